From an optimization exercise on the open Yosys and OpenROAD flow, aimed at small area, a short achievable clock period and few clock cycles per item; shortcuts taken in it are not production practice.
RTL that was checked went through simulation tests only; none was proved equivalent to the original.
The runs stand in the order in which they began. Some may have run side by side, so a run need not build on the results above it, and the first need not be the original design.
Not every run is shown, and edits may drop behaviour that the tests do not exercise.
For runs 4, 10, 23 and 28, only the layout was checked, not whether the RTL still works.

--- flow/design.v ---
module skid_buffer #(parameter WIDTH = 8)(
    input  logic clk, rstn, s_valid, m_ready,
    input  logic [WIDTH-1:0] s_data,
    output logic [WIDTH-1:0] m_data,
    output logic m_valid, s_ready
);
    assign s_ready = !m_valid || m_ready;
    wire load = s_valid && s_ready;
    always_ff @(posedge clk or negedge rstn)
        if (!rstn) m_valid <= 1'b0;
        else if (s_ready) m_valid <= s_valid;
    always_ff @(posedge clk)
        if (load) m_data <= s_data;
endmodule
module averaging_filter (
    input  logic [199:0] img,
    output logic [199:0] final_img
);
    function automatic logic [7:0] pix(input logic [199:0] im, input integer r, input integer c);
        if (r < 0 || r > 4 || c < 0 || c > 4) pix = 8'd0;
        else pix = im[(r*5 + c)*8 +: 8];
    endfunction
    genvar r, c;
    for (r = 0; r < 5; r++) begin : g_r
        for (c = 0; c < 5; c++) begin : g_c
            wire [11:0] s = pix(img, r-1, c-1) + pix(img, r-1, c) + pix(img, r-1, c+1)
                          + pix(img, r,   c-1) + pix(img, r,   c) + pix(img, r,   c+1)
                          + pix(img, r+1, c-1) + pix(img, r+1, c) + pix(img, r+1, c+1);
            assign final_img[(r*5 + c)*8 +: 8] = s / 4'd9;
        end
    end
endmodule
module axis_averaging_filter #(
    parameter R_I=5, C_I=5, W_I=8, R_K=3, C_K=3,
              DEPTH = $clog2(R_K*C_K),
              LATENCY = DEPTH + 1)(
    input                       clk, rstn,
    output                      s_axis_averaging_ready,
    input                       s_axis_averaging_valid,
    input  [R_I*C_I*W_I-1:0]    s_axis_averaging_data,
    input                       m_axis_averaging_ready,
    output                      m_axis_averaging_valid,
    output [R_I*C_I*W_I-1:0]    m_axis_averaging_data
);
    wire [R_I*C_I*W_I-1:0] f_data;
    averaging_filter AVERAGING_FILTER (
        .img(s_axis_averaging_data),
        .final_img(f_data)
    );
    skid_buffer #(.WIDTH(R_I*C_I*W_I)) SKID (
        .clk(clk), .rstn(rstn),
        .s_ready(s_axis_averaging_ready),
        .s_valid(s_axis_averaging_valid),
        .s_data (f_data),
        .m_ready(m_axis_averaging_ready),
        .m_valid(m_axis_averaging_valid),
        .m_data (m_axis_averaging_data)
    );
endmodule
--- flow/config.mk ---
export PLATFORM = sky130hd
export DESIGN_NAME = axis_averaging_filter
export DESIGN_NICKNAME = axis_averaging_filter
export VERILOG_FILES = /design/flow/design.v
export SDC_FILE = /design/flow/constraint.sdc
export NUM_CORES = 8
export LEC_CHECK = 0
export CAP_MARGIN = 20
export CORE_MARGIN = 2
export CORE_UTILIZATION = 40
export SLEW_MARGIN = 20
--- flow/run.sh ---
#!/bin/bash
# synth_recipe.tcl (not shown) runs the flow's synth.tcl, then flattens the netlist and writes it again
# the make line also repeats each setting of config.mk as NAME=value (left out here)
make -C /OpenROAD-flow-scripts/flow DESIGN_CONFIG=/design/flow/config.mk WORK_HOME=/design/flow/orfs CLKGATE_MAP_FILE= SYNTH_SCRIPT=/design/flow/synth_recipe.tcl finish
--- flow/constraint.sdc ---
create_clock -name core_clock -period 8.5 [get_ports {clk}]
set_input_delay 1.7000 -clock core_clock [delete_from_list [all_inputs] [get_ports {clk}]]
set_output_delay 1.7000 -clock core_clock [all_outputs]
set_load 0.01 [all_outputs]
==> qor.txt, run 1 <==
status = finished with violations
layout check faults = setup timing
slowest CP cell = fa_1
WL final = 268000 um
Startpoint Class = input port
gr usage total = 0.332
CTS tree = built
vias in the first global route = 72295
number of DRC markers in iteration 0 = 4826
Min Clock Period, post-route = 9.78 ns
Final Hold Viols = 0
Worst R2R End = SKID.m_data[45]
Reg2Reg Depth = 3
Reg clk slew, reported paths = 0.07 ns
fmax = 102 MHz
met1 Resource Use GR = 0.410
Final setup viols = 51
Bufs on Longest Clock Path = 2
FF-to-FF Start = SKID.m_valid
mapped cell area = 61800 sq um
wire per inst = 20.9 um
worst hold path depth = 2
Initial DRT Pass Iterations = 8
Yosys reg bits = 197
CP delay by family, top = adder cells
RSZ-0062 raised after global routing = true
gpl congestion = 1.02
layout cells sized above 1 = 0.439
first-pass GRT wire length = 407000 um
most common cell after layout, fill and taps aside = buf_4
Buffers & Inverters on Critical Path = 7
number of synthesized flops with an enable pin = 196
final setup TNS = -26.75 ns
area grow syn2layout = 64.6%
number of antenna violations at the first check in global routing = 32
CTS Buf Count = 17
crit end category = register
hold crit path type = register to register
hold_sp = SKID.m_valid
library cells used by synthesis = 140
core footprint = 154000 sq um
setup ws final = -1.28 ns
CP Max Fanout = 6
hold endpoint = SKID.m_valid
via count of the routed design = 70748
Worst-Skew Late Latency = 0.59 ns
max_cap viols = 0
clock sink total = 197
CTS H-Tree Depth = 4
Synth Area per Inst = 8.31 sq um
worst relative slew slack = 0.447
total grt overflow = 0
Placement Rows = 144
final count of pins violating max slew = 0
Top FF cell, synth = edfxtp_1
met2 Use GR = 0.562
post-DP HPWL = 223000 um
# DRC = 0
global routing's busiest layer = met2
M3 GR Usage = 0.0643
Critical Path AT = 10.10 ns
worst reg2reg setup slack = 6.26 ns
pin count of the biggest net entering global routing = 107
sequential-to-total area share from yosys stat = 0.0957
Critical Path RT = 8.82 ns
chip width = 397 um
I/O Buffers = 401
Avg Vias per Cell = 5.52
commonest non-fill, non-tap cells in the layout = buf_4, inv_1, fa_1, nor2_1, nand2_1
CP peak stage delay = 0.55 ns
Max Clock Skew = 0.0253 ns
Initial Utilization = 0.402
Final period util = 1.15
Fillers = 12590
antenna-violating nets left = 0
DIE AREA = 158000 sq um
Die Span Y = 397 um
Synthesis Warnings = 2
worst slew pin tran = 0.823 ns
Multi-input gate area = 60000 sq um
Post-Synthesis Cells = 7433
clk root buf = clkbuf_16
IO Pins = 406
Crit Path Class = input port to register
Layout Nets = 12117
Synth async-reset ratio = 0.00508
Seq. cell area = 5910 sq um
layout make-up:
| cell class | count | area share |
|---|---|---|
| diodes | 24 | 0.000591 |
| clock buffers | 18 | 0.00422 |
| clock inverters | 14 | 0.00128 |
| inverters | 1214 | 0.0452 |
| multi-input cells | 5861 | 0.590 |
| flip-flops and latches | 197 | 0.0581 |
| well taps | 2044 | 0.0251 |
| repair buffers | 3438 | 0.275 |
tightest hold or removal path, cell delays in order, from the launching register on:
cell and delay, ns:
dfrtp_1 0.35, nand2b_1 0.09, nand2b_1 0.09
per-layer routing:
| metal | vias to the layer above | share of wire |
|---|---|---|
| met4 | 10 | 0.049 |
| li1 | 33158 | - |
| met2 | 2299 | 0.48 |
| met1 | 34751 | 0.40 |
| met3 | 530 | 0.073 |
| met5 | - | 0.00020 |
Yosys cell counts, drive strengths merged (82+ instances only):
master | count | area [sq um]
inv | 1210 | 4540
fa | 722 | 14500
a21oi | 479 | 2430
nor2 | 464 | 1750
ha | 462 | 5780
o21ai | 431 | 2170
nand2 | 395 | 1480
xnor2 | 293 | 2580
nor3 | 199 | 1030
edfxtp | 196 | 5890
a21o | 179 | 1350
nand3 | 158 | 796
a211oi | 130 | 1020
clkbuf | 129 | 485
o21a | 106 | 797
xor2 | 101 | 892
o211ai | 91 | 698
o21bai | 83 | 623
a31oi | 82 | 519
how the worst max path moves through the flow:
| stage | start | to | slack (ns) | depth (start not counted) |
|---|---|---|---|---|
| 2_1_floorplan | s_axis_averaging_data[0] | SKID.m_data[48] | -1.65 | 39 |
| 4_1_cts | s_axis_averaging_data[56] | SKID.m_data[104] | -1.17 | 39 |
| 6_report | s_axis_averaging_data[57] | SKID.m_data[104] | -1.28 | 40 |
| 3_5_place_dp | s_axis_averaging_data[9] | SKID.m_data[48] | -2.52 | 40 |
| 5_1_grt | s_axis_averaging_data[59] | SKID.m_data[104] | -1.57 | 39 |
| 3_3_place_gp | s_axis_averaging_data[17] | SKID.m_data[56] | -2.47 | 38 |
stage by stage:
step,area (sq um),hold WS (ns),setup slack (ns),util,cells
global route,102000,0.604,-1.57,0.661,12798
floorplan,65300,0.622,-1.65,-,7436
global placement,91100,0.515,-2.47,0.593,12343
CTS,99200,0.562,-1.17,0.645,12700
detailed placement,91100,0.542,-2.52,0.593,12343
finish,102000,0.559,-1.28,0.662,12810
flip-flops by register name (all words and copies together), names as in the netlist:
name,count
SKID.m_valid,1
SKID.m_data,196
cell families (layout without fill, tap and decap cells):
group	after synthesis	in the layout	synth area share
other cells	1	28	0.0000607
flops	197	197	0.0957
mux	89	89	0.0149
compound gates	2344	2344	0.266
xor+xnor	398	398	0.0577
fa+ha+maj	1232	1232	0.335
buf+inv	1378	4684	0.0851
simple gates	1794	1794	0.145
what timing repair did:
action                      CTS  global route
hold buffers                  0             0
resized for setup          1227           437
gates cloned                  0             0
pin swaps                   924           422
setup endpoints to repair    73            68
setup buffers               343            96
Testbench counts, summed over its fixed seeds: cycles 2,056, items 2,048.
Power of run 1 is not shown: default switching activity piles up to over one toggle a cycle in this logic, so the estimate is an artifact.
==> run 2: changes to the inputs <==
==> flow/design.v (replaced) <==
module skid_buffer #(parameter WIDTH = 8)(
    input  logic clk, rstn, s_valid, m_ready,
    input  logic [WIDTH-1:0] s_data,
    output logic [WIDTH-1:0] m_data,
    output logic m_valid, s_ready
);
    assign s_ready = !m_valid || m_ready;
    wire load = s_valid && s_ready;
    always_ff @(posedge clk or negedge rstn)
        if (!rstn) m_valid <= 1'b0;
        else if (s_ready) m_valid <= s_valid;
    always_ff @(posedge clk)
        if (load) m_data <= s_data;
endmodule
module averaging_filter (
    input  logic [199:0] img,
    output logic [299:0] sums
);
    wire s1;
    wire c2;
    wire s3;
    wire c4;
    wire s5;
    wire c6;
    wire s7;
    wire c8;
    wire s9;
    wire c10;
    wire s11;
    wire c12;
    wire s13;
    wire c14;
    wire s15;
    wire c16;
    wire s17;
    wire c18;
    wire s19;
    wire c20;
    wire s21;
    wire c22;
    wire s23;
    wire c24;
    wire s25;
    wire c26;
    wire s27;
    wire c28;
    wire s29;
    wire c30;
    wire s31;
    wire c32;
    wire s33;
    wire c34;
    wire s35;
    wire c36;
    wire s37;
    wire c38;
    wire s39;
    wire c40;
    wire s41;
    wire c42;
    wire s43;
    wire c44;
    wire s45;
    wire c46;
    wire s47;
    wire c48;
    wire s49;
    wire c50;
    wire s51;
    wire c52;
    wire s53;
    wire c54;
    wire s55;
    wire c56;
    wire s57;
    wire c58;
    wire s59;
    wire c60;
    wire s61;
    wire c62;
    wire s63;
    wire c64;
    wire s65;
    wire c66;
    wire s67;
    wire c68;
    wire s69;
    wire c70;
    wire s71;
    wire c72;
    wire s73;
    wire c74;
    wire s75;
    wire c76;
    wire s77;
    wire c78;
    wire s79;
    wire c80;
    wire s81;
    wire c82;
    wire s83;
    wire c84;
    wire s85;
    wire c86;
    wire s87;
    wire c88;
    wire s89;
    wire c90;
    wire s91;
    wire c92;
    wire s93;
    wire c94;
    wire s95;
    wire c96;
    wire s97;
    wire c98;
    wire s99;
    wire c100;
    wire s101;
    wire c102;
    wire s103;
    wire c104;
    wire s105;
    wire c106;
    wire s107;
    wire c108;
    wire s109;
    wire c110;
    wire s111;
    wire c112;
    wire s113;
    wire c114;
    wire s115;
    wire c116;
    wire s117;
    wire c118;
    wire s119;
    wire c120;
    wire s121;
    wire c122;
    wire s123;
    wire c124;
    wire s125;
    wire c126;
    wire s127;
    wire c128;
    wire s129;
    wire c130;
    wire s131;
    wire c132;
    wire s133;
    wire c134;
    wire s135;
    wire c136;
    wire s137;
    wire c138;
    wire s139;
    wire c140;
    wire s141;
    wire c142;
    wire s143;
    wire c144;
    wire s145;
    wire c146;
    wire s147;
    wire c148;
    wire s149;
    wire c150;
    wire s151;
    wire c152;
    wire s153;
    wire c154;
    wire s155;
    wire c156;
    wire s157;
    wire c158;
    wire s159;
    wire c160;
    wire s161;
    wire c162;
    wire s163;
    wire c164;
    wire s165;
    wire c166;
    wire s167;
    wire c168;
    wire s169;
    wire c170;
    wire s171;
    wire c172;
    wire s173;
    wire c174;
    wire s175;
    wire c176;
    wire s177;
    wire c178;
    wire s179;
    wire c180;
    wire s181;
    wire c182;
    wire s183;
    wire c184;
    wire s185;
    wire c186;
    wire s187;
    wire c188;
    wire s189;
    wire c190;
    wire s191;
    wire c192;
    wire s193;
    wire c194;
    wire s195;
    wire c196;
    wire s197;
    wire c198;
    wire s199;
    wire c200;
    wire s201;
    wire c202;
    wire s203;
    wire c204;
    wire s205;
    wire c206;
    wire s207;
    wire c208;
    wire s209;
    wire c210;
    wire s211;
    wire c212;
    wire s213;
    wire c214;
    wire s215;
    wire c216;
    wire s217;
    wire c218;
    wire s219;
    wire c220;
    wire s221;
    wire c222;
    wire s223;
    wire c224;
    wire s225;
    wire c226;
    wire s227;
    wire c228;
    wire s229;
    wire c230;
    wire s231;
    wire c232;
    wire s233;
    wire c234;
    wire s235;
    wire c236;
    wire s237;
    wire c238;
    wire s239;
    wire c240;
    wire s241;
    wire c242;
    wire s243;
    wire c244;
    wire s245;
    wire c246;
    wire s247;
    wire c248;
    wire s249;
    wire c250;
    wire s251;
    wire c252;
    wire s253;
    wire c254;
    wire s255;
    wire c256;
    wire s257;
    wire c258;
    wire s259;
    wire c260;
    wire s261;
    wire c262;
    wire s263;
    wire c264;
    wire s265;
    wire c266;
    wire s267;
    wire c268;
    wire s269;
    wire c270;
    wire s271;
    wire c272;
    wire s273;
    wire c274;
    wire s275;
    wire c276;
    wire s277;
    wire c278;
    wire s279;
    wire c280;
    wire s281;
    wire c282;
    wire s283;
    wire c284;
    wire s285;
    wire c286;
    wire s287;
    wire c288;
    wire s289;
    wire c290;
    wire s291;
    wire c292;
    wire s293;
    wire c294;
    wire s295;
    wire c296;
    wire s297;
    wire c298;
    wire s299;
    wire c300;
    wire s301;
    wire c302;
    wire s303;
    wire c304;
    wire s305;
    wire c306;
    wire s307;
    wire c308;
    wire s309;
    wire c310;
    wire s311;
    wire c312;
    wire s313;
    wire c314;
    wire s315;
    wire c316;
    wire s317;
    wire c318;
    wire s319;
    wire c320;
    wire s321;
    wire c322;
    wire s323;
    wire c324;
    wire s325;
    wire c326;
    wire s327;
    wire c328;
    wire s329;
    wire c330;
    wire s331;
    wire c332;
    wire s333;
    wire c334;
    wire s335;
    wire c336;
    wire s337;
    wire c338;
    wire s339;
    wire c340;
    wire s341;
    wire c342;
    wire s343;
    wire c344;
    wire s345;
    wire c346;
    wire s347;
    wire c348;
    wire s349;
    wire c350;
    wire s351;
    wire c352;
    wire s353;
    wire c354;
    wire s355;
    wire c356;
    wire s357;
    wire c358;
    wire s359;
    wire c360;
    wire s361;
    wire c362;
    wire s363;
    wire c364;
    wire s365;
    wire c366;
    wire s367;
    wire c368;
    wire s369;
    wire c370;
    wire s371;
    wire c372;
    wire s373;
    wire c374;
    wire s375;
    wire c376;
    wire s377;
    wire c378;
    wire s379;
    wire c380;
    wire s381;
    wire c382;
    wire s383;
    wire c384;
    wire s385;
    wire c386;
    wire s387;
    wire c388;
    wire s389;
    wire c390;
    wire s391;
    wire c392;
    wire s393;
    wire c394;
    wire s395;
    wire c396;
    wire s397;
    wire c398;
    wire s399;
    wire c400;
    wire s401;
    wire c402;
    wire s403;
    wire c404;
    wire s405;
    wire c406;
    wire s407;
    wire c408;
    wire s409;
    wire c410;
    wire s411;
    wire c412;
    wire s413;
    wire c414;
    wire s415;
    wire c416;
    wire s417;
    wire c418;
    wire s419;
    wire c420;
    wire s421;
    wire c422;
    wire s423;
    wire c424;
    wire s425;
    wire c426;
    wire s427;
    wire c428;
    wire s429;
    wire c430;
    wire s431;
    wire c432;
    wire s433;
    wire c434;
    wire s435;
    wire c436;
    wire s437;
    wire c438;
    wire s439;
    wire c440;
    wire s441;
    wire c442;
    wire s443;
    wire c444;
    wire s445;
    wire c446;
    wire s447;
    wire c448;
    wire s449;
    wire c450;
    wire s451;
    wire c452;
    wire s453;
    wire c454;
    wire s455;
    wire c456;
    wire s457;
    wire c458;
    wire s459;
    wire c460;
    wire s461;
    wire c462;
    wire s463;
    wire c464;
    wire s465;
    wire c466;
    wire s467;
    wire c468;
    wire s469;
    wire c470;
    wire s471;
    wire c472;
    wire s473;
    wire c474;
    wire s475;
    wire c476;
    wire s477;
    wire c478;
    wire s479;
    wire c480;
    wire s481;
    wire c482;
    wire s483;
    wire c484;
    wire s485;
    wire c486;
    wire s487;
    wire c488;
    wire s489;
    wire c490;
    wire s491;
    wire c492;
    wire s493;
    wire c494;
    wire s495;
    wire c496;
    wire s497;
    wire c498;
    wire s499;
    wire c500;
    wire s501;
    wire c502;
    wire s503;
    wire c504;
    wire s505;
    wire c506;
    wire s507;
    wire c508;
    wire s509;
    wire c510;
    wire s511;
    wire c512;
    wire s513;
    wire c514;
    wire s515;
    wire c516;
    wire s517;
    wire c518;
    wire s519;
    wire c520;
    wire s521;
    wire c522;
    wire s523;
    wire c524;
    wire s525;
    wire c526;
    wire s527;
    wire c528;
    wire s529;
    wire c530;
    wire s531;
    wire c532;
    wire s533;
    wire c534;
    wire s535;
    wire c536;
    wire s537;
    wire c538;
    wire s539;
    wire c540;
    wire s541;
    wire c542;
    wire s543;
    wire c544;
    wire s545;
    wire c546;
    wire s547;
    wire c548;
    wire s549;
    wire c550;
    wire s551;
    wire c552;
    wire s553;
    wire c554;
    wire s555;
    wire c556;
    wire s557;
    wire c558;
    wire s559;
    wire c560;
    wire s561;
    wire c562;
    wire s563;
    wire c564;
    wire s565;
    wire c566;
    wire s567;
    wire c568;
    wire s569;
    wire c570;
    wire s571;
    wire c572;
    wire s573;
    wire c574;
    wire s575;
    wire c576;
    wire s577;
    wire c578;
    wire s579;
    wire c580;
    wire s581;
    wire c582;
    wire s583;
    wire c584;
    wire s585;
    wire c586;
    wire s587;
    wire c588;
    wire s589;
    wire c590;
    wire s591;
    wire c592;
    wire s593;
    wire c594;
    wire s595;
    wire c596;
    wire s597;
    wire c598;
    wire s599;
    wire c600;
    wire s601;
    wire c602;
    wire s603;
    wire c604;
    wire s605;
    wire c606;
    wire s607;
    wire c608;
    wire s609;
    wire c610;
    wire s611;
    wire c612;
    wire s613;
    wire c614;
    wire s615;
    wire c616;
    wire s617;
    wire c618;
    wire s619;
    wire c620;
    wire s621;
    wire c622;
    wire s623;
    wire c624;
    wire s625;
    wire c626;
    wire s627;
    wire c628;
    wire s629;
    wire c630;
    wire s631;
    wire c632;
    wire s633;
    wire c634;
    wire s635;
    wire c636;
    wire s637;
    wire c638;
    wire s639;
    wire c640;
    wire s641;
    wire c642;
    wire s643;
    wire c644;
    wire s645;
    wire c646;
    wire s647;
    wire c648;
    wire s649;
    wire c650;
    wire s651;
    wire c652;
    wire s653;
    wire c654;
    wire s655;
    wire c656;
    wire s657;
    wire c658;
    wire s659;
    wire c660;
    wire s661;
    wire c662;
    wire s663;
    wire c664;
    wire s665;
    wire c666;
    wire s667;
    wire c668;
    wire s669;
    wire c670;
    wire s671;
    wire c672;
    wire s673;
    wire c674;
    wire s675;
    wire c676;
    wire s677;
    wire c678;
    wire s679;
    wire c680;
    wire s681;
    wire c682;
    wire s683;
    wire c684;
    wire s685;
    wire c686;
    wire s687;
    wire c688;
    wire s689;
    wire c690;
    wire s691;
    wire c692;
    wire s693;
    wire c694;
    wire s695;
    wire c696;
    wire s697;
    wire c698;
    wire s699;
    wire c700;
    wire s701;
    wire c702;
    wire s703;
    wire c704;
    wire s705;
    wire c706;
    wire s707;
    wire c708;
    wire s709;
    wire c710;
    wire s711;
    wire c712;
    wire s713;
    wire c714;
    wire s715;
    wire c716;
    wire s717;
    wire c718;
    wire s719;
    wire c720;
    wire s721;
    wire c722;
    wire s723;
    wire c724;
    wire s725;
    wire c726;
    wire s727;
    wire c728;
    wire s729;
    wire c730;
    wire s731;
    wire c732;
    wire s733;
    wire c734;
    wire s735;
    wire c736;
    wire s737;
    wire c738;
    wire s739;
    wire c740;
    wire s741;
    wire c742;
    wire s743;
    wire c744;
    wire s745;
    wire c746;
    wire s747;
    wire c748;
    wire s749;
    wire c750;
    wire s751;
    wire c752;
    wire s753;
    wire c754;
    wire s755;
    wire c756;
    wire s757;
    wire c758;
    wire s759;
    wire c760;
    wire s761;
    wire c762;
    wire s763;
    wire c764;
    wire s765;
    wire c766;
    wire s767;
    wire c768;
    wire s769;
    wire c770;
    wire s771;
    wire c772;
    wire s773;
    wire c774;
    wire s775;
    wire c776;
    wire s777;
    wire c778;
    wire s779;
    wire c780;
    wire s781;
    wire c782;
    wire s783;
    wire c784;
    wire s785;
    wire c786;
    wire s787;
    wire c788;
    wire s789;
    wire c790;
    wire s791;
    wire c792;
    wire s793;
    wire c794;
    wire s795;
    wire c796;
    wire s797;
    wire c798;
    wire s799;
    wire c800;
    wire s801;
    wire c802;
    wire s803;
    wire c804;
    wire s805;
    wire c806;
    wire s807;
    wire c808;
    wire s809;
    wire c810;
    wire s811;
    wire c812;
    wire s813;
    wire c814;
    wire s815;
    wire c816;
    wire s817;
    wire c818;
    wire s819;
    wire c820;
    wire s821;
    wire c822;
    wire s823;
    wire c824;
    wire s825;
    wire c826;
    wire s827;
    wire c828;
    wire s829;
    wire c830;
    wire s831;
    wire c832;
    wire s833;
    wire c834;
    wire s835;
    wire c836;
    wire s837;
    wire c838;
    wire s839;
    wire c840;
    wire s841;
    wire c842;
    wire s843;
    wire c844;
    wire s845;
    wire c846;
    wire s847;
    wire c848;
    wire s849;
    wire c850;
    wire s851;
    wire c852;
    wire s853;
    wire c854;
    wire s855;
    wire c856;
    wire s857;
    wire c858;
    wire s859;
    wire c860;
    wire s861;
    wire c862;
    wire s863;
    wire c864;
    wire s865;
    wire c866;
    wire s867;
    wire c868;
    wire s869;
    wire c870;
    wire s871;
    wire c872;
    wire s873;
    wire c874;
    wire s875;
    wire c876;
    wire s877;
    wire c878;
    wire s879;
    wire c880;
    wire s881;
    wire c882;
    wire s883;
    wire c884;
    wire s885;
    wire c886;
    wire s887;
    wire c888;
    wire s889;
    wire c890;
    wire s891;
    wire c892;
    wire s893;
    wire c894;
    wire s895;
    wire c896;
    wire s897;
    wire c898;
    wire s899;
    wire c900;
    wire s901;
    wire c902;
    wire s903;
    wire c904;
    wire s905;
    wire c906;
    wire s907;
    wire c908;
    wire s909;
    wire c910;
    wire s911;
    wire c912;
    wire s913;
    wire c914;
    wire s915;
    wire c916;
    wire s917;
    wire c918;
    wire s919;
    wire c920;
    wire s921;
    wire c922;
    wire s923;
    wire c924;
    wire s925;
    wire c926;
    wire s927;
    wire c928;
    wire s929;
    wire c930;
    wire s931;
    wire c932;
    wire s933;
    wire c934;
    wire s935;
    wire c936;
    wire s937;
    wire c938;
    wire s939;
    wire c940;
    wire s941;
    wire c942;
    wire s943;
    wire c944;
    wire s945;
    wire c946;
    wire s947;
    wire c948;
    wire s949;
    wire c950;
    wire s951;
    wire c952;
    wire s953;
    wire c954;
    wire s955;
    wire c956;
    wire s957;
    wire c958;
    wire s959;
    wire c960;
    wire s961;
    wire c962;
    wire s963;
    wire c964;
    wire s965;
    wire c966;
    wire s967;
    wire c968;
    wire s969;
    wire c970;
    wire s971;
    wire c972;
    wire s973;
    wire c974;
    wire s975;
    wire c976;
    wire s977;
    wire c978;
    wire s979;
    wire c980;
    wire s981;
    wire c982;
    wire s983;
    wire c984;
    wire s985;
    wire c986;
    wire s987;
    wire c988;
    wire s989;
    wire c990;
    wire s991;
    wire c992;
    wire s993;
    wire c994;
    wire s995;
    wire c996;
    wire s997;
    wire c998;
    wire s999;
    wire c1000;
    wire s1001;
    wire c1002;
    wire s1003;
    wire c1004;
    wire s1005;
    wire c1006;
    wire s1007;
    wire c1008;
    wire s1009;
    wire c1010;
    wire s1011;
    wire c1012;
    wire s1013;
    wire c1014;
    wire s1015;
    wire c1016;
    wire s1017;
    wire c1018;
    wire s1019;
    wire c1020;
    wire s1021;
    wire c1022;
    wire s1023;
    wire c1024;
    wire s1025;
    wire c1026;
    wire s1027;
    wire c1028;
    wire s1029;
    wire c1030;
    wire s1031;
    wire c1032;
    wire s1033;
    wire c1034;
    wire s1035;
    wire c1036;
    wire s1037;
    wire c1038;
    wire s1039;
    wire c1040;
    wire s1041;
    wire c1042;
    wire s1043;
    wire c1044;
    wire s1045;
    wire c1046;
    wire s1047;
    wire c1048;
    wire s1049;
    wire c1050;
    wire s1051;
    wire c1052;
    wire s1053;
    wire c1054;
    wire s1055;
    wire c1056;
    wire s1057;
    wire c1058;
    wire s1059;
    wire c1060;
    wire s1061;
    wire c1062;
    wire s1063;
    wire c1064;
    wire s1065;
    wire c1066;
    wire s1067;
    wire c1068;
    wire s1069;
    wire c1070;
    wire s1071;
    wire c1072;
    wire s1073;
    wire c1074;
    wire s1075;
    wire c1076;
    wire s1077;
    wire c1078;
    wire s1079;
    wire c1080;
    wire s1081;
    wire c1082;
    wire s1083;
    wire c1084;
    wire s1085;
    wire c1086;
    wire s1087;
    wire c1088;
    wire s1089;
    wire c1090;
    wire s1091;
    wire c1092;
    wire s1093;
    wire c1094;
    wire s1095;
    wire c1096;
    wire s1097;
    wire c1098;
    wire s1099;
    wire c1100;
    wire s1101;
    wire c1102;
    wire s1103;
    wire c1104;
    wire s1105;
    wire c1106;
    wire s1107;
    wire c1108;
    wire s1109;
    wire c1110;
    wire s1111;
    wire c1112;
    wire s1113;
    wire c1114;
    wire s1115;
    wire c1116;
    assign s1 = img[0] ^ img[8];
    assign c2 = img[0] & img[8];
    assign s3 = img[1] ^ img[9] ^ c2;
    assign c4 = (img[1] & img[9]) | (img[1] & c2) | (img[9] & c2);
    assign s5 = img[2] ^ img[10] ^ c4;
    assign c6 = (img[2] & img[10]) | (img[2] & c4) | (img[10] & c4);
    assign s7 = img[3] ^ img[11] ^ c6;
    assign c8 = (img[3] & img[11]) | (img[3] & c6) | (img[11] & c6);
    assign s9 = img[4] ^ img[12] ^ c8;
    assign c10 = (img[4] & img[12]) | (img[4] & c8) | (img[12] & c8);
    assign s11 = img[5] ^ img[13] ^ c10;
    assign c12 = (img[5] & img[13]) | (img[5] & c10) | (img[13] & c10);
    assign s13 = img[6] ^ img[14] ^ c12;
    assign c14 = (img[6] & img[14]) | (img[6] & c12) | (img[14] & c12);
    assign s15 = img[7] ^ img[15] ^ c14;
    assign c16 = (img[7] & img[15]) | (img[7] & c14) | (img[15] & c14);
    assign s17 = img[8] ^ img[16];
    assign c18 = img[8] & img[16];
    assign s19 = img[9] ^ img[17] ^ c18;
    assign c20 = (img[9] & img[17]) | (img[9] & c18) | (img[17] & c18);
    assign s21 = img[10] ^ img[18] ^ c20;
    assign c22 = (img[10] & img[18]) | (img[10] & c20) | (img[18] & c20);
    assign s23 = img[11] ^ img[19] ^ c22;
    assign c24 = (img[11] & img[19]) | (img[11] & c22) | (img[19] & c22);
    assign s25 = img[12] ^ img[20] ^ c24;
    assign c26 = (img[12] & img[20]) | (img[12] & c24) | (img[20] & c24);
    assign s27 = img[13] ^ img[21] ^ c26;
    assign c28 = (img[13] & img[21]) | (img[13] & c26) | (img[21] & c26);
    assign s29 = img[14] ^ img[22] ^ c28;
    assign c30 = (img[14] & img[22]) | (img[14] & c28) | (img[22] & c28);
    assign s31 = img[15] ^ img[23] ^ c30;
    assign c32 = (img[15] & img[23]) | (img[15] & c30) | (img[23] & c30);
    assign s33 = img[24] ^ img[32];
    assign c34 = img[24] & img[32];
    assign s35 = img[25] ^ img[33] ^ c34;
    assign c36 = (img[25] & img[33]) | (img[25] & c34) | (img[33] & c34);
    assign s37 = img[26] ^ img[34] ^ c36;
    assign c38 = (img[26] & img[34]) | (img[26] & c36) | (img[34] & c36);
    assign s39 = img[27] ^ img[35] ^ c38;
    assign c40 = (img[27] & img[35]) | (img[27] & c38) | (img[35] & c38);
    assign s41 = img[28] ^ img[36] ^ c40;
    assign c42 = (img[28] & img[36]) | (img[28] & c40) | (img[36] & c40);
    assign s43 = img[29] ^ img[37] ^ c42;
    assign c44 = (img[29] & img[37]) | (img[29] & c42) | (img[37] & c42);
    assign s45 = img[30] ^ img[38] ^ c44;
    assign c46 = (img[30] & img[38]) | (img[30] & c44) | (img[38] & c44);
    assign s47 = img[31] ^ img[39] ^ c46;
    assign c48 = (img[31] & img[39]) | (img[31] & c46) | (img[39] & c46);
    assign s49 = s1 ^ img[16];
    assign c50 = s1 & img[16];
    assign s51 = s3 ^ img[17] ^ c50;
    assign c52 = (s3 & img[17]) | (s3 & c50) | (img[17] & c50);
    assign s53 = s5 ^ img[18] ^ c52;
    assign c54 = (s5 & img[18]) | (s5 & c52) | (img[18] & c52);
    assign s55 = s7 ^ img[19] ^ c54;
    assign c56 = (s7 & img[19]) | (s7 & c54) | (img[19] & c54);
    assign s57 = s9 ^ img[20] ^ c56;
    assign c58 = (s9 & img[20]) | (s9 & c56) | (img[20] & c56);
    assign s59 = s11 ^ img[21] ^ c58;
    assign c60 = (s11 & img[21]) | (s11 & c58) | (img[21] & c58);
    assign s61 = s13 ^ img[22] ^ c60;
    assign c62 = (s13 & img[22]) | (s13 & c60) | (img[22] & c60);
    assign s63 = s15 ^ img[23] ^ c62;
    assign c64 = (s15 & img[23]) | (s15 & c62) | (img[23] & c62);
    assign s65 = c16 ^ c64;
    assign c66 = c16 & c64;
    assign s67 = s17 ^ img[24];
    assign c68 = s17 & img[24];
    assign s69 = s19 ^ img[25] ^ c68;
    assign c70 = (s19 & img[25]) | (s19 & c68) | (img[25] & c68);
    assign s71 = s21 ^ img[26] ^ c70;
    assign c72 = (s21 & img[26]) | (s21 & c70) | (img[26] & c70);
    assign s73 = s23 ^ img[27] ^ c72;
    assign c74 = (s23 & img[27]) | (s23 & c72) | (img[27] & c72);
    assign s75 = s25 ^ img[28] ^ c74;
    assign c76 = (s25 & img[28]) | (s25 & c74) | (img[28] & c74);
    assign s77 = s27 ^ img[29] ^ c76;
    assign c78 = (s27 & img[29]) | (s27 & c76) | (img[29] & c76);
    assign s79 = s29 ^ img[30] ^ c78;
    assign c80 = (s29 & img[30]) | (s29 & c78) | (img[30] & c78);
    assign s81 = s31 ^ img[31] ^ c80;
    assign c82 = (s31 & img[31]) | (s31 & c80) | (img[31] & c80);
    assign s83 = c32 ^ c82;
    assign c84 = c32 & c82;
    assign s85 = s33 ^ img[16];
    assign c86 = s33 & img[16];
    assign s87 = s35 ^ img[17] ^ c86;
    assign c88 = (s35 & img[17]) | (s35 & c86) | (img[17] & c86);
    assign s89 = s37 ^ img[18] ^ c88;
    assign c90 = (s37 & img[18]) | (s37 & c88) | (img[18] & c88);
    assign s91 = s39 ^ img[19] ^ c90;
    assign c92 = (s39 & img[19]) | (s39 & c90) | (img[19] & c90);
    assign s93 = s41 ^ img[20] ^ c92;
    assign c94 = (s41 & img[20]) | (s41 & c92) | (img[20] & c92);
    assign s95 = s43 ^ img[21] ^ c94;
    assign c96 = (s43 & img[21]) | (s43 & c94) | (img[21] & c94);
    assign s97 = s45 ^ img[22] ^ c96;
    assign c98 = (s45 & img[22]) | (s45 & c96) | (img[22] & c96);
    assign s99 = s47 ^ img[23] ^ c98;
    assign c100 = (s47 & img[23]) | (s47 & c98) | (img[23] & c98);
    assign s101 = c48 ^ c100;
    assign c102 = c48 & c100;
    assign s103 = img[40] ^ img[48];
    assign c104 = img[40] & img[48];
    assign s105 = img[41] ^ img[49] ^ c104;
    assign c106 = (img[41] & img[49]) | (img[41] & c104) | (img[49] & c104);
    assign s107 = img[42] ^ img[50] ^ c106;
    assign c108 = (img[42] & img[50]) | (img[42] & c106) | (img[50] & c106);
    assign s109 = img[43] ^ img[51] ^ c108;
    assign c110 = (img[43] & img[51]) | (img[43] & c108) | (img[51] & c108);
    assign s111 = img[44] ^ img[52] ^ c110;
    assign c112 = (img[44] & img[52]) | (img[44] & c110) | (img[52] & c110);
    assign s113 = img[45] ^ img[53] ^ c112;
    assign c114 = (img[45] & img[53]) | (img[45] & c112) | (img[53] & c112);
    assign s115 = img[46] ^ img[54] ^ c114;
    assign c116 = (img[46] & img[54]) | (img[46] & c114) | (img[54] & c114);
    assign s117 = img[47] ^ img[55] ^ c116;
    assign c118 = (img[47] & img[55]) | (img[47] & c116) | (img[55] & c116);
    assign s119 = img[48] ^ img[56];
    assign c120 = img[48] & img[56];
    assign s121 = img[49] ^ img[57] ^ c120;
    assign c122 = (img[49] & img[57]) | (img[49] & c120) | (img[57] & c120);
    assign s123 = img[50] ^ img[58] ^ c122;
    assign c124 = (img[50] & img[58]) | (img[50] & c122) | (img[58] & c122);
    assign s125 = img[51] ^ img[59] ^ c124;
    assign c126 = (img[51] & img[59]) | (img[51] & c124) | (img[59] & c124);
    assign s127 = img[52] ^ img[60] ^ c126;
    assign c128 = (img[52] & img[60]) | (img[52] & c126) | (img[60] & c126);
    assign s129 = img[53] ^ img[61] ^ c128;
    assign c130 = (img[53] & img[61]) | (img[53] & c128) | (img[61] & c128);
    assign s131 = img[54] ^ img[62] ^ c130;
    assign c132 = (img[54] & img[62]) | (img[54] & c130) | (img[62] & c130);
    assign s133 = img[55] ^ img[63] ^ c132;
    assign c134 = (img[55] & img[63]) | (img[55] & c132) | (img[63] & c132);
    assign s135 = img[64] ^ img[72];
    assign c136 = img[64] & img[72];
    assign s137 = img[65] ^ img[73] ^ c136;
    assign c138 = (img[65] & img[73]) | (img[65] & c136) | (img[73] & c136);
    assign s139 = img[66] ^ img[74] ^ c138;
    assign c140 = (img[66] & img[74]) | (img[66] & c138) | (img[74] & c138);
    assign s141 = img[67] ^ img[75] ^ c140;
    assign c142 = (img[67] & img[75]) | (img[67] & c140) | (img[75] & c140);
    assign s143 = img[68] ^ img[76] ^ c142;
    assign c144 = (img[68] & img[76]) | (img[68] & c142) | (img[76] & c142);
    assign s145 = img[69] ^ img[77] ^ c144;
    assign c146 = (img[69] & img[77]) | (img[69] & c144) | (img[77] & c144);
    assign s147 = img[70] ^ img[78] ^ c146;
    assign c148 = (img[70] & img[78]) | (img[70] & c146) | (img[78] & c146);
    assign s149 = img[71] ^ img[79] ^ c148;
    assign c150 = (img[71] & img[79]) | (img[71] & c148) | (img[79] & c148);
    assign s151 = s103 ^ img[56];
    assign c152 = s103 & img[56];
    assign s153 = s105 ^ img[57] ^ c152;
    assign c154 = (s105 & img[57]) | (s105 & c152) | (img[57] & c152);
    assign s155 = s107 ^ img[58] ^ c154;
    assign c156 = (s107 & img[58]) | (s107 & c154) | (img[58] & c154);
    assign s157 = s109 ^ img[59] ^ c156;
    assign c158 = (s109 & img[59]) | (s109 & c156) | (img[59] & c156);
    assign s159 = s111 ^ img[60] ^ c158;
    assign c160 = (s111 & img[60]) | (s111 & c158) | (img[60] & c158);
    assign s161 = s113 ^ img[61] ^ c160;
    assign c162 = (s113 & img[61]) | (s113 & c160) | (img[61] & c160);
    assign s163 = s115 ^ img[62] ^ c162;
    assign c164 = (s115 & img[62]) | (s115 & c162) | (img[62] & c162);
    assign s165 = s117 ^ img[63] ^ c164;
    assign c166 = (s117 & img[63]) | (s117 & c164) | (img[63] & c164);
    assign s167 = c118 ^ c166;
    assign c168 = c118 & c166;
    assign s169 = s119 ^ img[64];
    assign c170 = s119 & img[64];
    assign s171 = s121 ^ img[65] ^ c170;
    assign c172 = (s121 & img[65]) | (s121 & c170) | (img[65] & c170);
    assign s173 = s123 ^ img[66] ^ c172;
    assign c174 = (s123 & img[66]) | (s123 & c172) | (img[66] & c172);
    assign s175 = s125 ^ img[67] ^ c174;
    assign c176 = (s125 & img[67]) | (s125 & c174) | (img[67] & c174);
    assign s177 = s127 ^ img[68] ^ c176;
    assign c178 = (s127 & img[68]) | (s127 & c176) | (img[68] & c176);
    assign s179 = s129 ^ img[69] ^ c178;
    assign c180 = (s129 & img[69]) | (s129 & c178) | (img[69] & c178);
    assign s181 = s131 ^ img[70] ^ c180;
    assign c182 = (s131 & img[70]) | (s131 & c180) | (img[70] & c180);
    assign s183 = s133 ^ img[71] ^ c182;
    assign c184 = (s133 & img[71]) | (s133 & c182) | (img[71] & c182);
    assign s185 = c134 ^ c184;
    assign c186 = c134 & c184;
    assign s187 = s135 ^ img[56];
    assign c188 = s135 & img[56];
    assign s189 = s137 ^ img[57] ^ c188;
    assign c190 = (s137 & img[57]) | (s137 & c188) | (img[57] & c188);
    assign s191 = s139 ^ img[58] ^ c190;
    assign c192 = (s139 & img[58]) | (s139 & c190) | (img[58] & c190);
    assign s193 = s141 ^ img[59] ^ c192;
    assign c194 = (s141 & img[59]) | (s141 & c192) | (img[59] & c192);
    assign s195 = s143 ^ img[60] ^ c194;
    assign c196 = (s143 & img[60]) | (s143 & c194) | (img[60] & c194);
    assign s197 = s145 ^ img[61] ^ c196;
    assign c198 = (s145 & img[61]) | (s145 & c196) | (img[61] & c196);
    assign s199 = s147 ^ img[62] ^ c198;
    assign c200 = (s147 & img[62]) | (s147 & c198) | (img[62] & c198);
    assign s201 = s149 ^ img[63] ^ c200;
    assign c202 = (s149 & img[63]) | (s149 & c200) | (img[63] & c200);
    assign s203 = c150 ^ c202;
    assign c204 = c150 & c202;
    assign s205 = img[80] ^ img[88];
    assign c206 = img[80] & img[88];
    assign s207 = img[81] ^ img[89] ^ c206;
    assign c208 = (img[81] & img[89]) | (img[81] & c206) | (img[89] & c206);
    assign s209 = img[82] ^ img[90] ^ c208;
    assign c210 = (img[82] & img[90]) | (img[82] & c208) | (img[90] & c208);
    assign s211 = img[83] ^ img[91] ^ c210;
    assign c212 = (img[83] & img[91]) | (img[83] & c210) | (img[91] & c210);
    assign s213 = img[84] ^ img[92] ^ c212;
    assign c214 = (img[84] & img[92]) | (img[84] & c212) | (img[92] & c212);
    assign s215 = img[85] ^ img[93] ^ c214;
    assign c216 = (img[85] & img[93]) | (img[85] & c214) | (img[93] & c214);
    assign s217 = img[86] ^ img[94] ^ c216;
    assign c218 = (img[86] & img[94]) | (img[86] & c216) | (img[94] & c216);
    assign s219 = img[87] ^ img[95] ^ c218;
    assign c220 = (img[87] & img[95]) | (img[87] & c218) | (img[95] & c218);
    assign s221 = img[88] ^ img[96];
    assign c222 = img[88] & img[96];
    assign s223 = img[89] ^ img[97] ^ c222;
    assign c224 = (img[89] & img[97]) | (img[89] & c222) | (img[97] & c222);
    assign s225 = img[90] ^ img[98] ^ c224;
    assign c226 = (img[90] & img[98]) | (img[90] & c224) | (img[98] & c224);
    assign s227 = img[91] ^ img[99] ^ c226;
    assign c228 = (img[91] & img[99]) | (img[91] & c226) | (img[99] & c226);
    assign s229 = img[92] ^ img[100] ^ c228;
    assign c230 = (img[92] & img[100]) | (img[92] & c228) | (img[100] & c228);
    assign s231 = img[93] ^ img[101] ^ c230;
    assign c232 = (img[93] & img[101]) | (img[93] & c230) | (img[101] & c230);
    assign s233 = img[94] ^ img[102] ^ c232;
    assign c234 = (img[94] & img[102]) | (img[94] & c232) | (img[102] & c232);
    assign s235 = img[95] ^ img[103] ^ c234;
    assign c236 = (img[95] & img[103]) | (img[95] & c234) | (img[103] & c234);
    assign s237 = img[104] ^ img[112];
    assign c238 = img[104] & img[112];
    assign s239 = img[105] ^ img[113] ^ c238;
    assign c240 = (img[105] & img[113]) | (img[105] & c238) | (img[113] & c238);
    assign s241 = img[106] ^ img[114] ^ c240;
    assign c242 = (img[106] & img[114]) | (img[106] & c240) | (img[114] & c240);
    assign s243 = img[107] ^ img[115] ^ c242;
    assign c244 = (img[107] & img[115]) | (img[107] & c242) | (img[115] & c242);
    assign s245 = img[108] ^ img[116] ^ c244;
    assign c246 = (img[108] & img[116]) | (img[108] & c244) | (img[116] & c244);
    assign s247 = img[109] ^ img[117] ^ c246;
    assign c248 = (img[109] & img[117]) | (img[109] & c246) | (img[117] & c246);
    assign s249 = img[110] ^ img[118] ^ c248;
    assign c250 = (img[110] & img[118]) | (img[110] & c248) | (img[118] & c248);
    assign s251 = img[111] ^ img[119] ^ c250;
    assign c252 = (img[111] & img[119]) | (img[111] & c250) | (img[119] & c250);
    assign s253 = s205 ^ img[96];
    assign c254 = s205 & img[96];
    assign s255 = s207 ^ img[97] ^ c254;
    assign c256 = (s207 & img[97]) | (s207 & c254) | (img[97] & c254);
    assign s257 = s209 ^ img[98] ^ c256;
    assign c258 = (s209 & img[98]) | (s209 & c256) | (img[98] & c256);
    assign s259 = s211 ^ img[99] ^ c258;
    assign c260 = (s211 & img[99]) | (s211 & c258) | (img[99] & c258);
    assign s261 = s213 ^ img[100] ^ c260;
    assign c262 = (s213 & img[100]) | (s213 & c260) | (img[100] & c260);
    assign s263 = s215 ^ img[101] ^ c262;
    assign c264 = (s215 & img[101]) | (s215 & c262) | (img[101] & c262);
    assign s265 = s217 ^ img[102] ^ c264;
    assign c266 = (s217 & img[102]) | (s217 & c264) | (img[102] & c264);
    assign s267 = s219 ^ img[103] ^ c266;
    assign c268 = (s219 & img[103]) | (s219 & c266) | (img[103] & c266);
    assign s269 = c220 ^ c268;
    assign c270 = c220 & c268;
    assign s271 = s221 ^ img[104];
    assign c272 = s221 & img[104];
    assign s273 = s223 ^ img[105] ^ c272;
    assign c274 = (s223 & img[105]) | (s223 & c272) | (img[105] & c272);
    assign s275 = s225 ^ img[106] ^ c274;
    assign c276 = (s225 & img[106]) | (s225 & c274) | (img[106] & c274);
    assign s277 = s227 ^ img[107] ^ c276;
    assign c278 = (s227 & img[107]) | (s227 & c276) | (img[107] & c276);
    assign s279 = s229 ^ img[108] ^ c278;
    assign c280 = (s229 & img[108]) | (s229 & c278) | (img[108] & c278);
    assign s281 = s231 ^ img[109] ^ c280;
    assign c282 = (s231 & img[109]) | (s231 & c280) | (img[109] & c280);
    assign s283 = s233 ^ img[110] ^ c282;
    assign c284 = (s233 & img[110]) | (s233 & c282) | (img[110] & c282);
    assign s285 = s235 ^ img[111] ^ c284;
    assign c286 = (s235 & img[111]) | (s235 & c284) | (img[111] & c284);
    assign s287 = c236 ^ c286;
    assign c288 = c236 & c286;
    assign s289 = s237 ^ img[96];
    assign c290 = s237 & img[96];
    assign s291 = s239 ^ img[97] ^ c290;
    assign c292 = (s239 & img[97]) | (s239 & c290) | (img[97] & c290);
    assign s293 = s241 ^ img[98] ^ c292;
    assign c294 = (s241 & img[98]) | (s241 & c292) | (img[98] & c292);
    assign s295 = s243 ^ img[99] ^ c294;
    assign c296 = (s243 & img[99]) | (s243 & c294) | (img[99] & c294);
    assign s297 = s245 ^ img[100] ^ c296;
    assign c298 = (s245 & img[100]) | (s245 & c296) | (img[100] & c296);
    assign s299 = s247 ^ img[101] ^ c298;
    assign c300 = (s247 & img[101]) | (s247 & c298) | (img[101] & c298);
    assign s301 = s249 ^ img[102] ^ c300;
    assign c302 = (s249 & img[102]) | (s249 & c300) | (img[102] & c300);
    assign s303 = s251 ^ img[103] ^ c302;
    assign c304 = (s251 & img[103]) | (s251 & c302) | (img[103] & c302);
    assign s305 = c252 ^ c304;
    assign c306 = c252 & c304;
    assign s307 = img[120] ^ img[128];
    assign c308 = img[120] & img[128];
    assign s309 = img[121] ^ img[129] ^ c308;
    assign c310 = (img[121] & img[129]) | (img[121] & c308) | (img[129] & c308);
    assign s311 = img[122] ^ img[130] ^ c310;
    assign c312 = (img[122] & img[130]) | (img[122] & c310) | (img[130] & c310);
    assign s313 = img[123] ^ img[131] ^ c312;
    assign c314 = (img[123] & img[131]) | (img[123] & c312) | (img[131] & c312);
    assign s315 = img[124] ^ img[132] ^ c314;
    assign c316 = (img[124] & img[132]) | (img[124] & c314) | (img[132] & c314);
    assign s317 = img[125] ^ img[133] ^ c316;
    assign c318 = (img[125] & img[133]) | (img[125] & c316) | (img[133] & c316);
    assign s319 = img[126] ^ img[134] ^ c318;
    assign c320 = (img[126] & img[134]) | (img[126] & c318) | (img[134] & c318);
    assign s321 = img[127] ^ img[135] ^ c320;
    assign c322 = (img[127] & img[135]) | (img[127] & c320) | (img[135] & c320);
    assign s323 = img[128] ^ img[136];
    assign c324 = img[128] & img[136];
    assign s325 = img[129] ^ img[137] ^ c324;
    assign c326 = (img[129] & img[137]) | (img[129] & c324) | (img[137] & c324);
    assign s327 = img[130] ^ img[138] ^ c326;
    assign c328 = (img[130] & img[138]) | (img[130] & c326) | (img[138] & c326);
    assign s329 = img[131] ^ img[139] ^ c328;
    assign c330 = (img[131] & img[139]) | (img[131] & c328) | (img[139] & c328);
    assign s331 = img[132] ^ img[140] ^ c330;
    assign c332 = (img[132] & img[140]) | (img[132] & c330) | (img[140] & c330);
    assign s333 = img[133] ^ img[141] ^ c332;
    assign c334 = (img[133] & img[141]) | (img[133] & c332) | (img[141] & c332);
    assign s335 = img[134] ^ img[142] ^ c334;
    assign c336 = (img[134] & img[142]) | (img[134] & c334) | (img[142] & c334);
    assign s337 = img[135] ^ img[143] ^ c336;
    assign c338 = (img[135] & img[143]) | (img[135] & c336) | (img[143] & c336);
    assign s339 = img[144] ^ img[152];
    assign c340 = img[144] & img[152];
    assign s341 = img[145] ^ img[153] ^ c340;
    assign c342 = (img[145] & img[153]) | (img[145] & c340) | (img[153] & c340);
    assign s343 = img[146] ^ img[154] ^ c342;
    assign c344 = (img[146] & img[154]) | (img[146] & c342) | (img[154] & c342);
    assign s345 = img[147] ^ img[155] ^ c344;
    assign c346 = (img[147] & img[155]) | (img[147] & c344) | (img[155] & c344);
    assign s347 = img[148] ^ img[156] ^ c346;
    assign c348 = (img[148] & img[156]) | (img[148] & c346) | (img[156] & c346);
    assign s349 = img[149] ^ img[157] ^ c348;
    assign c350 = (img[149] & img[157]) | (img[149] & c348) | (img[157] & c348);
    assign s351 = img[150] ^ img[158] ^ c350;
    assign c352 = (img[150] & img[158]) | (img[150] & c350) | (img[158] & c350);
    assign s353 = img[151] ^ img[159] ^ c352;
    assign c354 = (img[151] & img[159]) | (img[151] & c352) | (img[159] & c352);
    assign s355 = s307 ^ img[136];
    assign c356 = s307 & img[136];
    assign s357 = s309 ^ img[137] ^ c356;
    assign c358 = (s309 & img[137]) | (s309 & c356) | (img[137] & c356);
    assign s359 = s311 ^ img[138] ^ c358;
    assign c360 = (s311 & img[138]) | (s311 & c358) | (img[138] & c358);
    assign s361 = s313 ^ img[139] ^ c360;
    assign c362 = (s313 & img[139]) | (s313 & c360) | (img[139] & c360);
    assign s363 = s315 ^ img[140] ^ c362;
    assign c364 = (s315 & img[140]) | (s315 & c362) | (img[140] & c362);
    assign s365 = s317 ^ img[141] ^ c364;
    assign c366 = (s317 & img[141]) | (s317 & c364) | (img[141] & c364);
    assign s367 = s319 ^ img[142] ^ c366;
    assign c368 = (s319 & img[142]) | (s319 & c366) | (img[142] & c366);
    assign s369 = s321 ^ img[143] ^ c368;
    assign c370 = (s321 & img[143]) | (s321 & c368) | (img[143] & c368);
    assign s371 = c322 ^ c370;
    assign c372 = c322 & c370;
    assign s373 = s323 ^ img[144];
    assign c374 = s323 & img[144];
    assign s375 = s325 ^ img[145] ^ c374;
    assign c376 = (s325 & img[145]) | (s325 & c374) | (img[145] & c374);
    assign s377 = s327 ^ img[146] ^ c376;
    assign c378 = (s327 & img[146]) | (s327 & c376) | (img[146] & c376);
    assign s379 = s329 ^ img[147] ^ c378;
    assign c380 = (s329 & img[147]) | (s329 & c378) | (img[147] & c378);
    assign s381 = s331 ^ img[148] ^ c380;
    assign c382 = (s331 & img[148]) | (s331 & c380) | (img[148] & c380);
    assign s383 = s333 ^ img[149] ^ c382;
    assign c384 = (s333 & img[149]) | (s333 & c382) | (img[149] & c382);
    assign s385 = s335 ^ img[150] ^ c384;
    assign c386 = (s335 & img[150]) | (s335 & c384) | (img[150] & c384);
    assign s387 = s337 ^ img[151] ^ c386;
    assign c388 = (s337 & img[151]) | (s337 & c386) | (img[151] & c386);
    assign s389 = c338 ^ c388;
    assign c390 = c338 & c388;
    assign s391 = s339 ^ img[136];
    assign c392 = s339 & img[136];
    assign s393 = s341 ^ img[137] ^ c392;
    assign c394 = (s341 & img[137]) | (s341 & c392) | (img[137] & c392);
    assign s395 = s343 ^ img[138] ^ c394;
    assign c396 = (s343 & img[138]) | (s343 & c394) | (img[138] & c394);
    assign s397 = s345 ^ img[139] ^ c396;
    assign c398 = (s345 & img[139]) | (s345 & c396) | (img[139] & c396);
    assign s399 = s347 ^ img[140] ^ c398;
    assign c400 = (s347 & img[140]) | (s347 & c398) | (img[140] & c398);
    assign s401 = s349 ^ img[141] ^ c400;
    assign c402 = (s349 & img[141]) | (s349 & c400) | (img[141] & c400);
    assign s403 = s351 ^ img[142] ^ c402;
    assign c404 = (s351 & img[142]) | (s351 & c402) | (img[142] & c402);
    assign s405 = s353 ^ img[143] ^ c404;
    assign c406 = (s353 & img[143]) | (s353 & c404) | (img[143] & c404);
    assign s407 = c354 ^ c406;
    assign c408 = c354 & c406;
    assign s409 = img[160] ^ img[168];
    assign c410 = img[160] & img[168];
    assign s411 = img[161] ^ img[169] ^ c410;
    assign c412 = (img[161] & img[169]) | (img[161] & c410) | (img[169] & c410);
    assign s413 = img[162] ^ img[170] ^ c412;
    assign c414 = (img[162] & img[170]) | (img[162] & c412) | (img[170] & c412);
    assign s415 = img[163] ^ img[171] ^ c414;
    assign c416 = (img[163] & img[171]) | (img[163] & c414) | (img[171] & c414);
    assign s417 = img[164] ^ img[172] ^ c416;
    assign c418 = (img[164] & img[172]) | (img[164] & c416) | (img[172] & c416);
    assign s419 = img[165] ^ img[173] ^ c418;
    assign c420 = (img[165] & img[173]) | (img[165] & c418) | (img[173] & c418);
    assign s421 = img[166] ^ img[174] ^ c420;
    assign c422 = (img[166] & img[174]) | (img[166] & c420) | (img[174] & c420);
    assign s423 = img[167] ^ img[175] ^ c422;
    assign c424 = (img[167] & img[175]) | (img[167] & c422) | (img[175] & c422);
    assign s425 = img[168] ^ img[176];
    assign c426 = img[168] & img[176];
    assign s427 = img[169] ^ img[177] ^ c426;
    assign c428 = (img[169] & img[177]) | (img[169] & c426) | (img[177] & c426);
    assign s429 = img[170] ^ img[178] ^ c428;
    assign c430 = (img[170] & img[178]) | (img[170] & c428) | (img[178] & c428);
    assign s431 = img[171] ^ img[179] ^ c430;
    assign c432 = (img[171] & img[179]) | (img[171] & c430) | (img[179] & c430);
    assign s433 = img[172] ^ img[180] ^ c432;
    assign c434 = (img[172] & img[180]) | (img[172] & c432) | (img[180] & c432);
    assign s435 = img[173] ^ img[181] ^ c434;
    assign c436 = (img[173] & img[181]) | (img[173] & c434) | (img[181] & c434);
    assign s437 = img[174] ^ img[182] ^ c436;
    assign c438 = (img[174] & img[182]) | (img[174] & c436) | (img[182] & c436);
    assign s439 = img[175] ^ img[183] ^ c438;
    assign c440 = (img[175] & img[183]) | (img[175] & c438) | (img[183] & c438);
    assign s441 = img[184] ^ img[192];
    assign c442 = img[184] & img[192];
    assign s443 = img[185] ^ img[193] ^ c442;
    assign c444 = (img[185] & img[193]) | (img[185] & c442) | (img[193] & c442);
    assign s445 = img[186] ^ img[194] ^ c444;
    assign c446 = (img[186] & img[194]) | (img[186] & c444) | (img[194] & c444);
    assign s447 = img[187] ^ img[195] ^ c446;
    assign c448 = (img[187] & img[195]) | (img[187] & c446) | (img[195] & c446);
    assign s449 = img[188] ^ img[196] ^ c448;
    assign c450 = (img[188] & img[196]) | (img[188] & c448) | (img[196] & c448);
    assign s451 = img[189] ^ img[197] ^ c450;
    assign c452 = (img[189] & img[197]) | (img[189] & c450) | (img[197] & c450);
    assign s453 = img[190] ^ img[198] ^ c452;
    assign c454 = (img[190] & img[198]) | (img[190] & c452) | (img[198] & c452);
    assign s455 = img[191] ^ img[199] ^ c454;
    assign c456 = (img[191] & img[199]) | (img[191] & c454) | (img[199] & c454);
    assign s457 = s409 ^ img[176];
    assign c458 = s409 & img[176];
    assign s459 = s411 ^ img[177] ^ c458;
    assign c460 = (s411 & img[177]) | (s411 & c458) | (img[177] & c458);
    assign s461 = s413 ^ img[178] ^ c460;
    assign c462 = (s413 & img[178]) | (s413 & c460) | (img[178] & c460);
    assign s463 = s415 ^ img[179] ^ c462;
    assign c464 = (s415 & img[179]) | (s415 & c462) | (img[179] & c462);
    assign s465 = s417 ^ img[180] ^ c464;
    assign c466 = (s417 & img[180]) | (s417 & c464) | (img[180] & c464);
    assign s467 = s419 ^ img[181] ^ c466;
    assign c468 = (s419 & img[181]) | (s419 & c466) | (img[181] & c466);
    assign s469 = s421 ^ img[182] ^ c468;
    assign c470 = (s421 & img[182]) | (s421 & c468) | (img[182] & c468);
    assign s471 = s423 ^ img[183] ^ c470;
    assign c472 = (s423 & img[183]) | (s423 & c470) | (img[183] & c470);
    assign s473 = c424 ^ c472;
    assign c474 = c424 & c472;
    assign s475 = s425 ^ img[184];
    assign c476 = s425 & img[184];
    assign s477 = s427 ^ img[185] ^ c476;
    assign c478 = (s427 & img[185]) | (s427 & c476) | (img[185] & c476);
    assign s479 = s429 ^ img[186] ^ c478;
    assign c480 = (s429 & img[186]) | (s429 & c478) | (img[186] & c478);
    assign s481 = s431 ^ img[187] ^ c480;
    assign c482 = (s431 & img[187]) | (s431 & c480) | (img[187] & c480);
    assign s483 = s433 ^ img[188] ^ c482;
    assign c484 = (s433 & img[188]) | (s433 & c482) | (img[188] & c482);
    assign s485 = s435 ^ img[189] ^ c484;
    assign c486 = (s435 & img[189]) | (s435 & c484) | (img[189] & c484);
    assign s487 = s437 ^ img[190] ^ c486;
    assign c488 = (s437 & img[190]) | (s437 & c486) | (img[190] & c486);
    assign s489 = s439 ^ img[191] ^ c488;
    assign c490 = (s439 & img[191]) | (s439 & c488) | (img[191] & c488);
    assign s491 = c440 ^ c490;
    assign c492 = c440 & c490;
    assign s493 = s441 ^ img[176];
    assign c494 = s441 & img[176];
    assign s495 = s443 ^ img[177] ^ c494;
    assign c496 = (s443 & img[177]) | (s443 & c494) | (img[177] & c494);
    assign s497 = s445 ^ img[178] ^ c496;
    assign c498 = (s445 & img[178]) | (s445 & c496) | (img[178] & c496);
    assign s499 = s447 ^ img[179] ^ c498;
    assign c500 = (s447 & img[179]) | (s447 & c498) | (img[179] & c498);
    assign s501 = s449 ^ img[180] ^ c500;
    assign c502 = (s449 & img[180]) | (s449 & c500) | (img[180] & c500);
    assign s503 = s451 ^ img[181] ^ c502;
    assign c504 = (s451 & img[181]) | (s451 & c502) | (img[181] & c502);
    assign s505 = s453 ^ img[182] ^ c504;
    assign c506 = (s453 & img[182]) | (s453 & c504) | (img[182] & c504);
    assign s507 = s455 ^ img[183] ^ c506;
    assign c508 = (s455 & img[183]) | (s455 & c506) | (img[183] & c506);
    assign s509 = c456 ^ c508;
    assign c510 = c456 & c508;
    assign s511 = s1 ^ s103;
    assign c512 = s1 & s103;
    assign s513 = s3 ^ s105 ^ c512;
    assign c514 = (s3 & s105) | (s3 & c512) | (s105 & c512);
    assign s515 = s5 ^ s107 ^ c514;
    assign c516 = (s5 & s107) | (s5 & c514) | (s107 & c514);
    assign s517 = s7 ^ s109 ^ c516;
    assign c518 = (s7 & s109) | (s7 & c516) | (s109 & c516);
    assign s519 = s9 ^ s111 ^ c518;
    assign c520 = (s9 & s111) | (s9 & c518) | (s111 & c518);
    assign s521 = s11 ^ s113 ^ c520;
    assign c522 = (s11 & s113) | (s11 & c520) | (s113 & c520);
    assign s523 = s13 ^ s115 ^ c522;
    assign c524 = (s13 & s115) | (s13 & c522) | (s115 & c522);
    assign s525 = s15 ^ s117 ^ c524;
    assign c526 = (s15 & s117) | (s15 & c524) | (s117 & c524);
    assign s527 = c16 ^ c118 ^ c526;
    assign c528 = (c16 & c118) | (c16 & c526) | (c118 & c526);
    assign s529 = s103 ^ s205;
    assign c530 = s103 & s205;
    assign s531 = s105 ^ s207 ^ c530;
    assign c532 = (s105 & s207) | (s105 & c530) | (s207 & c530);
    assign s533 = s107 ^ s209 ^ c532;
    assign c534 = (s107 & s209) | (s107 & c532) | (s209 & c532);
    assign s535 = s109 ^ s211 ^ c534;
    assign c536 = (s109 & s211) | (s109 & c534) | (s211 & c534);
    assign s537 = s111 ^ s213 ^ c536;
    assign c538 = (s111 & s213) | (s111 & c536) | (s213 & c536);
    assign s539 = s113 ^ s215 ^ c538;
    assign c540 = (s113 & s215) | (s113 & c538) | (s215 & c538);
    assign s541 = s115 ^ s217 ^ c540;
    assign c542 = (s115 & s217) | (s115 & c540) | (s217 & c540);
    assign s543 = s117 ^ s219 ^ c542;
    assign c544 = (s117 & s219) | (s117 & c542) | (s219 & c542);
    assign s545 = c118 ^ c220 ^ c544;
    assign c546 = (c118 & c220) | (c118 & c544) | (c220 & c544);
    assign s547 = s307 ^ s409;
    assign c548 = s307 & s409;
    assign s549 = s309 ^ s411 ^ c548;
    assign c550 = (s309 & s411) | (s309 & c548) | (s411 & c548);
    assign s551 = s311 ^ s413 ^ c550;
    assign c552 = (s311 & s413) | (s311 & c550) | (s413 & c550);
    assign s553 = s313 ^ s415 ^ c552;
    assign c554 = (s313 & s415) | (s313 & c552) | (s415 & c552);
    assign s555 = s315 ^ s417 ^ c554;
    assign c556 = (s315 & s417) | (s315 & c554) | (s417 & c554);
    assign s557 = s317 ^ s419 ^ c556;
    assign c558 = (s317 & s419) | (s317 & c556) | (s419 & c556);
    assign s559 = s319 ^ s421 ^ c558;
    assign c560 = (s319 & s421) | (s319 & c558) | (s421 & c558);
    assign s561 = s321 ^ s423 ^ c560;
    assign c562 = (s321 & s423) | (s321 & c560) | (s423 & c560);
    assign s563 = c322 ^ c424 ^ c562;
    assign c564 = (c322 & c424) | (c322 & c562) | (c424 & c562);
    assign s565 = s511 ^ s205;
    assign c566 = s511 & s205;
    assign s567 = s513 ^ s207 ^ c566;
    assign c568 = (s513 & s207) | (s513 & c566) | (s207 & c566);
    assign s569 = s515 ^ s209 ^ c568;
    assign c570 = (s515 & s209) | (s515 & c568) | (s209 & c568);
    assign s571 = s517 ^ s211 ^ c570;
    assign c572 = (s517 & s211) | (s517 & c570) | (s211 & c570);
    assign s573 = s519 ^ s213 ^ c572;
    assign c574 = (s519 & s213) | (s519 & c572) | (s213 & c572);
    assign s575 = s521 ^ s215 ^ c574;
    assign c576 = (s521 & s215) | (s521 & c574) | (s215 & c574);
    assign s577 = s523 ^ s217 ^ c576;
    assign c578 = (s523 & s217) | (s523 & c576) | (s217 & c576);
    assign s579 = s525 ^ s219 ^ c578;
    assign c580 = (s525 & s219) | (s525 & c578) | (s219 & c578);
    assign s581 = s527 ^ c220 ^ c580;
    assign c582 = (s527 & c220) | (s527 & c580) | (c220 & c580);
    assign s583 = c528 ^ c582;
    assign c584 = c528 & c582;
    assign s585 = s529 ^ s307;
    assign c586 = s529 & s307;
    assign s587 = s531 ^ s309 ^ c586;
    assign c588 = (s531 & s309) | (s531 & c586) | (s309 & c586);
    assign s589 = s533 ^ s311 ^ c588;
    assign c590 = (s533 & s311) | (s533 & c588) | (s311 & c588);
    assign s591 = s535 ^ s313 ^ c590;
    assign c592 = (s535 & s313) | (s535 & c590) | (s313 & c590);
    assign s593 = s537 ^ s315 ^ c592;
    assign c594 = (s537 & s315) | (s537 & c592) | (s315 & c592);
    assign s595 = s539 ^ s317 ^ c594;
    assign c596 = (s539 & s317) | (s539 & c594) | (s317 & c594);
    assign s597 = s541 ^ s319 ^ c596;
    assign c598 = (s541 & s319) | (s541 & c596) | (s319 & c596);
    assign s599 = s543 ^ s321 ^ c598;
    assign c600 = (s543 & s321) | (s543 & c598) | (s321 & c598);
    assign s601 = s545 ^ c322 ^ c600;
    assign c602 = (s545 & c322) | (s545 & c600) | (c322 & c600);
    assign s603 = c546 ^ c602;
    assign c604 = c546 & c602;
    assign s605 = s547 ^ s205;
    assign c606 = s547 & s205;
    assign s607 = s549 ^ s207 ^ c606;
    assign c608 = (s549 & s207) | (s549 & c606) | (s207 & c606);
    assign s609 = s551 ^ s209 ^ c608;
    assign c610 = (s551 & s209) | (s551 & c608) | (s209 & c608);
    assign s611 = s553 ^ s211 ^ c610;
    assign c612 = (s553 & s211) | (s553 & c610) | (s211 & c610);
    assign s613 = s555 ^ s213 ^ c612;
    assign c614 = (s555 & s213) | (s555 & c612) | (s213 & c612);
    assign s615 = s557 ^ s215 ^ c614;
    assign c616 = (s557 & s215) | (s557 & c614) | (s215 & c614);
    assign s617 = s559 ^ s217 ^ c616;
    assign c618 = (s559 & s217) | (s559 & c616) | (s217 & c616);
    assign s619 = s561 ^ s219 ^ c618;
    assign c620 = (s561 & s219) | (s561 & c618) | (s219 & c618);
    assign s621 = s563 ^ c220 ^ c620;
    assign c622 = (s563 & c220) | (s563 & c620) | (c220 & c620);
    assign s623 = c564 ^ c622;
    assign c624 = c564 & c622;
    assign s625 = s49 ^ s151;
    assign c626 = s49 & s151;
    assign s627 = s51 ^ s153 ^ c626;
    assign c628 = (s51 & s153) | (s51 & c626) | (s153 & c626);
    assign s629 = s53 ^ s155 ^ c628;
    assign c630 = (s53 & s155) | (s53 & c628) | (s155 & c628);
    assign s631 = s55 ^ s157 ^ c630;
    assign c632 = (s55 & s157) | (s55 & c630) | (s157 & c630);
    assign s633 = s57 ^ s159 ^ c632;
    assign c634 = (s57 & s159) | (s57 & c632) | (s159 & c632);
    assign s635 = s59 ^ s161 ^ c634;
    assign c636 = (s59 & s161) | (s59 & c634) | (s161 & c634);
    assign s637 = s61 ^ s163 ^ c636;
    assign c638 = (s61 & s163) | (s61 & c636) | (s163 & c636);
    assign s639 = s63 ^ s165 ^ c638;
    assign c640 = (s63 & s165) | (s63 & c638) | (s165 & c638);
    assign s641 = s65 ^ s167 ^ c640;
    assign c642 = (s65 & s167) | (s65 & c640) | (s167 & c640);
    assign s643 = c66 ^ c168 ^ c642;
    assign c644 = (c66 & c168) | (c66 & c642) | (c168 & c642);
    assign s645 = s151 ^ s253;
    assign c646 = s151 & s253;
    assign s647 = s153 ^ s255 ^ c646;
    assign c648 = (s153 & s255) | (s153 & c646) | (s255 & c646);
    assign s649 = s155 ^ s257 ^ c648;
    assign c650 = (s155 & s257) | (s155 & c648) | (s257 & c648);
    assign s651 = s157 ^ s259 ^ c650;
    assign c652 = (s157 & s259) | (s157 & c650) | (s259 & c650);
    assign s653 = s159 ^ s261 ^ c652;
    assign c654 = (s159 & s261) | (s159 & c652) | (s261 & c652);
    assign s655 = s161 ^ s263 ^ c654;
    assign c656 = (s161 & s263) | (s161 & c654) | (s263 & c654);
    assign s657 = s163 ^ s265 ^ c656;
    assign c658 = (s163 & s265) | (s163 & c656) | (s265 & c656);
    assign s659 = s165 ^ s267 ^ c658;
    assign c660 = (s165 & s267) | (s165 & c658) | (s267 & c658);
    assign s661 = s167 ^ s269 ^ c660;
    assign c662 = (s167 & s269) | (s167 & c660) | (s269 & c660);
    assign s663 = c168 ^ c270 ^ c662;
    assign c664 = (c168 & c270) | (c168 & c662) | (c270 & c662);
    assign s665 = s355 ^ s457;
    assign c666 = s355 & s457;
    assign s667 = s357 ^ s459 ^ c666;
    assign c668 = (s357 & s459) | (s357 & c666) | (s459 & c666);
    assign s669 = s359 ^ s461 ^ c668;
    assign c670 = (s359 & s461) | (s359 & c668) | (s461 & c668);
    assign s671 = s361 ^ s463 ^ c670;
    assign c672 = (s361 & s463) | (s361 & c670) | (s463 & c670);
    assign s673 = s363 ^ s465 ^ c672;
    assign c674 = (s363 & s465) | (s363 & c672) | (s465 & c672);
    assign s675 = s365 ^ s467 ^ c674;
    assign c676 = (s365 & s467) | (s365 & c674) | (s467 & c674);
    assign s677 = s367 ^ s469 ^ c676;
    assign c678 = (s367 & s469) | (s367 & c676) | (s469 & c676);
    assign s679 = s369 ^ s471 ^ c678;
    assign c680 = (s369 & s471) | (s369 & c678) | (s471 & c678);
    assign s681 = s371 ^ s473 ^ c680;
    assign c682 = (s371 & s473) | (s371 & c680) | (s473 & c680);
    assign s683 = c372 ^ c474 ^ c682;
    assign c684 = (c372 & c474) | (c372 & c682) | (c474 & c682);
    assign s685 = s625 ^ s253;
    assign c686 = s625 & s253;
    assign s687 = s627 ^ s255 ^ c686;
    assign c688 = (s627 & s255) | (s627 & c686) | (s255 & c686);
    assign s689 = s629 ^ s257 ^ c688;
    assign c690 = (s629 & s257) | (s629 & c688) | (s257 & c688);
    assign s691 = s631 ^ s259 ^ c690;
    assign c692 = (s631 & s259) | (s631 & c690) | (s259 & c690);
    assign s693 = s633 ^ s261 ^ c692;
    assign c694 = (s633 & s261) | (s633 & c692) | (s261 & c692);
    assign s695 = s635 ^ s263 ^ c694;
    assign c696 = (s635 & s263) | (s635 & c694) | (s263 & c694);
    assign s697 = s637 ^ s265 ^ c696;
    assign c698 = (s637 & s265) | (s637 & c696) | (s265 & c696);
    assign s699 = s639 ^ s267 ^ c698;
    assign c700 = (s639 & s267) | (s639 & c698) | (s267 & c698);
    assign s701 = s641 ^ s269 ^ c700;
    assign c702 = (s641 & s269) | (s641 & c700) | (s269 & c700);
    assign s703 = s643 ^ c270 ^ c702;
    assign c704 = (s643 & c270) | (s643 & c702) | (c270 & c702);
    assign s705 = c644 ^ c704;
    assign c706 = c644 & c704;
    assign s707 = s645 ^ s355;
    assign c708 = s645 & s355;
    assign s709 = s647 ^ s357 ^ c708;
    assign c710 = (s647 & s357) | (s647 & c708) | (s357 & c708);
    assign s711 = s649 ^ s359 ^ c710;
    assign c712 = (s649 & s359) | (s649 & c710) | (s359 & c710);
    assign s713 = s651 ^ s361 ^ c712;
    assign c714 = (s651 & s361) | (s651 & c712) | (s361 & c712);
    assign s715 = s653 ^ s363 ^ c714;
    assign c716 = (s653 & s363) | (s653 & c714) | (s363 & c714);
    assign s717 = s655 ^ s365 ^ c716;
    assign c718 = (s655 & s365) | (s655 & c716) | (s365 & c716);
    assign s719 = s657 ^ s367 ^ c718;
    assign c720 = (s657 & s367) | (s657 & c718) | (s367 & c718);
    assign s721 = s659 ^ s369 ^ c720;
    assign c722 = (s659 & s369) | (s659 & c720) | (s369 & c720);
    assign s723 = s661 ^ s371 ^ c722;
    assign c724 = (s661 & s371) | (s661 & c722) | (s371 & c722);
    assign s725 = s663 ^ c372 ^ c724;
    assign c726 = (s663 & c372) | (s663 & c724) | (c372 & c724);
    assign s727 = c664 ^ c726;
    assign c728 = c664 & c726;
    assign s729 = s665 ^ s253;
    assign c730 = s665 & s253;
    assign s731 = s667 ^ s255 ^ c730;
    assign c732 = (s667 & s255) | (s667 & c730) | (s255 & c730);
    assign s733 = s669 ^ s257 ^ c732;
    assign c734 = (s669 & s257) | (s669 & c732) | (s257 & c732);
    assign s735 = s671 ^ s259 ^ c734;
    assign c736 = (s671 & s259) | (s671 & c734) | (s259 & c734);
    assign s737 = s673 ^ s261 ^ c736;
    assign c738 = (s673 & s261) | (s673 & c736) | (s261 & c736);
    assign s739 = s675 ^ s263 ^ c738;
    assign c740 = (s675 & s263) | (s675 & c738) | (s263 & c738);
    assign s741 = s677 ^ s265 ^ c740;
    assign c742 = (s677 & s265) | (s677 & c740) | (s265 & c740);
    assign s743 = s679 ^ s267 ^ c742;
    assign c744 = (s679 & s267) | (s679 & c742) | (s267 & c742);
    assign s745 = s681 ^ s269 ^ c744;
    assign c746 = (s681 & s269) | (s681 & c744) | (s269 & c744);
    assign s747 = s683 ^ c270 ^ c746;
    assign c748 = (s683 & c270) | (s683 & c746) | (c270 & c746);
    assign s749 = c684 ^ c748;
    assign c750 = c684 & c748;
    assign s751 = s67 ^ s169;
    assign c752 = s67 & s169;
    assign s753 = s69 ^ s171 ^ c752;
    assign c754 = (s69 & s171) | (s69 & c752) | (s171 & c752);
    assign s755 = s71 ^ s173 ^ c754;
    assign c756 = (s71 & s173) | (s71 & c754) | (s173 & c754);
    assign s757 = s73 ^ s175 ^ c756;
    assign c758 = (s73 & s175) | (s73 & c756) | (s175 & c756);
    assign s759 = s75 ^ s177 ^ c758;
    assign c760 = (s75 & s177) | (s75 & c758) | (s177 & c758);
    assign s761 = s77 ^ s179 ^ c760;
    assign c762 = (s77 & s179) | (s77 & c760) | (s179 & c760);
    assign s763 = s79 ^ s181 ^ c762;
    assign c764 = (s79 & s181) | (s79 & c762) | (s181 & c762);
    assign s765 = s81 ^ s183 ^ c764;
    assign c766 = (s81 & s183) | (s81 & c764) | (s183 & c764);
    assign s767 = s83 ^ s185 ^ c766;
    assign c768 = (s83 & s185) | (s83 & c766) | (s185 & c766);
    assign s769 = c84 ^ c186 ^ c768;
    assign c770 = (c84 & c186) | (c84 & c768) | (c186 & c768);
    assign s771 = s169 ^ s271;
    assign c772 = s169 & s271;
    assign s773 = s171 ^ s273 ^ c772;
    assign c774 = (s171 & s273) | (s171 & c772) | (s273 & c772);
    assign s775 = s173 ^ s275 ^ c774;
    assign c776 = (s173 & s275) | (s173 & c774) | (s275 & c774);
    assign s777 = s175 ^ s277 ^ c776;
    assign c778 = (s175 & s277) | (s175 & c776) | (s277 & c776);
    assign s779 = s177 ^ s279 ^ c778;
    assign c780 = (s177 & s279) | (s177 & c778) | (s279 & c778);
    assign s781 = s179 ^ s281 ^ c780;
    assign c782 = (s179 & s281) | (s179 & c780) | (s281 & c780);
    assign s783 = s181 ^ s283 ^ c782;
    assign c784 = (s181 & s283) | (s181 & c782) | (s283 & c782);
    assign s785 = s183 ^ s285 ^ c784;
    assign c786 = (s183 & s285) | (s183 & c784) | (s285 & c784);
    assign s787 = s185 ^ s287 ^ c786;
    assign c788 = (s185 & s287) | (s185 & c786) | (s287 & c786);
    assign s789 = c186 ^ c288 ^ c788;
    assign c790 = (c186 & c288) | (c186 & c788) | (c288 & c788);
    assign s791 = s373 ^ s475;
    assign c792 = s373 & s475;
    assign s793 = s375 ^ s477 ^ c792;
    assign c794 = (s375 & s477) | (s375 & c792) | (s477 & c792);
    assign s795 = s377 ^ s479 ^ c794;
    assign c796 = (s377 & s479) | (s377 & c794) | (s479 & c794);
    assign s797 = s379 ^ s481 ^ c796;
    assign c798 = (s379 & s481) | (s379 & c796) | (s481 & c796);
    assign s799 = s381 ^ s483 ^ c798;
    assign c800 = (s381 & s483) | (s381 & c798) | (s483 & c798);
    assign s801 = s383 ^ s485 ^ c800;
    assign c802 = (s383 & s485) | (s383 & c800) | (s485 & c800);
    assign s803 = s385 ^ s487 ^ c802;
    assign c804 = (s385 & s487) | (s385 & c802) | (s487 & c802);
    assign s805 = s387 ^ s489 ^ c804;
    assign c806 = (s387 & s489) | (s387 & c804) | (s489 & c804);
    assign s807 = s389 ^ s491 ^ c806;
    assign c808 = (s389 & s491) | (s389 & c806) | (s491 & c806);
    assign s809 = c390 ^ c492 ^ c808;
    assign c810 = (c390 & c492) | (c390 & c808) | (c492 & c808);
    assign s811 = s751 ^ s271;
    assign c812 = s751 & s271;
    assign s813 = s753 ^ s273 ^ c812;
    assign c814 = (s753 & s273) | (s753 & c812) | (s273 & c812);
    assign s815 = s755 ^ s275 ^ c814;
    assign c816 = (s755 & s275) | (s755 & c814) | (s275 & c814);
    assign s817 = s757 ^ s277 ^ c816;
    assign c818 = (s757 & s277) | (s757 & c816) | (s277 & c816);
    assign s819 = s759 ^ s279 ^ c818;
    assign c820 = (s759 & s279) | (s759 & c818) | (s279 & c818);
    assign s821 = s761 ^ s281 ^ c820;
    assign c822 = (s761 & s281) | (s761 & c820) | (s281 & c820);
    assign s823 = s763 ^ s283 ^ c822;
    assign c824 = (s763 & s283) | (s763 & c822) | (s283 & c822);
    assign s825 = s765 ^ s285 ^ c824;
    assign c826 = (s765 & s285) | (s765 & c824) | (s285 & c824);
    assign s827 = s767 ^ s287 ^ c826;
    assign c828 = (s767 & s287) | (s767 & c826) | (s287 & c826);
    assign s829 = s769 ^ c288 ^ c828;
    assign c830 = (s769 & c288) | (s769 & c828) | (c288 & c828);
    assign s831 = c770 ^ c830;
    assign c832 = c770 & c830;
    assign s833 = s771 ^ s373;
    assign c834 = s771 & s373;
    assign s835 = s773 ^ s375 ^ c834;
    assign c836 = (s773 & s375) | (s773 & c834) | (s375 & c834);
    assign s837 = s775 ^ s377 ^ c836;
    assign c838 = (s775 & s377) | (s775 & c836) | (s377 & c836);
    assign s839 = s777 ^ s379 ^ c838;
    assign c840 = (s777 & s379) | (s777 & c838) | (s379 & c838);
    assign s841 = s779 ^ s381 ^ c840;
    assign c842 = (s779 & s381) | (s779 & c840) | (s381 & c840);
    assign s843 = s781 ^ s383 ^ c842;
    assign c844 = (s781 & s383) | (s781 & c842) | (s383 & c842);
    assign s845 = s783 ^ s385 ^ c844;
    assign c846 = (s783 & s385) | (s783 & c844) | (s385 & c844);
    assign s847 = s785 ^ s387 ^ c846;
    assign c848 = (s785 & s387) | (s785 & c846) | (s387 & c846);
    assign s849 = s787 ^ s389 ^ c848;
    assign c850 = (s787 & s389) | (s787 & c848) | (s389 & c848);
    assign s851 = s789 ^ c390 ^ c850;
    assign c852 = (s789 & c390) | (s789 & c850) | (c390 & c850);
    assign s853 = c790 ^ c852;
    assign c854 = c790 & c852;
    assign s855 = s791 ^ s271;
    assign c856 = s791 & s271;
    assign s857 = s793 ^ s273 ^ c856;
    assign c858 = (s793 & s273) | (s793 & c856) | (s273 & c856);
    assign s859 = s795 ^ s275 ^ c858;
    assign c860 = (s795 & s275) | (s795 & c858) | (s275 & c858);
    assign s861 = s797 ^ s277 ^ c860;
    assign c862 = (s797 & s277) | (s797 & c860) | (s277 & c860);
    assign s863 = s799 ^ s279 ^ c862;
    assign c864 = (s799 & s279) | (s799 & c862) | (s279 & c862);
    assign s865 = s801 ^ s281 ^ c864;
    assign c866 = (s801 & s281) | (s801 & c864) | (s281 & c864);
    assign s867 = s803 ^ s283 ^ c866;
    assign c868 = (s803 & s283) | (s803 & c866) | (s283 & c866);
    assign s869 = s805 ^ s285 ^ c868;
    assign c870 = (s805 & s285) | (s805 & c868) | (s285 & c868);
    assign s871 = s807 ^ s287 ^ c870;
    assign c872 = (s807 & s287) | (s807 & c870) | (s287 & c870);
    assign s873 = s809 ^ c288 ^ c872;
    assign c874 = (s809 & c288) | (s809 & c872) | (c288 & c872);
    assign s875 = c810 ^ c874;
    assign c876 = c810 & c874;
    assign s877 = s85 ^ s187;
    assign c878 = s85 & s187;
    assign s879 = s87 ^ s189 ^ c878;
    assign c880 = (s87 & s189) | (s87 & c878) | (s189 & c878);
    assign s881 = s89 ^ s191 ^ c880;
    assign c882 = (s89 & s191) | (s89 & c880) | (s191 & c880);
    assign s883 = s91 ^ s193 ^ c882;
    assign c884 = (s91 & s193) | (s91 & c882) | (s193 & c882);
    assign s885 = s93 ^ s195 ^ c884;
    assign c886 = (s93 & s195) | (s93 & c884) | (s195 & c884);
    assign s887 = s95 ^ s197 ^ c886;
    assign c888 = (s95 & s197) | (s95 & c886) | (s197 & c886);
    assign s889 = s97 ^ s199 ^ c888;
    assign c890 = (s97 & s199) | (s97 & c888) | (s199 & c888);
    assign s891 = s99 ^ s201 ^ c890;
    assign c892 = (s99 & s201) | (s99 & c890) | (s201 & c890);
    assign s893 = s101 ^ s203 ^ c892;
    assign c894 = (s101 & s203) | (s101 & c892) | (s203 & c892);
    assign s895 = c102 ^ c204 ^ c894;
    assign c896 = (c102 & c204) | (c102 & c894) | (c204 & c894);
    assign s897 = s187 ^ s289;
    assign c898 = s187 & s289;
    assign s899 = s189 ^ s291 ^ c898;
    assign c900 = (s189 & s291) | (s189 & c898) | (s291 & c898);
    assign s901 = s191 ^ s293 ^ c900;
    assign c902 = (s191 & s293) | (s191 & c900) | (s293 & c900);
    assign s903 = s193 ^ s295 ^ c902;
    assign c904 = (s193 & s295) | (s193 & c902) | (s295 & c902);
    assign s905 = s195 ^ s297 ^ c904;
    assign c906 = (s195 & s297) | (s195 & c904) | (s297 & c904);
    assign s907 = s197 ^ s299 ^ c906;
    assign c908 = (s197 & s299) | (s197 & c906) | (s299 & c906);
    assign s909 = s199 ^ s301 ^ c908;
    assign c910 = (s199 & s301) | (s199 & c908) | (s301 & c908);
    assign s911 = s201 ^ s303 ^ c910;
    assign c912 = (s201 & s303) | (s201 & c910) | (s303 & c910);
    assign s913 = s203 ^ s305 ^ c912;
    assign c914 = (s203 & s305) | (s203 & c912) | (s305 & c912);
    assign s915 = c204 ^ c306 ^ c914;
    assign c916 = (c204 & c306) | (c204 & c914) | (c306 & c914);
    assign s917 = s391 ^ s493;
    assign c918 = s391 & s493;
    assign s919 = s393 ^ s495 ^ c918;
    assign c920 = (s393 & s495) | (s393 & c918) | (s495 & c918);
    assign s921 = s395 ^ s497 ^ c920;
    assign c922 = (s395 & s497) | (s395 & c920) | (s497 & c920);
    assign s923 = s397 ^ s499 ^ c922;
    assign c924 = (s397 & s499) | (s397 & c922) | (s499 & c922);
    assign s925 = s399 ^ s501 ^ c924;
    assign c926 = (s399 & s501) | (s399 & c924) | (s501 & c924);
    assign s927 = s401 ^ s503 ^ c926;
    assign c928 = (s401 & s503) | (s401 & c926) | (s503 & c926);
    assign s929 = s403 ^ s505 ^ c928;
    assign c930 = (s403 & s505) | (s403 & c928) | (s505 & c928);
    assign s931 = s405 ^ s507 ^ c930;
    assign c932 = (s405 & s507) | (s405 & c930) | (s507 & c930);
    assign s933 = s407 ^ s509 ^ c932;
    assign c934 = (s407 & s509) | (s407 & c932) | (s509 & c932);
    assign s935 = c408 ^ c510 ^ c934;
    assign c936 = (c408 & c510) | (c408 & c934) | (c510 & c934);
    assign s937 = s877 ^ s289;
    assign c938 = s877 & s289;
    assign s939 = s879 ^ s291 ^ c938;
    assign c940 = (s879 & s291) | (s879 & c938) | (s291 & c938);
    assign s941 = s881 ^ s293 ^ c940;
    assign c942 = (s881 & s293) | (s881 & c940) | (s293 & c940);
    assign s943 = s883 ^ s295 ^ c942;
    assign c944 = (s883 & s295) | (s883 & c942) | (s295 & c942);
    assign s945 = s885 ^ s297 ^ c944;
    assign c946 = (s885 & s297) | (s885 & c944) | (s297 & c944);
    assign s947 = s887 ^ s299 ^ c946;
    assign c948 = (s887 & s299) | (s887 & c946) | (s299 & c946);
    assign s949 = s889 ^ s301 ^ c948;
    assign c950 = (s889 & s301) | (s889 & c948) | (s301 & c948);
    assign s951 = s891 ^ s303 ^ c950;
    assign c952 = (s891 & s303) | (s891 & c950) | (s303 & c950);
    assign s953 = s893 ^ s305 ^ c952;
    assign c954 = (s893 & s305) | (s893 & c952) | (s305 & c952);
    assign s955 = s895 ^ c306 ^ c954;
    assign c956 = (s895 & c306) | (s895 & c954) | (c306 & c954);
    assign s957 = c896 ^ c956;
    assign c958 = c896 & c956;
    assign s959 = s897 ^ s391;
    assign c960 = s897 & s391;
    assign s961 = s899 ^ s393 ^ c960;
    assign c962 = (s899 & s393) | (s899 & c960) | (s393 & c960);
    assign s963 = s901 ^ s395 ^ c962;
    assign c964 = (s901 & s395) | (s901 & c962) | (s395 & c962);
    assign s965 = s903 ^ s397 ^ c964;
    assign c966 = (s903 & s397) | (s903 & c964) | (s397 & c964);
    assign s967 = s905 ^ s399 ^ c966;
    assign c968 = (s905 & s399) | (s905 & c966) | (s399 & c966);
    assign s969 = s907 ^ s401 ^ c968;
    assign c970 = (s907 & s401) | (s907 & c968) | (s401 & c968);
    assign s971 = s909 ^ s403 ^ c970;
    assign c972 = (s909 & s403) | (s909 & c970) | (s403 & c970);
    assign s973 = s911 ^ s405 ^ c972;
    assign c974 = (s911 & s405) | (s911 & c972) | (s405 & c972);
    assign s975 = s913 ^ s407 ^ c974;
    assign c976 = (s913 & s407) | (s913 & c974) | (s407 & c974);
    assign s977 = s915 ^ c408 ^ c976;
    assign c978 = (s915 & c408) | (s915 & c976) | (c408 & c976);
    assign s979 = c916 ^ c978;
    assign c980 = c916 & c978;
    assign s981 = s917 ^ s289;
    assign c982 = s917 & s289;
    assign s983 = s919 ^ s291 ^ c982;
    assign c984 = (s919 & s291) | (s919 & c982) | (s291 & c982);
    assign s985 = s921 ^ s293 ^ c984;
    assign c986 = (s921 & s293) | (s921 & c984) | (s293 & c984);
    assign s987 = s923 ^ s295 ^ c986;
    assign c988 = (s923 & s295) | (s923 & c986) | (s295 & c986);
    assign s989 = s925 ^ s297 ^ c988;
    assign c990 = (s925 & s297) | (s925 & c988) | (s297 & c988);
    assign s991 = s927 ^ s299 ^ c990;
    assign c992 = (s927 & s299) | (s927 & c990) | (s299 & c990);
    assign s993 = s929 ^ s301 ^ c992;
    assign c994 = (s929 & s301) | (s929 & c992) | (s301 & c992);
    assign s995 = s931 ^ s303 ^ c994;
    assign c996 = (s931 & s303) | (s931 & c994) | (s303 & c994);
    assign s997 = s933 ^ s305 ^ c996;
    assign c998 = (s933 & s305) | (s933 & c996) | (s305 & c996);
    assign s999 = s935 ^ c306 ^ c998;
    assign c1000 = (s935 & c306) | (s935 & c998) | (c306 & c998);
    assign s1001 = c936 ^ c1000;
    assign c1002 = c936 & c1000;
    assign s1003 = s33 ^ s135;
    assign c1004 = s33 & s135;
    assign s1005 = s35 ^ s137 ^ c1004;
    assign c1006 = (s35 & s137) | (s35 & c1004) | (s137 & c1004);
    assign s1007 = s37 ^ s139 ^ c1006;
    assign c1008 = (s37 & s139) | (s37 & c1006) | (s139 & c1006);
    assign s1009 = s39 ^ s141 ^ c1008;
    assign c1010 = (s39 & s141) | (s39 & c1008) | (s141 & c1008);
    assign s1011 = s41 ^ s143 ^ c1010;
    assign c1012 = (s41 & s143) | (s41 & c1010) | (s143 & c1010);
    assign s1013 = s43 ^ s145 ^ c1012;
    assign c1014 = (s43 & s145) | (s43 & c1012) | (s145 & c1012);
    assign s1015 = s45 ^ s147 ^ c1014;
    assign c1016 = (s45 & s147) | (s45 & c1014) | (s147 & c1014);
    assign s1017 = s47 ^ s149 ^ c1016;
    assign c1018 = (s47 & s149) | (s47 & c1016) | (s149 & c1016);
    assign s1019 = c48 ^ c150 ^ c1018;
    assign c1020 = (c48 & c150) | (c48 & c1018) | (c150 & c1018);
    assign s1021 = s135 ^ s237;
    assign c1022 = s135 & s237;
    assign s1023 = s137 ^ s239 ^ c1022;
    assign c1024 = (s137 & s239) | (s137 & c1022) | (s239 & c1022);
    assign s1025 = s139 ^ s241 ^ c1024;
    assign c1026 = (s139 & s241) | (s139 & c1024) | (s241 & c1024);
    assign s1027 = s141 ^ s243 ^ c1026;
    assign c1028 = (s141 & s243) | (s141 & c1026) | (s243 & c1026);
    assign s1029 = s143 ^ s245 ^ c1028;
    assign c1030 = (s143 & s245) | (s143 & c1028) | (s245 & c1028);
    assign s1031 = s145 ^ s247 ^ c1030;
    assign c1032 = (s145 & s247) | (s145 & c1030) | (s247 & c1030);
    assign s1033 = s147 ^ s249 ^ c1032;
    assign c1034 = (s147 & s249) | (s147 & c1032) | (s249 & c1032);
    assign s1035 = s149 ^ s251 ^ c1034;
    assign c1036 = (s149 & s251) | (s149 & c1034) | (s251 & c1034);
    assign s1037 = c150 ^ c252 ^ c1036;
    assign c1038 = (c150 & c252) | (c150 & c1036) | (c252 & c1036);
    assign s1039 = s339 ^ s441;
    assign c1040 = s339 & s441;
    assign s1041 = s341 ^ s443 ^ c1040;
    assign c1042 = (s341 & s443) | (s341 & c1040) | (s443 & c1040);
    assign s1043 = s343 ^ s445 ^ c1042;
    assign c1044 = (s343 & s445) | (s343 & c1042) | (s445 & c1042);
    assign s1045 = s345 ^ s447 ^ c1044;
    assign c1046 = (s345 & s447) | (s345 & c1044) | (s447 & c1044);
    assign s1047 = s347 ^ s449 ^ c1046;
    assign c1048 = (s347 & s449) | (s347 & c1046) | (s449 & c1046);
    assign s1049 = s349 ^ s451 ^ c1048;
    assign c1050 = (s349 & s451) | (s349 & c1048) | (s451 & c1048);
    assign s1051 = s351 ^ s453 ^ c1050;
    assign c1052 = (s351 & s453) | (s351 & c1050) | (s453 & c1050);
    assign s1053 = s353 ^ s455 ^ c1052;
    assign c1054 = (s353 & s455) | (s353 & c1052) | (s455 & c1052);
    assign s1055 = c354 ^ c456 ^ c1054;
    assign c1056 = (c354 & c456) | (c354 & c1054) | (c456 & c1054);
    assign s1057 = s1003 ^ s237;
    assign c1058 = s1003 & s237;
    assign s1059 = s1005 ^ s239 ^ c1058;
    assign c1060 = (s1005 & s239) | (s1005 & c1058) | (s239 & c1058);
    assign s1061 = s1007 ^ s241 ^ c1060;
    assign c1062 = (s1007 & s241) | (s1007 & c1060) | (s241 & c1060);
    assign s1063 = s1009 ^ s243 ^ c1062;
    assign c1064 = (s1009 & s243) | (s1009 & c1062) | (s243 & c1062);
    assign s1065 = s1011 ^ s245 ^ c1064;
    assign c1066 = (s1011 & s245) | (s1011 & c1064) | (s245 & c1064);
    assign s1067 = s1013 ^ s247 ^ c1066;
    assign c1068 = (s1013 & s247) | (s1013 & c1066) | (s247 & c1066);
    assign s1069 = s1015 ^ s249 ^ c1068;
    assign c1070 = (s1015 & s249) | (s1015 & c1068) | (s249 & c1068);
    assign s1071 = s1017 ^ s251 ^ c1070;
    assign c1072 = (s1017 & s251) | (s1017 & c1070) | (s251 & c1070);
    assign s1073 = s1019 ^ c252 ^ c1072;
    assign c1074 = (s1019 & c252) | (s1019 & c1072) | (c252 & c1072);
    assign s1075 = c1020 ^ c1074;
    assign c1076 = c1020 & c1074;
    assign s1077 = s1021 ^ s339;
    assign c1078 = s1021 & s339;
    assign s1079 = s1023 ^ s341 ^ c1078;
    assign c1080 = (s1023 & s341) | (s1023 & c1078) | (s341 & c1078);
    assign s1081 = s1025 ^ s343 ^ c1080;
    assign c1082 = (s1025 & s343) | (s1025 & c1080) | (s343 & c1080);
    assign s1083 = s1027 ^ s345 ^ c1082;
    assign c1084 = (s1027 & s345) | (s1027 & c1082) | (s345 & c1082);
    assign s1085 = s1029 ^ s347 ^ c1084;
    assign c1086 = (s1029 & s347) | (s1029 & c1084) | (s347 & c1084);
    assign s1087 = s1031 ^ s349 ^ c1086;
    assign c1088 = (s1031 & s349) | (s1031 & c1086) | (s349 & c1086);
    assign s1089 = s1033 ^ s351 ^ c1088;
    assign c1090 = (s1033 & s351) | (s1033 & c1088) | (s351 & c1088);
    assign s1091 = s1035 ^ s353 ^ c1090;
    assign c1092 = (s1035 & s353) | (s1035 & c1090) | (s353 & c1090);
    assign s1093 = s1037 ^ c354 ^ c1092;
    assign c1094 = (s1037 & c354) | (s1037 & c1092) | (c354 & c1092);
    assign s1095 = c1038 ^ c1094;
    assign c1096 = c1038 & c1094;
    assign s1097 = s1039 ^ s237;
    assign c1098 = s1039 & s237;
    assign s1099 = s1041 ^ s239 ^ c1098;
    assign c1100 = (s1041 & s239) | (s1041 & c1098) | (s239 & c1098);
    assign s1101 = s1043 ^ s241 ^ c1100;
    assign c1102 = (s1043 & s241) | (s1043 & c1100) | (s241 & c1100);
    assign s1103 = s1045 ^ s243 ^ c1102;
    assign c1104 = (s1045 & s243) | (s1045 & c1102) | (s243 & c1102);
    assign s1105 = s1047 ^ s245 ^ c1104;
    assign c1106 = (s1047 & s245) | (s1047 & c1104) | (s245 & c1104);
    assign s1107 = s1049 ^ s247 ^ c1106;
    assign c1108 = (s1049 & s247) | (s1049 & c1106) | (s247 & c1106);
    assign s1109 = s1051 ^ s249 ^ c1108;
    assign c1110 = (s1051 & s249) | (s1051 & c1108) | (s249 & c1108);
    assign s1111 = s1053 ^ s251 ^ c1110;
    assign c1112 = (s1053 & s251) | (s1053 & c1110) | (s251 & c1110);
    assign s1113 = s1055 ^ c252 ^ c1112;
    assign c1114 = (s1055 & c252) | (s1055 & c1112) | (c252 & c1112);
    assign s1115 = c1056 ^ c1114;
    assign c1116 = c1056 & c1114;
    wire [11:0] s_0_0 = {1'b0, 1'b0, c528, s527, s525, s523, s521, s519, s517, s515, s513, s511};
    wire [11:0] s_0_1 = {1'b0, c644, s643, s641, s639, s637, s635, s633, s631, s629, s627, s625};
    wire [11:0] s_0_2 = {1'b0, c770, s769, s767, s765, s763, s761, s759, s757, s755, s753, s751};
    wire [11:0] s_0_3 = {1'b0, c896, s895, s893, s891, s889, s887, s885, s883, s881, s879, s877};
    wire [11:0] s_0_4 = {1'b0, 1'b0, c1020, s1019, s1017, s1015, s1013, s1011, s1009, s1007, s1005, s1003};
    wire [11:0] s_1_0 = {1'b0, c584, s583, s581, s579, s577, s575, s573, s571, s569, s567, s565};
    wire [11:0] s_1_1 = {c706, s705, s703, s701, s699, s697, s695, s693, s691, s689, s687, s685};
    wire [11:0] s_1_2 = {c832, s831, s829, s827, s825, s823, s821, s819, s817, s815, s813, s811};
    wire [11:0] s_1_3 = {c958, s957, s955, s953, s951, s949, s947, s945, s943, s941, s939, s937};
    wire [11:0] s_1_4 = {1'b0, c1076, s1075, s1073, s1071, s1069, s1067, s1065, s1063, s1061, s1059, s1057};
    wire [11:0] s_2_0 = {1'b0, c604, s603, s601, s599, s597, s595, s593, s591, s589, s587, s585};
    wire [11:0] s_2_1 = {c728, s727, s725, s723, s721, s719, s717, s715, s713, s711, s709, s707};
    wire [11:0] s_2_2 = {c854, s853, s851, s849, s847, s845, s843, s841, s839, s837, s835, s833};
    wire [11:0] s_2_3 = {c980, s979, s977, s975, s973, s971, s969, s967, s965, s963, s961, s959};
    wire [11:0] s_2_4 = {1'b0, c1096, s1095, s1093, s1091, s1089, s1087, s1085, s1083, s1081, s1079, s1077};
    wire [11:0] s_3_0 = {1'b0, c624, s623, s621, s619, s617, s615, s613, s611, s609, s607, s605};
    wire [11:0] s_3_1 = {c750, s749, s747, s745, s743, s741, s739, s737, s735, s733, s731, s729};
    wire [11:0] s_3_2 = {c876, s875, s873, s871, s869, s867, s865, s863, s861, s859, s857, s855};
    wire [11:0] s_3_3 = {c1002, s1001, s999, s997, s995, s993, s991, s989, s987, s985, s983, s981};
    wire [11:0] s_3_4 = {1'b0, c1116, s1115, s1113, s1111, s1109, s1107, s1105, s1103, s1101, s1099, s1097};
    wire [11:0] s_4_0 = {1'b0, 1'b0, c564, s563, s561, s559, s557, s555, s553, s551, s549, s547};
    wire [11:0] s_4_1 = {1'b0, c684, s683, s681, s679, s677, s675, s673, s671, s669, s667, s665};
    wire [11:0] s_4_2 = {1'b0, c810, s809, s807, s805, s803, s801, s799, s797, s795, s793, s791};
    wire [11:0] s_4_3 = {1'b0, c936, s935, s933, s931, s929, s927, s925, s923, s921, s919, s917};
    wire [11:0] s_4_4 = {1'b0, 1'b0, c1056, s1055, s1053, s1051, s1049, s1047, s1045, s1043, s1041, s1039};
    assign sums[11:0] = s_0_0;
    assign sums[23:12] = s_0_1;
    assign sums[35:24] = s_0_2;
    assign sums[47:36] = s_0_3;
    assign sums[59:48] = s_0_4;
    assign sums[71:60] = s_1_0;
    assign sums[83:72] = s_1_1;
    assign sums[95:84] = s_1_2;
    assign sums[107:96] = s_1_3;
    assign sums[119:108] = s_1_4;
    assign sums[131:120] = s_2_0;
    assign sums[143:132] = s_2_1;
    assign sums[155:144] = s_2_2;
    assign sums[167:156] = s_2_3;
    assign sums[179:168] = s_2_4;
    assign sums[191:180] = s_3_0;
    assign sums[203:192] = s_3_1;
    assign sums[215:204] = s_3_2;
    assign sums[227:216] = s_3_3;
    assign sums[239:228] = s_3_4;
    assign sums[251:240] = s_4_0;
    assign sums[263:252] = s_4_1;
    assign sums[275:264] = s_4_2;
    assign sums[287:276] = s_4_3;
    assign sums[299:288] = s_4_4;
endmodule
module divide_all (
    input  logic [299:0] sums,
    output logic [199:0] final_img
);
    for (genvar i = 0; i < 25; i++) begin : g_d
        div9 u_d (.s(sums[i*12 +: 12]), .q(final_img[i*8 +: 8]));
    end
endmodule
module div9 (input logic [11:0] s, output logic [7:0] q);
    wire [13:0] t = {s, 3'b000} - s;
    wire [19:0] u = {t, 6'b000000} + t + 20'd256;
    assign q = u[19:12];
endmodule
module axis_averaging_filter #(
    parameter R_I=5, C_I=5, W_I=8, R_K=3, C_K=3,
              DEPTH = $clog2(R_K*C_K),
              LATENCY = DEPTH + 1)(
    input                       clk, rstn,
    output                      s_axis_averaging_ready,
    input                       s_axis_averaging_valid,
    input  [R_I*C_I*W_I-1:0]    s_axis_averaging_data,
    input                       m_axis_averaging_ready,
    output                      m_axis_averaging_valid,
    output [R_I*C_I*W_I-1:0]    m_axis_averaging_data
);
    wire [299:0] sums, sums_q;
    averaging_filter AVERAGING_FILTER (
        .img(s_axis_averaging_data),
        .sums(sums)
    );
    skid_buffer #(.WIDTH(300)) SKID (
        .clk(clk), .rstn(rstn),
        .s_ready(s_axis_averaging_ready),
        .s_valid(s_axis_averaging_valid),
        .s_data (sums),
        .m_ready(m_axis_averaging_ready),
        .m_valid(m_axis_averaging_valid),
        .m_data (sums_q)
    );
    divide_all DIVIDE (
        .sums(sums_q),
        .final_img(m_axis_averaging_data)
    );
endmodule
==> run 2 against run 1 <==
Now clean on timing, DRC and antenna. Critical path depth down 17. Die area decreased by 30%. Final cell count down 48%. Critical endpoint is now SKID.m_data[201]. Largest cell class unchanged.
==> qor.txt, run 2 <==
core footprint = 107000 sq um
gr usage total = 0.238
WL final = 133000 um
Reg clk slew, reported paths = 0.07 ns
max_cap viols = 0
final instance area = 50800 sq um
antenna-violating nets left = 0
share of Yosys cell area claimed by the top area cell type = 0.227
Post-CTS Setup Inserts = 0
clk root buf = clkbuf_16
Final setup viols = 0
CTS Buf Count = 36
via count of the routed design = 34419
DIE AREA = 111000 sq um
library cells used by synthesis = 70
final count of pins violating max slew = 0
Startpoint Class = input port
first-pass GRT wire length = 199000 um
top cells by count, synth = inv_1, ha_1, xnor2_1, nor2_1, edfxtp_1
fmax = 127 MHz
CP Max Fanout = 5
post-synth top area cell = ha_1
count leader, synth = inv_1
Yosys reg bits = 281
number of DRC markers in iteration 0 = 2393
Die Span Y = 333 um
Final Hold Viols = 0
post-DP HPWL = 119000 um
Max Clock Skew = 0.0206 ns
RSZ-0062 raised after global routing = false
hold-fix buffers at CTS = 0
pin count of the biggest net entering global routing = 170
CTS H-Tree Depth = 2
Crit Path Class = input port to register
total grt overflow = 0
biggest regs = SKID.m_data (280), SKID.m_valid (1)
Final period util = 0.929
Bufs on Longest Clock Path = 3
dpl ws = -0.0219 ns
Synth Area per Inst = 9.21 sq um
Synthesis Warnings = 1
IO Pins = 406
Critical Path RT = 8.81 ns
area grow syn2layout = 17.7%
Initial DRT Pass Iterations = 6
Worst-Skew Late Latency = 0.57 ns
Post-Synthesis Cells = 4688
vias in the first global route = 33762
number of antenna violations at the first check in global routing = 14
CTS tree = built
Hold Slack = 0.546 ns
worst relative slew slack = 0.334
clock sink total = 281
I/O Buffers = 405
chip width = 333 um
Synth async-reset ratio = 0.00356
layout cells sized above 1 = 0.0373
setup ws final = 0.602 ns
gpl congestion = 1.01
Placement Rows = 120
number of synthesized flops with an enable pin = 280
Initial Utilization = 0.403
most common cell after layout, fill and taps aside = inv_1
largest register by flop count = SKID.m_data
Area after DPL = 49600 sq um
hold crit path type = register to register
status = timing/DRC/antenna clean
worst slew pin tran = 0.998 ns
sequential-to-total area share from yosys stat = 0.195
max reg flops = 280
commonest non-fill, non-tap cells in the layout = inv_1, ha_1, xnor2_1, clkdlybuf4s50_1, nor2_1
mapped cell area = 43200 sq um
Core Util, Final = 0.475
# DRC = 0
wire per inst = 20.1 um
Critical Path AT = 8.21 ns
crit end category = register
Avg Vias per Cell = 5.19
top post-synthesis cells by area = ha_1, edfxtp_1, fa_1
Top FF cell, synth = edfxtp_1
Layout Nets = 6446
Fillers = 10203
Min Clock Period, post-route = 7.90 ns
run 2: worst paths after layout:
path | startpoint | to | slack, ns | cells after the start
max | s_axis_averaging_data[168] | SKID.m_data[201] | 0.60 | 23
min | SKID.m_valid | SKID.m_valid | 0.55 | 2
max reg2reg | SKID.m_valid | SKID.m_data[278] | 6.12 | 3
min reg2reg | SKID.m_valid | SKID.m_valid | 0.55 | 2
max in group asynchronous | rstn | SKID.m_valid | 7.14 | 1
min in group asynchronous | rstn | SKID.m_valid | 1.26 | 1
run 2: worst max-delay path, cell delays in order:
cell	delay, ns
clkdlybuf4s50_1	0.50
ha_1	0.15
inv_1	0.04
fa_1	0.37
fa_1	0.47
fa_1	0.44
fa_1	0.40
fa_1	0.39
fa_1	0.57
inv_1	0.07
ha_1	0.28
xnor2_1	0.26
ha_1	0.18
nand2b_1	0.17
o21ai_0	0.10
nor2b_1	0.15
fa_1	0.35
inv_1	0.08
fa_1	0.43
ha_1	0.34
or3_1	0.40
o311ai_0	0.28
nor3_1	0.07
run 2: cell families after synthesis:
group,Yosys count,synth area share
xor+xnor,660,0.136
buf+inv,925,0.0804
simple gates,973,0.113
flops,281,0.195
fa+ha+maj,1120,0.365
compound gates,728,0.110
mux,1,0.000232
run 2: final cells by class:
| type | count | area [sq um] | area share |
|---|---|---|---|
| diodes | 3 | 7.51 | 0.000148 |
| clock buffers | 40 | 937 | 0.0184 |
| clock inverters | 26 | 268 | 0.00527 |
| inverters | 909 | 3410 | 0.0672 |
| multi-input cells | 3482 | 31300 | 0.615 |
| flip-flops and latches | 281 | 8430 | 0.166 |
| well taps | 1403 | 1760 | 0.0345 |
| repair buffers | 493 | 4730 | 0.0930 |
run 2: per-stage QoR:
step,std cells,TNS (ns)
2_1_floorplan,4688,0
3_3_place_gp,6568,0
3_5_place_dp,6568,-0.0219
4_1_cts,6634,0
5_1_grt,6634,0
6_report,6637,0
run 2: layer usage:
layer	vias to the layer above	routed length, um	track usage
li1	16890	-	-
met1	16369	59600	0.327
met2	999	59000	0.379
met3	139	11500	0.0536
met4	22	3250	0.0588
met5	-	144	0
run 2: what timing repair did:
item	4_1_cts	5_1_grt
hold endpoints to repair	0	0
resized for setup	0	1
endpoints found under the setup margin	0	1
Testbench counts for the RTL of run 2, summed over its fixed seeds: cycles 2,056, items 2,048.
Power of run 2 is left out for the same reason.
==> run 3: changes to the inputs <==
==> flow/design.v (replaced) <==
module skid_buffer #(parameter WIDTH = 8)(
    input  logic clk, rstn, s_valid, m_ready,
    input  logic [WIDTH-1:0] s_data,
    output logic [WIDTH-1:0] m_data,
    output logic m_valid, s_ready
);
    assign s_ready = !m_valid || m_ready;
    wire load = s_valid && s_ready;
    always_ff @(posedge clk or negedge rstn)
        if (!rstn) m_valid <= 1'b0;
        else if (s_ready) m_valid <= s_valid;
    always_ff @(posedge clk)
        if (load) m_data <= s_data;
endmodule
module averaging_filter (
    input  logic [199:0] img,
    output logic [299:0] sums
);
    logic [7:0]  p [5][5];
    logic [9:0]  h [5][5];    
    logic [11:0] s [5][5];    
    always_comb begin
        for (int r = 0; r < 5; r++)
            for (int c = 0; c < 5; c++)
                p[r][c] = img[(r*5 + c)*8 +: 8];
    end
    genvar r, c;
    for (r = 0; r < 5; r++) begin : g_row
        wire [8:0] ab = p[r][0] + p[r][1];
        wire [8:0] bc = p[r][1] + p[r][2];
        wire [8:0] de = p[r][3] + p[r][4];
        assign h[r][0] = ab;
        assign h[r][1] = ab + p[r][2];
        assign h[r][2] = bc + p[r][3];
        assign h[r][3] = de + p[r][2];
        assign h[r][4] = de;
    end
    for (c = 0; c < 5; c++) begin : g_col
        wire [10:0] ab = h[0][c] + h[1][c];
        wire [10:0] bc = h[1][c] + h[2][c];
        wire [10:0] de = h[3][c] + h[4][c];
        assign s[0][c] = ab;
        assign s[1][c] = ab + h[2][c];
        assign s[2][c] = bc + h[3][c];
        assign s[3][c] = de + h[2][c];
        assign s[4][c] = de;
    end
    for (r = 0; r < 5; r++) begin : g_dr
        for (c = 0; c < 5; c++) begin : g_dc
            assign sums[(r*5 + c)*12 +: 12] = s[r][c];
        end
    end
endmodule
module divide_all (
    input  logic [299:0] sums,
    output logic [199:0] final_img
);
    for (genvar i = 0; i < 25; i++) begin : g_d
        div9 u_d (.s(sums[i*12 +: 12]), .q(final_img[i*8 +: 8]));
    end
endmodule
module div9 (
    input  logic [11:0] s,
    output logic [7:0]  q
);
    wire [13:0] t = {s, 3'b000} - s;
    wire [19:0] u = {t, 6'b000000} + t + 20'd256;
    assign q = u[19:12];
endmodule
module axis_averaging_filter #(
    parameter R_I=5, C_I=5, W_I=8, R_K=3, C_K=3,
              DEPTH = $clog2(R_K*C_K),
              LATENCY = DEPTH + 1)(
    input                       clk, rstn,
    output                      s_axis_averaging_ready,
    input                       s_axis_averaging_valid,
    input  [R_I*C_I*W_I-1:0]    s_axis_averaging_data,
    input                       m_axis_averaging_ready,
    output                      m_axis_averaging_valid,
    output [R_I*C_I*W_I-1:0]    m_axis_averaging_data
);
    wire [299:0] sums, sums_q;
    averaging_filter AVERAGING_FILTER (
        .img(s_axis_averaging_data),
        .sums(sums)
    );
    skid_buffer #(.WIDTH(300)) SKID (
        .clk(clk), .rstn(rstn),
        .s_ready(s_axis_averaging_ready),
        .s_valid(s_axis_averaging_valid),
        .s_data (sums),
        .m_ready(m_axis_averaging_ready),
        .m_valid(m_axis_averaging_valid),
        .m_data (sums_q)
    );
    divide_all DIVIDE (
        .sums(sums_q),
        .final_img(m_axis_averaging_data)
    );
endmodule
==> run 3 against run 2 <==
First-iteration DRC count grew 1.3%. Final cell count up 9.1%. Die area is 8.0% higher. Worst hold slack improved by 0.010 ns.
==> qor.txt, run 3 <==
number of antenna violations at the first check in global routing = 19
clock sink total = 281
adder-cell area share of the yosys netlist = 0.336
core footprint = 116000 sq um
# DRC = 0
CTS H-Tree Depth = 2
clk root buf = clkbuf_16
Critical Path AT = 5.89 ns
Placement Rows = 125
Core Util, Final = 0.466
Yosys reg bits = 281
pin count of the biggest net entering global routing = 119
Critical Path RT = 6.80 ns
Synth Area in XOR/XNOR = 0.138
main combinational cell family by area after synthesis = adder cells
Final Hold Viols = 0
most common cell after layout, fill and taps aside = ha_1
fmax = 132 MHz
Synth Area per Inst = 8.95 sq um
Post-CTS Setup Inserts = 0
CP Max Fanout = 5
top post-synthesis cells by area = ha_1, edfxtp_1, xnor2_1
library cells used by synthesis = 91
antenna-violating nets left = 0
final setup TNS = 0 ns
WL final = 146000 um
worst relative slew slack = 0.235
Max Clock Skew = 0.0145 ns
count leader, synth = ha_1
slowest CP cell = clkdlybuf4s50_1
share of Yosys cell area claimed by the top area cell type = 0.260
Post-Synthesis Cells = 5216
CTS tree = built
Reg clk slew, reported paths = 0.06 ns
total grt overflow = 0
worst path cell trace = ha_1 -> nor4b_1 -> o221ai_1 -> o211ai_1 -> a21oi_1 -> xnor2_1 -> inv_1 -> ha_1 -> ha_1 -> nand4_1 -> nor2_1 -> a41oi_1 -> nand2_1 -> nand3_1 -> a2111oi_2 -> nand2_1 -> xnor2_1 -> clkdlybuf4s50_1
largest register by flop count = SKID.m_data
crit-path most repeated cell = ha_1
crit end category = output pin
status = timing/DRC/antenna clean
RSZ-0062 raised after global routing = false
Initial Utilization = 0.403
Post-Synth Simple-Gate Area = 0.113
max_cap viols = 0
gr usage total = 0.238
Fillers = 11081
CP peak stage delay = 0.63 ns
Synth async-reset ratio = 0.00356
commonest non-fill, non-tap cells in the layout = ha_1, inv_1, xnor2_1, clkdlybuf4s50_1, a21oi_1
gpl congestion = 0.992
layout cells sized above 1 = 0.0235
max reg flops = 280
Startpoint Class = register
Bufs on Longest Clock Path = 3
Initial DRT Pass Iterations = 5
Compound-Gate Fraction of Synth Area = 0.162
Min Clock Period, post-route = 7.59 ns
area grow syn2layout = 15.8%
Final period util = 0.892
worst slew pin tran = 1.14 ns
final count of pins violating max slew = 0
Crit Path Class = register to output pin
hold-fix buffers at CTS = 0
hold crit path type = register to register
Final setup viols = 0
Die Span Y = 346 um
Top FF cell, synth = edfxtp_1
Worst-Skew Late Latency = 0.56 ns
via count of the routed design = 38409
wire per inst = 20.1 um
CTS Buf Count = 36
post-synthesis mux area share = 0.00223
Avg Vias per Cell = 5.31
Synthesis Warnings = 5
Layout Nets = 7031
number of synthesized flops with an enable pin = 280
IO Pins = 406
top cells by count, synth = ha_1, inv_1, xnor2_1, a21oi_1, nor2_1
mapped cell area = 46700 sq um
sequential-to-total area share from yosys stat = 0.181
number of DRC markers in iteration 0 = 2425
biggest regs = SKID.m_data (280), SKID.m_valid (1)
post-synth top area cell = ha_1
I/O Buffers = 405
post-DP HPWL = 127000 um
# resized after CTS = 0
DIE AREA = 119000 sq um
chip width = 346 um
first-pass GRT wire length = 217000 um
vias in the first global route = 37674
==> run 3: cell count changes after synthesis, sizes merged, moves of 42 or more <==
cell,delta
maj3,-81
ha,+183
fa,-76
xnor2,+89
nand2,+42
a21oi,+232
a21o,+106
inv,-67
==> run 3: through the flow <==
stage | cell area, sq um | instances | worst slack [ns] | hold WS [ns]
global placement | 52800 | 7167 | 0.785 | 0.526
detailed placement | 52800 | 7167 | 0.702 | 0.538
global route | 54000 | 7237 | 0.278 | 0.614
finish | 54000 | 7239 | 0.915 | 0.556
CTS | 54000 | 7232 | 0.879 | 0.554
floorplan | 46700 | 5216 | 2.00 | 0.622
==> run 3: logic make-up (layout without fill, tap and decap cells) <==
| group | count (synthesis) | count (layout) |
|---|---|---|
| other cells | 0 | 7 |
| fa+ha+maj | 1146 | 1146 |
| flops | 281 | 281 |
| compound gates | 1160 | 1160 |
| buf+inv | 845 | 1337 |
| simple gates | 1044 | 1044 |
| xor+xnor | 730 | 730 |
| mux | 10 | 10 |
==> run 3: worst paths after layout <==
kind | cells after the start | start | slack [ns] | endpoint
worst max-delay path | 18 | SKID.m_data[168] | 0.91 | m_axis_averaging_data[119]
worst min-delay path | 2 | SKID.m_valid | 0.56 | SKID.m_valid
worst max register to register | 3 | SKID.m_valid | 6.28 | SKID.m_data[161]
worst min register to register | 2 | SKID.m_valid | 0.56 | SKID.m_valid
max in group asynchronous | 1 | rstn | 7.10 | SKID.m_valid
min in group asynchronous | 1 | rstn | 1.29 | SKID.m_valid
==> run 3: per-layer routing <==
layer | vias to the layer above | share of wire | GRT usage
met1 | 17985 | 0.44 | 0.313
li1 | 19187 | - | -
met3 | 150 | 0.099 | 0.0783
met2 | 1073 | 0.43 | 0.376
met5 | - | 0.0012 | 0.00560
met4 | 14 | 0.022 | 0.0578
==> run 3: cell type report <==
| type | instances | area, sq um | area share |
|---|---|---|---|
| antenna | 7 | 17.5 | 0.000324 |
| timing repair buffer | 430 | 4250 | 0.0787 |
| clock buffer | 40 | 937 | 0.0173 |
| sequential | 281 | 8430 | 0.156 |
| tap | 1524 | 1910 | 0.0353 |
| clock inverter | 25 | 250 | 0.00463 |
| inverter | 842 | 3160 | 0.0585 |
| multi-input combinational | 4090 | 35100 | 0.649 |
==> run 3: worst max-delay path, delay by kind of cell (launching register included) <==
kind,cells,cell delay [ns]
AO/OA/AOI/OAI,5,1.20
AND/OR/NAND/NOR,6,1.17
adder cells (fa/ha/maj),3,1.04
buffers and inverters,2,0.79
XOR/XNOR,2,0.64
flip-flops,1,0.49
Testbench counts for the RTL of run 3, summed over its fixed seeds: cycles 2,056, items 2,048.
Power of run 3 is left out for the same reason.
--- run 4: outline of the changes from run 3 ---
flow/design.v: 100 -> 1783 lines; modules unchanged: 3
  averaging_filter: edited, 39 -> 1704 lines, shown in part
  fa: new, 7 lines
  ha: new, 7 lines
  div9: edited, 8 -> 12 lines
==> module averaging_filter, changes in run 4, first 18 of 1740 lines <==
@@ -1,39 +1,1704 @@
 module averaging_filter (
     input  logic [199:0] img,
-    output logic [299:0] sums
+    output logic [299:0] sums           
 );
-    logic [7:0]  p [5][5];
-    logic [9:0]  h [5][5];    
-    logic [11:0] s [5][5];    
-    always_comb begin
-        for (int r = 0; r < 5; r++)
-            for (int c = 0; c < 5; c++)
-                p[r][c] = img[(r*5 + c)*8 +: 8];
-    end
-    genvar r, c;
-    for (r = 0; r < 5; r++) begin : g_row
-        wire [8:0] ab = p[r][0] + p[r][1];
-        wire [8:0] bc = p[r][1] + p[r][2];
==> module fa as of run 4 <==
module fa (
    input  logic a, b, c,
    output logic s, co
);
    assign s  = a ^ b ^ c;
    assign co = (a & b) | (a & c) | (b & c);
endmodule
==> module ha as of run 4 <==
module ha (
    input  logic a, b,
    output logic s, co
);
    assign s  = a ^ b;
    assign co = a & b;
endmodule
==> module div9 as of run 4 <==
module div9 (input logic [11:0] s, output logic [7:0] q);
    logic [3:0] rem [9];
    always_comb begin
        logic [4:0] t;
        rem[0] = s[11:8];
        for (int i = 0; i < 8; i++) begin
            t = {rem[i], s[7-i]};
            q[7-i] = t >= 5'd9;
            rem[i+1] = q[7-i] ? 4'(t - 5'd9) : t[3:0];
        end
    end
endmodule
removed: flow/run.sh
==> flow/flow/run.sh (new file) <==
#!/bin/bash
# Layout flow: the standard ORFS flow, except that some leaf modules of the
# design are technology-mapped here first (premap.py) and handed to the
# standard synthesis as fixed cell netlists. Registers are not touched.
set -uo pipefail
cd "$(dirname "$0")/.."
python3 flow/premap.py > premap.log 2>&1 || { echo "premap failed, standard flow"; cp design.v design_premapped.v; }
bash standard.sh VERILOG_FILES=$PWD/design_premapped.v > standard.log 2>&1
==> flow/flow/premap.json (new file) <==
{
  "fa": {"ports": "input a, input b, input c, output s, output co",
         "cell": "sky130_fd_sc_hd__fa_1", "pins": {"A": "a", "B": "b", "CIN": "c", "SUM": "s", "COUT": "co"}},
  "ha": {"ports": "input a, input b, output s, output co",
         "cell": "sky130_fd_sc_hd__ha_1", "pins": {"A": "a", "B": "b", "SUM": "s", "COUT": "co"}},
  "div9": {"abc": ["strash", "&get -n", "&deepsyn -T 60 -S 1", "&put", "dch -f", "map -a", "topo"]}
}
==> flow/flow/premap.py (new file) <==
#!/usr/bin/env python3
"""Map the leaf modules listed in flow/premap.json to sky130hd cells.

Each entry is either {"cell": ..., "pins": {...}} (a module that is exactly one
library cell) or {"abc": [script lines]} (a combinational module mapped by
ABC). Writes design_premapped.v: design.v with those modules replaced by
their mapped netlists.
"""
import json, os, re, subprocess, sys

lib = os.path.join(os.environ['FLOW_HOME'], 'platforms', os.environ.get('FLOW_PLATFORM', 'sky130hd'),
                   'lib', 'sky130_fd_sc_hd__tt_025C_1v80.lib')
cfg = json.load(open('flow/premap.json'))
src = open('design.v').read()

def module_text(name):
    m = re.search(r'^\s*module\s+' + re.escape(name) + r'\b.*?^\s*endmodule\b', src, re.S | re.M)
    return m

out = src
mapped = []
for name, spec in cfg.items():
    m = module_text(name)
    if not m:
        print(f'module {name} not in design, skipped'); continue
    if 'cell' in spec:
        ports = re.search(r'module\s+' + name + r'\s*\((.*?)\);', m.group(0), re.S).group(1)
        conns = ', '.join(f'.{p}({s})' for p, s in spec['pins'].items())
        decl = spec['ports']
        mapped.append(f'module {name} ({decl});\n  {spec["cell"]} u_cell ({conns});\nendmodule\n')
    else:
        os.makedirs('premap', exist_ok=True)
        with open(f'premap/{name}.v', 'w') as f:
            f.write(m.group(0) + '\n')
        with open(f'premap/{name}.abc', 'w') as f:
            f.write('\n'.join(spec['abc']) + '\n')
        ys = f'''read_liberty -lib {lib}
read_verilog -sv premap/{name}.v
synth -top {name} -flatten -nofsm -noshare
abc -liberty {lib} -script premap/{name}.abc
opt_clean -purge
stat -liberty {lib}
write_verilog -noattr -noexpr premap/{name}_mapped.v
'''
        open(f'premap/{name}.ys', 'w').write(ys)
        r = subprocess.run(['yosys', '-s', f'premap/{name}.ys'], capture_output=True, text=True)
        open(f'premap/{name}.log', 'w').write(r.stdout + r.stderr)
        if r.returncode != 0:
            sys.exit(f'yosys failed on {name}')
        mapped.append(open(f'premap/{name}_mapped.v').read())
    out = out.replace(m.group(0), f'// module {name}: premapped below\n')
open('design_premapped.v', 'w').write(out + '\n' + '\n'.join(mapped))
print('ok')
==> flow/standard.sh (new file) <==
#!/bin/bash
# synth_recipe.tcl (not shown) runs the flow's synth.tcl, then flattens the netlist and writes it again
# the make line also repeats each setting of config.mk as NAME=value (left out here)
make -C /OpenROAD-flow-scripts/flow DESIGN_CONFIG=/design/flow/config.mk WORK_HOME=/design/flow/orfs CLKGATE_MAP_FILE= SYNTH_SCRIPT=/design/flow/synth_recipe.tcl "${@:-finish}"
==> run 4 against run 3 <==
Synthesized area fell by 39%. Critical path type is now input port to register. Synthesized cell count fell by 45%. Setup slack got worse by 0.38 ns. Clock skew barely moved. Routed wire length fell by 33%. Die area fell by 39%. Via count fell by 42%. Sequential share of layout area rose by 7.8 points. First-iteration DRC count fell by 28%. Core utilization rose by 4.7 points. Still clean on timing, DRC and antenna. Highest routed layer unchanged.
==> qor.txt, run 4 <==
status = timing/DRC/antenna clean
hold endpoint = SKID.m_valid
clk root buf = clkbuf_16
Avg Vias per Cell = 5.00
worst slew pin tran = 1.06 ns
fmax = 125 MHz
Layout Nets = 4217
number of antenna violations at the first check in global routing = 14
CTS Buf Count = 37
most common cell after layout, fill and taps aside = clkinv_1
post-DP HPWL = 85600 um
pin count of the biggest net entering global routing = 151
Reg2Reg Depth = 3
FF-to-FF Start = SKID.m_valid
commonest non-fill, non-tap cells in the layout = clkinv_1, fa_1, nand2_1, clkdlybuf4s50_1, nor2_1
Multi-input gate area = 18400 sq um
Top FF cell, synth = edfxtp_1
clock sink total = 281
# DRC = 0
slowest CP cell = fa_1
Post-Synthesis Cells = 2868
worst relative slew slack = 0.293
Initial Utilization = 0.405
worst hold path depth = 2
vias in the first global route = 21754
wire per inst = 21.9 um
crit-path most repeated cell = fa_1
antenna-violating nets left = 0
Reg clk slew, reported paths = 0.06 ns
DIE AREA = 73100 sq um
core footprint = 70100 sq um
Critical Path RT = 8.80 ns
gr usage total = 0.267
number of DRC markers in iteration 0 = 1737
hold_sp = SKID.m_valid
Synthesis Warnings = 1
mapped cell area = 28400 sq um
top post-synthesis cells by area = fa_1, edfxtp_1, clkinv_1
total grt overflow = 0
Placement Rows = 97
IO Pins = 406
library cells used by synthesis = 26
Final period util = 0.938
Seq. cell area = 8430 sq um
post-synth top area cell = fa_1
Worst R2R End = SKID.m_data[273]
largest register by flop count = SKID.m_data
Max Clock Skew = 0.0147 ns
Crit Path Class = input port to register
Hold Slack = 0.540 ns
Initial DRT Pass Iterations = 5
share of Yosys cell area claimed by the top area cell type = 0.330
WL final = 97000 um
max_cap viols = 0
CP delay by family, top = adder cells
Synth async-reset ratio = 0.00356
via count of the routed design = 22155
Startpoint Class = input port
max reg flops = 280
Min Clock Period, post-route = 7.97 ns
Final Hold Viols = 0
hold crit path type = register to register
number of synthesized flops with an enable pin = 280
gpl congestion = 0.949
Die Span Y = 270 um
worst path cell trace = clkdlybuf4s50_1 -> buf_4 -> fa_1 -> fa_1 -> fa_1 -> fa_1 -> fa_1 -> fa_1 -> fa_1 -> fa_1 -> fa_1 -> fa_1 -> fa_1 -> fa_1 -> ha_1
Final setup viols = 0
CP peak stage delay = 0.64 ns
top cells by count, synth = clkinv_1, fa_1, nand2_1, nor2_1, edfxtp_1
first-pass GRT wire length = 141000 um
Bufs on Longest Clock Path = 3
Fillers = 6500
I/O Buffers = 401
CTS H-Tree Depth = 2
layout cells sized above 1 = 0.0729
CP Max Fanout = 2
CTS tree = built
final count of pins violating max slew = 0
area grow syn2layout = 27.0%
chip width = 270 um
worst reg2reg setup slack = 5.93 ns
Worst-Skew Late Latency = 0.56 ns
count leader, synth = clkinv_1
biggest regs = SKID.m_data (280), SKID.m_valid (1)
Critical Path AT = 8.27 ns
Synth Area per Inst = 9.89 sq um
Buffers & Inverters on Critical Path = 2
Yosys reg bits = 281
crit end category = register
sequential-to-total area share from yosys stat = 0.297
run 4: cell types whose count changed in the layout (fill, tap and decap cells not counted), sizes merged, moves of 231 or more:
cell,previous run,this run
inv,846,1
xnor2,498,0
nand2,169,400
ha,968,90
fa,178,468
clkinv,12,566
a21oi,358,75
run 4: cells by family after synthesis:
| logic type | count (synthesis) | synth area share |
|---|---|---|
| other cells | 1 | 0.000132 |
| flops | 281 | 0.297 |
| xor+xnor | 50 | 0.0154 |
| mux | 25 | 0.00882 |
| simple gates | 903 | 0.126 |
| compound gates | 475 | 0.101 |
| buf+inv | 550 | 0.0728 |
| fa+ha+maj | 583 | 0.379 |
run 4: area by class of cell:
class,count,area share
multi-input combinational,2092,0.511
sequential,281,0.234
antenna,9,0.000625
inverter,550,0.0573
timing repair buffer,493,0.131
tap,940,0.0326
clock buffer,46,0.0278
clock inverter,22,0.00472
run 4: how the worst max path moves through the flow:
stage / start / to / slack, ns / cells past startpoint
global route: SKID.m_data[142] / m_axis_averaging_data[89] / -0.09 / 40
detailed placement: s_axis_averaging_data[136] / SKID.m_data[214] / 0.01 / 15
CTS: SKID.m_data[142] / m_axis_averaging_data[88] / 0.02 / 41
global placement: s_axis_averaging_data[49] / SKID.m_data[94] / -0.005 / 15
floorplan: s_axis_averaging_data[80] / SKID.m_data[142] / 0.92 / 14
finish: s_axis_averaging_data[49] / SKID.m_data[94] / 0.53 / 15
run 4: metal layers:
layer  routed length (um)  vias up  global-route usage
met4                 2940       10              0.0736
met5                   57        -                   0
li1                     -    10465                   -
met1                41800    10702               0.372
met2                42800      851               0.406
met3                 9330      127              0.0777
run 4: worst min-delay path, cell delays in order, from the launching register on:
cell,delay [ns]
dfrtp_1,0.38
nand2b_4,0.07
nand2b_1,0.06
run 4: what timing repair did:
item | 4_1_cts | 5_1_grt
buffers inserted | 0 | 6
hold endpoints to repair | 0 | 0
pin swaps | 0 | 4
endpoints found under the setup margin | 1 | 42
resized for setup | 1 | 130
hold buffers | 0 | 0
run 4: stage by stage:
| step | setup slack [ns] | util | std cells | area (sq um) | setup TNS [ns] |
|---|---|---|---|---|---|
| CTS | 0.0177 | 0.508 | 4418 | 35600 | 0 |
| global route | -0.0870 | 0.513 | 4425 | 36000 | -0.320 |
| floorplan | 0.921 | - | 2923 | 28600 | 0 |
| finish | 0.531 | 0.514 | 4433 | 36000 | 0 |
| detailed placement | 0.0133 | 0.491 | 4350 | 34400 | 0 |
| global placement | -0.00450 | 0.491 | 4350 | 34400 | -0.00450 |
Power of run 4 is left out for the same reason.
==> run 5: changes to the inputs <==
--- a/flow/design.v
+++ b/flow/design.v
@@ -14,7 +14,7 @@
 endmodule
 module averaging_filter (
     input  logic [199:0] img,
-    output logic [299:0] sums           
+    output logic [279:0] sums           
 );
     wire s1;
     wire c2;
@@ -1690,39 +1690,61 @@
     fa u_s1111 (.a(s1053), .b(s251), .c(c1110), .s(s1111), .co(c1112));
     fa u_s1113 (.a(s1055), .b(c252), .c(c1112), .s(s1113), .co(c1114));
     ha u_s1115 (.a(c1056), .b(c1114), .s(s1115), .co(c1116));
-    assign sums[11:0] = {1'b0, 1'b0, c528, s527, s525, s523, s521, s519, s517, s515, s513, s511};
-    assign sums[23:12] = {1'b0, c644, s643, s641, s639, s637, s635, s633, s631, s629, s627, s625};
-    assign sums[35:24] = {1'b0, c770, s769, s767, s765, s763, s761, s759, s757, s755, s753, s751};
-    assign sums[47:36] = {1'b0, c896, s895, s893, s891, s889, s887, s885, s883, s881, s879, s877};
-    assign sums[59:48] = {1'b0, 1'b0, c1020, s1019, s1017, s1015, s1013, s1011, s1009, s1007, s1005, s1003};
-    assign sums[71:60] = {1'b0, c584, s583, s581, s579, s577, s575, s573, s571, s569, s567, s565};
-    assign sums[83:72] = {c706, s705, s703, s701, s699, s697, s695, s693, s691, s689, s687, s685};
-    assign sums[95:84] = {c832, s831, s829, s827, s825, s823, s821, s819, s817, s815, s813, s811};
-    assign sums[107:96] = {c958, s957, s955, s953, s951, s949, s947, s945, s943, s941, s939, s937};
-    assign sums[119:108] = {1'b0, c1076, s1075, s1073, s1071, s1069, s1067, s1065, s1063, s1061, s1059, s1057};
-    assign sums[131:120] = {1'b0, c604, s603, s601, s599, s597, s595, s593, s591, s589, s587, s585};
-    assign sums[143:132] = {c728, s727, s725, s723, s721, s719, s717, s715, s713, s711, s709, s707};
-    assign sums[155:144] = {c854, s853, s851, s849, s847, s845, s843, s841, s839, s837, s835, s833};
-    assign sums[167:156] = {c980, s979, s977, s975, s973, s971, s969, s967, s965, s963, s961, s959};
-    assign sums[179:168] = {1'b0, c1096, s1095, s1093, s1091, s1089, s1087, s1085, s1083, s1081, s1079, s1077};
-    assign sums[191:180] = {1'b0, c624, s623, s621, s619, s617, s615, s613, s611, s609, s607, s605};
-    assign sums[203:192] = {c750, s749, s747, s745, s743, s741, s739, s737, s735, s733, s731, s729};
-    assign sums[215:204] = {c876, s875, s873, s871, s869, s867, s865, s863, s861, s859, s857, s855};
-    assign sums[227:216] = {c1002, s1001, s999, s997, s995, s993, s991, s989, s987, s985, s983, s981};
-    assign sums[239:228] = {1'b0, c1116, s1115, s1113, s1111, s1109, s1107, s1105, s1103, s1101, s1099, s1097};
-    assign sums[251:240] = {1'b0, 1'b0, c564, s563, s561, s559, s557, s555, s553, s551, s549, s547};
-    assign sums[263:252] = {1'b0, c684, s683, s681, s679, s677, s675, s673, s671, s669, s667, s665};
-    assign sums[275:264] = {1'b0, c810, s809, s807, s805, s803, s801, s799, s797, s795, s793, s791};
-    assign sums[287:276] = {1'b0, c936, s935, s933, s931, s929, s927, s925, s923, s921, s919, s917};
-    assign sums[299:288] = {1'b0, 1'b0, c1056, s1055, s1053, s1051, s1049, s1047, s1045, s1043, s1041, s1039};
+    assign sums[9:0] = {c528, s527, s525, s523, s521, s519, s517, s515, s513, s511};
+    assign sums[20:10] = {c644, s643, s641, s639, s637, s635, s633, s631, s629, s627, s625};
+    assign sums[31:21] = {c770, s769, s767, s765, s763, s761, s759, s757, s755, s753, s751};
+    assign sums[42:32] = {c896, s895, s893, s891, s889, s887, s885, s883, s881, s879, s877};
+    assign sums[52:43] = {c1020, s1019, s1017, s1015, s1013, s1011, s1009, s1007, s1005, s1003};
+    assign sums[63:53] = {c584, s583, s581, s579, s577, s575, s573, s571, s569, s567, s565};
+    assign sums[75:64] = {c706, s705, s703, s701, s699, s697, s695, s693, s691, s689, s687, s685};
+    assign sums[87:76] = {c832, s831, s829, s827, s825, s823, s821, s819, s817, s815, s813, s811};
+    assign sums[99:88] = {c958, s957, s955, s953, s951, s949, s947, s945, s943, s941, s939, s937};
+    assign sums[110:100] = {c1076, s1075, s1073, s1071, s1069, s1067, s1065, s1063, s1061, s1059, s1057};
+    assign sums[121:111] = {c604, s603, s601, s599, s597, s595, s593, s591, s589, s587, s585};
+    assign sums[133:122] = {c728, s727, s725, s723, s721, s719, s717, s715, s713, s711, s709, s707};
+    assign sums[145:134] = {c854, s853, s851, s849, s847, s845, s843, s841, s839, s837, s835, s833};
+    assign sums[157:146] = {c980, s979, s977, s975, s973, s971, s969, s967, s965, s963, s961, s959};
+    assign sums[168:158] = {c1096, s1095, s1093, s1091, s1089, s1087, s1085, s1083, s1081, s1079, s1077};
+    assign sums[179:169] = {c624, s623, s621, s619, s617, s615, s613, s611, s609, s607, s605};
+    assign sums[191:180] = {c750, s749, s747, s745, s743, s741, s739, s737, s735, s733, s731, s729};
+    assign sums[203:192] = {c876, s875, s873, s871, s869, s867, s865, s863, s861, s859, s857, s855};
+    assign sums[215:204] = {c1002, s1001, s999, s997, s995, s993, s991, s989, s987, s985, s983, s981};
+    assign sums[226:216] = {c1116, s1115, s1113, s1111, s1109, s1107, s1105, s1103, s1101, s1099, s1097};
+    assign sums[236:227] = {c564, s563, s561, s559, s557, s555, s553, s551, s549, s547};
+    assign sums[247:237] = {c684, s683, s681, s679, s677, s675, s673, s671, s669, s667, s665};
+    assign sums[258:248] = {c810, s809, s807, s805, s803, s801, s799, s797, s795, s793, s791};
+    assign sums[269:259] = {c936, s935, s933, s931, s929, s927, s925, s923, s921, s919, s917};
+    assign sums[279:270] = {c1056, s1055, s1053, s1051, s1049, s1047, s1045, s1043, s1041, s1039};
 endmodule
 module divide_all (
-    input  logic [299:0] sums,
+    input  logic [279:0] sums,
     output logic [199:0] final_img
 );
-    for (genvar i = 0; i < 25; i++) begin : g_d
-        div9 u_d (.s(sums[i*12 +: 12]), .q(final_img[i*8 +: 8]));
-    end
+    div9_w10 u_div_0_0 (.s(sums[9:0]), .q(final_img[7:0]));
+    div9_w11 u_div_0_1 (.s(sums[20:10]), .q(final_img[15:8]));
+    div9_w11 u_div_0_2 (.s(sums[31:21]), .q(final_img[23:16]));
+    div9_w11 u_div_0_3 (.s(sums[42:32]), .q(final_img[31:24]));
+    div9_w10 u_div_0_4 (.s(sums[52:43]), .q(final_img[39:32]));
+    div9_w11 u_div_1_0 (.s(sums[63:53]), .q(final_img[47:40]));
+    div9_w12 u_div_1_1 (.s(sums[75:64]), .q(final_img[55:48]));
+    div9_w12 u_div_1_2 (.s(sums[87:76]), .q(final_img[63:56]));
+    div9_w12 u_div_1_3 (.s(sums[99:88]), .q(final_img[71:64]));
+    div9_w11 u_div_1_4 (.s(sums[110:100]), .q(final_img[79:72]));
+    div9_w11 u_div_2_0 (.s(sums[121:111]), .q(final_img[87:80]));
+    div9_w12 u_div_2_1 (.s(sums[133:122]), .q(final_img[95:88]));
+    div9_w12 u_div_2_2 (.s(sums[145:134]), .q(final_img[103:96]));
+    div9_w12 u_div_2_3 (.s(sums[157:146]), .q(final_img[111:104]));
+    div9_w11 u_div_2_4 (.s(sums[168:158]), .q(final_img[119:112]));
+    div9_w11 u_div_3_0 (.s(sums[179:169]), .q(final_img[127:120]));
+    div9_w12 u_div_3_1 (.s(sums[191:180]), .q(final_img[135:128]));
+    div9_w12 u_div_3_2 (.s(sums[203:192]), .q(final_img[143:136]));
+    div9_w12 u_div_3_3 (.s(sums[215:204]), .q(final_img[151:144]));
+    div9_w11 u_div_3_4 (.s(sums[226:216]), .q(final_img[159:152]));
+    div9_w10 u_div_4_0 (.s(sums[236:227]), .q(final_img[167:160]));
+    div9_w11 u_div_4_1 (.s(sums[247:237]), .q(final_img[175:168]));
+    div9_w11 u_div_4_2 (.s(sums[258:248]), .q(final_img[183:176]));
+    div9_w11 u_div_4_3 (.s(sums[269:259]), .q(final_img[191:184]));
+    div9_w10 u_div_4_4 (.s(sums[279:270]), .q(final_img[199:192]));
 endmodule
 module fa (
     input  logic a, b, c,
@@ -1738,17 +1760,14 @@
     assign s  = a ^ b;
     assign co = a & b;
 endmodule
-module div9 (input logic [11:0] s, output logic [7:0] q);
-    logic [3:0] rem [9];
-    always_comb begin
-        logic [4:0] t;
-        rem[0] = s[11:8];
-        for (int i = 0; i < 8; i++) begin
-            t = {rem[i], s[7-i]};
-            q[7-i] = t >= 5'd9;
-            rem[i+1] = q[7-i] ? 4'(t - 5'd9) : t[3:0];
-        end
-    end
+module div9_w10 (input logic [9:0] s, output logic [7:0] q);
+    assign q = 8'(s / 4'd9);
+endmodule
+module div9_w11 (input logic [10:0] s, output logic [7:0] q);
+    assign q = 8'(s / 4'd9);
+endmodule
+module div9_w12 (input logic [11:0] s, output logic [7:0] q);
+    assign q = 8'(s / 4'd9);
 endmodule
 module axis_averaging_filter #(
     parameter R_I=5, C_I=5, W_I=8, R_K=3, C_K=3,
@@ -1762,12 +1781,12 @@
     output                      m_axis_averaging_valid,
     output [R_I*C_I*W_I-1:0]    m_axis_averaging_data
 );
-    wire [299:0] sums, sums_q;
+    wire [279:0] sums, sums_q;
     averaging_filter AVERAGING_FILTER (
         .img(s_axis_averaging_data),
         .sums(sums)
     );
-    skid_buffer #(.WIDTH(300)) SKID (
+    skid_buffer #(.WIDTH(280)) SKID (
         .clk(clk), .rstn(rstn),
         .s_ready(s_axis_averaging_ready),
         .s_valid(s_axis_averaging_valid),
==> flow/flow/run.sh (replaced) <==
#!/bin/bash
# Layout flow: the standard ORFS flow (standard.sh), except that
#  - the combinational leaf modules listed in flow/premap.json are mapped to
#    cells first (premap.py) and handed to the standard synthesis as fixed
#    netlists; registers and all other logic go through standard synthesis;
#  - the port buffers are sky130_fd_sc_hd__buf_1 cells.
# Each tool's output goes to a log file in this folder.
set -uo pipefail
cd "$(dirname "$0")/.."
if ! python3 flow/premap.py > premap.log 2>&1; then
    echo "premap failed, using the design as is" >> premap.log
    cp design.v design_premapped.v
fi
bash standard.sh VERILOG_FILES=$PWD/design_premapped.v \
    BUFFER_PORTS_ARGS="-buffer_cell sky130_fd_sc_hd__buf_1" > standard.log 2>&1
==> flow/flow/premap.json (replaced) <==
{
  "fa": {"ports": "input a, input b, input c, output s, output co",
         "cell": "sky130_fd_sc_hd__fa_1", "pins": {"A": "a", "B": "b", "CIN": "c", "SUM": "s", "COUT": "co"}},
  "ha": {"ports": "input a, input b, output s, output co",
         "cell": "sky130_fd_sc_hd__ha_1", "pins": {"A": "a", "B": "b", "SUM": "s", "COUT": "co"}},
  "div9_w10": {"abc": ["strash", "&get -n", "&deepsyn -T 60 -S 1", "&put", "dch -f", "&get -n", "&nf -R 1000", "&put"]},
  "div9_w11": {"abc": ["strash", "&get -n", "&deepsyn -T 60 -S 1", "&put", "dch -f", "&get -n", "&nf -R 1000", "&put"]},
  "div9_w12": {"abc": ["strash", "&get -n", "&deepsyn -T 60 -S 1", "&put", "dch -f", "&get -n", "&nf -R 1000", "&put"]}
}
--- a/flow/flow/premap.py
+++ b/flow/flow/premap.py
@@ -11,6 +11,8 @@
 lib = os.path.join(os.environ['FLOW_HOME'], 'platforms', os.environ.get('FLOW_PLATFORM', 'sky130hd'),
                    'lib', 'sky130_fd_sc_hd__tt_025C_1v80.lib')
 cfg = json.load(open('flow/premap.json'))
+# the platform's don't-use cells (sky130hd config.mk: probe and lpflow cells)
+dont_use = '-dont_use *probe* -dont_use *lpflow*'
 src = open('design.v').read()
 
 def module_text(name):
@@ -19,6 +21,7 @@
 
 out = src
 mapped = []
+jobs = []
 for name, spec in cfg.items():
     m = module_text(name)
     if not m:
@@ -37,17 +40,18 @@
         ys = f'''read_liberty -lib {lib}
 read_verilog -sv premap/{name}.v
 synth -top {name} -flatten -nofsm -noshare
-abc -liberty {lib} -script premap/{name}.abc
+abc -liberty {lib} {dont_use} -script premap/{name}.abc
 opt_clean -purge
 stat -liberty {lib}
 write_verilog -noattr -noexpr premap/{name}_mapped.v
 '''
         open(f'premap/{name}.ys', 'w').write(ys)
-        r = subprocess.run(['yosys', '-s', f'premap/{name}.ys'], capture_output=True, text=True)
-        open(f'premap/{name}.log', 'w').write(r.stdout + r.stderr)
-        if r.returncode != 0:
-            sys.exit(f'yosys failed on {name}')
-        mapped.append(open(f'premap/{name}_mapped.v').read())
+        log = open(f'premap/{name}.log', 'w')
+        jobs.append((name, subprocess.Popen(['yosys', '-s', f'premap/{name}.ys'], stdout=log, stderr=subprocess.STDOUT)))
     out = out.replace(m.group(0), f'// module {name}: premapped below\n')
+for name, p in jobs:
+    if p.wait() != 0:
+        sys.exit(f'yosys failed on {name}')
+    mapped.append(open(f'premap/{name}_mapped.v').read())
 open('design_premapped.v', 'w').write(out + '\n' + '\n'.join(mapped))
 print('ok')
==> run 5 against run 4 <==
Still clean on timing, DRC and antenna. Die area shrank 7.1%. Global-route usage down 0.61 points. Synthesized area down 7.2%. Critical endpoint is now m_axis_averaging_data[24]. Largest cell class unchanged. Highest routed layer unchanged.
==> qor.txt, run 5 <==
Critical Path End = m_axis_averaging_data[24]
CP delay by family, top = compound AO/OA/AOI/OAI gates
Max Clock Skew = 0.0140 ns
Yosys reg bits = 281
top post-synthesis cells by area = fa_1, edfxtp_1, ha_1
share of Yosys cell area claimed by the top area cell type = 0.356
CTS H-Tree Depth = 2
vias in the first global route = 19490
Placement Rows = 94
Worst R2R End = SKID.m_data[195]
hold crit path type = register to register
FF-to-FF Start = SKID.m_valid
slowest CP cell = edfxtp_1
number of DRC markers in iteration 0 = 1522
gpl congestion = 0.945
Crit Path Class = register to output pin
max reg flops = 280
commonest non-fill, non-tap cells in the layout = fa_1, buf_1, edfxtp_1, nand2_1, clkinv_1
Worst-Skew Late Latency = 0.57 ns
largest register by flop count = SKID.m_data
Startpoint Class = register
number of synthesized flops with an enable pin = 280
chip width = 261 um
layout cells sized above 1 = 0.0424
clk root buf = clkbuf_16
Fillers = 5962
Avg Vias per Cell = 5.41
antenna-violating nets left = 0
Min Clock Period, post-route = 8.23 ns
mapped cell area = 26300 sq um
Top FF cell, synth = edfxtp_1
number of antenna violations at the first check in global routing = 10
Seq. cell area = 8430 sq um
Synth Area per Inst = 12.3 sq um
Bufs on Longest Clock Path = 3
final count of pins violating max slew = 0
first-pass GRT wire length = 125000 um
worst relative slew slack = 0.306
fmax = 121 MHz
gr usage total = 0.261
Reg clk slew, reported paths = 0.06 ns
worst slew pin tran = 1.04 ns
WL final = 87900 um
DIE AREA = 67900 sq um
library cells used by synthesis = 36
CP Max Fanout = 4
Synth async-reset ratio = 0.00356
via count of the routed design = 19018
area grow syn2layout = 16.1%
crit-path most repeated cell = a21oi_1
Initial Utilization = 0.402
Synthesis Warnings = 1
sequential-to-total area share from yosys stat = 0.320
top cells by count, synth = fa_1, edfxtp_1, nand2_1, nor2_1, clkinv_1
core footprint = 65500 sq um
post-synth top area cell = fa_1
crit end category = output pin
most common cell after layout, fill and taps aside = fa_1
total grt overflow = 0
CTS tree = built
pin count of the biggest net entering global routing = 151
IO Pins = 406
Final Hold Viols = 0
biggest regs = SKID.m_data (280), SKID.m_valid (1)
Final setup viols = 0
Reg2Reg Depth = 3
post-DP HPWL = 77400 um
status = timing/DRC/antenna clean
Multi-input gate area = 17400 sq um
worst reg2reg setup slack = 5.92 ns
wire per inst = 25.0 um
Layout Nets = 3380
Initial DRT Pass Iterations = 7
final setup TNS = 0 ns
count leader, synth = fa_1
CP Depth = 26
Critical Path RT = 6.80 ns
max_cap viols = 0
Die Span Y = 261 um
Setup crit start = SKID.m_data[37]
Post-Synthesis Cells = 2142
hold-fix buffers at CTS = 0
CP peak stage delay = 0.43 ns
# DRC = 0
Final period util = 0.968
clock sink total = 281
Critical Path AT = 6.53 ns
CTS Buf Count = 36
Buffers & Inverters on Critical Path = 2
I/O Buffers = 401
run 5: cell types whose count changed after synthesis, moves of 47 or more:
| cell | previous run | this run |
|---|---|---|
| nor2b_1 | 0 | 67 |
| o21ai_0 | 200 | 84 |
| clkinv_1 | 550 | 152 |
| nand2_1 | 400 | 177 |
| nor2_1 | 400 | 157 |
| nand2b_1 | 1 | 48 |
| xnor2_1 | 0 | 61 |
run 5: how the worst min path moves through the flow:
stage	from	to	slack [ns]	cells after the start
final	SKID.m_valid	SKID.m_valid	0.58	2
after global routing	SKID.m_valid	SKID.m_valid	0.64	2
after CTS	SKID.m_valid	SKID.m_valid	0.59	2
after detailed placement	SKID.m_valid	SKID.m_valid	0.57	2
after global placement	SKID.m_valid	SKID.m_valid	0.56	2
after floorplan	SKID.m_valid	SKID.m_valid	0.59	2
run 5: worst reg2reg max path: stages, from the launching register on:
cell and delay [ns]:
dfrtp_1 0.42, nand2b_4 0.10, and2_4 0.73, buf_4 0.87
run 5: cells by family after synthesis:
logic type,Yosys count,synth area share
AO/OA/AOI/OAI,377,0.0933
XOR/XNOR,149,0.0495
adder cells (fa/ha/maj),570,0.403
buffers and inverters,156,0.0228
flip-flops,281,0.320
other,1,0.000142
AND/OR/NAND/NOR,608,0.111
run 5: timing repair:
item / CTS / global route
setup endpoints to repair: 1 / 14
gates cloned: 0 / 0
pin swaps: 0 / 2
resized for setup: 2 / 40
buffers inserted: 0 / 1
run 5: metal layers:
layer	up-vias	track usage	routed length [um]
met4	8	0.0967	3380
met1	9614	0.352	35900
met3	148	0.0506	7260
li1	8386	-	-
met5	-	0	126
met2	862	0.420	41300
run 5: cell type report:
cell class                      instances  area share
Multi-Input combinational cell       1708       0.570
Sequential cell                       281       0.276
Timing Repair Buffer                  439      0.0590
Tap cell                              864      0.0354
Clock buffer                           43      0.0310
Inverter                              152      0.0187
Clock inverter                         21     0.00913
Antenna cell                            7    0.000573
run 5: metrics by stage:
stage               setup WS, ns  std cells  cell area (sq um)  hold WS (ns)   util
finish                     0.269       3515              30600         0.581  0.467
detailed placement         0.143       3443              29200         0.574  0.446
global route           -0.000662       3509              30600         0.636  0.466
global placement           0.198       3443              29200         0.558  0.446
CTS                      0.00163       3507              30400         0.588  0.464
floorplan                  0.921       2145              26300         0.593      -
Testbench counts for the RTL of run 5, summed over its fixed seeds: cycles 2,056, items 2,048.
Power of run 5 is left out for the same reason.
==> run 6: changes to the inputs <==
--- a/flow/config.mk
+++ b/flow/config.mk
@@ -8,4 +8,5 @@
 export CAP_MARGIN = 20
 export CORE_MARGIN = 2
 export CORE_UTILIZATION = 40
+export SETUP_SLACK_MARGIN = 1.5
 export SLEW_MARGIN = 20
==> run 6 against run 5 <==
Via count grew 24%. Design area rose by 32%. Critical endpoint is now m_axis_averaging_data[128]. Register-to-register slack better by 0.12 ns. Setup slack improved by 0.57 ns. Final cell count increased by 20%.
==> qor.txt, run 6 <==
status = timing/DRC/antenna clean
Reg2Reg Depth = 3
met2 Use GR = 0.486
RSZ-0062 raised after global routing = true
Compound-Gate Fraction of Synth Area = 0.0933
Placement Rows = 94
DIE AREA = 67900 sq um
core footprint = 65500 sq um
clock sink total = 281
antenna-violating nets left = 0
Final setup viols = 0
gpl congestion = 0.966
Initial Utilization = 0.402
fmax = 131 MHz
biggest regs = SKID.m_data (280), SKID.m_valid (1)
library cells used by synthesis = 36
max_cap viols = 0
Cell Count, Final, Fillers Out = 4215
Reg clk slew, reported paths = 0.06 ns
Synthesis Warnings = 1
Layout Nets = 4074
final setup TNS = 0 ns
Critical Path RT = 6.80 ns
vias in the first global route = 23178
worst slew pin tran = 1.09 ns
CTS H-Tree Depth = 2
setup ws final = 0.843 ns
crit end category = output pin
Fillers = 4818
CP Max Fanout = 3
sequential-to-total area share from yosys stat = 0.320
hold crit path type = register to register
top post-synthesis cells by area = fa_1, edfxtp_1, ha_1
post-synth top area cell = fa_1
Yosys reg bits = 281
first-pass GRT wire length = 144000 um
count leader, synth = fa_1
Startpoint Class = register
area grow syn2layout = 52.7%
number of DRC markers in iteration 0 = 2013
chip width = 261 um
Synth Area in XOR/XNOR = 0.0495
post-synthesis mux area share = 0
Min Clock Period, post-route = 7.66 ns
largest register by flop count = SKID.m_data
dpl ws = 0.549 ns
share of Yosys cell area claimed by the top area cell type = 0.356
CP peak stage delay = 0.46 ns
most common cell after layout, fill and taps aside = buf_4
met1 Resource Use GR = 0.371
Post-Synth Simple-Gate Area = 0.111
main combinational cell family by area after synthesis = adder cells
Setup crit start = SKID.m_data[191]
Synth async-reset ratio = 0.00356
Synth Area per Inst = 12.3 sq um
CTS tree = built
Post-Synthesis Cells = 2142
WL final = 113000 um
Bufs on Longest Clock Path = 3
hold-fix buffers at CTS = 0
Top FF cell, synth = edfxtp_1
max reg flops = 280
worst relative slew slack = 0.274
worst reg2reg setup slack = 6.04 ns
Die Span Y = 261 um
# DRC = 0
total grt overflow = 0
commonest non-fill, non-tap cells in the layout = buf_4, buf_1, fa_2, edfxtp_1, buf_6
worst hold path depth = 2
Final Hold Viols = 0
Final period util = 0.901
post-DP HPWL = 78100 um
mapped cell area = 26300 sq um
slowest CP cell = edfxtp_1
Worst R2R End = SKID.m_data[133]
Max Clock Skew = 0.0241 ns
adder-cell area share of the yosys netlist = 0.403
top cells by count, synth = fa_1, edfxtp_1, nand2_1, nor2_1, clkinv_1
Avg Vias per Cell = 5.58
clk root buf = clkbuf_16
global routing's busiest layer = met2
Initial DRT Pass Iterations = 5
Critical Path AT = 5.96 ns
number of antenna violations at the first check in global routing = 15
IO Pins = 406
layout cells sized above 1 = 0.499
Worst-Skew Late Latency = 0.57 ns
CTS Buf Count = 34
dpl cells = 3415
wire per inst = 26.7 um
I/O Buffers = 401
via count of the routed design = 23519
FF-to-FF Start = SKID.m_valid
gr usage total = 0.296
M3 GR Usage = 0.0630
final count of pins violating max slew = 0
number of synthesized flops with an enable pin = 280
hold endpoint = SKID.m_valid
pin count of the biggest net entering global routing = 161
Hold Slack = 0.543 ns
hold_sp = SKID.m_valid
Crit Path Class = register to output pin
## run 6: cell counts after synthesis
No cell type changed its count.
## run 6: layout make-up
cell class,count,area [sq um],share of cell area
diodes,13,32.5,0.000809
clock buffers,44,962,0.0239
clock inverters,18,160,0.00398
inverters,152,587,0.0146
multi-input cells,1708,21100,0.526
flip-flops and latches,281,8430,0.210
well taps,864,1080,0.0269
repair buffers,1135,7830,0.195
## run 6: stage by stage
stage / util / area, sq um
floorplan: - / 27200
global placement: 0.455 / 29800
detailed placement: 0.455 / 29800
CTS: 0.545 / 35700
global route: 0.614 / 40200
finish: 0.614 / 40200
## run 6: logic make-up (layout without fill, tap and decap cells)
logic type	Yosys count	count (layout)
xor+xnor	149	149
other cells	1	17
simple gates	608	608
compound gates	377	377
flops	281	281
buf+inv	156	1349
fa+ha+maj	570	570
## run 6: repair_timing
action,4_1_cts,5_1_grt
setup buffers,445,280
gates resized for setup,399,669
setup endpoints to repair,74,78
pin swaps,269,468
## run 6: worst max-delay path, delay by kind of cell, from the launching register on
kind	cells	cell delay, ns
compound gates	10	1.66
xor+xnor	3	0.54
flops	1	0.46
buf+inv	5	0.65
simple gates	11	2.07
## run 6: metal layers
metal | vias up | part of all wire
met5 | - | 0.00084
met4 | 14 | 0.070
met3 | 426 | 0.093
met2 | 1391 | 0.48
met1 | 11962 | 0.36
li1 | 9726 | -
## run 6: how the worst max path moves through the flow
stage / endpoint / slack (ns) / cells past startpoint
2_1_floorplan: SKID.m_data[202] / 1.13 / 14
5_1_grt: m_axis_averaging_data[128] / 0.72 / 30
6_report: m_axis_averaging_data[128] / 0.84 / 29
4_1_cts: m_axis_averaging_data[120] / 1.01 / 27
3_3_place_gp: SKID.m_data[202] / 0.60 / 15
3_5_place_dp: SKID.m_data[202] / 0.55 / 15
Power of run 6 is left out for the same reason.
==> run 7: changes to the inputs <==
==> flow/flow/premap.json (replaced) <==
{
  "fa": {"ports": "input a, input b, input c, output s, output co",
         "cell": "sky130_fd_sc_hd__fa_1", "pins": {"A": "a", "B": "b", "CIN": "c", "SUM": "s", "COUT": "co"}},
  "ha": {"ports": "input a, input b, output s, output co",
         "cell": "sky130_fd_sc_hd__ha_1", "pins": {"A": "a", "B": "b", "SUM": "s", "COUT": "co"}},
  "div9_w10": {"abc": ["strash", "&get -n", "&deepsyn -T 60 -S 1", "&put", "dch -f", "map -D 3200", "topo"]},
  "div9_w11": {"abc": ["strash", "&get -n", "&deepsyn -T 60 -S 1", "&put", "dch -f", "map -D 3200", "topo"]},
  "div9_w12": {"abc": ["strash", "&get -n", "&deepsyn -T 60 -S 1", "&put", "dch -f", "map -D 3200", "topo"]}
}
--- a/flow/config.mk
+++ b/flow/config.mk
@@ -8,5 +8,4 @@
 export CAP_MARGIN = 20
 export CORE_MARGIN = 2
 export CORE_UTILIZATION = 40
-export SETUP_SLACK_MARGIN = 1.5
 export SLEW_MARGIN = 20
==> run 7 against run 6 <==
Die area increased by 2.7%. Worst hold slack improved by 0.020 ns. Register-to-register slack about the same. Final cell count decreased by 8.5%. Flip-flop and latch count unchanged. Clock skew increased by 0.0019 ns. Critical path depth decreased by 14.
==> qor.txt, run 7 <==
status = timing/DRC/antenna clean
crit end category = register
chip width = 264 um
post-DP HPWL = 81600 um
via count of the routed design = 20932
Synthesis Warnings = 1
number of antenna violations at the first check in global routing = 7
first-pass GRT wire length = 135000 um
total grt overflow = 0
Final Hold Viols = 0
max reg flops = 280
Yosys reg bits = 281
final count of pins violating max slew = 0
Initial Utilization = 0.404
core footprint = 67000 sq um
final setup TNS = 0 ns
pin count of the biggest net entering global routing = 170
largest register by flop count = SKID.m_data
top post-synthesis cells by area = fa_1, edfxtp_1, nand2_1
CTS H-Tree Depth = 2
worst hold path depth = 2
Critical Path AT = 8.00 ns
vias in the first global route = 21235
Layout Nets = 3716
number of DRC markers in iteration 0 = 1771
IO Pins = 406
Reg2Reg Depth = 3
# resized after CTS = 0
Synth Area per Inst = 10.9 sq um
Post-CTS Setup Inserts = 0
Post-Synthesis Cells = 2490
hold crit path type = register to register
Reg clk slew, reported paths = 0.06 ns
CP Max Fanout = 4
clk root buf = clkbuf_16
library cells used by synthesis = 37
Critical Path RT = 8.79 ns
biggest regs = SKID.m_data (280), SKID.m_valid (1)
Synth async-reset ratio = 0.00356
I/O Buffers = 401
share of Yosys cell area claimed by the top area cell type = 0.346
Bufs on Longest Clock Path = 3
Fillers = 6236
# DRC = 0
wire per inst = 24.1 um
gpl congestion = 0.937
fmax = 130 MHz
Final setup viols = 0
Final period util = 0.907
RSZ-0062 raised after global routing = false
clock sink total = 281
Initial DRT Pass Iterations = 7
mapped cell area = 27100 sq um
gr usage total = 0.269
Top FF cell, synth = edfxtp_1
sequential-to-total area share from yosys stat = 0.312
Crit Path Class = input port to register
CTS tree = built
DIE AREA = 69700 sq um
Max Clock Skew = 0.0260 ns
commonest non-fill, non-tap cells in the layout = fa_1, nand2_1, buf_1, clkinv_1, edfxtp_1
CTS Buf Count = 35
WL final = 92900 um
max_cap viols = 0
slowest CP cell = fa_1
area grow syn2layout = 14.6%
Min Clock Period, post-route = 7.71 ns
top cells by count, synth = fa_1, nand2_1, clkinv_1, edfxtp_1, nor2_1
Worst-Skew Late Latency = 0.56 ns
CP peak stage delay = 0.71 ns
Die Span Y = 264 um
crit-path most repeated cell = fa_1
worst relative slew slack = 0.259
count leader, synth = fa_1
worst slew pin tran = 1.11 ns
Startpoint Class = input port
worst path cell trace = buf_1 -> ha_1 -> fa_1 -> fa_1 -> fa_1 -> fa_1 -> fa_1 -> fa_1 -> fa_1 -> fa_1 -> fa_1 -> fa_1 -> fa_1 -> fa_1 -> ha_1
layout cells sized above 1 = 0.0581
Avg Vias per Cell = 5.43
Placement Rows = 95
post-synth top area cell = fa_1
number of synthesized flops with an enable pin = 280
hold-fix buffers at CTS = 0
antenna-violating nets left = 0
most common cell after layout, fill and taps aside = fa_1
-- run 7: changes by cell type after synthesis, moves of 25 or more --
cell and delta:
nand2_1 +289, clkinv_1 +149, nand3_1 +112, nor2b_1 -67
nand2b_1 -47, or2_0 -33, xnor2_1 -32, or3_1 -27
and2_0 -25, o31a_1 -25, or2_2 +25
-- run 7: cell families (layout without fill, tap and decap cells) --
logic type | Yosys count | after routing | synth area share
simple gates | 868 | 868 | 0.136
fa+ha+maj | 558 | 558 | 0.388
compound gates | 372 | 372 | 0.0873
buf+inv | 305 | 792 | 0.0429
flops | 281 | 281 | 0.312
xor+xnor | 105 | 105 | 0.0340
other cells | 1 | 7 | 0.000139
-- run 7: metrics by stage --
| stage | setup slack (ns) | utilization | hold slack [ns] | instance area [sq um] | instances |
|---|---|---|---|---|---|
| floorplan | 0.921 | - | 0.593 | 27100 | 2493 |
| global placement | 0.247 | 0.445 | 0.530 | 29900 | 3790 |
| detailed placement | 0.185 | 0.445 | 0.567 | 29900 | 3790 |
| CTS | 0.783 | 0.462 | 0.578 | 31000 | 3853 |
| global route | 0.612 | 0.462 | 0.593 | 31000 | 3853 |
| finish | 0.793 | 0.463 | 0.563 | 31000 | 3856 |
-- run 7: layer usage --
| layer | wire, um | vias up | GRT usage |
|---|---|---|---|
| met1 | 39000 | 10528 | 0.369 |
| met3 | 8820 | 147 | 0.0646 |
| li1 | - | 9303 | - |
| met2 | 41700 | 946 | 0.419 |
| met4 | 3330 | 8 | 0.0918 |
| met5 | 44 | - | 0 |
-- run 7: cell type report --
| cell class | count | area, sq um | area share |
|---|---|---|---|
| sequential | 281 | 8430 | 0.272 |
| tap | 873 | 1090 | 0.0352 |
| timing repair buffer | 428 | 1720 | 0.0555 |
| clock inverter | 17 | 185 | 0.00597 |
| multi-input combinational | 1907 | 17500 | 0.564 |
| inverter | 301 | 1130 | 0.0364 |
| clock buffer | 46 | 960 | 0.0310 |
| antenna | 3 | 7.51 | 0.000242 |
-- run 7: worst max-delay path, delay by kind of cell --
kind                       cells  cell delay, ns
buffers and inverters          1            0.17
adders and majority gates     14            6.13
-- run 7: final timing paths --
kind / slack, ns / from / endpoint
worst max-delay path: 0.79 / s_axis_averaging_data[112] / SKID.m_data[156]
worst min-delay path: 0.56 / SKID.m_valid / SKID.m_valid
worst max register to register: 6.03 / SKID.m_valid / SKID.m_data[25]
worst min register to register: 0.56 / SKID.m_valid / SKID.m_valid
max in group asynchronous: 7.50 / rstn / SKID.m_valid
min in group asynchronous: 0.89 / rstn / SKID.m_valid
Power of run 7 is left out for the same reason.
==> run 8: changes to the inputs <==
==> flow/flow/premap.json (replaced) <==
{
  "fa": {"ports": "input a, input b, input c, output s, output co",
         "cell": "sky130_fd_sc_hd__fa_1", "pins": {"A": "a", "B": "b", "CIN": "c", "SUM": "s", "COUT": "co"}},
  "ha": {"ports": "input a, input b, output s, output co",
         "cell": "sky130_fd_sc_hd__ha_1", "pins": {"A": "a", "B": "b", "SUM": "s", "COUT": "co"}},
  "div9_w10": {"abc": ["strash", "&get -n", "&deepsyn -T 60 -S 1", "&put", "dch -f", "&get -n", "&nf -R 1000", "&put"]},
  "div9_w11": {"abc": ["strash", "&get -n", "&deepsyn -T 60 -S 1", "&put", "dch -f", "&get -n", "&nf -R 1000", "&put"]},
  "div9_w12": {"abc": ["strash", "&get -n", "&deepsyn -T 60 -S 1", "&put", "dch -f", "&get -n", "&nf -R 1000", "&put"]}
}
--- a/flow/config.mk
+++ b/flow/config.mk
@@ -7,5 +7,6 @@
 export LEC_CHECK = 0
 export CAP_MARGIN = 20
 export CORE_MARGIN = 2
-export CORE_UTILIZATION = 40
+export CORE_UTILIZATION = 55
+export CTS_BUF_LIST = sky130_fd_sc_hd__clkbuf_4 sky130_fd_sc_hd__clkbuf_8
 export SLEW_MARGIN = 20
==> run 8 against run 7 <==
Critical endpoint is now m_axis_averaging_data[16]. Critical path depth rose by 11. Sequential share of layout area is 0.92 points higher. Non-clock buffer count unchanged. Count of clock-buffer cells in the layout is 16 higher. Via count is 8.2% lower. Synthesized cell count down 14%. Global-route usage rose by 6.7 points. Maximum frequency shrank 6.0%. Largest cell class unchanged. Clock skew decreased by 0.0071 ns. Core utilization up 17 points. Worst hold slack got worse by 0.022 ns.
==> qor.txt, run 8 <==
WL final = 81700 um
sequential-to-total area share from yosys stat = 0.320
Worst R2R End = SKID.m_data[215]
Critical Path End = m_axis_averaging_data[16]
post-DP HPWL = 71400 um
pin count of the biggest net entering global routing = 164
count leader, synth = fa_1
number of synthesized flops with an enable pin = 280
Compound-Gate Fraction of Synth Area = 0.0933
vias in the first global route = 19448
max_cap viols = 0
number of antenna violations at the first check in global routing = 7
# resized after CTS = 0
Final period util = 0.965
Min Clock Period, post-route = 8.20 ns
first-pass GRT wire length = 119000 um
number of DRC markers in iteration 0 = 1764
I/O Buffers = 401
Reg clk slew, reported paths = 0.06 ns
Worst-Skew Late Latency = 0.66 ns
IO Pins = 406
mapped cell area = 26300 sq um
most common cell after layout, fill and taps aside = fa_1
Bufs on Longest Clock Path = 3
commonest non-fill, non-tap cells in the layout = fa_1, buf_1, edfxtp_1, nand2_1, clkinv_1
via count of the routed design = 19211
area grow syn2layout = 13.9%
Buffers & Inverters on Critical Path = 2
slowest CP cell = edfxtp_1
Top FF cell, synth = edfxtp_1
Startpoint Class = register
CP peak stage delay = 0.50 ns
crit end category = output pin
Synth async-reset ratio = 0.00356
total grt overflow = 0
hold_sp = SKID.m_valid
CP delay by family, top = compound AO/OA/AOI/OAI gates
final count of pins violating max slew = 0
chip width = 223 um
worst hold path depth = 2
Initial Utilization = 0.554
antenna-violating nets left = 0
Avg Vias per Cell = 5.85
Reg2Reg Depth = 3
worst relative slew slack = 0.319
Initial DRT Pass Iterations = 6
CP Max Fanout = 4
Post-CTS Setup Inserts = 0
main combinational cell family by area after synthesis = adder cells
post-synthesis mux area share = 0
crit-path most repeated cell = a21oi_1
FF-to-FF Start = SKID.m_valid
Synth Area in XOR/XNOR = 0.0495
gpl congestion = 0.963
M3 GR Usage = 0.0883
Max Clock Skew = 0.0189 ns
met2 Use GR = 0.519
post-synth top area cell = fa_1
Core Util, Final = 0.631
Synth Area per Inst = 12.3 sq um
worst slew pin tran = 1.02 ns
hold-fix buffers at CTS = 0
clk root buf = clkbuf_8
max reg flops = 280
Critical Path RT = 6.80 ns
Synthesis Warnings = 1
CP Depth = 26
adder-cell area share of the yosys netlist = 0.403
DIE AREA = 49700 sq um
dpl ws = 0.140 ns
Layout Nets = 3385
met1 Resource Use GR = 0.464
core footprint = 47500 sq um
biggest regs = SKID.m_data (280), SKID.m_valid (1)
Post-Synth Simple-Gate Area = 0.111
Placement Rows = 80
Fillers = 3822
hold crit path type = register to register
Setup crit start = SKID.m_data[26]
Post-Synthesis Cells = 2142
top post-synthesis cells by area = fa_1, edfxtp_1, ha_1
CTS H-Tree Depth = 2
share of Yosys cell area claimed by the top area cell type = 0.356
Final Hold Viols = 0
clock sink total = 281
CTS tree = built
fmax = 122 MHz
Final setup viols = 0
Die Span Y = 223 um
layout cells sized above 1 = 0.0511
status = timing/DRC/antenna clean
setup ws final = 0.299 ns
CTS Buf Count = 52
top cells by count, synth = fa_1, edfxtp_1, nand2_1, nor2_1, clkinv_1
# DRC = 0
gr usage total = 0.335
Yosys reg bits = 281
Critical Path AT = 6.50 ns
worst reg2reg setup slack = 6.05 ns
library cells used by synthesis = 36
largest register by flop count = SKID.m_data
global routing's busiest layer = met2
Crit Path Class = register to output pin
wire per inst = 24.9 um
-- run 8: changes by cell type after synthesis, moves of 22 or more --
| cell | previous run | this run |
|---|---|---|
| xnor2_1 | 29 | 61 |
| clkinv_1 | 301 | 152 |
| or2_2 | 25 | 0 |
| o31a_1 | 0 | 25 |
| or2_0 | 0 | 33 |
| nor2b_1 | 0 | 67 |
| nand3_1 | 134 | 22 |
| o21ai_0 | 107 | 84 |
| or3_1 | 0 | 27 |
| and2_0 | 0 | 25 |
| nand2_1 | 466 | 177 |
| a21o_1 | 0 | 22 |
| nand2b_1 | 1 | 48 |
-- run 8: how the worst min path moves through the flow --
stage / to / slack [ns]
3_3_place_gp: SKID.m_valid / 0.53
4_1_cts: SKID.m_valid / 0.55
6_report: SKID.m_valid / 0.54
2_1_floorplan: SKID.m_valid / 0.59
3_5_place_dp: SKID.m_valid / 0.53
5_1_grt: SKID.m_valid / 0.58
-- run 8: layout make-up --
| cell class | count | area (sq um) | area share |
|---|---|---|---|
| antenna | 5 | 12.5 | 0.000417 |
| clock buffer | 62 | 797 | 0.0266 |
| clock inverter | 33 | 244 | 0.00813 |
| inverter | 152 | 571 | 0.0190 |
| multi-input combinational | 1708 | 17400 | 0.582 |
| sequential | 281 | 8430 | 0.281 |
| tap | 615 | 769 | 0.0257 |
| timing repair buffer | 428 | 1720 | 0.0574 |
-- run 8: through the flow --
| stage | cell area (sq um) | hold slack, ns | TNS [ns] | instances |
|---|---|---|---|---|
| detailed placement | 28800 | 0.532 | 0 | 3184 |
| floorplan | 26300 | 0.593 | 0 | 2145 |
| global placement | 28800 | 0.532 | 0 | 3184 |
| global route | 30000 | 0.577 | -0.0974 | 3280 |
| finish | 30000 | 0.541 | 0 | 3284 |
| CTS | 29800 | 0.551 | 0 | 3279 |
-- run 8: kinds of logic (layout without fill, tap and decap cells) --
| logic type | after synthesis | after routing |
|---|---|---|
| AO/OA/AOI/OAI | 377 | 377 |
| XOR/XNOR | 149 | 149 |
| adder cells (fa/ha/maj) | 570 | 570 |
| buffers and inverters | 156 | 675 |
| flip-flops | 281 | 281 |
| other | 1 | 9 |
| AND/OR/NAND/NOR | 608 | 608 |
-- run 8: worst reg2reg max path: cells and delay by family, from the launching register on --
family | cells | cell delay, ns
DFF | 1 | 0.40
buffers and inverters | 1 | 0.63
and+or+nand+nor | 2 | 0.76
-- run 8: layer usage --
layer	share of wire	vias up
met4	0.039	6
li1	-	8392
met1	0.41	9661
met5	0.00042	-
met2	0.45	972
met3	0.098	180
Power of run 8 is left out for the same reason.
==> run 9: changes to the inputs <==
==> flow/flow/premap.json (replaced) <==
{
  "fa": {"ports": "input a, input b, input c, output s, output co",
         "cell": "sky130_fd_sc_hd__fa_1", "pins": {"A": "a", "B": "b", "CIN": "c", "SUM": "s", "COUT": "co"}},
  "ha": {"ports": "input a, input b, output s, output co",
         "cell": "sky130_fd_sc_hd__ha_1", "pins": {"A": "a", "B": "b", "SUM": "s", "COUT": "co"}},
  "div9_w10": {"abc": ["strash", "&get -n", "&deepsyn -T 60 -S 1", "&put", "dch -f", "map -D 3200", "topo"]},
  "div9_w11": {"abc": ["strash", "&get -n", "&deepsyn -T 60 -S 1", "&put", "dch -f", "map -D 3200", "topo"]},
  "div9_w12": {"abc": ["strash", "&get -n", "&deepsyn -T 60 -S 1", "&put", "dch -f", "map -D 3200", "topo"]}
}
==> run 9 against run 8 <==
Setup slack improved by 0.56 ns. Critical path depth is 3 higher. Final cell count rose by 12%. Design area is 2.0% higher. Synthesized cell count increased by 16%. Core utilization decreased by 0.33 points. Worst hold slack gained 0.0064 ns. First-iteration DRC count increased by 1.9%. Sequential share of layout area fell by 0.55 points. Routed wire length is 3.5% higher.
==> qor.txt, run 9 <==
number of synthesized flops with an enable pin = 280
I/O Buffers = 401
sequential-to-total area share from yosys stat = 0.312
gpl congestion = 0.975
Initial Utilization = 0.555
Final Hold Viols = 0
Final period util = 0.899
IO Pins = 406
mapped cell area = 27100 sq um
total grt overflow = 0
number of antenna violations at the first check in global routing = 11
Die Span Y = 226 um
layout cells sized above 1 = 0.0656
CTS tree = built
first-pass GRT wire length = 123000 um
Max Clock Skew = 0.0233 ns
Yosys reg bits = 281
Synthesis Warnings = 1
fmax = 131 MHz
Startpoint Class = register
final count of pins violating max slew = 0
WL final = 84600 um
most common cell after layout, fill and taps aside = fa_1
CP peak stage delay = 0.56 ns
post-DP HPWL = 74300 um
library cells used by synthesis = 37
share of Yosys cell area claimed by the top area cell type = 0.346
antenna-violating nets left = 0
Post-CTS Setup Inserts = 0
top post-synthesis cells by area = fa_1, edfxtp_1, nand2_1
Avg Vias per Cell = 5.73
crit end category = output pin
area grow syn2layout = 13.1%
post-synth top area cell = fa_1
via count of the routed design = 21038
RSZ-0062 raised after global routing = false
biggest regs = SKID.m_data (280), SKID.m_valid (1)
wire per inst = 23.0 um
Synth Area per Inst = 10.9 sq um
status = timing/DRC/antenna clean
final setup TNS = 0 ns
Bufs on Longest Clock Path = 3
# resized after CTS = 0
hold-fix buffers at CTS = 0
worst slew pin tran = 1.00 ns
worst relative slew slack = 0.330
Critical Path AT = 5.94 ns
gr usage total = 0.339
hold crit path type = register to register
clock sink total = 281
commonest non-fill, non-tap cells in the layout = fa_1, nand2_1, buf_1, clkinv_1, edfxtp_1
Post-Synthesis Cells = 2490
# DRC = 0
Min Clock Period, post-route = 7.64 ns
max_cap viols = 0
max reg flops = 280
count leader, synth = fa_1
Reg clk slew, reported paths = 0.07 ns
Initial DRT Pass Iterations = 7
Worst-Skew Late Latency = 0.66 ns
pin count of the biggest net entering global routing = 163
CTS H-Tree Depth = 2
Final setup viols = 0
Top FF cell, synth = edfxtp_1
number of DRC markers in iteration 0 = 1798
core footprint = 48700 sq um
CTS Buf Count = 51
chip width = 226 um
crit-path most repeated cell = nand2_1
Crit Path Class = register to output pin
DIE AREA = 51000 sq um
largest register by flop count = SKID.m_data
clk root buf = clkbuf_8
CP Max Fanout = 4
Placement Rows = 81
Synth async-reset ratio = 0.00356
Critical Path RT = 6.80 ns
top cells by count, synth = fa_1, nand2_1, clkinv_1, edfxtp_1, nor2_1
Layout Nets = 3726
slowest CP cell = a21boi_0
vias in the first global route = 20499
## run 9: changes by cell type after synthesis, sizes merged, moves of 20 or more
cell and delta:
a21boi -20, a21oi -20, clkinv +149, nand2 +289, nand2b -47, nand3 +112, nor2 +21, nor2b -67
nor3 -20, o21ai +23, or3 -23, xnor2 -32
## run 9: kinds of logic (layout without fill, tap and decap cells)
family,Yosys count,after routing,share of synthesized area
AO/OA/AOI/OAI,372,372,0.0873
XOR/XNOR,105,105,0.0340
adder cells (fa/ha/maj),558,558,0.388
buffers and inverters,305,813,0.0429
flip-flops,281,281,0.312
other,1,11,0.000139
AND/OR/NAND/NOR,868,868,0.136
## run 9: stage by stage
stage	setup slack (ns)	instance area (sq um)	hold WS, ns	instances	utilization
finish	0.856	30600	0.547	3672	0.628
global route	0.538	30600	0.581	3666	0.627
CTS	0.896	30600	0.555	3665	0.627
detailed placement	0.191	29500	0.539	3575	0.606
global placement	0.211	29500	0.520	3575	0.606
floorplan	0.921	27100	0.593	2493	-
## run 9: cell type report
class                           instances  area, sq um
Antenna cell                            7         17.5
Clock buffer                           65          813
Clock inverter                         25          216
Fill cell                            4066        18200
Inverter                              301         1130
Multi-Input combinational cell       1907        17500
Sequential cell                       281         8430
Tap cell                              664          831
Timing Repair Buffer                  422         1680
## run 9: critical path: cells and delay by family, from the launching register on
| family | cells | cell delay [ns] |
|---|---|---|
| compound gates | 14 | 2.93 |
| xor+xnor | 1 | 0.30 |
| buf+inv | 2 | 0.34 |
| flops | 1 | 0.42 |
| simple gates | 12 | 1.30 |
## run 9: final timing paths
| kind | endpoint | slack [ns] | cells after the start | from |
|---|---|---|---|---|
| worst max register to register | SKID.m_data[92] | 6.05 | 3 | SKID.m_valid |
| worst min-delay path | SKID.m_valid | 0.55 | 2 | SKID.m_valid |
| min in group asynchronous | SKID.m_valid | 0.81 | 1 | rstn |
| worst min register to register | SKID.m_valid | 0.55 | 2 | SKID.m_valid |
| worst max-delay path | m_axis_averaging_data[96] | 0.86 | 29 | SKID.m_data[145] |
| max in group asynchronous | SKID.m_valid | 7.59 | 1 | rstn |
## run 9: metal layers
metal  track usage  wire [um]
met1         0.465      34000
met2         0.526      38900
met4         0.118       3110
met3        0.0891       8580
met5             0         69
Power of run 9 is left out for the same reason.
==> run 10: too many edits to list; what changed since run 9 <==
flow/design.v: 1802 -> 1774 lines; modules unchanged: 4
  averaging_filter: edited, 1704 -> 1659 lines, shown in part
  divide_all: edited, 30 -> 30 lines, not shown
  div9_w10: edited, 3 -> 6 lines
  div9_w11: edited, 3 -> 6 lines
  div9_w11p: new, 7 lines
  div9_w12p: new, 7 lines
  removed: div9_w12
==> module averaging_filter as of run 10, first 125 of 1659 lines <==
module averaging_filter (
    input  logic [199:0] img,
    output logic [279:0] sums
);
    wire s1;
    wire c2;
    wire s3;
    wire c4;
    wire s5;
    wire c6;
    wire s7;
    wire c8;
    wire s9;
    wire c10;
    wire s11;
    wire c12;
    wire s13;
    wire c14;
    wire s15;
    wire c16;
    wire s17;
    wire c18;
    wire s19;
    wire c20;
    wire s21;
    wire c22;
    wire s23;
    wire c24;
    wire s25;
    wire c26;
    wire s27;
    wire c28;
    wire s29;
    wire c30;
    wire s31;
    wire c32;
    wire s33;
    wire c34;
    wire s35;
    wire c36;
    wire s37;
    wire c38;
    wire s39;
    wire c40;
    wire s41;
    wire c42;
    wire s43;
    wire c44;
    wire s45;
    wire c46;
    wire s47;
    wire c48;
    wire s49;
    wire c50;
    wire s51;
    wire c52;
    wire s53;
    wire c54;
    wire s55;
    wire c56;
    wire s57;
    wire c58;
    wire s59;
    wire c60;
    wire s61;
    wire c62;
    wire s63;
    wire c64;
    wire s65;
    wire c66;
    wire s67;
    wire c68;
    wire s69;
    wire c70;
    wire s71;
    wire c72;
    wire s73;
    wire c74;
    wire s75;
    wire c76;
    wire s77;
    wire c78;
    wire s79;
    wire c80;
    wire s81;
    wire c82;
    wire s83;
    wire c84;
    wire s85;
    wire c86;
    wire s87;
    wire c88;
    wire s89;
    wire c90;
    wire s91;
    wire c92;
    wire s93;
    wire c94;
    wire s95;
    wire c96;
    wire s97;
    wire c98;
    wire s99;
    wire c100;
    wire s101;
    wire c102;
    wire s103;
    wire c104;
    wire s105;
    wire c106;
    wire s107;
    wire c108;
    wire s109;
    wire c110;
    wire s111;
    wire c112;
    wire s113;
    wire c114;
    wire s115;
    wire c116;
    wire s117;
    wire c118;
    wire s119;
    wire c120;
    wire s121;
==> module div9_w10 as of run 10 <==
module div9_w10 (
    input  logic [9:0] s,
    output logic [7:0] q
);
    assign q = 8'(s / 4'd9);
endmodule
==> module div9_w11 as of run 10 <==
module div9_w11 (
    input  logic [10:0] s,
    output logic [7:0] q
);
    assign q = 8'(s / 4'd9);
endmodule
==> module div9_w11p as of run 10 <==
module div9_w11p (
    input  logic [10:0] s,
    output logic [7:0] q
);
    wire [10:0] sum = {s[10] & s[9], s[10] ^ s[9], s[8:0]};
    assign q = 8'(sum / 4'd9);
endmodule
==> module div9_w12p as of run 10 <==
module div9_w12p (
    input  logic [11:0] s,
    output logic [7:0] q
);
    wire [11:0] sum = {s[11] & s[10], s[11] ^ s[10], s[9:0]};
    assign q = 8'(sum / 4'd9);
endmodule
==> flow/flow/premap.json (replaced) <==
{
  "fa": {"ports": "input a, input b, input c, output s, output co",
         "cell": "sky130_fd_sc_hd__fa_1", "pins": {"A": "a", "B": "b", "CIN": "c", "SUM": "s", "COUT": "co"}},
  "ha": {"ports": "input a, input b, output s, output co",
         "cell": "sky130_fd_sc_hd__ha_1", "pins": {"A": "a", "B": "b", "SUM": "s", "COUT": "co"}},
  "div9_*": {"abc": ["strash", "&get -n", "&deepsyn -T 60 -S 1", "&put", "dch -f", "map -D 3200", "topo"]}
}
--- a/flow/flow/premap.py
+++ b/flow/flow/premap.py
@@ -22,7 +22,12 @@
 out = src
 mapped = []
 jobs = []
-for name, spec in cfg.items():
+import fnmatch
+names = re.findall(r'^\s*module\s+(\w+)', src, re.M)
+items = []
+for pat, spec in cfg.items():
+    items += [(n, spec) for n in names if fnmatch.fnmatchcase(n, pat)]
+for name, spec in items:
     m = module_text(name)
     if not m:
         print(f'module {name} not in design, skipped'); continue
==> run 10 against run 9 <==
Synthesized area decreased by 1.2%. Design area decreased by 1.4%. Die area decreased by 1.1%. Global-route usage increased by 0.078 points. Largest cell class unchanged.
==> qor.txt, run 10 <==
# DRC = 0
clk root buf = clkbuf_8
Initial DRT Pass Iterations = 6
Max Clock Skew = 0.0263 ns
IO Pins = 406
Final Hold Viols = 0
number of DRC markers in iteration 0 = 1848
CP Max Fanout = 3
final setup TNS = 0 ns
post-DP HPWL = 72900 um
library cells used by synthesis = 33
worst relative slew slack = 0.334
# resized after CTS = 0
largest register by flop count = SKID.m_data
Synth Area per Inst = 10.4 sq um
status = timing/DRC/antenna clean
Fillers = 3918
count leader, synth = nand2_1
worst slew pin tran = 0.999 ns
Final period util = 0.870
RSZ-0062 raised after global routing = false
Top FF cell, synth = edfxtp_1
top cells by count, synth = nand2_1, fa_1, clkinv_1, nor2_1, edfxtp_1
gpl congestion = 1.00
vias in the first global route = 20600
CTS tree = built
chip width = 225 um
number of antenna violations at the first check in global routing = 4
CTS H-Tree Depth = 2
max_cap viols = 0
Critical Path AT = 7.78 ns
CTS Buf Count = 50
hold-fix buffers at CTS = 0
Worst-Skew Late Latency = 0.66 ns
Placement Rows = 80
clock sink total = 271
Bufs on Longest Clock Path = 3
Avg Vias per Cell = 5.62
I/O Buffers = 401
first-pass GRT wire length = 122000 um
top post-synthesis cells by area = fa_1, edfxtp_1, nand2_1
Die Span Y = 225 um
via count of the routed design = 20746
Synth async-reset ratio = 0.00369
Yosys reg bits = 271
Min Clock Period, post-route = 7.39 ns
Post-CTS Setup Inserts = 0
core footprint = 47800 sq um
commonest non-fill, non-tap cells in the layout = nand2_1, fa_1, buf_1, clkinv_1, nor2_1
pin count of the biggest net entering global routing = 142
Synthesis Warnings = 1
wire per inst = 22.6 um
total grt overflow = 0
Crit Path Class = input port to register
most common cell after layout, fill and taps aside = nand2_1
Critical Path RT = 8.88 ns
Final setup viols = 0
max reg flops = 270
number of synthesized flops with an enable pin = 270
share of Yosys cell area claimed by the top area cell type = 0.350
Reg clk slew, reported paths = 0.06 ns
sequential-to-total area share from yosys stat = 0.304
DIE AREA = 50400 sq um
area grow syn2layout = 12.7%
layout cells sized above 1 = 0.0582
biggest regs = SKID.m_data (270), SKID.m_valid (1)
crit end category = register
Post-Synthesis Cells = 2576
antenna-violating nets left = 0
Startpoint Class = input port
Initial Utilization = 0.559
post-synth top area cell = fa_1
fmax = 135 MHz
hold crit path type = register to register
mapped cell area = 26700 sq um
WL final = 83600 um
gr usage total = 0.339
Layout Nets = 3781
final count of pins violating max slew = 0
==> run 10: cell count changes after synthesis, moves of 18 or more <==
cell / delta
nand3_1: -51
o21ai_0: +48
a21o_2: -18
nor2_1: +102
clkinv_1: +39
or2_2: +18
==> run 10: kinds of logic (layout without fill, tap and decap cells) <==
| group | Yosys count | count (layout) | share of synthesized area |
|---|---|---|---|
| DFF | 271 | 271 | 0.304 |
| AOI/OAI and AO/OA | 354 | 354 | 0.0764 |
| buffers and inverters | 344 | 839 | 0.0488 |
| and+or+nand+nor | 958 | 958 | 0.151 |
| other | 1 | 8 | 0.000140 |
| adders and majority gates | 543 | 543 | 0.385 |
| xor gates and xnor gates | 105 | 105 | 0.0344 |
==> run 10: area by class of cell <==
type / instances / area, sq um / share of cell area
Sequential cell: 271 / 8130 / 0.270
Multi-Input combinational cell: 1964 / 17300 / 0.574
Timing Repair Buffer: 407 / 1560 / 0.0518
Tap cell: 615 / 769 / 0.0255
Clock inverter: 29 / 278 / 0.00921
Antenna cell: 4 / 10.0 / 0.000332
Clock buffer: 63 / 805 / 0.0267
Inverter: 340 / 1280 / 0.0423
==> run 10: worst paths after layout <==
kind | from | to | slack, ns | depth (start not counted)
min in group asynchronous | rstn | SKID.m_valid | 0.81 | 1
min | SKID.m_valid | SKID.m_valid | 0.54 | 2
min reg2reg | SKID.m_valid | SKID.m_valid | 0.54 | 2
max in group asynchronous | rstn | SKID.m_valid | 7.59 | 1
max | s_axis_averaging_data[96] | SKID.m_data[143] | 1.11 | 14
max reg2reg | SKID.m_valid | SKID.m_data[218] | 5.97 | 3
==> run 10: layer usage <==
metal | part of all wire | global-route usage | vias up
li1 | - | - | 9387
met1 | 0.40 | 0.463 | 10146
met2 | 0.45 | 0.520 | 1024
met3 | 0.099 | 0.0861 | 189
met4 | 0.046 | 0.148 | 0
met5 | 0 | 0 | -
==> run 10: worst max-delay path: stages <==
cell and delay [ns]:
buf_1 0.33, ha_1 0.24, fa_1 0.44, fa_1 0.45, fa_1 0.74, fa_1 0.56
fa_1 0.47, fa_1 0.39, fa_1 0.39, fa_1 0.39, fa_1 0.39, fa_1 0.40
fa_1 0.39, fa_1 0.49
==> run 10: stage by stage <==
stage	hold WS [ns]	instances	cell area [sq um]	util	worst slack, ns
final	0.541	3693	30200	0.630	1.11
after global routing	0.566	3689	30100	0.630	0.781
after CTS	0.548	3689	30100	0.630	1.15
after detailed placement	0.533	3597	29100	0.607	0.449
after global placement	0.521	3597	29100	0.607	0.472
after floorplan	0.593	2579	26800	-	1.12
Power of run 10 is left out for the same reason.
==> run 11: changes to the inputs <==
--- a/flow/design.v
+++ b/flow/design.v
@@ -1711,21 +1711,24 @@
     input  logic [10:0] s,
     output logic [7:0] q
 );
-    assign q = 8'(s / 4'd9);
+    wire [10:0] t = s[10] ? {2'b10, s[8:0]} : s;
+    assign q = 8'(t / 4'd9);
 endmodule
 module div9_w11p (
     input  logic [10:0] s,
     output logic [7:0] q
 );
     wire [10:0] sum = {s[10] & s[9], s[10] ^ s[9], s[8:0]};
-    assign q = 8'(sum / 4'd9);
+    wire [10:0] t = sum[10] ? {2'b10, sum[8:0]} : sum;
+    assign q = 8'(t / 4'd9);
 endmodule
 module div9_w12p (
     input  logic [11:0] s,
     output logic [7:0] q
 );
     wire [11:0] sum = {s[11] & s[10], s[11] ^ s[10], s[9:0]};
-    assign q = 8'(sum / 4'd9);
+    wire [11:0] t = sum[11] ? {4'b1000, sum[7:0]} : sum;
+    assign q = 8'(t / 4'd9);
 endmodule
 module fa (
     input  logic a, b, c,
==> run 11 against run 10 <==
Synthesized area is 0.58% lower. Count of clock-buffer cells in the layout shrank 5. Non-clock buffer count is 2 higher. Via count up 2.7%. Die area shrank 0.56%. Final cell count decreased by 0.24%. Worst hold slack better by 0.022 ns. Clock skew shrank 0.0056 ns. Maximum frequency fell by 0.96%. Global-route usage is 1.1 points higher. Setup slack worse by 0.071 ns. Critical endpoint is now SKID.m_data[131]. Largest cell class unchanged.
==> qor.txt, run 11 <==
status = timing/DRC/antenna clean
pin count of the biggest net entering global routing = 158
Yosys reg bits = 271
via count of the routed design = 21303
DIE AREA = 50100 sq um
setup ws final = 1.04 ns
Post-CTS Setup Inserts = 0
Seq. cell area = 8130 sq um
fmax = 134 MHz
top cells by count, synth = fa_1, nand2_1, clkinv_1, edfxtp_1, nor2_1
final instance area = 29900 sq um
Initial Utilization = 0.557
hold endpoint = SKID.m_valid
library cells used by synthesis = 36
Post-Synthesis Cells = 2570
Reg2Reg Depth = 3
global routing's busiest layer = met2
max reg flops = 270
post-synth top area cell = fa_1
Crit Path Class = input port to register
Final Hold Viols = 0
commonest non-fill, non-tap cells in the layout = fa_1, nand2_1, clkinv_1, buf_1, edfxtp_1
Multi-input gate area = 16900 sq um
Critical Path AT = 7.83 ns
share of Yosys cell area claimed by the top area cell type = 0.352
core footprint = 47700 sq um
diode count = 0
Synth async-reset ratio = 0.00369
chip width = 224 um
CP Max Fanout = 4
Synthesis Warnings = 1
worst hold path depth = 2
CTS H-Tree Depth = 2
Final period util = 0.878
Die Span Y = 224 um
top post-synthesis cells by area = fa_1, edfxtp_1, nand2_1
CTS tree = built
hold_sp = SKID.m_valid
count leader, synth = fa_1
Area after DPL = 28900 sq um
sequential-to-total area share from yosys stat = 0.306
layout cells sized above 1 = 0.0437
hold crit path type = register to register
WL final = 85800 um
Worst R2R End = SKID.m_data[64]
final setup TNS = 0 ns
mapped cell area = 26600 sq um
gpl congestion = 0.985
most common cell after layout, fill and taps aside = fa_1
number of DRC markers in iteration 0 = 1689
total grt overflow = 0
Avg Vias per Cell = 5.78
largest register by flop count = SKID.m_data
dpl ws = 0.402 ns
I/O Buffers = 401
# DRC = 0
Max Clock Skew = 0.0208 ns
area grow syn2layout = 12.6%
worst reg2reg setup slack = 6.12 ns
number of synthesized flops with an enable pin = 270
final count of pins violating max slew = 0
Final setup viols = 0
crit end category = register
IO Pins = 406
Initial DRT Pass Iterations = 6
clk root buf = clkbuf_8
Layout Nets = 3776
number of antenna violations at the first check in global routing = 3
gr usage total = 0.350
met2 Use GR = 0.532
clock sink total = 271
vias in the first global route = 21304
Top FF cell, synth = edfxtp_1
Synth Area per Inst = 10.3 sq um
antenna-violating nets left = 0
biggest regs = SKID.m_data (270), SKID.m_valid (1)
hold-fix buffers at CTS = 0
FF-to-FF Start = SKID.m_valid
met1 Resource Use GR = 0.493
worst slew pin tran = 1.06 ns
Placement Rows = 80
Min Clock Period, post-route = 7.46 ns
Bufs on Longest Clock Path = 3
M3 GR Usage = 0.0715
RSZ-0062 raised after global routing = false
first-pass GRT wire length = 126000 um
Worst-Skew Late Latency = 0.64 ns
Critical Path RT = 8.87 ns
wire per inst = 23.3 um
Fillers = 3929
worst relative slew slack = 0.293
Reg clk slew, reported paths = 0.06 ns
max_cap viols = 0
# resized after CTS = 0
post-DP HPWL = 75200 um
CTS Buf Count = 49
Startpoint Class = input port
## run 11: how the worst max path moves through the flow
stage                         startpoint                         end  depth (start not counted)
2_1_floorplan  s_axis_averaging_data[80]            SKID.m_data[131]                         13
3_3_place_gp   s_axis_averaging_data[80]            SKID.m_data[131]                         14
3_5_place_dp   s_axis_averaging_data[80]            SKID.m_data[131]                         14
4_1_cts        s_axis_averaging_data[80]            SKID.m_data[131]                         14
5_1_grt                 SKID.m_data[269]  m_axis_averaging_data[144]                         31
6_report       s_axis_averaging_data[80]            SKID.m_data[131]                         14
## run 11: layout make-up
type / count / share of cell area
Multi-Input combinational cell: 1883 / 0.564
Sequential cell: 271 / 0.272
Timing Repair Buffer: 409 / 0.0527
Inverter: 415 / 0.0520
Tap cell: 615 / 0.0257
Clock buffer: 58 / 0.0248
Clock inverter: 33 / 0.00948
## run 11: kinds of logic (layout without fill, tap and decap cells)
kind of cell | after synthesis | after routing | synth area share
simple gates | 847 | 847 | 0.131
fa+ha+maj | 549 | 549 | 0.390
compound gates | 435 | 435 | 0.0974
buf+inv | 419 | 915 | 0.0597
flops | 271 | 271 | 0.306
xor+xnor | 48 | 48 | 0.0158
other cells | 1 | 4 | 0.000141
## run 11: routing by layer
layer  share of wire  wire length [um]  vias to the layer above
li1                -                 -                     9500
met1            0.42             35700                    10532
met2            0.44             38200                     1075
met3           0.089              7620                      190
met4           0.050              4300                        6
met5         0.00040                34                        -
## run 11: metrics by stage
stage / hold WS [ns] / util / cells
2_1_floorplan: 0.593 / - / 2573
3_3_place_gp: 0.527 / 0.606 / 3593
3_5_place_dp: 0.552 / 0.606 / 3593
4_1_cts: 0.566 / 0.627 / 3684
5_1_grt: 0.583 / 0.627 / 3684
6_report: 0.563 / 0.627 / 3684
## run 11: critical path, cell delays in order
cell and delay, ns:
buf_1 0.12, ha_1 0.22, fa_1 0.38, fa_1 0.46, fa_1 0.82, fa_1 0.60
fa_1 0.46, fa_1 0.42, fa_1 0.41, fa_1 0.43, fa_1 0.48, fa_1 0.46
fa_1 0.41, fa_1 0.45
Testbench counts for the RTL of run 11, summed over its fixed seeds: cycles 2,056, items 2,048.
Power of run 11 is left out for the same reason.
==> run 12: changes to the inputs <==
==> flow/flow/div9_w10.v (new file) <==
module div9_w10 (s, q);
  input [9:0] s;
  wire [9:0] s;
  output [7:0] q;
  wire [7:0] q;
  wire _00_;
  wire _01_;
  wire _02_;
  wire _03_;
  wire _04_;
  wire _05_;
  wire _06_;
  wire _07_;
  wire _08_;
  wire _09_;
  wire _10_;
  wire _11_;
  wire _12_;
  wire _13_;
  wire _14_;
  wire _15_;
  wire _16_;
  wire _17_;
  wire _18_;
  wire _19_;
  wire _20_;
  wire _21_;
  wire _22_;
  wire _23_;
  wire _24_;
  wire _25_;
  wire _26_;
  wire _27_;
  wire _28_;
  wire _29_;
  wire _30_;
  wire _31_;
  wire _32_;
  wire _33_;
  wire _34_;
  wire _35_;
  wire _36_;
  wire _37_;
  wire _38_;
  wire _39_;
  sky130_fd_sc_hd__clkinv_1 _40_ (.A(s[8]), .Y(_00_));
  sky130_fd_sc_hd__clkinv_1 _41_ (.A(s[4]), .Y(_01_));
  sky130_fd_sc_hd__nand2_1 _42_ (.A(_01_), .B(s[7]), .Y(_02_));
  sky130_fd_sc_hd__o21ai_0 _43_ (.A1(_00_), .A2(s[5]), .B1(_02_), .Y(_03_));
  sky130_fd_sc_hd__nand2_1 _44_ (.A(_00_), .B(s[5]), .Y(_04_));
  sky130_fd_sc_hd__nand2_1 _45_ (.A(_03_), .B(_04_), .Y(_05_));
  sky130_fd_sc_hd__clkinv_1 _46_ (.A(s[9]), .Y(_06_));
  sky130_fd_sc_hd__or2_2 _47_ (.A(s[6]), .B(_06_), .X(_07_));
  sky130_fd_sc_hd__nand2_1 _48_ (.A(_05_), .B(_07_), .Y(_08_));
  sky130_fd_sc_hd__nand2_1 _49_ (.A(_06_), .B(s[6]), .Y(_09_));
  sky130_fd_sc_hd__nand2_1 _50_ (.A(_08_), .B(_09_), .Y(_10_));
  sky130_fd_sc_hd__nor2_1 _51_ (.A(s[7]), .B(_10_), .Y(_11_));
  sky130_fd_sc_hd__a21oi_1 _52_ (.A1(_11_), .A2(_00_), .B1(_06_), .Y(q[6]));
  sky130_fd_sc_hd__xor2_1 _53_ (.A(s[8]), .B(_11_), .X(q[5]));
  sky130_fd_sc_hd__clkinv_1 _54_ (.A(_11_), .Y(_12_));
  sky130_fd_sc_hd__nand2_1 _55_ (.A(_10_), .B(s[7]), .Y(_13_));
  sky130_fd_sc_hd__nand2_1 _56_ (.A(_12_), .B(_13_), .Y(q[4]));
  sky130_fd_sc_hd__nand2_1 _57_ (.A(_07_), .B(_09_), .Y(_14_));
  sky130_fd_sc_hd__xnor2_1 _58_ (.A(s[5]), .B(q[5]), .Y(_15_));
  sky130_fd_sc_hd__o21ai_0 _59_ (.A1(_03_), .A2(_14_), .B1(_15_), .Y(_16_));
  sky130_fd_sc_hd__nand2_1 _60_ (.A(q[4]), .B(_01_), .Y(_17_));
  sky130_fd_sc_hd__nand3_1 _61_ (.A(_12_), .B(s[4]), .C(_13_), .Y(_18_));
  sky130_fd_sc_hd__nand2_1 _62_ (.A(_17_), .B(_18_), .Y(_19_));
  sky130_fd_sc_hd__clkinv_1 _63_ (.A(_19_), .Y(_20_));
  sky130_fd_sc_hd__nand3b_1 _64_ (.A_N(_16_), .B(s[3]), .C(_20_), .Y(_21_));
  sky130_fd_sc_hd__a21oi_1 _65_ (.A1(_18_), .A2(_04_), .B1(_09_), .Y(_22_));
  sky130_fd_sc_hd__nand3_1 _66_ (.A(_14_), .B(_03_), .C(_04_), .Y(_23_));
  sky130_fd_sc_hd__o21ai_0 _67_ (.A1(_08_), .A2(_22_), .B1(_23_), .Y(_24_));
  sky130_fd_sc_hd__nand2_1 _68_ (.A(_21_), .B(_24_), .Y(q[3]));
  sky130_fd_sc_hd__nor2_1 _69_ (.A(s[3]), .B(_24_), .Y(_25_));
  sky130_fd_sc_hd__o21ai_0 _70_ (.A1(s[2]), .A2(_15_), .B1(_16_), .Y(_26_));
  sky130_fd_sc_hd__nand2_1 _71_ (.A(_24_), .B(s[3]), .Y(_27_));
  sky130_fd_sc_hd__o211ai_1 _72_ (.A1(_25_), .A2(_26_), .B1(_20_), .C1(_27_), .Y(_28_));
  sky130_fd_sc_hd__nand2_1 _73_ (.A(_28_), .B(_17_), .Y(_29_));
  sky130_fd_sc_hd__xnor2_1 _74_ (.A(_15_), .B(_29_), .Y(q[2]));
  sky130_fd_sc_hd__clkinv_1 _75_ (.A(s[2]), .Y(_30_));
  sky130_fd_sc_hd__nor2_1 _76_ (.A(_30_), .B(q[2]), .Y(_31_));
  sky130_fd_sc_hd__or3_2 _77_ (.A(s[1]), .B(_20_), .C(_31_), .X(_32_));
  sky130_fd_sc_hd__nand2_1 _78_ (.A(q[2]), .B(_30_), .Y(_33_));
  sky130_fd_sc_hd__clkinv_1 _79_ (.A(_25_), .Y(_34_));
  sky130_fd_sc_hd__nand2_1 _80_ (.A(_34_), .B(_27_), .Y(_35_));
  sky130_fd_sc_hd__a31oi_1 _81_ (.A1(_32_), .A2(_28_), .A3(_33_), .B1(_35_), .Y(_36_));
  sky130_fd_sc_hd__o31ai_1 _82_ (.A1(_20_), .A2(_25_), .A3(_36_), .B1(_28_), .Y(q[1]));
  sky130_fd_sc_hd__nor2_1 _83_ (.A(s[0]), .B(s[1]), .Y(_37_));
  sky130_fd_sc_hd__a21oi_1 _84_ (.A1(s[0]), .A2(s[1]), .B1(_31_), .Y(_38_));
  sky130_fd_sc_hd__o21ai_0 _85_ (.A1(_37_), .A2(q[1]), .B1(_38_), .Y(_39_));
  sky130_fd_sc_hd__a41o_2 _86_ (.A1(_21_), .A2(_39_), .A3(_35_), .A4(_33_), .B1(_36_), .X(q[0]));
  assign q[7] = 1'h0;
endmodule
==> flow/flow/div9_w11.v (new file) <==
module div9_w11 (s, q);
  input [10:0] s;
  wire [10:0] s;
  output [7:0] q;
  wire [7:0] q;
  wire _000_;
  wire _001_;
  wire _002_;
  wire _003_;
  wire _004_;
  wire _005_;
  wire _006_;
  wire _007_;
  wire _008_;
  wire _009_;
  wire _010_;
  wire _011_;
  wire _012_;
  wire _013_;
  wire _014_;
  wire _015_;
  wire _016_;
  wire _017_;
  wire _018_;
  wire _019_;
  wire _020_;
  wire _021_;
  wire _022_;
  wire _023_;
  wire _024_;
  wire _025_;
  wire _026_;
  wire _027_;
  wire _028_;
  wire _029_;
  wire _030_;
  wire _031_;
  wire _032_;
  wire _033_;
  wire _034_;
  wire _035_;
  wire _036_;
  wire _037_;
  wire _038_;
  wire _039_;
  wire _040_;
  wire _041_;
  wire _042_;
  wire _043_;
  wire _044_;
  wire _045_;
  wire _046_;
  wire _047_;
  wire _048_;
  wire _049_;
  wire _050_;
  wire _051_;
  wire _052_;
  wire _053_;
  wire _054_;
  wire _055_;
  sky130_fd_sc_hd__clkinv_1 _056_ (.A(s[10]), .Y(_000_));
  sky130_fd_sc_hd__nor2_1 _057_ (.A(s[8]), .B(s[7]), .Y(_001_));
  sky130_fd_sc_hd__nor2_1 _058_ (.A(_000_), .B(_001_), .Y(q[7]));
  sky130_fd_sc_hd__clkinv_1 _059_ (.A(s[6]), .Y(_002_));
  sky130_fd_sc_hd__nand2_1 _060_ (.A(_002_), .B(s[9]), .Y(_003_));
  sky130_fd_sc_hd__nand2_1 _061_ (.A(_003_), .B(_000_), .Y(_004_));
  sky130_fd_sc_hd__nand2_1 _062_ (.A(_004_), .B(_001_), .Y(_005_));
  sky130_fd_sc_hd__a21oi_1 _063_ (.A1(_005_), .A2(s[9]), .B1(s[10]), .Y(_006_));
  sky130_fd_sc_hd__nor2_1 _064_ (.A(q[7]), .B(_006_), .Y(q[6]));
  sky130_fd_sc_hd__xor2_1 _065_ (.A(s[6]), .B(q[6]), .X(_007_));
  sky130_fd_sc_hd__clkinv_1 _066_ (.A(s[7]), .Y(_008_));
  sky130_fd_sc_hd__nand2_1 _067_ (.A(_004_), .B(_008_), .Y(_009_));
  sky130_fd_sc_hd__clkinv_1 _068_ (.A(s[5]), .Y(_010_));
  sky130_fd_sc_hd__nand3_1 _069_ (.A(_009_), .B(s[8]), .C(_010_), .Y(_011_));
  sky130_fd_sc_hd__nand2_1 _070_ (.A(_011_), .B(_005_), .Y(_012_));
  sky130_fd_sc_hd__nor2_1 _071_ (.A(_012_), .B(_007_), .Y(_013_));
  sky130_fd_sc_hd__nor2_1 _072_ (.A(_007_), .B(_013_), .Y(_014_));
  sky130_fd_sc_hd__nand3_1 _073_ (.A(_003_), .B(_000_), .C(s[7]), .Y(_015_));
  sky130_fd_sc_hd__nand2_1 _074_ (.A(_014_), .B(_015_), .Y(_016_));
  sky130_fd_sc_hd__nand3_1 _075_ (.A(_016_), .B(s[8]), .C(_009_), .Y(_017_));
  sky130_fd_sc_hd__nand2_1 _076_ (.A(_017_), .B(_005_), .Y(q[5]));
  sky130_fd_sc_hd__nor2_1 _077_ (.A(_015_), .B(_014_), .Y(_018_));
  sky130_fd_sc_hd__nand2_1 _078_ (.A(_016_), .B(_009_), .Y(_019_));
  sky130_fd_sc_hd__nor2_1 _079_ (.A(_018_), .B(_019_), .Y(_020_));
  sky130_fd_sc_hd__nand2_1 _080_ (.A(q[5]), .B(_010_), .Y(_021_));
  sky130_fd_sc_hd__nand3_1 _081_ (.A(_017_), .B(s[5]), .C(_005_), .Y(_022_));
  sky130_fd_sc_hd__and2_2 _082_ (.A(_021_), .B(_022_), .X(_023_));
  sky130_fd_sc_hd__nand2_1 _083_ (.A(_023_), .B(_013_), .Y(_024_));
  sky130_fd_sc_hd__nor2_1 _084_ (.A(s[4]), .B(_024_), .Y(_025_));
  sky130_fd_sc_hd__nor2_1 _085_ (.A(_020_), .B(_025_), .Y(q[4]));
  sky130_fd_sc_hd__nor2_1 _086_ (.A(s[4]), .B(_020_), .Y(_026_));
  sky130_fd_sc_hd__nor2_1 _087_ (.A(_026_), .B(_024_), .Y(_027_));
  sky130_fd_sc_hd__nand3_1 _088_ (.A(_023_), .B(s[3]), .C(_007_), .Y(_028_));
  sky130_fd_sc_hd__clkinv_1 _089_ (.A(_028_), .Y(_029_));
  sky130_fd_sc_hd__clkinv_1 _090_ (.A(_026_), .Y(_030_));
  sky130_fd_sc_hd__nand2_1 _091_ (.A(_020_), .B(s[4]), .Y(_031_));
  sky130_fd_sc_hd__a21oi_1 _092_ (.A1(_030_), .A2(_031_), .B1(_025_), .Y(_032_));
  sky130_fd_sc_hd__nor3_1 _093_ (.A(_027_), .B(_029_), .C(_032_), .Y(_033_));
  sky130_fd_sc_hd__o21ai_0 _094_ (.A1(_026_), .A2(_033_), .B1(_023_), .Y(_034_));
  sky130_fd_sc_hd__nand2_1 _095_ (.A(_034_), .B(_021_), .Y(_035_));
  sky130_fd_sc_hd__xnor2_1 _096_ (.A(_007_), .B(_035_), .Y(_036_));
  sky130_fd_sc_hd__clkinv_1 _097_ (.A(_036_), .Y(q[3]));
  sky130_fd_sc_hd__nand2_1 _098_ (.A(_036_), .B(s[3]), .Y(_037_));
  sky130_fd_sc_hd__clkinv_1 _099_ (.A(s[2]), .Y(_038_));
  sky130_fd_sc_hd__nor2_1 _100_ (.A(s[3]), .B(_036_), .Y(_039_));
  sky130_fd_sc_hd__a211oi_1 _101_ (.A1(_037_), .A2(_038_), .B1(_023_), .C1(_039_), .Y(_040_));
  sky130_fd_sc_hd__nor4_1 _102_ (.A(_032_), .B(_027_), .C(_029_), .D(_040_), .Y(_041_));
  sky130_fd_sc_hd__o31ai_1 _103_ (.A1(_023_), .A2(_026_), .A3(_041_), .B1(_034_), .Y(q[2]));
  sky130_fd_sc_hd__or2_2 _104_ (.A(_038_), .B(q[2]), .X(_042_));
  sky130_fd_sc_hd__nand2_1 _105_ (.A(q[2]), .B(_038_), .Y(_043_));
  sky130_fd_sc_hd__nand2_1 _106_ (.A(_043_), .B(s[1]), .Y(_044_));
  sky130_fd_sc_hd__clkinv_1 _107_ (.A(_032_), .Y(_045_));
  sky130_fd_sc_hd__clkinv_1 _108_ (.A(_039_), .Y(_046_));
  sky130_fd_sc_hd__nand2_1 _109_ (.A(_046_), .B(_037_), .Y(_047_));
  sky130_fd_sc_hd__nor2_1 _110_ (.A(_045_), .B(_047_), .Y(_048_));
  sky130_fd_sc_hd__a21oi_1 _111_ (.A1(_032_), .A2(_046_), .B1(_041_), .Y(_049_));
  sky130_fd_sc_hd__a31oi_1 _112_ (.A1(_042_), .A2(_044_), .A3(_048_), .B1(_049_), .Y(q[1]));
  sky130_fd_sc_hd__nor2_1 _113_ (.A(s[1]), .B(s[0]), .Y(_050_));
  sky130_fd_sc_hd__a21oi_1 _114_ (.A1(s[1]), .A2(s[0]), .B1(_049_), .Y(_051_));
  sky130_fd_sc_hd__o21ai_0 _115_ (.A1(_050_), .A2(_051_), .B1(_042_), .Y(_052_));
  sky130_fd_sc_hd__nand3_1 _116_ (.A(_052_), .B(_043_), .C(_047_), .Y(_053_));
  sky130_fd_sc_hd__nand3_1 _117_ (.A(_042_), .B(_044_), .C(_048_), .Y(_054_));
  sky130_fd_sc_hd__nand2_1 _118_ (.A(_041_), .B(_046_), .Y(_055_));
  sky130_fd_sc_hd__nand3_1 _119_ (.A(_053_), .B(_054_), .C(_055_), .Y(q[0]));
endmodule
==> flow/flow/div9_w11p.v (new file) <==
module div9_w11p (s, q);
  input [10:0] s;
  wire [10:0] s;
  output [7:0] q;
  wire [7:0] q;
  wire _000_;
  wire _001_;
  wire _002_;
  wire _003_;
  wire _004_;
  wire _005_;
  wire _006_;
  wire _007_;
  wire _008_;
  wire _009_;
  wire _010_;
  wire _011_;
  wire _012_;
  wire _013_;
  wire _014_;
  wire _015_;
  wire _016_;
  wire _017_;
  wire _018_;
  wire _019_;
  wire _020_;
  wire _021_;
  wire _022_;
  wire _023_;
  wire _024_;
  wire _025_;
  wire _026_;
  wire _027_;
  wire _028_;
  wire _029_;
  wire _030_;
  wire _031_;
  wire _032_;
  wire _033_;
  wire _034_;
  wire _035_;
  wire _036_;
  wire _037_;
  wire _038_;
  wire _039_;
  wire _040_;
  wire _041_;
  wire _042_;
  wire _043_;
  wire _044_;
  wire _045_;
  wire _046_;
  wire _047_;
  wire _048_;
  wire _049_;
  wire _050_;
  wire _051_;
  wire _052_;
  wire _053_;
  wire _054_;
  wire _055_;
  wire _056_;
  sky130_fd_sc_hd__nor2_1 _057_ (.A(s[8]), .B(s[7]), .Y(_000_));
  sky130_fd_sc_hd__and2_2 _058_ (.A(s[9]), .B(s[10]), .X(_001_));
  sky130_fd_sc_hd__clkinv_1 _059_ (.A(_001_), .Y(_002_));
  sky130_fd_sc_hd__nor2_1 _060_ (.A(_000_), .B(_002_), .Y(q[7]));
  sky130_fd_sc_hd__clkinv_1 _061_ (.A(s[6]), .Y(_003_));
  sky130_fd_sc_hd__nor2_1 _062_ (.A(s[9]), .B(s[10]), .Y(_004_));
  sky130_fd_sc_hd__nor2_1 _063_ (.A(_004_), .B(q[7]), .Y(_005_));
  sky130_fd_sc_hd__clkinv_1 _064_ (.A(_005_), .Y(_006_));
  sky130_fd_sc_hd__a31oi_1 _065_ (.A1(_003_), .A2(_000_), .A3(_002_), .B1(_006_), .Y(q[6]));
  sky130_fd_sc_hd__clkinv_1 _066_ (.A(s[7]), .Y(_007_));
  sky130_fd_sc_hd__o21ai_0 _067_ (.A1(s[6]), .A2(_004_), .B1(_002_), .Y(_008_));
  sky130_fd_sc_hd__nor2_1 _068_ (.A(_007_), .B(_008_), .Y(_009_));
  sky130_fd_sc_hd__nand2_1 _069_ (.A(_008_), .B(_007_), .Y(_010_));
  sky130_fd_sc_hd__clkinv_1 _070_ (.A(_010_), .Y(_011_));
  sky130_fd_sc_hd__nor2_1 _071_ (.A(_009_), .B(_011_), .Y(_012_));
  sky130_fd_sc_hd__clkinv_1 _072_ (.A(_012_), .Y(_013_));
  sky130_fd_sc_hd__nand2_1 _073_ (.A(q[6]), .B(_003_), .Y(_014_));
  sky130_fd_sc_hd__nand2_1 _074_ (.A(_006_), .B(s[6]), .Y(_015_));
  sky130_fd_sc_hd__nand2_1 _075_ (.A(_014_), .B(_015_), .Y(_016_));
  sky130_fd_sc_hd__nor2_1 _076_ (.A(_013_), .B(_016_), .Y(_017_));
  sky130_fd_sc_hd__clkinv_1 _077_ (.A(s[5]), .Y(_018_));
  sky130_fd_sc_hd__xor2_1 _078_ (.A(s[8]), .B(_010_), .X(_019_));
  sky130_fd_sc_hd__a21oi_1 _079_ (.A1(_017_), .A2(_018_), .B1(_019_), .Y(q[5]));
  sky130_fd_sc_hd__nand2_1 _080_ (.A(_019_), .B(s[5]), .Y(_020_));
  sky130_fd_sc_hd__nor2_1 _081_ (.A(s[4]), .B(_012_), .Y(_021_));
  sky130_fd_sc_hd__nor2_1 _082_ (.A(s[5]), .B(_019_), .Y(_022_));
  sky130_fd_sc_hd__a21oi_1 _083_ (.A1(_020_), .A2(_021_), .B1(_022_), .Y(_023_));
  sky130_fd_sc_hd__clkinv_1 _084_ (.A(_023_), .Y(_024_));
  sky130_fd_sc_hd__a21oi_1 _085_ (.A1(_000_), .A2(_008_), .B1(_024_), .Y(_025_));
  sky130_fd_sc_hd__nor2_1 _086_ (.A(_016_), .B(_025_), .Y(_026_));
  sky130_fd_sc_hd__o21ai_0 _087_ (.A1(_000_), .A2(_012_), .B1(_026_), .Y(_027_));
  sky130_fd_sc_hd__o21ai_0 _088_ (.A1(_012_), .A2(_026_), .B1(_027_), .Y(q[4]));
  sky130_fd_sc_hd__clkinv_1 _089_ (.A(_020_), .Y(_028_));
  sky130_fd_sc_hd__nand2_1 _090_ (.A(_017_), .B(_018_), .Y(_029_));
  sky130_fd_sc_hd__o21ai_0 _091_ (.A1(_028_), .A2(_022_), .B1(_029_), .Y(_030_));
  sky130_fd_sc_hd__clkinv_1 _092_ (.A(_030_), .Y(_031_));
  sky130_fd_sc_hd__clkinv_1 _093_ (.A(s[4]), .Y(_032_));
  sky130_fd_sc_hd__xor2_1 _094_ (.A(_032_), .B(q[4]), .X(_033_));
  sky130_fd_sc_hd__clkinv_1 _095_ (.A(_026_), .Y(_034_));
  sky130_fd_sc_hd__clkinv_1 _096_ (.A(s[3]), .Y(_035_));
  sky130_fd_sc_hd__nand2_1 _097_ (.A(_016_), .B(_035_), .Y(_036_));
  sky130_fd_sc_hd__nand3_1 _098_ (.A(_034_), .B(_030_), .C(_036_), .Y(_037_));
  sky130_fd_sc_hd__nand2_1 _099_ (.A(_033_), .B(_037_), .Y(_038_));
  sky130_fd_sc_hd__o211ai_1 _100_ (.A1(_031_), .A2(_038_), .B1(_016_), .C1(_023_), .Y(_039_));
  sky130_fd_sc_hd__nand2_1 _101_ (.A(_039_), .B(_034_), .Y(q[3]));
  sky130_fd_sc_hd__nand3_1 _102_ (.A(_039_), .B(s[3]), .C(_034_), .Y(_040_));
  sky130_fd_sc_hd__clkinv_1 _103_ (.A(s[2]), .Y(_041_));
  sky130_fd_sc_hd__nand2_1 _104_ (.A(_040_), .B(_041_), .Y(_042_));
  sky130_fd_sc_hd__nand2_1 _105_ (.A(q[3]), .B(_035_), .Y(_043_));
  sky130_fd_sc_hd__a31o_2 _106_ (.A1(_042_), .A2(_043_), .A3(_031_), .B1(_038_), .X(_044_));
  sky130_fd_sc_hd__clkinv_1 _107_ (.A(_044_), .Y(_045_));
  sky130_fd_sc_hd__a21oi_1 _108_ (.A1(_032_), .A2(q[4]), .B1(_045_), .Y(_046_));
  sky130_fd_sc_hd__xor2_1 _109_ (.A(_030_), .B(_046_), .X(q[2]));
  sky130_fd_sc_hd__nand2_1 _110_ (.A(_043_), .B(_040_), .Y(_047_));
  sky130_fd_sc_hd__nor2_1 _111_ (.A(_041_), .B(q[2]), .Y(_048_));
  sky130_fd_sc_hd__nor3_1 _112_ (.A(_033_), .B(_047_), .C(_048_), .Y(_049_));
  sky130_fd_sc_hd__nand2_1 _113_ (.A(q[2]), .B(_041_), .Y(_050_));
  sky130_fd_sc_hd__nand2_1 _114_ (.A(_050_), .B(s[1]), .Y(_051_));
  sky130_fd_sc_hd__a21oi_1 _115_ (.A1(q[3]), .A2(_035_), .B1(_033_), .Y(_052_));
  sky130_fd_sc_hd__nor2_1 _116_ (.A(_052_), .B(_045_), .Y(_053_));
  sky130_fd_sc_hd__a21oi_1 _117_ (.A1(_049_), .A2(_051_), .B1(_053_), .Y(q[1]));
  sky130_fd_sc_hd__maj3_1 _118_ (.A(s[0]), .B(_053_), .C(s[1]), .X(_054_));
  sky130_fd_sc_hd__o211ai_1 _119_ (.A1(_054_), .A2(_048_), .B1(_050_), .C1(_047_), .Y(_055_));
  sky130_fd_sc_hd__nand2_1 _120_ (.A(_049_), .B(_051_), .Y(_056_));
  sky130_fd_sc_hd__o211ai_1 _121_ (.A1(_044_), .A2(_047_), .B1(_055_), .C1(_056_), .Y(q[0]));
endmodule
==> flow/flow/div9_w12p.v (new file) <==
module div9_w12p (s, q);
  input [11:0] s;
  wire [11:0] s;
  output [7:0] q;
  wire [7:0] q;
  wire _000_;
  wire _001_;
  wire _002_;
  wire _003_;
  wire _004_;
  wire _005_;
  wire _006_;
  wire _007_;
  wire _008_;
  wire _009_;
  wire _010_;
  wire _011_;
  wire _012_;
  wire _013_;
  wire _014_;
  wire _015_;
  wire _016_;
  wire _017_;
  wire _018_;
  wire _019_;
  wire _020_;
  wire _021_;
  wire _022_;
  wire _023_;
  wire _024_;
  wire _025_;
  wire _026_;
  wire _027_;
  wire _028_;
  wire _029_;
  wire _030_;
  wire _031_;
  wire _032_;
  wire _033_;
  wire _034_;
  wire _035_;
  wire _036_;
  wire _037_;
  wire _038_;
  wire _039_;
  wire _040_;
  wire _041_;
  wire _042_;
  wire _043_;
  wire _044_;
  wire _045_;
  wire _046_;
  wire _047_;
  wire _048_;
  wire _049_;
  wire _050_;
  wire _051_;
  wire _052_;
  wire _053_;
  wire _054_;
  wire _055_;
  wire _056_;
  wire _057_;
  wire _058_;
  sky130_fd_sc_hd__nor2_1 _059_ (.A(s[10]), .B(s[11]), .Y(_000_));
  sky130_fd_sc_hd__nor2_1 _060_ (.A(s[7]), .B(_000_), .Y(_001_));
  sky130_fd_sc_hd__clkinv_1 _061_ (.A(s[9]), .Y(_002_));
  sky130_fd_sc_hd__clkinv_1 _062_ (.A(s[8]), .Y(_003_));
  sky130_fd_sc_hd__nand2_1 _063_ (.A(s[10]), .B(s[11]), .Y(_004_));
  sky130_fd_sc_hd__nand4_1 _064_ (.A(_001_), .B(_002_), .C(_003_), .D(_004_), .Y(_005_));
  sky130_fd_sc_hd__clkinv_1 _065_ (.A(_005_), .Y(_006_));
  sky130_fd_sc_hd__nor2_1 _066_ (.A(_000_), .B(_006_), .Y(q[7]));
  sky130_fd_sc_hd__nand2_1 _067_ (.A(_000_), .B(s[7]), .Y(_007_));
  sky130_fd_sc_hd__clkinv_1 _068_ (.A(s[6]), .Y(_008_));
  sky130_fd_sc_hd__a31oi_1 _069_ (.A1(_007_), .A2(_008_), .A3(s[9]), .B1(_001_), .Y(_009_));
  sky130_fd_sc_hd__or2_2 _070_ (.A(s[8]), .B(_009_), .X(_010_));
  sky130_fd_sc_hd__nand2_1 _071_ (.A(_010_), .B(s[9]), .Y(_011_));
  sky130_fd_sc_hd__nand3_1 _072_ (.A(_001_), .B(_002_), .C(_003_), .Y(_012_));
  sky130_fd_sc_hd__nand3_1 _073_ (.A(_011_), .B(_004_), .C(_012_), .Y(q[6]));
  sky130_fd_sc_hd__nand2_1 _074_ (.A(_010_), .B(_004_), .Y(_013_));
  sky130_fd_sc_hd__a21oi_1 _075_ (.A1(s[8]), .A2(_009_), .B1(_013_), .Y(_014_));
  sky130_fd_sc_hd__nand2_1 _076_ (.A(_005_), .B(_001_), .Y(_015_));
  sky130_fd_sc_hd__nand2_1 _077_ (.A(_015_), .B(_007_), .Y(_016_));
  sky130_fd_sc_hd__nand2_1 _078_ (.A(q[6]), .B(_008_), .Y(_017_));
  sky130_fd_sc_hd__nand4_1 _079_ (.A(_011_), .B(s[6]), .C(_004_), .D(_012_), .Y(_018_));
  sky130_fd_sc_hd__and2_2 _080_ (.A(_017_), .B(_018_), .X(_019_));
  sky130_fd_sc_hd__nand2_1 _081_ (.A(_013_), .B(_015_), .Y(_020_));
  sky130_fd_sc_hd__nand2_1 _082_ (.A(_019_), .B(_020_), .Y(_021_));
  sky130_fd_sc_hd__nor3_1 _083_ (.A(s[5]), .B(_016_), .C(_021_), .Y(_022_));
  sky130_fd_sc_hd__nor2_1 _084_ (.A(_014_), .B(_022_), .Y(q[5]));
  sky130_fd_sc_hd__or2_2 _085_ (.A(s[5]), .B(_014_), .X(_023_));
  sky130_fd_sc_hd__nand2_1 _086_ (.A(_014_), .B(s[5]), .Y(_024_));
  sky130_fd_sc_hd__clkinv_1 _087_ (.A(s[4]), .Y(_025_));
  sky130_fd_sc_hd__nand3_1 _088_ (.A(_024_), .B(_025_), .C(_016_), .Y(_026_));
  sky130_fd_sc_hd__nand2_1 _089_ (.A(_023_), .B(_026_), .Y(_027_));
  sky130_fd_sc_hd__o21ai_0 _090_ (.A1(_027_), .A2(_021_), .B1(_018_), .Y(_028_));
  sky130_fd_sc_hd__xnor2_1 _091_ (.A(_016_), .B(_028_), .Y(q[4]));
  sky130_fd_sc_hd__nand2_1 _092_ (.A(q[4]), .B(_025_), .Y(_029_));
  sky130_fd_sc_hd__clkinv_1 _093_ (.A(_019_), .Y(_030_));
  sky130_fd_sc_hd__nand4_1 _094_ (.A(_029_), .B(_030_), .C(_023_), .D(_024_), .Y(_031_));
  sky130_fd_sc_hd__nor2_1 _095_ (.A(_025_), .B(q[4]), .Y(_032_));
  sky130_fd_sc_hd__nor2_1 _096_ (.A(s[3]), .B(_032_), .Y(_033_));
  sky130_fd_sc_hd__nand2_1 _097_ (.A(_030_), .B(_024_), .Y(_034_));
  sky130_fd_sc_hd__o21ai_0 _098_ (.A1(_021_), .A2(_027_), .B1(_034_), .Y(_035_));
  sky130_fd_sc_hd__o21ai_0 _099_ (.A1(_031_), .A2(_033_), .B1(_035_), .Y(q[3]));
  sky130_fd_sc_hd__a21o_2 _100_ (.A1(_023_), .A2(_024_), .B1(_022_), .X(_036_));
  sky130_fd_sc_hd__clkinv_1 _101_ (.A(_032_), .Y(_037_));
  sky130_fd_sc_hd__nand2_1 _102_ (.A(_037_), .B(_029_), .Y(_038_));
  sky130_fd_sc_hd__clkinv_1 _103_ (.A(s[3]), .Y(_039_));
  sky130_fd_sc_hd__xor2_1 _104_ (.A(_039_), .B(q[3]), .X(_040_));
  sky130_fd_sc_hd__clkinv_1 _105_ (.A(s[2]), .Y(_041_));
  sky130_fd_sc_hd__nor2_1 _106_ (.A(_039_), .B(_019_), .Y(_042_));
  sky130_fd_sc_hd__nor2_1 _107_ (.A(s[3]), .B(_030_), .Y(_043_));
  sky130_fd_sc_hd__o21ai_0 _108_ (.A1(_042_), .A2(_043_), .B1(_036_), .Y(_044_));
  sky130_fd_sc_hd__o2111ai_1 _109_ (.A1(_041_), .A2(_036_), .B1(_029_), .C1(_044_), .D1(_037_), .Y(_045_));
  sky130_fd_sc_hd__or2_2 _110_ (.A(_039_), .B(q[3]), .X(_046_));
  sky130_fd_sc_hd__clkinv_1 _111_ (.A(_046_), .Y(_047_));
  sky130_fd_sc_hd__a21oi_1 _112_ (.A1(_040_), .A2(_045_), .B1(_047_), .Y(_048_));
  sky130_fd_sc_hd__or2_2 _113_ (.A(_038_), .B(_048_), .X(_049_));
  sky130_fd_sc_hd__nand2_1 _114_ (.A(_049_), .B(_037_), .Y(_050_));
  sky130_fd_sc_hd__xor2_1 _115_ (.A(_036_), .B(_050_), .X(q[2]));
  sky130_fd_sc_hd__nor2_1 _116_ (.A(_041_), .B(q[2]), .Y(_051_));
  sky130_fd_sc_hd__nand2_1 _117_ (.A(q[2]), .B(_041_), .Y(_052_));
  sky130_fd_sc_hd__o211ai_1 _118_ (.A1(s[1]), .A2(_051_), .B1(_040_), .C1(_052_), .Y(_053_));
  sky130_fd_sc_hd__nand2_1 _119_ (.A(_053_), .B(_038_), .Y(_054_));
  sky130_fd_sc_hd__o21a_1 _120_ (.A1(_047_), .A2(_054_), .B1(_049_), .X(q[1]));
  sky130_fd_sc_hd__nand2_1 _121_ (.A(s[0]), .B(s[1]), .Y(_055_));
  sky130_fd_sc_hd__nand2_1 _122_ (.A(q[1]), .B(_055_), .Y(_056_));
  sky130_fd_sc_hd__o211ai_1 _123_ (.A1(s[0]), .A2(s[1]), .B1(_052_), .C1(_056_), .Y(_057_));
  sky130_fd_sc_hd__nor2_1 _124_ (.A(_040_), .B(_051_), .Y(_058_));
  sky130_fd_sc_hd__a32oi_1 _125_ (.A1(_040_), .A2(_045_), .A3(_054_), .B1(_057_), .B2(_058_), .Y(q[0]));
endmodule
==> flow/flow/premap.json (replaced) <==
{
  "fa": {"ports": "input a, input b, input c, output s, output co",
         "cell": "sky130_fd_sc_hd__fa_1", "pins": {"A": "a", "B": "b", "CIN": "c", "SUM": "s", "COUT": "co"}},
  "ha": {"ports": "input a, input b, output s, output co",
         "cell": "sky130_fd_sc_hd__ha_1", "pins": {"A": "a", "B": "b", "SUM": "s", "COUT": "co"}},
  "div9_w10": {"netlist": "div9_w10.v"},
  "div9_w11": {"netlist": "div9_w11.v"},
  "div9_w11p": {"netlist": "div9_w11p.v"},
  "div9_w12p": {"netlist": "div9_w12p.v"},
  "div9_*": {"abc": ["strash", "&get -n", "&deepsyn -T 60 -S 1", "&put", "dch -f", "map -D 3200", "topo"]}
}
==> flow/flow/premap.py (replaced) <==
#!/usr/bin/env python3
"""Map leaf modules of design.v to sky130hd cells before the standard flow.

flow/premap.json maps module-name patterns to one of:
  {"cell": ..., "ports": ..., "pins": {...}}  a module that is one library cell;
  {"netlist": FILE}  a cell netlist of the module kept in flow/ (made offline
                     by gen/optdiv.py); used only if yosys proves it equal to
                     the module in design.v, else the "abc" entry is used;
  {"abc": [script lines]}  map the combinational module with this ABC script.
Writes design_premapped.v: design.v with those modules replaced.
"""
import fnmatch, json, os, re, subprocess, sys

lib = os.path.join(os.environ['FLOW_HOME'], 'platforms', os.environ.get('FLOW_PLATFORM', 'sky130hd'),
                   'lib', 'sky130_fd_sc_hd__tt_025C_1v80.lib')
# the platform's don't-use cells (sky130hd config.mk: probe and lpflow cells)
dont_use = '-dont_use *probe* -dont_use *lpflow*'
cfg = json.load(open('flow/premap.json'))
src = open('design.v').read()
os.makedirs('premap', exist_ok=True)

def module_text(name):
    return re.search(r'^\s*module\s+' + re.escape(name) + r'\b.*?^\s*endmodule\b', src, re.S | re.M)

def yosys(tag, script):
    open(f'premap/{tag}.ys', 'w').write(script)
    with open(f'premap/{tag}.log', 'w') as log:
        return subprocess.Popen(['yosys', '-s', f'premap/{tag}.ys'], stdout=log, stderr=subprocess.STDOUT)

def abc_job(name, spec):
    open(f'premap/{name}.abc', 'w').write('\n'.join(spec['abc']) + '\n')
    return yosys(name, f'''read_liberty -lib {lib}
read_verilog -sv premap/{name}.v
synth -top {name} -flatten -nofsm -noshare
abc -liberty {lib} {dont_use} -script premap/{name}.abc
opt_clean -purge
stat -liberty {lib}
write_verilog -noattr -noexpr premap/{name}_mapped.v
''')

def check_job(name, netlist):
    return yosys(name + '_check', f'''read_verilog -sv premap/{name}.v
rename {name} gold
read_liberty -ignore_miss_func {lib}
read_verilog {netlist}
rename {name} gate
proc
flatten
opt_clean
miter -equiv -flatten -make_assert gold gate miter
hierarchy -top miter
flatten
opt -fast
sat -verify -prove-asserts miter
''')

names = re.findall(r'^\s*module\s+(\w+)', src, re.M)
items = []
for n in names:
    specs = [spec for pat, spec in cfg.items() if fnmatch.fnmatchcase(n, pat)]
    if specs:
        spec = dict(specs[0])
        for other in specs[1:]:          # e.g. the ABC fallback of a netlist entry
            for k, v in other.items():
                spec.setdefault(k, v)
        items.append((n, spec))

mapped, out, jobs = [], src, []
for name, spec in items:
    m = module_text(name)
    open(f'premap/{name}.v', 'w').write(m.group(0) + '\n')
    if 'cell' in spec:
        conns = ', '.join(f'.{p}({s})' for p, s in spec['pins'].items())
        mapped.append(f'module {name} ({spec["ports"]});\n  {spec["cell"]} u_cell ({conns});\nendmodule\n')
    elif 'netlist' in spec and os.path.exists('flow/' + spec['netlist']):
        jobs.append((name, spec, 'check', check_job(name, 'flow/' + spec['netlist'])))
    else:
        jobs.append((name, spec, 'abc', abc_job(name, spec)))
    out = out.replace(m.group(0), f'// module {name}: premapped below\n')
for name, spec, kind, p in jobs:
    ok = p.wait() == 0
    if kind == 'check':
        if ok:
            print(f'{name}: netlist {spec["netlist"]} proven equal')
            mapped.append(open('flow/' + spec['netlist']).read())
            continue
        print(f'{name}: netlist {spec["netlist"]} NOT proven equal, mapping with ABC')
        if 'abc' not in spec:
            sys.exit(f'no ABC script for {name}')
        ok = abc_job(name, spec).wait() == 0
    if not ok:
        sys.exit(f'yosys failed on {name}')
    mapped.append(open(f'premap/{name}_mapped.v').read())
open('design_premapped.v', 'w').write(out + '\n' + '\n'.join(mapped))
print('ok')
==> run 12 against run 11 <==
Still clean on timing, DRC and antenna. Design area decreased by 2.1%. First-iteration DRC count grew 10%. Synthesized area shrank 2.5%. Largest cell class unchanged.
==> qor.txt, run 12 <==
Reg clk slew, reported paths = 0.05 ns
Critical Path AT = 6.21 ns
Top FF cell, synth = edfxtp_1
layout cells sized above 1 = 0.0627
Final setup viols = 0
hold crit path type = register to register
Post-Synthesis Cells = 2387
post-DP HPWL = 71800 um
share of Yosys cell area claimed by the top area cell type = 0.361
fmax = 126 MHz
first-pass GRT wire length = 120000 um
DIE AREA = 48900 sq um
final instance area = 29300 sq um
Synth Area per Inst = 10.9 sq um
largest register by flop count = SKID.m_data
hold-fix buffers at CTS = 0
Core Util, Final = 0.630
RSZ-0062 raised after global routing = false
number of synthesized flops with an enable pin = 270
area grow syn2layout = 13.0%
Bufs on Longest Clock Path = 3
gpl congestion = 0.961
# resized after CTS = 0
Critical Path RT = 6.80 ns
Fillers = 3855
crit end category = output pin
antenna-violating nets left = 0
CP delay by family, top = compound AO/OA/AOI/OAI gates
core footprint = 46600 sq um
Multi-input gate area = 16800 sq um
CTS H-Tree Depth = 2
Worst-Skew Late Latency = 0.64 ns
sequential-to-total area share from yosys stat = 0.314
Placement Rows = 79
library cells used by synthesis = 35
top cells by count, synth = fa_1, nand2_1, edfxtp_1, clkinv_1, nor2_1
Cell Count, Final, Fillers Out = 3500
Final Hold Viols = 0
Layout Nets = 3595
most common cell after layout, fill and taps aside = fa_1
I/O Buffers = 401
IO Pins = 406
Synthesis Warnings = 1
Max Clock Skew = 0.0213 ns
worst slew pin tran = 0.985 ns
WL final = 81600 um
Post-CTS Setup Inserts = 0
CP peak stage delay = 0.62 ns
number of antenna violations at the first check in global routing = 12
Area after DPL = 28300 sq um
total grt overflow = 0
Min Clock Period, post-route = 7.91 ns
Buffers & Inverters on Critical Path = 1
Avg Vias per Cell = 5.71
Initial DRT Pass Iterations = 6
CTS tree = built
chip width = 221 um
gr usage total = 0.337
# DRC = 0
Synth async-reset ratio = 0.00369
wire per inst = 23.3 um
count leader, synth = fa_1
mapped cell area = 25900 sq um
CTS Buf Count = 50
clk root buf = clkbuf_8
post-synth top area cell = fa_1
Seq. cell area = 8130 sq um
via count of the routed design = 19983
slowest CP cell = o21ai_0
final count of pins violating max slew = 0
clock sink total = 271
crit-path most repeated cell = nand2_1
number of DRC markers in iteration 0 = 1866
biggest regs = SKID.m_data (270), SKID.m_valid (1)
Final period util = 0.930
status = timing/DRC/antenna clean
Initial Utilization = 0.557
max reg flops = 270
pin count of the biggest net entering global routing = 157
final setup TNS = 0 ns
commonest non-fill, non-tap cells in the layout = fa_1, nand2_1, buf_1, clkinv_1, edfxtp_1
worst relative slew slack = 0.343
Crit Path Class = register to output pin
vias in the first global route = 19989
dpl cells = 3403
max_cap viols = 0
Yosys reg bits = 271
Startpoint Class = register
CP Max Fanout = 4
Die Span Y = 221 um
top post-synthesis cells by area = fa_1, edfxtp_1, nand2_1
## run 12: cell count changes after synthesis, moves of 18 or more
cell,before,now
clkinv_1,415,268
o21ai_0,152,92
a31oi_1,67,25
or2_2,4,46
a21oi_1,108,90
nand4_1,9,27
## run 12: worst min-delay path, delay by kind of cell (launching register included)
| kind | cells | cell delay, ns |
|---|---|---|
| flip-flops | 1 | 0.39 |
| AND/OR/NAND/NOR | 2 | 0.14 |
## run 12: worst paths after layout
path / startpoint / end / slack (ns) / cells after the start
max in group asynchronous: rstn / SKID.m_valid / 7.56 / 1
min in group asynchronous: rstn / SKID.m_valid / 0.83 / 1
worst max register to register: SKID.m_valid / SKID.m_data[215] / 6.07 / 3
worst min-delay path: SKID.m_valid / SKID.m_valid / 0.57 / 2
worst max-delay path: SKID.m_data[144] / m_axis_averaging_data[96] / 0.59 / 27
worst min register to register: SKID.m_valid / SKID.m_valid / 0.57 / 2
## run 12: kinds of logic (layout without fill, tap and decap cells)
logic type	after synthesis	count (layout)	synth area share
xor gates and xnor gates	69	69	0.0233
other	1	10	0.000145
and+or+nand+nor	916	916	0.151
buffers and inverters	272	769	0.0399
DFF	271	271	0.314
adders and majority gates	549	549	0.400
AOI/OAI and AO/OA	309	309	0.0728
## run 12: metal layers
metal	global-route usage	wire length, um	vias to the layer above
met5	0	75	-
met4	0.103	2860	12
met3	0.0848	7820	163
met2	0.519	36700	956
met1	0.478	34100	9900
li1	-	-	8952
## run 12: metrics by stage
stage | setup slack, ns | hold slack (ns)
3_3_place_gp | 0.378 | 0.527
6_report | 0.593 | 0.567
3_5_place_dp | 0.366 | 0.560
4_1_cts | 0.793 | 0.576
2_1_floorplan | 1.12 | 0.593
5_1_grt | 0.154 | 0.597
## run 12: area by class of cell
class,instances,area share
repair buffers,410,0.0541
diodes,6,0.000512
clock buffers,61,0.0269
well taps,607,0.0259
multi-input cells,1847,0.572
clock inverters,30,0.00845
inverters,268,0.0343
flip-flops and latches,271,0.277
Power of run 12 is left out for the same reason.
==> run 13: changes to the inputs <==
--- a/flow/config.mk
+++ b/flow/config.mk
@@ -9,4 +9,5 @@
 export CORE_MARGIN = 2
 export CORE_UTILIZATION = 55
 export CTS_BUF_LIST = sky130_fd_sc_hd__clkbuf_4 sky130_fd_sc_hd__clkbuf_8
+export SETUP_SLACK_MARGIN = 1.6
 export SLEW_MARGIN = 20
==> run 13 against run 12 <==
Synthesized area did not move. Global-route usage is 0.59 points higher. Design area increased by 10%. First-iteration DRC count decreased by 8.0%. Non-clock buffer count is 135 higher. Critical path depth fell by 13. Synthesized cell count stayed put.
==> qor.txt, run 13 <==
worst path cell trace = buf_2 -> ha_4 -> fa_2 -> fa_2 -> fa_2 -> fa_2 -> fa_1 -> fa_2 -> fa_2 -> fa_2 -> fa_2 -> fa_2 -> fa_1 -> fa_2
max reg flops = 270
top cells by count, synth = fa_1, nand2_1, edfxtp_1, clkinv_1, nor2_1
sequential-to-total area share from yosys stat = 0.314
Yosys reg bits = 271
Bufs on Longest Clock Path = 3
CTS Buf Count = 49
number of antenna violations at the first check in global routing = 15
Worst-Skew Late Latency = 0.64 ns
CTS tree = built
largest register by flop count = SKID.m_data
area grow syn2layout = 24.4%
post-DP HPWL = 71600 um
gr usage total = 0.343
mapped cell area = 25900 sq um
layout cells sized above 1 = 0.275
number of synthesized flops with an enable pin = 270
Post-Synthesis Cells = 2387
Startpoint Class = input port
IO Pins = 406
first-pass GRT wire length = 123000 um
CP peak stage delay = 0.62 ns
Critical Path RT = 8.86 ns
CP Max Fanout = 3
Die Span Y = 221 um
Final period util = 0.806
Synthesis Warnings = 1
slowest CP cell = fa_2
Crit Path Class = input port to register
final setup TNS = 0 ns
antenna-violating nets left = 0
Reg clk slew, reported paths = 0.06 ns
Synth async-reset ratio = 0.00369
Max Clock Skew = 0.0285 ns
fmax = 146 MHz
Synth Area per Inst = 10.9 sq um
Top FF cell, synth = edfxtp_1
final count of pins violating max slew = 0
max_cap viols = 0
wire per inst = 23.4 um
count leader, synth = fa_1
WL final = 84900 um
vias in the first global route = 20416
Initial DRT Pass Iterations = 5
Placement Rows = 79
CTS H-Tree Depth = 2
share of Yosys cell area claimed by the top area cell type = 0.361
biggest regs = SKID.m_data (270), SKID.m_valid (1)
# DRC = 0
Layout Nets = 3729
number of DRC markers in iteration 0 = 1716
worst relative slew slack = 0.326
library cells used by synthesis = 35
clock sink total = 271
Final Hold Viols = 0
most common cell after layout, fill and taps aside = nand2_1
Final setup viols = 0
post-synth top area cell = fa_1
I/O Buffers = 401
Critical Path AT = 7.21 ns
crit end category = register
chip width = 221 um
total grt overflow = 0
clk root buf = clkbuf_8
DIE AREA = 48900 sq um
worst slew pin tran = 1.01 ns
hold-fix buffers at CTS = 0
Avg Vias per Cell = 5.72
crit-path most repeated cell = fa_2
top post-synthesis cells by area = fa_1, edfxtp_1, nand2_1
CP delay by family, top = adder cells
hold crit path type = register to register
commonest non-fill, non-tap cells in the layout = nand2_1, buf_1, clkinv_1, edfxtp_1, fa_2
Initial Utilization = 0.557
gpl congestion = 0.974
via count of the routed design = 20804
status = timing/DRC/antenna clean
core footprint = 46600 sq um
Buffers & Inverters on Critical Path = 1
RSZ-0062 raised after global routing = true
pin count of the biggest net entering global routing = 152
Min Clock Period, post-route = 6.85 ns
run 13: cell count changes in the layout (fill, tap and decap cells not counted), moves of 22 or more:
cell / delta
xor2_1: -30
nor2_1: -57
buf_1: -36
nand2_1: -30
nor2_2: +36
o21ai_0: -35
fa_2: +262
a21oi_1: -22
buf_4: +134
xor2_2: +29
fa_1: -262
nand2_2: +28
run 13: final cells by class:
class                   instances  area, sq um
multi-input cells            1847        18700
fillers                      3518        14300
flip-flops and latches        271         8130
repair buffers                545         2660
inverters                     268         1010
well taps                     607          759
clock buffers                  57          734
clock inverters                34          324
diodes                          7         17.5
run 13: what timing repair did:
item,4_1_cts,5_1_grt
setup buffers,16,126
setup endpoints to repair,29,63
pin swaps,24,142
cloned,0,0
gates resized for setup,77,271
run 13: cell families (layout without fill, tap and decap cells):
| family | after synthesis | count (layout) | share of synthesized area |
|---|---|---|---|
| xor+xnor | 69 | 69 | 0.0233 |
| buf+inv | 272 | 904 | 0.0399 |
| other cells | 1 | 11 | 0.000145 |
| compound gates | 309 | 309 | 0.0728 |
| simple gates | 916 | 916 | 0.151 |
| flops | 271 | 271 | 0.314 |
| fa+ha+maj | 549 | 549 | 0.400 |
run 13: final timing paths:
kind / startpoint / end / slack [ns] / cells after the start
max in group asynchronous: rstn / SKID.m_valid / 7.60 / 1
min: SKID.m_valid / SKID.m_valid / 0.54 / 2
min in group asynchronous: rstn / SKID.m_valid / 0.81 / 1
max: s_axis_averaging_data[128] / SKID.m_data[189] / 1.65 / 14
min reg2reg: SKID.m_valid / SKID.m_valid / 0.54 / 2
max reg2reg: SKID.m_valid / SKID.m_data[143] / 6.08 / 3
run 13: metrics by stage:
step	instances	worst slack, ns	util	cell area (sq um)	hold slack (ns)
finish	3636	1.65	0.693	32300	0.540
global route	3630	1.48	0.693	32300	0.565
CTS	3503	1.50	0.653	30400	0.548
detailed placement	3396	0.641	0.622	28900	0.531
global placement	3396	0.708	0.622	28900	0.520
floorplan	2390	1.29	-	26700	0.593
run 13: worst reg2reg max path: stages, from the launching register on:
cell,delay (ns)
dfrtp_1,0.40
nand2b_4,0.08
and2_4,0.58
buf_4,0.87
run 13: metal layers:
metal  routed length, um  global-route usage  vias to the layer above
met5                 121                   0                        -
met1               33200               0.471                    10423
met4                3460               0.116                       18
met3                7850              0.0834                      179
met2               40300               0.542                      989
li1                    -                   -                     9195
Power of run 13 is left out for the same reason.
==> run 14: changes to the inputs <==
--- a/flow/config.mk
+++ b/flow/config.mk
@@ -9,5 +9,5 @@
 export CORE_MARGIN = 2
 export CORE_UTILIZATION = 55
 export CTS_BUF_LIST = sky130_fd_sc_hd__clkbuf_4 sky130_fd_sc_hd__clkbuf_8
-export SETUP_SLACK_MARGIN = 1.6
+export SETUP_SLACK_MARGIN = 2.0
 export SLEW_MARGIN = 20
==> run 14 against run 13 <==
Synthesized cell count unchanged. Global-route usage increased by 2.3 points. First-iteration DRC count increased by 39%. Count of clock-buffer cells in the layout decreased by 1. Critical endpoint is now m_axis_averaging_data[8]. Synthesized area unchanged. Setup slack got worse by 0.087 ns. Sequential share of layout area decreased by 2.8 points. Worst hold slack got worse by 0.0032 ns. Via count increased by 13%.
==> qor.txt, run 14 <==
total grt overflow = 0
worst relative slew slack = 0.376
Top FF cell, synth = edfxtp_1
Initial Utilization = 0.557
Crit Path Class = register to output pin
biggest regs = SKID.m_data (270), SKID.m_valid (1)
Synth Area per Inst = 10.9 sq um
Post-Synthesis Cells = 2387
number of DRC markers in iteration 0 = 2383
Initial DRT Pass Iterations = 8
largest register by flop count = SKID.m_data
hold endpoint = SKID.m_valid
hold-fix buffers at CTS = 0
fmax = 144 MHz
Yosys reg bits = 271
number of antenna violations at the first check in global routing = 26
Synthesis Warnings = 1
first-pass GRT wire length = 131000 um
commonest non-fill, non-tap cells in the layout = buf_4, buf_1, fa_2, nand2_1, edfxtp_1
CTS Buf Count = 48
# DRC = 0
Die Span Y = 221 um
layout cells sized above 1 = 0.435
max reg flops = 270
wire per inst = 24.7 um
gr usage total = 0.366
final setup TNS = 0 ns
WL final = 97800 um
area grow syn2layout = 39.7%
CTS tree = built
Worst R2R End = SKID.m_data[91]
IO Pins = 406
dpl ws = 0.801 ns
Final period util = 0.817
hold_sp = SKID.m_valid
Startpoint Class = register
FF-to-FF Start = SKID.m_valid
core footprint = 46600 sq um
Final Hold Viols = 0
post-DP HPWL = 71600 um
Reg2Reg Depth = 3
Reg clk slew, reported paths = 0.07 ns
Avg Vias per Cell = 5.92
CTS H-Tree Depth = 2
Bufs on Longest Clock Path = 3
worst reg2reg setup slack = 6.19 ns
status = timing/DRC/antenna clean
via count of the routed design = 23466
crit-path most repeated cell = nand2_2
DIE AREA = 48900 sq um
library cells used by synthesis = 35
Worst-Skew Late Latency = 0.66 ns
CP peak stage delay = 0.39 ns
top cells by count, synth = fa_1, nand2_1, edfxtp_1, clkinv_1, nor2_1
slowest CP cell = edfxtp_1
Hold Slack = 0.537 ns
Placement Rows = 79
Critical Path AT = 5.24 ns
antenna-violating nets left = 0
Final setup viols = 0
top post-synthesis cells by area = fa_1, edfxtp_1, nand2_1
mapped cell area = 25900 sq um
most common cell after layout, fill and taps aside = buf_4
I/O Buffers = 401
hold crit path type = register to register
final count of pins violating max slew = 0
Max Clock Skew = 0.0351 ns
pin count of the biggest net entering global routing = 162
number of synthesized flops with an enable pin = 270
clock sink total = 271
Critical Path RT = 6.80 ns
crit end category = output pin
CP Max Fanout = 4
share of Yosys cell area claimed by the top area cell type = 0.361
Synth async-reset ratio = 0.00369
count leader, synth = fa_1
setup ws final = 1.56 ns
sequential-to-total area share from yosys stat = 0.314
worst hold path depth = 2
Min Clock Period, post-route = 6.94 ns
vias in the first global route = 22302
gpl congestion = 0.999
Layout Nets = 4049
clk root buf = clkbuf_8
RSZ-0062 raised after global routing = true
chip width = 221 um
post-synth top area cell = fa_1
worst slew pin tran = 0.936 ns
max_cap viols = 0
-- run 14: worst max-delay path, delay by kind of cell (launching register included) --
kind | cells | cell delay [ns]
AND/OR/NAND/NOR | 20 | 2.06
AO/OA/AOI/OAI | 5 | 1.37
XOR/XNOR | 2 | 0.42
flip-flops | 1 | 0.39
buffers and inverters | 3 | 0.33
-- run 14: worst max-delay path by stage --
stage | start | endpoint | slack, ns
6_report | SKID.m_data[74] | m_axis_averaging_data[8] | 1.56
5_1_grt | SKID.m_data[74] | m_axis_averaging_data[8] | 1.37
4_1_cts | s_axis_averaging_data[8] | SKID.m_data[73] | 1.69
3_5_place_dp | s_axis_averaging_data[65] | SKID.m_data[97] | 0.80
3_3_place_gp | s_axis_averaging_data[137] | SKID.m_data[201] | 0.88
2_1_floorplan | s_axis_averaging_data[40] | SKID.m_data[73] | 1.34
-- run 14: logic make-up (layout without fill, tap and decap cells) --
group,after synthesis,in the layout,synth area share
other cells,1,19,0.000145
xor+xnor,69,69,0.0233
compound gates,309,309,0.0728
fa+ha+maj,549,549,0.400
simple gates,916,916,0.151
buf+inv,272,1223,0.0399
flops,271,271,0.314
-- run 14: through the flow --
step | cell area [sq um] | util | instances
4_1_cts | 32900 | 0.706 | 3739
3_3_place_gp | 29000 | 0.623 | 3398
5_1_grt | 36200 | 0.778 | 3950
6_report | 36300 | 0.779 | 3963
2_1_floorplan | 26700 | - | 2390
3_5_place_dp | 29000 | 0.623 | 3398
-- run 14: final cells by class --
| type | count | area, sq um |
|---|---|---|
| sequential | 271 | 8130 |
| multi-input combinational | 1847 | 20100 |
| tap | 607 | 759 |
| clock buffer | 56 | 721 |
| clock inverter | 33 | 205 |
| timing repair buffer | 866 | 5260 |
| inverter | 268 | 1010 |
| fill | 2783 | 10300 |
| antenna | 15 | 37.5 |
-- run 14: timing repair --
item | in CTS | in global routing
resized for setup | 339 | 492
setup buffers | 252 | 209
cloned | 0 | 0
pin swaps | 232 | 395
setup endpoints to repair | 70 | 77
-- run 14: metal layers --
layer,up-vias,global-route usage,part of all wire
met5,-,0,0.0016
met2,1524,0.561,0.46
met4,22,0.145,0.059
met3,439,0.0920,0.11
met1,11654,0.507,0.37
li1,9827,-,-
Power of run 14 is left out for the same reason.
==> run 15: changes to the inputs <==
--- a/flow/config.mk
+++ b/flow/config.mk
@@ -9,5 +9,5 @@
 export CORE_MARGIN = 2
 export CORE_UTILIZATION = 55
 export CTS_BUF_LIST = sky130_fd_sc_hd__clkbuf_4 sky130_fd_sc_hd__clkbuf_8
-export SETUP_SLACK_MARGIN = 2.0
+export SETUP_SLACK_MARGIN = 1.3
 export SLEW_MARGIN = 20
==> run 15 against run 14 <==
Still clean. Non-clock buffer count shrank 441. Critical path depth is 16 lower. Count of clock-buffer cells in the layout up 10.
==> qor.txt, run 15 <==
Min Clock Period, post-route = 7.10 ns
CTS Buf Count = 48
worst slew pin tran = 1.08 ns
I/O Buffers = 401
post-DP HPWL = 71800 um
hold crit path type = register to register
area grow syn2layout = 16.4%
Top FF cell, synth = edfxtp_1
Final setup viols = 0
clock sink total = 271
hold_sp = SKID.m_valid
total grt overflow = 0
via count of the routed design = 20130
biggest regs = SKID.m_data (270), SKID.m_valid (1)
Synth Area per Inst = 10.9 sq um
Placement Rows = 79
CTS H-Tree Depth = 2
routed wl met2 = 37600 um
Max Used Layer = met5
Seq. cell area = 8130 sq um
Buffers & Inverters on Critical Path = 1
Reg clk slew, reported paths = 0.07 ns
status = timing/DRC/antenna clean
Max Clock Skew = 0.0235 ns
gr usage total = 0.339
post-synth top area cell = fa_1
Critical Path AT = 7.48 ns
CP delay by family, top = adder cells
Final Hold Viols = 0
worst hold path depth = 2
Initial DRT Pass Iterations = 6
Post-Synthesis Cells = 2387
IO Pins = 406
Startpoint Class = input port
Multi-input gate area = 17600 sq um
number of synthesized flops with an enable pin = 270
CP Max Fanout = 3
Avg Vias per Cell = 5.74
mapped cell area = 25900 sq um
share of Yosys cell area claimed by the top area cell type = 0.361
max_cap viols = 0
Worst-Skew Late Latency = 0.64 ns
antenna-violating nets left = 0
Initial Utilization = 0.557
largest register by flop count = SKID.m_data
number of DRC markers in iteration 0 = 1646
fmax = 141 MHz
Bufs on Longest Clock Path = 3
crit end category = register
Critical Path RT = 8.88 ns
top cells by count, synth = fa_1, nand2_1, edfxtp_1, clkinv_1, nor2_1
core footprint = 46600 sq um
slowest CP cell = fa_2
Final period util = 0.836
commonest non-fill, non-tap cells in the layout = nand2_1, buf_1, fa_1, clkinv_1, edfxtp_1
top post-synthesis cells by area = fa_1, edfxtp_1, nand2_1
Fillers = 3700
pin count of the biggest net entering global routing = 151
DIE AREA = 48900 sq um
clk root buf = clkbuf_8
# DRC = 0
met1 WL = 33800 um
CP Depth = 14
wire per inst = 23.4 um
met3 routed WL = 7590 um
crit-path most repeated cell = fa_1
Synthesis Warnings = 1
number of antenna violations at the first check in global routing = 7
layout cells sized above 1 = 0.152
worst reg2reg setup slack = 6.10 ns
final count of pins violating max slew = 0
gpl congestion = 0.974
chip width = 221 um
worst relative slew slack = 0.278
CP peak stage delay = 0.68 ns
Reg2Reg Depth = 3
library cells used by synthesis = 35
Synth async-reset ratio = 0.00369
most common cell after layout, fill and taps aside = nand2_1
WL final = 82300 um
worst path cell trace = buf_2 -> ha_1 -> fa_1 -> fa_1 -> fa_1 -> fa_2 -> fa_2 -> fa_1 -> fa_1 -> fa_1 -> fa_1 -> fa_1 -> fa_1 -> fa_1
CTS tree = built
Layout Nets = 3608
first-pass GRT wire length = 121000 um
Die Span Y = 221 um
vias in the first global route = 19928
Setup crit start = s_axis_averaging_data[96]
hold-fix buffers at CTS = 0
final setup TNS = 0 ns
count leader, synth = fa_1
sequential-to-total area share from yosys stat = 0.314
RSZ-0062 raised after global routing = true
FF-to-FF Start = SKID.m_valid
Crit Path Class = input port to register
max reg flops = 270
Yosys reg bits = 271
[run 15: cell types whose count changed in the layout (fill, tap and decap cells not counted), moves of 81 or more]
cell	delta
buf_4	-425
fa_1	+153
fa_2	-153
nand2_1	+106
nor2_1	+94
nand2_2	-81
[run 15: final timing paths]
| check | end |
|---|---|
| worst max-delay path | SKID.m_data[143] |
| worst min-delay path | SKID.m_valid |
| worst max register to register | SKID.m_data[93] |
| worst min register to register | SKID.m_valid |
| max in group asynchronous | SKID.m_valid |
| min in group asynchronous | SKID.m_valid |
[run 15: what timing repair did]
action	4_1_cts	5_1_grt
setup endpoints to repair	5	29
gates resized for setup	7	85
pin swaps	1	21
buffers inserted	1	18
[run 15: worst reg2reg max path, cell delays in order, from the launching register on]
cell      delay, ns
dfrtp_1        0.40
nand2b_4       0.08
and2_4         0.52
buf_4          0.92
[run 15: final cells by class]
| class | count | area share |
|---|---|---|
| Sequential cell | 271 | 0.269 |
| Inverter | 268 | 0.0333 |
| Timing Repair Buffer | 425 | 0.0564 |
| Tap cell | 607 | 0.0252 |
| Clock inverter | 22 | 0.00526 |
| Antenna cell | 4 | 0.000332 |
| Clock buffer | 66 | 0.0266 |
| Multi-Input combinational cell | 1847 | 0.584 |
[run 15: cell families after synthesis]
| group | Yosys count | share of synthesized area |
|---|---|---|
| adders and majority gates | 549 | 0.400 |
| and+or+nand+nor | 916 | 0.151 |
| AOI/OAI and AO/OA | 309 | 0.0728 |
| xor gates and xnor gates | 69 | 0.0233 |
| buffers and inverters | 272 | 0.0399 |
| other | 1 | 0.000145 |
| DFF | 271 | 0.314 |
[run 15: stage by stage]
stage                     hold slack, ns   util  instances  area, sq um  setup WS, ns
final                              0.546  0.648       3510        30200          1.40
after global routing               0.582  0.648       3507        30200          1.02
after CTS                          0.552  0.638       3488        29700          1.31
after detailed placement           0.540  0.616       3399        28700         0.516
after global placement             0.524  0.616       3399        28700         0.493
after floorplan                    0.593      -       2390        26400          1.26
[run 15: routing by layer]
metal | up-vias | GRT usage
met5 | - | 0
met4 | 10 | 0.119
met3 | 163 | 0.0760
met2 | 988 | 0.515
met1 | 10022 | 0.485
li1 | 8947 | -
Power of run 15 is left out for the same reason.
==> run 16: changes to the inputs <==
--- a/flow/config.mk
+++ b/flow/config.mk
@@ -7,7 +7,7 @@
 export LEC_CHECK = 0
 export CAP_MARGIN = 20
 export CORE_MARGIN = 2
-export CORE_UTILIZATION = 55
+export CORE_UTILIZATION = 65
 export CTS_BUF_LIST = sky130_fd_sc_hd__clkbuf_4 sky130_fd_sc_hd__clkbuf_8
 export SETUP_SLACK_MARGIN = 1.3
 export SLEW_MARGIN = 20
==> run 16 against run 15 <==
Still clean on timing, DRC and antenna. Register-to-register slack improved by 0.34 ns. Critical path depth stayed put. Maximum frequency grew 0.25%. Die area decreased by 15%.
==> qor.txt, run 16 <==
worst reg2reg setup slack = 6.44 ns
Critical Path RT = 8.89 ns
share of Yosys cell area claimed by the top area cell type = 0.361
IO Pins = 406
mapped cell area = 25900 sq um
Final setup viols = 0
Initial DRT Pass Iterations = 8
post-synth top area cell = fa_1
DIE AREA = 41500 sq um
Seq. cell area = 8130 sq um
Multi-input gate area = 17600 sq um
Top FF cell, synth = edfxtp_1
hold crit path type = register to register
slowest CP cell = fa_2
Die Span Y = 204 um
Avg Vias per Cell = 6.12
Post-Synthesis Cells = 2387
Layout Nets = 3605
number of antenna violations at the first check in global routing = 11
core footprint = 39500 sq um
first-pass GRT wire length = 121000 um
Startpoint Class = input port
Initial Utilization = 0.656
top cells by count, synth = fa_1, nand2_1, edfxtp_1, clkinv_1, nor2_1
CTS Buf Count = 48
CP peak stage delay = 0.74 ns
Final Hold Viols = 0
RSZ-0062 raised after global routing = true
largest register by flop count = SKID.m_data
Worst-Skew Late Latency = 0.65 ns
Critical Path AT = 7.48 ns
CTS tree = built
Hold Slack = 0.541 ns
number of DRC markers in iteration 0 = 2164
FF-to-FF Start = SKID.m_valid
count leader, synth = fa_1
CTS H-Tree Depth = 2
top post-synthesis cells by area = fa_1, edfxtp_1, nand2_1
crit-path most repeated cell = fa_2
sequential-to-total area share from yosys stat = 0.314
Min Clock Period, post-route = 7.09 ns
worst relative slew slack = 0.342
gpl congestion = 1.01
via count of the routed design = 20983
total grt overflow = 0
# DRC = 0
WL final = 82500 um
clk root buf = clkbuf_8
area grow syn2layout = 16.2%
max_cap viols = 0
gr usage total = 0.405
Core Util, Final = 0.762
Max Clock Skew = 0.0260 ns
wire per inst = 24.1 um
Crit Path Class = input port to register
final setup TNS = 0 ns
commonest non-fill, non-tap cells in the layout = nand2_1, buf_1, fa_1, clkinv_1, edfxtp_1
antenna-violating nets left = 0
I/O Buffers = 401
layout cells sized above 1 = 0.152
Final period util = 0.834
vias in the first global route = 20948
Fillers = 2622
Cell Count, Final, Fillers Out = 3428
clock sink total = 271
max reg flops = 270
biggest regs = SKID.m_data (270), SKID.m_valid (1)
Placement Rows = 73
Bufs on Longest Clock Path = 3
Critical Path End = SKID.m_data[131]
chip width = 204 um
Setup crit start = s_axis_averaging_data[88]
Worst R2R End = SKID.m_data[88]
post-DP HPWL = 70500 um
Reg2Reg Depth = 3
pin count of the biggest net entering global routing = 172
Yosys reg bits = 271
Synthesis Warnings = 1
number of synthesized flops with an enable pin = 270
library cells used by synthesis = 35
dpl cells = 3316
worst slew pin tran = 0.987 ns
Reg clk slew, reported paths = 0.06 ns
crit end category = register
CP Max Fanout = 4
Synth Area per Inst = 10.9 sq um
status = timing/DRC/antenna clean
worst path cell trace = buf_1 -> ha_1 -> fa_2 -> fa_2 -> fa_2 -> fa_2 -> fa_2 -> fa_2 -> fa_2 -> fa_1 -> fa_1 -> fa_1 -> fa_1 -> fa_1
final count of pins violating max slew = 0
most common cell after layout, fill and taps aside = nand2_1
Synth async-reset ratio = 0.00369
fmax = 141 MHz
==> run 16: cell counts after synthesis <==
Identical to the previous run, type by type.
==> run 16: logic make-up (layout without fill, tap and decap cells) <==
group                      count (synthesis)  after routing  synth area share
other                                      1             10          0.000145
and+or+nand+nor                          916            916             0.151
xor gates and xnor gates                  69             69            0.0233
adders and majority gates                549            549             0.400
buffers and inverters                    272            779            0.0399
DFF                                      271            271             0.314
AOI/OAI and AO/OA                        309            309            0.0728
==> run 16: layout make-up <==
cell class,instances,share of cell area
Sequential cell,271,0.270
Inverter,268,0.0334
Clock inverter,35,0.0117
Multi-Input combinational cell,1847,0.583
Clock buffer,54,0.0236
Tap cell,525,0.0218
Antenna cell,6,0.000498
Timing Repair Buffer,422,0.0563
==> run 16: how the worst min path moves through the flow <==
stage	depth (start not counted)	startpoint	slack, ns	to
finish	2	SKID.m_valid	0.54	SKID.m_valid
global route	2	SKID.m_valid	0.56	SKID.m_valid
CTS	2	SKID.m_valid	0.54	SKID.m_valid
detailed placement	2	SKID.m_valid	0.53	SKID.m_valid
global placement	2	SKID.m_valid	0.52	SKID.m_valid
floorplan	2	SKID.m_valid	0.59	SKID.m_valid
==> run 16: routing by layer <==
| layer | GRT usage | routed length, um |
|---|---|---|
| met1 | 0.546 | 30100 |
| met2 | 0.625 | 37900 |
| met3 | 0.101 | 9820 |
| met4 | 0.197 | 4520 |
| met5 | 0 | 104 |
==> run 16: per-stage QoR <==
| stage | instance area, sq um | worst slack, ns |
|---|---|---|
| floorplan | 26400 | 1.26 |
| CTS | 29600 | 1.34 |
| detailed placement | 28600 | 0.718 |
| global route | 30100 | 1.22 |
| global placement | 28600 | 0.770 |
| finish | 30200 | 1.41 |
==> run 16: timing repair <==
item,4_1_cts,5_1_grt
setup endpoints to repair,1,35
hold buffers,0,0
pin swaps,0,12
buffers inserted,0,16
gates resized for setup,1,93
==> run 16: critical path: cells and delay by family <==
family / cells / cell delay, ns
adders and majority gates: 13 / 5.59
buffers and inverters: 1 / 0.16
Power of run 16 is left out for the same reason.
==> run 17: changes to the inputs <==
--- a/flow/config.mk
+++ b/flow/config.mk
@@ -7,7 +7,8 @@
 export LEC_CHECK = 0
 export CAP_MARGIN = 20
 export CORE_MARGIN = 2
-export CORE_UTILIZATION = 65
-export CTS_BUF_LIST = sky130_fd_sc_hd__clkbuf_4 sky130_fd_sc_hd__clkbuf_8
+export CORE_UTILIZATION = 55
+export CTS_BUF_LIST = sky130_fd_sc_hd__clkbuf_4
+export CTS_CLUSTER_SIZE = 40
 export SETUP_SLACK_MARGIN = 1.3
 export SLEW_MARGIN = 20
==> run 17 against run 16 <==
Critical path type is now register to output pin. Clock skew is 0.0018 ns lower. Sequential share of layout area fell by 0.53 points. Largest cell class unchanged. Flip-flop and latch count unchanged.
==> qor.txt, run 17 <==
post-synth top area cell = fa_1
met1 Resource Use GR = 0.485
via count of the routed design = 20710
IO Pins = 406
clock sink total = 271
I/O Buffers = 401
count leader, synth = fa_1
met2 Use GR = 0.519
Startpoint Class = register
Synth async-reset ratio = 0.00369
Die Span Y = 221 um
mapped cell area = 25900 sq um
CP peak stage delay = 0.41 ns
antenna-violating nets left = 0
Initial DRT Pass Iterations = 5
Initial Utilization = 0.557
Min Clock Period, post-route = 7.18 ns
WL final = 83900 um
Layout Nets = 3670
share of Yosys cell area claimed by the top area cell type = 0.361
area grow syn2layout = 18.6%
commonest non-fill, non-tap cells in the layout = nand2_1, buf_1, fa_1, clkinv_1, edfxtp_1
Placement Rows = 79
DIE AREA = 48900 sq um
pin count of the biggest net entering global routing = 151
Max Clock Skew = 0.0242 ns
gpl congestion = 0.974
post-DP HPWL = 71800 um
top post-synthesis cells by area = fa_1, edfxtp_1, nand2_1
max reg flops = 270
Final period util = 0.845
hold crit path type = register to register
global routing's busiest layer = met2
final count of pins violating max slew = 0
status = timing/DRC/antenna clean
Bufs on Longest Clock Path = 3
CP Max Fanout = 5
slowest CP cell = edfxtp_1
number of DRC markers in iteration 0 = 1804
Buffers & Inverters on Critical Path = 2
Final Hold Viols = 0
CTS Buf Count = 75
first-pass GRT wire length = 122000 um
vias in the first global route = 20281
most common cell after layout, fill and taps aside = nand2_1
clk root buf = clkbuf_4
crit-path most repeated cell = nand2_1
CTS H-Tree Depth = 3
Critical Path RT = 6.80 ns
core footprint = 46600 sq um
# DRC = 0
final setup TNS = 0 ns
max_cap viols = 0
biggest regs = SKID.m_data (270), SKID.m_valid (1)
Yosys reg bits = 271
Reg clk slew, reported paths = 0.07 ns
sequential-to-total area share from yosys stat = 0.314
layout cells sized above 1 = 0.194
number of synthesized flops with an enable pin = 270
M3 GR Usage = 0.0725
Avg Vias per Cell = 5.77
Worst-Skew Late Latency = 0.81 ns
largest register by flop count = SKID.m_data
CP delay by family, top = simple AND/OR/NAND/NOR gates
worst relative slew slack = 0.295
CTS tree = built
Post-Synthesis Cells = 2387
chip width = 221 um
gr usage total = 0.341
crit end category = output pin
top cells by count, synth = fa_1, nand2_1, edfxtp_1, clkinv_1, nor2_1
Synthesis Warnings = 1
wire per inst = 23.4 um
RSZ-0062 raised after global routing = true
Critical Path AT = 5.48 ns
total grt overflow = 0
Top FF cell, synth = edfxtp_1
number of antenna violations at the first check in global routing = 8
Crit Path Class = register to output pin
worst slew pin tran = 1.06 ns
hold-fix buffers at CTS = 0
Final setup viols = 0
Synth Area per Inst = 10.9 sq um
fmax = 139 MHz
library cells used by synthesis = 35
run 17: cell counts after synthesis:
No cell type changed its count.
run 17: tightest hold or removal path, stage by stage, from the launching register on:
cell	delay [ns]
dfrtp_1	0.39
nand2b_4	0.07
nand2b_1	0.06
run 17: layer usage:
layer / part of all wire / wire (um)
met1: 0.41 / 34000
met2: 0.46 / 38800
met3: 0.093 / 7770
met4: 0.038 / 3210
met5: 0.0011 / 93
run 17: stage by stage:
| step | instances | instance area [sq um] | worst slack, ns | utilization | hold WS [ns] |
|---|---|---|---|---|---|
| finish | 3590 | 30800 | 1.32 | 0.661 | 0.549 |
| global route | 3588 | 30800 | 1.06 | 0.661 | 0.587 |
| CTS | 3534 | 29700 | 1.23 | 0.639 | 0.557 |
| detailed placement | 3399 | 28700 | 0.516 | 0.616 | 0.540 |
| global placement | 3399 | 28700 | 0.493 | 0.616 | 0.524 |
| floorplan | 2390 | 26400 | 1.26 | - | 0.593 |
run 17: cells by family (layout without fill, tap and decap cells):
family	Yosys count	in the layout	share of synthesized area
xor gates and xnor gates	69	69	0.0233
AOI/OAI and AO/OA	309	309	0.0728
and+or+nand+nor	916	916	0.151
buffers and inverters	272	861	0.0399
other	1	8	0.000145
DFF	271	271	0.314
adders and majority gates	549	549	0.400
run 17: worst paths after layout:
path                            startpoint                         to  slack [ns]  cells after the start
max in group asynchronous             rstn               SKID.m_valid        7.76                      1
setup reg to reg              SKID.m_valid           SKID.m_data[163]        6.10                      3
setup / recovery           SKID.m_data[86]  m_axis_averaging_data[16]        1.32                     29
hold / removal                SKID.m_valid               SKID.m_valid        0.55                      2
hold reg to reg               SKID.m_valid               SKID.m_valid        0.55                      2
min in group asynchronous             rstn               SKID.m_valid        0.64                      1
run 17: layout make-up:
type	instances	area [sq um]
antenna	4	10.0
timing repair buffer	460	1970
sequential	271	8130
multi-input combinational	1847	17900
tap	607	759
clock buffer	94	706
clock inverter	39	243
fill	3725	15800
inverter	268	1010
run 17: timing repair:
item / in CTS / in global routing
resized for setup: 19 / 162
pin swaps: 2 / 53
setup endpoints to repair: 7 / 41
buffers inserted: 2 / 52
Power of run 17 is left out for the same reason.
==> run 18: changes to the inputs <==
--- a/flow/config.mk
+++ b/flow/config.mk
@@ -7,8 +7,8 @@
 export LEC_CHECK = 0
 export CAP_MARGIN = 20
 export CORE_MARGIN = 2
-export CORE_UTILIZATION = 55
-export CTS_BUF_LIST = sky130_fd_sc_hd__clkbuf_4
-export CTS_CLUSTER_SIZE = 40
+export CORE_UTILIZATION = 65
+export CTS_BUF_LIST = sky130_fd_sc_hd__clkbuf_4 sky130_fd_sc_hd__clkbuf_8
+export PLACE_DENSITY = 0.8
 export SETUP_SLACK_MARGIN = 1.3
 export SLEW_MARGIN = 20
==> run 18 against run 17 <==
Final cell count decreased by 3.7%. Maximum frequency is 1.3% lower. Register-to-register slack better by 0.27 ns. Clock skew up 0.00099 ns. Critical endpoint unchanged. Die area shrank 15%. Core utilization rose by 11 points. Routed wire length increased by 2.4%. Global-route usage rose by 7.5 points. Via count grew 2.8%. Sequential share of layout area rose by 0.24 points. Highest routed layer unchanged. Still clean on timing, DRC and antenna. Non-clock buffer count decreased by 9.
==> qor.txt, run 18 <==
status = timing/DRC/antenna clean
Synthesis Warnings = 1
clk root buf = clkbuf_8
library cells used by synthesis = 35
worst hold path depth = 2
Bufs on Longest Clock Path = 3
slowest CP cell = edfxtp_1
CP Depth = 29
post-synth top area cell = fa_1
number of DRC markers in iteration 0 = 2561
layout cells sized above 1 = 0.172
via count of the routed design = 21298
hold endpoint = SKID.m_valid
fmax = 137 MHz
Reg2Reg Depth = 3
final setup TNS = 0 ns
hold crit path type = register to register
Placement Rows = 73
Crit Path Class = register to output pin
Critical Path RT = 6.80 ns
Buffers & Inverters on Critical Path = 2
pin count of the biggest net entering global routing = 177
# DRC = 0
Worst R2R End = SKID.m_data[238]
CTS H-Tree Depth = 2
Max Clock Skew = 0.0252 ns
number of antenna violations at the first check in global routing = 11
Avg Vias per Cell = 6.16
Initial DRT Pass Iterations = 6
top cells by count, synth = fa_1, nand2_1, edfxtp_1, clkinv_1, nor2_1
core footprint = 39500 sq um
sequential-to-total area share from yosys stat = 0.314
biggest regs = SKID.m_data (270), SKID.m_valid (1)
largest register by flop count = SKID.m_data
chip width = 204 um
WL final = 85900 um
Final Hold Viols = 0
commonest non-fill, non-tap cells in the layout = nand2_1, buf_1, fa_1, clkinv_1, edfxtp_1
mapped cell area = 25900 sq um
gr usage total = 0.416
max_cap viols = 0
I/O Buffers = 401
RSZ-0062 raised after global routing = true
most common cell after layout, fill and taps aside = nand2_1
wire per inst = 24.8 um
FF-to-FF Start = SKID.m_valid
CTS tree = built
final count of pins violating max slew = 0
worst reg2reg setup slack = 6.37 ns
Critical Path AT = 5.58 ns
clock sink total = 271
Top FF cell, synth = edfxtp_1
first-pass GRT wire length = 124000 um
share of Yosys cell area claimed by the top area cell type = 0.361
gpl congestion = 1.04
CP Max Fanout = 5
top post-synthesis cells by area = fa_1, edfxtp_1, nand2_1
CP delay by family, top = simple AND/OR/NAND/NOR gates
Synth Area per Inst = 10.9 sq um
Yosys reg bits = 271
crit end category = output pin
crit-path most repeated cell = nand2_1
count leader, synth = fa_1
area grow syn2layout = 17.5%
antenna-violating nets left = 0
Die Span Y = 204 um
Min Clock Period, post-route = 7.28 ns
post-DP HPWL = 71800 um
IO Pins = 406
CP peak stage delay = 0.50 ns
Initial Utilization = 0.656
Worst-Skew Late Latency = 0.65 ns
hold-fix buffers at CTS = 0
hold_sp = SKID.m_valid
vias in the first global route = 21141
Final setup viols = 0
CTS Buf Count = 49
total grt overflow = 0
Post-Synthesis Cells = 2387
number of synthesized flops with an enable pin = 270
Synth async-reset ratio = 0.00369
worst relative slew slack = 0.266
max reg flops = 270
Reg clk slew, reported paths = 0.07 ns
Layout Nets = 3635
DIE AREA = 41500 sq um
Hold Slack = 0.550 ns
worst slew pin tran = 1.10 ns
Final period util = 0.856
Startpoint Class = register
## run 18: worst min-delay path, stage by stage (launching register included)
cell and delay, ns:
dfrtp_1 0.39, nand2b_4 0.07, nand2b_1 0.06
## run 18: routing by layer
| metal | part of all wire | global-route usage |
|---|---|---|
| met1 | 0.37 | 0.564 |
| met2 | 0.45 | 0.623 |
| met3 | 0.13 | 0.128 |
| met4 | 0.058 | 0.196 |
| met5 | 0.00051 | 0 |
## run 18: logic make-up (layout without fill, tap and decap cells)
group	Yosys count	count (layout)	synth area share
flip-flops	271	271	0.314
XOR/XNOR	69	69	0.0233
AO/OA/AOI/OAI	309	309	0.0728
adder cells (fa/ha/maj)	549	549	0.400
buffers and inverters	272	806	0.0399
other	1	11	0.000145
AND/OR/NAND/NOR	916	916	0.151
## run 18: repair_timing
item,in CTS,in global routing
gates cloned,0,0
pin swaps,0,35
resized for setup,7,124
endpoints found under the setup margin,4,39
setup buffers,0,46
## run 18: cell type report
cell class / count / area, sq um
multi-input combinational: 1847 / 17700
tap: 525 / 657
antenna: 7 / 17.5
timing repair buffer: 451 / 1900
sequential: 271 / 8130
clock inverter: 24 / 241
inverter: 268 / 1010
clock buffer: 63 / 798
fill: 2529 / 9060
## run 18: worst max path at each step
stage	from	end	slack, ns
6_report	SKID.m_data[86]	m_axis_averaging_data[16]	1.22
3_3_place_gp	s_axis_averaging_data[104]	SKID.m_data[155]	0.68
5_1_grt	SKID.m_data[27]	m_axis_averaging_data[16]	1.09
4_1_cts	s_axis_averaging_data[136]	SKID.m_data[201]	1.30
2_1_floorplan	s_axis_averaging_data[80]	SKID.m_data[131]	1.26
3_5_place_dp	s_axis_averaging_data[104]	SKID.m_data[155]	0.64
## run 18: per-stage QoR
step | cell area, sq um | instances | setup WS, ns | utilization
final | 30500 | 3456 | 1.22 | 0.771
after global routing | 30500 | 3450 | 1.09 | 0.771
after CTS | 29600 | 3403 | 1.30 | 0.749
after detailed placement | 28600 | 3316 | 0.636 | 0.722
after global placement | 28600 | 3316 | 0.676 | 0.722
after floorplan | 26400 | 2390 | 1.26 | -
Power of run 18 is left out for the same reason.
==> run 19: changes to the inputs <==
==> flow/flow/div9_w10.v (replaced) <==
module div9_w10 (s, q);
  input [9:0] s;
  wire [9:0] s;
  output [7:0] q;
  wire [7:0] q;
  wire _00_;
  wire _01_;
  wire _02_;
  wire _03_;
  wire _04_;
  wire _05_;
  wire _06_;
  wire _07_;
  wire _08_;
  wire _09_;
  wire _10_;
  wire _11_;
  wire _12_;
  wire _13_;
  wire _14_;
  wire _15_;
  wire _16_;
  wire _17_;
  wire _18_;
  wire _19_;
  wire _20_;
  wire _21_;
  wire _22_;
  wire _23_;
  wire _24_;
  wire _25_;
  wire _26_;
  wire _27_;
  wire _28_;
  wire _29_;
  wire _30_;
  wire _31_;
  wire _32_;
  sky130_fd_sc_hd__clkinv_1 _33_ (.A(s[8]), .Y(_00_));
  sky130_fd_sc_hd__nand2b_1 _34_ (.A_N(s[4]), .B(s[7]), .Y(_01_));
  sky130_fd_sc_hd__maj3_1 _35_ (.A(_00_), .B(s[5]), .C(_01_), .X(_02_));
  sky130_fd_sc_hd__nand2_1 _36_ (.A(s[6]), .B(_02_), .Y(_03_));
  sky130_fd_sc_hd__nor2_1 _37_ (.A(s[6]), .B(_02_), .Y(_04_));
  sky130_fd_sc_hd__a21oi_1 _38_ (.A1(s[9]), .A2(_03_), .B1(_04_), .Y(_05_));
  sky130_fd_sc_hd__nor2_1 _39_ (.A(s[7]), .B(_05_), .Y(_06_));
  sky130_fd_sc_hd__a21boi_0 _40_ (.A1(_00_), .A2(_06_), .B1_N(s[9]), .Y(q[6]));
  sky130_fd_sc_hd__xnor2_1 _41_ (.A(_00_), .B(_06_), .Y(q[5]));
  sky130_fd_sc_hd__nand2_1 _42_ (.A(s[7]), .B(_05_), .Y(_07_));
  sky130_fd_sc_hd__nand2b_1 _43_ (.A_N(_06_), .B(_07_), .Y(q[4]));
  sky130_fd_sc_hd__and2_0 _44_ (.A(s[9]), .B(_04_), .X(_08_));
  sky130_fd_sc_hd__xor2_1 _45_ (.A(s[4]), .B(q[4]), .X(_09_));
  sky130_fd_sc_hd__xor2_1 _46_ (.A(s[8]), .B(s[5]), .X(_10_));
  sky130_fd_sc_hd__a21oi_1 _47_ (.A1(s[4]), .A2(_07_), .B1(_06_), .Y(_11_));
  sky130_fd_sc_hd__xnor2_1 _48_ (.A(_10_), .B(_11_), .Y(_12_));
  sky130_fd_sc_hd__nor2_1 _49_ (.A(_09_), .B(_12_), .Y(_13_));
  sky130_fd_sc_hd__o21ai_0 _50_ (.A1(_05_), .A2(_08_), .B1(_13_), .Y(_14_));
  sky130_fd_sc_hd__nor2_1 _51_ (.A(s[3]), .B(_14_), .Y(_15_));
  sky130_fd_sc_hd__o21ai_0 _52_ (.A1(_09_), .A2(_12_), .B1(_08_), .Y(_16_));
  sky130_fd_sc_hd__o21ai_0 _53_ (.A1(s[9]), .A2(_03_), .B1(_05_), .Y(_17_));
  sky130_fd_sc_hd__nand2_1 _54_ (.A(_16_), .B(_17_), .Y(_18_));
  sky130_fd_sc_hd__nor2_1 _55_ (.A(_15_), .B(_18_), .Y(q[3]));
  sky130_fd_sc_hd__nand2_1 _56_ (.A(s[3]), .B(_18_), .Y(_19_));
  sky130_fd_sc_hd__nor2_1 _57_ (.A(s[2]), .B(_12_), .Y(_20_));
  sky130_fd_sc_hd__a22oi_1 _58_ (.A1(s[1]), .A2(_09_), .B1(_12_), .B2(s[2]), .Y(_21_));
  sky130_fd_sc_hd__o21ai_0 _59_ (.A1(_20_), .A2(_21_), .B1(_14_), .Y(_22_));
  sky130_fd_sc_hd__o21ai_0 _60_ (.A1(s[3]), .A2(_18_), .B1(_22_), .Y(_23_));
  sky130_fd_sc_hd__a21oi_1 _61_ (.A1(_19_), .A2(_23_), .B1(_09_), .Y(_24_));
  sky130_fd_sc_hd__xor2_1 _62_ (.A(_12_), .B(_24_), .X(_25_));
  sky130_fd_sc_hd__clkinv_1 _63_ (.A(_25_), .Y(q[2]));
  sky130_fd_sc_hd__and3_1 _64_ (.A(_09_), .B(_19_), .C(_23_), .X(_26_));
  sky130_fd_sc_hd__nor2_1 _65_ (.A(_24_), .B(_26_), .Y(q[1]));
  sky130_fd_sc_hd__nand2_1 _66_ (.A(s[0]), .B(s[1]), .Y(_27_));
  sky130_fd_sc_hd__nand2_1 _67_ (.A(q[1]), .B(_27_), .Y(_28_));
  sky130_fd_sc_hd__o221ai_1 _68_ (.A1(s[0]), .A2(s[1]), .B1(_25_), .B2(s[2]), .C1(_28_), .Y(_29_));
  sky130_fd_sc_hd__or3_1 _69_ (.A(s[3]), .B(_18_), .C(_22_), .X(_30_));
  sky130_fd_sc_hd__a22oi_1 _70_ (.A1(s[2]), .A2(_25_), .B1(_30_), .B2(_19_), .Y(_31_));
  sky130_fd_sc_hd__a21oi_1 _71_ (.A1(s[3]), .A2(_18_), .B1(_23_), .Y(_32_));
  sky130_fd_sc_hd__a21oi_1 _72_ (.A1(_29_), .A2(_31_), .B1(_32_), .Y(q[0]));
  assign q[7] = 1'h0;
endmodule
==> flow/flow/div9_w11.v (replaced) <==
module div9_w11 (s, q);
  input [10:0] s;
  wire [10:0] s;
  output [7:0] q;
  wire [7:0] q;
  wire _00_;
  wire _01_;
  wire _02_;
  wire _03_;
  wire _04_;
  wire _05_;
  wire _06_;
  wire _07_;
  wire _08_;
  wire _09_;
  wire _10_;
  wire _11_;
  wire _12_;
  wire _13_;
  wire _14_;
  wire _15_;
  wire _16_;
  wire _17_;
  wire _18_;
  wire _19_;
  wire _20_;
  wire _21_;
  wire _22_;
  wire _23_;
  wire _24_;
  wire _25_;
  wire _26_;
  wire _27_;
  wire _28_;
  wire _29_;
  wire _30_;
  wire _31_;
  wire _32_;
  wire _33_;
  wire _34_;
  wire _35_;
  wire _36_;
  wire _37_;
  sky130_fd_sc_hd__clkinv_1 _38_ (.A(s[6]), .Y(_00_));
  sky130_fd_sc_hd__a21oi_1 _39_ (.A1(_00_), .A2(s[9]), .B1(s[10]), .Y(_01_));
  sky130_fd_sc_hd__or3_1 _40_ (.A(s[8]), .B(s[7]), .C(_01_), .X(_02_));
  sky130_fd_sc_hd__and2_0 _41_ (.A(s[10]), .B(_02_), .X(q[7]));
  sky130_fd_sc_hd__a21oi_1 _42_ (.A1(s[9]), .A2(_02_), .B1(s[10]), .Y(_03_));
  sky130_fd_sc_hd__nor2_1 _43_ (.A(q[7]), .B(_03_), .Y(q[6]));
  sky130_fd_sc_hd__clkinv_1 _44_ (.A(s[5]), .Y(_04_));
  sky130_fd_sc_hd__nand2b_1 _45_ (.A_N(s[9]), .B(s[6]), .Y(_05_));
  sky130_fd_sc_hd__nand3_1 _46_ (.A(s[8]), .B(_04_), .C(_05_), .Y(_06_));
  sky130_fd_sc_hd__and3_1 _47_ (.A(s[10]), .B(_00_), .C(_04_), .X(_07_));
  sky130_fd_sc_hd__a21oi_1 _48_ (.A1(s[7]), .A2(_05_), .B1(_07_), .Y(_08_));
  sky130_fd_sc_hd__a21oi_1 _49_ (.A1(s[7]), .A2(_07_), .B1(_08_), .Y(_09_));
  sky130_fd_sc_hd__o22ai_1 _50_ (.A1(s[7]), .A2(_01_), .B1(_06_), .B2(_09_), .Y(_10_));
  sky130_fd_sc_hd__xor2_1 _51_ (.A(s[8]), .B(_10_), .X(q[5]));
  sky130_fd_sc_hd__xnor2_1 _52_ (.A(_04_), .B(q[5]), .Y(_11_));
  sky130_fd_sc_hd__nor3b_1 _53_ (.A(_11_), .B(s[4]), .C_N(_09_), .Y(_12_));
  sky130_fd_sc_hd__a31oi_1 _54_ (.A1(s[7]), .A2(_01_), .A3(_06_), .B1(_10_), .Y(_13_));
  sky130_fd_sc_hd__nor2_1 _55_ (.A(_12_), .B(_13_), .Y(q[4]));
  sky130_fd_sc_hd__xnor2_1 _56_ (.A(s[6]), .B(q[6]), .Y(_14_));
  sky130_fd_sc_hd__clkinv_1 _57_ (.A(s[3]), .Y(_15_));
  sky130_fd_sc_hd__o22ai_1 _58_ (.A1(_09_), .A2(_13_), .B1(_14_), .B2(s[4]), .Y(_16_));
  sky130_fd_sc_hd__o21ai_0 _59_ (.A1(_15_), .A2(_14_), .B1(_16_), .Y(_17_));
  sky130_fd_sc_hd__or2_0 _60_ (.A(s[4]), .B(_13_), .X(_18_));
  sky130_fd_sc_hd__a21oi_1 _61_ (.A1(_17_), .A2(_18_), .B1(_11_), .Y(_19_));
  sky130_fd_sc_hd__a21oi_1 _62_ (.A1(_04_), .A2(q[5]), .B1(_19_), .Y(_20_));
  sky130_fd_sc_hd__xnor2_1 _63_ (.A(_14_), .B(_20_), .Y(_21_));
  sky130_fd_sc_hd__clkinv_1 _64_ (.A(_21_), .Y(q[3]));
  sky130_fd_sc_hd__nor2_1 _65_ (.A(s[3]), .B(_21_), .Y(_22_));
  sky130_fd_sc_hd__nand2_1 _66_ (.A(s[4]), .B(_13_), .Y(_23_));
  sky130_fd_sc_hd__nand2_1 _67_ (.A(_18_), .B(_23_), .Y(_24_));
  sky130_fd_sc_hd__nand2b_1 _68_ (.A_N(_12_), .B(_24_), .Y(_25_));
  sky130_fd_sc_hd__nand2_1 _69_ (.A(_22_), .B(_25_), .Y(_26_));
  sky130_fd_sc_hd__a31oi_1 _70_ (.A1(_11_), .A2(_18_), .A3(_26_), .B1(_19_), .Y(_27_));
  sky130_fd_sc_hd__xnor2_1 _71_ (.A(s[3]), .B(_21_), .Y(_28_));
  sky130_fd_sc_hd__nor4b_1 _72_ (.A(s[2]), .B(_24_), .C(_28_), .D_N(_11_), .Y(_29_));
  sky130_fd_sc_hd__nor2_1 _73_ (.A(_27_), .B(_29_), .Y(q[2]));
  sky130_fd_sc_hd__clkinv_1 _74_ (.A(_25_), .Y(_30_));
  sky130_fd_sc_hd__xnor2_1 _75_ (.A(_22_), .B(_30_), .Y(_31_));
  sky130_fd_sc_hd__nand2_1 _76_ (.A(_19_), .B(_31_), .Y(_32_));
  sky130_fd_sc_hd__nor2_1 _77_ (.A(s[2]), .B(_27_), .Y(_33_));
  sky130_fd_sc_hd__a211oi_1 _78_ (.A1(s[2]), .A2(_27_), .B1(_31_), .C1(s[1]), .Y(_34_));
  sky130_fd_sc_hd__nor2_1 _79_ (.A(_33_), .B(_34_), .Y(_35_));
  sky130_fd_sc_hd__a21oi_1 _80_ (.A1(_32_), .A2(_35_), .B1(_28_), .Y(_36_));
  sky130_fd_sc_hd__mux2i_1 _81_ (.A0(_31_), .A1(_30_), .S(_36_), .Y(q[1]));
  sky130_fd_sc_hd__a221o_1 _82_ (.A1(s[2]), .A2(_27_), .B1(_31_), .B2(s[1]), .C1(s[0]), .X(_37_));
  sky130_fd_sc_hd__a31o_1 _83_ (.A1(_28_), .A2(_35_), .A3(_37_), .B1(_36_), .X(q[0]));
endmodule
==> flow/flow/div9_w11p.v (replaced) <==
module div9_w11p (s, q);
  input [10:0] s;
  wire [10:0] s;
  output [7:0] q;
  wire [7:0] q;
  wire _000_;
  wire _001_;
  wire _002_;
  wire _003_;
  wire _004_;
  wire _005_;
  wire _006_;
  wire _007_;
  wire _008_;
  wire _009_;
  wire _010_;
  wire _011_;
  wire _012_;
  wire _013_;
  wire _014_;
  wire _015_;
  wire _016_;
  wire _017_;
  wire _018_;
  wire _019_;
  wire _020_;
  wire _021_;
  wire _022_;
  wire _023_;
  wire _024_;
  wire _025_;
  wire _026_;
  wire _027_;
  wire _028_;
  wire _029_;
  wire _030_;
  wire _031_;
  wire _032_;
  wire _033_;
  wire _034_;
  wire _035_;
  wire _036_;
  wire _037_;
  wire _038_;
  wire _039_;
  wire _040_;
  wire _041_;
  wire _042_;
  wire _043_;
  wire _044_;
  wire _045_;
  wire _046_;
  wire _047_;
  wire _048_;
  sky130_fd_sc_hd__nor2_1 _049_ (.A(s[8]), .B(s[7]), .Y(_000_));
  sky130_fd_sc_hd__nand2_1 _050_ (.A(s[9]), .B(s[10]), .Y(_001_));
  sky130_fd_sc_hd__nor2_1 _051_ (.A(_000_), .B(_001_), .Y(q[7]));
  sky130_fd_sc_hd__clkinv_1 _052_ (.A(s[6]), .Y(_002_));
  sky130_fd_sc_hd__o22ai_1 _053_ (.A1(_000_), .A2(_001_), .B1(s[9]), .B2(s[10]), .Y(_003_));
  sky130_fd_sc_hd__a31oi_1 _054_ (.A1(_002_), .A2(_000_), .A3(_001_), .B1(_003_), .Y(q[6]));
  sky130_fd_sc_hd__clkinv_1 _055_ (.A(s[7]), .Y(_004_));
  sky130_fd_sc_hd__nor2_1 _056_ (.A(s[9]), .B(s[10]), .Y(_005_));
  sky130_fd_sc_hd__o21ai_0 _057_ (.A1(s[6]), .A2(_005_), .B1(_001_), .Y(_006_));
  sky130_fd_sc_hd__nand2_1 _058_ (.A(_004_), .B(_006_), .Y(_007_));
  sky130_fd_sc_hd__nor2_1 _059_ (.A(s[8]), .B(_007_), .Y(_008_));
  sky130_fd_sc_hd__a21oi_1 _060_ (.A1(s[8]), .A2(_007_), .B1(_008_), .Y(_009_));
  sky130_fd_sc_hd__o22ai_1 _061_ (.A1(s[6]), .A2(q[6]), .B1(_002_), .B2(_003_), .Y(_010_));
  sky130_fd_sc_hd__o21ai_0 _062_ (.A1(_004_), .A2(_006_), .B1(_007_), .Y(_011_));
  sky130_fd_sc_hd__clkinv_1 _063_ (.A(_011_), .Y(_012_));
  sky130_fd_sc_hd__nand2_1 _064_ (.A(_010_), .B(_012_), .Y(_013_));
  sky130_fd_sc_hd__nor2_1 _065_ (.A(s[5]), .B(_013_), .Y(_014_));
  sky130_fd_sc_hd__nor2_1 _066_ (.A(_009_), .B(_014_), .Y(q[5]));
  sky130_fd_sc_hd__and2_0 _067_ (.A(s[5]), .B(_009_), .X(_015_));
  sky130_fd_sc_hd__clkinv_1 _068_ (.A(s[4]), .Y(_016_));
  sky130_fd_sc_hd__nor2_1 _069_ (.A(s[5]), .B(_009_), .Y(_017_));
  sky130_fd_sc_hd__a21oi_1 _070_ (.A1(_016_), .A2(_011_), .B1(_017_), .Y(_018_));
  sky130_fd_sc_hd__nor2_1 _071_ (.A(_015_), .B(_018_), .Y(_019_));
  sky130_fd_sc_hd__o21a_1 _072_ (.A1(_008_), .A2(_019_), .B1(_010_), .X(_020_));
  sky130_fd_sc_hd__o21ai_0 _073_ (.A1(_000_), .A2(_012_), .B1(_020_), .Y(_021_));
  sky130_fd_sc_hd__o21ai_0 _074_ (.A1(_012_), .A2(_020_), .B1(_021_), .Y(q[4]));
  sky130_fd_sc_hd__nor2_1 _075_ (.A(_010_), .B(_019_), .Y(_022_));
  sky130_fd_sc_hd__nor2_1 _076_ (.A(_020_), .B(_022_), .Y(_023_));
  sky130_fd_sc_hd__nor2_1 _077_ (.A(_016_), .B(q[4]), .Y(_024_));
  sky130_fd_sc_hd__nor2_1 _078_ (.A(s[3]), .B(_023_), .Y(_025_));
  sky130_fd_sc_hd__a21o_1 _079_ (.A1(_016_), .A2(q[4]), .B1(_024_), .X(_026_));
  sky130_fd_sc_hd__nor2_1 _080_ (.A(_025_), .B(_026_), .Y(_027_));
  sky130_fd_sc_hd__nor2_1 _081_ (.A(_024_), .B(_027_), .Y(_028_));
  sky130_fd_sc_hd__a21oi_1 _082_ (.A1(_013_), .A2(_017_), .B1(_015_), .Y(_029_));
  sky130_fd_sc_hd__nand2_1 _083_ (.A(_028_), .B(_029_), .Y(_030_));
  sky130_fd_sc_hd__nor3_1 _084_ (.A(_010_), .B(_019_), .C(_030_), .Y(_031_));
  sky130_fd_sc_hd__nor2_1 _085_ (.A(_023_), .B(_031_), .Y(q[3]));
  sky130_fd_sc_hd__o21a_1 _086_ (.A1(_028_), .A2(_029_), .B1(_030_), .X(_032_));
  sky130_fd_sc_hd__nand2_1 _087_ (.A(_020_), .B(_029_), .Y(_033_));
  sky130_fd_sc_hd__clkinv_1 _088_ (.A(_033_), .Y(_034_));
  sky130_fd_sc_hd__nor2_1 _089_ (.A(s[2]), .B(_029_), .Y(_035_));
  sky130_fd_sc_hd__a21oi_1 _090_ (.A1(s[3]), .A2(_023_), .B1(_025_), .Y(_036_));
  sky130_fd_sc_hd__o21ai_0 _091_ (.A1(_034_), .A2(_035_), .B1(_036_), .Y(_037_));
  sky130_fd_sc_hd__nor2_1 _092_ (.A(_026_), .B(_037_), .Y(_038_));
  sky130_fd_sc_hd__o21ai_0 _093_ (.A1(_032_), .A2(_038_), .B1(_033_), .Y(q[2]));
  sky130_fd_sc_hd__clkinv_1 _094_ (.A(_037_), .Y(_039_));
  sky130_fd_sc_hd__a21oi_1 _095_ (.A1(_025_), .A2(_026_), .B1(_027_), .Y(_040_));
  sky130_fd_sc_hd__clkinv_1 _096_ (.A(s[1]), .Y(_041_));
  sky130_fd_sc_hd__nor2_1 _097_ (.A(s[2]), .B(_032_), .Y(_042_));
  sky130_fd_sc_hd__nand2_1 _098_ (.A(s[2]), .B(_032_), .Y(_043_));
  sky130_fd_sc_hd__o2111ai_1 _099_ (.A1(_041_), .A2(_042_), .B1(_026_), .C1(_036_), .D1(_043_), .Y(_044_));
  sky130_fd_sc_hd__o21a_1 _100_ (.A1(_039_), .A2(_040_), .B1(_044_), .X(q[1]));
  sky130_fd_sc_hd__nor2_1 _101_ (.A(s[0]), .B(s[1]), .Y(_045_));
  sky130_fd_sc_hd__a21boi_0 _102_ (.A1(s[0]), .A2(s[1]), .B1_N(q[1]), .Y(_046_));
  sky130_fd_sc_hd__o31a_1 _103_ (.A1(_042_), .A2(_045_), .A3(_046_), .B1(_043_), .X(_047_));
  sky130_fd_sc_hd__nor2_1 _104_ (.A(_031_), .B(_038_), .Y(_048_));
  sky130_fd_sc_hd__o211ai_1 _105_ (.A1(_036_), .A2(_047_), .B1(_044_), .C1(_048_), .Y(q[0]));
endmodule
==> flow/flow/div9_w12p.v (replaced) <==
module div9_w12p (s, q);
  input [11:0] s;
  wire [11:0] s;
  output [7:0] q;
  wire [7:0] q;
  wire _000_;
  wire _001_;
  wire _002_;
  wire _003_;
  wire _004_;
  wire _005_;
  wire _006_;
  wire _007_;
  wire _008_;
  wire _009_;
  wire _010_;
  wire _011_;
  wire _012_;
  wire _013_;
  wire _014_;
  wire _015_;
  wire _016_;
  wire _017_;
  wire _018_;
  wire _019_;
  wire _020_;
  wire _021_;
  wire _022_;
  wire _023_;
  wire _024_;
  wire _025_;
  wire _026_;
  wire _027_;
  wire _028_;
  wire _029_;
  wire _030_;
  wire _031_;
  wire _032_;
  wire _033_;
  wire _034_;
  wire _035_;
  wire _036_;
  wire _037_;
  wire _038_;
  wire _039_;
  wire _040_;
  wire _041_;
  wire _042_;
  wire _043_;
  wire _044_;
  wire _045_;
  wire _046_;
  wire _047_;
  sky130_fd_sc_hd__nand2_1 _048_ (.A(s[10]), .B(s[11]), .Y(_000_));
  sky130_fd_sc_hd__nor2_1 _049_ (.A(s[10]), .B(s[11]), .Y(_001_));
  sky130_fd_sc_hd__or2_0 _050_ (.A(s[7]), .B(_001_), .X(_002_));
  sky130_fd_sc_hd__nor3_1 _051_ (.A(s[9]), .B(s[8]), .C(_002_), .Y(_003_));
  sky130_fd_sc_hd__a21oi_1 _052_ (.A1(_000_), .A2(_003_), .B1(_001_), .Y(q[7]));
  sky130_fd_sc_hd__clkinv_1 _053_ (.A(s[9]), .Y(_004_));
  sky130_fd_sc_hd__nand2_1 _054_ (.A(s[7]), .B(_001_), .Y(_005_));
  sky130_fd_sc_hd__nand3b_1 _055_ (.A_N(s[6]), .B(s[9]), .C(_005_), .Y(_006_));
  sky130_fd_sc_hd__a21oi_1 _056_ (.A1(_002_), .A2(_006_), .B1(s[8]), .Y(_007_));
  sky130_fd_sc_hd__a21oi_1 _057_ (.A1(s[10]), .A2(s[11]), .B1(_003_), .Y(_008_));
  sky130_fd_sc_hd__o21ai_0 _058_ (.A1(_004_), .A2(_007_), .B1(_008_), .Y(q[6]));
  sky130_fd_sc_hd__o2111ai_1 _059_ (.A1(s[6]), .A2(_004_), .B1(_000_), .C1(_002_), .D1(_005_), .Y(_009_));
  sky130_fd_sc_hd__a21oi_1 _060_ (.A1(s[6]), .A2(_004_), .B1(_009_), .Y(_010_));
  sky130_fd_sc_hd__nor2b_1 _061_ (.A(s[5]), .B_N(_010_), .Y(_011_));
  sky130_fd_sc_hd__and3_1 _062_ (.A(s[8]), .B(_002_), .C(_006_), .X(_012_));
  sky130_fd_sc_hd__a211oi_1 _063_ (.A1(s[10]), .A2(s[11]), .B1(_007_), .C1(_012_), .Y(_013_));
  sky130_fd_sc_hd__nor2_1 _064_ (.A(_011_), .B(_013_), .Y(q[5]));
  sky130_fd_sc_hd__a21oi_1 _065_ (.A1(s[8]), .A2(_011_), .B1(_009_), .Y(_014_));
  sky130_fd_sc_hd__clkinv_1 _066_ (.A(q[6]), .Y(_015_));
  sky130_fd_sc_hd__a222oi_1 _067_ (.A1(_000_), .A2(_003_), .B1(_005_), .B2(_002_), .C1(_015_), .C2(s[6]), .Y(_016_));
  sky130_fd_sc_hd__nor2_1 _068_ (.A(_014_), .B(_016_), .Y(_017_));
  sky130_fd_sc_hd__and2_0 _069_ (.A(s[5]), .B(_013_), .X(_018_));
  sky130_fd_sc_hd__nor2_1 _070_ (.A(s[4]), .B(_018_), .Y(_019_));
  sky130_fd_sc_hd__xor2_1 _071_ (.A(s[6]), .B(q[6]), .X(_020_));
  sky130_fd_sc_hd__nor2_1 _072_ (.A(s[5]), .B(_013_), .Y(_021_));
  sky130_fd_sc_hd__nor4_1 _073_ (.A(_010_), .B(_019_), .C(_020_), .D(_021_), .Y(_022_));
  sky130_fd_sc_hd__nor2_1 _074_ (.A(_017_), .B(_022_), .Y(_023_));
  sky130_fd_sc_hd__clkinv_1 _075_ (.A(_023_), .Y(q[4]));
  sky130_fd_sc_hd__nor2_1 _076_ (.A(s[4]), .B(_010_), .Y(_024_));
  sky130_fd_sc_hd__nor2_1 _077_ (.A(s[4]), .B(_023_), .Y(_025_));
  sky130_fd_sc_hd__nand2_1 _078_ (.A(s[3]), .B(_020_), .Y(_026_));
  sky130_fd_sc_hd__o22ai_1 _079_ (.A1(_017_), .A2(_024_), .B1(_025_), .B2(_026_), .Y(_027_));
  sky130_fd_sc_hd__o21bai_1 _080_ (.A1(_018_), .A2(_021_), .B1_N(_011_), .Y(_028_));
  sky130_fd_sc_hd__nand2b_1 _081_ (.A_N(_027_), .B(_028_), .Y(_029_));
  sky130_fd_sc_hd__nor2b_1 _082_ (.A(_021_), .B_N(_029_), .Y(_030_));
  sky130_fd_sc_hd__xnor2_1 _083_ (.A(_020_), .B(_030_), .Y(q[3]));
  sky130_fd_sc_hd__xnor2_1 _084_ (.A(_027_), .B(_028_), .Y(_031_));
  sky130_fd_sc_hd__clkinv_1 _085_ (.A(s[2]), .Y(_032_));
  sky130_fd_sc_hd__xnor2_1 _086_ (.A(s[4]), .B(_023_), .Y(_033_));
  sky130_fd_sc_hd__xnor2_1 _087_ (.A(s[3]), .B(q[3]), .Y(_034_));
  sky130_fd_sc_hd__nand2b_1 _088_ (.A_N(_033_), .B(_034_), .Y(_035_));
  sky130_fd_sc_hd__nor2_1 _089_ (.A(_028_), .B(_035_), .Y(_036_));
  sky130_fd_sc_hd__mux2i_1 _090_ (.A0(_031_), .A1(_032_), .S(_036_), .Y(q[2]));
  sky130_fd_sc_hd__o21ai_0 _091_ (.A1(s[2]), .A2(_031_), .B1(s[1]), .Y(_037_));
  sky130_fd_sc_hd__nand2_1 _092_ (.A(s[2]), .B(_031_), .Y(_038_));
  sky130_fd_sc_hd__and4_1 _093_ (.A(_033_), .B(_034_), .C(_037_), .D(_038_), .X(_039_));
  sky130_fd_sc_hd__nor2b_1 _094_ (.A(s[3]), .B_N(q[3]), .Y(_040_));
  sky130_fd_sc_hd__xnor2_1 _095_ (.A(_033_), .B(_040_), .Y(_041_));
  sky130_fd_sc_hd__nor2_1 _096_ (.A(_029_), .B(_035_), .Y(_042_));
  sky130_fd_sc_hd__a21oi_1 _097_ (.A1(_032_), .A2(_036_), .B1(_042_), .Y(_043_));
  sky130_fd_sc_hd__o21ai_0 _098_ (.A1(_039_), .A2(_041_), .B1(_043_), .Y(q[1]));
  sky130_fd_sc_hd__o21ai_0 _099_ (.A1(s[0]), .A2(s[1]), .B1(_041_), .Y(_044_));
  sky130_fd_sc_hd__nand2_1 _100_ (.A(s[0]), .B(s[1]), .Y(_045_));
  sky130_fd_sc_hd__nor2_1 _101_ (.A(s[2]), .B(_031_), .Y(_046_));
  sky130_fd_sc_hd__a311o_1 _102_ (.A1(_038_), .A2(_044_), .A3(_045_), .B1(_046_), .C1(_034_), .X(_047_));
  sky130_fd_sc_hd__nand3b_1 _103_ (.A_N(_039_), .B(_047_), .C(_043_), .Y(q[0]));
endmodule
--- a/flow/config.mk
+++ b/flow/config.mk
@@ -7,8 +7,7 @@
 export LEC_CHECK = 0
 export CAP_MARGIN = 20
 export CORE_MARGIN = 2
-export CORE_UTILIZATION = 65
+export CORE_UTILIZATION = 55
 export CTS_BUF_LIST = sky130_fd_sc_hd__clkbuf_4 sky130_fd_sc_hd__clkbuf_8
-export PLACE_DENSITY = 0.8
 export SETUP_SLACK_MARGIN = 1.3
 export SLEW_MARGIN = 20
==> run 19 against run 18 <==
Non-clock buffer count fell by 6. Synthesized cell count is 12% lower. Maximum frequency is 2.1% higher. Worst hold slack got worse by 0.0026 ns.
==> qor.txt, run 19 <==
commonest non-fill, non-tap cells in the layout = buf_1, nor2_1, fa_1, edfxtp_1, fa_2
core footprint = 45600 sq um
Final Hold Viols = 0
share of Yosys cell area claimed by the top area cell type = 0.367
IO Pins = 406
worst relative slew slack = 0.288
RSZ-0062 raised after global routing = true
CTS H-Tree Depth = 2
Min Clock Period, post-route = 7.13 ns
# DRC = 0
fmax = 140 MHz
Layout Nets = 3346
Max Clock Skew = 0.0165 ns
largest register by flop count = SKID.m_data
worst slew pin tran = 1.07 ns
WL final = 81100 um
Worst-Skew Late Latency = 0.63 ns
CP peak stage delay = 0.69 ns
hold crit path type = register to register
Critical Path AT = 7.48 ns
mapped cell area = 25500 sq um
Hold Slack = 0.547 ns
Critical Path RT = 8.85 ns
Die Span Y = 220 um
CP Max Fanout = 4
crit-path most repeated cell = fa_2
final setup TNS = 0 ns
max_cap viols = 0
number of antenna violations at the first check in global routing = 3
most common cell after layout, fill and taps aside = buf_1
Final period util = 0.838
Startpoint Class = input port
pin count of the biggest net entering global routing = 168
top post-synthesis cells by area = fa_1, edfxtp_1, nor2_1
Synth async-reset ratio = 0.00369
crit end category = register
Initial Utilization = 0.560
total grt overflow = 0
biggest regs = SKID.m_data (270), SKID.m_valid (1)
gr usage total = 0.345
CTS tree = built
hold-fix buffers at CTS = 0
post-synth top area cell = fa_1
number of synthesized flops with an enable pin = 270
top cells by count, synth = fa_1, nor2_1, edfxtp_1, a21oi_1, nand2_1
library cells used by synthesis = 46
I/O Buffers = 401
vias in the first global route = 19060
via count of the routed design = 19299
Avg Vias per Cell = 5.97
number of DRC markers in iteration 0 = 1730
chip width = 220 um
gpl congestion = 1.02
Crit Path Class = input port to register
post-DP HPWL = 70100 um
status = timing/DRC/antenna clean
Reg clk slew, reported paths = 0.06 ns
Final setup viols = 0
Post-Synthesis Cells = 2104
final count of pins violating max slew = 0
CTS Buf Count = 49
max reg flops = 270
DIE AREA = 48200 sq um
clock sink total = 271
Bufs on Longest Clock Path = 3
sequential-to-total area share from yosys stat = 0.318
antenna-violating nets left = 0
area grow syn2layout = 15.7%
Synth Area per Inst = 12.1 sq um
count leader, synth = fa_1
worst path cell trace = clkbuf_2 -> ha_2 -> fa_2 -> fa_2 -> fa_2 -> fa_2 -> fa_2 -> fa_2 -> fa_2 -> fa_2 -> fa_1 -> fa_2 -> fa_1 -> fa_1
clk root buf = clkbuf_8
Placement Rows = 78
Initial DRT Pass Iterations = 9
layout cells sized above 1 = 0.118
slowest CP cell = fa_2
wire per inst = 25.1 um
Yosys reg bits = 271
Top FF cell, synth = edfxtp_1
Synthesis Warnings = 1
first-pass GRT wire length = 118000 um
-- run 19: area by class of cell --
cell class / count / area, sq um
clock buffers: 54 / 712
clock inverters: 27 / 224
fillers: 3582 / 16000
inverters: 116 / 435
diodes: 2 / 5.00
multi-input cells: 1716 / 17400
repair buffers: 445 / 1850
flip-flops and latches: 271 / 8130
well taps: 600 / 751
-- run 19: cell families (layout without fill, tap and decap cells) --
group | Yosys count | count (layout) | share of synthesized area
AOI/OAI and AO/OA | 422 | 422 | 0.101
xor gates and xnor gates | 110 | 110 | 0.0377
adders and majority gates | 547 | 547 | 0.405
buffers and inverters | 120 | 642 | 0.0182
DFF | 271 | 271 | 0.318
muxes | 15 | 15 | 0.00588
other | 1 | 6 | 0.000147
and+or+nand+nor | 618 | 618 | 0.113
-- run 19: path summary, 6_finish.rpt --
kind | end | from | slack (ns) | cells past startpoint
min reg2reg | SKID.m_valid | SKID.m_valid | 0.55 | 2
min in group asynchronous | SKID.m_valid | rstn | 0.84 | 1
max in group asynchronous | SKID.m_valid | rstn | 7.57 | 1
max reg2reg | SKID.m_data[91] | SKID.m_valid | 6.30 | 3
max | SKID.m_data[131] | s_axis_averaging_data[88] | 1.37 | 14
min | SKID.m_valid | SKID.m_valid | 0.55 | 2
-- run 19: through the flow --
stage | utilization | instance area [sq um] | worst slack [ns] | std cells
2_1_floorplan | - | 26000 | 1.26 | 2107
3_3_place_gp | 0.620 | 28300 | 0.571 | 3107
3_5_place_dp | 0.620 | 28300 | 0.608 | 3107
4_1_cts | 0.641 | 29200 | 1.31 | 3188
5_1_grt | 0.648 | 29500 | 1.27 | 3229
6_report | 0.648 | 29500 | 1.37 | 3231
-- run 19: repair_timing --
| action | 4_1_cts | 5_1_grt |
|---|---|---|
| buffers inserted | 0 | 41 |
| pin swaps | 1 | 28 |
| endpoints found under the setup margin | 1 | 9 |
| resized for setup | 1 | 16 |
-- run 19: worst max-delay path, delay by kind of cell --
family	cells	cell delay, ns
adders and majority gates	13	5.63
buffers and inverters	1	0.15
-- run 19: per-layer routing --
| layer | part of all wire | up-vias | track usage | wire [um] |
|---|---|---|---|---|
| met4 | 0.041 | 2 | 0.129 | 3310 |
| met2 | 0.46 | 1007 | 0.534 | 37300 |
| met1 | 0.40 | 9720 | 0.489 | 32500 |
| met3 | 0.097 | 161 | 0.0683 | 7890 |
| li1 | - | 8409 | - | - |
| met5 | 0.00016 | - | 0 | 13 |
Power of run 19 is left out for the same reason.
==> run 20: changes to the inputs <==
--- a/flow/config.mk
+++ b/flow/config.mk
@@ -8,6 +8,8 @@
 export CAP_MARGIN = 20
 export CORE_MARGIN = 2
 export CORE_UTILIZATION = 55
-export CTS_BUF_LIST = sky130_fd_sc_hd__clkbuf_4 sky130_fd_sc_hd__clkbuf_8
+export CTS_BUF_LIST = sky130_fd_sc_hd__clkbuf_8
+export CTS_CLUSTER_DIAMETER = 60
+export CTS_CLUSTER_SIZE = 15
 export SETUP_SLACK_MARGIN = 1.3
 export SLEW_MARGIN = 20
==> run 20 against run 19 <==
Still clean on timing, DRC and antenna. Count of clock-buffer cells in the layout down 25. Register-to-register slack is essentially flat. Clock skew increased by 0.013 ns. Synthesized cell count unchanged. Final cell count decreased by 1.5%. Maximum frequency decreased by 0.18%. Synthesized area is the same. Non-clock buffer count fell by 16. Critical path type unchanged. Critical endpoint is now SKID.m_data[143]. Largest cell class unchanged.
==> qor.txt, run 20 <==
RSZ-0062 raised after global routing = true
Critical Path AT = 7.54 ns
DIE AREA = 48200 sq um
Startpoint Class = input port
number of antenna violations at the first check in global routing = 3
Reg clk slew, reported paths = 0.09 ns
sequential-to-total area share from yosys stat = 0.318
CTS tree = built
number of DRC markers in iteration 0 = 1718
Critical Path RT = 8.90 ns
Post-Synthesis Cells = 2104
status = timing/DRC/antenna clean
share of Yosys cell area claimed by the top area cell type = 0.367
Crit Path Class = input port to register
CTS H-Tree Depth = 1
chip width = 220 um
final count of pins violating max slew = 0
Final Hold Viols = 0
CTS Buf Count = 29
Die Span Y = 220 um
Placement Rows = 78
vias in the first global route = 18889
hold_sp = SKID.m_valid
Synth async-reset ratio = 0.00369
Fillers = 3618
post-DP HPWL = 70100 um
worst reg2reg setup slack = 6.30 ns
number of synthesized flops with an enable pin = 270
clock sink total = 271
Max Clock Skew = 0.0290 ns
global routing's busiest layer = met2
met1 Resource Use GR = 0.487
Worst R2R End = SKID.m_data[163]
area grow syn2layout = 13.9%
Yosys reg bits = 271
top post-synthesis cells by area = fa_1, edfxtp_1, nor2_1
Synthesis Warnings = 1
Min Clock Period, post-route = 7.14 ns
core footprint = 45600 sq um
worst hold path depth = 2
Avg Vias per Cell = 6.01
most common cell after layout, fill and taps aside = buf_1
antenna-violating nets left = 0
worst relative slew slack = 0.272
Final period util = 0.840
Bufs on Longest Clock Path = 3
final setup TNS = 0 ns
fmax = 140 MHz
via count of the routed design = 19140
commonest non-fill, non-tap cells in the layout = buf_1, fa_1, nor2_1, edfxtp_1, fa_2
hold-fix buffers at CTS = 0
Worst-Skew Late Latency = 0.65 ns
CP Max Fanout = 3
wire per inst = 25.2 um
FF-to-FF Start = SKID.m_valid
Reg2Reg Depth = 3
total grt overflow = 0
clk root buf = clkbuf_8
# DRC = 0
max reg flops = 270
Synth Area per Inst = 12.1 sq um
Initial Utilization = 0.560
WL final = 80400 um
layout cells sized above 1 = 0.102
hold endpoint = SKID.m_valid
Layout Nets = 3310
largest register by flop count = SKID.m_data
count leader, synth = fa_1
top cells by count, synth = fa_1, nor2_1, edfxtp_1, a21oi_1, nand2_1
post-synth top area cell = fa_1
gr usage total = 0.342
pin count of the biggest net entering global routing = 168
Initial DRT Pass Iterations = 6
worst slew pin tran = 1.09 ns
library cells used by synthesis = 46
Top FF cell, synth = edfxtp_1
first-pass GRT wire length = 117000 um
Final setup viols = 0
met2 Use GR = 0.537
mapped cell area = 25500 sq um
biggest regs = SKID.m_data (270), SKID.m_valid (1)
M3 GR Usage = 0.0660
I/O Buffers = 401
hold crit path type = register to register
IO Pins = 406
max_cap viols = 0
gpl congestion = 1.02
crit end category = register
-- run 20: cell counts after synthesis --
No cell type changed its count.
-- run 20: stage by stage --
step	area, sq um	cells	hold WS (ns)	worst slack [ns]	util
after global routing	29100	3182	0.592	1.29	0.638
after detailed placement	28300	3107	0.537	0.608	0.620
after CTS	28900	3157	0.556	1.31	0.634
after floorplan	26000	2107	0.593	1.26	-
after global placement	28300	3107	0.519	0.571	0.620
final	29100	3184	0.547	1.36	0.638
-- run 20: area by class of cell --
type / instances / area (sq um) / share of cell area
Antenna cell: 2 / 5.00 / 0.000172
Multi-Input combinational cell: 1716 / 17400 / 0.598
Clock inverter: 21 / 226 / 0.00778
Sequential cell: 271 / 8130 / 0.280
Tap cell: 600 / 751 / 0.0258
Clock buffer: 29 / 399 / 0.0137
Inverter: 116 / 435 / 0.0150
Timing Repair Buffer: 429 / 1730 / 0.0596
-- run 20: cells by family after synthesis --
family                   count (synthesis)  synth area share
AND/OR/NAND/NOR                        618             0.113
adder cells (fa/ha/maj)                547             0.405
AO/OA/AOI/OAI                          422             0.101
flip-flops                             271             0.318
buffers and inverters                  120            0.0182
XOR/XNOR                               110            0.0377
multiplexers                            15           0.00588
other                                    1          0.000147
-- run 20: worst max-delay path by stage --
stage | startpoint | end | slack, ns | depth (start not counted)
2_1_floorplan | s_axis_averaging_data[80] | SKID.m_data[131] | 1.26 | 13
3_3_place_gp | s_axis_averaging_data[96] | SKID.m_data[143] | 0.57 | 14
3_5_place_dp | s_axis_averaging_data[96] | SKID.m_data[143] | 0.61 | 14
4_1_cts | s_axis_averaging_data[96] | SKID.m_data[143] | 1.31 | 14
5_1_grt | s_axis_averaging_data[104] | SKID.m_data[155] | 1.29 | 14
6_report | s_axis_averaging_data[96] | SKID.m_data[143] | 1.36 | 14
-- run 20: critical path, cell delays in order --
cell	delay (ns)
clkbuf_2	0.16
ha_1	0.23
fa_1	0.39
fa_1	0.42
fa_1	0.39
fa_1	0.46
fa_2	0.68
fa_1	0.53
fa_1	0.49
fa_1	0.42
fa_1	0.40
fa_1	0.42
fa_1	0.40
fa_1	0.43
-- run 20: routing by layer --
| metal | up-vias | share of wire |
|---|---|---|
| met1 | 9686 | 0.41 |
| met2 | 968 | 0.46 |
| met5 | - | 0.00016 |
| met3 | 163 | 0.089 |
| li1 | 8321 | - |
| met4 | 2 | 0.037 |
-- run 20: timing repair --
item	4_1_cts	5_1_grt
setup endpoints to repair	0	5
buffers inserted	0	25
resized for setup	0	9
Power of run 20 is left out for the same reason.
==> run 21: changes to the inputs <==
--- a/flow/config.mk
+++ b/flow/config.mk
@@ -8,8 +8,8 @@
 export CAP_MARGIN = 20
 export CORE_MARGIN = 2
 export CORE_UTILIZATION = 55
-export CTS_BUF_LIST = sky130_fd_sc_hd__clkbuf_8
+export CTS_BUF_LIST = sky130_fd_sc_hd__clkbuf_8 sky130_fd_sc_hd__clkbuf_16
 export CTS_CLUSTER_DIAMETER = 60
-export CTS_CLUSTER_SIZE = 15
+export CTS_CLUSTER_SIZE = 20
 export SETUP_SLACK_MARGIN = 1.3
 export SLEW_MARGIN = 20
==> run 21 against run 20 <==
Maximum frequency fell by 0.50%. Critical endpoint unchanged. Largest cell class unchanged. Die area did not move. Core utilization rose by 1.2 points. Setup slack got worse by 0.036 ns. Highest routed layer unchanged. Critical path type unchanged. First-iteration DRC count fell by 6.7%. Design area rose by 2.0%.
==> qor.txt, run 21 <==
slowest CP cell = fa_2
IO Pins = 406
Core Util, Final = 0.651
layout cells sized above 1 = 0.115
DIE AREA = 48200 sq um
Critical Path AT = 7.52 ns
final setup TNS = 0 ns
top post-synthesis cells by area = fa_1, edfxtp_1, nor2_1
I/O Buffers = 401
Yosys reg bits = 271
first-pass GRT wire length = 117000 um
Die Span Y = 220 um
count leader, synth = fa_1
max_cap viols = 0
Final period util = 0.844
share of Yosys cell area claimed by the top area cell type = 0.367
Synth Area in XOR/XNOR = 0.0377
RSZ-0062 raised after global routing = true
main combinational cell family by area after synthesis = adder cells
CTS H-Tree Depth = 1
Synth Area per Inst = 12.1 sq um
hold_sp = SKID.m_valid
mapped cell area = 25500 sq um
crit end category = register
antenna-violating nets left = 0
clock sink total = 271
number of DRC markers in iteration 0 = 1603
area grow syn2layout = 16.1%
Compound-Gate Fraction of Synth Area = 0.101
WL final = 81000 um
max reg flops = 270
Reg clk slew, reported paths = 0.08 ns
Avg Vias per Cell = 5.99
most common cell after layout, fill and taps aside = buf_1
wire per inst = 25.2 um
hold endpoint = SKID.m_valid
Final Hold Viols = 0
post-synth top area cell = fa_1
post-synthesis mux area share = 0.00588
biggest regs = SKID.m_data (270), SKID.m_valid (1)
hold crit path type = register to register
Reg2Reg Depth = 3
status = timing/DRC/antenna clean
worst slew pin tran = 1.06 ns
Worst-Skew Late Latency = 0.60 ns
fmax = 139 MHz
hold-fix buffers at CTS = 0
final instance area = 29700 sq um
Final setup viols = 0
final count of pins violating max slew = 0
Min Clock Period, post-route = 7.18 ns
library cells used by synthesis = 46
core footprint = 45600 sq um
Bufs on Longest Clock Path = 3
Layout Nets = 3332
Startpoint Class = input port
worst reg2reg setup slack = 6.33 ns
Post-Synth Simple-Gate Area = 0.113
gr usage total = 0.342
Initial Utilization = 0.560
Synth async-reset ratio = 0.00369
crit-path most repeated cell = fa_1
pin count of the biggest net entering global routing = 168
gpl congestion = 1.02
Post-Synthesis Cells = 2104
worst hold path depth = 2
Critical Path RT = 8.85 ns
worst relative slew slack = 0.295
clk root buf = clkbuf_16
vias in the first global route = 18872
number of antenna violations at the first check in global routing = 2
CTS tree = built
CP peak stage delay = 0.71 ns
commonest non-fill, non-tap cells in the layout = buf_1, nor2_1, fa_1, edfxtp_1, fa_2
worst path cell trace = clkbuf_2 -> ha_1 -> fa_1 -> fa_1 -> fa_1 -> fa_1 -> fa_1 -> fa_2 -> fa_2 -> fa_1 -> fa_1 -> fa_1 -> fa_1 -> fa_1
via count of the routed design = 19226
Buffers & Inverters on Critical Path = 1
Placement Rows = 78
adder-cell area share of the yosys netlist = 0.405
Synthesis Warnings = 1
Max Clock Skew = 0.0174 ns
CP delay by family, top = adder cells
# DRC = 0
number of synthesized flops with an enable pin = 270
Initial DRT Pass Iterations = 8
Crit Path Class = input port to register
FF-to-FF Start = SKID.m_valid
largest register by flop count = SKID.m_data
chip width = 220 um
Area after DPL = 28300 sq um
Top FF cell, synth = edfxtp_1
sequential-to-total area share from yosys stat = 0.318
post-DP HPWL = 70100 um
CP Max Fanout = 3
top cells by count, synth = fa_1, nor2_1, edfxtp_1, a21oi_1, nand2_1
total grt overflow = 0
CTS Buf Count = 28
Worst R2R End = SKID.m_data[160]
## run 21: layout make-up
cell class	count	area, sq um
well taps	600	751
flip-flops and latches	271	8130
clock inverters	23	300
repair buffers	452	1910
multi-input cells	1716	17400
clock buffers	28	701
inverters	116	435
fillers	3552	15900
diodes	2	5.00
## run 21: routing by layer
| layer | up-vias | share of wire | global-route usage |
|---|---|---|---|
| li1 | 8381 | - | - |
| met2 | 1052 | 0.46 | 0.536 |
| met3 | 155 | 0.097 | 0.0636 |
| met1 | 9636 | 0.40 | 0.489 |
| met4 | 2 | 0.039 | 0.111 |
| met5 | - | 0.00016 | 0 |
## run 21: kinds of logic after synthesis
| family | Yosys count |
|---|---|
| AOI/OAI and AO/OA | 422 |
| xor gates and xnor gates | 110 |
| adders and majority gates | 547 |
| buffers and inverters | 120 |
| DFF | 271 |
| muxes | 15 |
| other | 1 |
| and+or+nand+nor | 618 |
## run 21: tightest hold or removal path: cells and delay by family, from the launching register on
| family | cells | cell delay, ns |
|---|---|---|
| AND/OR/NAND/NOR | 2 | 0.13 |
| flip-flops | 1 | 0.39 |
## run 21: metrics by stage
stage               std cells  setup WS, ns  hold slack (ns)
CTS                      3160          1.30            0.555
detailed placement       3107         0.608            0.537
global placement         3107         0.571            0.519
finish                   3208          1.32            0.548
floorplan                2107          1.26            0.593
global route             3206          1.26            0.590
## run 21: worst max-delay path by stage
stage	startpoint	end	slack [ns]	cells past startpoint
6_report	s_axis_averaging_data[88]	SKID.m_data[143]	1.32	14
5_1_grt	s_axis_averaging_data[88]	SKID.m_data[143]	1.26	14
4_1_cts	s_axis_averaging_data[88]	SKID.m_data[143]	1.30	14
3_5_place_dp	s_axis_averaging_data[96]	SKID.m_data[143]	0.61	14
3_3_place_gp	s_axis_averaging_data[96]	SKID.m_data[143]	0.57	14
2_1_floorplan	s_axis_averaging_data[80]	SKID.m_data[131]	1.26	13
## run 21: timing repair
item,CTS,global route
gates resized for setup,4,14
endpoints found under the setup margin,3,10
pin swaps,5,27
setup buffers,2,46
gates cloned,0,0
Power of run 21 is left out for the same reason.
--- run 22: outline of the changes from run 21 ---
flow/design.v: 1777 -> 1762 lines; modules unchanged: 7
  averaging_filter: edited, 1659 -> 1614 lines, shown in part
  divide_all: edited, 30 -> 60 lines, not shown
  axis_averaging_filter: edited, 31 -> 31 lines
==> module averaging_filter as of run 22, first 125 of 1614 lines <==
module averaging_filter (
    input  logic [199:0] img,
    output logic [294:0] sums
);
    wire s1;
    wire c2;
    wire s3;
    wire c4;
    wire s5;
    wire c6;
    wire s7;
    wire c8;
    wire s9;
    wire c10;
    wire s11;
    wire c12;
    wire s13;
    wire c14;
    wire s15;
    wire c16;
    wire s17;
    wire c18;
    wire s19;
    wire c20;
    wire s21;
    wire c22;
    wire s23;
    wire c24;
    wire s25;
    wire c26;
    wire s27;
    wire c28;
    wire s29;
    wire c30;
    wire s31;
    wire c32;
    wire s33;
    wire c34;
    wire s35;
    wire c36;
    wire s37;
    wire c38;
    wire s39;
    wire c40;
    wire s41;
    wire c42;
    wire s43;
    wire c44;
    wire s45;
    wire c46;
    wire s47;
    wire c48;
    wire s49;
    wire c50;
    wire s51;
    wire c52;
    wire s53;
    wire c54;
    wire s55;
    wire c56;
    wire s57;
    wire c58;
    wire s59;
    wire c60;
    wire s61;
    wire c62;
    wire s63;
    wire c64;
    wire s65;
    wire c66;
    wire s67;
    wire c68;
    wire s69;
    wire c70;
    wire s71;
    wire c72;
    wire s73;
    wire c74;
    wire s75;
    wire c76;
    wire s77;
    wire c78;
    wire s79;
    wire c80;
    wire s81;
    wire c82;
    wire s83;
    wire c84;
    wire s85;
    wire c86;
    wire s87;
    wire c88;
    wire s89;
    wire c90;
    wire s91;
    wire c92;
    wire s93;
    wire c94;
    wire s95;
    wire c96;
    wire s97;
    wire c98;
    wire s99;
    wire c100;
    wire s101;
    wire c102;
    wire s103;
    wire c104;
    wire s105;
    wire c106;
    wire s107;
    wire c108;
    wire s109;
    wire c110;
    wire s111;
    wire c112;
    wire s113;
    wire c114;
    wire s115;
    wire c116;
    wire s117;
    wire c118;
    wire s119;
    wire c120;
    wire s121;
==> module axis_averaging_filter, changes in run 22 <==
@@ -10,12 +10,12 @@
     output                      m_axis_averaging_valid,
     output [R_I*C_I*W_I-1:0]    m_axis_averaging_data
 );
-    wire [279:0] sums, sums_q;
+    wire [294:0] sums, sums_q;
     averaging_filter AVERAGING_FILTER (
         .img(s_axis_averaging_data),
         .sums(sums)
     );
-    skid_buffer #(.WIDTH(280)) SKID (
+    skid_buffer #(.WIDTH(295)) SKID (
         .clk(clk), .rstn(rstn),
         .s_ready(s_axis_averaging_ready),
         .s_valid(s_axis_averaging_valid),
--- a/flow/config.mk
+++ b/flow/config.mk
@@ -8,8 +8,8 @@
 export CAP_MARGIN = 20
 export CORE_MARGIN = 2
 export CORE_UTILIZATION = 55
-export CTS_BUF_LIST = sky130_fd_sc_hd__clkbuf_8 sky130_fd_sc_hd__clkbuf_16
+export CTS_BUF_LIST = sky130_fd_sc_hd__clkbuf_8
 export CTS_CLUSTER_DIAMETER = 60
-export CTS_CLUSTER_SIZE = 20
+export CTS_CLUSTER_SIZE = 15
 export SETUP_SLACK_MARGIN = 1.3
 export SLEW_MARGIN = 20
==> run 22 against run 21 <==
Still clean on timing, DRC and antenna. Sequential share of layout area up 1.1 points. Count of clock-buffer cells in the layout up 1. Critical path depth down 1. Die area unchanged. Core utilization down 2.6 points. Synthesized cell count unchanged. Non-clock buffer count down 46. Setup slack better by 0.088 ns. Synthesized area unchanged. First-iteration DRC count up 14%. Clock skew up 0.026 ns. Maximum frequency up 1.2%. Critical path type unchanged. Highest routed layer unchanged.
==> qor.txt, run 22 <==
status = timing/DRC/antenna clean
top post-synthesis cells by area = fa_1, edfxtp_1, nor2_1
Bufs on Longest Clock Path = 3
slowest CP cell = fa_1
sequential-to-total area share from yosys stat = 0.318
count leader, synth = fa_1
dpl ws = 0.784 ns
Critical Path AT = 7.43 ns
dpl cells = 3108
CP Max Fanout = 4
clk root buf = clkbuf_8
Avg Vias per Cell = 6.13
most common cell after layout, fill and taps aside = fa_1
worst relative slew slack = 0.283
I/O Buffers = 401
chip width = 220 um
RSZ-0062 raised after global routing = true
total grt overflow = 0
number of synthesized flops with an enable pin = 270
number of DRC markers in iteration 0 = 1827
# DRC = 0
Final Hold Viols = 0
core footprint = 45600 sq um
library cells used by synthesis = 46
antenna-violating nets left = 0
Post-Synthesis Cells = 2104
first-pass GRT wire length = 119000 um
share of Yosys cell area claimed by the top area cell type = 0.367
via count of the routed design = 19367
Core Util, Final = 0.625
Synth Area in XOR/XNOR = 0.0377
CTS Buf Count = 28
Reg clk slew, reported paths = 0.09 ns
layout cells sized above 1 = 0.0238
gpl congestion = 0.977
commonest non-fill, non-tap cells in the layout = fa_1, buf_1, nor2_1, edfxtp_1, a21oi_1
worst slew pin tran = 1.08 ns
DIE AREA = 48200 sq um
Final setup viols = 0
post-synthesis mux area share = 0.00588
fmax = 141 MHz
Synth Area per Inst = 12.1 sq um
biggest regs = SKID.m_data (270), SKID.m_valid (1)
max_cap viols = 0
Worst-Skew Late Latency = 0.65 ns
hold-fix buffers at CTS = 0
area grow syn2layout = 11.6%
Min Clock Period, post-route = 7.09 ns
Cell Count, Final, Fillers Out = 3161
post-synth top area cell = fa_1
max reg flops = 270
Final period util = 0.834
Yosys reg bits = 271
vias in the first global route = 18860
final setup TNS = 0 ns
Compound-Gate Fraction of Synth Area = 0.101
main combinational cell family by area after synthesis = adder cells
crit end category = register
Initial Utilization = 0.560
CTS tree = built
Crit Path Class = input port to register
wire per inst = 26.2 um
adder-cell area share of the yosys netlist = 0.405
final count of pins violating max slew = 0
Synth async-reset ratio = 0.00369
WL final = 83000 um
setup ws final = 1.41 ns
Post-CTS Setup Inserts = 0
crit-path most repeated cell = fa_1
Die Span Y = 220 um
gr usage total = 0.350
Layout Nets = 3286
Initial DRT Pass Iterations = 7
Synthesis Warnings = 1
clock sink total = 271
Placement Rows = 78
Critical Path RT = 8.85 ns
Post-Synth Simple-Gate Area = 0.113
Startpoint Class = input port
post-DP HPWL = 72600 um
worst path cell trace = buf_1 -> ha_1 -> fa_1 -> fa_1 -> fa_1 -> fa_1 -> fa_1 -> fa_1 -> fa_2 -> fa_1 -> fa_1 -> fa_1 -> fa_1
mapped cell area = 25500 sq um
IO Pins = 406
Top FF cell, synth = edfxtp_1
Max Clock Skew = 0.0439 ns
number of antenna violations at the first check in global routing = 8
hold crit path type = register to register
CP peak stage delay = 0.86 ns
top cells by count, synth = fa_1, nor2_1, edfxtp_1, a21oi_1, nand2_1
pin count of the biggest net entering global routing = 152
largest register by flop count = SKID.m_data
Fillers = 3678
CTS H-Tree Depth = 1
[run 22: path summary, 6_finish.rpt]
check / start / end / slack (ns) / depth (start not counted)
hold reg to reg: SKID.m_valid / SKID.m_valid / 0.55 / 2
min in group asynchronous: rstn / SKID.m_valid / 0.83 / 1
hold / removal: SKID.m_valid / SKID.m_valid / 0.55 / 2
max in group asynchronous: rstn / SKID.m_valid / 7.57 / 1
setup / recovery: s_axis_averaging_data[88] / SKID.m_data[136] / 1.41 / 13
setup reg to reg: SKID.m_valid / SKID.m_data[81] / 6.23 / 4
[run 22: layer usage]
layer | global-route usage | share of wire | vias up
met4 | 0.116 | 0.037 | 10
met5 | 0 | 0.00075 | -
met2 | 0.536 | 0.45 | 1161
li1 | - | - | 8284
met1 | 0.503 | 0.40 | 9740
met3 | 0.0758 | 0.11 | 172
[run 22: final cells by class]
type / instances / area, sq um / area share
Multi-Input combinational cell: 1716 / 17000 / 0.596
Clock inverter: 21 / 221 / 0.00777
Tap cell: 600 / 751 / 0.0263
Antenna cell: 2 / 5.00 / 0.000176
Sequential cell: 271 / 8130 / 0.285
Timing Repair Buffer: 406 / 1570 / 0.0550
Inverter: 116 / 435 / 0.0153
Clock buffer: 29 / 399 / 0.0140
[run 22: cell families after synthesis]
| family | Yosys count |
|---|---|
| AND/OR/NAND/NOR | 618 |
| AO/OA/AOI/OAI | 422 |
| XOR/XNOR | 110 |
| flip-flops | 271 |
| other | 1 |
| buffers and inverters | 120 |
| multiplexers | 15 |
| adder cells (fa/ha/maj) | 547 |
[run 22: repair_timing]
action / 4_1_cts / 5_1_grt
endpoints found under the setup margin: 0 / 12
hold endpoints to repair: 0 / 0
resized for setup: 0 / 18
[run 22: worst max-delay path: cells and delay by family]
family | cells | cell delay (ns)
fa+ha+maj | 12 | 5.56
buf+inv | 1 | 0.14
[run 22: metrics by stage]
stage	hold WS, ns	cell area, sq um
after floorplan	0.593	25600
after detailed placement	0.542	27800
after CTS	0.565	28400
after global placement	0.523	27800
final	0.554	28500
after global routing	0.589	28500
Testbench counts for the RTL of run 22, summed over its fixed seeds: cycles 2,056, items 2,048.
Power of run 22 is left out for the same reason.
--- run 23: outline of the changes from run 22 ---
flow/design.v: 1762 -> 1747 lines; modules unchanged: 7
  averaging_filter: edited, 1614 -> 1569 lines, shown in part
  divide_all: edited, 60 -> 90 lines, not shown
  axis_averaging_filter: edited, 31 -> 31 lines
==> module averaging_filter as of run 23, first 125 of 1569 lines <==
module averaging_filter (
    input  logic [199:0] img,
    output logic [309:0] sums
);
    wire s1;
    wire c2;
    wire s3;
    wire c4;
    wire s5;
    wire c6;
    wire s7;
    wire c8;
    wire s9;
    wire c10;
    wire s11;
    wire c12;
    wire s13;
    wire c14;
    wire s15;
    wire c16;
    wire s17;
    wire c18;
    wire s19;
    wire c20;
    wire s21;
    wire c22;
    wire s23;
    wire c24;
    wire s25;
    wire c26;
    wire s27;
    wire c28;
    wire s29;
    wire c30;
    wire s31;
    wire c32;
    wire s33;
    wire c34;
    wire s35;
    wire c36;
    wire s37;
    wire c38;
    wire s39;
    wire c40;
    wire s41;
    wire c42;
    wire s43;
    wire c44;
    wire s45;
    wire c46;
    wire s47;
    wire c48;
    wire s49;
    wire c50;
    wire s51;
    wire c52;
    wire s53;
    wire c54;
    wire s55;
    wire c56;
    wire s57;
    wire c58;
    wire s59;
    wire c60;
    wire s61;
    wire c62;
    wire s63;
    wire c64;
    wire s65;
    wire c66;
    wire s67;
    wire c68;
    wire s69;
    wire c70;
    wire s71;
    wire c72;
    wire s73;
    wire c74;
    wire s75;
    wire c76;
    wire s77;
    wire c78;
    wire s79;
    wire c80;
    wire s81;
    wire c82;
    wire s83;
    wire c84;
    wire s85;
    wire c86;
    wire s87;
    wire c88;
    wire s89;
    wire c90;
    wire s91;
    wire c92;
    wire s93;
    wire c94;
    wire s95;
    wire c96;
    wire s97;
    wire c98;
    wire s99;
    wire c100;
    wire s101;
    wire c102;
    wire s103;
    wire c104;
    wire s105;
    wire c106;
    wire s107;
    wire c108;
    wire s109;
    wire c110;
    wire s111;
    wire c112;
    wire s113;
    wire c114;
    wire s115;
    wire c116;
    wire s117;
    wire c118;
    wire s119;
    wire c120;
    wire s121;
==> module axis_averaging_filter, changes in run 23 <==
@@ -10,12 +10,12 @@
     output                      m_axis_averaging_valid,
     output [R_I*C_I*W_I-1:0]    m_axis_averaging_data
 );
-    wire [294:0] sums, sums_q;
+    wire [309:0] sums, sums_q;
     averaging_filter AVERAGING_FILTER (
         .img(s_axis_averaging_data),
         .sums(sums)
     );
-    skid_buffer #(.WIDTH(295)) SKID (
+    skid_buffer #(.WIDTH(310)) SKID (
         .clk(clk), .rstn(rstn),
         .s_ready(s_axis_averaging_ready),
         .s_valid(s_axis_averaging_valid),
==> run 23 against run 22 <==
Setup slack improved by 0.053 ns. Die area did not move. Final cell count rose by 1.1%. Via count fell by 0.60%.
==> qor.txt, run 23 <==
count leader, synth = fa_1
vias in the first global route = 18756
worst path cell trace = fa_1 -> fa_2 -> nor2_1 -> or2_1 -> a21oi_1 -> a211oi_2 -> and2_0 -> nor2_1 -> nor4_2 -> nor2_4 -> nor2_1 -> o22ai_2 -> nand2b_1 -> nor2b_2 -> xnor2_2 -> nor2b_1 -> xnor2_1 -> o21ai_0 -> a311o_1 -> nand3b_1 -> buf_1
number of antenna violations at the first check in global routing = 12
max reg flops = 270
mapped cell area = 25500 sq um
clock sink total = 271
WL final = 81900 um
area grow syn2layout = 14.2%
library cells used by synthesis = 46
CTS Buf Count = 31
sequential-to-total area share from yosys stat = 0.318
Min Clock Period, post-route = 7.03 ns
Reg clk slew, reported paths = 0.10 ns
Post-Synthesis Cells = 2104
CTS tree = built
largest register by flop count = SKID.m_data
Yosys reg bits = 271
Area after DPL = 27800 sq um
Worst-Skew Late Latency = 0.63 ns
final instance area = 29200 sq um
layout cells sized above 1 = 0.0744
fmax = 142 MHz
number of synthesized flops with an enable pin = 270
max_cap viols = 0
worst relative slew slack = 0.274
commonest non-fill, non-tap cells in the layout = fa_1, buf_1, edfxtp_1, nor2_1, a21oi_1
post-synth top area cell = fa_1
gr usage total = 0.342
top cells by count, synth = fa_1, nor2_1, edfxtp_1, a21oi_1, nand2_1
Final setup viols = 0
Final Hold Viols = 0
Top FF cell, synth = edfxtp_1
clk root buf = clkbuf_8
number of DRC markers in iteration 0 = 1750
hold crit path type = register to register
Avg Vias per Cell = 6.02
slowest CP cell = edfxtp_1
chip width = 220 um
CTS H-Tree Depth = 1
Layout Nets = 3317
Buffers & Inverters on Critical Path = 1
Bufs on Longest Clock Path = 3
RSZ-0062 raised after global routing = true
Placement Rows = 78
DIE AREA = 48200 sq um
CP peak stage delay = 0.49 ns
Synth async-reset ratio = 0.00369
top post-synthesis cells by area = fa_1, edfxtp_1, nor2_1
antenna-violating nets left = 0
Critical Path AT = 5.33 ns
via count of the routed design = 19250
first-pass GRT wire length = 117000 um
total grt overflow = 0
Max Clock Skew = 0.0243 ns
most common cell after layout, fill and taps aside = fa_1
CP Max Fanout = 5
wire per inst = 25.6 um
Initial DRT Pass Iterations = 6
Initial Utilization = 0.560
pin count of the biggest net entering global routing = 139
Final period util = 0.828
status = timing/DRC/antenna clean
core footprint = 45600 sq um
share of Yosys cell area claimed by the top area cell type = 0.367
CP delay by family, top = simple AND/OR/NAND/NOR gates
Die Span Y = 220 um
final count of pins violating max slew = 0
crit-path most repeated cell = nor2_1
Startpoint Class = register
Crit Path Class = register to output pin
Critical Path RT = 6.80 ns
post-DP HPWL = 71000 um
biggest regs = SKID.m_data (270), SKID.m_valid (1)
I/O Buffers = 401
gpl congestion = 0.978
worst slew pin tran = 1.09 ns
Synth Area per Inst = 12.1 sq um
final setup TNS = 0 ns
# DRC = 0
crit end category = output pin
IO Pins = 406
Synthesis Warnings = 1
worst reg2reg setup slack = 5.96 ns
## run 23: routing by layer
metal | global-route usage | wire [um] | vias to the layer above | share of wire
met1 | 0.493 | 33600 | 9820 | 0.41
met3 | 0.0730 | 7540 | 159 | 0.092
met2 | 0.530 | 37800 | 929 | 0.46
met5 | 0 | 123 | - | 0.0015
met4 | 0.0977 | 2840 | 18 | 0.035
li1 | - | - | 8324 | -
## run 23: final timing paths
check                      depth (start not counted)        startpoint                   endpoint
setup / recovery                                  21  SKID.m_data[213]  m_axis_averaging_data[48]
hold / removal                                     2      SKID.m_valid               SKID.m_valid
setup reg to reg                                   3      SKID.m_valid            SKID.m_data[94]
hold reg to reg                                    2      SKID.m_valid               SKID.m_valid
max in group asynchronous                          1              rstn               SKID.m_valid
min in group asynchronous                          1              rstn               SKID.m_valid
## run 23: kinds of logic (layout without fill, tap and decap cells)
kind of cell,after synthesis,count (layout),share of synthesized area
and+or+nand+nor,618,618,0.113
adders and majority gates,547,547,0.405
AOI/OAI and AO/OA,422,422,0.101
DFF,271,271,0.318
buffers and inverters,120,606,0.0182
xor gates and xnor gates,110,110,0.0377
muxes,15,15,0.00588
other,1,7,0.000147
## run 23: what timing repair did
action | in CTS | in global routing
buffers inserted | 0 | 31
gates resized for setup | 17 | 121
setup endpoints to repair | 11 | 33
endpoints found under the hold margin | 0 | 0
pin swaps | 1 | 25
hold buffers | 0 | 0
## run 23: through the flow
stage / cells / hold slack [ns] / worst slack [ns] / util
CTS: 3162 / 0.554 / 1.26 / 0.626
global placement: 3106 / 0.519 / 1.04 / 0.610
detailed placement: 3106 / 0.536 / 0.988 / 0.610
floorplan: 2107 / 0.593 / 1.66 / -
finish: 3196 / 0.546 / 1.47 / 0.640
global route: 3193 / 0.586 / 1.11 / 0.640
## run 23: worst min-delay path, delay by kind of cell (launching register included)
| kind | cells | cell delay [ns] |
|---|---|---|
| flops | 1 | 0.39 |
| simple gates | 2 | 0.13 |
## run 23: area by class of cell
type,count,area [sq um]
Multi-Input combinational cell,1716,17400
Fill cell,3615,16400
Sequential cell,271,8130
Timing Repair Buffer,434,1770
Tap cell,600,751
Inverter,116,435
Clock buffer,31,427
Clock inverter,25,250
Antenna cell,3,7.51
Power of run 23 is left out for the same reason.
==> run 24: changes to the inputs <==
==> flow/design.v: back to that of run 22 <==
--- a/flow/config.mk
+++ b/flow/config.mk
@@ -11,5 +11,5 @@
 export CTS_BUF_LIST = sky130_fd_sc_hd__clkbuf_8
 export CTS_CLUSTER_DIAMETER = 60
 export CTS_CLUSTER_SIZE = 15
-export SETUP_SLACK_MARGIN = 1.3
+export SETUP_SLACK_MARGIN = 1.5
 export SLEW_MARGIN = 20
==> run 24 against run 23 <==
Core utilization is 0.86 points lower. Routed wire length rose by 2.0%. Design area is 1.3% lower. Flip-flop and latch count is the same. Sequential share of layout area grew 0.38 points.
==> qor.txt, run 24 <==
post-DP HPWL = 72600 um
max_cap viols = 0
main combinational cell family by area after synthesis = adder cells
hold crit path type = register to register
clock sink total = 271
Die Span Y = 220 um
antenna-violating nets left = 0
# DRC = 0
Critical Path AT = 7.28 ns
met2 Use GR = 0.540
count leader, synth = fa_1
area grow syn2layout = 12.7%
crit end category = register
dpl cells = 3108
Compound-Gate Fraction of Synth Area = 0.101
post-synthesis mux area share = 0.00588
status = timing/DRC/antenna clean
Post-Synth Simple-Gate Area = 0.113
Layout Nets = 3300
final count of pins violating max slew = 0
Reg clk slew, reported paths = 0.09 ns
gpl congestion = 0.977
Startpoint Class = input port
number of synthesized flops with an enable pin = 270
Post-Synthesis Cells = 2104
chip width = 220 um
biggest regs = SKID.m_data (270), SKID.m_valid (1)
adder-cell area share of the yosys netlist = 0.405
hold-fix buffers at CTS = 0
Initial DRT Pass Iterations = 6
Synth Area in XOR/XNOR = 0.0377
vias in the first global route = 18821
most common cell after layout, fill and taps aside = fa_1
max reg flops = 270
Synth async-reset ratio = 0.00369
Top FF cell, synth = edfxtp_1
top post-synthesis cells by area = fa_1, edfxtp_1, nor2_1
Final Hold Viols = 0
Cell Count, Final, Fillers Out = 3176
Core Util, Final = 0.632
fmax = 145 MHz
I/O Buffers = 401
post-synth top area cell = fa_1
DIE AREA = 48200 sq um
first-pass GRT wire length = 119000 um
largest register by flop count = SKID.m_data
Min Clock Period, post-route = 6.89 ns
Fillers = 3664
pin count of the biggest net entering global routing = 152
CTS tree = built
Crit Path Class = input port to register
Yosys reg bits = 271
layout cells sized above 1 = 0.0478
CTS Buf Count = 28
number of DRC markers in iteration 0 = 1802
sequential-to-total area share from yosys stat = 0.318
Placement Rows = 78
Final period util = 0.810
dpl ws = 0.784 ns
Max Clock Skew = 0.0444 ns
M3 GR Usage = 0.0792
Worst-Skew Late Latency = 0.66 ns
Final setup viols = 0
clk root buf = clkbuf_8
IO Pins = 406
total grt overflow = 0
setup ws final = 1.61 ns
number of antenna violations at the first check in global routing = 8
RSZ-0062 raised after global routing = true
final setup TNS = 0 ns
Synthesis Warnings = 1
Bufs on Longest Clock Path = 3
Critical Path RT = 8.89 ns
Multi-input gate area = 17200 sq um
CP Max Fanout = 3
top cells by count, synth = fa_1, nor2_1, edfxtp_1, a21oi_1, nand2_1
gr usage total = 0.350
worst slew pin tran = 1.12 ns
WL final = 83600 um
via count of the routed design = 19455
Initial Utilization = 0.560
Seq. cell area = 8130 sq um
Avg Vias per Cell = 6.13
commonest non-fill, non-tap cells in the layout = fa_1, buf_1, nor2_1, edfxtp_1, a21oi_1
met1 Resource Use GR = 0.502
library cells used by synthesis = 46
mapped cell area = 25500 sq um
core footprint = 45600 sq um
global routing's busiest layer = met2
CTS H-Tree Depth = 1
worst relative slew slack = 0.251
share of Yosys cell area claimed by the top area cell type = 0.367
wire per inst = 26.3 um
Synth Area per Inst = 12.1 sq um
==> run 24: final timing paths <==
path | from | to | slack [ns] | cells past startpoint
worst min register to register | SKID.m_valid | SKID.m_valid | 0.55 | 2
worst max register to register | SKID.m_valid | SKID.m_data[139] | 6.22 | 4
worst max-delay path | s_axis_averaging_data[137] | SKID.m_data[212] | 1.61 | 12
worst min-delay path | SKID.m_valid | SKID.m_valid | 0.55 | 2
min in group asynchronous | rstn | SKID.m_valid | 0.83 | 1
max in group asynchronous | rstn | SKID.m_valid | 7.58 | 1
==> run 24: metrics by stage <==
step	hold slack, ns	instance area, sq um
after global placement	0.523	27800
final	0.554	28800
after floorplan	0.593	25600
after global routing	0.589	28800
after CTS	0.565	28500
after detailed placement	0.542	27800
==> run 24: what timing repair did <==
action / CTS / global route
pin swaps: 0 / 6
setup buffers: 0 / 14
gates cloned: 0 / 0
endpoints found under the setup margin: 3 / 39
gates resized for setup: 6 / 71
==> run 24: worst max-delay path, cell delays in order <==
cell   delay (ns)
buf_1        0.39
fa_1         0.55
fa_1         0.45
fa_1         0.56
fa_1         0.47
fa_1         0.40
fa_1         0.58
fa_1         0.47
fa_1         0.39
fa_1         0.40
fa_1         0.47
fa_1         0.45
==> run 24: cell families (layout without fill, tap and decap cells) <==
group	Yosys count	after routing
AND/OR/NAND/NOR	618	618
adder cells (fa/ha/maj)	547	547
AO/OA/AOI/OAI	422	422
flip-flops	271	271
buffers and inverters	120	586
XOR/XNOR	110	110
multiplexers	15	15
other	1	7
==> run 24: layout make-up <==
type,count,share of cell area
Antenna cell,3,0.000261
Clock buffer,29,0.0139
Clock inverter,21,0.00769
Inverter,116,0.0151
Multi-Input combinational cell,1716,0.596
Sequential cell,271,0.282
Tap cell,600,0.0261
Timing Repair Buffer,420,0.0582
==> run 24: routing by layer <==
layer | share of wire | vias up | wire (um)
met5 | 0.00073 | - | 61
met1 | 0.40 | 9826 | 33500
met3 | 0.11 | 172 | 9040
met4 | 0.037 | 10 | 3110
li1 | - | 8324 | -
met2 | 0.45 | 1123 | 37800
Testbench counts for the RTL of run 24, summed over its fixed seeds: cycles 2,056, items 2,048.
Power of run 24 is left out for the same reason.
==> run 25: changes to the inputs <==
--- a/flow/config.mk
+++ b/flow/config.mk
@@ -11,5 +11,5 @@
 export CTS_BUF_LIST = sky130_fd_sc_hd__clkbuf_8
 export CTS_CLUSTER_DIAMETER = 60
 export CTS_CLUSTER_SIZE = 15
-export SETUP_SLACK_MARGIN = 1.5
+export SETUP_SLACK_MARGIN = 1.9
 export SLEW_MARGIN = 20
==> run 25 against run 24 <==
Critical path depth up 13. Die area did not move. Register-to-register slack gained 0.07 ns. Critical path type is now register to output pin. Count of clock-buffer cells in the layout increased by 1. Synthesized cell count unchanged. Maximum frequency grew 4.9%. Non-clock buffer count up 97. Final cell count up 3.1%. Routed wire length increased by 1.2%. Clock skew shrank 0.033 ns. Via count up 1.6%.
==> qor.txt, run 25 <==
share of Yosys cell area claimed by the top area cell type = 0.367
top post-synthesis cells by area = fa_1, edfxtp_1, nor2_1
layout cells sized above 1 = 0.252
final setup TNS = 0 ns
Core Util, Final = 0.682
worst reg2reg setup slack = 6.29 ns
Min Clock Period, post-route = 6.56 ns
# DRC = 0
top cells by count, synth = fa_1, nor2_1, edfxtp_1, a21oi_1, nand2_1
wire per inst = 25.8 um
number of antenna violations at the first check in global routing = 2
Avg Vias per Cell = 6.04
max reg flops = 270
final count of pins violating max slew = 0
area grow syn2layout = 21.7%
worst slew pin tran = 1.01 ns
number of synthesized flops with an enable pin = 270
library cells used by synthesis = 46
CTS H-Tree Depth = 1
Final Hold Viols = 0
crit-path most repeated cell = nor2_2
vias in the first global route = 19118
crit end category = output pin
IO Pins = 406
largest register by flop count = SKID.m_data
clk root buf = clkbuf_8
I/O Buffers = 401
antenna-violating nets left = 0
number of DRC markers in iteration 0 = 1730
Layout Nets = 3399
Critical Path RT = 6.80 ns
pin count of the biggest net entering global routing = 174
Yosys reg bits = 271
count leader, synth = fa_1
Synth Area per Inst = 12.1 sq um
Critical Path AT = 4.86 ns
CP peak stage delay = 0.44 ns
core footprint = 45600 sq um
CTS Buf Count = 30
clock sink total = 271
Reg2Reg Depth = 3
max_cap viols = 0
worst relative slew slack = 0.325
Crit Path Class = register to output pin
Final setup viols = 0
Synthesis Warnings = 1
Die Span Y = 220 um
gpl congestion = 0.962
fmax = 152 MHz
slowest CP cell = fa_2
Post-Synthesis Cells = 2104
post-synth top area cell = fa_1
total grt overflow = 0
status = timing/DRC/antenna clean
Synth async-reset ratio = 0.00369
Top FF cell, synth = edfxtp_1
Initial DRT Pass Iterations = 5
hold crit path type = register to register
post-DP HPWL = 71500 um
DIE AREA = 48200 sq um
Max Clock Skew = 0.0118 ns
RSZ-0062 raised after global routing = true
most common cell after layout, fill and taps aside = buf_1
biggest regs = SKID.m_data (270), SKID.m_valid (1)
Fillers = 3462
commonest non-fill, non-tap cells in the layout = buf_1, fa_2, edfxtp_1, nor2_1, fa_1
gr usage total = 0.347
sequential-to-total area share from yosys stat = 0.318
mapped cell area = 25500 sq um
worst hold path depth = 2
CP Max Fanout = 4
Placement Rows = 78
WL final = 84500 um
chip width = 220 um
Worst-Skew Late Latency = 0.65 ns
Bufs on Longest Clock Path = 3
CTS tree = built
Reg clk slew, reported paths = 0.09 ns
Startpoint Class = register
via count of the routed design = 19766
Initial Utilization = 0.560
first-pass GRT wire length = 118000 um
Final period util = 0.772
[run 25: cell counts after synthesis]
Identical to the previous run, type by type.
[run 25: area by class of cell]
| cell class | instances | area, sq um | area share |
|---|---|---|---|
| Clock inverter | 21 | 279 | 0.00898 |
| Inverter | 116 | 435 | 0.0140 |
| Tap cell | 600 | 751 | 0.0242 |
| Antenna cell | 2 | 5.00 | 0.000161 |
| Clock buffer | 30 | 413 | 0.0133 |
| Multi-Input combinational cell | 1716 | 18600 | 0.599 |
| Sequential cell | 271 | 8130 | 0.262 |
| Timing Repair Buffer | 517 | 2430 | 0.0784 |
[run 25: cell families after synthesis]
group / synth area share
simple gates: 0.113
compound gates: 0.101
other cells: 0.000147
mux: 0.00588
buf+inv: 0.0182
xor+xnor: 0.0377
fa+ha+maj: 0.405
flops: 0.318
[run 25: critical path, delay by kind of cell, from the launching register on]
| kind | cells | cell delay, ns |
|---|---|---|
| adder cells (fa/ha/maj) | 1 | 0.44 |
| buffers and inverters | 1 | 0.18 |
| flip-flops | 1 | 0.43 |
| AND/OR/NAND/NOR | 10 | 1.06 |
| AO/OA/AOI/OAI | 13 | 2.07 |
[run 25: worst paths after layout]
path | startpoint | end
max in group asynchronous | rstn | SKID.m_valid
setup reg to reg | SKID.m_valid | SKID.m_data[223]
hold reg to reg | SKID.m_valid | SKID.m_valid
min in group asynchronous | rstn | SKID.m_valid
hold / removal | SKID.m_valid | SKID.m_valid
setup / recovery | SKID.m_data[112] | m_axis_averaging_data[72]
[run 25: metrics by stage]
stage	area, sq um	instances	setup slack (ns)	hold slack, ns
3_5_place_dp	28500	3106	1.08	0.534
3_3_place_gp	28500	3106	1.10	0.529
4_1_cts	29500	3174	1.86	0.558
5_1_grt	31100	3271	1.69	0.579
6_report	31100	3273	1.94	0.553
2_1_floorplan	26300	2107	1.71	0.593
[run 25: metal layers]
layer | up-vias | track usage | routed length [um]
li1 | 8489 | - | -
met1 | 10031 | 0.497 | 33700
met2 | 1057 | 0.538 | 39400
met3 | 185 | 0.0635 | 8010
met4 | 4 | 0.127 | 3390
met5 | - | 0 | 27
[run 25: what timing repair did]
action                                  in CTS  in global routing
pin swaps                                    7                125
endpoints found under the hold margin        0                  0
endpoints found under the setup margin      34                 42
hold buffers                                 0                  0
setup buffers                               17                 97
resized for setup                           65                252
Power of run 25 is left out for the same reason.
==> run 26: changes to the inputs <==
--- a/flow/config.mk
+++ b/flow/config.mk
@@ -11,5 +11,5 @@
 export CTS_BUF_LIST = sky130_fd_sc_hd__clkbuf_8
 export CTS_CLUSTER_DIAMETER = 60
 export CTS_CLUSTER_SIZE = 15
-export SETUP_SLACK_MARGIN = 1.9
+export SETUP_SLACK_MARGIN = 2.1
 export SLEW_MARGIN = 20
==> run 26 against run 25 <==
Still clean. Count of clock-buffer cells in the layout down 1. Sequential share of layout area is 1.6 points lower. Register-to-register slack worse by 0.34 ns. Clock skew up 0.030 ns. Worst hold slack better by 0.0026 ns. Die area unchanged. Global-route usage rose by 0.73 points. Largest cell class unchanged.
==> qor.txt, run 26 <==
met2 Use GR = 0.561
hold crit path type = register to register
total grt overflow = 0
post-synth top area cell = fa_1
number of DRC markers in iteration 0 = 2012
setup ws final = 1.95 ns
count leader, synth = fa_1
I/O Buffers = 401
share of Yosys cell area claimed by the top area cell type = 0.367
Initial Utilization = 0.560
Synth Area per Inst = 12.1 sq um
Area after DPL = 28600 sq um
Avg Vias per Cell = 6.05
Seq. cell area = 8130 sq um
clk root buf = clkbuf_8
area grow syn2layout = 29.4%
IO Pins = 406
Post-Synthesis Cells = 2104
wire per inst = 25.8 um
largest register by flop count = SKID.m_data
Yosys reg bits = 271
sequential-to-total area share from yosys stat = 0.318
Die Span Y = 220 um
gr usage total = 0.355
mapped cell area = 25500 sq um
top post-synthesis cells by area = fa_1, edfxtp_1, nor2_1
number of antenna violations at the first check in global routing = 3
Reg clk slew, reported paths = 0.10 ns
post-DP HPWL = 71000 um
max_cap viols = 0
final instance area = 33100 sq um
gpl congestion = 1.00
dpl ws = 1.05 ns
DIE AREA = 48200 sq um
core footprint = 45600 sq um
via count of the routed design = 20590
post-synthesis mux area share = 0.00588
# DRC = 0
status = timing/DRC/antenna clean
Multi-input gate area = 19600 sq um
CP Max Fanout = 4
WL final = 87800 um
library cells used by synthesis = 46
RSZ-0062 raised after global routing = true
fmax = 153 MHz
Top FF cell, synth = edfxtp_1
most common cell after layout, fill and taps aside = buf_1
max reg flops = 270
top cells by count, synth = fa_1, nor2_1, edfxtp_1, a21oi_1, nand2_1
Initial DRT Pass Iterations = 6
Critical Path RT = 6.80 ns
CTS tree = built
CTS Buf Count = 29
CTS H-Tree Depth = 1
clock sink total = 271
Synthesis Warnings = 1
worst slew pin tran = 1.06 ns
global routing's busiest layer = met2
worst relative slew slack = 0.296
Crit Path Class = register to output pin
Final period util = 0.771
adder-cell area share of the yosys netlist = 0.405
Bufs on Longest Clock Path = 3
Compound-Gate Fraction of Synth Area = 0.101
final count of pins violating max slew = 0
number of synthesized flops with an enable pin = 270
commonest non-fill, non-tap cells in the layout = buf_1, fa_2, edfxtp_1, buf_4, nor2_1
layout cells sized above 1 = 0.359
Min Clock Period, post-route = 6.55 ns
Final setup viols = 0
Layout Nets = 3531
Final Hold Viols = 0
vias in the first global route = 19837
Worst-Skew Late Latency = 0.66 ns
main combinational cell family by area after synthesis = adder cells
Synth async-reset ratio = 0.00369
Startpoint Class = register
biggest regs = SKID.m_data (270), SKID.m_valid (1)
Critical Path AT = 4.85 ns
final setup TNS = 0 ns
crit end category = output pin
chip width = 220 um
M3 GR Usage = 0.0594
Post-Synth Simple-Gate Area = 0.113
pin count of the biggest net entering global routing = 147
Max Clock Skew = 0.0414 ns
Fillers = 3097
Synth Area in XOR/XNOR = 0.0377
antenna-violating nets left = 0
Placement Rows = 78
met1 Resource Use GR = 0.501
first-pass GRT wire length = 122000 um
-- run 26: cell counts after synthesis --
Identical to the previous run, type by type.
-- run 26: layout make-up --
class / count / share of cell area
Antenna cell: 2 / 0.000151
Clock buffer: 29 / 0.0121
Clock inverter: 20 / 0.00594
Inverter: 116 / 0.0133
Multi-Input combinational cell: 1716 / 0.593
Sequential cell: 271 / 0.246
Tap cell: 600 / 0.0227
Timing Repair Buffer: 650 / 0.107
-- run 26: logic make-up (layout without fill, tap and decap cells) --
kind of cell             after synthesis  count (layout)
flip-flops                           271             271
adder cells (fa/ha/maj)              547             547
XOR/XNOR                             110             110
other                                  1               6
buffers and inverters                120             815
AND/OR/NAND/NOR                      618             618
multiplexers                          15              15
AO/OA/AOI/OAI                        422             422
-- run 26: layer usage --
metal | wire (um) | up-vias
met4 | 4030 | 4
li1 | - | 8766
met5 | 28 | -
met2 | 41700 | 1187
met1 | 34000 | 10422
met3 | 8040 | 211
-- run 26: worst paths after layout --
| path | to | slack (ns) | cells past startpoint | start |
|---|---|---|---|---|
| worst max-delay path | m_axis_averaging_data[112] | 1.95 | 20 | SKID.m_data[178] |
| worst min-delay path | SKID.m_valid | 0.56 | 2 | SKID.m_valid |
| worst max register to register | SKID.m_data[11] | 5.95 | 3 | SKID.m_valid |
| worst min register to register | SKID.m_valid | 0.56 | 2 | SKID.m_valid |
| max in group asynchronous | SKID.m_valid | 7.58 | 1 | rstn |
| min in group asynchronous | SKID.m_valid | 0.82 | 1 | rstn |
-- run 26: critical path, cell delays in order, from the launching register on --
cell	delay (ns)
edfxtp_1	0.44
fa_2	0.66
nor2_4	0.08
o22ai_2	0.21
a31oi_2	0.09
o22ai_2	0.26
o21a_2	0.22
o21ai_2	0.07
o21ai_2	0.08
nor2_2	0.06
a21o_1	0.19
nor2_2	0.15
nor2_1	0.08
o21a_1	0.23
nor2_2	0.15
o2111ai_2	0.15
o21a_1	0.16
a21boi_1	0.13
o31a_1	0.24
o211ai_1	0.32
buf_2	0.20
-- run 26: what timing repair did --
| action | in CTS | in global routing |
|---|---|---|
| setup buffers | 97 | 150 |
| cloned | 0 | 0 |
| setup endpoints to repair | 49 | 60 |
| hold buffers | 0 | 0 |
| resized for setup | 191 | 384 |
| pin swaps | 89 | 236 |
-- run 26: per-stage QoR --
| step | cells | hold WS, ns | utilization |
|---|---|---|---|
| final | 3404 | 0.556 | 0.725 |
| after global routing | 3402 | 0.581 | 0.725 |
| after CTS | 3252 | 0.572 | 0.670 |
| after detailed placement | 3106 | 0.555 | 0.628 |
| after global placement | 3106 | 0.527 | 0.628 |
| after floorplan | 2107 | 0.593 | - |
Power of run 26 is left out for the same reason.
==> run 27: changes to the inputs <==
--- a/flow/config.mk
+++ b/flow/config.mk
@@ -11,5 +11,5 @@
 export CTS_BUF_LIST = sky130_fd_sc_hd__clkbuf_8
 export CTS_CLUSTER_DIAMETER = 60
 export CTS_CLUSTER_SIZE = 15
-export SETUP_SLACK_MARGIN = 2.1
+export SETUP_SLACK_MARGIN = 1.7
 export SLEW_MARGIN = 20
==> run 27 against run 26 <==
Critical endpoint is now SKID.m_data[199]. Core utilization is 8.1 points lower. Global-route usage decreased by 1.5 points. Count of clock-buffer cells in the layout did not move. Flip-flop and latch count did not move. Still clean on timing, DRC and antenna. Design area shrank 11%. Largest cell class unchanged. Maximum frequency shrank 2.3%. Critical path depth down 7. Non-clock buffer count is 232 lower. Setup slack lost 0.15 ns. Worst hold slack worse by 0.0039 ns. Die area unchanged.
==> qor.txt, run 27 <==
clock sink total = 271
crit-path most repeated cell = fa_1
Seq. cell area = 8130 sq um
Crit Path Class = input port to register
Critical Path RT = 8.85 ns
routed wl met2 = 37600 um
CTS H-Tree Depth = 1
I/O Buffers = 401
worst slew pin tran = 1.11 ns
FF-to-FF Start = SKID.m_valid
Synthesis Warnings = 1
Startpoint Class = input port
Cell Count, Final, Fillers Out = 3170
Critical Path End = SKID.m_data[199]
pin count of the biggest net entering global routing = 164
Initial DRT Pass Iterations = 6
first-pass GRT wire length = 117000 um
number of synthesized flops with an enable pin = 270
Post-Synthesis Cells = 2104
Worst R2R End = SKID.m_data[66]
status = timing/DRC/antenna clean
Worst-Skew Late Latency = 0.65 ns
Initial Utilization = 0.560
CTS Buf Count = 29
Avg Vias per Cell = 6.09
CTS tree = built
hold-fix buffers at CTS = 0
CP Depth = 13
Final setup viols = 0
count leader, synth = fa_1
Yosys reg bits = 271
Multi-input gate area = 17800 sq um
Setup crit start = s_axis_averaging_data[168]
top post-synthesis cells by area = fa_1, edfxtp_1, nor2_1
Die Span Y = 220 um
# DRC = 0
Max Used Layer = met5
worst hold path depth = 2
WL final = 81300 um
post-DP HPWL = 69700 um
Final period util = 0.789
CP delay by family, top = adder cells
crit end category = register
Final Hold Viols = 0
worst relative slew slack = 0.262
Reg2Reg Depth = 3
top cells by count, synth = fa_1, nor2_1, edfxtp_1, a21oi_1, nand2_1
Max Clock Skew = 0.0278 ns
slowest CP cell = fa_1
vias in the first global route = 18967
Top FF cell, synth = edfxtp_1
Placement Rows = 78
most common cell after layout, fill and taps aside = buf_1
library cells used by synthesis = 46
post-synth top area cell = fa_1
max reg flops = 270
clk root buf = clkbuf_8
area grow syn2layout = 14.9%
commonest non-fill, non-tap cells in the layout = buf_1, fa_1, edfxtp_1, nor2_1, fa_2
final count of pins violating max slew = 0
Fillers = 3554
gr usage total = 0.340
gpl congestion = 0.947
core footprint = 45600 sq um
Bufs on Longest Clock Path = 3
wire per inst = 25.6 um
Synth Area per Inst = 12.1 sq um
layout cells sized above 1 = 0.132
CP peak stage delay = 0.60 ns
Layout Nets = 3299
max_cap viols = 0
antenna-violating nets left = 0
met3 routed WL = 7380 um
DIE AREA = 48200 sq um
Reg clk slew, reported paths = 0.09 ns
number of antenna violations at the first check in global routing = 6
total grt overflow = 0
largest register by flop count = SKID.m_data
worst reg2reg setup slack = 6.23 ns
Buffers & Inverters on Critical Path = 1
fmax = 149 MHz
share of Yosys cell area claimed by the top area cell type = 0.367
hold crit path type = register to register
Hold Slack = 0.552 ns
mapped cell area = 25500 sq um
number of DRC markers in iteration 0 = 1804
Min Clock Period, post-route = 6.71 ns
worst path cell trace = buf_1 -> ha_1 -> fa_1 -> fa_1 -> fa_1 -> fa_1 -> fa_1 -> fa_1 -> fa_1 -> fa_2 -> fa_1 -> fa_2 -> fa_1
via count of the routed design = 19313
chip width = 220 um
met1 WL = 32000 um
dpl cells = 3106
RSZ-0062 raised after global routing = false
final setup TNS = 0 ns
Synth async-reset ratio = 0.00369
CP Max Fanout = 2
biggest regs = SKID.m_data (270), SKID.m_valid (1)
Critical Path AT = 7.06 ns
sequential-to-total area share from yosys stat = 0.318
IO Pins = 406
==> run 27: cell types whose count changed in the layout (fill, tap and decap cells not counted), moves of 44 or more <==
cell    before  now
buf_4      243   16
fa_1       150  291
fa_2       318  177
nor2_1     201  262
buf_1      344  391
nor2_2      65   21
==> run 27: worst register-to-register path, delay by kind of cell, from the launching register on <==
kind                   cells  cell delay [ns]
flip-flops                 1             0.42
AND/OR/NAND/NOR            2             0.47
buffers and inverters      1             0.88
==> run 27: logic make-up (layout without fill, tap and decap cells) <==
family / Yosys count / after routing / synth area share
compound gates: 422 / 422 / 0.101
xor+xnor: 110 / 110 / 0.0377
fa+ha+maj: 547 / 547 / 0.405
buf+inv: 120 / 580 / 0.0182
flops: 271 / 271 / 0.318
mux: 15 / 15 / 0.00588
other cells: 1 / 7 / 0.000147
simple gates: 618 / 618 / 0.113
==> run 27: metal layers <==
metal  vias up  track usage
li1       8275            -
met1      9777        0.471
met2      1054        0.527
met3       201       0.0639
met4         6        0.154
met5         -            0
==> run 27: cell type report <==
type | instances | area share
Clock inverter | 17 | 0.00695
Timing Repair Buffer | 418 | 0.0565
Antenna cell | 3 | 0.000256
Clock buffer | 29 | 0.0136
Sequential cell | 271 | 0.277
Multi-Input combinational cell | 1716 | 0.605
Tap cell | 600 | 0.0256
Inverter | 116 | 0.0148
==> run 27: stage by stage <==
| step | utilization | worst slack (ns) | area (sq um) |
|---|---|---|---|
| after floorplan | - | 1.64 | 26000 |
| after global placement | 0.619 | 1.02 | 28200 |
| after detailed placement | 0.619 | 1.02 | 28200 |
| after CTS | 0.633 | 1.67 | 28900 |
| after global routing | 0.644 | 1.61 | 29400 |
| final | 0.644 | 1.79 | 29400 |
==> run 27: how the worst min path moves through the flow <==
stage                      start            to  slack [ns]
floorplan           SKID.m_valid  SKID.m_valid        0.59
global placement    SKID.m_valid  SKID.m_valid        0.52
detailed placement  SKID.m_valid  SKID.m_valid        0.54
CTS                 SKID.m_valid  SKID.m_valid        0.56
global route        SKID.m_valid  SKID.m_valid        0.60
finish              SKID.m_valid  SKID.m_valid        0.55
==> run 27: what timing repair did <==
action / CTS / global route
cloned: 0 / 0
pin swaps: 0 / 21
resized for setup: 18 / 120
endpoints found under the setup margin: 11 / 41
setup buffers: 0 / 15
Power of run 27 is left out for the same reason.
==> run 28: changes to the inputs <==
==> flow/design.v: back to that of run 23 <==
==> run 28 against run 27 <==
Still clean. Maximum frequency down 1.4%. Core utilization grew 3.5 points. Final cell count increased by 4.4%. Synthesized area is the same. Via count grew 4.0%. Count of clock-buffer cells in the layout increased by 8. Routed wire length grew 4.9%. First-iteration DRC count fell by 1.1%. Critical path type is now register to output pin. Synthesized cell count stayed put. Worst hold slack better by 0.0066 ns. Design area increased by 5.4%. Register-to-register slack got worse by 0.02 ns. Largest cell class unchanged.
==> qor.txt, run 28 <==
Initial DRT Pass Iterations = 6
Die Span Y = 220 um
clk root buf = clkbuf_8
top post-synthesis cells by area = fa_1, edfxtp_1, nor2_1
worst relative slew slack = 0.300
library cells used by synthesis = 46
final instance area = 31000 sq um
chip width = 220 um
setup ws final = 1.70 ns
post-DP HPWL = 71600 um
Final setup viols = 0
sequential-to-total area share from yosys stat = 0.318
Min Clock Period, post-route = 6.80 ns
number of DRC markers in iteration 0 = 1784
most common cell after layout, fill and taps aside = fa_1
number of synthesized flops with an enable pin = 270
routed wl met2 = 39900 um
CTS tree = built
crit end category = output pin
status = timing/DRC/antenna clean
number of antenna violations at the first check in global routing = 6
Initial Utilization = 0.560
Final Hold Viols = 0
pin count of the biggest net entering global routing = 163
final setup TNS = 0 ns
max reg flops = 270
top cells by count, synth = fa_1, nor2_1, edfxtp_1, a21oi_1, nand2_1
total grt overflow = 0
I/O Buffers = 401
hold crit path type = register to register
core footprint = 45600 sq um
Top FF cell, synth = edfxtp_1
CP Max Fanout = 4
largest register by flop count = SKID.m_data
Crit Path Class = register to output pin
Synth async-reset ratio = 0.00369
met3 routed WL = 8310 um
Critical Path AT = 5.10 ns
Synthesis Warnings = 1
worst slew pin tran = 1.05 ns
IO Pins = 406
Startpoint Class = register
layout cells sized above 1 = 0.184
biggest regs = SKID.m_data (270), SKID.m_valid (1)
first-pass GRT wire length = 119000 um
Synth Area per Inst = 12.1 sq um
max_cap viols = 0
Placement Rows = 78
final count of pins violating max slew = 0
dpl ws = 1.04 ns
RSZ-0062 raised after global routing = true
gr usage total = 0.351
post-synth top area cell = fa_1
Worst-Skew Late Latency = 0.61 ns
Avg Vias per Cell = 6.07
Final period util = 0.800
CTS Buf Count = 34
via count of the routed design = 20086
Layout Nets = 3430
share of Yosys cell area claimed by the top area cell type = 0.367
Area after DPL = 27800 sq um
wire per inst = 25.8 um
met1 WL = 33400 um
gpl congestion = 0.998
Reg clk slew, reported paths = 0.08 ns
Cell Count, Final, Fillers Out = 3308
FF-to-FF Start = SKID.m_valid
WL final = 85200 um
Critical Path RT = 6.80 ns
Bufs on Longest Clock Path = 3
Setup crit start = SKID.m_data[131]
hold_sp = SKID.m_valid
CTS H-Tree Depth = 2
clock sink total = 271
commonest non-fill, non-tap cells in the layout = fa_1, buf_1, edfxtp_1, nor2_1, buf_4
DIE AREA = 48200 sq um
dpl cells = 3106
Yosys reg bits = 271
antenna-violating nets left = 0
Max Clock Skew = 0.0135 ns
area grow syn2layout = 21.2%
# DRC = 0
count leader, synth = fa_1
mapped cell area = 25500 sq um
vias in the first global route = 19198
Post-Synthesis Cells = 2104
fmax = 147 MHz
Max Used Layer = met5
run 28: cell families after synthesis:
group / after synthesis / synth area share
flops: 271 / 0.318
simple gates: 618 / 0.113
fa+ha+maj: 547 / 0.405
buf+inv: 120 / 0.0182
mux: 15 / 0.00588
other cells: 1 / 0.000147
xor+xnor: 110 / 0.0377
compound gates: 422 / 0.101
run 28: path summary, 6_finish.rpt:
kind                                        endpoint  slack [ns]  cells past startpoint
setup reg to reg                    SKID.m_data[103]        6.21                      3
min in group asynchronous               SKID.m_valid        0.84                      1
setup / recovery           m_axis_averaging_data[80]        1.70                     22
hold reg to reg                         SKID.m_valid        0.56                      2
hold / removal                          SKID.m_valid        0.56                      2
max in group asynchronous               SKID.m_valid        7.56                      1
run 28: timing repair:
action,4_1_cts,5_1_grt
resized for setup,117,274
endpoints found under the setup margin,34,38
setup buffers,32,109
pin swaps,28,142
hold buffers,0,0
run 28: cell type report:
cell class	count	area, sq um
multi-input cells	1716	18200
fillers	3434	14600
flip-flops and latches	271	8130
repair buffers	544	2620
well taps	600	751
clock buffers	37	509
inverters	116	435
clock inverters	23	277
diodes	1	2.50
run 28: worst max-delay path: stages (launching register included):
cell       delay, ns
edfxtp_1        0.49
fa_2            0.40
fa_2            0.50
nor2_2          0.27
o22ai_2         0.16
a31oi_2         0.23
o22ai_2         0.13
o21a_2          0.17
o21ai_2         0.07
o21ai_2         0.10
nor2_2          0.14
a21o_1          0.15
nor2_2          0.06
nor2_2          0.13
nand2_1         0.08
o21a_1          0.16
nor2_2          0.15
o2111ai_2       0.16
o21a_1          0.16
a21boi_1        0.13
o31a_1          0.29
o211ai_1        0.20
buf_2           0.17
run 28: metrics by stage:
step,utilization,hold slack [ns]
after detailed placement,0.610,0.540
after global routing,0.679,0.579
final,0.679,0.558
after global placement,0.610,0.518
after CTS,0.641,0.559
after floorplan,-,0.593
run 28: per-layer routing:
layer,GRT usage,vias up
met5,0,-
met4,0.132,10
met3,0.0776,189
met2,0.546,1072
met1,0.488,10268
li1,-,8547
Power of run 28 is left out for the same reason.
==> run 29: changes to the inputs <==
==> flow/design.v: back to that of run 22 <==
--- a/flow/config.mk
+++ b/flow/config.mk
@@ -5,11 +5,11 @@
 export SDC_FILE = /design/flow/constraint.sdc
 export NUM_CORES = 8
 export LEC_CHECK = 0
-export CAP_MARGIN = 20
+export CAP_MARGIN = 5
 export CORE_MARGIN = 2
 export CORE_UTILIZATION = 55
 export CTS_BUF_LIST = sky130_fd_sc_hd__clkbuf_8
 export CTS_CLUSTER_DIAMETER = 60
 export CTS_CLUSTER_SIZE = 15
 export SETUP_SLACK_MARGIN = 1.7
-export SLEW_MARGIN = 20
+export SLEW_MARGIN = 5
==> run 29 against run 28 <==
Still clean. Non-clock buffer count decreased by 126. Clock skew increased by 0.014 ns. Global-route usage decreased by 1.1 points. Synthesized area unchanged. Flip-flop and latch count unchanged. Setup slack improved by 0.093 ns. Design area decreased by 5.2%. Maximum frequency increased by 1.4%. Routed wire length decreased by 4.6%. Die area unchanged. Critical path type is now input port to register. Largest cell class unchanged.
==> qor.txt, run 29 <==
status = timing/DRC/antenna clean
Initial Utilization = 0.560
DIE AREA = 48200 sq um
mapped cell area = 25500 sq um
clock sink total = 271
Placement Rows = 78
Layout Nets = 3299
clk root buf = clkbuf_8
pin count of the biggest net entering global routing = 164
Post-Synthesis Cells = 2104
top cells by count, synth = fa_1, nor2_1, edfxtp_1, a21oi_1, nand2_1
CTS H-Tree Depth = 1
number of antenna violations at the first check in global routing = 6
library cells used by synthesis = 46
CP delay by family, top = adder cells
CTS tree = built
crit end category = register
Startpoint Class = input port
Avg Vias per Cell = 6.09
Synth async-reset ratio = 0.00369
max reg flops = 270
Critical Path AT = 7.06 ns
antenna-violating nets left = 0
number of DRC markers in iteration 0 = 1804
worst slew pin tran = 1.11 ns
hold crit path type = register to register
Crit Path Class = input port to register
worst relative slew slack = 0.262
vias in the first global route = 18967
final count of pins violating max slew = 0
first-pass GRT wire length = 117000 um
routed wl met2 = 37600 um
# DRC = 0
slowest CP cell = fa_1
largest register by flop count = SKID.m_data
Max Used Layer = met5
via count of the routed design = 19313
max_cap viols = 0
Min Clock Period, post-route = 6.71 ns
Bufs on Longest Clock Path = 3
Top FF cell, synth = edfxtp_1
CTS Buf Count = 29
wire per inst = 25.6 um
Max Clock Skew = 0.0278 ns
biggest regs = SKID.m_data (270), SKID.m_valid (1)
post-synth top area cell = fa_1
core footprint = 45600 sq um
fmax = 149 MHz
number of synthesized flops with an enable pin = 270
met3 routed WL = 7380 um
CP Max Fanout = 2
met1 WL = 32000 um
WL final = 81300 um
Buffers & Inverters on Critical Path = 1
IO Pins = 406
Synth Area per Inst = 12.1 sq um
Initial DRT Pass Iterations = 6
Final period util = 0.789
most common cell after layout, fill and taps aside = buf_1
commonest non-fill, non-tap cells in the layout = buf_1, fa_1, edfxtp_1, nor2_1, fa_2
chip width = 220 um
crit-path most repeated cell = fa_1
Final Hold Viols = 0
gpl congestion = 0.947
Synthesis Warnings = 1
gr usage total = 0.340
RSZ-0062 raised after global routing = false
worst path cell trace = buf_1 -> ha_1 -> fa_1 -> fa_1 -> fa_1 -> fa_1 -> fa_1 -> fa_1 -> fa_1 -> fa_2 -> fa_1 -> fa_2 -> fa_1
count leader, synth = fa_1
Reg clk slew, reported paths = 0.09 ns
Worst-Skew Late Latency = 0.65 ns
layout cells sized above 1 = 0.132
Yosys reg bits = 271
share of Yosys cell area claimed by the top area cell type = 0.367
total grt overflow = 0
post-DP HPWL = 69700 um
area grow syn2layout = 14.9%
top post-synthesis cells by area = fa_1, edfxtp_1, nor2_1
hold-fix buffers at CTS = 0
final setup TNS = 0 ns
Critical Path RT = 8.85 ns
sequential-to-total area share from yosys stat = 0.318
I/O Buffers = 401
CP peak stage delay = 0.60 ns
Die Span Y = 220 um
Final setup viols = 0
==> run 29: cell counts after synthesis <==
No cell type changed its count.
==> run 29: cell type report <==
type | count | area, sq um
Antenna cell | 3 | 7.51
Tap cell | 600 | 751
Inverter | 116 | 435
Fill cell | 3554 | 16200
Clock inverter | 17 | 204
Clock buffer | 29 | 399
Multi-Input combinational cell | 1716 | 17800
Sequential cell | 271 | 8130
Timing Repair Buffer | 418 | 1660
==> run 29: worst paths after layout <==
| kind | slack (ns) | to | start | depth (start not counted) |
|---|---|---|---|---|
| max | 1.79 | SKID.m_data[199] | s_axis_averaging_data[168] | 13 |
| min | 0.55 | SKID.m_valid | SKID.m_valid | 2 |
| max reg2reg | 6.23 | SKID.m_data[66] | SKID.m_valid | 3 |
| min reg2reg | 0.55 | SKID.m_valid | SKID.m_valid | 2 |
| max in group asynchronous | 7.58 | SKID.m_valid | rstn | 1 |
| min in group asynchronous | 0.82 | SKID.m_valid | rstn | 1 |
==> run 29: layer usage <==
layer,GRT usage,vias to the layer above
met4,0.154,6
met3,0.0639,201
met5,0,-
li1,-,8275
met2,0.527,1054
met1,0.471,9777
==> run 29: repair_timing <==
item / in CTS / in global routing
endpoints found under the setup margin: 11 / 41
pin swaps: 0 / 21
buffers inserted: 0 / 15
gates resized for setup: 18 / 120
==> run 29: kinds of logic (layout without fill, tap and decap cells) <==
family / count (synthesis) / in the layout / synth area share
AND/OR/NAND/NOR: 618 / 618 / 0.113
adder cells (fa/ha/maj): 547 / 547 / 0.405
AO/OA/AOI/OAI: 422 / 422 / 0.101
flip-flops: 271 / 271 / 0.318
buffers and inverters: 120 / 580 / 0.0182
XOR/XNOR: 110 / 110 / 0.0377
multiplexers: 15 / 15 / 0.00588
other: 1 / 7 / 0.000147
==> run 29: worst register-to-register path: stages, from the launching register on <==
cell      delay [ns]
dfrtp_1         0.42
nand2b_4        0.08
and2_4          0.39
buf_4           0.88
==> run 29: stage by stage <==
stage                     hold WS (ns)  std cells  worst slack (ns)  cell area, sq um   util
after CTS                        0.563       3152              1.67             28900  0.633
after detailed placement         0.541       3106              1.02             28200  0.619
after global placement           0.522       3106              1.02             28200  0.619
after global routing             0.599       3170              1.61             29400  0.644
after floorplan                  0.593       2107              1.64             26000      -
final                            0.552       3170              1.79             29400  0.644
Testbench counts for the RTL of run 29, summed over its fixed seeds: cycles 2,056, items 2,048.
Power of run 29 is left out for the same reason.
==> run 30: changes to the inputs <==
--- a/flow/config.mk
+++ b/flow/config.mk
@@ -5,11 +5,11 @@
 export SDC_FILE = /design/flow/constraint.sdc
 export NUM_CORES = 8
 export LEC_CHECK = 0
-export CAP_MARGIN = 5
+export CAP_MARGIN = 20
 export CORE_MARGIN = 2
 export CORE_UTILIZATION = 55
 export CTS_BUF_LIST = sky130_fd_sc_hd__clkbuf_8
 export CTS_CLUSTER_DIAMETER = 60
 export CTS_CLUSTER_SIZE = 15
-export SETUP_SLACK_MARGIN = 1.7
-export SLEW_MARGIN = 5
+export SETUP_SLACK_MARGIN = 1.6
+export SLEW_MARGIN = 20
==> run 30 against run 29 <==
Critical path type unchanged. Critical endpoint is now SKID.m_data[149]. Worst hold slack better by 0.0041 ns. Flip-flop and latch count unchanged. Routed wire length grew 0.30%. Register-to-register slack hardly changed.
==> qor.txt, run 30 <==
Top FF cell, synth = edfxtp_1
post-synth top area cell = fa_1
number of antenna violations at the first check in global routing = 5
number of DRC markers in iteration 0 = 1484
Final Hold Viols = 0
Initial Utilization = 0.560
WL final = 81500 um
Critical Path AT = 7.25 ns
Crit Path Class = input port to register
wire per inst = 25.6 um
CP delay by family, top = adder cells
Synth async-reset ratio = 0.00369
status = timing/DRC/antenna clean
Max Clock Skew = 0.0430 ns
I/O Buffers = 401
max_cap viols = 0
count leader, synth = fa_1
Buffers & Inverters on Critical Path = 1
DIE AREA = 48200 sq um
top cells by count, synth = fa_1, nor2_1, edfxtp_1, a21oi_1, nand2_1
Layout Nets = 3307
layout cells sized above 1 = 0.0743
antenna-violating nets left = 0
Worst-Skew Late Latency = 0.68 ns
crit end category = register
IO Pins = 406
total grt overflow = 0
CTS H-Tree Depth = 1
Critical Path RT = 8.92 ns
CTS tree = built
vias in the first global route = 18873
sequential-to-total area share from yosys stat = 0.318
library cells used by synthesis = 46
final count of pins violating max slew = 0
area grow syn2layout = 13.8%
CTS Buf Count = 31
biggest regs = SKID.m_data (270), SKID.m_valid (1)
final setup TNS = 0 ns
max reg flops = 270
Reg clk slew, reported paths = 0.09 ns
share of Yosys cell area claimed by the top area cell type = 0.367
hold crit path type = register to register
top post-synthesis cells by area = fa_1, edfxtp_1, nor2_1
clk root buf = clkbuf_8
# DRC = 0
worst slew pin tran = 0.954 ns
worst path cell trace = buf_1 -> ha_1 -> fa_1 -> fa_1 -> fa_1 -> fa_1 -> fa_1 -> fa_1 -> fa_1 -> fa_2 -> fa_1 -> fa_1 -> fa_1
Synth Area per Inst = 12.1 sq um
Bufs on Longest Clock Path = 3
first-pass GRT wire length = 117000 um
crit-path most repeated cell = fa_1
chip width = 220 um
number of synthesized flops with an enable pin = 270
clock sink total = 271
fmax = 146 MHz
Placement Rows = 78
Startpoint Class = input port
slowest CP cell = fa_2
worst relative slew slack = 0.364
commonest non-fill, non-tap cells in the layout = fa_1, buf_1, nor2_1, edfxtp_1, a21oi_1
Final setup viols = 0
post-DP HPWL = 70600 um
Die Span Y = 220 um
via count of the routed design = 19248
Min Clock Period, post-route = 6.83 ns
Synthesis Warnings = 1
Yosys reg bits = 271
RSZ-0062 raised after global routing = true
pin count of the biggest net entering global routing = 167
mapped cell area = 25500 sq um
gpl congestion = 0.974
Initial DRT Pass Iterations = 6
CP peak stage delay = 0.71 ns
most common cell after layout, fill and taps aside = fa_1
gr usage total = 0.342
largest register by flop count = SKID.m_data
Final period util = 0.804
Post-Synthesis Cells = 2104
Avg Vias per Cell = 6.04
CP Max Fanout = 3
core footprint = 45600 sq um
run 30: area by class of cell:
cell class / count / area (sq um)
multi-input cells: 1716 / 17400
fillers: 3642 / 16500
flip-flops and latches: 271 / 8130
repair buffers: 424 / 1700
well taps: 600 / 751
inverters: 116 / 435
clock buffers: 31 / 427
clock inverters: 26 / 246
diodes: 5 / 12.5
run 30: cells by family after synthesis:
logic type	after synthesis	synth area share
simple gates	618	0.113
fa+ha+maj	547	0.405
compound gates	422	0.101
flops	271	0.318
buf+inv	120	0.0182
xor+xnor	110	0.0377
mux	15	0.00588
other cells	1	0.000147
run 30: worst register-to-register path, stage by stage (launching register included):
cell      delay, ns
dfrtp_1        0.41
nand2b_4       0.08
and2_4         0.54
buf_12         0.77
run 30: timing repair:
item | CTS | global route
setup endpoints to repair | 2 | 39
setup buffers | 0 | 21
cloned | 0 | 0
hold buffers | 0 | 0
pin swaps | 0 | 11
resized for setup | 3 | 111
hold endpoints to repair | 0 | 0
run 30: per-layer routing:
metal  part of all wire  vias to the layer above  wire length (um)  GRT usage
li1                   -                     8306                 -          -
met5            0.00048                        -                39          0
met3              0.099                      134              8030     0.0772
met4              0.035                        6              2840      0.106
met2               0.46                      972             37900      0.529
met1               0.40                     9830             32700      0.487
run 30: stage by stage:
stage	area [sq um]	hold WS, ns	utilization	setup WS (ns)	std cells
3_3_place_gp	27900	0.525	0.611	0.925	3106
5_1_grt	29100	0.586	0.638	1.50	3184
2_1_floorplan	25600	0.593	-	1.60	2107
6_report	29100	0.556	0.638	1.67	3189
3_5_place_dp	27900	0.550	0.611	0.867	3106
4_1_cts	28500	0.572	0.626	1.62	3163
run 30: worst paths after layout:
kind / startpoint / to / slack, ns / cells past startpoint
max: s_axis_averaging_data[96] / SKID.m_data[149] / 1.67 / 13
min: SKID.m_valid / SKID.m_valid / 0.56 / 2
max reg2reg: SKID.m_valid / SKID.m_data[218] / 6.24 / 3
min reg2reg: SKID.m_valid / SKID.m_valid / 0.56 / 2
max in group asynchronous: rstn / SKID.m_valid / 7.60 / 1
min in group asynchronous: rstn / SKID.m_valid / 0.80 / 1
Power of run 30 is left out for the same reason.
==> run 31: changes to the inputs <==
--- a/flow/config.mk
+++ b/flow/config.mk
@@ -11,5 +11,5 @@
 export CTS_BUF_LIST = sky130_fd_sc_hd__clkbuf_8
 export CTS_CLUSTER_DIAMETER = 60
 export CTS_CLUSTER_SIZE = 15
-export SETUP_SLACK_MARGIN = 1.6
+export SETUP_SLACK_MARGIN = 1.8
 export SLEW_MARGIN = 20
==> run 31 against run 30 <==
Synthesized cell count unchanged. Design area grew 3.9%. Core utilization up 2.5 points. Sequential share of layout area fell by 1.0 points. Maximum frequency rose by 3.3%. Synthesized area is the same. Routed wire length grew 1.4%. Non-clock buffer count increased by 45. Final cell count rose by 1.2%. First-iteration DRC count increased by 31%. Critical endpoint is now SKID.m_data[225]. Highest routed layer unchanged.
==> qor.txt, run 31 <==
mapped cell area = 25500 sq um
Layout Nets = 3349
Final Hold Viols = 0
clock sink total = 271
core footprint = 45600 sq um
top cells by count, synth = fa_1, nor2_1, edfxtp_1, a21oi_1, nand2_1
Startpoint Class = input port
status = timing/DRC/antenna clean
largest register by flop count = SKID.m_data
Synth Area per Inst = 12.1 sq um
first-pass GRT wire length = 118000 um
Placement Rows = 78
worst slew pin tran = 1.08 ns
Crit Path Class = input port to register
area grow syn2layout = 18.3%
vias in the first global route = 19002
Bufs on Longest Clock Path = 3
gpl congestion = 1.01
Worst-Skew Late Latency = 0.64 ns
Final period util = 0.778
CTS Buf Count = 28
Max Used Layer = met5
clk root buf = clkbuf_8
CP Max Fanout = 3
Initial DRT Pass Iterations = 6
chip width = 220 um
CTS tree = built
biggest regs = SKID.m_data (270), SKID.m_valid (1)
total grt overflow = 0
library cells used by synthesis = 46
share of Yosys cell area claimed by the top area cell type = 0.367
IO Pins = 406
Critical Path RT = 8.87 ns
CTS H-Tree Depth = 1
WL final = 82700 um
RSZ-0062 raised after global routing = true
Synthesis Warnings = 1
Die Span Y = 220 um
final count of pins violating max slew = 0
Final setup viols = 0
Yosys reg bits = 271
sequential-to-total area share from yosys stat = 0.318
via count of the routed design = 19548
met3 routed WL = 7510 um
pin count of the biggest net entering global routing = 81
commonest non-fill, non-tap cells in the layout = buf_1, edfxtp_1, nor2_1, fa_1, fa_2
post-synth top area cell = fa_1
gr usage total = 0.344
I/O Buffers = 401
Synth async-reset ratio = 0.00369
max reg flops = 270
most common cell after layout, fill and taps aside = buf_1
fmax = 151 MHz
top post-synthesis cells by area = fa_1, edfxtp_1, nor2_1
Initial Utilization = 0.560
Post-Synthesis Cells = 2104
Min Clock Period, post-route = 6.61 ns
Reg clk slew, reported paths = 0.09 ns
layout cells sized above 1 = 0.187
Max Clock Skew = 0.0122 ns
count leader, synth = fa_1
post-DP HPWL = 70300 um
routed wl met2 = 38300 um
antenna-violating nets left = 0
worst relative slew slack = 0.282
number of synthesized flops with an enable pin = 270
met1 WL = 33100 um
hold crit path type = register to register
number of antenna violations at the first check in global routing = 10
# DRC = 0
Avg Vias per Cell = 6.06
max_cap viols = 0
final setup TNS = 0 ns
hold-fix buffers at CTS = 0
wire per inst = 25.6 um
Top FF cell, synth = edfxtp_1
crit end category = register
Critical Path AT = 6.99 ns
DIE AREA = 48200 sq um
number of DRC markers in iteration 0 = 1945
-- run 31: cell counts after synthesis --
Identical to the previous run, type by type.
-- run 31: per-layer routing --
| layer | vias to the layer above | GRT usage |
|---|---|---|
| li1 | 8402 | - |
| met4 | 10 | 0.129 |
| met3 | 201 | 0.0515 |
| met2 | 1009 | 0.537 |
| met1 | 9926 | 0.495 |
| met5 | - | 0 |
-- run 31: cell type report --
type / instances / area, sq um
multi-input cells: 1716 / 18200
fillers: 3492 / 15400
flip-flops and latches: 271 / 8130
repair buffers: 469 / 2030
well taps: 600 / 751
inverters: 116 / 435
clock buffers: 29 / 399
clock inverters: 20 / 263
diodes: 5 / 12.5
-- run 31: kinds of logic after synthesis --
| kind of cell | after synthesis | share of synthesized area |
|---|---|---|
| XOR/XNOR | 110 | 0.0377 |
| adder cells (fa/ha/maj) | 547 | 0.405 |
| AND/OR/NAND/NOR | 618 | 0.113 |
| multiplexers | 15 | 0.00588 |
| other | 1 | 0.000147 |
| buffers and inverters | 120 | 0.0182 |
| flip-flops | 271 | 0.318 |
| AO/OA/AOI/OAI | 422 | 0.101 |
-- run 31: worst paths after layout --
kind,slack (ns),endpoint,startpoint,cells after the start
worst max-delay path,1.89,SKID.m_data[225],s_axis_averaging_data[144],13
worst min-delay path,0.55,SKID.m_valid,SKID.m_valid,2
worst max register to register,5.95,SKID.m_data[207],SKID.m_valid,3
min in group asynchronous,0.82,SKID.m_valid,rstn,1
worst min register to register,0.55,SKID.m_valid,SKID.m_valid,2
max in group asynchronous,7.58,SKID.m_valid,rstn,1
-- run 31: worst max-delay path: stages --
cell	delay, ns
buf_1	0.23
ha_4	0.18
fa_2	0.55
fa_2	0.43
fa_2	0.34
fa_1	0.39
fa_1	0.40
fa_1	0.40
fa_2	0.35
fa_1	0.57
fa_2	0.43
fa_1	0.57
fa_2	0.44
-- run 31: repair_timing --
item | 4_1_cts | 5_1_grt
endpoints found under the hold margin | 0 | 0
resized for setup | 40 | 159
pin swaps | 3 | 53
endpoints found under the setup margin | 19 | 38
setup buffers | 7 | 58
-- run 31: per-stage QoR --
step           hold slack (ns)  utilization  std cells  instance area, sq um  setup WS [ns]
2_1_floorplan            0.593            -       2107                 26100           1.69
3_3_place_gp             0.523        0.623       3107                 28400           1.18
6_report                 0.548        0.663       3226                 30200           1.89
5_1_grt                  0.601        0.663       3222                 30200           1.62
3_5_place_dp             0.540        0.623       3107                 28400           1.12
4_1_cts                  0.560        0.641       3163                 29200           1.76
Power of run 31 is left out for the same reason.
==> run 32: changes to the inputs <==
==> flow/flow/div9_w12p.v (replaced) <==
module div9_w12p (s, q);
  input [11:0] s;
  wire [11:0] s;
  output [7:0] q;
  wire [7:0] q;
  wire _000_;
  wire _001_;
  wire _002_;
  wire _003_;
  wire _004_;
  wire _005_;
  wire _006_;
  wire _007_;
  wire _008_;
  wire _009_;
  wire _010_;
  wire _011_;
  wire _012_;
  wire _013_;
  wire _014_;
  wire _015_;
  wire _016_;
  wire _017_;
  wire _018_;
  wire _019_;
  wire _020_;
  wire _021_;
  wire _022_;
  wire _023_;
  wire _024_;
  wire _025_;
  wire _026_;
  wire _027_;
  wire _028_;
  wire _029_;
  wire _030_;
  wire _031_;
  wire _032_;
  wire _033_;
  wire _034_;
  wire _035_;
  wire _036_;
  wire _037_;
  wire _038_;
  wire _039_;
  wire _040_;
  wire _041_;
  wire _042_;
  wire _043_;
  wire _044_;
  wire _045_;
  wire _046_;
  wire _047_;
  wire _048_;
  wire _049_;
  wire _050_;
  wire _051_;
  wire _052_;
  wire _053_;
  wire _054_;
  wire _055_;
  wire _056_;
  wire _057_;
  wire _058_;
  wire _059_;
  wire _060_;
  wire _061_;
  wire _062_;
  wire _063_;
  sky130_fd_sc_hd__nor2_1 _064_ (.A(s[10]), .B(s[11]), .Y(_000_));
  sky130_fd_sc_hd__nor2_1 _065_ (.A(s[7]), .B(_000_), .Y(_001_));
  sky130_fd_sc_hd__nand2_1 _066_ (.A(s[10]), .B(s[11]), .Y(_002_));
  sky130_fd_sc_hd__nor2_1 _067_ (.A(s[9]), .B(s[8]), .Y(_003_));
  sky130_fd_sc_hd__a31oi_1 _068_ (.A1(_001_), .A2(_002_), .A3(_003_), .B1(_000_), .Y(q[7]));
  sky130_fd_sc_hd__clkinv_1 _069_ (.A(s[6]), .Y(_004_));
  sky130_fd_sc_hd__a21oi_1 _070_ (.A1(_004_), .A2(s[9]), .B1(_001_), .Y(_005_));
  sky130_fd_sc_hd__clkinv_1 _071_ (.A(_005_), .Y(_006_));
  sky130_fd_sc_hd__nand2_1 _072_ (.A(_000_), .B(s[7]), .Y(_007_));
  sky130_fd_sc_hd__nand3b_1 _073_ (.A_N(s[8]), .B(_006_), .C(_007_), .Y(_008_));
  sky130_fd_sc_hd__nand2_1 _074_ (.A(_008_), .B(s[9]), .Y(_009_));
  sky130_fd_sc_hd__nand2_1 _075_ (.A(_001_), .B(_003_), .Y(_010_));
  sky130_fd_sc_hd__nand3_1 _076_ (.A(_009_), .B(_002_), .C(_010_), .Y(q[6]));
  sky130_fd_sc_hd__clkinv_1 _077_ (.A(_007_), .Y(_011_));
  sky130_fd_sc_hd__o21ai_0 _078_ (.A1(_011_), .A2(_005_), .B1(s[8]), .Y(_012_));
  sky130_fd_sc_hd__nand3_1 _079_ (.A(_008_), .B(_002_), .C(_012_), .Y(_013_));
  sky130_fd_sc_hd__clkinv_1 _080_ (.A(_013_), .Y(_014_));
  sky130_fd_sc_hd__clkinv_1 _081_ (.A(_002_), .Y(_015_));
  sky130_fd_sc_hd__nor3_1 _082_ (.A(_015_), .B(_011_), .C(_006_), .Y(_016_));
  sky130_fd_sc_hd__o21ai_0 _083_ (.A1(_004_), .A2(s[9]), .B1(_016_), .Y(_017_));
  sky130_fd_sc_hd__nor2_1 _084_ (.A(s[5]), .B(_017_), .Y(_018_));
  sky130_fd_sc_hd__nor2_1 _085_ (.A(_014_), .B(_018_), .Y(q[5]));
  sky130_fd_sc_hd__clkinv_1 _086_ (.A(s[5]), .Y(_019_));
  sky130_fd_sc_hd__nor2_1 _087_ (.A(_019_), .B(_013_), .Y(_020_));
  sky130_fd_sc_hd__nor2_1 _088_ (.A(s[5]), .B(_014_), .Y(_021_));
  sky130_fd_sc_hd__clkinv_1 _089_ (.A(_021_), .Y(_022_));
  sky130_fd_sc_hd__xor2_1 _090_ (.A(_004_), .B(q[6]), .X(_023_));
  sky130_fd_sc_hd__o2111ai_1 _091_ (.A1(s[4]), .A2(_020_), .B1(_017_), .C1(_022_), .D1(_023_), .Y(_024_));
  sky130_fd_sc_hd__nor2_1 _092_ (.A(_004_), .B(q[6]), .Y(_025_));
  sky130_fd_sc_hd__o22ai_1 _093_ (.A1(_001_), .A2(_011_), .B1(_015_), .B2(_010_), .Y(_026_));
  sky130_fd_sc_hd__nand2_1 _094_ (.A(_018_), .B(s[8]), .Y(_027_));
  sky130_fd_sc_hd__nand2_1 _095_ (.A(_027_), .B(_016_), .Y(_028_));
  sky130_fd_sc_hd__o21ai_0 _096_ (.A1(_025_), .A2(_026_), .B1(_028_), .Y(_029_));
  sky130_fd_sc_hd__nand2_1 _097_ (.A(_024_), .B(_029_), .Y(q[4]));
  sky130_fd_sc_hd__clkinv_1 _098_ (.A(s[4]), .Y(_030_));
  sky130_fd_sc_hd__nand2_1 _099_ (.A(q[4]), .B(_030_), .Y(_031_));
  sky130_fd_sc_hd__nand3b_1 _100_ (.A_N(_023_), .B(_031_), .C(s[3]), .Y(_032_));
  sky130_fd_sc_hd__nand2_1 _101_ (.A(_017_), .B(_030_), .Y(_033_));
  sky130_fd_sc_hd__nand2_1 _102_ (.A(_029_), .B(_033_), .Y(_034_));
  sky130_fd_sc_hd__a21oi_1 _103_ (.A1(_021_), .A2(_017_), .B1(_020_), .Y(_035_));
  sky130_fd_sc_hd__nand3_1 _104_ (.A(_032_), .B(_034_), .C(_035_), .Y(_036_));
  sky130_fd_sc_hd__nand2_1 _105_ (.A(_036_), .B(_022_), .Y(_037_));
  sky130_fd_sc_hd__xor2_1 _106_ (.A(_023_), .B(_037_), .X(_038_));
  sky130_fd_sc_hd__clkinv_1 _107_ (.A(_038_), .Y(q[3]));
  sky130_fd_sc_hd__or2_2 _108_ (.A(s[3]), .B(_038_), .X(_039_));
  sky130_fd_sc_hd__nand2_1 _109_ (.A(_038_), .B(s[3]), .Y(_040_));
  sky130_fd_sc_hd__nand2_1 _110_ (.A(_039_), .B(_040_), .Y(_041_));
  sky130_fd_sc_hd__clkinv_1 _111_ (.A(_041_), .Y(_042_));
  sky130_fd_sc_hd__xor2_1 _112_ (.A(_030_), .B(q[4]), .X(_043_));
  sky130_fd_sc_hd__nand2_1 _113_ (.A(_042_), .B(_043_), .Y(_044_));
  sky130_fd_sc_hd__nor2_1 _114_ (.A(_035_), .B(_044_), .Y(_045_));
  sky130_fd_sc_hd__nand2_1 _115_ (.A(_032_), .B(_034_), .Y(_046_));
  sky130_fd_sc_hd__xnor2_1 _116_ (.A(_035_), .B(_046_), .Y(_047_));
  sky130_fd_sc_hd__clkinv_1 _117_ (.A(_047_), .Y(_048_));
  sky130_fd_sc_hd__clkinv_1 _118_ (.A(s[2]), .Y(_049_));
  sky130_fd_sc_hd__nand2_1 _119_ (.A(_045_), .B(_049_), .Y(_050_));
  sky130_fd_sc_hd__o21a_1 _120_ (.A1(_045_), .A2(_048_), .B1(_050_), .X(q[2]));
  sky130_fd_sc_hd__o21ai_0 _121_ (.A1(_036_), .A2(_044_), .B1(_050_), .Y(_051_));
  sky130_fd_sc_hd__clkinv_1 _122_ (.A(_051_), .Y(_052_));
  sky130_fd_sc_hd__nand2_1 _123_ (.A(_048_), .B(_049_), .Y(_053_));
  sky130_fd_sc_hd__nor2_1 _124_ (.A(_049_), .B(_048_), .Y(_054_));
  sky130_fd_sc_hd__a211oi_1 _125_ (.A1(_053_), .A2(s[1]), .B1(_043_), .C1(_054_), .Y(_055_));
  sky130_fd_sc_hd__nand2_1 _126_ (.A(_042_), .B(_055_), .Y(_056_));
  sky130_fd_sc_hd__xor2_1 _127_ (.A(_043_), .B(_039_), .X(_057_));
  sky130_fd_sc_hd__nand2_1 _128_ (.A(_056_), .B(_057_), .Y(_058_));
  sky130_fd_sc_hd__nand2_1 _129_ (.A(_052_), .B(_058_), .Y(q[1]));
  sky130_fd_sc_hd__clkinv_1 _130_ (.A(s[0]), .Y(_059_));
  sky130_fd_sc_hd__clkinv_1 _131_ (.A(s[1]), .Y(_060_));
  sky130_fd_sc_hd__nor2_1 _132_ (.A(_059_), .B(_060_), .Y(_061_));
  sky130_fd_sc_hd__a21oi_1 _133_ (.A1(_059_), .A2(_060_), .B1(_057_), .Y(_062_));
  sky130_fd_sc_hd__o311ai_0 _134_ (.A1(_054_), .A2(_061_), .A3(_062_), .B1(_041_), .C1(_053_), .Y(_063_));
  sky130_fd_sc_hd__nand3_1 _135_ (.A(_052_), .B(_056_), .C(_063_), .Y(q[0]));
endmodule
--- a/flow/config.mk
+++ b/flow/config.mk
@@ -11,5 +11,5 @@
 export CTS_BUF_LIST = sky130_fd_sc_hd__clkbuf_8
 export CTS_CLUSTER_DIAMETER = 60
 export CTS_CLUSTER_SIZE = 15
-export SETUP_SLACK_MARGIN = 1.8
+export SETUP_SLACK_MARGIN = 1.7
 export SLEW_MARGIN = 20
==> run 32 against run 31 <==
Routed wire length fell by 4.1%. Flip-flop and latch count did not move. Core utilization fell by 2.7 points. Clock skew rose by 0.010 ns. Maximum frequency fell by 1.3%. Final cell count rose by 3.4%. First-iteration DRC count fell by 22%. Critical endpoint is now SKID.m_data[149].
==> qor.txt, run 32 <==
status = timing/DRC/antenna clean
Reg2Reg Depth = 3
Cell Count, Final, Fillers Out = 3337
wire per inst = 23.8 um
via count of the routed design = 19476
WL final = 79300 um
Min Clock Period, post-route = 6.70 ns
Crit Path Class = input port to register
Initial DRT Pass Iterations = 5
Critical Path AT = 7.08 ns
worst hold path depth = 2
worst slew pin tran = 0.943 ns
number of antenna violations at the first check in global routing = 10
worst relative slew slack = 0.371
chip width = 220 um
clk root buf = clkbuf_8
Post-Synthesis Cells = 2248
CTS tree = built
gr usage total = 0.331
first-pass GRT wire length = 114000 um
M3 GR Usage = 0.0609
crit end category = register
I/O Buffers = 401
Final period util = 0.789
fmax = 149 MHz
total grt overflow = 0
Placement Rows = 79
commonest non-fill, non-tap cells in the layout = buf_1, fa_1, nor2_1, edfxtp_1, nand2_1
RSZ-0062 raised after global routing = true
Reg clk slew, reported paths = 0.08 ns
library cells used by synthesis = 42
Seq. cell area = 8130 sq um
antenna-violating nets left = 0
top post-synthesis cells by area = fa_1, edfxtp_1, nor2_1
largest register by flop count = SKID.m_data
Bufs on Longest Clock Path = 3
Yosys reg bits = 271
post-synth top area cell = fa_1
Final setup viols = 0
# DRC = 0
final setup TNS = 0 ns
biggest regs = SKID.m_data (270), SKID.m_valid (1)
hold endpoint = SKID.m_valid
count leader, synth = fa_1
Initial Utilization = 0.555
Critical Path RT = 8.88 ns
met2 Use GR = 0.530
hold_sp = SKID.m_valid
dpl cells = 3257
clock sink total = 271
DIE AREA = 48500 sq um
CP Max Fanout = 3
top cells by count, synth = fa_1, nor2_1, edfxtp_1, nand2_1, clkinv_1
share of Yosys cell area claimed by the top area cell type = 0.364
mapped cell area = 25700 sq um
Layout Nets = 3452
Final Hold Viols = 0
gpl congestion = 0.979
Worst-Skew Late Latency = 0.65 ns
core footprint = 46400 sq um
hold-fix buffers at CTS = 0
worst reg2reg setup slack = 6.02 ns
Worst R2R End = SKID.m_data[217]
Max Clock Skew = 0.0225 ns
area grow syn2layout = 14.7%
Synth async-reset ratio = 0.00369
Synthesis Warnings = 1
most common cell after layout, fill and taps aside = buf_1
Startpoint Class = input port
FF-to-FF Start = SKID.m_valid
Synth Area per Inst = 11.4 sq um
Multi-input gate area = 17500 sq um
number of synthesized flops with an enable pin = 270
post-DP HPWL = 68900 um
CTS Buf Count = 30
Avg Vias per Cell = 5.84
Top FF cell, synth = edfxtp_1
Die Span Y = 220 um
Fillers = 3737
CTS H-Tree Depth = 1
hold crit path type = register to register
global routing's busiest layer = met2
vias in the first global route = 18885
met1 Resource Use GR = 0.465
max reg flops = 270
number of DRC markers in iteration 0 = 1522
final count of pins violating max slew = 0
sequential-to-total area share from yosys stat = 0.316
pin count of the biggest net entering global routing = 145
max_cap viols = 0
layout cells sized above 1 = 0.116
IO Pins = 406
==> run 32: cell count changes after synthesis, sizes merged, moves of 18 or more <==
cell / delta
nand2: +135
clkinv: +99
nand3: +36
xnor2: -36
a21oi: -27
nor2b: -27
xor2: +27
nand2b: -18
==> run 32: logic make-up (layout without fill, tap and decap cells) <==
kind of cell               count (synthesis)  after routing  synth area share
buffers and inverters                    219            692            0.0325
and+or+nand+nor                          708            708             0.118
muxes                                      6              6           0.00233
xor gates and xnor gates                 101            101            0.0344
adders and majority gates                547            547             0.402
DFF                                      271            271             0.316
other                                      1             10          0.000146
AOI/OAI and AO/OA                        395            395            0.0938
==> run 32: layout make-up <==
type | count | share of cell area
clock inverters | 20 | 0.00628
flip-flops and latches | 271 | 0.276
clock buffers | 31 | 0.0145
diodes | 6 | 0.000509
repair buffers | 426 | 0.0582
well taps | 607 | 0.0257
multi-input cells | 1761 | 0.592
inverters | 215 | 0.0274
==> run 32: how the worst max path moves through the flow <==
stage,cells past startpoint,from,end
final,13,s_axis_averaging_data[96],SKID.m_data[149]
after global placement,13,s_axis_averaging_data[96],SKID.m_data[149]
after floorplan,12,s_axis_averaging_data[80],SKID.m_data[136]
after detailed placement,13,s_axis_averaging_data[96],SKID.m_data[149]
after global routing,25,SKID.m_data[175],m_axis_averaging_data[112]
after CTS,20,SKID.m_data[177],m_axis_averaging_data[112]
==> run 32: timing repair <==
| item | 4_1_cts | 5_1_grt |
|---|---|---|
| setup endpoints to repair | 2 | 34 |
| buffers inserted | 0 | 23 |
| pin swaps | 0 | 21 |
| gates resized for setup | 3 | 89 |
==> run 32: critical path, stage by stage <==
cell	delay, ns
buf_2	0.16
ha_1	0.24
fa_1	0.41
fa_1	0.39
fa_1	0.38
fa_1	0.39
fa_1	0.48
fa_2	0.70
fa_1	0.51
fa_1	0.48
fa_1	0.40
fa_1	0.39
fa_1	0.45
==> run 32: per-layer routing <==
layer	up-vias	wire length, um	share of wire
met5	-	57	0.00072
met4	10	3000	0.038
met3	148	6800	0.086
met2	902	37600	0.47
met1	9807	31900	0.40
li1	8609	-	-
==> run 32: per-stage QoR <==
stage	hold WS [ns]	setup slack, ns	area [sq um]	utilization
floorplan	0.593	1.64	26100	-
global placement	0.528	1.05	28400	0.613
detailed placement	0.556	0.986	28400	0.613
CTS	0.576	1.73	29000	0.626
global route	0.598	1.63	29500	0.636
finish	0.562	1.80	29500	0.636
Power of run 32 is left out for the same reason.
==> run 33: changes to the inputs <==
--- a/flow/config.mk
+++ b/flow/config.mk
@@ -11,5 +11,5 @@
 export CTS_BUF_LIST = sky130_fd_sc_hd__clkbuf_8
 export CTS_CLUSTER_DIAMETER = 60
 export CTS_CLUSTER_SIZE = 15
-export SETUP_SLACK_MARGIN = 1.7
+export SETUP_SLACK_MARGIN = 1.9
 export SLEW_MARGIN = 20
==> run 33 against run 32 <==
Core utilization rose by 2.3 points. Count of clock-buffer cells in the layout unchanged. Clock skew rose by 0.00091 ns. Critical path type unchanged. Critical endpoint is now SKID.m_data[225]. Largest cell class unchanged.
==> qor.txt, run 33 <==
status = timing/DRC/antenna clean
Bufs on Longest Clock Path = 3
WL final = 83600 um
Final setup viols = 0
total grt overflow = 0
Placement Rows = 79
Layout Nets = 3503
Final period util = 0.770
post-DP HPWL = 71700 um
max_cap viols = 0
chip width = 220 um
top cells by count, synth = fa_1, nor2_1, edfxtp_1, nand2_1, clkinv_1
library cells used by synthesis = 42
DIE AREA = 48500 sq um
Worst-Skew Late Latency = 0.67 ns
wire per inst = 24.7 um
area grow syn2layout = 18.9%
count leader, synth = fa_1
Min Clock Period, post-route = 6.55 ns
CTS H-Tree Depth = 1
most common cell after layout, fill and taps aside = buf_1
Initial DRT Pass Iterations = 5
crit-path most repeated cell = fa_2
Final Hold Viols = 0
CTS Buf Count = 31
core footprint = 46400 sq um
Synth async-reset ratio = 0.00369
Crit Path Class = input port to register
fmax = 153 MHz
gpl congestion = 0.974
Initial Utilization = 0.555
hold-fix buffers at CTS = 0
worst path cell trace = buf_1 -> ha_4 -> fa_2 -> fa_2 -> fa_2 -> fa_2 -> fa_2 -> fa_2 -> fa_2 -> fa_1 -> fa_1 -> fa_2 -> fa_2
Critical Path RT = 8.91 ns
via count of the routed design = 19952
Synthesis Warnings = 1
post-synth top area cell = fa_1
# DRC = 0
Die Span Y = 220 um
final setup TNS = 0 ns
share of Yosys cell area claimed by the top area cell type = 0.364
Top FF cell, synth = edfxtp_1
gr usage total = 0.342
CP peak stage delay = 0.68 ns
sequential-to-total area share from yosys stat = 0.316
worst relative slew slack = 0.325
number of DRC markers in iteration 0 = 1773
layout cells sized above 1 = 0.195
worst slew pin tran = 1.01 ns
CTS tree = built
IO Pins = 406
clk root buf = clkbuf_8
hold crit path type = register to register
RSZ-0062 raised after global routing = true
vias in the first global route = 18911
I/O Buffers = 401
Reg clk slew, reported paths = 0.09 ns
first-pass GRT wire length = 117000 um
slowest CP cell = fa_2
Avg Vias per Cell = 5.89
Startpoint Class = input port
biggest regs = SKID.m_data (270), SKID.m_valid (1)
max reg flops = 270
Critical Path AT = 6.96 ns
mapped cell area = 25700 sq um
Yosys reg bits = 271
top post-synthesis cells by area = fa_1, edfxtp_1, nor2_1
number of antenna violations at the first check in global routing = 6
crit end category = register
antenna-violating nets left = 0
Post-Synthesis Cells = 2248
pin count of the biggest net entering global routing = 174
final count of pins violating max slew = 0
CP Max Fanout = 3
Max Clock Skew = 0.0234 ns
clock sink total = 271
number of synthesized flops with an enable pin = 270
largest register by flop count = SKID.m_data
Synth Area per Inst = 11.4 sq um
commonest non-fill, non-tap cells in the layout = buf_1, edfxtp_1, fa_2, nand2_1, nor2_1
-- run 33: cells by family (layout without fill, tap and decap cells) --
group / count (synthesis) / in the layout / share of synthesized area
compound gates: 395 / 395 / 0.0938
xor+xnor: 101 / 101 / 0.0344
fa+ha+maj: 547 / 547 / 0.402
buf+inv: 219 / 746 / 0.0325
flops: 271 / 271 / 0.316
mux: 6 / 6 / 0.00233
other cells: 1 / 8 / 0.000146
simple gates: 708 / 708 / 0.118
-- run 33: per-stage QoR --
step / hold slack [ns] / instances / setup WS [ns] / cell area [sq um] / utilization
detailed placement: 0.533 / 3257 / 1.15 / 28700 / 0.619
floorplan: 0.593 / 2251 / 1.71 / 26400 / -
global placement: 0.523 / 3257 / 1.19 / 28700 / 0.619
finish: 0.548 / 3389 / 1.95 / 30600 / 0.660
CTS: 0.552 / 3312 / 1.90 / 29400 / 0.634
global route: 0.567 / 3385 / 1.67 / 30600 / 0.659
-- run 33: final cells by class --
cell class | instances | area (sq um)
antenna | 4 | 10.0
clock inverter | 24 | 258
sequential | 271 | 8130
inverter | 215 | 807
clock buffer | 31 | 427
multi-input combinational | 1761 | 18100
timing repair buffer | 476 | 2110
fill | 3634 | 15800
tap | 607 | 759
-- run 33: what timing repair did --
item	in CTS	in global routing
setup buffers	0	73
hold endpoints to repair	0	0
pin swaps	1	65
endpoints found under the setup margin	12	41
resized for setup	11	189
-- run 33: path summary, 6_finish.rpt --
path	startpoint	end	slack, ns	depth (start not counted)
min in group asynchronous	rstn	SKID.m_valid	0.77	1
max in group asynchronous	rstn	SKID.m_valid	7.63	1
setup / recovery	s_axis_averaging_data[144]	SKID.m_data[225]	1.95	13
hold reg to reg	SKID.m_valid	SKID.m_valid	0.55	2
hold / removal	SKID.m_valid	SKID.m_valid	0.55	2
setup reg to reg	SKID.m_valid	SKID.m_data[158]	6.38	3
-- run 33: critical path: cells and delay by family --
family / cells / cell delay, ns
buffers and inverters: 1 / 0.16
adders and majority gates: 12 / 5.09
-- run 33: routing by layer --
| layer | vias up | GRT usage | part of all wire |
|---|---|---|---|
| met2 | 950 | 0.533 | 0.47 |
| met3 | 172 | 0.0785 | 0.099 |
| met4 | 8 | 0.109 | 0.036 |
| met5 | - | 0 | 0.00055 |
| li1 | 8706 | - | - |
| met1 | 10116 | 0.483 | 0.40 |
Power of run 33 is left out for the same reason.
==> run 34: changes to the inputs <==
==> flow/flow/div9_w12p.v: back to that of run 19 <==
--- a/flow/config.mk
+++ b/flow/config.mk
@@ -11,5 +11,6 @@
 export CTS_BUF_LIST = sky130_fd_sc_hd__clkbuf_8
 export CTS_CLUSTER_DIAMETER = 60
 export CTS_CLUSTER_SIZE = 15
-export SETUP_SLACK_MARGIN = 1.9
+export GPL_ROUTABILITY_DRIVEN = 0
+export SETUP_SLACK_MARGIN = 1.7
 export SLEW_MARGIN = 20
==> run 34 against run 33 <==
Register-to-register slack worse by 0.06 ns. Sequential share of layout area up 0.90 points. Critical path type unchanged. Synthesized area down 0.70%. Die area down 0.69%. First-iteration DRC count up 1.3%. Flip-flop and latch count unchanged. Worst hold slack better by 0.00061 ns.
==> qor.txt, run 34 <==
Final Hold Viols = 0
Area after DPL = 28200 sq um
clk root buf = clkbuf_8
largest register by flop count = SKID.m_data
top post-synthesis cells by area = fa_1, edfxtp_1, nor2_1
Placement Rows = 78
Synth async-reset ratio = 0.00369
Initial DRT Pass Iterations = 7
worst relative slew slack = 0.306
worst slew pin tran = 1.04 ns
Final setup viols = 0
crit end category = register
CTS H-Tree Depth = 1
wire per inst = 24.9 um
final count of pins violating max slew = 0
total grt overflow = 0
gr usage total = 0.334
CP Max Fanout = 4
max_cap viols = 0
vias in the first global route = 18975
Fillers = 3529
Top FF cell, synth = edfxtp_1
final setup TNS = 0 ns
Multi-input gate area = 17900 sq um
Avg Vias per Cell = 6.00
fmax = 150 MHz
Layout Nets = 3310
Min Clock Period, post-route = 6.68 ns
I/O Buffers = 401
sequential-to-total area share from yosys stat = 0.318
Yosys reg bits = 271
Seq. cell area = 8130 sq um
Worst-Skew Late Latency = 0.65 ns
number of synthesized flops with an enable pin = 270
RSZ-0062 raised after global routing = true
clock sink total = 271
hold-fix buffers at CTS = 0
via count of the routed design = 19115
chip width = 220 um
Final period util = 0.786
Die Span Y = 220 um
number of DRC markers in iteration 0 = 1796
DIE AREA = 48200 sq um
pin count of the biggest net entering global routing = 167
post-DP HPWL = 68600 um
WL final = 79400 um
Critical Path RT = 8.89 ns
first-pass GRT wire length = 115000 um
area grow syn2layout = 15.8%
Crit Path Class = input port to register
core footprint = 45600 sq um
Max Clock Skew = 0.0387 ns
library cells used by synthesis = 46
max reg flops = 270
final instance area = 29600 sq um
number of antenna violations at the first check in global routing = 6
IO Pins = 406
status = timing/DRC/antenna clean
Reg clk slew, reported paths = 0.09 ns
post-synth top area cell = fa_1
mapped cell area = 25500 sq um
Initial Utilization = 0.560
antenna-violating nets left = 0
count leader, synth = fa_1
Synth Area per Inst = 12.1 sq um
commonest non-fill, non-tap cells in the layout = buf_1, fa_1, edfxtp_1, nor2_1, fa_2
Critical Path AT = 7.07 ns
Post-Synthesis Cells = 2104
biggest regs = SKID.m_data (270), SKID.m_valid (1)
# DRC = 0
layout cells sized above 1 = 0.139
Startpoint Class = input port
CTS tree = built
CTS Buf Count = 28
hold crit path type = register to register
top cells by count, synth = fa_1, nor2_1, edfxtp_1, a21oi_1, nand2_1
most common cell after layout, fill and taps aside = buf_1
share of Yosys cell area claimed by the top area cell type = 0.367
Bufs on Longest Clock Path = 3
Synthesis Warnings = 1
==> run 34: layout make-up <==
cell class | instances | share of cell area
Clock inverter | 20 | 0.00808
Sequential cell | 271 | 0.275
Antenna cell | 4 | 0.000339
Tap cell | 600 | 0.0254
Inverter | 116 | 0.0147
Clock buffer | 29 | 0.0135
Multi-Input combinational cell | 1716 | 0.604
Timing Repair Buffer | 430 | 0.0590
==> run 34: metrics by stage <==
step | utilization | std cells | worst slack (ns) | hold slack [ns]
4_1_cts | 0.634 | 3156 | 1.57 | 0.558
6_report | 0.649 | 3186 | 1.82 | 0.549
3_5_place_dp | 0.619 | 3106 | 0.993 | 0.538
3_3_place_gp | 0.619 | 3106 | 1.03 | 0.523
2_1_floorplan | - | 2107 | 1.64 | 0.593
5_1_grt | 0.649 | 3184 | 1.55 | 0.596
==> run 34: routing by layer <==
metal  track usage  share of wire  up-vias
met4         0.116          0.039        6
met3        0.0493          0.083      156
met5             0        0.00045        -
met1         0.474           0.41     9672
li1              -              -     8313
met2         0.531           0.47      968
==> run 34: critical path, stage by stage <==
cell and delay, ns:
buf_1 0.17, ha_1 0.27, fa_2 0.37, fa_2 0.39, fa_2 0.70, fa_2 0.58, fa_2 0.38, fa_2 0.35
fa_1 0.41, fa_1 0.39, fa_1 0.48, fa_1 0.45, fa_1 0.43
==> run 34: final timing paths <==
kind                            cells past startpoint                       start  slack, ns                to
worst min register to register                      2                SKID.m_valid       0.55      SKID.m_valid
min in group asynchronous                           1                        rstn       0.83      SKID.m_valid
worst max register to register                      3                SKID.m_valid       6.32  SKID.m_data[134]
worst max-delay path                               13  s_axis_averaging_data[104]       1.82  SKID.m_data[162]
max in group asynchronous                           1                        rstn       7.57      SKID.m_valid
worst min-delay path                                2                SKID.m_valid       0.55      SKID.m_valid
==> run 34: timing repair <==
item                       in CTS  in global routing
gates resized for setup        16                130
cloned                          0                  0
setup endpoints to repair      12                 39
pin swaps                       0                 21
buffers inserted                1                 26
==> run 34: cells by family (layout without fill, tap and decap cells) <==
logic type               count (synthesis)  in the layout  synth area share
multiplexers                            15             15           0.00588
AO/OA/AOI/OAI                          422            422             0.101
flip-flops                             271            271             0.318
XOR/XNOR                               110            110            0.0377
AND/OR/NAND/NOR                        618            618             0.113
adder cells (fa/ha/maj)                547            547             0.405
buffers and inverters                  120            595            0.0182
other                                    1              8          0.000147
Power of run 34 is left out for the same reason.
==> run 35: changes to the inputs <==
--- a/flow/config.mk
+++ b/flow/config.mk
@@ -9,8 +9,7 @@
 export CORE_MARGIN = 2
 export CORE_UTILIZATION = 55
 export CTS_BUF_LIST = sky130_fd_sc_hd__clkbuf_8
-export CTS_CLUSTER_DIAMETER = 60
-export CTS_CLUSTER_SIZE = 15
-export GPL_ROUTABILITY_DRIVEN = 0
+export CTS_CLUSTER_DIAMETER = 65
+export CTS_CLUSTER_SIZE = 17
 export SETUP_SLACK_MARGIN = 1.7
 export SLEW_MARGIN = 20
==> run 35 against run 34 <==
Global-route usage is 0.54 points higher. Count of clock-buffer cells in the layout is 4 lower. Clock skew is 0.016 ns lower. Sequential share of layout area is 0.19 points higher. Synthesized area stayed put. Design area is 0.67% lower. Via count is 0.58% higher. Worst hold slack better by 0.0038 ns. Critical path depth stayed put. First-iteration DRC count is 6.7% lower. Maximum frequency is 0.13% higher. Critical path type unchanged. Critical endpoint is now SKID.m_data[199]. Highest routed layer unchanged.
==> qor.txt, run 35 <==
status = timing/DRC/antenna clean
most common cell after layout, fill and taps aside = buf_1
I/O Buffers = 401
Post-Synthesis Cells = 2104
biggest regs = SKID.m_data (270), SKID.m_valid (1)
sequential-to-total area share from yosys stat = 0.318
count leader, synth = fa_1
CP delay by family, top = adder cells
Final setup viols = 0
Buffers & Inverters on Critical Path = 1
top post-synthesis cells by area = fa_1, edfxtp_1, nor2_1
library cells used by synthesis = 46
Multi-input gate area = 17800 sq um
number of synthesized flops with an enable pin = 270
first-pass GRT wire length = 116000 um
gpl congestion = 0.947
share of Yosys cell area claimed by the top area cell type = 0.367
Crit Path Class = input port to register
top cells by count, synth = fa_1, nor2_1, edfxtp_1, a21oi_1, nand2_1
FF-to-FF Start = SKID.m_valid
crit-path most repeated cell = fa_1
worst relative slew slack = 0.256
antenna-violating nets left = 0
crit end category = register
worst hold path depth = 2
number of antenna violations at the first check in global routing = 6
DIE AREA = 48200 sq um
Layout Nets = 3302
CP peak stage delay = 0.60 ns
CTS H-Tree Depth = 1
gr usage total = 0.339
Seq. cell area = 8130 sq um
slowest CP cell = fa_1
clock sink total = 271
pin count of the biggest net entering global routing = 164
final count of pins violating max slew = 0
via count of the routed design = 19225
Initial Utilization = 0.560
Synthesis Warnings = 1
WL final = 81300 um
fmax = 150 MHz
CTS Buf Count = 25
area grow syn2layout = 15.0%
layout cells sized above 1 = 0.131
hold-fix buffers at CTS = 0
CTS tree = built
hold crit path type = register to register
# DRC = 0
Top FF cell, synth = edfxtp_1
Worst R2R End = SKID.m_data[85]
max_cap viols = 0
vias in the first global route = 19004
core footprint = 45600 sq um
Final Hold Viols = 0
total grt overflow = 0
Avg Vias per Cell = 6.06
Critical Path RT = 8.86 ns
hold_sp = SKID.m_valid
RSZ-0062 raised after global routing = true
hold endpoint = SKID.m_valid
commonest non-fill, non-tap cells in the layout = buf_1, fa_1, edfxtp_1, nor2_1, fa_2
worst reg2reg setup slack = 6.22 ns
wire per inst = 25.6 um
clk root buf = clkbuf_8
CP Max Fanout = 2
Bufs on Longest Clock Path = 3
Fillers = 3570
Critical Path AT = 7.04 ns
worst path cell trace = buf_1 -> ha_1 -> fa_1 -> fa_1 -> fa_1 -> fa_1 -> fa_1 -> fa_1 -> fa_1 -> fa_2 -> fa_1 -> fa_2 -> fa_1
largest register by flop count = SKID.m_data
post-synth top area cell = fa_1
Final period util = 0.785
final setup TNS = 0 ns
Synth Area per Inst = 12.1 sq um
worst slew pin tran = 1.12 ns
Yosys reg bits = 271
Min Clock Period, post-route = 6.67 ns
Initial DRT Pass Iterations = 6
IO Pins = 406
Worst-Skew Late Latency = 0.61 ns
Placement Rows = 78
mapped cell area = 25500 sq um
number of DRC markers in iteration 0 = 1675
chip width = 220 um
Startpoint Class = input port
Max Clock Skew = 0.0231 ns
Synth async-reset ratio = 0.00369
max reg flops = 270
Reg clk slew, reported paths = 0.10 ns
Reg2Reg Depth = 3
post-DP HPWL = 69700 um
Die Span Y = 220 um
[run 35: cell counts after synthesis]
No cell type changed its count.
[run 35: area by class of cell]
type | count | share of cell area
flip-flops and latches | 271 | 0.277
inverters | 116 | 0.0148
multi-input cells | 1716 | 0.605
diodes | 4 | 0.000341
clock buffers | 25 | 0.0117
well taps | 600 | 0.0256
clock inverters | 18 | 0.00745
repair buffers | 425 | 0.0582
[run 35: cells by family (layout without fill, tap and decap cells)]
group           after synthesis  after routing  share of synthesized area
fa+ha+maj                   547            547                      0.405
simple gates                618            618                      0.113
buf+inv                     120            584                     0.0182
flops                       271            271                      0.318
xor+xnor                    110            110                     0.0377
compound gates              422            422                      0.101
other cells                   1              8                   0.000147
mux                          15             15                    0.00588
[run 35: through the flow]
step | instances | setup slack (ns) | instance area, sq um | utilization | hold WS, ns
finish | 3175 | 1.83 | 29400 | 0.644 | 0.552
global route | 3174 | 1.60 | 29400 | 0.644 | 0.599
CTS | 3149 | 1.68 | 28800 | 0.632 | 0.564
detailed placement | 3106 | 1.02 | 28200 | 0.619 | 0.541
global placement | 3106 | 1.02 | 28200 | 0.619 | 0.522
floorplan | 2107 | 1.64 | 26000 | - | 0.593
[run 35: worst max-delay path by stage]
stage,cells after the start,from,endpoint
6_report,13,s_axis_averaging_data[168],SKID.m_data[199]
5_1_grt,21,SKID.m_data[215],m_axis_averaging_data[136]
4_1_cts,20,SKID.m_data[137],m_axis_averaging_data[88]
3_5_place_dp,13,s_axis_averaging_data[96],SKID.m_data[149]
3_3_place_gp,13,s_axis_averaging_data[96],SKID.m_data[149]
2_1_floorplan,12,s_axis_averaging_data[80],SKID.m_data[136]
[run 35: what timing repair did]
| item | in CTS | in global routing |
|---|---|---|
| gates resized for setup | 14 | 122 |
| buffers inserted | 0 | 22 |
| endpoints found under the hold margin | 0 | 0 |
| pin swaps | 0 | 21 |
| endpoints found under the setup margin | 10 | 39 |
| cloned | 0 | 0 |
[run 35: worst min-delay path, delay by kind of cell (launching register included)]
kind / cells / cell delay [ns]
flops: 1 / 0.40
simple gates: 2 / 0.13
[run 35: per-layer routing]
| layer | wire length (um) | global-route usage | share of wire | vias up |
|---|---|---|---|---|
| met4 | 4020 | 0.147 | 0.049 | 6 |
| met5 | 44 | 0 | 0.00054 | - |
| met3 | 6950 | 0.0682 | 0.086 | 196 |
| met2 | 37900 | 0.531 | 0.47 | 951 |
| li1 | - | - | - | 8284 |
| met1 | 32300 | 0.464 | 0.40 | 9788 |
Power of run 35 is left out for the same reason.

## separate check: timing with driven ports
Ports are ideal in the flow. The routed layouts listed here were re-timed in OpenROAD. Step 1 sets driving cells, clkbuf_16 on the clock port and buf_2 on the other inputs (assumed; they add their load-dependent delay and slew). Step 2 moves the port delays by t, midway between the first and last clock arrival at a register: inputs arrive t later, outputs are due t later. That takes back most of the time a late clock gives input paths. Slacks: no drivers / after step 1 / after step 2; pairs: no drivers / after step 1.
run | t (ns) | setup WS [ns] | worst hold slack (ns) | worst setup path after step 2 | latest minus earliest clock arrival (ns)
run 1 | 0.665 | -1.281 / -1.295 / -1.960 | 0.559 / 0.559 / 0.559 | input to register | 0.027 / 0.027
run 2 | 0.629 | 0.602 / 0.586 / 0.010 | 0.546 / 0.546 / 0.546 | input to register | 0.021 / 0.021
run 3 | 0.628 | 0.915 / 0.837 / 0.565 | 0.556 / 0.556 / 0.556 | input to register | 0.027 / 0.028
run 4 | 0.617 | 0.531 / 0.510 / -0.058 | 0.540 / 0.540 / 0.540 | input to register | 0.017 / 0.017
run 5 | 0.617 | 0.269 / 0.211 / 0.135 | 0.581 / 0.581 / 0.581 | input to register | 0.024 / 0.023
run 6 | 0.615 | 0.843 / 0.778 / 0.671 | 0.543 / 0.543 / 0.543 | input to register | 0.032 / 0.033
run 7 | 0.613 | 0.793 / 0.835 / 0.222 | 0.563 / 0.563 / 0.563 | input to register | 0.034 / 0.034
run 8 | 0.701 | 0.299 / 0.236 / 0.200 | 0.541 / 0.541 / 0.541 | input to register | 0.037 / 0.036
run 9 | 0.705 | 0.856 / 0.793 / 0.176 | 0.547 / 0.547 / 0.547 | input to register | 0.037 / 0.036
run 10 | 0.700 | 1.109 / 1.140 / 0.441 | 0.541 / 0.541 / 0.541 | input to register | 0.033 / 0.033
run 11 | 0.695 | 1.037 / 1.011 / 0.372 | 0.563 / 0.563 / 0.563 | input to register | 0.032 / 0.032
run 12 | 0.686 | 0.593 / 0.534 / 0.342 | 0.567 / 0.567 / 0.567 | input to register | 0.024 / 0.024
run 13 | 0.698 | 1.646 / 1.665 / 0.967 | 0.540 / 0.540 / 0.540 | input to register | 0.047 / 0.047
run 14 | 0.694 | 1.558 / 1.500 / 1.050 | 0.537 / 0.537 / 0.537 | input to register | 0.043 / 0.044
run 15 | 0.684 | 1.396 / 1.433 / 0.749 | 0.546 / 0.546 / 0.546 | input to register | 0.029 / 0.029
run 16 | 0.682 | 1.414 / 1.419 / 0.746 | 0.541 / 0.541 / 0.541 | input to register | 0.036 / 0.035
run 17 | 0.861 | 1.320 / 1.262 / 0.679 | 0.549 / 0.549 / 0.549 | input to register | 0.034 / 0.034
run 18 | 0.698 | 1.223 / 1.167 / 0.708 | 0.550 / 0.550 / 0.550 | input to register | 0.043 / 0.042
run 19 | 0.669 | 1.373 / 1.402 / 0.733 | 0.547 / 0.547 / 0.547 | input to register | 0.030 / 0.029
run 20 | 0.691 | 1.360 / 1.385 / 0.695 | 0.547 / 0.547 / 0.547 | input to register | 0.029 / 0.029
run 21 | 0.651 | 1.324 / 1.359 / 0.707 | 0.548 / 0.548 / 0.548 | input to register | 0.021 / 0.021
run 22 | 0.684 | 1.413 / 1.437 / 0.765 | 0.554 / 0.554 / 0.554 | input to register | 0.051 / 0.051
run 23 | 0.677 | 1.466 / 1.410 / 0.892 | 0.546 / 0.546 / 0.546 | input to register | 0.033 / 0.033
run 24 | 0.688 | 1.613 / 1.622 / 0.959 | 0.554 / 0.554 / 0.554 | input to register | 0.051 / 0.052
run 25 | 0.709 | 1.936 / 1.878 / 1.271 | 0.553 / 0.553 / 0.553 | input to register | 0.021 / 0.022
run 26 | 0.701 | 1.945 / 1.886 / 1.395 | 0.556 / 0.556 / 0.556 | input to register | 0.042 / 0.042
run 27 | 0.682 | 1.791 / 1.820 / 1.137 | 0.552 / 0.552 / 0.552 | input to register | 0.042 / 0.043
run 28 | 0.657 | 1.697 / 1.641 / 1.146 | 0.558 / 0.558 / 0.558 | input to register | 0.025 / 0.025
run 29 | 0.682 | 1.791 / 1.820 / 1.137 | 0.552 / 0.552 / 0.552 | input to register | 0.042 / 0.043
run 30 | 0.714 | 1.670 / 1.706 / 0.992 | 0.556 / 0.556 / 0.556 | input to register | 0.048 / 0.047
run 31 | 0.685 | 1.885 / 1.849 / 1.227 | 0.548 / 0.548 / 0.548 | input to register | 0.016 / 0.016
run 32 | 0.695 | 1.797 / 1.827 / 1.132 | 0.562 / 0.562 / 0.562 | input to register | 0.024 / 0.024
run 33 | 0.725 | 1.953 / 1.933 / 1.253 | 0.548 / 0.548 / 0.548 | input to register | 0.042 / 0.042
run 34 | 0.685 | 1.819 / 1.781 / 1.162 | 0.549 / 0.549 / 0.549 | input to register | 0.042 / 0.042
run 35 | 0.662 | 1.827 / 1.833 / 1.192 | 0.552 / 0.552 / 0.552 | input to register | 0.034 / 0.034
Met with ideal ports but missed after step 2: setup timing in run 4. The setup slack of run 33, which loses most, moves by -0.020 ns with the drivers and by -0.700 ns with both steps.
